This is an optimization exercise on Yosys and OpenROAD, whose aim is small area and a short achievable clock period, not a production implementation. At most, simulation tests tie the RTL to the original design; equivalence was not proved. Order is by start time. A run may have started before the one above it ended, and the first run may already hold edits. The series may have gaps, and a smaller design here may also do less where the tests do not look. For runs 9, 10, 12, 13, 18 to 20 and 23, only the layout was checked, not whether the RTL still works. Power is estimated from default activity; no workload was simulated.

$ cat flow/config.mk
export PLATFORM = sky130hd
export DESIGN_NAME = Power_Spec_Cal
export DESIGN_NICKNAME = Power_Spec_Cal
export VERILOG_FILES = /design/flow/design.v
export SDC_FILE = /design/flow/constraint.sdc
export NUM_CORES = 4
export LEC_CHECK = 0
export CAP_MARGIN = 20
export CORE_MARGIN = 2
export CORE_UTILIZATION = 40
export PLACE_DENSITY = 0.6
export SLEW_MARGIN = 20
$ cat flow/run.sh
#!/bin/bash
# synth_recipe.tcl (not shown) runs the flow's synth.tcl, then flattens the netlist and writes it again
# the make line also repeats each setting of config.mk as NAME=value (left out here)
make -C /OpenROAD-flow-scripts/flow DESIGN_CONFIG=/design/flow/config.mk WORK_HOME=/design/flow/orfs CLKGATE_MAP_FILE= SYNTH_SCRIPT=/design/flow/synth_recipe.tcl finish
$ cat flow/design.v
`timescale 1ns / 1ps
module Multiplier_25 (
    input  wire               clk,
    input  wire signed [24:0] a,
    input  wire signed [24:0] b,
    output wire signed [49:0] p
);
reg signed [24:0] a_r, b_r;
reg signed [49:0] p_1, p_2, p_3;
always @(posedge clk) begin
    a_r <= a;
    b_r <= b;
    p_1 <= a_r * b_r;
    p_2 <= p_1;
    p_3 <= p_2;
end
assign p = p_3;
endmodule
`timescale 1ns / 1ps
module Power_Spec_Cal(
           input wire clk,
           input wire rst,
           input wire dv,
           input wire [9:0] xk_index,
           input wire [24:0] fft_data_out_re,
           input wire [24:0] fft_data_out_im,
           output reg [49:0] Power_Spec,		 
           output reg data_valid,				 
           output reg dv_FFT					 
       );
reg signed [24:0] fftout_re_d;
reg signed [24:0] fftout_im_d;
wire signed [49:0] re_square;
wire signed [49:0] im_square;
reg [0:2] dv_reg;
always @(posedge clk or posedge rst)
begin : PipelineRegister_process
    if (rst == 1'b1) begin
        fftout_re_d <= 25'sb0;
        fftout_im_d <= 25'sb0;
    end
    else begin
        fftout_re_d <= fft_data_out_re;
        fftout_im_d <= fft_data_out_im;
    end
end
Multiplier_25 Multiplier_RE (
                  .clk(clk),  
                  .a(fftout_re_d),  
                  .b(fftout_re_d),  
                  .p(re_square)  
              );
Multiplier_25 Multiplier_IM (
                  .clk(clk),  
                  .a(fftout_im_d),  
                  .b(fftout_im_d),  
                  .p(im_square)  
              );
always @(posedge clk or posedge rst)
begin
    if(rst == 1)
        Power_Spec <= 0;
    else
        Power_Spec <= re_square + im_square;
end
always @(posedge clk or posedge rst)
begin
    if(rst == 1)
        data_valid <= 0;
    else
        data_valid <= dv_reg[1];
end
always @(posedge clk or posedge rst)
begin
    if(rst == 1)
    begin
        dv_reg[0] <= 0;
        dv_reg[1] <= 0;
        dv_reg[2] <= 0;
    end
    else
    begin
        dv_reg[0] <= (dv & xk_index[9]);	 
        dv_reg[1] <= dv_reg[0];
        dv_reg[2] <= dv_reg[1];
    end
end
always @(posedge clk or posedge rst)
begin
    if(rst == 1)
    begin
        dv_FFT <= 0;
    end
    else
    begin
        dv_FFT <= dv;
    end
end
endmodule
$ cat flow/constraint.sdc
create_clock -name core_clock -period 8.0 [get_ports {clk}]
set_input_delay 1.6000 -clock core_clock [delete_from_list [all_inputs] [get_ports {clk}]]
set_output_delay 1.6000 -clock core_clock [all_outputs]
set_load 0.01 [all_outputs]
==> flow_summary_export.csv, run 1 <==
group,metric,value,unit
outcome,status,"complete, no violations",
critical_path,path_cells,"buf_4 -> and2_1 -> fa_1 -> fa_1 -> inv_1 -> fa_1 -> inv_1 -> fa_1 -> fa_1 -> fa_1 -> inv_1 -> fa_1 -> inv_1 -> ha_1 -> a21oi_1 -> nor2b_1 -> o21ai_0 -> nand2_1 -> a21o_1 -> a21o_1 -> a21oi_1 -> o21ai_1 -> a21oi_1 -> xnor2_1",
yosys,syn_inst,5013,
yosys,synth_most_common_cell,"inv_1",
critical_path,path_delay_family,"adder cells",
grt,grt_remaining_overflow,0,
clock_network,cts_hold_buf,0,
hold_path,hold_class,"reg -> reg",
final_layout,regMostFlops,"Power_Spec",
timing,finalCritPeriodShare,0.946,
critical_path,cp_num_buf_inv,5,
final_layout,fin_nets,6810,
grt,grt_pass1_wl,190000,um
detailed_routing,wl_per_cell,16.2,um
yosys,syn_area,0.0525,mm2
timing,relSlewSlack,0.364,
timing,finalHoldViolations,0,
detailed_routing,wl_met2,55600,um
timing,skew,0.0302,ns
critical_path,crit_start,"Multiplier_RE.a_r[3]",
hold_path,hold_path_end,"Multiplier_IM.p_2[3]",
placed_design,place_congestion,0.875,
yosys,synthArstFlopShare,0.232,
final_layout,largest_reg_flops,50,
critical_path,path_max_fanout,10,
critical_path,startpoint_type,"flop",
critical_path,rrSetupSlack,0.43,ns
hold_path,hp-start,"Multiplier_IM.p_1[3]",
clock_network,path_clk_slew,0.08,ns
floorplan,std_cell_rows,132,
detailed_routing,drtIter0Drc,1354,
clock_network,cts-htree-levels,2,
yosys,yosysTopAreaCell,"fa_1",
final_layout,drive_above_1_share,0.0508,
detailed_routing,m1WireLength,49000,um
clock_network,cts_buffer_depth,3,
yosys,yosys-top-cells-area,"fa_1 (46%), dfxtp_1 (13%), inv_1 (10%), ha_1 (8.4%), dfrtp_1 (5.0%)",
floorplan,die_x,366,um
floorplan,initial_core_util,0.404,
critical_path,critical_path_class,"reg -> reg",
clock_network,cts_tree,"done",
timing,worst_pin_slew,0.952,ns
detailed_routing,met3_length,5530,um
job,cap_violations,0,
critical_path,slowest_stage,"fa_1",
final_layout,postLayoutCoreUtil,0.448,
timing,rsz0062_at_grt,"false",
grt,grt.total_usage,0.179,
placed_design,numPortBuffers,105,
detailed_routing,drtAntennaViolNets,0,
detailed_routing,top_layer_used,"met4",
detailed_routing,vias,32500,
floorplan,ios,115,
detailed_routing,drt_first_pass_iters,5,
clock_network,root_buffer,"clkbuf_16",
clock_network,cts_buffers,47,
final_layout,regArea,0.00949,mm2
critical_path,cp.arrival,8.13,ns
floorplan,fp.dieH,366,um
yosys,synth-main-ff-cell,"dfxtp_1",
hold_path,hold_path_depth,0,
yosys,postSynthAreaPerCell,10.5,um2
floorplan,core,0.130,mm2
clock_network,cts.sinks,448,
yosys,synth_edf_count,0,
critical_path,cpMostUsedCell,"fa_1",
detailed_routing,drc,0,
timing,finalCriticalPeriod,7.57,ns
final_layout,multiInputGateArea,0.0373,mm2
timing,slew_violations,0,
critical_path,critical-path-max-stage-delay,0.74,ns
grt,grt_pass1_vias,36900,
yosys,synthDistinctLibCells,83,
critical_path,timing.rr.end,"Multiplier_RE.p_1[46]",
floorplan,die_area,0.134,mm2
placed_design,hpwl,95900,um
yosys,yosysTopAreaCellShare,0.463,
critical_path,ff2ff_path_depth,24,
critical_path,critPathCaptureType,"flop",
timing,tns,0,ns
critical_path,r2r-start,"Multiplier_RE.a_r[3]",
timing,finalSetupViolations,0,
detailed_routing,vias_per_cell,4.67,
critical_path,critPathRequiredTime,8.57,ns
yosys,synth_commonest_cells,"inv_1 (1404), fa_1 (1213), nand2_1 (401)",
yosys,synth-seq-cells,448,
clock_network,clock_latency,0.66,ns
final_layout,n_fill_cell,12300,
detailed_routing,wirelength,113000,um
final_layout,syn2layout_area_growth,10.7,%
yosys,yosys_warnings,2,
timing,fmax,0.132,GHz
grt,grt_max_degree,70,
yosys,ys_seq_area_frac,0.181,
grt,antenna_found_initial,3,
layout make-up:
| cell class | instances | share of cell area |
|---|---|---|
| clock buffers | 63 | 0.0243 |
| repair buffers | 243 | 0.0370 |
| multi-input cells | 3037 | 0.641 |
| inverters | 1404 | 0.0908 |
| clock inverters | 24 | 0.00562 |
| diodes | 2 | 0.0000861 |
| well taps | 1742 | 0.0375 |
| flip-flops and latches | 448 | 0.163 |
cells in the final DEF (no fill, tap or decap), types with 6 or more instances in the layout:
cell type        synthesis  final
o21bai_1                11     11
nor3_1                  15     15
o211ai_1                 7      7
a21oi_1                104    104
o21ai_1                 26     26
nand3_1                 25     25
a211oi_1                10     10
clkdlybuf4s50_1          0    105
dfrtp_1                104    104
nor2_1                 128    128
nand2_1                401    401
clkbuf_16                0     51
ha_1                   353    353
inv_1                 1404   1403
dfxtp_1                344    343
nand4_1                 12     12
nor2b_1                 46     46
xnor2_1                115    115
o21ai_0                 39     39
nand2b_1                23     23
a31o_2                   6      6
a31oi_1                  8      8
and3_1                  10     10
buf_4                    0    133
fa_1                  1213   1213
o21a_1                  13     13
clkbuf_8                 0      9
xor2_1                  54     54
inv_6                    0      7
and2_1                 237    237
a21o_1                  88     88
routing by layer:
metal | up-vias | track usage
li1 | 14900 | -
met2 | 588 | 0.304
met4 | 0 | 0.0474
met5 | - | 0
met3 | 159 | 0.0275
met1 | 16800 | 0.239
per-stage QoR:
step	std cells	cell area, um2	setup slack (ns)	hold WS [ns]
floorplan	5013	52500	0.923	0.310
global placement	6874	56400	0.325	0.312
detailed placement	6874	56400	0.296	0.312
CTS	6961	58100	0.278	0.309
global route	6961	58100	0.0400	0.321
finish	6963	58100	0.434	0.310
cell families (layout without fill, tap and decap cells):
family                     Yosys count  in the layout  share of synthesized area
adders and majority gates         1566           1566                      0.547
buffers and inverters             1528           1734                      0.109
and+or+nand+nor                    923            923                     0.0851
DFF                                448            448                      0.181
AOI/OAI and AO/OA                  372            372                     0.0484
xor gates and xnor gates           169            169                     0.0282
muxes                                7              7                    0.00141
other                                0              2                          0
how the worst max path moves through the flow:
stage	to	cells past startpoint	slack [ns]
CTS	Multiplier_RE.p_1[47]	27	0.28
global route	Multiplier_RE.p_1[46]	24	0.04
finish	Multiplier_RE.p_1[46]	24	0.43
detailed placement	Multiplier_RE.p_1[48]	26	0.30
floorplan	Multiplier_IM.p_1[47]	25	0.92
global placement	Multiplier_RE.p_1[48]	26	0.33
repair_timing:
action | CTS | global route
setup endpoints to repair | 0 | 6
setup buffers | 0 | 0
hold endpoints to repair | 0 | 0
gates resized for setup | 0 | 1
Power of run 1 is left out: the tool's default activity adds up to more than one toggle a clock period on the data nets, which glitch-free logic cannot reach.
==> run 2: changes to the inputs <==
==> flow/design.v (replaced) <==
`timescale 1ns / 1ps
module Power_Spec_Cal(
           input wire clk,
           input wire rst,
           input wire dv,
           input wire [9:0] xk_index,
           input wire [24:0] fft_data_out_re,
           input wire [24:0] fft_data_out_im,
           output reg [49:0] Power_Spec,
           output reg data_valid,
           output reg dv_FFT
       );
reg [24:0] re1, im1;
reg [49:0] csa_a_r, csa_b_r;
reg [49:0] p3, p4, p5;
wire [49:0] csa_a, csa_b;
reg [0:1] dv_reg;
always @(posedge clk) begin
    re1 <= fft_data_out_re;
    im1 <= fft_data_out_im;
    csa_a_r <= csa_a;
    csa_b_r <= csa_b;
    p3 <= csa_a_r + csa_b_r;
    p4 <= p3;
    p5 <= p4;
    Power_Spec <= p5;
end
always @(posedge clk or posedge rst) begin
    if (rst == 1'b1) begin
        dv_reg[0] <= 1'b0;
        dv_reg[1] <= 1'b0;
        data_valid <= 1'b0;
        dv_FFT <= 1'b0;
    end else begin
        dv_reg[0] <= dv & xk_index[9];
        dv_reg[1] <= dv_reg[0];
        data_valid <= dv_reg[1];
        dv_FFT <= dv;
    end
end
wire w0 = re1[0];
wire w2 = re1[1];
wire w4 = re1[2];
wire w6 = re1[3];
wire w8 = re1[4];
wire w10 = re1[5];
wire w12 = re1[6];
wire w14 = re1[7];
wire w16 = re1[8];
wire w18 = re1[9];
wire w20 = re1[10];
wire w22 = re1[11];
wire w24 = re1[12];
wire w26 = re1[13];
wire w28 = re1[14];
wire w30 = re1[15];
wire w32 = re1[16];
wire w34 = re1[17];
wire w36 = re1[18];
wire w38 = re1[19];
wire w40 = re1[20];
wire w42 = re1[21];
wire w44 = re1[22];
wire w46 = re1[23];
wire w48 = (re1[0] & re1[1]);
wire w50 = (re1[0] & re1[2]);
wire w52 = (re1[0] & re1[3]);
wire w54 = (re1[0] & re1[4]);
wire w56 = (re1[0] & re1[5]);
wire w58 = (re1[0] & re1[6]);
wire w60 = (re1[0] & re1[7]);
wire w62 = (re1[0] & re1[8]);
wire w64 = (re1[0] & re1[9]);
wire w66 = (re1[0] & re1[10]);
wire w68 = (re1[0] & re1[11]);
wire w70 = (re1[0] & re1[12]);
wire w72 = (re1[0] & re1[13]);
wire w74 = (re1[0] & re1[14]);
wire w76 = (re1[0] & re1[15]);
wire w78 = (re1[0] & re1[16]);
wire w80 = (re1[0] & re1[17]);
wire w82 = (re1[0] & re1[18]);
wire w84 = (re1[0] & re1[19]);
wire w86 = (re1[0] & re1[20]);
wire w88 = (re1[0] & re1[21]);
wire w90 = (re1[0] & re1[22]);
wire w92 = (re1[0] & re1[23]);
wire w94 = (re1[1] & re1[2]);
wire w96 = (re1[1] & re1[3]);
wire w98 = (re1[1] & re1[4]);
wire w100 = (re1[1] & re1[5]);
wire w102 = (re1[1] & re1[6]);
wire w104 = (re1[1] & re1[7]);
wire w106 = (re1[1] & re1[8]);
wire w108 = (re1[1] & re1[9]);
wire w110 = (re1[1] & re1[10]);
wire w112 = (re1[1] & re1[11]);
wire w114 = (re1[1] & re1[12]);
wire w116 = (re1[1] & re1[13]);
wire w118 = (re1[1] & re1[14]);
wire w120 = (re1[1] & re1[15]);
wire w122 = (re1[1] & re1[16]);
wire w124 = (re1[1] & re1[17]);
wire w126 = (re1[1] & re1[18]);
wire w128 = (re1[1] & re1[19]);
wire w130 = (re1[1] & re1[20]);
wire w132 = (re1[1] & re1[21]);
wire w134 = (re1[1] & re1[22]);
wire w136 = (re1[1] & re1[23]);
wire w138 = (re1[2] & re1[3]);
wire w140 = (re1[2] & re1[4]);
wire w142 = (re1[2] & re1[5]);
wire w144 = (re1[2] & re1[6]);
wire w146 = (re1[2] & re1[7]);
wire w148 = (re1[2] & re1[8]);
wire w150 = (re1[2] & re1[9]);
wire w152 = (re1[2] & re1[10]);
wire w154 = (re1[2] & re1[11]);
wire w156 = (re1[2] & re1[12]);
wire w158 = (re1[2] & re1[13]);
wire w160 = (re1[2] & re1[14]);
wire w162 = (re1[2] & re1[15]);
wire w164 = (re1[2] & re1[16]);
wire w166 = (re1[2] & re1[17]);
wire w168 = (re1[2] & re1[18]);
wire w170 = (re1[2] & re1[19]);
wire w172 = (re1[2] & re1[20]);
wire w174 = (re1[2] & re1[21]);
wire w176 = (re1[2] & re1[22]);
wire w178 = (re1[2] & re1[23]);
wire w180 = (re1[3] & re1[4]);
wire w182 = (re1[3] & re1[5]);
wire w184 = (re1[3] & re1[6]);
wire w186 = (re1[3] & re1[7]);
wire w188 = (re1[3] & re1[8]);
wire w190 = (re1[3] & re1[9]);
wire w192 = (re1[3] & re1[10]);
wire w194 = (re1[3] & re1[11]);
wire w196 = (re1[3] & re1[12]);
wire w198 = (re1[3] & re1[13]);
wire w200 = (re1[3] & re1[14]);
wire w202 = (re1[3] & re1[15]);
wire w204 = (re1[3] & re1[16]);
wire w206 = (re1[3] & re1[17]);
wire w208 = (re1[3] & re1[18]);
wire w210 = (re1[3] & re1[19]);
wire w212 = (re1[3] & re1[20]);
wire w214 = (re1[3] & re1[21]);
wire w216 = (re1[3] & re1[22]);
wire w218 = (re1[3] & re1[23]);
wire w220 = (re1[4] & re1[5]);
wire w222 = (re1[4] & re1[6]);
wire w224 = (re1[4] & re1[7]);
wire w226 = (re1[4] & re1[8]);
wire w228 = (re1[4] & re1[9]);
wire w230 = (re1[4] & re1[10]);
wire w232 = (re1[4] & re1[11]);
wire w234 = (re1[4] & re1[12]);
wire w236 = (re1[4] & re1[13]);
wire w238 = (re1[4] & re1[14]);
wire w240 = (re1[4] & re1[15]);
wire w242 = (re1[4] & re1[16]);
wire w244 = (re1[4] & re1[17]);
wire w246 = (re1[4] & re1[18]);
wire w248 = (re1[4] & re1[19]);
wire w250 = (re1[4] & re1[20]);
wire w252 = (re1[4] & re1[21]);
wire w254 = (re1[4] & re1[22]);
wire w256 = (re1[4] & re1[23]);
wire w258 = (re1[5] & re1[6]);
wire w260 = (re1[5] & re1[7]);
wire w262 = (re1[5] & re1[8]);
wire w264 = (re1[5] & re1[9]);
wire w266 = (re1[5] & re1[10]);
wire w268 = (re1[5] & re1[11]);
wire w270 = (re1[5] & re1[12]);
wire w272 = (re1[5] & re1[13]);
wire w274 = (re1[5] & re1[14]);
wire w276 = (re1[5] & re1[15]);
wire w278 = (re1[5] & re1[16]);
wire w280 = (re1[5] & re1[17]);
wire w282 = (re1[5] & re1[18]);
wire w284 = (re1[5] & re1[19]);
wire w286 = (re1[5] & re1[20]);
wire w288 = (re1[5] & re1[21]);
wire w290 = (re1[5] & re1[22]);
wire w292 = (re1[5] & re1[23]);
wire w294 = (re1[6] & re1[7]);
wire w296 = (re1[6] & re1[8]);
wire w298 = (re1[6] & re1[9]);
wire w300 = (re1[6] & re1[10]);
wire w302 = (re1[6] & re1[11]);
wire w304 = (re1[6] & re1[12]);
wire w306 = (re1[6] & re1[13]);
wire w308 = (re1[6] & re1[14]);
wire w310 = (re1[6] & re1[15]);
wire w312 = (re1[6] & re1[16]);
wire w314 = (re1[6] & re1[17]);
wire w316 = (re1[6] & re1[18]);
wire w318 = (re1[6] & re1[19]);
wire w320 = (re1[6] & re1[20]);
wire w322 = (re1[6] & re1[21]);
wire w324 = (re1[6] & re1[22]);
wire w326 = (re1[6] & re1[23]);
wire w328 = (re1[7] & re1[8]);
wire w330 = (re1[7] & re1[9]);
wire w332 = (re1[7] & re1[10]);
wire w334 = (re1[7] & re1[11]);
wire w336 = (re1[7] & re1[12]);
wire w338 = (re1[7] & re1[13]);
wire w340 = (re1[7] & re1[14]);
wire w342 = (re1[7] & re1[15]);
wire w344 = (re1[7] & re1[16]);
wire w346 = (re1[7] & re1[17]);
wire w348 = (re1[7] & re1[18]);
wire w350 = (re1[7] & re1[19]);
wire w352 = (re1[7] & re1[20]);
wire w354 = (re1[7] & re1[21]);
wire w356 = (re1[7] & re1[22]);
wire w358 = (re1[7] & re1[23]);
wire w360 = (re1[8] & re1[9]);
wire w362 = (re1[8] & re1[10]);
wire w364 = (re1[8] & re1[11]);
wire w366 = (re1[8] & re1[12]);
wire w368 = (re1[8] & re1[13]);
wire w370 = (re1[8] & re1[14]);
wire w372 = (re1[8] & re1[15]);
wire w374 = (re1[8] & re1[16]);
wire w376 = (re1[8] & re1[17]);
wire w378 = (re1[8] & re1[18]);
wire w380 = (re1[8] & re1[19]);
wire w382 = (re1[8] & re1[20]);
wire w384 = (re1[8] & re1[21]);
wire w386 = (re1[8] & re1[22]);
wire w388 = (re1[8] & re1[23]);
wire w390 = (re1[9] & re1[10]);
wire w392 = (re1[9] & re1[11]);
wire w394 = (re1[9] & re1[12]);
wire w396 = (re1[9] & re1[13]);
wire w398 = (re1[9] & re1[14]);
wire w400 = (re1[9] & re1[15]);
wire w402 = (re1[9] & re1[16]);
wire w404 = (re1[9] & re1[17]);
wire w406 = (re1[9] & re1[18]);
wire w408 = (re1[9] & re1[19]);
wire w410 = (re1[9] & re1[20]);
wire w412 = (re1[9] & re1[21]);
wire w414 = (re1[9] & re1[22]);
wire w416 = (re1[9] & re1[23]);
wire w418 = (re1[10] & re1[11]);
wire w420 = (re1[10] & re1[12]);
wire w422 = (re1[10] & re1[13]);
wire w424 = (re1[10] & re1[14]);
wire w426 = (re1[10] & re1[15]);
wire w428 = (re1[10] & re1[16]);
wire w430 = (re1[10] & re1[17]);
wire w432 = (re1[10] & re1[18]);
wire w434 = (re1[10] & re1[19]);
wire w436 = (re1[10] & re1[20]);
wire w438 = (re1[10] & re1[21]);
wire w440 = (re1[10] & re1[22]);
wire w442 = (re1[10] & re1[23]);
wire w444 = (re1[11] & re1[12]);
wire w446 = (re1[11] & re1[13]);
wire w448 = (re1[11] & re1[14]);
wire w450 = (re1[11] & re1[15]);
wire w452 = (re1[11] & re1[16]);
wire w454 = (re1[11] & re1[17]);
wire w456 = (re1[11] & re1[18]);
wire w458 = (re1[11] & re1[19]);
wire w460 = (re1[11] & re1[20]);
wire w462 = (re1[11] & re1[21]);
wire w464 = (re1[11] & re1[22]);
wire w466 = (re1[11] & re1[23]);
wire w468 = (re1[12] & re1[13]);
wire w470 = (re1[12] & re1[14]);
wire w472 = (re1[12] & re1[15]);
wire w474 = (re1[12] & re1[16]);
wire w476 = (re1[12] & re1[17]);
wire w478 = (re1[12] & re1[18]);
wire w480 = (re1[12] & re1[19]);
wire w482 = (re1[12] & re1[20]);
wire w484 = (re1[12] & re1[21]);
wire w486 = (re1[12] & re1[22]);
wire w488 = (re1[12] & re1[23]);
wire w490 = (re1[13] & re1[14]);
wire w492 = (re1[13] & re1[15]);
wire w494 = (re1[13] & re1[16]);
wire w496 = (re1[13] & re1[17]);
wire w498 = (re1[13] & re1[18]);
wire w500 = (re1[13] & re1[19]);
wire w502 = (re1[13] & re1[20]);
wire w504 = (re1[13] & re1[21]);
wire w506 = (re1[13] & re1[22]);
wire w508 = (re1[13] & re1[23]);
wire w510 = (re1[14] & re1[15]);
wire w512 = (re1[14] & re1[16]);
wire w514 = (re1[14] & re1[17]);
wire w516 = (re1[14] & re1[18]);
wire w518 = (re1[14] & re1[19]);
wire w520 = (re1[14] & re1[20]);
wire w522 = (re1[14] & re1[21]);
wire w524 = (re1[14] & re1[22]);
wire w526 = (re1[14] & re1[23]);
wire w528 = (re1[15] & re1[16]);
wire w530 = (re1[15] & re1[17]);
wire w532 = (re1[15] & re1[18]);
wire w534 = (re1[15] & re1[19]);
wire w536 = (re1[15] & re1[20]);
wire w538 = (re1[15] & re1[21]);
wire w540 = (re1[15] & re1[22]);
wire w542 = (re1[15] & re1[23]);
wire w544 = (re1[16] & re1[17]);
wire w546 = (re1[16] & re1[18]);
wire w548 = (re1[16] & re1[19]);
wire w550 = (re1[16] & re1[20]);
wire w552 = (re1[16] & re1[21]);
wire w554 = (re1[16] & re1[22]);
wire w556 = (re1[16] & re1[23]);
wire w558 = (re1[17] & re1[18]);
wire w560 = (re1[17] & re1[19]);
wire w562 = (re1[17] & re1[20]);
wire w564 = (re1[17] & re1[21]);
wire w566 = (re1[17] & re1[22]);
wire w568 = (re1[17] & re1[23]);
wire w570 = (re1[18] & re1[19]);
wire w572 = (re1[18] & re1[20]);
wire w574 = (re1[18] & re1[21]);
wire w576 = (re1[18] & re1[22]);
wire w578 = (re1[18] & re1[23]);
wire w580 = (re1[19] & re1[20]);
wire w582 = (re1[19] & re1[21]);
wire w584 = (re1[19] & re1[22]);
wire w586 = (re1[19] & re1[23]);
wire w588 = (re1[20] & re1[21]);
wire w590 = (re1[20] & re1[22]);
wire w592 = (re1[20] & re1[23]);
wire w594 = (re1[21] & re1[22]);
wire w596 = (re1[21] & re1[23]);
wire w598 = (re1[22] & re1[23]);
wire w600 = (re1[24] & ~re1[0]);
wire w602 = (re1[24] & ~re1[1]);
wire w604 = (re1[24] & ~re1[2]);
wire w606 = (re1[24] & ~re1[3]);
wire w608 = (re1[24] & ~re1[4]);
wire w610 = (re1[24] & ~re1[5]);
wire w612 = (re1[24] & ~re1[6]);
wire w614 = (re1[24] & ~re1[7]);
wire w616 = (re1[24] & ~re1[8]);
wire w618 = (re1[24] & ~re1[9]);
wire w620 = (re1[24] & ~re1[10]);
wire w622 = (re1[24] & ~re1[11]);
wire w624 = (re1[24] & ~re1[12]);
wire w626 = (re1[24] & ~re1[13]);
wire w628 = (re1[24] & ~re1[14]);
wire w630 = (re1[24] & ~re1[15]);
wire w632 = (re1[24] & ~re1[16]);
wire w634 = (re1[24] & ~re1[17]);
wire w636 = (re1[24] & ~re1[18]);
wire w638 = (re1[24] & ~re1[19]);
wire w640 = (re1[24] & ~re1[20]);
wire w642 = (re1[24] & ~re1[21]);
wire w644 = (re1[24] & ~re1[22]);
wire w646 = (re1[24] & ~re1[23]);
wire w648 = re1[24];
wire w650 = re1[24];
wire w652 = re1[24];
wire w654 = im1[0];
wire w656 = im1[1];
wire w658 = im1[2];
wire w660 = im1[3];
wire w662 = im1[4];
wire w664 = im1[5];
wire w666 = im1[6];
wire w668 = im1[7];
wire w670 = im1[8];
wire w672 = im1[9];
wire w674 = im1[10];
wire w676 = im1[11];
wire w678 = im1[12];
wire w680 = im1[13];
wire w682 = im1[14];
wire w684 = im1[15];
wire w686 = im1[16];
wire w688 = im1[17];
wire w690 = im1[18];
wire w692 = im1[19];
wire w694 = im1[20];
wire w696 = im1[21];
wire w698 = im1[22];
wire w700 = im1[23];
wire w702 = (im1[0] & im1[1]);
wire w704 = (im1[0] & im1[2]);
wire w706 = (im1[0] & im1[3]);
wire w708 = (im1[0] & im1[4]);
wire w710 = (im1[0] & im1[5]);
wire w712 = (im1[0] & im1[6]);
wire w714 = (im1[0] & im1[7]);
wire w716 = (im1[0] & im1[8]);
wire w718 = (im1[0] & im1[9]);
wire w720 = (im1[0] & im1[10]);
wire w722 = (im1[0] & im1[11]);
wire w724 = (im1[0] & im1[12]);
wire w726 = (im1[0] & im1[13]);
wire w728 = (im1[0] & im1[14]);
wire w730 = (im1[0] & im1[15]);
wire w732 = (im1[0] & im1[16]);
wire w734 = (im1[0] & im1[17]);
wire w736 = (im1[0] & im1[18]);
wire w738 = (im1[0] & im1[19]);
wire w740 = (im1[0] & im1[20]);
wire w742 = (im1[0] & im1[21]);
wire w744 = (im1[0] & im1[22]);
wire w746 = (im1[0] & im1[23]);
wire w748 = (im1[1] & im1[2]);
wire w750 = (im1[1] & im1[3]);
wire w752 = (im1[1] & im1[4]);
wire w754 = (im1[1] & im1[5]);
wire w756 = (im1[1] & im1[6]);
wire w758 = (im1[1] & im1[7]);
wire w760 = (im1[1] & im1[8]);
wire w762 = (im1[1] & im1[9]);
wire w764 = (im1[1] & im1[10]);
wire w766 = (im1[1] & im1[11]);
wire w768 = (im1[1] & im1[12]);
wire w770 = (im1[1] & im1[13]);
wire w772 = (im1[1] & im1[14]);
wire w774 = (im1[1] & im1[15]);
wire w776 = (im1[1] & im1[16]);
wire w778 = (im1[1] & im1[17]);
wire w780 = (im1[1] & im1[18]);
wire w782 = (im1[1] & im1[19]);
wire w784 = (im1[1] & im1[20]);
wire w786 = (im1[1] & im1[21]);
wire w788 = (im1[1] & im1[22]);
wire w790 = (im1[1] & im1[23]);
wire w792 = (im1[2] & im1[3]);
wire w794 = (im1[2] & im1[4]);
wire w796 = (im1[2] & im1[5]);
wire w798 = (im1[2] & im1[6]);
wire w800 = (im1[2] & im1[7]);
wire w802 = (im1[2] & im1[8]);
wire w804 = (im1[2] & im1[9]);
wire w806 = (im1[2] & im1[10]);
wire w808 = (im1[2] & im1[11]);
wire w810 = (im1[2] & im1[12]);
wire w812 = (im1[2] & im1[13]);
wire w814 = (im1[2] & im1[14]);
wire w816 = (im1[2] & im1[15]);
wire w818 = (im1[2] & im1[16]);
wire w820 = (im1[2] & im1[17]);
wire w822 = (im1[2] & im1[18]);
wire w824 = (im1[2] & im1[19]);
wire w826 = (im1[2] & im1[20]);
wire w828 = (im1[2] & im1[21]);
wire w830 = (im1[2] & im1[22]);
wire w832 = (im1[2] & im1[23]);
wire w834 = (im1[3] & im1[4]);
wire w836 = (im1[3] & im1[5]);
wire w838 = (im1[3] & im1[6]);
wire w840 = (im1[3] & im1[7]);
wire w842 = (im1[3] & im1[8]);
wire w844 = (im1[3] & im1[9]);
wire w846 = (im1[3] & im1[10]);
wire w848 = (im1[3] & im1[11]);
wire w850 = (im1[3] & im1[12]);
wire w852 = (im1[3] & im1[13]);
wire w854 = (im1[3] & im1[14]);
wire w856 = (im1[3] & im1[15]);
wire w858 = (im1[3] & im1[16]);
wire w860 = (im1[3] & im1[17]);
wire w862 = (im1[3] & im1[18]);
wire w864 = (im1[3] & im1[19]);
wire w866 = (im1[3] & im1[20]);
wire w868 = (im1[3] & im1[21]);
wire w870 = (im1[3] & im1[22]);
wire w872 = (im1[3] & im1[23]);
wire w874 = (im1[4] & im1[5]);
wire w876 = (im1[4] & im1[6]);
wire w878 = (im1[4] & im1[7]);
wire w880 = (im1[4] & im1[8]);
wire w882 = (im1[4] & im1[9]);
wire w884 = (im1[4] & im1[10]);
wire w886 = (im1[4] & im1[11]);
wire w888 = (im1[4] & im1[12]);
wire w890 = (im1[4] & im1[13]);
wire w892 = (im1[4] & im1[14]);
wire w894 = (im1[4] & im1[15]);
wire w896 = (im1[4] & im1[16]);
wire w898 = (im1[4] & im1[17]);
wire w900 = (im1[4] & im1[18]);
wire w902 = (im1[4] & im1[19]);
wire w904 = (im1[4] & im1[20]);
wire w906 = (im1[4] & im1[21]);
wire w908 = (im1[4] & im1[22]);
wire w910 = (im1[4] & im1[23]);
wire w912 = (im1[5] & im1[6]);
wire w914 = (im1[5] & im1[7]);
wire w916 = (im1[5] & im1[8]);
wire w918 = (im1[5] & im1[9]);
wire w920 = (im1[5] & im1[10]);
wire w922 = (im1[5] & im1[11]);
wire w924 = (im1[5] & im1[12]);
wire w926 = (im1[5] & im1[13]);
wire w928 = (im1[5] & im1[14]);
wire w930 = (im1[5] & im1[15]);
wire w932 = (im1[5] & im1[16]);
wire w934 = (im1[5] & im1[17]);
wire w936 = (im1[5] & im1[18]);
wire w938 = (im1[5] & im1[19]);
wire w940 = (im1[5] & im1[20]);
wire w942 = (im1[5] & im1[21]);
wire w944 = (im1[5] & im1[22]);
wire w946 = (im1[5] & im1[23]);
wire w948 = (im1[6] & im1[7]);
wire w950 = (im1[6] & im1[8]);
wire w952 = (im1[6] & im1[9]);
wire w954 = (im1[6] & im1[10]);
wire w956 = (im1[6] & im1[11]);
wire w958 = (im1[6] & im1[12]);
wire w960 = (im1[6] & im1[13]);
wire w962 = (im1[6] & im1[14]);
wire w964 = (im1[6] & im1[15]);
wire w966 = (im1[6] & im1[16]);
wire w968 = (im1[6] & im1[17]);
wire w970 = (im1[6] & im1[18]);
wire w972 = (im1[6] & im1[19]);
wire w974 = (im1[6] & im1[20]);
wire w976 = (im1[6] & im1[21]);
wire w978 = (im1[6] & im1[22]);
wire w980 = (im1[6] & im1[23]);
wire w982 = (im1[7] & im1[8]);
wire w984 = (im1[7] & im1[9]);
wire w986 = (im1[7] & im1[10]);
wire w988 = (im1[7] & im1[11]);
wire w990 = (im1[7] & im1[12]);
wire w992 = (im1[7] & im1[13]);
wire w994 = (im1[7] & im1[14]);
wire w996 = (im1[7] & im1[15]);
wire w998 = (im1[7] & im1[16]);
wire w1000 = (im1[7] & im1[17]);
wire w1002 = (im1[7] & im1[18]);
wire w1004 = (im1[7] & im1[19]);
wire w1006 = (im1[7] & im1[20]);
wire w1008 = (im1[7] & im1[21]);
wire w1010 = (im1[7] & im1[22]);
wire w1012 = (im1[7] & im1[23]);
wire w1014 = (im1[8] & im1[9]);
wire w1016 = (im1[8] & im1[10]);
wire w1018 = (im1[8] & im1[11]);
wire w1020 = (im1[8] & im1[12]);
wire w1022 = (im1[8] & im1[13]);
wire w1024 = (im1[8] & im1[14]);
wire w1026 = (im1[8] & im1[15]);
wire w1028 = (im1[8] & im1[16]);
wire w1030 = (im1[8] & im1[17]);
wire w1032 = (im1[8] & im1[18]);
wire w1034 = (im1[8] & im1[19]);
wire w1036 = (im1[8] & im1[20]);
wire w1038 = (im1[8] & im1[21]);
wire w1040 = (im1[8] & im1[22]);
wire w1042 = (im1[8] & im1[23]);
wire w1044 = (im1[9] & im1[10]);
wire w1046 = (im1[9] & im1[11]);
wire w1048 = (im1[9] & im1[12]);
wire w1050 = (im1[9] & im1[13]);
wire w1052 = (im1[9] & im1[14]);
wire w1054 = (im1[9] & im1[15]);
wire w1056 = (im1[9] & im1[16]);
wire w1058 = (im1[9] & im1[17]);
wire w1060 = (im1[9] & im1[18]);
wire w1062 = (im1[9] & im1[19]);
wire w1064 = (im1[9] & im1[20]);
wire w1066 = (im1[9] & im1[21]);
wire w1068 = (im1[9] & im1[22]);
wire w1070 = (im1[9] & im1[23]);
wire w1072 = (im1[10] & im1[11]);
wire w1074 = (im1[10] & im1[12]);
wire w1076 = (im1[10] & im1[13]);
wire w1078 = (im1[10] & im1[14]);
wire w1080 = (im1[10] & im1[15]);
wire w1082 = (im1[10] & im1[16]);
wire w1084 = (im1[10] & im1[17]);
wire w1086 = (im1[10] & im1[18]);
wire w1088 = (im1[10] & im1[19]);
wire w1090 = (im1[10] & im1[20]);
wire w1092 = (im1[10] & im1[21]);
wire w1094 = (im1[10] & im1[22]);
wire w1096 = (im1[10] & im1[23]);
wire w1098 = (im1[11] & im1[12]);
wire w1100 = (im1[11] & im1[13]);
wire w1102 = (im1[11] & im1[14]);
wire w1104 = (im1[11] & im1[15]);
wire w1106 = (im1[11] & im1[16]);
wire w1108 = (im1[11] & im1[17]);
wire w1110 = (im1[11] & im1[18]);
wire w1112 = (im1[11] & im1[19]);
wire w1114 = (im1[11] & im1[20]);
wire w1116 = (im1[11] & im1[21]);
wire w1118 = (im1[11] & im1[22]);
wire w1120 = (im1[11] & im1[23]);
wire w1122 = (im1[12] & im1[13]);
wire w1124 = (im1[12] & im1[14]);
wire w1126 = (im1[12] & im1[15]);
wire w1128 = (im1[12] & im1[16]);
wire w1130 = (im1[12] & im1[17]);
wire w1132 = (im1[12] & im1[18]);
wire w1134 = (im1[12] & im1[19]);
wire w1136 = (im1[12] & im1[20]);
wire w1138 = (im1[12] & im1[21]);
wire w1140 = (im1[12] & im1[22]);
wire w1142 = (im1[12] & im1[23]);
wire w1144 = (im1[13] & im1[14]);
wire w1146 = (im1[13] & im1[15]);
wire w1148 = (im1[13] & im1[16]);
wire w1150 = (im1[13] & im1[17]);
wire w1152 = (im1[13] & im1[18]);
wire w1154 = (im1[13] & im1[19]);
wire w1156 = (im1[13] & im1[20]);
wire w1158 = (im1[13] & im1[21]);
wire w1160 = (im1[13] & im1[22]);
wire w1162 = (im1[13] & im1[23]);
wire w1164 = (im1[14] & im1[15]);
wire w1166 = (im1[14] & im1[16]);
wire w1168 = (im1[14] & im1[17]);
wire w1170 = (im1[14] & im1[18]);
wire w1172 = (im1[14] & im1[19]);
wire w1174 = (im1[14] & im1[20]);
wire w1176 = (im1[14] & im1[21]);
wire w1178 = (im1[14] & im1[22]);
wire w1180 = (im1[14] & im1[23]);
wire w1182 = (im1[15] & im1[16]);
wire w1184 = (im1[15] & im1[17]);
wire w1186 = (im1[15] & im1[18]);
wire w1188 = (im1[15] & im1[19]);
wire w1190 = (im1[15] & im1[20]);
wire w1192 = (im1[15] & im1[21]);
wire w1194 = (im1[15] & im1[22]);
wire w1196 = (im1[15] & im1[23]);
wire w1198 = (im1[16] & im1[17]);
wire w1200 = (im1[16] & im1[18]);
wire w1202 = (im1[16] & im1[19]);
wire w1204 = (im1[16] & im1[20]);
wire w1206 = (im1[16] & im1[21]);
wire w1208 = (im1[16] & im1[22]);
wire w1210 = (im1[16] & im1[23]);
wire w1212 = (im1[17] & im1[18]);
wire w1214 = (im1[17] & im1[19]);
wire w1216 = (im1[17] & im1[20]);
wire w1218 = (im1[17] & im1[21]);
wire w1220 = (im1[17] & im1[22]);
wire w1222 = (im1[17] & im1[23]);
wire w1224 = (im1[18] & im1[19]);
wire w1226 = (im1[18] & im1[20]);
wire w1228 = (im1[18] & im1[21]);
wire w1230 = (im1[18] & im1[22]);
wire w1232 = (im1[18] & im1[23]);
wire w1234 = (im1[19] & im1[20]);
wire w1236 = (im1[19] & im1[21]);
wire w1238 = (im1[19] & im1[22]);
wire w1240 = (im1[19] & im1[23]);
wire w1242 = (im1[20] & im1[21]);
wire w1244 = (im1[20] & im1[22]);
wire w1246 = (im1[20] & im1[23]);
wire w1248 = (im1[21] & im1[22]);
wire w1250 = (im1[21] & im1[23]);
wire w1252 = (im1[22] & im1[23]);
wire w1254 = (im1[24] & ~im1[0]);
wire w1256 = (im1[24] & ~im1[1]);
wire w1258 = (im1[24] & ~im1[2]);
wire w1260 = (im1[24] & ~im1[3]);
wire w1262 = (im1[24] & ~im1[4]);
wire w1264 = (im1[24] & ~im1[5]);
wire w1266 = (im1[24] & ~im1[6]);
wire w1268 = (im1[24] & ~im1[7]);
wire w1270 = (im1[24] & ~im1[8]);
wire w1272 = (im1[24] & ~im1[9]);
wire w1274 = (im1[24] & ~im1[10]);
wire w1276 = (im1[24] & ~im1[11]);
wire w1278 = (im1[24] & ~im1[12]);
wire w1280 = (im1[24] & ~im1[13]);
wire w1282 = (im1[24] & ~im1[14]);
wire w1284 = (im1[24] & ~im1[15]);
wire w1286 = (im1[24] & ~im1[16]);
wire w1288 = (im1[24] & ~im1[17]);
wire w1290 = (im1[24] & ~im1[18]);
wire w1292 = (im1[24] & ~im1[19]);
wire w1294 = (im1[24] & ~im1[20]);
wire w1296 = (im1[24] & ~im1[21]);
wire w1298 = (im1[24] & ~im1[22]);
wire w1300 = (im1[24] & ~im1[23]);
wire w1302 = im1[24];
wire w1304 = im1[24];
wire w1306 = im1[24];
wire w1308, w1309;
ha uw1308 (.a(w18), .b(w672), .s(w1308), .co(w1309));
wire w1312, w1313;
fa uw1312 (.a(w20), .b(w674), .c(w84), .s(w1312), .co(w1313));
wire w1316, w1317;
ha uw1316 (.a(w126), .b(w166), .s(w1316), .co(w1317));
wire w1320, w1321;
fa uw1320 (.a(w86), .b(w128), .c(w168), .s(w1320), .co(w1321));
wire w1324, w1325;
ha uw1324 (.a(w206), .b(w242), .s(w1324), .co(w1325));
wire w1328, w1329;
fa uw1328 (.a(w22), .b(w676), .c(w88), .s(w1328), .co(w1329));
wire w1332, w1333;
fa uw1332 (.a(w130), .b(w170), .c(w208), .s(w1332), .co(w1333));
wire w1336, w1337;
fa uw1336 (.a(w244), .b(w278), .c(w310), .s(w1336), .co(w1337));
wire w1340, w1341;
ha uw1340 (.a(w340), .b(w368), .s(w1340), .co(w1341));
wire w1344, w1345;
fa uw1344 (.a(w90), .b(w132), .c(w172), .s(w1344), .co(w1345));
wire w1348, w1349;
fa uw1348 (.a(w210), .b(w246), .c(w280), .s(w1348), .co(w1349));
wire w1352, w1353;
fa uw1352 (.a(w312), .b(w342), .c(w370), .s(w1352), .co(w1353));
wire w1356, w1357;
ha uw1356 (.a(w396), .b(w420), .s(w1356), .co(w1357));
wire w1360, w1361;
fa uw1360 (.a(w24), .b(w678), .c(w92), .s(w1360), .co(w1361));
wire w1364, w1365;
fa uw1364 (.a(w134), .b(w174), .c(w212), .s(w1364), .co(w1365));
wire w1368, w1369;
fa uw1368 (.a(w248), .b(w282), .c(w314), .s(w1368), .co(w1369));
wire w1372, w1373;
fa uw1372 (.a(w344), .b(w372), .c(w398), .s(w1372), .co(w1373));
wire w1376, w1377;
fa uw1376 (.a(w422), .b(w444), .c(w746), .s(w1376), .co(w1377));
wire w1380, w1381;
ha uw1380 (.a(w788), .b(w828), .s(w1380), .co(w1381));
wire w1384, w1385;
fa uw1384 (.a(w648), .b(w1302), .c(w136), .s(w1384), .co(w1385));
wire w1388, w1389;
fa uw1388 (.a(w176), .b(w214), .c(w250), .s(w1388), .co(w1389));
wire w1392, w1393;
fa uw1392 (.a(w284), .b(w316), .c(w346), .s(w1392), .co(w1393));
wire w1396, w1397;
fa uw1396 (.a(w374), .b(w400), .c(w424), .s(w1396), .co(w1397));
wire w1400, w1401;
fa uw1400 (.a(w446), .b(w600), .c(w790), .s(w1400), .co(w1401));
wire w1404, w1405;
fa uw1404 (.a(w830), .b(w868), .c(w904), .s(w1404), .co(w1405));
wire w1408, w1409;
ha uw1408 (.a(w938), .b(w970), .s(w1408), .co(w1409));
wire w1412, w1413;
fa uw1412 (.a(w26), .b(w680), .c(w178), .s(w1412), .co(w1413));
wire w1416, w1417;
fa uw1416 (.a(w216), .b(w252), .c(w286), .s(w1416), .co(w1417));
wire w1420, w1421;
fa uw1420 (.a(w318), .b(w348), .c(w376), .s(w1420), .co(w1421));
wire w1424, w1425;
fa uw1424 (.a(w402), .b(w426), .c(w448), .s(w1424), .co(w1425));
wire w1428, w1429;
fa uw1428 (.a(w468), .b(w602), .c(w832), .s(w1428), .co(w1429));
wire w1432, w1433;
fa uw1432 (.a(w870), .b(w906), .c(w940), .s(w1432), .co(w1433));
wire w1436, w1437;
fa uw1436 (.a(w972), .b(w1002), .c(w1030), .s(w1436), .co(w1437));
wire w1440, w1441;
fa uw1440 (.a(w218), .b(w254), .c(w288), .s(w1440), .co(w1441));
wire w1444, w1445;
fa uw1444 (.a(w320), .b(w350), .c(w378), .s(w1444), .co(w1445));
wire w1448, w1449;
fa uw1448 (.a(w404), .b(w428), .c(w450), .s(w1448), .co(w1449));
wire w1452, w1453;
fa uw1452 (.a(w470), .b(w604), .c(w872), .s(w1452), .co(w1453));
wire w1456, w1457;
fa uw1456 (.a(w908), .b(w942), .c(w974), .s(w1456), .co(w1457));
wire w1460, w1461;
fa uw1460 (.a(w28), .b(w682), .c(w256), .s(w1460), .co(w1461));
wire w1464, w1465;
fa uw1464 (.a(w290), .b(w322), .c(w352), .s(w1464), .co(w1465));
wire w1468, w1469;
fa uw1468 (.a(w380), .b(w406), .c(w430), .s(w1468), .co(w1469));
wire w1472, w1473;
fa uw1472 (.a(w452), .b(w472), .c(w490), .s(w1472), .co(w1473));
wire w1476, w1477;
fa uw1476 (.a(w606), .b(w910), .c(w944), .s(w1476), .co(w1477));
wire w1480, w1481;
fa uw1480 (.a(w292), .b(w324), .c(w354), .s(w1480), .co(w1481));
wire w1484, w1485;
fa uw1484 (.a(w382), .b(w408), .c(w432), .s(w1484), .co(w1485));
wire w1488, w1489;
fa uw1488 (.a(w454), .b(w474), .c(w492), .s(w1488), .co(w1489));
wire w1492, w1493;
fa uw1492 (.a(w30), .b(w684), .c(w326), .s(w1492), .co(w1493));
wire w1496, w1497;
fa uw1496 (.a(w356), .b(w384), .c(w410), .s(w1496), .co(w1497));
wire w1500, w1501;
fa uw1500 (.a(w434), .b(w456), .c(w476), .s(w1500), .co(w1501));
wire w1504, w1505;
fa uw1504 (.a(w358), .b(w386), .c(w412), .s(w1504), .co(w1505));
wire w1508, w1509;
fa uw1508 (.a(w32), .b(w686), .c(w388), .s(w1508), .co(w1509));
wire w1512, w1513;
ha uw1512 (.a(w12), .b(w666), .s(w1512), .co(w1513));
wire w1516, w1517;
fa uw1516 (.a(w14), .b(w668), .c(w72), .s(w1516), .co(w1517));
wire w1520, w1521;
ha uw1520 (.a(w114), .b(w154), .s(w1520), .co(w1521));
wire w1524, w1525;
fa uw1524 (.a(w74), .b(w116), .c(w156), .s(w1524), .co(w1525));
wire w1528, w1529;
ha uw1528 (.a(w194), .b(w230), .s(w1528), .co(w1529));
wire w1532, w1533;
fa uw1532 (.a(w16), .b(w670), .c(w76), .s(w1532), .co(w1533));
wire w1536, w1537;
fa uw1536 (.a(w118), .b(w158), .c(w196), .s(w1536), .co(w1537));
wire w1540, w1541;
fa uw1540 (.a(w232), .b(w266), .c(w298), .s(w1540), .co(w1541));
wire w1544, w1545;
ha uw1544 (.a(w328), .b(w730), .s(w1544), .co(w1545));
wire w1548, w1549;
fa uw1548 (.a(w78), .b(w120), .c(w160), .s(w1548), .co(w1549));
wire w1552, w1553;
fa uw1552 (.a(w198), .b(w234), .c(w268), .s(w1552), .co(w1553));
wire w1556, w1557;
fa uw1556 (.a(w300), .b(w330), .c(w732), .s(w1556), .co(w1557));
wire w1560, w1561;
ha uw1560 (.a(w774), .b(w814), .s(w1560), .co(w1561));
wire w1564, w1565;
fa uw1564 (.a(w80), .b(w122), .c(w162), .s(w1564), .co(w1565));
wire w1568, w1569;
fa uw1568 (.a(w200), .b(w236), .c(w270), .s(w1568), .co(w1569));
wire w1572, w1573;
fa uw1572 (.a(w302), .b(w332), .c(w360), .s(w1572), .co(w1573));
wire w1576, w1577;
fa uw1576 (.a(w734), .b(w776), .c(w816), .s(w1576), .co(w1577));
wire w1580, w1581;
fa uw1580 (.a(w854), .b(w890), .c(w924), .s(w1580), .co(w1581));
wire w1584, w1585;
fa uw1584 (.a(w82), .b(w124), .c(w164), .s(w1584), .co(w1585));
wire w1588, w1589;
fa uw1588 (.a(w202), .b(w238), .c(w272), .s(w1588), .co(w1589));
wire w1592, w1593;
fa uw1592 (.a(w304), .b(w334), .c(w362), .s(w1592), .co(w1593));
wire w1596, w1597;
fa uw1596 (.a(w736), .b(w778), .c(w818), .s(w1596), .co(w1597));
wire w1600, w1601;
fa uw1600 (.a(w856), .b(w892), .c(w926), .s(w1600), .co(w1601));
wire w1604, w1605;
ha uw1604 (.a(w958), .b(w988), .s(w1604), .co(w1605));
wire w1608, w1609;
fa uw1608 (.a(w204), .b(w240), .c(w274), .s(w1608), .co(w1609));
wire w1612, w1613;
fa uw1612 (.a(w306), .b(w336), .c(w364), .s(w1612), .co(w1613));
wire w1616, w1617;
fa uw1616 (.a(w390), .b(w738), .c(w780), .s(w1616), .co(w1617));
wire w1620, w1621;
fa uw1620 (.a(w820), .b(w858), .c(w894), .s(w1620), .co(w1621));
wire w1624, w1625;
fa uw1624 (.a(w928), .b(w960), .c(w990), .s(w1624), .co(w1625));
wire w1628, w1629;
fa uw1628 (.a(w1018), .b(w1044), .c(w1312), .s(w1628), .co(w1629));
wire w1632, w1633;
fa uw1632 (.a(w276), .b(w308), .c(w338), .s(w1632), .co(w1633));
wire w1636, w1637;
fa uw1636 (.a(w366), .b(w392), .c(w740), .s(w1636), .co(w1637));
wire w1640, w1641;
fa uw1640 (.a(w782), .b(w822), .c(w860), .s(w1640), .co(w1641));
wire w1644, w1645;
fa uw1644 (.a(w896), .b(w930), .c(w962), .s(w1644), .co(w1645));
wire w1648, w1649;
fa uw1648 (.a(w992), .b(w1020), .c(w1046), .s(w1648), .co(w1649));
wire w1652, w1653;
fa uw1652 (.a(w1313), .b(w1317), .c(w1320), .s(w1652), .co(w1653));
wire w1656, w1657;
fa uw1656 (.a(w394), .b(w418), .c(w742), .s(w1656), .co(w1657));
wire w1660, w1661;
fa uw1660 (.a(w784), .b(w824), .c(w862), .s(w1660), .co(w1661));
wire w1664, w1665;
fa uw1664 (.a(w898), .b(w932), .c(w964), .s(w1664), .co(w1665));
wire w1668, w1669;
fa uw1668 (.a(w994), .b(w1022), .c(w1048), .s(w1668), .co(w1669));
wire w1672, w1673;
fa uw1672 (.a(w1072), .b(w1321), .c(w1325), .s(w1672), .co(w1673));
wire w1676, w1677;
fa uw1676 (.a(w1328), .b(w1332), .c(w1336), .s(w1676), .co(w1677));
wire w1680, w1681;
fa uw1680 (.a(w744), .b(w786), .c(w826), .s(w1680), .co(w1681));
wire w1684, w1685;
fa uw1684 (.a(w864), .b(w900), .c(w934), .s(w1684), .co(w1685));
wire w1688, w1689;
fa uw1688 (.a(w966), .b(w996), .c(w1024), .s(w1688), .co(w1689));
wire w1692, w1693;
fa uw1692 (.a(w1050), .b(w1074), .c(w1329), .s(w1692), .co(w1693));
wire w1696, w1697;
fa uw1696 (.a(w1333), .b(w1337), .c(w1341), .s(w1696), .co(w1697));
wire w1700, w1701;
fa uw1700 (.a(w1344), .b(w1348), .c(w1352), .s(w1700), .co(w1701));
wire w1704, w1705;
fa uw1704 (.a(w866), .b(w902), .c(w936), .s(w1704), .co(w1705));
wire w1708, w1709;
fa uw1708 (.a(w968), .b(w998), .c(w1026), .s(w1708), .co(w1709));
wire w1712, w1713;
fa uw1712 (.a(w1052), .b(w1076), .c(w1098), .s(w1712), .co(w1713));
wire w1716, w1717;
fa uw1716 (.a(w1345), .b(w1349), .c(w1353), .s(w1716), .co(w1717));
wire w1720, w1721;
fa uw1720 (.a(w1357), .b(w1360), .c(w1364), .s(w1720), .co(w1721));
wire w1724, w1725;
fa uw1724 (.a(w1368), .b(w1372), .c(w1376), .s(w1724), .co(w1725));
wire w1728, w1729;
fa uw1728 (.a(w1000), .b(w1028), .c(w1054), .s(w1728), .co(w1729));
wire w1732, w1733;
fa uw1732 (.a(w1078), .b(w1100), .c(w1254), .s(w1732), .co(w1733));
wire w1736, w1737;
fa uw1736 (.a(w1361), .b(w1365), .c(w1369), .s(w1736), .co(w1737));
wire w1740, w1741;
fa uw1740 (.a(w1373), .b(w1377), .c(w1381), .s(w1740), .co(w1741));
wire w1744, w1745;
fa uw1744 (.a(w1384), .b(w1388), .c(w1392), .s(w1744), .co(w1745));
wire w1748, w1749;
fa uw1748 (.a(w1396), .b(w1400), .c(w1404), .s(w1748), .co(w1749));
wire w1752, w1753;
fa uw1752 (.a(w1056), .b(w1080), .c(w1102), .s(w1752), .co(w1753));
wire w1756, w1757;
fa uw1756 (.a(w1122), .b(w1256), .c(w1385), .s(w1756), .co(w1757));
wire w1760, w1761;
fa uw1760 (.a(w1389), .b(w1393), .c(w1397), .s(w1760), .co(w1761));
wire w1764, w1765;
fa uw1764 (.a(w1401), .b(w1405), .c(w1409), .s(w1764), .co(w1765));
wire w1768, w1769;
fa uw1768 (.a(w1412), .b(w1416), .c(w1420), .s(w1768), .co(w1769));
wire w1772, w1773;
fa uw1772 (.a(w1424), .b(w1428), .c(w1432), .s(w1772), .co(w1773));
wire w1776, w1777;
fa uw1776 (.a(w1004), .b(w1032), .c(w1058), .s(w1776), .co(w1777));
wire w1780, w1781;
fa uw1780 (.a(w1082), .b(w1104), .c(w1124), .s(w1780), .co(w1781));
wire w1784, w1785;
fa uw1784 (.a(w1258), .b(w1413), .c(w1417), .s(w1784), .co(w1785));
wire w1788, w1789;
fa uw1788 (.a(w1421), .b(w1425), .c(w1429), .s(w1788), .co(w1789));
wire w1792, w1793;
fa uw1792 (.a(w1433), .b(w1437), .c(w1440), .s(w1792), .co(w1793));
wire w1796, w1797;
fa uw1796 (.a(w1444), .b(w1448), .c(w1452), .s(w1796), .co(w1797));
wire w1800, w1801;
fa uw1800 (.a(w976), .b(w1006), .c(w1034), .s(w1800), .co(w1801));
wire w1804, w1805;
fa uw1804 (.a(w1060), .b(w1084), .c(w1106), .s(w1804), .co(w1805));
wire w1808, w1809;
fa uw1808 (.a(w1126), .b(w1144), .c(w1260), .s(w1808), .co(w1809));
wire w1812, w1813;
fa uw1812 (.a(w1441), .b(w1445), .c(w1449), .s(w1812), .co(w1813));
wire w1816, w1817;
fa uw1816 (.a(w1453), .b(w1457), .c(w1460), .s(w1816), .co(w1817));
wire w1820, w1821;
fa uw1820 (.a(w1464), .b(w1468), .c(w1472), .s(w1820), .co(w1821));
wire w1824, w1825;
fa uw1824 (.a(w608), .b(w946), .c(w978), .s(w1824), .co(w1825));
wire w1828, w1829;
fa uw1828 (.a(w1008), .b(w1036), .c(w1062), .s(w1828), .co(w1829));
wire w1832, w1833;
fa uw1832 (.a(w1086), .b(w1108), .c(w1128), .s(w1832), .co(w1833));
wire w1836, w1837;
fa uw1836 (.a(w1146), .b(w1262), .c(w1461), .s(w1836), .co(w1837));
wire w1840, w1841;
fa uw1840 (.a(w1465), .b(w1469), .c(w1473), .s(w1840), .co(w1841));
wire w1844, w1845;
fa uw1844 (.a(w1477), .b(w1480), .c(w1484), .s(w1844), .co(w1845));
wire w1848, w1849;
fa uw1848 (.a(w494), .b(w510), .c(w610), .s(w1848), .co(w1849));
wire w1852, w1853;
fa uw1852 (.a(w980), .b(w1010), .c(w1038), .s(w1852), .co(w1853));
wire w1856, w1857;
fa uw1856 (.a(w1064), .b(w1088), .c(w1110), .s(w1856), .co(w1857));
wire w1860, w1861;
fa uw1860 (.a(w1130), .b(w1148), .c(w1164), .s(w1860), .co(w1861));
wire w1864, w1865;
fa uw1864 (.a(w1264), .b(w1481), .c(w1485), .s(w1864), .co(w1865));
wire w1868, w1869;
fa uw1868 (.a(w1489), .b(w1492), .c(w1496), .s(w1868), .co(w1869));
wire w1872, w1873;
fa uw1872 (.a(w436), .b(w458), .c(w478), .s(w1872), .co(w1873));
wire w1876, w1877;
fa uw1876 (.a(w496), .b(w512), .c(w612), .s(w1876), .co(w1877));
wire w1880, w1881;
fa uw1880 (.a(w1012), .b(w1040), .c(w1066), .s(w1880), .co(w1881));
wire w1884, w1885;
fa uw1884 (.a(w1090), .b(w1112), .c(w1132), .s(w1884), .co(w1885));
wire w1888, w1889;
fa uw1888 (.a(w1150), .b(w1166), .c(w1266), .s(w1888), .co(w1889));
wire w1892, w1893;
fa uw1892 (.a(w1493), .b(w1497), .c(w1501), .s(w1892), .co(w1893));
wire w1896, w1897;
fa uw1896 (.a(w414), .b(w438), .c(w460), .s(w1896), .co(w1897));
wire w1900, w1901;
fa uw1900 (.a(w480), .b(w498), .c(w514), .s(w1900), .co(w1901));
wire w1904, w1905;
fa uw1904 (.a(w528), .b(w614), .c(w1042), .s(w1904), .co(w1905));
wire w1908, w1909;
fa uw1908 (.a(w1068), .b(w1092), .c(w1114), .s(w1908), .co(w1909));
wire w1912, w1913;
fa uw1912 (.a(w1134), .b(w1152), .c(w1168), .s(w1912), .co(w1913));
wire w1916, w1917;
fa uw1916 (.a(w1182), .b(w1268), .c(w1505), .s(w1916), .co(w1917));
wire w1920, w1921;
fa uw1920 (.a(w416), .b(w440), .c(w462), .s(w1920), .co(w1921));
wire w1924, w1925;
fa uw1924 (.a(w482), .b(w500), .c(w516), .s(w1924), .co(w1925));
wire w1928, w1929;
fa uw1928 (.a(w530), .b(w616), .c(w1070), .s(w1928), .co(w1929));
wire w1932, w1933;
fa uw1932 (.a(w1094), .b(w1116), .c(w1136), .s(w1932), .co(w1933));
wire w1936, w1937;
fa uw1936 (.a(w1154), .b(w1170), .c(w1184), .s(w1936), .co(w1937));
wire w1940, w1941;
fa uw1940 (.a(w34), .b(w688), .c(w442), .s(w1940), .co(w1941));
wire w1944, w1945;
fa uw1944 (.a(w464), .b(w484), .c(w502), .s(w1944), .co(w1945));
wire w1948, w1949;
fa uw1948 (.a(w518), .b(w532), .c(w544), .s(w1948), .co(w1949));
wire w1952, w1953;
fa uw1952 (.a(w618), .b(w1096), .c(w1118), .s(w1952), .co(w1953));
wire w1956, w1957;
fa uw1956 (.a(w1138), .b(w1156), .c(w1172), .s(w1956), .co(w1957));
wire w1960, w1961;
fa uw1960 (.a(w466), .b(w486), .c(w504), .s(w1960), .co(w1961));
wire w1964, w1965;
fa uw1964 (.a(w520), .b(w534), .c(w546), .s(w1964), .co(w1965));
wire w1968, w1969;
fa uw1968 (.a(w620), .b(w1120), .c(w1140), .s(w1968), .co(w1969));
wire w1972, w1973;
fa uw1972 (.a(w36), .b(w690), .c(w488), .s(w1972), .co(w1973));
wire w1976, w1977;
fa uw1976 (.a(w506), .b(w522), .c(w536), .s(w1976), .co(w1977));
wire w1980, w1981;
fa uw1980 (.a(w548), .b(w558), .c(w622), .s(w1980), .co(w1981));
wire w1984, w1985;
fa uw1984 (.a(w508), .b(w524), .c(w538), .s(w1984), .co(w1985));
wire w1988, w1989;
fa uw1988 (.a(w38), .b(w692), .c(w526), .s(w1988), .co(w1989));
wire w1992, w1993;
ha uw1992 (.a(w8), .b(w662), .s(w1992), .co(w1993));
wire w1996, w1997;
fa uw1996 (.a(w10), .b(w664), .c(w64), .s(w1996), .co(w1997));
wire w2000, w2001;
ha uw2000 (.a(w106), .b(w146), .s(w2000), .co(w2001));
wire w2004, w2005;
fa uw2004 (.a(w66), .b(w108), .c(w148), .s(w2004), .co(w2005));
wire w2008, w2009;
ha uw2008 (.a(w186), .b(w222), .s(w2008), .co(w2009));
wire w2012, w2013;
fa uw2012 (.a(w68), .b(w110), .c(w150), .s(w2012), .co(w2013));
wire w2016, w2017;
fa uw2016 (.a(w188), .b(w224), .c(w258), .s(w2016), .co(w2017));
wire w2020, w2021;
fa uw2020 (.a(w722), .b(w764), .c(w804), .s(w2020), .co(w2021));
wire w2024, w2025;
fa uw2024 (.a(w70), .b(w112), .c(w152), .s(w2024), .co(w2025));
wire w2028, w2029;
fa uw2028 (.a(w190), .b(w226), .c(w260), .s(w2028), .co(w2029));
wire w2032, w2033;
fa uw2032 (.a(w724), .b(w766), .c(w806), .s(w2032), .co(w2033));
wire w2036, w2037;
ha uw2036 (.a(w844), .b(w880), .s(w2036), .co(w2037));
wire w2040, w2041;
fa uw2040 (.a(w192), .b(w228), .c(w262), .s(w2040), .co(w2041));
wire w2044, w2045;
fa uw2044 (.a(w294), .b(w726), .c(w768), .s(w2044), .co(w2045));
wire w2048, w2049;
fa uw2048 (.a(w808), .b(w846), .c(w882), .s(w2048), .co(w2049));
wire w2052, w2053;
fa uw2052 (.a(w916), .b(w948), .c(w1516), .s(w2052), .co(w2053));
wire w2056, w2057;
fa uw2056 (.a(w264), .b(w296), .c(w728), .s(w2056), .co(w2057));
wire w2060, w2061;
fa uw2060 (.a(w770), .b(w810), .c(w848), .s(w2060), .co(w2061));
wire w2064, w2065;
fa uw2064 (.a(w884), .b(w918), .c(w950), .s(w2064), .co(w2065));
wire w2068, w2069;
fa uw2068 (.a(w1517), .b(w1521), .c(w1524), .s(w2068), .co(w2069));
wire w2072, w2073;
fa uw2072 (.a(w772), .b(w812), .c(w850), .s(w2072), .co(w2073));
wire w2076, w2077;
fa uw2076 (.a(w886), .b(w920), .c(w952), .s(w2076), .co(w2077));
wire w2080, w2081;
fa uw2080 (.a(w982), .b(w1525), .c(w1529), .s(w2080), .co(w2081));
wire w2084, w2085;
fa uw2084 (.a(w1532), .b(w1536), .c(w1540), .s(w2084), .co(w2085));
wire w2088, w2089;
fa uw2088 (.a(w852), .b(w888), .c(w922), .s(w2088), .co(w2089));
wire w2092, w2093;
fa uw2092 (.a(w954), .b(w984), .c(w1533), .s(w2092), .co(w2093));
wire w2096, w2097;
fa uw2096 (.a(w1537), .b(w1541), .c(w1545), .s(w2096), .co(w2097));
wire w2100, w2101;
fa uw2100 (.a(w1548), .b(w1552), .c(w1556), .s(w2100), .co(w2101));
wire w2104, w2105;
fa uw2104 (.a(w956), .b(w986), .c(w1014), .s(w2104), .co(w2105));
wire w2108, w2109;
fa uw2108 (.a(w1308), .b(w1549), .c(w1553), .s(w2108), .co(w2109));
wire w2112, w2113;
fa uw2112 (.a(w1557), .b(w1561), .c(w1564), .s(w2112), .co(w2113));
wire w2116, w2117;
fa uw2116 (.a(w1568), .b(w1572), .c(w1576), .s(w2116), .co(w2117));
wire w2120, w2121;
fa uw2120 (.a(w1016), .b(w1309), .c(w1565), .s(w2120), .co(w2121));
wire w2124, w2125;
fa uw2124 (.a(w1569), .b(w1573), .c(w1577), .s(w2124), .co(w2125));
wire w2128, w2129;
fa uw2128 (.a(w1581), .b(w1584), .c(w1588), .s(w2128), .co(w2129));
wire w2132, w2133;
fa uw2132 (.a(w1592), .b(w1596), .c(w1600), .s(w2132), .co(w2133));
wire w2136, w2137;
fa uw2136 (.a(w1585), .b(w1589), .c(w1593), .s(w2136), .co(w2137));
wire w2140, w2141;
fa uw2140 (.a(w1597), .b(w1601), .c(w1605), .s(w2140), .co(w2141));
wire w2144, w2145;
fa uw2144 (.a(w1316), .b(w1608), .c(w1612), .s(w2144), .co(w2145));
wire w2148, w2149;
fa uw2148 (.a(w1616), .b(w1620), .c(w1624), .s(w2148), .co(w2149));
wire w2152, w2153;
fa uw2152 (.a(w1609), .b(w1613), .c(w1617), .s(w2152), .co(w2153));
wire w2156, w2157;
fa uw2156 (.a(w1621), .b(w1625), .c(w1324), .s(w2156), .co(w2157));
wire w2160, w2161;
fa uw2160 (.a(w1632), .b(w1636), .c(w1640), .s(w2160), .co(w2161));
wire w2164, w2165;
fa uw2164 (.a(w1644), .b(w1648), .c(w1629), .s(w2164), .co(w2165));
wire w2168, w2169;
fa uw2168 (.a(w1633), .b(w1637), .c(w1641), .s(w2168), .co(w2169));
wire w2172, w2173;
fa uw2172 (.a(w1645), .b(w1649), .c(w1340), .s(w2172), .co(w2173));
wire w2176, w2177;
fa uw2176 (.a(w1656), .b(w1660), .c(w1664), .s(w2176), .co(w2177));
wire w2180, w2181;
fa uw2180 (.a(w1668), .b(w1653), .c(w1672), .s(w2180), .co(w2181));
wire w2184, w2185;
fa uw2184 (.a(w1657), .b(w1661), .c(w1665), .s(w2184), .co(w2185));
wire w2188, w2189;
fa uw2188 (.a(w1669), .b(w1356), .c(w1680), .s(w2188), .co(w2189));
wire w2192, w2193;
fa uw2192 (.a(w1684), .b(w1688), .c(w1673), .s(w2192), .co(w2193));
wire w2196, w2197;
fa uw2196 (.a(w1677), .b(w1692), .c(w1696), .s(w2196), .co(w2197));
wire w2200, w2201;
fa uw2200 (.a(w1681), .b(w1685), .c(w1689), .s(w2200), .co(w2201));
wire w2204, w2205;
fa uw2204 (.a(w1380), .b(w1704), .c(w1708), .s(w2204), .co(w2205));
wire w2208, w2209;
fa uw2208 (.a(w1712), .b(w1693), .c(w1697), .s(w2208), .co(w2209));
wire w2212, w2213;
fa uw2212 (.a(w1701), .b(w1716), .c(w1720), .s(w2212), .co(w2213));
wire w2216, w2217;
fa uw2216 (.a(w1705), .b(w1709), .c(w1713), .s(w2216), .co(w2217));
wire w2220, w2221;
fa uw2220 (.a(w1408), .b(w1728), .c(w1732), .s(w2220), .co(w2221));
wire w2224, w2225;
fa uw2224 (.a(w1717), .b(w1721), .c(w1725), .s(w2224), .co(w2225));
wire w2228, w2229;
fa uw2228 (.a(w1736), .b(w1740), .c(w1744), .s(w2228), .co(w2229));
wire w2232, w2233;
fa uw2232 (.a(w1729), .b(w1733), .c(w1436), .s(w2232), .co(w2233));
wire w2236, w2237;
fa uw2236 (.a(w1752), .b(w1737), .c(w1741), .s(w2236), .co(w2237));
wire w2240, w2241;
fa uw2240 (.a(w1745), .b(w1749), .c(w1756), .s(w2240), .co(w2241));
wire w2244, w2245;
fa uw2244 (.a(w1760), .b(w1764), .c(w1768), .s(w2244), .co(w2245));
wire w2248, w2249;
fa uw2248 (.a(w1753), .b(w1456), .c(w1776), .s(w2248), .co(w2249));
wire w2252, w2253;
fa uw2252 (.a(w1780), .b(w1757), .c(w1761), .s(w2252), .co(w2253));
wire w2256, w2257;
fa uw2256 (.a(w1765), .b(w1769), .c(w1773), .s(w2256), .co(w2257));
wire w2260, w2261;
fa uw2260 (.a(w1784), .b(w1788), .c(w1792), .s(w2260), .co(w2261));
wire w2264, w2265;
fa uw2264 (.a(w1777), .b(w1781), .c(w1476), .s(w2264), .co(w2265));
wire w2268, w2269;
fa uw2268 (.a(w1800), .b(w1804), .c(w1808), .s(w2268), .co(w2269));
wire w2272, w2273;
fa uw2272 (.a(w1785), .b(w1789), .c(w1793), .s(w2272), .co(w2273));
wire w2276, w2277;
fa uw2276 (.a(w1797), .b(w1812), .c(w1816), .s(w2276), .co(w2277));
wire w2280, w2281;
fa uw2280 (.a(w1801), .b(w1805), .c(w1809), .s(w2280), .co(w2281));
wire w2284, w2285;
fa uw2284 (.a(w1488), .b(w1824), .c(w1828), .s(w2284), .co(w2285));
wire w2288, w2289;
fa uw2288 (.a(w1832), .b(w1813), .c(w1817), .s(w2288), .co(w2289));
wire w2292, w2293;
fa uw2292 (.a(w1821), .b(w1836), .c(w1840), .s(w2292), .co(w2293));
wire w2296, w2297;
fa uw2296 (.a(w1825), .b(w1829), .c(w1833), .s(w2296), .co(w2297));
wire w2300, w2301;
fa uw2300 (.a(w1500), .b(w1848), .c(w1852), .s(w2300), .co(w2301));
wire w2304, w2305;
fa uw2304 (.a(w1856), .b(w1860), .c(w1837), .s(w2304), .co(w2305));
wire w2308, w2309;
fa uw2308 (.a(w1841), .b(w1845), .c(w1864), .s(w2308), .co(w2309));
wire w2312, w2313;
fa uw2312 (.a(w1849), .b(w1853), .c(w1857), .s(w2312), .co(w2313));
wire w2316, w2317;
fa uw2316 (.a(w1861), .b(w1504), .c(w1872), .s(w2316), .co(w2317));
wire w2320, w2321;
fa uw2320 (.a(w1876), .b(w1880), .c(w1884), .s(w2320), .co(w2321));
wire w2324, w2325;
fa uw2324 (.a(w1888), .b(w1865), .c(w1869), .s(w2324), .co(w2325));
wire w2328, w2329;
fa uw2328 (.a(w1873), .b(w1877), .c(w1881), .s(w2328), .co(w2329));
wire w2332, w2333;
fa uw2332 (.a(w1885), .b(w1889), .c(w1508), .s(w2332), .co(w2333));
wire w2336, w2337;
fa uw2336 (.a(w1896), .b(w1900), .c(w1904), .s(w2336), .co(w2337));
wire w2340, w2341;
fa uw2340 (.a(w1908), .b(w1912), .c(w1893), .s(w2340), .co(w2341));
wire w2344, w2345;
fa uw2344 (.a(w1270), .b(w1509), .c(w1897), .s(w2344), .co(w2345));
wire w2348, w2349;
fa uw2348 (.a(w1901), .b(w1905), .c(w1909), .s(w2348), .co(w2349));
wire w2352, w2353;
fa uw2352 (.a(w1913), .b(w1920), .c(w1924), .s(w2352), .co(w2353));
wire w2356, w2357;
fa uw2356 (.a(w1928), .b(w1932), .c(w1936), .s(w2356), .co(w2357));
wire w2360, w2361;
fa uw2360 (.a(w1186), .b(w1198), .c(w1272), .s(w2360), .co(w2361));
wire w2364, w2365;
fa uw2364 (.a(w1921), .b(w1925), .c(w1929), .s(w2364), .co(w2365));
wire w2368, w2369;
fa uw2368 (.a(w1933), .b(w1937), .c(w1940), .s(w2368), .co(w2369));
wire w2372, w2373;
fa uw2372 (.a(w1944), .b(w1948), .c(w1952), .s(w2372), .co(w2373));
wire w2376, w2377;
fa uw2376 (.a(w1158), .b(w1174), .c(w1188), .s(w2376), .co(w2377));
wire w2380, w2381;
fa uw2380 (.a(w1200), .b(w1274), .c(w1941), .s(w2380), .co(w2381));
wire w2384, w2385;
fa uw2384 (.a(w1945), .b(w1949), .c(w1953), .s(w2384), .co(w2385));
wire w2388, w2389;
fa uw2388 (.a(w1957), .b(w1960), .c(w1964), .s(w2388), .co(w2389));
wire w2392, w2393;
fa uw2392 (.a(w1142), .b(w1160), .c(w1176), .s(w2392), .co(w2393));
wire w2396, w2397;
fa uw2396 (.a(w1190), .b(w1202), .c(w1212), .s(w2396), .co(w2397));
wire w2400, w2401;
fa uw2400 (.a(w1276), .b(w1961), .c(w1965), .s(w2400), .co(w2401));
wire w2404, w2405;
fa uw2404 (.a(w1969), .b(w1972), .c(w1976), .s(w2404), .co(w2405));
wire w2408, w2409;
fa uw2408 (.a(w550), .b(w560), .c(w624), .s(w2408), .co(w2409));
wire w2412, w2413;
fa uw2412 (.a(w1162), .b(w1178), .c(w1192), .s(w2412), .co(w2413));
wire w2416, w2417;
fa uw2416 (.a(w1204), .b(w1214), .c(w1278), .s(w2416), .co(w2417));
wire w2420, w2421;
fa uw2420 (.a(w1973), .b(w1977), .c(w1981), .s(w2420), .co(w2421));
wire w2424, w2425;
fa uw2424 (.a(w540), .b(w552), .c(w562), .s(w2424), .co(w2425));
wire w2428, w2429;
fa uw2428 (.a(w570), .b(w626), .c(w1180), .s(w2428), .co(w2429));
wire w2432, w2433;
fa uw2432 (.a(w1194), .b(w1206), .c(w1216), .s(w2432), .co(w2433));
wire w2436, w2437;
fa uw2436 (.a(w1224), .b(w1280), .c(w1985), .s(w2436), .co(w2437));
wire w2440, w2441;
fa uw2440 (.a(w542), .b(w554), .c(w564), .s(w2440), .co(w2441));
wire w2444, w2445;
fa uw2444 (.a(w572), .b(w628), .c(w1196), .s(w2444), .co(w2445));
wire w2448, w2449;
fa uw2448 (.a(w1208), .b(w1218), .c(w1226), .s(w2448), .co(w2449));
wire w2452, w2453;
fa uw2452 (.a(w40), .b(w694), .c(w556), .s(w2452), .co(w2453));
wire w2456, w2457;
fa uw2456 (.a(w566), .b(w574), .c(w580), .s(w2456), .co(w2457));
wire w2460, w2461;
fa uw2460 (.a(w630), .b(w1210), .c(w1220), .s(w2460), .co(w2461));
wire w2464, w2465;
fa uw2464 (.a(w568), .b(w576), .c(w582), .s(w2464), .co(w2465));
wire w2468, w2469;
fa uw2468 (.a(w42), .b(w696), .c(w578), .s(w2468), .co(w2469));
wire w2472, w2473;
fa uw2472 (.a(w6), .b(w660), .c(w56), .s(w2472), .co(w2473));
wire w2476, w2477;
ha uw2476 (.a(w58), .b(w100), .s(w2476), .co(w2477));
wire w2480, w2481;
fa uw2480 (.a(w60), .b(w102), .c(w142), .s(w2480), .co(w2481));
wire w2484, w2485;
fa uw2484 (.a(w180), .b(w714), .c(w756), .s(w2484), .co(w2485));
wire w2488, w2489;
fa uw2488 (.a(w62), .b(w104), .c(w144), .s(w2488), .co(w2489));
wire w2492, w2493;
fa uw2492 (.a(w182), .b(w716), .c(w758), .s(w2492), .co(w2493));
wire w2496, w2497;
ha uw2496 (.a(w798), .b(w836), .s(w2496), .co(w2497));
wire w2500, w2501;
fa uw2500 (.a(w184), .b(w220), .c(w718), .s(w2500), .co(w2501));
wire w2504, w2505;
fa uw2504 (.a(w760), .b(w800), .c(w838), .s(w2504), .co(w2505));
wire w2508, w2509;
fa uw2508 (.a(w874), .b(w1996), .c(w2000), .s(w2508), .co(w2509));
wire w2512, w2513;
fa uw2512 (.a(w720), .b(w762), .c(w802), .s(w2512), .co(w2513));
wire w2516, w2517;
fa uw2516 (.a(w840), .b(w876), .c(w1997), .s(w2516), .co(w2517));
wire w2520, w2521;
fa uw2520 (.a(w2001), .b(w2004), .c(w2008), .s(w2520), .co(w2521));
wire w2524, w2525;
fa uw2524 (.a(w842), .b(w878), .c(w912), .s(w2524), .co(w2525));
wire w2528, w2529;
fa uw2528 (.a(w1512), .b(w2005), .c(w2009), .s(w2528), .co(w2529));
wire w2532, w2533;
fa uw2532 (.a(w2012), .b(w2016), .c(w2020), .s(w2532), .co(w2533));
wire w2536, w2537;
fa uw2536 (.a(w914), .b(w1513), .c(w2013), .s(w2536), .co(w2537));
wire w2540, w2541;
fa uw2540 (.a(w2017), .b(w2021), .c(w2024), .s(w2540), .co(w2541));
wire w2544, w2545;
fa uw2544 (.a(w2028), .b(w2032), .c(w2036), .s(w2544), .co(w2545));
wire w2548, w2549;
fa uw2548 (.a(w2025), .b(w2029), .c(w2033), .s(w2548), .co(w2549));
wire w2552, w2553;
fa uw2552 (.a(w2037), .b(w1520), .c(w2040), .s(w2552), .co(w2553));
wire w2556, w2557;
fa uw2556 (.a(w2044), .b(w2048), .c(w2052), .s(w2556), .co(w2557));
wire w2560, w2561;
fa uw2560 (.a(w2041), .b(w2045), .c(w2049), .s(w2560), .co(w2561));
wire w2564, w2565;
fa uw2564 (.a(w1528), .b(w2056), .c(w2060), .s(w2564), .co(w2565));
wire w2568, w2569;
fa uw2568 (.a(w2064), .b(w2053), .c(w2068), .s(w2568), .co(w2569));
wire w2572, w2573;
fa uw2572 (.a(w2057), .b(w2061), .c(w2065), .s(w2572), .co(w2573));
wire w2576, w2577;
fa uw2576 (.a(w1544), .b(w2072), .c(w2076), .s(w2576), .co(w2577));
wire w2580, w2581;
fa uw2580 (.a(w2069), .b(w2080), .c(w2084), .s(w2580), .co(w2581));
wire w2584, w2585;
fa uw2584 (.a(w2073), .b(w2077), .c(w1560), .s(w2584), .co(w2585));
wire w2588, w2589;
fa uw2588 (.a(w2088), .b(w2081), .c(w2085), .s(w2588), .co(w2589));
wire w2592, w2593;
fa uw2592 (.a(w2092), .b(w2096), .c(w2100), .s(w2592), .co(w2593));
wire w2596, w2597;
fa uw2596 (.a(w2089), .b(w1580), .c(w2104), .s(w2596), .co(w2597));
wire w2600, w2601;
fa uw2600 (.a(w2093), .b(w2097), .c(w2101), .s(w2600), .co(w2601));
wire w2604, w2605;
fa uw2604 (.a(w2108), .b(w2112), .c(w2116), .s(w2604), .co(w2605));
wire w2608, w2609;
fa uw2608 (.a(w2105), .b(w1604), .c(w2109), .s(w2608), .co(w2609));
wire w2612, w2613;
fa uw2612 (.a(w2113), .b(w2117), .c(w2120), .s(w2612), .co(w2613));
wire w2616, w2617;
fa uw2616 (.a(w2124), .b(w2128), .c(w2132), .s(w2616), .co(w2617));
wire w2620, w2621;
fa uw2620 (.a(w2121), .b(w2125), .c(w2129), .s(w2620), .co(w2621));
wire w2624, w2625;
fa uw2624 (.a(w2133), .b(w2136), .c(w2140), .s(w2624), .co(w2625));
wire w2628, w2629;
fa uw2628 (.a(w1628), .b(w2144), .c(w2148), .s(w2628), .co(w2629));
wire w2632, w2633;
fa uw2632 (.a(w2137), .b(w2141), .c(w2145), .s(w2632), .co(w2633));
wire w2636, w2637;
fa uw2636 (.a(w2149), .b(w2152), .c(w1652), .s(w2636), .co(w2637));
wire w2640, w2641;
fa uw2640 (.a(w2156), .b(w2160), .c(w2164), .s(w2640), .co(w2641));
wire w2644, w2645;
fa uw2644 (.a(w2153), .b(w2157), .c(w2161), .s(w2644), .co(w2645));
wire w2648, w2649;
fa uw2648 (.a(w2168), .b(w1676), .c(w2172), .s(w2648), .co(w2649));
wire w2652, w2653;
fa uw2652 (.a(w2176), .b(w2165), .c(w2180), .s(w2652), .co(w2653));
wire w2656, w2657;
fa uw2656 (.a(w2169), .b(w2173), .c(w2177), .s(w2656), .co(w2657));
wire w2660, w2661;
fa uw2660 (.a(w2184), .b(w1700), .c(w2188), .s(w2660), .co(w2661));
wire w2664, w2665;
fa uw2664 (.a(w2181), .b(w2192), .c(w2196), .s(w2664), .co(w2665));
wire w2668, w2669;
fa uw2668 (.a(w2185), .b(w2189), .c(w2200), .s(w2668), .co(w2669));
wire w2672, w2673;
fa uw2672 (.a(w1724), .b(w2204), .c(w2193), .s(w2672), .co(w2673));
wire w2676, w2677;
fa uw2676 (.a(w2197), .b(w2208), .c(w2212), .s(w2676), .co(w2677));
wire w2680, w2681;
fa uw2680 (.a(w2201), .b(w2205), .c(w2216), .s(w2680), .co(w2681));
wire w2684, w2685;
fa uw2684 (.a(w1748), .b(w2220), .c(w2209), .s(w2684), .co(w2685));
wire w2688, w2689;
fa uw2688 (.a(w2213), .b(w2224), .c(w2228), .s(w2688), .co(w2689));
wire w2692, w2693;
fa uw2692 (.a(w2217), .b(w2221), .c(w1772), .s(w2692), .co(w2693));
wire w2696, w2697;
fa uw2696 (.a(w2232), .b(w2225), .c(w2236), .s(w2696), .co(w2697));
wire w2700, w2701;
fa uw2700 (.a(w2229), .b(w2240), .c(w2244), .s(w2700), .co(w2701));
wire w2704, w2705;
fa uw2704 (.a(w2233), .b(w1796), .c(w2248), .s(w2704), .co(w2705));
wire w2708, w2709;
fa uw2708 (.a(w2237), .b(w2241), .c(w2252), .s(w2708), .co(w2709));
wire w2712, w2713;
fa uw2712 (.a(w2245), .b(w2256), .c(w2260), .s(w2712), .co(w2713));
wire w2716, w2717;
fa uw2716 (.a(w2249), .b(w1820), .c(w2264), .s(w2716), .co(w2717));
wire w2720, w2721;
fa uw2720 (.a(w2268), .b(w2253), .c(w2257), .s(w2720), .co(w2721));
wire w2724, w2725;
fa uw2724 (.a(w2261), .b(w2272), .c(w2276), .s(w2724), .co(w2725));
wire w2728, w2729;
fa uw2728 (.a(w2265), .b(w2269), .c(w2280), .s(w2728), .co(w2729));
wire w2732, w2733;
fa uw2732 (.a(w1844), .b(w2284), .c(w2273), .s(w2732), .co(w2733));
wire w2736, w2737;
fa uw2736 (.a(w2277), .b(w2288), .c(w2292), .s(w2736), .co(w2737));
wire w2740, w2741;
fa uw2740 (.a(w2281), .b(w2285), .c(w2296), .s(w2740), .co(w2741));
wire w2744, w2745;
fa uw2744 (.a(w1868), .b(w2300), .c(w2289), .s(w2744), .co(w2745));
wire w2748, w2749;
fa uw2748 (.a(w2293), .b(w2304), .c(w2308), .s(w2748), .co(w2749));
wire w2752, w2753;
fa uw2752 (.a(w2297), .b(w1892), .c(w2301), .s(w2752), .co(w2753));
wire w2756, w2757;
fa uw2756 (.a(w2312), .b(w2316), .c(w2320), .s(w2756), .co(w2757));
wire w2760, w2761;
fa uw2760 (.a(w2305), .b(w2309), .c(w2324), .s(w2760), .co(w2761));
wire w2764, w2765;
fa uw2764 (.a(w2313), .b(w1916), .c(w2317), .s(w2764), .co(w2765));
wire w2768, w2769;
fa uw2768 (.a(w2321), .b(w2328), .c(w2332), .s(w2768), .co(w2769));
wire w2772, w2773;
fa uw2772 (.a(w2336), .b(w2325), .c(w2340), .s(w2772), .co(w2773));
wire w2776, w2777;
fa uw2776 (.a(w1917), .b(w2329), .c(w2333), .s(w2776), .co(w2777));
wire w2780, w2781;
fa uw2780 (.a(w2337), .b(w2344), .c(w2348), .s(w2780), .co(w2781));
wire w2784, w2785;
fa uw2784 (.a(w2352), .b(w2356), .c(w2341), .s(w2784), .co(w2785));
wire w2788, w2789;
fa uw2788 (.a(w1956), .b(w2360), .c(w2345), .s(w2788), .co(w2789));
wire w2792, w2793;
fa uw2792 (.a(w2349), .b(w2353), .c(w2357), .s(w2792), .co(w2793));
wire w2796, w2797;
fa uw2796 (.a(w2364), .b(w2368), .c(w2372), .s(w2796), .co(w2797));
wire w2800, w2801;
fa uw2800 (.a(w2361), .b(w1968), .c(w2376), .s(w2800), .co(w2801));
wire w2804, w2805;
fa uw2804 (.a(w2365), .b(w2369), .c(w2373), .s(w2804), .co(w2805));
wire w2808, w2809;
fa uw2808 (.a(w2380), .b(w2384), .c(w2388), .s(w2808), .co(w2809));
wire w2812, w2813;
fa uw2812 (.a(w2377), .b(w1980), .c(w2392), .s(w2812), .co(w2813));
wire w2816, w2817;
fa uw2816 (.a(w2396), .b(w2381), .c(w2385), .s(w2816), .co(w2817));
wire w2820, w2821;
fa uw2820 (.a(w2389), .b(w2400), .c(w2404), .s(w2820), .co(w2821));
wire w2824, w2825;
fa uw2824 (.a(w2393), .b(w2397), .c(w1984), .s(w2824), .co(w2825));
wire w2828, w2829;
fa uw2828 (.a(w2408), .b(w2412), .c(w2416), .s(w2828), .co(w2829));
wire w2832, w2833;
fa uw2832 (.a(w2401), .b(w2405), .c(w2420), .s(w2832), .co(w2833));
wire w2836, w2837;
fa uw2836 (.a(w2409), .b(w2413), .c(w2417), .s(w2836), .co(w2837));
wire w2840, w2841;
fa uw2840 (.a(w1988), .b(w2424), .c(w2428), .s(w2840), .co(w2841));
wire w2844, w2845;
fa uw2844 (.a(w2432), .b(w2421), .c(w2436), .s(w2844), .co(w2845));
wire w2848, w2849;
fa uw2848 (.a(w1282), .b(w1989), .c(w2425), .s(w2848), .co(w2849));
wire w2852, w2853;
fa uw2852 (.a(w2429), .b(w2433), .c(w2440), .s(w2852), .co(w2853));
wire w2856, w2857;
fa uw2856 (.a(w2444), .b(w2448), .c(w2437), .s(w2856), .co(w2857));
wire w2860, w2861;
fa uw2860 (.a(w1228), .b(w1234), .c(w1284), .s(w2860), .co(w2861));
wire w2864, w2865;
fa uw2864 (.a(w2441), .b(w2445), .c(w2449), .s(w2864), .co(w2865));
wire w2868, w2869;
fa uw2868 (.a(w2452), .b(w2456), .c(w2460), .s(w2868), .co(w2869));
wire w2872, w2873;
fa uw2872 (.a(w632), .b(w1222), .c(w1230), .s(w2872), .co(w2873));
wire w2876, w2877;
fa uw2876 (.a(w1236), .b(w1286), .c(w2453), .s(w2876), .co(w2877));
wire w2880, w2881;
fa uw2880 (.a(w2457), .b(w2461), .c(w2464), .s(w2880), .co(w2881));
wire w2884, w2885;
fa uw2884 (.a(w584), .b(w588), .c(w634), .s(w2884), .co(w2885));
wire w2888, w2889;
fa uw2888 (.a(w1232), .b(w1238), .c(w1242), .s(w2888), .co(w2889));
wire w2892, w2893;
fa uw2892 (.a(w1288), .b(w2465), .c(w2468), .s(w2892), .co(w2893));
wire w2896, w2897;
fa uw2896 (.a(w586), .b(w590), .c(w636), .s(w2896), .co(w2897));
wire w2900, w2901;
fa uw2900 (.a(w1240), .b(w1244), .c(w1290), .s(w2900), .co(w2901));
wire w2904, w2905;
fa uw2904 (.a(w44), .b(w698), .c(w592), .s(w2904), .co(w2905));
wire w2908, w2909;
fa uw2908 (.a(w594), .b(w638), .c(w1246), .s(w2908), .co(w2909));
wire w2912, w2913;
fa uw2912 (.a(w4), .b(w658), .c(w52), .s(w2912), .co(w2913));
wire w2916, w2917;
ha uw2916 (.a(w54), .b(w96), .s(w2916), .co(w2917));
wire w2920, w2921;
fa uw2920 (.a(w98), .b(w138), .c(w710), .s(w2920), .co(w2921));
wire w2924, w2925;
ha uw2924 (.a(w752), .b(w792), .s(w2924), .co(w2925));
wire w2928, w2929;
fa uw2928 (.a(w140), .b(w712), .c(w754), .s(w2928), .co(w2929));
wire w2932, w2933;
fa uw2932 (.a(w794), .b(w2473), .c(w2476), .s(w2932), .co(w2933));
wire w2936, w2937;
fa uw2936 (.a(w796), .b(w834), .c(w1992), .s(w2936), .co(w2937));
wire w2940, w2941;
fa uw2940 (.a(w2477), .b(w2480), .c(w2484), .s(w2940), .co(w2941));
wire w2944, w2945;
fa uw2944 (.a(w1993), .b(w2481), .c(w2485), .s(w2944), .co(w2945));
wire w2948, w2949;
fa uw2948 (.a(w2488), .b(w2492), .c(w2496), .s(w2948), .co(w2949));
wire w2952, w2953;
fa uw2952 (.a(w2489), .b(w2493), .c(w2497), .s(w2952), .co(w2953));
wire w2956, w2957;
fa uw2956 (.a(w2500), .b(w2504), .c(w2508), .s(w2956), .co(w2957));
wire w2960, w2961;
fa uw2960 (.a(w2501), .b(w2505), .c(w2512), .s(w2960), .co(w2961));
wire w2964, w2965;
fa uw2964 (.a(w2509), .b(w2516), .c(w2520), .s(w2964), .co(w2965));
wire w2968, w2969;
fa uw2968 (.a(w2513), .b(w2524), .c(w2517), .s(w2968), .co(w2969));
wire w2972, w2973;
fa uw2972 (.a(w2521), .b(w2528), .c(w2532), .s(w2972), .co(w2973));
wire w2976, w2977;
fa uw2976 (.a(w2525), .b(w2529), .c(w2533), .s(w2976), .co(w2977));
wire w2980, w2981;
fa uw2980 (.a(w2536), .b(w2540), .c(w2544), .s(w2980), .co(w2981));
wire w2984, w2985;
fa uw2984 (.a(w2537), .b(w2541), .c(w2545), .s(w2984), .co(w2985));
wire w2988, w2989;
fa uw2988 (.a(w2548), .b(w2552), .c(w2556), .s(w2988), .co(w2989));
wire w2992, w2993;
fa uw2992 (.a(w2549), .b(w2553), .c(w2560), .s(w2992), .co(w2993));
wire w2996, w2997;
fa uw2996 (.a(w2564), .b(w2557), .c(w2568), .s(w2996), .co(w2997));
wire w3000, w3001;
fa uw3000 (.a(w2561), .b(w2565), .c(w2572), .s(w3000), .co(w3001));
wire w3004, w3005;
fa uw3004 (.a(w2576), .b(w2569), .c(w2580), .s(w3004), .co(w3005));
wire w3008, w3009;
fa uw3008 (.a(w2573), .b(w2577), .c(w2584), .s(w3008), .co(w3009));
wire w3012, w3013;
fa uw3012 (.a(w2581), .b(w2588), .c(w2592), .s(w3012), .co(w3013));
wire w3016, w3017;
fa uw3016 (.a(w2585), .b(w2596), .c(w2589), .s(w3016), .co(w3017));
wire w3020, w3021;
fa uw3020 (.a(w2593), .b(w2600), .c(w2604), .s(w3020), .co(w3021));
wire w3024, w3025;
fa uw3024 (.a(w2597), .b(w2601), .c(w2608), .s(w3024), .co(w3025));
wire w3028, w3029;
fa uw3028 (.a(w2605), .b(w2612), .c(w2616), .s(w3028), .co(w3029));
wire w3032, w3033;
fa uw3032 (.a(w2609), .b(w2613), .c(w2617), .s(w3032), .co(w3033));
wire w3036, w3037;
fa uw3036 (.a(w2620), .b(w2624), .c(w2628), .s(w3036), .co(w3037));
wire w3040, w3041;
fa uw3040 (.a(w2621), .b(w2625), .c(w2629), .s(w3040), .co(w3041));
wire w3044, w3045;
fa uw3044 (.a(w2632), .b(w2636), .c(w2640), .s(w3044), .co(w3045));
wire w3048, w3049;
fa uw3048 (.a(w2633), .b(w2637), .c(w2644), .s(w3048), .co(w3049));
wire w3052, w3053;
fa uw3052 (.a(w2648), .b(w2641), .c(w2652), .s(w3052), .co(w3053));
wire w3056, w3057;
fa uw3056 (.a(w2645), .b(w2649), .c(w2656), .s(w3056), .co(w3057));
wire w3060, w3061;
fa uw3060 (.a(w2660), .b(w2653), .c(w2664), .s(w3060), .co(w3061));
wire w3064, w3065;
fa uw3064 (.a(w2657), .b(w2661), .c(w2668), .s(w3064), .co(w3065));
wire w3068, w3069;
fa uw3068 (.a(w2672), .b(w2665), .c(w2676), .s(w3068), .co(w3069));
wire w3072, w3073;
fa uw3072 (.a(w2669), .b(w2680), .c(w2673), .s(w3072), .co(w3073));
wire w3076, w3077;
fa uw3076 (.a(w2684), .b(w2677), .c(w2688), .s(w3076), .co(w3077));
wire w3080, w3081;
fa uw3080 (.a(w2681), .b(w2692), .c(w2685), .s(w3080), .co(w3081));
wire w3084, w3085;
fa uw3084 (.a(w2696), .b(w2689), .c(w2700), .s(w3084), .co(w3085));
wire w3088, w3089;
fa uw3088 (.a(w2693), .b(w2704), .c(w2697), .s(w3088), .co(w3089));
wire w3092, w3093;
fa uw3092 (.a(w2708), .b(w2701), .c(w2712), .s(w3092), .co(w3093));
wire w3096, w3097;
fa uw3096 (.a(w2705), .b(w2716), .c(w2709), .s(w3096), .co(w3097));
wire w3100, w3101;
fa uw3100 (.a(w2720), .b(w2713), .c(w2724), .s(w3100), .co(w3101));
wire w3104, w3105;
fa uw3104 (.a(w2717), .b(w2728), .c(w2721), .s(w3104), .co(w3105));
wire w3108, w3109;
fa uw3108 (.a(w2732), .b(w2725), .c(w2736), .s(w3108), .co(w3109));
wire w3112, w3113;
fa uw3112 (.a(w2729), .b(w2740), .c(w2733), .s(w3112), .co(w3113));
wire w3116, w3117;
fa uw3116 (.a(w2737), .b(w2744), .c(w2748), .s(w3116), .co(w3117));
wire w3120, w3121;
fa uw3120 (.a(w2741), .b(w2752), .c(w2756), .s(w3120), .co(w3121));
wire w3124, w3125;
fa uw3124 (.a(w2745), .b(w2749), .c(w2760), .s(w3124), .co(w3125));
wire w3128, w3129;
fa uw3128 (.a(w2753), .b(w2757), .c(w2764), .s(w3128), .co(w3129));
wire w3132, w3133;
fa uw3132 (.a(w2768), .b(w2761), .c(w2772), .s(w3132), .co(w3133));
wire w3136, w3137;
fa uw3136 (.a(w2765), .b(w2769), .c(w2776), .s(w3136), .co(w3137));
wire w3140, w3141;
fa uw3140 (.a(w2780), .b(w2773), .c(w2784), .s(w3140), .co(w3141));
wire w3144, w3145;
fa uw3144 (.a(w2777), .b(w2781), .c(w2788), .s(w3144), .co(w3145));
wire w3148, w3149;
fa uw3148 (.a(w2792), .b(w2796), .c(w2785), .s(w3148), .co(w3149));
wire w3152, w3153;
fa uw3152 (.a(w2800), .b(w2789), .c(w2793), .s(w3152), .co(w3153));
wire w3156, w3157;
fa uw3156 (.a(w2797), .b(w2804), .c(w2808), .s(w3156), .co(w3157));
wire w3160, w3161;
fa uw3160 (.a(w2801), .b(w2812), .c(w2805), .s(w3160), .co(w3161));
wire w3164, w3165;
fa uw3164 (.a(w2816), .b(w2809), .c(w2820), .s(w3164), .co(w3165));
wire w3168, w3169;
fa uw3168 (.a(w2813), .b(w2824), .c(w2828), .s(w3168), .co(w3169));
wire w3172, w3173;
fa uw3172 (.a(w2817), .b(w2821), .c(w2832), .s(w3172), .co(w3173));
wire w3176, w3177;
fa uw3176 (.a(w2825), .b(w2829), .c(w2836), .s(w3176), .co(w3177));
wire w3180, w3181;
fa uw3180 (.a(w2840), .b(w2833), .c(w2844), .s(w3180), .co(w3181));
wire w3184, w3185;
fa uw3184 (.a(w2837), .b(w2841), .c(w2848), .s(w3184), .co(w3185));
wire w3188, w3189;
fa uw3188 (.a(w2852), .b(w2845), .c(w2856), .s(w3188), .co(w3189));
wire w3192, w3193;
fa uw3192 (.a(w2860), .b(w2849), .c(w2853), .s(w3192), .co(w3193));
wire w3196, w3197;
fa uw3196 (.a(w2864), .b(w2868), .c(w2857), .s(w3196), .co(w3197));
wire w3200, w3201;
fa uw3200 (.a(w2861), .b(w2872), .c(w2865), .s(w3200), .co(w3201));
wire w3204, w3205;
fa uw3204 (.a(w2869), .b(w2876), .c(w2880), .s(w3204), .co(w3205));
wire w3208, w3209;
fa uw3208 (.a(w2873), .b(w2884), .c(w2888), .s(w3208), .co(w3209));
wire w3212, w3213;
fa uw3212 (.a(w2877), .b(w2881), .c(w2892), .s(w3212), .co(w3213));
wire w3216, w3217;
fa uw3216 (.a(w2469), .b(w2885), .c(w2889), .s(w3216), .co(w3217));
wire w3220, w3221;
fa uw3220 (.a(w2896), .b(w2900), .c(w2893), .s(w3220), .co(w3221));
wire w3224, w3225;
fa uw3224 (.a(w1248), .b(w1292), .c(w2897), .s(w3224), .co(w3225));
wire w3228, w3229;
fa uw3228 (.a(w2901), .b(w2904), .c(w2908), .s(w3228), .co(w3229));
wire w3232, w3233;
fa uw3232 (.a(w596), .b(w640), .c(w1250), .s(w3232), .co(w3233));
wire w3236, w3237;
fa uw3236 (.a(w1294), .b(w2905), .c(w2909), .s(w3236), .co(w3237));
wire w3240, w3241;
fa uw3240 (.a(w46), .b(w700), .c(w598), .s(w3240), .co(w3241));
wire w3244, w3245;
fa uw3244 (.a(w642), .b(w1252), .c(w1296), .s(w3244), .co(w3245));
wire w3248, w3249;
ha uw3248 (.a(w2), .b(w656), .s(w3248), .co(w3249));
wire w3252, w3253;
ha uw3252 (.a(w94), .b(w706), .s(w3252), .co(w3253));
wire w3256, w3257;
fa uw3256 (.a(w708), .b(w750), .c(w2913), .s(w3256), .co(w3257));
wire w3260, w3261;
fa uw3260 (.a(w2917), .b(w2472), .c(w2920), .s(w3260), .co(w3261));
wire w3264, w3265;
fa uw3264 (.a(w2921), .b(w2925), .c(w2928), .s(w3264), .co(w3265));
wire w3268, w3269;
fa uw3268 (.a(w2929), .b(w2936), .c(w2933), .s(w3268), .co(w3269));
wire w3272, w3273;
fa uw3272 (.a(w2937), .b(w2941), .c(w2944), .s(w3272), .co(w3273));
wire w3276, w3277;
fa uw3276 (.a(w2945), .b(w2949), .c(w2952), .s(w3276), .co(w3277));
wire w3280, w3281;
fa uw3280 (.a(w2953), .b(w2960), .c(w2957), .s(w3280), .co(w3281));
wire w3284, w3285;
fa uw3284 (.a(w2961), .b(w2968), .c(w2965), .s(w3284), .co(w3285));
wire w3288, w3289;
fa uw3288 (.a(w2969), .b(w2973), .c(w2976), .s(w3288), .co(w3289));
wire w3292, w3293;
fa uw3292 (.a(w2977), .b(w2981), .c(w2984), .s(w3292), .co(w3293));
wire w3296, w3297;
fa uw3296 (.a(w2985), .b(w2992), .c(w2989), .s(w3296), .co(w3297));
wire w3300, w3301;
fa uw3300 (.a(w2993), .b(w3000), .c(w2997), .s(w3300), .co(w3301));
wire w3304, w3305;
fa uw3304 (.a(w3001), .b(w3008), .c(w3005), .s(w3304), .co(w3305));
wire w3308, w3309;
fa uw3308 (.a(w3009), .b(w3016), .c(w3013), .s(w3308), .co(w3309));
wire w3312, w3313;
fa uw3312 (.a(w3017), .b(w3024), .c(w3021), .s(w3312), .co(w3313));
wire w3316, w3317;
fa uw3316 (.a(w3025), .b(w3029), .c(w3032), .s(w3316), .co(w3317));
wire w3320, w3321;
fa uw3320 (.a(w3033), .b(w3037), .c(w3040), .s(w3320), .co(w3321));
wire w3324, w3325;
fa uw3324 (.a(w3041), .b(w3048), .c(w3045), .s(w3324), .co(w3325));
wire w3328, w3329;
fa uw3328 (.a(w3049), .b(w3056), .c(w3053), .s(w3328), .co(w3329));
wire w3332, w3333;
fa uw3332 (.a(w3057), .b(w3064), .c(w3061), .s(w3332), .co(w3333));
wire w3336, w3337;
fa uw3336 (.a(w3065), .b(w3072), .c(w3069), .s(w3336), .co(w3337));
wire w3340, w3341;
fa uw3340 (.a(w3073), .b(w3080), .c(w3077), .s(w3340), .co(w3341));
wire w3344, w3345;
fa uw3344 (.a(w3081), .b(w3088), .c(w3085), .s(w3344), .co(w3345));
wire w3348, w3349;
fa uw3348 (.a(w3089), .b(w3096), .c(w3093), .s(w3348), .co(w3349));
wire w3352, w3353;
fa uw3352 (.a(w3097), .b(w3104), .c(w3101), .s(w3352), .co(w3353));
wire w3356, w3357;
fa uw3356 (.a(w3105), .b(w3112), .c(w3109), .s(w3356), .co(w3357));
wire w3360, w3361;
fa uw3360 (.a(w3120), .b(w3113), .c(w3117), .s(w3360), .co(w3361));
wire w3364, w3365;
fa uw3364 (.a(w3121), .b(w3128), .c(w3125), .s(w3364), .co(w3365));
wire w3368, w3369;
fa uw3368 (.a(w3129), .b(w3136), .c(w3133), .s(w3368), .co(w3369));
wire w3372, w3373;
fa uw3372 (.a(w3137), .b(w3144), .c(w3141), .s(w3372), .co(w3373));
wire w3376, w3377;
fa uw3376 (.a(w3145), .b(w3152), .c(w3149), .s(w3376), .co(w3377));
wire w3380, w3381;
fa uw3380 (.a(w3153), .b(w3160), .c(w3157), .s(w3380), .co(w3381));
wire w3384, w3385;
fa uw3384 (.a(w3168), .b(w3161), .c(w3165), .s(w3384), .co(w3385));
wire w3388, w3389;
fa uw3388 (.a(w3169), .b(w3176), .c(w3173), .s(w3388), .co(w3389));
wire w3392, w3393;
fa uw3392 (.a(w3177), .b(w3184), .c(w3181), .s(w3392), .co(w3393));
wire w3396, w3397;
fa uw3396 (.a(w3185), .b(w3192), .c(w3189), .s(w3396), .co(w3397));
wire w3400, w3401;
fa uw3400 (.a(w3193), .b(w3200), .c(w3204), .s(w3400), .co(w3401));
wire w3404, w3405;
fa uw3404 (.a(w3208), .b(w3201), .c(w3205), .s(w3404), .co(w3405));
wire w3408, w3409;
fa uw3408 (.a(w3209), .b(w3216), .c(w3213), .s(w3408), .co(w3409));
wire w3412, w3413;
fa uw3412 (.a(w3217), .b(w3224), .c(w3228), .s(w3412), .co(w3413));
wire w3416, w3417;
fa uw3416 (.a(w3232), .b(w3225), .c(w3229), .s(w3416), .co(w3417));
wire w3420, w3421;
fa uw3420 (.a(w3233), .b(w3240), .c(w3244), .s(w3420), .co(w3421));
wire w3424, w3425;
fa uw3424 (.a(w644), .b(w1298), .c(w3241), .s(w3424), .co(w3425));
wire w3428, w3429;
fa uw3428 (.a(w650), .b(w1304), .c(w646), .s(w3428), .co(w3429));
wire w3432, w3433;
ha uw3432 (.a(w48), .b(w702), .s(w3432), .co(w3433));
wire w3436, w3437;
fa uw3436 (.a(w50), .b(w704), .c(w3249), .s(w3436), .co(w3437));
wire w3440, w3441;
fa uw3440 (.a(w748), .b(w2912), .c(w3252), .s(w3440), .co(w3441));
wire w3444, w3445;
fa uw3444 (.a(w3253), .b(w2916), .c(w3256), .s(w3444), .co(w3445));
wire w3448, w3449;
fa uw3448 (.a(w2924), .b(w3257), .c(w3260), .s(w3448), .co(w3449));
wire w3452, w3453;
fa uw3452 (.a(w3261), .b(w2932), .c(w3264), .s(w3452), .co(w3453));
wire w3456, w3457;
fa uw3456 (.a(w3265), .b(w2940), .c(w3268), .s(w3456), .co(w3457));
wire w3460, w3461;
fa uw3460 (.a(w2948), .b(w3269), .c(w3272), .s(w3460), .co(w3461));
wire w3464, w3465;
fa uw3464 (.a(w3273), .b(w3276), .c(w2956), .s(w3464), .co(w3465));
wire w3468, w3469;
fa uw3468 (.a(w3277), .b(w2964), .c(w3280), .s(w3468), .co(w3469));
wire w3472, w3473;
fa uw3472 (.a(w2972), .b(w3281), .c(w3284), .s(w3472), .co(w3473));
wire w3476, w3477;
fa uw3476 (.a(w2980), .b(w3285), .c(w3288), .s(w3476), .co(w3477));
wire w3480, w3481;
fa uw3480 (.a(w3289), .b(w3292), .c(w2988), .s(w3480), .co(w3481));
wire w3484, w3485;
fa uw3484 (.a(w3293), .b(w2996), .c(w3296), .s(w3484), .co(w3485));
wire w3488, w3489;
fa uw3488 (.a(w3004), .b(w3297), .c(w3300), .s(w3488), .co(w3489));
wire w3492, w3493;
fa uw3492 (.a(w3012), .b(w3301), .c(w3304), .s(w3492), .co(w3493));
wire w3496, w3497;
fa uw3496 (.a(w3020), .b(w3305), .c(w3308), .s(w3496), .co(w3497));
wire w3500, w3501;
fa uw3500 (.a(w3028), .b(w3309), .c(w3312), .s(w3500), .co(w3501));
wire w3504, w3505;
fa uw3504 (.a(w3036), .b(w3313), .c(w3316), .s(w3504), .co(w3505));
wire w3508, w3509;
fa uw3508 (.a(w3317), .b(w3044), .c(w3320), .s(w3508), .co(w3509));
wire w3512, w3513;
fa uw3512 (.a(w3321), .b(w3052), .c(w3324), .s(w3512), .co(w3513));
wire w3516, w3517;
fa uw3516 (.a(w3060), .b(w3325), .c(w3328), .s(w3516), .co(w3517));
wire w3520, w3521;
fa uw3520 (.a(w3068), .b(w3329), .c(w3332), .s(w3520), .co(w3521));
wire w3524, w3525;
fa uw3524 (.a(w3076), .b(w3333), .c(w3336), .s(w3524), .co(w3525));
wire w3528, w3529;
fa uw3528 (.a(w3084), .b(w3337), .c(w3340), .s(w3528), .co(w3529));
wire w3532, w3533;
fa uw3532 (.a(w3092), .b(w3341), .c(w3344), .s(w3532), .co(w3533));
wire w3536, w3537;
fa uw3536 (.a(w3100), .b(w3345), .c(w3348), .s(w3536), .co(w3537));
wire w3540, w3541;
fa uw3540 (.a(w3108), .b(w3349), .c(w3352), .s(w3540), .co(w3541));
wire w3544, w3545;
fa uw3544 (.a(w3116), .b(w3353), .c(w3356), .s(w3544), .co(w3545));
wire w3548, w3549;
fa uw3548 (.a(w3124), .b(w3357), .c(w3360), .s(w3548), .co(w3549));
wire w3552, w3553;
fa uw3552 (.a(w3132), .b(w3361), .c(w3364), .s(w3552), .co(w3553));
wire w3556, w3557;
fa uw3556 (.a(w3140), .b(w3365), .c(w3368), .s(w3556), .co(w3557));
wire w3560, w3561;
fa uw3560 (.a(w3148), .b(w3369), .c(w3372), .s(w3560), .co(w3561));
wire w3564, w3565;
fa uw3564 (.a(w3156), .b(w3373), .c(w3376), .s(w3564), .co(w3565));
wire w3568, w3569;
fa uw3568 (.a(w3164), .b(w3377), .c(w3380), .s(w3568), .co(w3569));
wire w3572, w3573;
fa uw3572 (.a(w3172), .b(w3381), .c(w3384), .s(w3572), .co(w3573));
wire w3576, w3577;
fa uw3576 (.a(w3180), .b(w3385), .c(w3388), .s(w3576), .co(w3577));
wire w3580, w3581;
fa uw3580 (.a(w3188), .b(w3389), .c(w3392), .s(w3580), .co(w3581));
wire w3584, w3585;
fa uw3584 (.a(w3196), .b(w3393), .c(w3396), .s(w3584), .co(w3585));
wire w3588, w3589;
fa uw3588 (.a(w3197), .b(w3400), .c(w3397), .s(w3588), .co(w3589));
wire w3592, w3593;
fa uw3592 (.a(w3212), .b(w3401), .c(w3404), .s(w3592), .co(w3593));
wire w3596, w3597;
fa uw3596 (.a(w3220), .b(w3405), .c(w3408), .s(w3596), .co(w3597));
wire w3600, w3601;
fa uw3600 (.a(w3221), .b(w3412), .c(w3409), .s(w3600), .co(w3601));
wire w3604, w3605;
fa uw3604 (.a(w3236), .b(w3413), .c(w3416), .s(w3604), .co(w3605));
wire w3608, w3609;
fa uw3608 (.a(w3237), .b(w3420), .c(w3417), .s(w3608), .co(w3609));
wire w3612, w3613;
fa uw3612 (.a(w3245), .b(w3421), .c(w3424), .s(w3612), .co(w3613));
wire w3616, w3617;
fa uw3616 (.a(w1300), .b(w3428), .c(w3425), .s(w3616), .co(w3617));
wire w3620, w3621;
fa uw3620 (.a(w652), .b(w1306), .c(w3429), .s(w3620), .co(w3621));
assign csa_a[0] = w0;
assign csa_b[0] = w654;
assign csa_a[1] = 1'b0;
assign csa_b[1] = 1'b0;
assign csa_a[2] = w3432;
assign csa_b[2] = w3248;
assign csa_a[3] = w3433;
assign csa_b[3] = w3436;
assign csa_a[4] = w3437;
assign csa_b[4] = w3440;
assign csa_a[5] = w3441;
assign csa_b[5] = w3444;
assign csa_a[6] = w3445;
assign csa_b[6] = w3448;
assign csa_a[7] = w3449;
assign csa_b[7] = w3452;
assign csa_a[8] = w3453;
assign csa_b[8] = w3456;
assign csa_a[9] = w3457;
assign csa_b[9] = w3460;
assign csa_a[10] = w3461;
assign csa_b[10] = w3464;
assign csa_a[11] = w3465;
assign csa_b[11] = w3468;
assign csa_a[12] = w3469;
assign csa_b[12] = w3472;
assign csa_a[13] = w3473;
assign csa_b[13] = w3476;
assign csa_a[14] = w3477;
assign csa_b[14] = w3480;
assign csa_a[15] = w3481;
assign csa_b[15] = w3484;
assign csa_a[16] = w3485;
assign csa_b[16] = w3488;
assign csa_a[17] = w3489;
assign csa_b[17] = w3492;
assign csa_a[18] = w3493;
assign csa_b[18] = w3496;
assign csa_a[19] = w3497;
assign csa_b[19] = w3500;
assign csa_a[20] = w3501;
assign csa_b[20] = w3504;
assign csa_a[21] = w3505;
assign csa_b[21] = w3508;
assign csa_a[22] = w3509;
assign csa_b[22] = w3512;
assign csa_a[23] = w3513;
assign csa_b[23] = w3516;
assign csa_a[24] = w3517;
assign csa_b[24] = w3520;
assign csa_a[25] = w3521;
assign csa_b[25] = w3524;
assign csa_a[26] = w3525;
assign csa_b[26] = w3528;
assign csa_a[27] = w3529;
assign csa_b[27] = w3532;
assign csa_a[28] = w3533;
assign csa_b[28] = w3536;
assign csa_a[29] = w3537;
assign csa_b[29] = w3540;
assign csa_a[30] = w3541;
assign csa_b[30] = w3544;
assign csa_a[31] = w3545;
assign csa_b[31] = w3548;
assign csa_a[32] = w3549;
assign csa_b[32] = w3552;
assign csa_a[33] = w3553;
assign csa_b[33] = w3556;
assign csa_a[34] = w3557;
assign csa_b[34] = w3560;
assign csa_a[35] = w3561;
assign csa_b[35] = w3564;
assign csa_a[36] = w3565;
assign csa_b[36] = w3568;
assign csa_a[37] = w3569;
assign csa_b[37] = w3572;
assign csa_a[38] = w3573;
assign csa_b[38] = w3576;
assign csa_a[39] = w3577;
assign csa_b[39] = w3580;
assign csa_a[40] = w3581;
assign csa_b[40] = w3584;
assign csa_a[41] = w3585;
assign csa_b[41] = w3588;
assign csa_a[42] = w3589;
assign csa_b[42] = w3592;
assign csa_a[43] = w3593;
assign csa_b[43] = w3596;
assign csa_a[44] = w3597;
assign csa_b[44] = w3600;
assign csa_a[45] = w3601;
assign csa_b[45] = w3604;
assign csa_a[46] = w3605;
assign csa_b[46] = w3608;
assign csa_a[47] = w3609;
assign csa_b[47] = w3612;
assign csa_a[48] = w3613;
assign csa_b[48] = w3616;
assign csa_a[49] = w3617;
assign csa_b[49] = w3620;
endmodule
module fa (input wire a, input wire b, input wire c, output wire s, output wire co);
assign s = a ^ b ^ c;
assign co = (a & b) | (a & c) | (b & c);
endmodule
module ha (input wire a, input wire b, output wire s, output wire co);
assign s = a ^ b;
assign co = a & b;
endmodule
--- a/flow/config.mk
+++ b/flow/config.mk
@@ -11,2 +11,4 @@
 export PLACE_DENSITY = 0.6
 export SLEW_MARGIN = 20
+export SYNTH_HIERARCHICAL = 1
+export SYNTH_MINIMUM_KEEP_SIZE = 0
==> run 2 against run 1 <==
Compared with the run above:
- register-to-register slack improved by 2.7 ns
- cell count is 57% lower
- setup slack gained 2.7 ns
- global-route usage up 3.4 points
- via count is 52% lower
- sequential share of layout area increased by 8.3 points
- design area down 51%
- maximum frequency grew 56%
- non-clock buffer count decreased by 89
- largest cell class unchanged
==> flow_summary_export.csv, run 2 <==
group,metric,value,unit
outcome,status,"complete, no violations",
grt,grt_remaining_overflow,0,
power_and_ir_drop,p_per_area,390,mW/mm2
detailed_routing,drtIter0Drc,1233,
final_layout,syn2layout_area_growth,13.2,%
critical_path,cp.arrival,5.27,ns
yosys,synth-seq-cells,352,
grt,grt.busiest_layer,"met2",
yosys,synthArstFlopShare,0.0114,
final_layout,postLayoutCoreUtil,0.457,
final_layout,fin_nets,2807,
grt,grt.total_usage,0.213,
clock_network,cts_hold_buf,0,
power_and_ir_drop,ir_drop,0.000237,V
hold_path,hold_class,"reg -> reg",
floorplan,core,0.0629,mm2
floorplan,fp.dieH,256,um
final_layout,final_cell_mix,"and2_1 (556), fa_1 (556), dfxtp_1 (347)",
critical_path,cp_num_buf_inv,1,
critical_path,critical_path_class,"reg -> reg",
yosys,synth-main-ff-cell,"dfxtp_1",
clock_network,cts-htree-levels,2,
critical_path,critPathCaptureType,"flop",
yosys,postSynthAreaPerCell,12.5,um2
detailed_routing,drtAntennaViolNets,0,
yosys,syn_inst,2027,
clock_network,cts_buffers,39,
grt,grt_pass1_vias,17900,
timing,tns,0,ns
timing,finalCritPeriodShare,0.606,
job,cap_violations,0,
floorplan,ios,115,
critical_path,path_max_fanout,15,
floorplan,die_area,0.0654,mm2
timing,worst_pin_slew,0.920,ns
timing,relSlewSlack,0.385,
yosys,synthDistinctLibCells,59,
yosys,syn_area,0.0254,mm2
detailed_routing,drt_first_pass_iters,7,
final_layout,drive_above_1_share,0.0605,
floorplan,std_cell_rows,92,
final_layout,n_fill_cell,5711,
floorplan,die_x,256,um
detailed_routing,vias_per_cell,5.18,
critical_path,slowest_stage,"dfxtp_1",
critical_path,startpoint_type,"flop",
timing,rsz0062_at_grt,"false",
detailed_routing,drc,0,
yosys,yosysTopAreaCellShare,0.439,
clock_network,cts_resized,0,
clock_network,cts_buffer_depth,3,
detailed_routing,wirelength,67900,um
clock_network,cts_setup_buffers,0,
clock_network,cts.sinks,352,
floorplan,initial_core_util,0.404,
placed_design,numPortBuffers,105,
timing,skew,0.0252,ns
timing,finalSetupViolations,0,
yosys,synth_edf_count,0,
clock_network,cts_tree,"done",
critical_path,critical-path-max-stage-delay,0.78,ns
yosys,synth_commonest_cells,"and2_1 (556), fa_1 (556), dfxtp_1 (348)",
clock_network,path_clk_slew,0.06,ns
grt,antenna_found_initial,2,
grt,gr-usage-met1,0.278,
grt,use_met2,0.346,
yosys,yosysTopAreaCell,"fa_1",
placed_design,place_congestion,0.893,
grt,grt_max_degree,28,
timing,finalCriticalPeriod,4.84,ns
critical_path,cpMostUsedCell,"fa_1",
yosys,yosys-top-cells-area,"fa_1 (44%), dfxtp_1 (27%), and2_1 (14%), ha_1 (3.6%), clkbuf_1 (1.5%)",
critical_path,critPathRequiredTime,8.43,ns
grt,grt_use_met3,0.0526,
critical_path,path_delay_family,"adder cells",
timing,slew_violations,0,
grt,grt_pass1_wl,106000,um
clock_network,clock_latency,0.56,ns
detailed_routing,vias,15500,
detailed_routing,wl_per_cell,22.7,um
critical_path,path_cells,"buf_4 -> and2_1 -> fa_1 -> fa_1 -> fa_1 -> fa_1 -> fa_1 -> fa_1 -> fa_1",
power_and_ir_drop,leakage,12.2,nW
yosys,ys_seq_area_frac,0.279,
placed_design,hpwl,45900,um
timing,fmax,0.206,GHz
clock_network,root_buffer,"clkbuf_16",
timing,finalHoldViolations,0,
yosys,yosys_warnings,7,
==> run 2: changes by cell type in the layout (fill, tap and decap cells not counted), moves of 89 or more <==
cell | before | now
inv_1 | 1403 | 14
nor2_1 | 128 | 33
nand2_1 | 401 | 44
dfrtp_1 | 104 | 4
fa_1 | 1213 | 556
ha_1 | 353 | 72
and2_1 | 237 | 556
xnor2_1 | 115 | 26
==> run 2: area by class of cell <==
cell class / instances / area (um2) / area share
clock inverter: 21 / 184 / 0.00640
clock buffer: 51 / 1100 / 0.0384
tap: 846 / 1060 / 0.0369
multi-input combinational: 1555 / 17800 / 0.621
inverter: 14 / 52.6 / 0.00183
sequential: 352 / 7070 / 0.246
antenna: 3 / 7.51 / 0.000261
timing repair buffer: 154 / 1420 / 0.0494
==> run 2: power by group <==
part           switching [mW]  internal [mW]  total, mW  leakage (nW)
combinational            3.72           2.88       6.60          8.57
sequential              0.205           2.65       2.85          2.98
clock                   0.734           1.02       1.75         0.622
total                    4.66           6.54       11.2          12.2
==> run 2: final timing paths <==
| kind | cells after the start | slack (ns) | from | endpoint |
|---|---|---|---|---|
| max | 9 | 3.16 | re1[15] | csa_b_r[27] |
| min | 0 | 0.32 | p3[18] | p4[18] |
| max reg2reg | 9 | 3.16 | re1[15] | csa_b_r[27] |
| min reg2reg | 0 | 0.32 | p3[18] | p4[18] |
| max in group asynchronous | 2 | 6.62 | rst | dv_reg[0] |
| min in group asynchronous | 2 | 1.23 | rst | dv_FFT |
==> run 2: kinds of logic (layout without fill, tap and decap cells) <==
group / after synthesis / in the layout / share of synthesized area
xor gates and xnor gates: 43 / 43 / 0.0148
AOI/OAI and AO/OA: 157 / 157 / 0.0419
DFF: 352 / 352 / 0.279
buffers and inverters: 120 / 240 / 0.0184
and+or+nand+nor: 727 / 727 / 0.172
other: 0 / 3 / 0
adders and majority gates: 628 / 628 / 0.474
==> run 2: through the flow <==
step,setup slack [ns],cell area [um2],hold WS [ns],total power [mW],std cells
after floorplan,3.86,25400,0.310,6.84,2027
after global placement,3.30,27400,0.310,9.21,2921
after detailed placement,3.24,27400,0.312,9.35,2921
after CTS,3.24,28700,0.321,11.2,2993
after global routing,3.09,28700,0.327,12.1,2993
final,3.16,28700,0.320,11.2,2996
==> run 2: Yosys stat by module (local to each module, per instance) <==
module / area [um2] / times used / cells
Power_Spec_Cal: 14000 / 1 / 1448
fa: 20.0 / 555 / 1
ha: 12.5 / 24 / 1
==> run 2: metal layers <==
metal / share of wire / wire length [um]
met1: 0.42 / 28300
met4: 0.028 / 1910
met2: 0.47 / 32200
met3: 0.080 / 5460
met5: 0 / 0
==> run 3: too many edits to list; what changed since run 2 <==
flow/design.v: 1961 -> 2185 lines; modules unchanged: 2
  Power_Spec_Cal: edited, 1952 -> 2172 lines, shown in part
  hai: new, 4 lines
==> module Power_Spec_Cal as of run 3, first 28 of 2172 lines <==
module Power_Spec_Cal(
           input wire clk,
           input wire rst,
           input wire dv,
           input wire [9:0] xk_index,
           input wire [24:0] fft_data_out_re,
           input wire [24:0] fft_data_out_im,
           output reg [49:0] Power_Spec,
           output reg data_valid,
           output reg dv_FFT
       );
reg [0:1] dv_reg;
always @(posedge clk or posedge rst) begin
    if (rst == 1'b1) begin
        dv_reg[0] <= 1'b0;
        dv_reg[1] <= 1'b0;
        data_valid <= 1'b0;
        dv_FFT <= 1'b0;
    end else begin
        dv_reg[0] <= dv & xk_index[9];
        dv_reg[1] <= dv_reg[0];
        data_valid <= dv_reg[1];
        dv_FFT <= dv;
    end
end
reg [24:0] re1, im1;
always @(posedge clk) begin re1 <= fft_data_out_re; im1 <= fft_data_out_im; end
reg [227:0] r2;
==> module hai as of run 3 <==
module hai (input wire a, input wire b, output wire s, output wire co);
assign s = ~(a ^ b);
assign co = a | b;
endmodule
==> run 3 against run 2 <==
Compared with the run above:
- still clean
- setup slack improved by 1.4 ns
- routed wire length increased by 10%
- die area increased by 9.0%
- design area increased by 11%
- critical path depth unchanged
- core utilization increased by 0.68 points
- total power increased by 15%
- register-to-register slack improved by 1.4 ns
- non-clock buffer count unchanged
- cell count increased by 13%
==> flow_summary_export.csv, run 3 <==
group,metric,value,unit
floorplan,core,0.0686,mm2
grt,grt_use_met3,0.0544,
power_and_ir_drop,p_sw,4.80,mW
grt,grt_pass1_wl,114000,um
yosys,synth_compound_area_frac,0.0330,
final_layout,fin_nets,3095,
placed_design,pre_cts_slack,4.59,ns
floorplan,die_x,267,um
power_and_ir_drop,seq_power_share,0.323,
critical_path,ff2ff_path_depth,9,
placed_design,dp_cells,3279,
detailed_routing,wl_per_cell,22.1,um
detailed_routing,drt_first_pass_iters,5,
critical_path,critPathCaptureType,"flop",
timing,finalCriticalPeriod,3.41,ns
yosys,synth_most_common_cell,"nand2_1",
yosys,synthMuxAreaShare,0.000362,
final_layout,final_cell_mix,"nand2_1 (621), fa_1 (557), dfxtp_1 (523)",
detailed_routing,drc,0,
outcome,status,"complete, no violations",
clock_network,cts_buffers,57,
yosys,yosys-top-cells-area,"fa_1 (40%), dfxtp_1 (38%), nand2_1 (8.4%), ha_1 (3.1%), inv_1 (2.0%)",
yosys,yosys_warnings,7,
clock_network,cts_tree,"done",
grt,grt_pass1_vias,19700,
final_layout,syn2layout_area_growth,14.9,%
grt,grt_remaining_overflow,0,
clock_network,cts_hold_buf,0,
yosys,yosysTopAreaCellShare,0.403,
hold_path,hold_class,"reg -> reg",
power_and_ir_drop,total_power,12.8,mW
final_layout,regMostFlops,"r2",
final_layout,drive_above_1_share,0.0619,
yosys,synth-main-ff-cell,"dfxtp_1",
power_and_ir_drop,combPwrFrac,0.465,
grt,grt.busiest_layer,"met2",
power_and_ir_drop,internal_power,8.04,mW
critical_path,startpoint_type,"flop",
power_and_ir_drop,leakage,12.5,nW
yosys,synth_edf_count,0,
detailed_routing,vias_per_cell,5.19,
yosys,postSynthAreaPerCell,12.0,um2
critical_path,path_max_fanout,8,
power_and_ir_drop,switching_share,0.374,
power_and_ir_drop,ir_drop,0.000210,V
power_and_ir_drop,p_per_area,404,mW/mm2
floorplan,die_area,0.0713,mm2
clock_network,path_clk_slew,0.06,ns
yosys,synth-xor-area-share,0.0139,
timing,finalSetupViolations,0,
timing,slew_violations,0,
critical_path,critical_path_class,"reg -> reg",
power_and_ir_drop,clockPowerShare,0.212,
yosys,synthDistinctLibCells,52,
timing,worst_pin_slew,0.851,ns
hold_path,hold_path_depth,0,
yosys,syn_inst,2305,
timing,setup_slack,4.59,ns
yosys,synthArstFlopShare,0.00758,
final_layout,n_fill_cell,6133,
clock_network,root_buffer,"clkbuf_16",
final_layout,layout_commonest_cell,"nand2_1",
yosys,synth-seq-cells,528,
placed_design,hpwl,50200,um
timing,finalCritPeriodShare,0.427,
placed_design,placed_area,0.0298,mm2
detailed_routing,drtAntennaViolNets,0,
timing,rsz0062_at_grt,"false",
placed_design,numPortBuffers,105,
yosys,ys_seq_area_frac,0.383,
final_layout,largest_reg_flops,228,
timing,relSlewSlack,0.433,
detailed_routing,wirelength,74700,um
clock_network,cts-htree-levels,2,
clock_network,cts_buffer_depth,3,
yosys,synth_top_family_by_area,"adder cells",
floorplan,initial_core_util,0.404,
critical_path,critical-path-max-stage-delay,0.64,ns
final_layout,diodes,0,
grt,antenna_found_initial,3,
yosys,syn_area,0.0277,mm2
final_layout,postLayoutCoreUtil,0.464,
yosys,synth_adder_area_share,0.434,
timing,finalHoldViolations,0,
critical_path,slowest_stage,"a211oi_1",
timing,fmax,0.293,GHz
critical_path,cp.arrival,3.91,ns
timing,skew,0.0298,ns
timing,tns,0,ns
floorplan,fp.dieH,267,um
floorplan,ios,115,
final_layout,reg_top3,"r2 x228, r3 x96",
clock_network,clock_latency,0.63,ns
timing,fin_hold_ws,0.321,ns
final_layout,fin_cells,3385,
critical_path,path_cells,"ha_1 -> nand4_1 -> nor3_1 -> a221oi_1 -> a211oi_1 -> o21ai_1 -> a31oi_1 -> a2111oi_0 -> a311oi_1",
grt,gr-usage-met1,0.276,
final_layout,stdcell_area,0.0318,mm2
grt,grt_max_degree,26,
yosys,synth_commonest_cells,"nand2_1 (621), fa_1 (557), dfxtp_1 (524)",
yosys,synthSimpleGateAreaFrac,0.101,
grt,use_met2,0.341,
critical_path,critPathRequiredTime,8.50,ns
yosys,yosysTopAreaCell,"fa_1",
clock_network,cts_resized,0,
grt,grt.total_usage,0.213,
detailed_routing,drtIter0Drc,1618,
detailed_routing,vias,17600,
clock_network,cts_setup_buffers,0,
floorplan,std_cell_rows,96,
job,cap_violations,0,
placed_design,place_congestion,0.897,
clock_network,cts.sinks,528,
[run 3: changes by cell type after synthesis, sizes merged, moves of 11 or more]
cell / previous run / this run
and2: 556 / 7
dfxtp: 348 / 524
inv: 14 / 150
nand2: 46 / 622
nor2: 33 / 22
nor2b: 51 / 4
[run 3: cell type report]
cell class	instances	area, um2	area share
clock buffer	81	1650	0.0518
clock inverter	25	314	0.00987
inverter	150	563	0.0177
multi-input combinational	1516	16100	0.506
sequential	528	10600	0.333
tap	931	1160	0.0366
timing repair buffer	154	1420	0.0446
[run 3: worst paths after layout]
check	from	end	slack, ns
worst max-delay path	r3[24]	p4[45]	4.59
worst min-delay path	p5[28]	Power_Spec[28]	0.32
worst max register to register	r3[24]	p4[45]	4.59
worst min register to register	p5[28]	Power_Spec[28]	0.32
max in group asynchronous	rst	data_valid	6.68
min in group asynchronous	rst	dv_FFT	1.18
[run 3: critical path, delay by kind of cell, from the launching register on]
family / cells / cell delay (ns)
DFF: 1 / 0.30
adders and majority gates: 1 / 0.42
AOI/OAI and AO/OA: 6 / 2.02
and+or+nand+nor: 2 / 0.56
[run 3: power groups by stage]
stage,clock (mW),combinational (mW),sequential (mW)
4_1_cts,2.79,5.97,4.18
5_1_grt,2.88,6.68,4.26
3_3_place_gp,0,5.83,4.21
2_1_floorplan,0,3.64,4.19
3_5_place_dp,0,5.95,4.23
6_report,2.72,5.97,4.15
[run 3: per-layer routing]
layer	vias up	share of wire
met1	8962	0.39
met3	263	0.10
li1	7246	-
met2	1110	0.46
met4	4	0.041
met5	-	0.00032
[run 3: cell families after synthesis]
logic type,Yosys count
and+or+nand+nor,708
adders and majority gates,625
DFF,528
buffers and inverters,261
AOI/OAI and AO/OA,138
xor gates and xnor gates,44
muxes,1
[run 3: per-module statistics from Yosys (local to each module, per instance)]
module,cell area (um2),times used,flip-flops and latches
Power_Spec_Cal,16000,1,528
fa,20.0,557,0
hai,27.5,21,0
--- run 4: outline of the changes from run 3 ---
flow/design.v: 2185 -> 2127 lines; modules unchanged: 3
  Power_Spec_Cal: edited, 2172 -> 2114 lines, shown in part
==> module Power_Spec_Cal, changes in run 4, first 25 of 1206 lines <==
@@ -26,5 +26,5 @@
 reg [24:0] re1, im1;
 always @(posedge clk) begin re1 <= fft_data_out_re; im1 <= fft_data_out_im; end
-reg [227:0] r2;
+reg [170:0] r2;
 always @(posedge clk) r2[0] <= w0;
 always @(posedge clk) r2[1] <= w654;
@@ -33,227 +33,170 @@
 always @(posedge clk) r2[4] <= w2108;
 always @(posedge clk) r2[5] <= w2647;
-always @(posedge clk) r2[6] <= w1320;
-always @(posedge clk) r2[7] <= w2112;
-always @(posedge clk) r2[8] <= w2648;
-always @(posedge clk) r2[9] <= w2116;
-always @(posedge clk) r2[10] <= w2651;
-always @(posedge clk) r2[11] <= w2652;
-always @(posedge clk) r2[12] <= w2655;
-always @(posedge clk) r2[13] <= w2656;
-always @(posedge clk) r2[14] <= w2659;
-always @(posedge clk) r2[15] <= w2132;
-always @(posedge clk) r2[16] <= w2136;
-always @(posedge clk) r2[17] <= w2660;
-always @(posedge clk) r2[18] <= w2663;
-always @(posedge clk) r2[19] <= w2144;
-always @(posedge clk) r2[20] <= w2664;
==> run 4 against run 3 <==
Compared with the run above:
- sequential cell count fell by 58
- sequential power fell by 7.5%
- sequential share of layout area fell by 2.3 points
- area after synthesis fell by 3.7%
- first-iteration DRC count fell by 10%
- hold slack barely moved
- die area fell by 3.6%
- clock power fell by 13%
- design area fell by 4.4%
- cell count fell by 3.7%
- register-to-register slack got worse by 0.12 ns
- largest cell class unchanged
- highest routed layer unchanged
==> flow_summary_export.csv, run 4 <==
group,metric,value,unit
yosys,synthDistinctLibCells,62,
final_layout,reg_top3,"r2 x171, r3 x95",
detailed_routing,drtIter0Drc,1456,
detailed_routing,wl_per_cell,22.3,um
clock_network,cts_resized,0,
detailed_routing,drtAntennaViolNets,0,
clock_network,clock_latency,0.60,ns
timing,finalHoldViolations,0,
timing,finalCritPeriodShare,0.441,
final_layout,largest_reg_flops,171,
grt,antenna_found_initial,1,
critical_path,slowest_stage,"o311ai_0",
floorplan,die_area,0.0688,mm2
yosys,postSynthAreaPerCell,11.8,um2
critical_path,startpoint_type,"flop",
critical_path,critical-path-max-stage-delay,1.06,ns
clock_network,path_clk_slew,0.06,ns
placed_design,dp_cells,3168,
timing,tns,0,ns
critical_path,rrSetupSlack,4.47,ns
critical_path,ff2ff_path_depth,9,
placed_design,numPortBuffers,105,
final_layout,fin_nets,3042,
grt,grt_pass1_vias,19100,
critical_path,critPathRequiredTime,8.48,ns
grt,grt_max_degree,26,
yosys,synth-main-ff-cell,"dfxtp_1",
yosys,synthArstFlopShare,0.00851,
power_and_ir_drop,total_power,12.0,mW
job,cap_violations,0,
outcome,status,"complete, no violations",
yosys,synth-seq-cells,470,
yosys,yosysTopAreaCellShare,0.419,
critical_path,cp.arrival,4.01,ns
floorplan,core,0.0659,mm2
hold_path,hp-start,"p5[39]",
timing,finalSetupViolations,0,
floorplan,fp.dieH,262,um
detailed_routing,wirelength,72600,um
clock_network,cts_hold_buf,0,
clock_network,cts_buffers,49,
clock_network,cts_tree,"done",
clock_network,cts_buffer_depth,3,
final_layout,drive_above_1_share,0.0639,
final_layout,final_cell_mix,"nand2_1 (628), fa_1 (558), dfxtp_1 (466)",
timing,finalCriticalPeriod,3.53,ns
detailed_routing,drt_first_pass_iters,7,
timing,rsz0062_at_grt,"false",
floorplan,initial_core_util,0.405,
timing,relSlewSlack,0.229,
final_layout,layout_commonest_cell,"nand2_1",
detailed_routing,vias_per_cell,5.19,
yosys,synth_edf_count,0,
timing,worst_pin_slew,1.14,ns
critical_path,timing.rr.end,"p4[47]",
yosys,yosysTopAreaCell,"fa_1",
final_layout,regMostFlops,"r2",
placed_design,hpwl,49200,um
hold_path,hold_class,"reg -> reg",
clock_network,cts-htree-levels,2,
hold_path,hold_path_depth,0,
detailed_routing,drc,0,
timing,skew,0.0151,ns
critical_path,critical_path_class,"reg -> reg",
hold_path,hold_path_end,"Power_Spec[39]",
critical_path,path_cells,"ha_1 -> nand2_1 -> nor2_1 -> nand3_1 -> o311ai_0 -> nor3_2 -> o31ai_2 -> a41oi_2 -> xnor2_1",
grt,grt_pass1_wl,111000,um
yosys,syn_area,0.0267,mm2
power_and_ir_drop,p_per_area,393,mW/mm2
critical_path,path_delay_family,"compound AO/OA/AOI/OAI gates",
timing,fmax,0.283,GHz
yosys,yosys_warnings,7,
final_layout,fin_cells,3259,
timing,slew_violations,0,
clock_network,root_buffer,"clkbuf_16",
yosys,synth_most_common_cell,"nand2_1",
yosys,syn_inst,2267,
final_layout,syn2layout_area_growth,14.1,%
power_and_ir_drop,ir_drop,0.000222,V
placed_design,place_congestion,0.863,
power_and_ir_drop,leakage,11.9,nW
floorplan,ios,115,
yosys,synth_commonest_cells,"nand2_1 (628), fa_1 (558), dfxtp_1 (466)",
clock_network,cts.sinks,470,
critical_path,cp_num_buf_inv,0,
critical_path,critPathCaptureType,"flop",
critical_path,r2r-start,"r3[45]",
timing,fin_hold_ws,0.320,ns
final_layout,diodes,0,
grt,grt.total_usage,0.213,
grt,grt_remaining_overflow,0,
yosys,yosys-top-cells-area,"fa_1 (42%), dfxtp_1 (35%), nand2_1 (8.8%), ha_1 (3.1%), inv_1 (2.0%)",
clock_network,cts_setup_buffers,0,
critical_path,path_max_fanout,6,
detailed_routing,vias,16900,
yosys,ys_seq_area_frac,0.354,
floorplan,std_cell_rows,94,
floorplan,die_x,262,um
==> run 4: cell count changes after synthesis, sizes merged, moves of 6 or more <==
cell,delta
a21o,+8
dfxtp,-58
nand2,+6
nor3,+10
or3,-6
xnor2,-7
==> run 4: cell families (layout without fill, tap and decap cells) <==
group / count (synthesis) / in the layout / synth area share
adder cells (fa/ha/maj): 624 / 624 / 0.450
buffers and inverters: 263 / 391 / 0.0371
XOR/XNOR: 42 / 42 / 0.0138
AO/OA/AOI/OAI: 154 / 154 / 0.0388
multiplexers: 1 / 1 / 0.000375
AND/OR/NAND/NOR: 713 / 713 / 0.106
flip-flops: 470 / 470 / 0.354
==> run 4: routing by layer <==
metal  up-vias  global-route usage  share of wire
met1      8506               0.265           0.39
li1       7138                   -              -
met5         -                   0        0.00018
met4         2               0.104          0.046
met2      1042               0.335           0.46
met3       230              0.0673           0.11
==> run 4: worst max-delay path by stage <==
stage,start,end,cells after the start
floorplan,re1[24],r2[84],7
global placement,r3[45],p4[47],9
detailed placement,r3[45],p4[47],9
CTS,r3[45],p4[47],9
global route,r3[2],p4[48],11
finish,r3[45],p4[47],9
==> run 4: modules after synthesis, one instance, submodules excluded <==
module          flops+latches  times used
Power_Spec_Cal            470           1
fa                          0         558
hai                         0          20
==> run 4: per-stage QoR <==
step | area [um2] | utilization | setup WS [ns]
after floorplan | 26700 | - | 5.03
after global placement | 28700 | 0.436 | 4.69
after detailed placement | 28700 | 0.436 | 4.67
after CTS | 30400 | 0.462 | 4.64
after global routing | 30400 | 0.462 | 4.52
final | 30400 | 0.462 | 4.47
==> run 4: final cells by class <==
class | instances | area (um2)
Clock buffer | 60 | 1350
Timing Repair Buffer | 155 | 1430
Inverter | 145 | 544
Sequential cell | 470 | 9430
Fill cell | 5930 | 35400
Tap cell | 864 | 1080
Multi-Input combinational cell | 1534 | 16300
Clock inverter | 31 | 343
==> run 4: report_power, final <==
group	internal (mW)	total, mW	leakage, nW	switching (mW)
Sequential	3.48	3.84	3.98	0.360
Clock	1.36	2.36	0.833	1.00
Combinational	2.49	5.76	7.11	3.27
==> run 4: worst reg2reg max path, cell delays in order, from the launching register on <==
cell	delay, ns
dfxtp_1	0.31
ha_1	0.39
nand2_1	0.14
nor2_1	0.22
nand3_1	0.32
o311ai_0	1.06
nor3_2	0.17
o31ai_2	0.48
a41oi_2	0.18
xnor2_1	0.16
==> run 5: changes to the inputs <==
==> flow/design.v: back to that of run 3 <==
--- a/flow/config.mk
+++ b/flow/config.mk
@@ -10,4 +10,5 @@
 export CORE_UTILIZATION = 40
 export PLACE_DENSITY = 0.6
+export SETUP_SLACK_MARGIN = 5
 export SLEW_MARGIN = 20
 export SYNTH_HIERARCHICAL = 1
==> run 5 against run 4 <==
Compared with the run above:
- sequential cell count up 58
- cell count is 4.0% higher
- maximum frequency grew 19%
- still clean
- total power increased by 8.5%
- sequential share of layout area up 2.1 points
- combinational power increased by 5.6%
- non-clock buffer count is 4 higher
- core utilization is 0.44 points higher
==> flow_summary_export.csv, run 5 <==
group,metric,value,unit
outcome,status,"complete, no violations",
detailed_routing,vias_per_cell,5.19,
timing,finalCriticalPeriod,2.97,ns
final_layout,final_cell_mix,"nand2_1 (621), fa_1 (557), dfxtp_1 (523)",
timing,rsz0062_at_grt,"true",
timing,finalHoldViolations,0,
clock_network,path_clk_slew,0.06,ns
clock_network,cts_buffer_depth,3,
timing,slew_violations,0,
detailed_routing,drt_first_pass_iters,6,
grt,grt_max_degree,26,
final_layout,fin_nets,3100,
yosys,synth_commonest_cells,"nand2_1 (621), fa_1 (557), dfxtp_1 (524)",
timing,fmax,0.337,GHz
yosys,postSynthAreaPerCell,12.0,um2
yosys,yosysTopAreaCellShare,0.403,
clock_network,cts_hold_buf,0,
final_layout,syn2layout_area_growth,15.5,%
grt,grt_remaining_overflow,0,
yosys,yosys-top-cells-area,"fa_1 (40%), dfxtp_1 (38%), nand2_1 (8.4%), ha_1 (3.1%), inv_1 (2.0%)",
critical_path,critPathCaptureType,"flop",
detailed_routing,drtIter0Drc,1613,
clock_network,clock_latency,0.62,ns
yosys,synth_most_common_cell,"nand2_1",
placed_design,hpwl,50200,um
yosys,yosys_warnings,7,
floorplan,die_x,267,um
final_layout,regMostFlops,"r2",
job,cap_violations,0,
power_and_ir_drop,leakage,12.6,nW
critical_path,critical_path_class,"reg -> reg",
timing,worst_pin_slew,0.872,ns
critical_path,cp.arrival,3.46,ns
floorplan,initial_core_util,0.404,
timing,skew,0.0274,ns
placed_design,numPortBuffers,105,
clock_network,cts.sinks,528,
floorplan,die_area,0.0713,mm2
critical_path,critPathRequiredTime,8.49,ns
detailed_routing,drc,0,
power_and_ir_drop,ir_drop,0.000211,V
floorplan,ios,115,
timing,relSlewSlack,0.419,
final_layout,largest_reg_flops,228,
clock_network,cts-htree-levels,2,
yosys,syn_area,0.0277,mm2
floorplan,core,0.0686,mm2
clock_network,root_buffer,"clkbuf_16",
hold_path,hold_class,"reg -> reg",
timing,finalCritPeriodShare,0.371,
yosys,synthDistinctLibCells,52,
yosys,synthArstFlopShare,0.00758,
grt,grt_pass1_wl,114000,um
detailed_routing,vias,17600,
grt,antenna_found_initial,3,
final_layout,reg_top3,"r2 x228, r3 x96",
timing,tns,0,ns
yosys,syn_inst,2305,
detailed_routing,wl_per_cell,22.1,um
power_and_ir_drop,p_per_area,406,mW/mm2
grt,grt_pass1_vias,19700,
final_layout,postLayoutCoreUtil,0.466,
floorplan,fp.dieH,267,um
yosys,yosysTopAreaCell,"fa_1",
timing,finalSetupViolations,0,
yosys,synth_edf_count,0,
yosys,synth-seq-cells,528,
clock_network,cts_tree,"done",
grt,grt.total_usage,0.214,
final_layout,diodes,0,
placed_design,place_congestion,0.897,
clock_network,cts_buffers,57,
yosys,synth-main-ff-cell,"dfxtp_1",
power_and_ir_drop,total_power,13.0,mW
critical_path,path_max_fanout,7,
detailed_routing,drtAntennaViolNets,0,
critical_path,startpoint_type,"flop",
yosys,ys_seq_area_frac,0.383,
floorplan,std_cell_rows,96,
final_layout,layout_commonest_cell,"nand2_1",
final_layout,drive_above_1_share,0.0716,
detailed_routing,wirelength,75000,um
==> run 5: changes by cell type after synthesis, sizes merged, moves of 5 or more <==
| cell | delta |
|---|---|
| and2 | +5 |
| nand2 | -6 |
| xor2 | -5 |
| nand4 | -5 |
| inv | +5 |
| o21a | -5 |
| or3 | +6 |
| nor3 | -10 |
| clkbuf | -5 |
| a21o | -8 |
| xnor2 | +7 |
| nand2b | +5 |
| dfxtp | +58 |
==> run 5: path summary, 6_finish.rpt <==
| check | startpoint | endpoint | slack (ns) | cells past startpoint |
|---|---|---|---|---|
| worst max register to register | r3[23] | p4[45] | 5.03 | 11 |
| worst min-delay path | p5[28] | Power_Spec[28] | 0.32 | 0 |
| worst min register to register | p5[28] | Power_Spec[28] | 0.32 | 0 |
| worst max-delay path | r3[23] | p4[45] | 5.03 | 11 |
| min in group asynchronous | rst | dv_FFT | 1.18 | 2 |
| max in group asynchronous | rst | data_valid | 6.68 | 2 |
==> run 5: through the flow <==
stage / setup slack, ns / instance area, um2 / instances / hold slack, ns
after floorplan: 5.44 / 27700 / 2305 / 0.310
after global placement: 4.66 / 29800 / 3279 / 0.310
after detailed placement: 4.59 / 29800 / 3279 / 0.312
after CTS: 4.89 / 31900 / 3387 / 0.324
after global routing: 4.95 / 32000 / 3390 / 0.327
final: 5.03 / 32000 / 3390 / 0.321
==> run 5: report_power, final <==
group / switching (mW) / internal (mW)
sequential: 0.382 / 3.79
clock: 1.09 / 1.63
combinational: 3.41 / 2.67
total: 4.88 / 8.09
==> run 5: cells by family after synthesis <==
family / share of synthesized area
AO/OA/AOI/OAI: 0.0330
buffers and inverters: 0.0354
adder cells (fa/ha/maj): 0.434
multiplexers: 0.000362
flip-flops: 0.383
AND/OR/NAND/NOR: 0.101
XOR/XNOR: 0.0139
==> run 5: timing repair <==
item | 4_1_cts | 5_1_grt
pin swaps | 3 | 11
setup buffers | 2 | 3
gates resized for setup | 68 | 15
setup endpoints to repair | 60 | 8
==> run 5: critical path, stage by stage (launching register included) <==
cell and delay [ns]:
dfxtp_1 0.33, ha_4 0.31, nand4_1 0.25, nor3_2 0.32, a221oi_2 0.09, buf_4 0.19
a211oi_4 0.22, buf_4 0.18, o21ai_1 0.14, a31oi_2 0.30, a2111oi_0 0.11, a311oi_1 0.40
==> run 5: final cells by class <==
class,count,area (um2)
inverter,150,563
timing repair buffer,159,1400
fill,6124,36600
tap,931,1160
clock buffer,81,1650
multi-input combinational,1516,16300
clock inverter,25,314
sequential,528,10600
==> run 5: metal layers <==
layer | up-vias | global-route usage | wire (um)
met3 | 254 | 0.0546 | 7860
met5 | - | 0 | 24
met1 | 8961 | 0.276 | 29200
met2 | 1121 | 0.342 | 34900
met4 | 4 | 0.0934 | 2970
li1 | 7262 | - | -
==> run 5: modules after synthesis, one instance, submodules excluded <==
module,flops+latches,cells inside,area [um2]
Power_Spec_Cal,528,1643,16000
hai,0,5,27.5
fa,0,1,20.0
==> run 6: changes to the inputs <==
==> flow/design.v: back to that of run 4 <==
==> run 6 against run 5 <==
Compared with the run above:
- critical path depth unchanged
- via count is 3.3% lower
- cell count fell by 3.8%
- count of clock-buffer cells in the layout fell by 21
- first-iteration DRC count fell by 9.8%
- combinational power down 5.8%
- register-to-register slack got worse by 0.04 ns
- die area fell by 3.6%
- core utilization shrank 0.10 points
- clock power shrank 13%
==> flow_summary_export.csv, run 6 <==
group,metric,value,unit
detailed_routing,vias_per_cell,5.22,
critical_path,critical_path_class,"reg -> reg",
critical_path,path_cells,"inv_1 -> ha_1 -> ha_1 -> nor3b_2 -> o2bb2ai_1 -> a211oi_4 -> a211o_1 -> a21oi_2 -> a31oi_2 -> o41ai_1 -> xnor2_1",
timing,fin_hold_ws,0.319,ns
timing,rsz0062_at_grt,"true",
final_layout,drive_above_1_share,0.0672,
final_layout,n_fill_cell,5945,
critical_path,path_max_fanout,5,
yosys,postSynthAreaPerCell,11.8,um2
grt,grt_pass1_vias,19200,
yosys,synthMuxAreaShare,0.000375,
critical_path,cp.arrival,3.52,ns
detailed_routing,vias,17000,
yosys,synthArstFlopShare,0.00851,
detailed_routing,drt_first_pass_iters,5,
yosys,synth_compound_area_frac,0.0388,
job,cap_violations,0,
yosys,synth-main-ff-cell,"dfxtp_1",
critical_path,critPathRequiredTime,8.51,ns
floorplan,core,0.0659,mm2
clock_network,path_clk_slew,0.06,ns
timing,slew_violations,0,
yosys,synth-xor-area-share,0.0138,
yosys,synth-seq-cells,470,
yosys,synth_edf_count,0,
yosys,synth_most_common_cell,"nand2_1",
yosys,yosysTopAreaCellShare,0.419,
final_layout,regMostFlops,"r2",
detailed_routing,drtIter0Drc,1455,
yosys,synthSimpleGateAreaFrac,0.106,
grt,grt_pass1_wl,111000,um
clock_network,cts.sinks,470,
yosys,yosys_warnings,7,
final_layout,layout_commonest_cell,"nand2_1",
critical_path,cp_num_buf_inv,1,
clock_network,cts_buffer_depth,3,
power_and_ir_drop,p_per_area,389,mW/mm2
yosys,ys_seq_area_frac,0.354,
yosys,synth_top_family_by_area,"adder cells",
detailed_routing,wirelength,72400,um
power_and_ir_drop,leakage,12.1,nW
critical_path,critical-path-max-stage-delay,0.46,ns
yosys,yosysTopAreaCell,"fa_1",
final_layout,final_cell_mix,"nand2_1 (628), fa_1 (558), dfxtp_1 (466)",
detailed_routing,drtAntennaViolNets,0,
timing,fmax,0.333,GHz
timing,finalCritPeriodShare,0.376,
timing,relSlewSlack,0.661,
yosys,synth_commonest_cells,"nand2_1 (628), fa_1 (558), dfxtp_1 (466)",
final_layout,diodes,0,
yosys,synth_adder_area_share,0.450,
floorplan,ios,115,
timing,tns,0,ns
grt,grt.total_usage,0.213,
yosys,yosys-top-cells-area,"fa_1 (42%), dfxtp_1 (35%), nand2_1 (8.8%), ha_1 (3.1%), inv_1 (2.0%)",
critical_path,cp_num_cells,11,
placed_design,hpwl,49200,um
outcome,status,"complete, no violations",
detailed_routing,wl_per_cell,22.2,um
final_layout,largest_reg_flops,171,
timing,worst_pin_slew,0.508,ns
critical_path,critPathCaptureType,"flop",
detailed_routing,drc,0,
grt,antenna_found_initial,1,
clock_network,cts_tree,"done",
hold_path,hold_path_depth,0,
critical_path,path_delay_family,"compound AO/OA/AOI/OAI gates",
clock_network,clock_latency,0.61,ns
grt,grt_max_degree,26,
clock_network,root_buffer,"clkbuf_16",
timing,finalCriticalPeriod,3.01,ns
floorplan,std_cell_rows,94,
yosys,syn_inst,2267,
critical_path,cpMostUsedCell,"ha_1",
timing,skew,0.0160,ns
floorplan,die_area,0.0688,mm2
power_and_ir_drop,ir_drop,0.000223,V
final_layout,syn2layout_area_growth,14.9,%
critical_path,startpoint_type,"flop",
timing,finalHoldViolations,0,
yosys,syn_area,0.0267,mm2
hold_path,hold_class,"reg -> reg",
clock_network,cts-htree-levels,2,
floorplan,die_x,262,um
clock_network,cts_buffers,49,
final_layout,reg_top3,"r2 x171, r3 x95",
placed_design,numPortBuffers,105,
critical_path,ff2ff_path_depth,11,
floorplan,initial_core_util,0.405,
floorplan,fp.dieH,262,um
placed_design,place_congestion,0.863,
yosys,synthDistinctLibCells,62,
final_layout,fin_nets,3044,
timing,finalSetupViolations,0,
grt,grt_remaining_overflow,0,
critical_path,slowest_stage,"o41ai_1",
power_and_ir_drop,total_power,11.9,mW
run 6: changes by cell type in the layout (fill, tap and decap cells not counted), moves of 8 or more:
cell | before | now
dfxtp_1 | 523 | 466
buf_4 | 53 | 4
buf_6 | 0 | 38
ha_4 | 9 | 0
a21o_1 | 25 | 33
nor3_1 | 4 | 12
run 6: timing repair:
action,4_1_cts,5_1_grt
pin swaps,1,1
hold endpoints to repair,0,0
buffers inserted,1,1
setup endpoints to repair,79,35
resized for setup,76,46
hold buffers,0,0
run 6: worst register-to-register path, stage by stage (launching register included):
cell	delay, ns
dfxtp_1	0.31
inv_1	0.04
ha_1	0.22
ha_1	0.21
nor3b_2	0.19
o2bb2ai_1	0.26
a211oi_4	0.15
a211o_1	0.34
a21oi_2	0.34
a31oi_2	0.22
o41ai_1	0.46
xnor2_1	0.19
run 6: area by class of cell:
| cell class | instances | area [um2] | share of cell area |
|---|---|---|---|
| clock buffer | 60 | 1350 | 0.0441 |
| clock inverter | 31 | 343 | 0.0112 |
| multi-input combinational | 1534 | 16300 | 0.531 |
| tap | 864 | 1080 | 0.0353 |
| sequential | 470 | 9430 | 0.308 |
| inverter | 145 | 548 | 0.0179 |
| timing repair buffer | 157 | 1610 | 0.0525 |
run 6: power by group:
| group | leakage [nW] | internal, mW | switching [mW] | total [mW] |
|---|---|---|---|---|
| Sequential | 3.98 | 3.48 | 0.357 | 3.84 |
| Clock | 0.833 | 1.36 | 1.00 | 2.36 |
| Combinational | 7.28 | 2.42 | 3.30 | 5.73 |
| Total | 12.1 | 7.26 | 4.66 | 11.9 |
run 6: routing by layer:
layer	routed length [um]	global-route usage	share of wire
met2	33200	0.338	0.46
met1	27900	0.265	0.39
met4	3370	0.103	0.046
met3	7990	0.0651	0.11
met5	13	0	0.00018
run 6: Yosys stat by module (local to each module, per instance):
module          cells  flops+latches  times used  area (um2)
fa                  1              0         558        20.0
Power_Spec_Cal   1609            470           1       14900
hai                 5              0          20        27.5
run 6: per-stage QoR:
step / instance area (um2) / utilization / setup WS (ns) / std cells
after global routing: 30600 / 0.465 / 4.94 / 3261
after detailed placement: 28700 / 0.436 / 4.67 / 3168
after floorplan: 26700 / - / 5.03 / 2267
after global placement: 28700 / 0.436 / 4.69 / 3168
after CTS: 30500 / 0.462 / 5.00 / 3260
final: 30600 / 0.465 / 4.99 / 3261
run 6: logic make-up (layout without fill, tap and decap cells):
family,count (synthesis),after routing
flops,470,470
buf+inv,263,393
mux,1,1
simple gates,713,713
compound gates,154,154
fa+ha+maj,624,624
xor+xnor,42,42
run 6: path summary, 6_finish.rpt:
path | from | to | slack, ns
max | r3[2] | p4[46] | 4.99
min | p5[39] | Power_Spec[39] | 0.32
max reg2reg | r3[2] | p4[46] | 4.99
min reg2reg | p5[39] | Power_Spec[39] | 0.32
max in group asynchronous | rst | dv_reg[1] | 6.67
min in group asynchronous | rst | dv_FFT | 1.19
==> run 7: changes to the inputs <==
--- a/flow/config.mk
+++ b/flow/config.mk
@@ -8,6 +8,6 @@
 export CAP_MARGIN = 20
 export CORE_MARGIN = 2
-export CORE_UTILIZATION = 40
-export PLACE_DENSITY = 0.6
+export CORE_UTILIZATION = 60
+export PLACE_DENSITY = 0.75
 export SETUP_SLACK_MARGIN = 5
 export SLEW_MARGIN = 20
==> run 7 against run 6 <==
Compared with the run above:
- still clean on timing, DRC and antenna
- core utilization increased by 22 points
- routed wire length fell by 1.8%
- synthesized cell count unchanged
- setup slack got worse by 0.024 ns
- sequential share of layout area rose by 0.54 points
- critical path depth shrank 5
- register-to-register slack worse by 0.02 ns
- area after synthesis unchanged
- die area decreased by 33%
- hold slack improved by 0.00067 ns
- global-route usage increased by 10 points
- critical path type unchanged
==> flow_summary_export.csv, run 7 <==
group,metric,value,unit
power_and_ir_drop,p_per_area,397,mW/mm2
placed_design,dp_cells,2895,
grt,grt.total_usage,0.315,
clock_network,cts-htree-levels,2,
clock_network,cts_buffers,47,
critical_path,crit_start,"re1[10]",
detailed_routing,vias,17700,
clock_network,cts_tree,"done",
timing,skew,0.0189,ns
detailed_routing,drtIter0Drc,1868,
clock_network,clock_latency,0.60,ns
yosys,ys_seq_area_frac,0.354,
timing,tns,0,ns
floorplan,initial_core_util,0.606,
critical_path,critical-path-max-stage-delay,0.55,ns
critical_path,startpoint_type,"flop",
detailed_routing,drc,0,
clock_network,cts_buffer_depth,3,
hold_path,hold_class,"reg -> reg",
timing,finalSetupViolations,0,
yosys,synth-seq-cells,470,
grt,grt_pass1_vias,19500,
power_and_ir_drop,ir_drop,0.000251,V
critical_path,cpMostUsedCell,"fa_1",
yosys,syn_inst,2267,
yosys,synth_edf_count,0,
yosys,yosys_warnings,7,
yosys,yosys-top-cells-area,"fa_1 (42%), dfxtp_1 (35%), nand2_1 (8.8%), ha_1 (3.1%), inv_1 (2.0%)",
critical_path,path_cells,"buf_6 -> inv_1 -> fa_1 -> fa_1 -> fa_1 -> fa_1",
detailed_routing,drt_first_pass_iters,5,
hold_path,hold_path_depth,0,
final_layout,syn2layout_area_growth,13.0,%
floorplan,die_area,0.0462,mm2
yosys,synth_commonest_cells,"nand2_1 (628), fa_1 (558), dfxtp_1 (466)",
outcome,status,"complete, no violations",
hold_path,hold_path_end,"p5[0]",
yosys,syn_area,0.0267,mm2
final_layout,regMostFlops,"r2",
yosys,synth_most_common_cell,"nand2_1",
placed_design,hpwl,46500,um
detailed_routing,wl_per_cell,23.9,um
critical_path,rrSetupSlack,4.97,ns
yosys,synth-main-ff-cell,"dfxtp_1",
floorplan,core,0.0440,mm2
floorplan,ios,115,
floorplan,fp.dieH,215,um
final_layout,drive_above_1_share,0.0624,
placed_design,numPortBuffers,105,
critical_path,critPathCaptureType,"flop",
timing,finalCriticalPeriod,3.03,ns
final_layout,final_cell_mix,"nand2_1 (628), fa_1 (558), dfxtp_1 (465)",
grt,antenna_found_initial,3,
grt,grt_remaining_overflow,0,
yosys,yosysTopAreaCell,"fa_1",
placed_design,place_congestion,0.923,
final_layout,fin_cells,2980,
yosys,synthDistinctLibCells,62,
clock_network,root_buffer,"clkbuf_16",
timing,rsz0062_at_grt,"true",
timing,relSlewSlack,0.643,
final_layout,reg_top3,"r2 x171, r3 x95",
critical_path,r2r-start,"re1[10]",
critical_path,path_max_fanout,24,
clock_network,cts_setup_buffers,0,
clock_network,cts.sinks,470,
timing,worst_pin_slew,0.536,ns
floorplan,std_cell_rows,77,
timing,finalHoldViolations,0,
floorplan,die_x,215,um
detailed_routing,wirelength,71100,um
final_layout,layout_commonest_cell,"nand2_1",
final_layout,postLayoutCoreUtil,0.684,
timing,fmax,0.330,GHz
power_and_ir_drop,leakage,12.0,nW
final_layout,fin_nets,3039,
critical_path,cp.arrival,3.47,ns
grt,grt_pass1_wl,109000,um
yosys,synthArstFlopShare,0.00851,
clock_network,cts_hold_buf,0,
power_and_ir_drop,total_power,12.0,mW
critical_path,critical_path_class,"reg -> reg",
yosys,yosysTopAreaCellShare,0.419,
grt,grt_max_degree,26,
timing,slew_violations,0,
critical_path,slowest_stage,"fa_1",
detailed_routing,vias_per_cell,5.92,
hold_path,hp-start,"p4[0]",
timing,finalCritPeriodShare,0.379,
critical_path,critPathRequiredTime,8.44,ns
final_layout,largest_reg_flops,171,
detailed_routing,drtAntennaViolNets,0,
critical_path,ff2ff_path_depth,6,
clock_network,path_clk_slew,0.06,ns
critical_path,timing.rr.end,"r2[62]",
job,cap_violations,0,
yosys,postSynthAreaPerCell,11.8,um2
==> run 7: logic make-up (layout without fill, tap and decap cells) <==
family / Yosys count / count (layout) / share of synthesized area
and+or+nand+nor: 713 / 713 / 0.106
buffers and inverters: 263 / 383 / 0.0371
DFF: 470 / 470 / 0.354
adders and majority gates: 624 / 624 / 0.450
xor gates and xnor gates: 42 / 42 / 0.0138
muxes: 1 / 1 / 0.000375
AOI/OAI and AO/OA: 154 / 154 / 0.0388
other: 0 / 1 / 0
==> run 7: worst max-delay path by stage <==
stage	endpoint	cells past startpoint	slack (ns)
2_1_floorplan	r2[84]	7	5.03
3_3_place_gp	r2[57]	5	4.56
3_5_place_dp	r2[57]	5	4.54
4_1_cts	r2[57]	6	4.99
5_1_grt	p4[48]	9	4.93
6_report	r2[62]	6	4.97
==> run 7: per-module statistics from Yosys, one instance, submodules excluded <==
module,copies in the design,flip-flops and latches
Power_Spec_Cal,1,470
fa,558,0
hai,20,0
==> run 7: through the flow <==
step | worst slack, ns | hold slack [ns] | instance area (um2)
after global placement | 4.56 | 0.310 | 28400
after global routing | 4.93 | 0.326 | 30100
final | 4.97 | 0.320 | 30100
after detailed placement | 4.54 | 0.312 | 28400
after floorplan | 5.03 | 0.310 | 26700
after CTS | 4.99 | 0.323 | 29900
==> run 7: repair_timing <==
item	CTS	global route
setup endpoints to repair	121	31
gates cloned	0	0
gates resized for setup	68	44
==> run 7: metal layers <==
layer / vias up / global-route usage / routed length, um
met5: - / 0 / 27
met4: 4 / 0.175 / 4150
met3: 361 / 0.108 / 10000
met2: 1433 / 0.488 / 32000
met1: 8740 / 0.389 / 24900
li1: 7117 / - / -
==> run 7: cell type report <==
| type | instances | area (um2) |
|---|---|---|
| sequential | 470 | 9430 |
| clock buffer | 61 | 1320 |
| fill | 3098 | 13900 |
| clock inverter | 23 | 254 |
| inverter | 145 | 544 |
| timing repair buffer | 154 | 1550 |
| tap | 592 | 741 |
| multi-input combinational | 1534 | 16300 |
| antenna | 1 | 2.50 |
==> run 7: worst max-delay path: cells and delay by family, from the launching register on <==
kind,cells,cell delay [ns]
fa+ha+maj,4,2.04
buf+inv,2,0.50
flops,1,0.32
==> run 7: power by group <==
group | switching (mW) | leakage, nW | internal, mW | total, mW
combinational | 3.44 | 7.26 | 2.48 | 5.92
sequential | 0.355 | 3.98 | 3.48 | 3.83
clock | 0.941 | 0.753 | 1.27 | 2.21
==> run 8: changes to the inputs <==
--- a/flow/config.mk
+++ b/flow/config.mk
@@ -8,6 +8,7 @@
 export CAP_MARGIN = 20
 export CORE_MARGIN = 2
-export CORE_UTILIZATION = 60
-export PLACE_DENSITY = 0.75
+export CORE_UTILIZATION = 40
+export CTS_BUF_LIST = sky130_fd_sc_hd__clkbuf_4 sky130_fd_sc_hd__clkbuf_8
+export PLACE_DENSITY = 0.6
 export SETUP_SLACK_MARGIN = 5
 export SLEW_MARGIN = 20
==> run 8 against run 7 <==
Compared with the run above:
- sequential share of layout area decreased by 0.69 points
- core utilization decreased by 22 points
- still clean on timing, DRC and antenna
- sequential power about the same
- critical endpoint is now p4[47]
==> flow_summary_export.csv, run 8 <==
group,metric,value,unit
power_and_ir_drop,ir_drop,0.000268,V
yosys,yosysTopAreaCellShare,0.419,
grt,grt_max_degree,26,
timing,fmax,0.332,GHz
clock_network,clock_latency,0.68,ns
clock_network,root_buffer,"clkbuf_8",
yosys,yosys_warnings,7,
detailed_routing,vias_per_cell,5.17,
floorplan,core,0.0659,mm2
final_layout,syn2layout_area_growth,15.5,%
outcome,status,"complete, no violations",
yosys,synth_edf_count,0,
detailed_routing,vias,17200,
critical_path,critical_path_class,"reg -> reg",
critical_path,slowest_stage,"o311ai_2",
clock_network,cts_buffer_depth,3,
critical_path,rrSetupSlack,4.99,ns
power_and_ir_drop,seq_power_share,0.319,
floorplan,fp.dieH,262,um
power_and_ir_drop,clockPowerShare,0.205,
final_layout,fin_cells,3315,
hold_path,hp-start,"p4[13]",
final_layout,n_fill_cell,5945,
yosys,ys_seq_area_frac,0.354,
hold_path,hold_class,"reg -> reg",
grt,grt_pass1_vias,19500,
timing,skew,0.0384,ns
yosys,yosysTopAreaCell,"fa_1",
critical_path,critPathCaptureType,"flop",
power_and_ir_drop,switching_share,0.389,
final_layout,drive_above_1_share,0.0890,
yosys,synth-seq-cells,470,
floorplan,std_cell_rows,94,
critical_path,crit_path_end,"p4[47]",
timing,relSlewSlack,0.655,
final_layout,largest_reg_flops,171,
critical_path,startpoint_type,"flop",
yosys,syn_area,0.0267,mm2
placed_design,hpwl,49200,um
grt,antenna_found_initial,5,
yosys,synth-main-ff-cell,"dfxtp_1",
floorplan,ios,115,
timing,finalSetupViolations,0,
critical_path,cp.arrival,3.57,ns
final_layout,final_cell_mix,"nand2_1 (628), fa_1 (558), dfxtp_1 (466)",
final_layout,layout_commonest_cell,"nand2_1",
yosys,synthDistinctLibCells,62,
critical_path,critical-path-max-stage-delay,0.60,ns
grt,grt_remaining_overflow,0,
timing,rsz0062_at_grt,"true",
power_and_ir_drop,internal_power,7.36,mW
placed_design,dp_cells,3168,
power_and_ir_drop,combPwrFrac,0.477,
timing,tns,0,ns
detailed_routing,wirelength,72900,um
placed_design,place_congestion,0.863,
yosys,postSynthAreaPerCell,11.8,um2
yosys,synthArstFlopShare,0.00851,
timing,finalHoldViolations,0,
detailed_routing,drtIter0Drc,1314,
detailed_routing,drc,0,
grt,grt.total_usage,0.215,
clock_network,cts.sinks,470,
yosys,yosys-top-cells-area,"fa_1 (42%), dfxtp_1 (35%), nand2_1 (8.8%), ha_1 (3.1%), inv_1 (2.0%)",
detailed_routing,wl_per_cell,22.0,um
floorplan,initial_core_util,0.405,
clock_network,cts_hold_buf,0,
power_and_ir_drop,p_per_area,391,mW/mm2
clock_network,cts_tree,"done",
timing,worst_pin_slew,0.517,ns
timing,slew_violations,0,
grt,grt_pass1_wl,112000,um
yosys,syn_inst,2267,
timing,finalCritPeriodShare,0.376,
critical_path,r2r-start,"r3[45]",
detailed_routing,drt_first_pass_iters,5,
final_layout,reg_top3,"r2 x171, r3 x95",
final_layout,regMostFlops,"r2",
critical_path,timing.rr.end,"p4[47]",
job,cap_violations,0,
critical_path,ff2ff_path_depth,9,
final_layout,fin_nets,3075,
critical_path,critPathRequiredTime,8.56,ns
timing,finalCriticalPeriod,3.01,ns
clock_network,cts-htree-levels,3,
critical_path,path_cells,"ha_1 -> nand2_1 -> nor2_1 -> nand3_1 -> o311ai_2 -> nor3_2 -> o31ai_2 -> a41oi_2 -> xnor2_1",
detailed_routing,drtAntennaViolNets,0,
critical_path,path_max_fanout,6,
floorplan,die_area,0.0688,mm2
critical_path,crit_start,"r3[45]",
clock_network,path_clk_slew,0.06,ns
placed_design,numPortBuffers,105,
yosys,synth_most_common_cell,"nand2_1",
floorplan,die_x,262,um
clock_network,cts_buffers,81,
power_and_ir_drop,leakage,12.2,nW
power_and_ir_drop,p_sw,4.69,mW
yosys,synth_commonest_cells,"nand2_1 (628), fa_1 (558), dfxtp_1 (466)",
-- run 8: kinds of logic (layout without fill, tap and decap cells) --
kind of cell    count (synthesis)  after routing  share of synthesized area
buf+inv                       263            446                     0.0371
other cells                     0              1                          0
simple gates                  713            713                      0.106
compound gates                154            154                     0.0388
flops                         470            470                      0.354
fa+ha+maj                     624            624                      0.450
mux                             1              1                   0.000375
xor+xnor                       42             42                     0.0138
-- run 8: through the flow --
step | setup WS, ns | power (mW) | util | hold WS, ns | area (um2)
2_1_floorplan | 5.03 | 7.40 | - | 0.310 | 26700
3_3_place_gp | 4.69 | 9.42 | 0.436 | 0.310 | 28700
3_5_place_dp | 4.67 | 9.58 | 0.436 | 0.312 | 28700
4_1_cts | 5.00 | 12.0 | 0.465 | 0.323 | 30600
5_1_grt | 4.96 | 13.0 | 0.468 | 0.317 | 30800
6_report | 4.99 | 12.0 | 0.468 | 0.321 | 30800
-- run 8: layout make-up --
class | count | area (um2) | share of cell area
diodes | 1 | 2.50 | 0.0000813
multi-input cells | 1534 | 16300 | 0.529
inverters | 145 | 544 | 0.0177
repair buffers | 156 | 1590 | 0.0516
flip-flops and latches | 470 | 9430 | 0.306
clock buffers | 115 | 1450 | 0.0471
clock inverters | 30 | 414 | 0.0134
well taps | 864 | 1080 | 0.0351
-- run 8: critical path, delay by kind of cell (launching register included) --
family	cells	cell delay (ns)
XOR/XNOR	1	0.16
AND/OR/NAND/NOR	4	0.84
adder cells (fa/ha/maj)	1	0.39
flip-flops	1	0.30
AO/OA/AOI/OAI	3	1.23
-- run 8: routing by layer --
layer  vias up  global-route usage  part of all wire  routed length (um)
met2      1057               0.337              0.46               33200
met4         4               0.115             0.049                3570
met3       253              0.0690              0.11                8210
met5         -                   0           0.00040                  29
met1      8642               0.264              0.38               27800
li1       7199                   -                 -                   -
-- run 8: what timing repair did --
item,CTS,global route
setup endpoints to repair,81,30
setup buffers,1,0
pin swaps,1,1
resized for setup,77,41
cloned,0,0
-- run 8: modules after synthesis (local to each module, per instance) --
module	area, um2	flops+latches	copies in the design	cells inside
hai	27.5	0	20	5
Power_Spec_Cal	14900	470	1	1609
fa	20.0	0	558	1
-- run 8: worst min-delay path by stage --
stage | end | cells past startpoint
CTS | Power_Spec[44] | 0
global route | r3[4] | 0
global placement | p5[12] | 0
finish | p5[13] | 0
floorplan | Power_Spec[0] | 0
detailed placement | Power_Spec[10] | 0
-- run 8: power groups by stage --
stage          combinational (mW)  clock (mW)  sequential [mW]
2_1_floorplan                3.53           0             3.86
3_3_place_gp                 5.54           0             3.88
3_5_place_dp                 5.67           0             3.91
4_1_cts                      5.64        2.55             3.85
5_1_grt                      6.38        2.65             3.94
6_report                     5.74        2.46             3.84
## Run 9: large edit since run 8, in outline
flow/design.v: 2127 -> 2186 lines; modules unchanged: 3
  Power_Spec_Cal: edited, 2114 -> 2173 lines, not shown
removed: flow/run.sh
==> flow/flow/run.sh (new file) <==
#!/bin/bash
set -euo pipefail
MARGIN=$(cat flow/margin.txt)
PORTBUF=$(cat flow/port_buffer.txt)
bash standard.sh "SETUP_SLACK_MARGIN=$MARGIN" "BUFFER_PORTS_ARGS=-buffer_cell $PORTBUF" finish > standard_flow.log 2>&1
==> flow/flow/margin.txt (new file) <==
5.3
==> flow/flow/port_buffer.txt (new file) <==
sky130_fd_sc_hd__buf_2
==> flow/standard.sh (new file) <==
#!/bin/bash
# synth_recipe.tcl (not shown) runs the flow's synth.tcl, then flattens the netlist and writes it again
# the make line also repeats each setting of config.mk as NAME=value (left out here)
make -C /OpenROAD-flow-scripts/flow DESIGN_CONFIG=/design/flow/config.mk WORK_HOME=/design/flow/orfs CLKGATE_MAP_FILE= SYNTH_SCRIPT=/design/flow/synth_recipe.tcl "${@:-finish}"
--- a/flow/config.mk
+++ b/flow/config.mk
@@ -9,7 +9,5 @@
 export CORE_MARGIN = 2
 export CORE_UTILIZATION = 40
-export CTS_BUF_LIST = sky130_fd_sc_hd__clkbuf_4 sky130_fd_sc_hd__clkbuf_8
 export PLACE_DENSITY = 0.6
-export SETUP_SLACK_MARGIN = 5
 export SLEW_MARGIN = 20
 export SYNTH_HIERARCHICAL = 1
==> run 9 against run 8 <==
Compared with the run above:
- sequential share of layout area up 2.7 points
- core utilization shrank 0.18 points
- setup slack improved by 0.17 ns
- critical path depth is 1 higher
- highest routed layer unchanged
- combinational power up 7.7%
==> flow_summary_export.csv, run 9 <==
group,metric,value,unit
clock_network,root_buffer,"clkbuf_16",
timing,worst_pin_slew,0.507,ns
critical_path,slowest_stage,"a2111o_1",
timing,relSlewSlack,0.662,
floorplan,die_x,267,um
final_layout,fin_nets,3111,
yosys,yosysTopAreaCell,"fa_1",
grt,antenna_found_initial,2,
timing,finalCritPeriodShare,0.355,
critical_path,critical-path-max-stage-delay,0.43,ns
timing,slew_violations,0,
final_layout,drive_above_1_share,0.137,
grt,grt_max_degree,26,
final_layout,reg_top3,"r2 x228, r3 x96",
clock_network,cts_hold_buf,0,
yosys,synthArstFlopShare,0.00758,
final_layout,syn2layout_area_growth,15.4,%
final_layout,largest_reg_flops,228,
final_layout,regMostFlops,"r2",
yosys,yosys-top-cells-area,"fa_1 (40%), dfxtp_1 (38%), nand2_1 (8.4%), ha_1 (3.1%), inv_1 (2.0%)",
yosys,synth_edf_count,0,
timing,skew,0.0280,ns
final_layout,multiInputGateArea,0.0164,mm2
yosys,postSynthAreaPerCell,12.0,um2
yosys,syn_inst,2305,
final_layout,final_cell_mix,"nand2_1 (620), fa_1 (557), dfxtp_1 (496)",
yosys,yosys_warnings,7,
final_layout,regArea,0.0106,mm2
critical_path,critPathRequiredTime,8.50,ns
critical_path,critPathCaptureType,"flop",
yosys,syn_area,0.0277,mm2
critical_path,cp_num_buf_inv,1,
yosys,synth_commonest_cells,"nand2_1 (621), fa_1 (557), dfxtp_1 (524)",
timing,finalCriticalPeriod,2.84,ns
timing,rsz0062_at_grt,"true",
floorplan,die_area,0.0713,mm2
yosys,synth-seq-cells,528,
floorplan,ios,115,
floorplan,core,0.0686,mm2
clock_network,path_clk_slew,0.06,ns
grt,grt_remaining_overflow,0,
clock_network,cts_tree,"done",
critical_path,path_delay_family,"compound AO/OA/AOI/OAI gates",
critical_path,critical_path_class,"reg -> reg",
clock_network,cts_buffer_depth,3,
grt,grt_pass1_wl,113000,um
placed_design,numPortBuffers,105,
yosys,synthDistinctLibCells,52,
detailed_routing,drt_first_pass_iters,13,
power_and_ir_drop,total_power,13.2,mW
floorplan,fp.dieH,267,um
hold_path,hold_class,"reg -> reg",
job,cap_violations,0,
critical_path,path_max_fanout,5,
detailed_routing,drc,0,
yosys,yosysTopAreaCellShare,0.403,
final_layout,layout_commonest_cell,"nand2_1",
clock_network,cts.sinks,528,
final_layout,diodes,0,
detailed_routing,wirelength,74800,um
clock_network,cts_buffers,58,
power_and_ir_drop,ir_drop,0.000231,V
detailed_routing,vias_per_cell,5.11,
grt,grt.total_usage,0.213,
yosys,ys_seq_area_frac,0.383,
placed_design,place_congestion,0.881,
critical_path,cp.arrival,3.34,ns
timing,tns,0,ns
grt,grt_pass1_vias,19500,
detailed_routing,wl_per_cell,22.0,um
final_layout,n_fill_cell,6142,
yosys,synth_most_common_cell,"nand2_1",
yosys,synth-main-ff-cell,"dfxtp_1",
outcome,status,"complete, no violations",
floorplan,initial_core_util,0.404,
timing,finalHoldViolations,0,
critical_path,startpoint_type,"flop",
timing,fmax,0.352,GHz
timing,finalSetupViolations,0,
critical_path,path_cells,"ha_4 -> nand2_4 -> or3_4 -> a2111o_1 -> a31oi_4 -> buf_12 -> a22oi_2 -> o32a_1 -> a31o_1 -> xor2_1",
floorplan,std_cell_rows,96,
detailed_routing,drtIter0Drc,1508,
detailed_routing,drtAntennaViolNets,0,
clock_network,clock_latency,0.64,ns
placed_design,hpwl,50200,um
power_and_ir_drop,leakage,12.7,nW
detailed_routing,vias,17400,
power_and_ir_drop,p_per_area,414,mW/mm2
clock_network,cts-htree-levels,2,
==> run 9: metrics by stage <==
| stage | utilization | worst slack, ns | area [um2] | std cells | hold WS, ns |
|---|---|---|---|---|---|
| after CTS | 0.462 | 5.16 | 31700 | 3401 | 0.324 |
| after floorplan | - | 5.44 | 27700 | 2305 | 0.310 |
| after detailed placement | 0.428 | 4.77 | 29300 | 3279 | 0.312 |
| after global routing | 0.466 | 5.10 | 31900 | 3402 | 0.328 |
| final | 0.466 | 5.16 | 31900 | 3402 | 0.323 |
| after global placement | 0.428 | 4.78 | 29300 | 3279 | 0.312 |
==> run 9: per-layer routing <==
metal | global-route usage | wire length [um] | vias up
met2 | 0.341 | 34900 | 1086
met4 | 0.0937 | 3160 | 4
li1 | - | - | 7280
met5 | 0 | 25 | -
met1 | 0.273 | 28900 | 8767
met3 | 0.0552 | 7840 | 264
==> run 9: power breakdown <==
group          internal (mW)  switching [mW]  total, mW
registers               3.80           0.405       4.21
logic                   2.73            3.45       6.18
clock network           1.68            1.14       2.82
total                   8.21            5.00       13.2
==> run 9: Yosys stat by module (local to each module, per instance) <==
module,cells inside,copies in the design
fa,1,557
Power_Spec_Cal,1643,1
hai,5,21
==> run 9: final cells by class <==
| cell class | count | share of cell area |
|---|---|---|
| clock buffer | 77 | 0.0511 |
| clock inverter | 31 | 0.0132 |
| inverter | 150 | 0.0176 |
| multi-input combinational | 1516 | 0.512 |
| sequential | 528 | 0.333 |
| tap | 931 | 0.0365 |
| timing repair buffer | 169 | 0.0365 |
==> run 9: path summary, 6_finish.rpt <==
path | slack [ns] | startpoint | cells after the start | end
min in group asynchronous | 0.85 | rst | 2 | dv_FFT
max in group asynchronous | 7.00 | rst | 2 | data_valid
min | 0.32 | r2[8] | 0 | r3[6]
min reg2reg | 0.32 | r2[8] | 0 | r3[6]
max reg2reg | 5.16 | r3[31] | 10 | p4[46]
max | 5.16 | r3[31] | 10 | p4[46]
==> run 9: cells by family (layout without fill, tap and decap cells) <==
logic type | after synthesis | count (layout) | share of synthesized area
compound gates | 138 | 138 | 0.0330
xor+xnor | 44 | 44 | 0.0139
fa+ha+maj | 625 | 625 | 0.434
buf+inv | 261 | 427 | 0.0354
flops | 528 | 528 | 0.383
mux | 1 | 1 | 0.000362
simple gates | 708 | 708 | 0.101
==> run 9: worst register-to-register path: stages, from the launching register on <==
cell      delay (ns)
dfxtp_4         0.36
ha_4            0.29
nand2_4         0.06
or3_4           0.33
a2111o_1        0.43
a31oi_4         0.24
buf_12          0.15
a22oi_2         0.10
o32a_1          0.38
a31o_1          0.23
xor2_1          0.14
==> run 9: repair_timing <==
action / 4_1_cts / 5_1_grt
setup endpoints to repair: 48 / 43
gates resized for setup: 52 / 52
buffers inserted: 14 / 1
pin swaps: 18 / 11
==> run 10: changes to the inputs <==
--- a/flow/design.v
+++ b/flow/design.v
@@ -1862,28 +1862,42 @@
 wire w3003, w3004;
 fa uw3003 (.a(w1300), .b(w2104), .c(w2641), .s(w3003), .co(w3004));
-wire w3235, w3236;
-hai uw3235 (.a(r2[59]), .b(r2[60]), .s(w3235), .co(w3236));
-wire w3239, w3240;
-hai uw3239 (.a(r2[66]), .b(r2[67]), .s(w3239), .co(w3240));
-wire w3243, w3244;
-hai uw3243 (.a(r2[72]), .b(r2[73]), .s(w3243), .co(w3244));
+wire w3235;
+g_xnor2 uw3235 (.a(r2[59]), .b(r2[60]), .y(w3235));
+wire w3236;
+g_or2 uw3236 (.a(r2[59]), .b(r2[60]), .y(w3236));
+wire w3239;
+g_xnor2 uw3239 (.a(r2[66]), .b(r2[67]), .y(w3239));
+wire w3240;
+g_or2 uw3240 (.a(r2[66]), .b(r2[67]), .y(w3240));
+wire w3243;
+g_xnor2 uw3243 (.a(r2[72]), .b(r2[73]), .y(w3243));
+wire w3244;
+g_or2 uw3244 (.a(r2[72]), .b(r2[73]), .y(w3244));
 wire w3247, w3248;
 fa uw3247 (.a(r2[78]), .b(r2[79]), .c(r2[80]), .s(w3247), .co(w3248));
-wire w3251, w3252;
-hai uw3251 (.a(r2[81]), .b(r2[82]), .s(w3251), .co(w3252));
+wire w3251;
+g_xnor2 uw3251 (.a(r2[81]), .b(r2[82]), .y(w3251));
+wire w3252;
+g_or2 uw3252 (.a(r2[81]), .b(r2[82]), .y(w3252));
 wire w3255, w3256;
 fa uw3255 (.a(r2[86]), .b(r2[87]), .c(r2[88]), .s(w3255), .co(w3256));
-wire w3259, w3260;
-hai uw3259 (.a(r2[89]), .b(r2[90]), .s(w3259), .co(w3260));
+wire w3259;
+g_xnor2 uw3259 (.a(r2[89]), .b(r2[90]), .y(w3259));
+wire w3260;
+g_or2 uw3260 (.a(r2[89]), .b(r2[90]), .y(w3260));
 wire w3263, w3264;
 fa uw3263 (.a(r2[93]), .b(r2[94]), .c(r2[95]), .s(w3263), .co(w3264));
-wire w3267, w3268;
-hai uw3267 (.a(r2[96]), .b(r2[97]), .s(w3267), .co(w3268));
+wire w3267;
+g_xnor2 uw3267 (.a(r2[96]), .b(r2[97]), .y(w3267));
+wire w3268;
+g_or2 uw3268 (.a(r2[96]), .b(r2[97]), .y(w3268));
 wire w3271, w3272;
 fa uw3271 (.a(r2[100]), .b(r2[101]), .c(r2[102]), .s(w3271), .co(w3272));
 wire w3275, w3276;
 fa uw3275 (.a(r2[103]), .b(r2[104]), .c(r2[105]), .s(w3275), .co(w3276));
-wire w3279, w3280;
-hai uw3279 (.a(r2[106]), .b(r2[107]), .s(w3279), .co(w3280));
+wire w3279;
+g_xnor2 uw3279 (.a(r2[106]), .b(r2[107]), .y(w3279));
+wire w3280;
+g_or2 uw3280 (.a(r2[106]), .b(r2[107]), .y(w3280));
 wire w3283, w3284;
 fa uw3283 (.a(r2[109]), .b(r2[110]), .c(r2[111]), .s(w3283), .co(w3284));
@@ -1912,26 +1926,40 @@
 wire w3331, w3332;
 fa uw3331 (.a(r2[161]), .b(r2[162]), .c(r2[163]), .s(w3331), .co(w3332));
-wire w3335, w3336;
-hai uw3335 (.a(r2[25]), .b(r2[26]), .s(w3335), .co(w3336));
-wire w3339, w3340;
-hai uw3339 (.a(r2[30]), .b(r2[31]), .s(w3339), .co(w3340));
-wire w3343, w3344;
-hai uw3343 (.a(r2[34]), .b(r2[35]), .s(w3343), .co(w3344));
+wire w3335;
+g_xnor2 uw3335 (.a(r2[25]), .b(r2[26]), .y(w3335));
+wire w3336;
+g_or2 uw3336 (.a(r2[25]), .b(r2[26]), .y(w3336));
+wire w3339;
+g_xnor2 uw3339 (.a(r2[30]), .b(r2[31]), .y(w3339));
+wire w3340;
+g_or2 uw3340 (.a(r2[30]), .b(r2[31]), .y(w3340));
+wire w3343;
+g_xnor2 uw3343 (.a(r2[34]), .b(r2[35]), .y(w3343));
+wire w3344;
+g_or2 uw3344 (.a(r2[34]), .b(r2[35]), .y(w3344));
 wire w3347, w3348;
 fa uw3347 (.a(r2[38]), .b(r2[39]), .c(r2[40]), .s(w3347), .co(w3348));
-wire w3351, w3352;
-hai uw3351 (.a(r2[41]), .b(r2[42]), .s(w3351), .co(w3352));
+wire w3351;
+g_xnor2 uw3351 (.a(r2[41]), .b(r2[42]), .y(w3351));
+wire w3352;
+g_or2 uw3352 (.a(r2[41]), .b(r2[42]), .y(w3352));
 wire w3355, w3356;
 fa uw3355 (.a(r2[44]), .b(r2[45]), .c(r2[46]), .s(w3355), .co(w3356));
-wire w3359, w3360;
-hai uw3359 (.a(r2[47]), .b(r2[48]), .s(w3359), .co(w3360));
+wire w3359;
+g_xnor2 uw3359 (.a(r2[47]), .b(r2[48]), .y(w3359));
+wire w3360;
+g_or2 uw3360 (.a(r2[47]), .b(r2[48]), .y(w3360));
 wire w3363, w3364;
 fa uw3363 (.a(r2[49]), .b(r2[50]), .c(r2[51]), .s(w3363), .co(w3364));
-wire w3367, w3368;
-hai uw3367 (.a(r2[52]), .b(r2[53]), .s(w3367), .co(w3368));
+wire w3367;
+g_xnor2 uw3367 (.a(r2[52]), .b(r2[53]), .y(w3367));
+wire w3368;
+g_or2 uw3368 (.a(r2[52]), .b(r2[53]), .y(w3368));
 wire w3371, w3372;
 fa uw3371 (.a(r2[54]), .b(r2[55]), .c(r2[56]), .s(w3371), .co(w3372));
-wire w3375, w3376;
-hai uw3375 (.a(r2[57]), .b(r2[58]), .s(w3375), .co(w3376));
+wire w3375;
+g_xnor2 uw3375 (.a(r2[57]), .b(r2[58]), .y(w3375));
+wire w3376;
+g_or2 uw3376 (.a(r2[57]), .b(r2[58]), .y(w3376));
 wire w3379, w3380;
 fa uw3379 (.a(r2[61]), .b(r2[62]), .c(r2[63]), .s(w3379), .co(w3380));
@@ -2014,10 +2042,16 @@
 wire w3535, w3536;
 fa uw3535 (.a(r2[199]), .b(r2[200]), .c(r2[201]), .s(w3535), .co(w3536));
-wire w3539, w3540;
-hai uw3539 (.a(r2[15]), .b(r2[16]), .s(w3539), .co(w3540));
-wire w3543, w3544;
-hai uw3543 (.a(r2[19]), .b(r2[20]), .s(w3543), .co(w3544));
-wire w3547, w3548;
-hai uw3547 (.a(r2[22]), .b(r2[23]), .s(w3547), .co(w3548));
+wire w3539;
+g_xnor2 uw3539 (.a(r2[15]), .b(r2[16]), .y(w3539));
+wire w3540;
+g_or2 uw3540 (.a(r2[15]), .b(r2[16]), .y(w3540));
+wire w3543;
+g_xnor2 uw3543 (.a(r2[19]), .b(r2[20]), .y(w3543));
+wire w3544;
+g_or2 uw3544 (.a(r2[19]), .b(r2[20]), .y(w3544));
+wire w3547;
+g_xnor2 uw3547 (.a(r2[22]), .b(r2[23]), .y(w3547));
+wire w3548;
+g_or2 uw3548 (.a(r2[22]), .b(r2[23]), .y(w3548));
 wire w3551, w3552;
 fa uw3551 (.a(r2[27]), .b(r2[28]), .c(r2[29]), .s(w3551), .co(w3552));
@@ -2084,12 +2118,20 @@
 wire w3675, w3676;
 fa uw3675 (.a(r2[211]), .b(r2[212]), .c(r2[213]), .s(w3675), .co(w3676));
-wire w3679, w3680;
-hai uw3679 (.a(r2[6]), .b(r2[7]), .s(w3679), .co(w3680));
-wire w3683, w3684;
-hai uw3683 (.a(r2[9]), .b(r2[10]), .s(w3683), .co(w3684));
-wire w3687, w3688;
-hai uw3687 (.a(r2[11]), .b(r2[12]), .s(w3687), .co(w3688));
-wire w3691, w3692;
-hai uw3691 (.a(r2[13]), .b(r2[14]), .s(w3691), .co(w3692));
+wire w3679;
+g_xnor2 uw3679 (.a(r2[6]), .b(r2[7]), .y(w3679));
+wire w3680;
+g_or2 uw3680 (.a(r2[6]), .b(r2[7]), .y(w3680));
+wire w3683;
+g_xnor2 uw3683 (.a(r2[9]), .b(r2[10]), .y(w3683));
+wire w3684;
+g_or2 uw3684 (.a(r2[9]), .b(r2[10]), .y(w3684));
+wire w3687;
+g_xnor2 uw3687 (.a(r2[11]), .b(r2[12]), .y(w3687));
+wire w3688;
+g_or2 uw3688 (.a(r2[11]), .b(r2[12]), .y(w3688));
+wire w3691;
+g_xnor2 uw3691 (.a(r2[13]), .b(r2[14]), .y(w3691));
+wire w3692;
+g_or2 uw3692 (.a(r2[13]), .b(r2[14]), .y(w3692));
 wire w3695, w3696;
 fa uw3695 (.a(r2[17]), .b(r2[18]), .c(w3539), .s(w3695), .co(w3696));
@@ -2185,2 +2227,8 @@
 assign co = a & b;
 endmodule
+module g_or2 (input wire a, input wire b, output wire y);
+assign y = a | b;
+endmodule
+module g_xnor2 (input wire a, input wire b, output wire y);
+assign y = ~(a ^ b);
+endmodule
--- a/flow/config.mk
+++ b/flow/config.mk
@@ -9,4 +9,6 @@
 export CORE_MARGIN = 2
 export CORE_UTILIZATION = 40
+export CTS_CLUSTER_DIAMETER = 120
+export CTS_CLUSTER_SIZE = 25
 export PLACE_DENSITY = 0.6
 export SLEW_MARGIN = 20
==> run 10 against run 9 <==
Compared with the run above:
- sequential power about the same
- highest routed layer unchanged
- cell count down 5.9%
- count of clock-buffer cells in the layout down 50
- maximum frequency up 1.1%
- clock power down 49%
- area after synthesis down 0.95%
- sequential share of layout area up 2.0 points
- die area down 0.93%
- critical path type unchanged
- first-iteration DRC count up 2.7%
- routed wire length down 0.34%
==> flow_summary_export.csv, run 10 <==
group,metric,value,unit
floorplan,fp.dieH,266,um
final_layout,layout_commonest_cell,"nand2_1",
timing,finalCritPeriodShare,0.351,
timing,slew_violations,0,
yosys,synth-main-ff-cell,"dfxtp_1",
yosys,yosys_warnings,7,
critical_path,critPathRequiredTime,8.47,ns
timing,finalSetupViolations,0,
detailed_routing,wl_per_cell,23.3,um
hold_path,hp-start,"p4[38]",
grt,antenna_found_initial,2,
yosys,synthDistinctLibCells,53,
timing,setup_slack,5.19,ns
final_layout,fin_cells,3200,
power_and_ir_drop,combPwrFrac,0.523,
clock_network,clock_latency,0.60,ns
yosys,yosys-top-cells-area,"fa_1 (41%), dfxtp_1 (38%), nand2_1 (8.5%), ha_1 (2.1%), clkbuf_1 (1.5%)",
final_layout,final_cell_mix,"nand2_1 (621), fa_1 (557), dfxtp_1 (515)",
floorplan,core,0.0675,mm2
grt,grt_pass1_wl,113000,um
final_layout,regMostFlops,"r2",
final_layout,diodes,0,
placed_design,place_congestion,0.851,
power_and_ir_drop,clockPowerShare,0.121,
yosys,synth_most_common_cell,"nand2_1",
placed_design,pre_cts_slack,4.76,ns
clock_network,cts_tree,"done",
power_and_ir_drop,leakage,11.5,nW
yosys,synthArstFlopShare,0.00758,
final_layout,largest_reg_flops,228,
floorplan,die_area,0.0707,mm2
yosys,syn_area,0.0274,mm2
detailed_routing,vias_per_cell,5.35,
final_layout,multiInputGateArea,0.0164,mm2
grt,grt.total_usage,0.213,
clock_network,root_buffer,"clkbuf_16",
detailed_routing,drtIter0Drc,1548,
clock_network,cts-htree-levels,1,
detailed_routing,drt_first_pass_iters,6,
timing,finalHoldViolations,0,
power_and_ir_drop,p_per_area,393,mW/mm2
final_layout,fin_nets,2992,
critical_path,timing.rr.end,"p4[46]",
critical_path,ff2ff_path_depth,12,
detailed_routing,drtAntennaViolNets,0,
power_and_ir_drop,internal_power,7.10,mW
timing,relSlewSlack,0.635,
detailed_routing,vias,17100,
floorplan,initial_core_util,0.406,
grt,grt_pass1_vias,19200,
critical_path,cp.arrival,3.28,ns
yosys,synth-seq-cells,528,
yosys,synth_edf_count,0,
floorplan,std_cell_rows,95,
placed_design,dp_cells,3157,
final_layout,syn2layout_area_growth,9.70,%
job,cap_violations,0,
hold_path,hold_path_end,"p5[38]",
hold_path,hold_path_depth,0,
power_and_ir_drop,switching_share,0.399,
floorplan,die_x,266,um
hold_path,hold_class,"reg -> reg",
clock_network,path_clk_slew,0.10,ns
power_and_ir_drop,p_sw,4.72,mW
yosys,synth_commonest_cells,"nand2_1 (621), fa_1 (557), dfxtp_1 (524)",
clock_network,cts_hold_buf,0,
yosys,syn_inst,2242,
critical_path,critical_path_class,"reg -> reg",
timing,tns,0,ns
timing,worst_pin_slew,0.541,ns
detailed_routing,wirelength,74600,um
critical_path,rrSetupSlack,5.19,ns
detailed_routing,drc,0,
final_layout,regArea,0.0106,mm2
final_layout,reg_top3,"r2 x228, r3 x96",
grt,grt_remaining_overflow,0,
critical_path,startpoint_type,"flop",
placed_design,hpwl,50100,um
critical_path,path_max_fanout,5,
yosys,ys_seq_area_frac,0.386,
timing,finalCriticalPeriod,2.81,ns
timing,rsz0062_at_grt,"true",
yosys,yosysTopAreaCell,"fa_1",
power_and_ir_drop,ir_drop,0.000218,V
timing,skew,0.0310,ns
yosys,postSynthAreaPerCell,12.2,um2
clock_network,cts.sinks,528,
placed_design,numPortBuffers,105,
power_and_ir_drop,seq_power_share,0.356,
yosys,yosysTopAreaCellShare,0.407,
clock_network,cts_buffers,25,
clock_network,cts_buffer_depth,3,
timing,fmax,0.356,GHz
critical_path,r2r-start,"r3[2]",
grt,grt_max_degree,26,
critical_path,critPathCaptureType,"flop",
final_layout,drive_above_1_share,0.102,
final_layout,n_fill_cell,6100,
floorplan,ios,115,
outcome,status,"complete, no violations",
[run 10: cell count changes in the layout (fill, tap and decap cells not counted), sizes merged]
cell | previous run | this run
ha | 68 | 47
inv | 159 | 67
or2 | 2 | 23
clkbuf | 77 | 27
buf | 169 | 167
clkinv | 11 | 1
clkinvlp | 4 | 0
bufinv | 7 | 0
xnor2 | 23 | 44
[run 10: worst max-delay path: stages (launching register included)]
cell and delay [ns]:
dfxtp_1 0.32, inv_1 0.04, ha_2 0.19, ha_4 0.17, nand2b_4 0.06, nand4_1 0.12, a2111o_1 0.52, a31oi_4 0.22
buf_12 0.15, a22oi_2 0.09, o32a_1 0.43, a31o_1 0.24, xor2_1 0.13
[run 10: per-layer routing]
metal	global-route usage	routed length [um]	vias to the layer above
met5	0	13	-
met4	0.0835	2810	2
met3	0.0503	7750	240
li1	-	-	7032
met1	0.280	29500	8771
met2	0.341	34500	1065
[run 10: metrics by stage]
| stage | total power [mW] | utilization | hold slack, ns | instance area [um2] |
|---|---|---|---|---|
| 2_1_floorplan | 7.83 | - | 0.310 | 27400 |
| 3_3_place_gp | 9.95 | 0.429 | 0.311 | 29000 |
| 3_5_place_dp | 10.1 | 0.429 | 0.312 | 29000 |
| 4_1_cts | 11.8 | 0.444 | 0.324 | 30000 |
| 5_1_grt | 12.7 | 0.446 | 0.334 | 30100 |
| 6_report | 11.8 | 0.446 | 0.326 | 30100 |
[run 10: logic make-up (layout without fill, tap and decap cells)]
group,Yosys count,in the layout,share of synthesized area
AOI/OAI and AO/OA,138,138,0.0333
adders and majority gates,604,604,0.428
xor gates and xnor gates,65,65,0.0208
buffers and inverters,177,262,0.0242
and+or+nand+nor,729,729,0.107
DFF,528,528,0.386
muxes,1,1,0.000365
[run 10: what timing repair did]
action | CTS | global route
resized for setup | 41 | 17
endpoints found under the setup margin | 37 | 22
setup buffers | 10 | 4
pin swaps | 19 | 12
[run 10: per-module statistics from Yosys, one instance, submodules excluded]
module	times used	flops+latches	area, um2
Power_Spec_Cal	1	528	16000
fa	557	0	20.0
g_xnor2	21	0	8.76
g_or2	21	0	6.26
[run 10: worst max path at each step]
stage          startpoint     end  slack, ns  cells after the start
2_1_floorplan       r3[2]  p4[46]       5.44                     11
3_3_place_gp       r3[24]  p4[45]       4.79                      9
3_5_place_dp       r3[24]  p4[45]       4.76                      9
4_1_cts             r3[3]  p4[48]       5.21                     12
5_1_grt             r3[2]  p4[46]       5.06                     12
6_report            r3[2]  p4[46]       5.19                     12
[run 10: area by class of cell]
type | instances | share of cell area
Multi-Input combinational cell | 1537 | 0.546
Clock buffer | 27 | 0.0218
Sequential cell | 528 | 0.353
Inverter | 66 | 0.00824
Tap cell | 873 | 0.0363
Timing Repair Buffer | 167 | 0.0344
Clock inverter | 2 | 0.000707
[run 10: power by group through the flow]
stage | Combinational (mW) | Clock (mW) | Sequential (mW)
finish | 6.18 | 1.43 | 4.21
global route | 6.83 | 1.56 | 4.31
CTS | 6.09 | 1.48 | 4.23
detailed placement | 5.85 | 0 | 4.26
global placement | 5.72 | 0 | 4.24
floorplan | 3.62 | 0 | 4.21
==> run 11: changes to the inputs <==
--- a/flow/design.v
+++ b/flow/design.v
@@ -2210,8 +2210,717 @@
 wire w3843, w3844;
 fa uw3843 (.a(r2[220]), .b(r2[221]), .c(r2[222]), .s(w3843), .co(w3844));
-wire [49:0] add_a = {r3[94], r3[92], r3[90], r3[88], r3[86], r3[84], r3[82], r3[80], r3[78], r3[76], r3[74], r3[72], r3[70], r3[68], r3[66], r3[64], r3[62], r3[60], r3[58], r3[56], r3[54], r3[52], r3[50], r3[48], r3[46], r3[44], r3[42], r3[40], r3[38], r3[36], r3[34], r3[32], r3[30], r3[28], r3[26], r3[24], r3[22], r3[20], r3[18], r3[16], r3[14], r3[12], r3[10], r3[8], r3[6], r3[5], r3[4], r3[2], 1'b1, r3[0]};
-wire [49:0] add_b = {r3[95], r3[93], r3[91], r3[89], r3[87], r3[85], r3[83], r3[81], r3[79], r3[77], r3[75], r3[73], r3[71], r3[69], r3[67], r3[65], r3[63], r3[61], r3[59], r3[57], r3[55], r3[53], r3[51], r3[49], r3[47], r3[45], r3[43], r3[41], r3[39], r3[37], r3[35], r3[33], r3[31], r3[29], r3[27], r3[25], r3[23], r3[21], r3[19], r3[17], r3[15], r3[13], r3[11], r3[9], r3[7], 1'b1, 1'b1, r3[3], 1'b1, r3[1]};
-wire [50:0] add_t = {add_a, 1'b1} + {add_b, 1'b1};
-wire [49:0] add_y = ~add_t[50:1];
+wire w3943;
+g_nor2 uw3943 (.a(r3[0]), .b(r3[1]), .y(w3943));
+wire w3944;
+g_xor2 uw3944 (.a(r3[0]), .b(r3[1]), .y(w3944));
+wire w3945;
+g_nor2 uw3945 (.a(r3[2]), .b(r3[3]), .y(w3945));
+wire w3946;
+g_xor2 uw3946 (.a(r3[2]), .b(r3[3]), .y(w3946));
+wire w3947;
+g_inv uw3947 (.a(r3[4]), .y(w3947));
+wire w3948;
+g_inv uw3948 (.a(r3[5]), .y(w3948));
+wire w3949;
+g_nor2 uw3949 (.a(r3[6]), .b(r3[7]), .y(w3949));
+wire w3950;
+g_xor2 uw3950 (.a(r3[6]), .b(r3[7]), .y(w3950));
+wire w3951;
+g_nor2 uw3951 (.a(r3[8]), .b(r3[9]), .y(w3951));
+wire w3952;
+g_xor2 uw3952 (.a(r3[8]), .b(r3[9]), .y(w3952));
+wire w3953;
+g_nor2 uw3953 (.a(r3[10]), .b(r3[11]), .y(w3953));
+wire w3954;
+g_xor2 uw3954 (.a(r3[10]), .b(r3[11]), .y(w3954));
+wire w3955;
+g_nor2 uw3955 (.a(r3[12]), .b(r3[13]), .y(w3955));
+wire w3956;
+g_xor2 uw3956 (.a(r3[12]), .b(r3[13]), .y(w3956));
+wire w3957;
+g_nor2 uw3957 (.a(r3[14]), .b(r3[15]), .y(w3957));
+wire w3958;
+g_xor2 uw3958 (.a(r3[14]), .b(r3[15]), .y(w3958));
+wire w3959;
+g_nor2 uw3959 (.a(r3[16]), .b(r3[17]), .y(w3959));
+wire w3960;
+g_xor2 uw3960 (.a(r3[16]), .b(r3[17]), .y(w3960));
+wire w3961;
+g_nor2 uw3961 (.a(r3[18]), .b(r3[19]), .y(w3961));
+wire w3962;
+g_xor2 uw3962 (.a(r3[18]), .b(r3[19]), .y(w3962));
+wire w3963;
+g_nor2 uw3963 (.a(r3[20]), .b(r3[21]), .y(w3963));
+wire w3964;
+g_xor2 uw3964 (.a(r3[20]), .b(r3[21]), .y(w3964));
+wire w3965;
+g_nor2 uw3965 (.a(r3[22]), .b(r3[23]), .y(w3965));
+wire w3966;
+g_xor2 uw3966 (.a(r3[22]), .b(r3[23]), .y(w3966));
+wire w3967;
+g_nor2 uw3967 (.a(r3[24]), .b(r3[25]), .y(w3967));
+wire w3968;
+g_xor2 uw3968 (.a(r3[24]), .b(r3[25]), .y(w3968));
+wire w3969;
+g_nor2 uw3969 (.a(r3[26]), .b(r3[27]), .y(w3969));
+wire w3970;
+g_xor2 uw3970 (.a(r3[26]), .b(r3[27]), .y(w3970));
+wire w3971;
+g_nor2 uw3971 (.a(r3[28]), .b(r3[29]), .y(w3971));
+wire w3972;
+g_xor2 uw3972 (.a(r3[28]), .b(r3[29]), .y(w3972));
+wire w3973;
+g_nor2 uw3973 (.a(r3[30]), .b(r3[31]), .y(w3973));
+wire w3974;
+g_xor2 uw3974 (.a(r3[30]), .b(r3[31]), .y(w3974));
+wire w3975;
+g_nor2 uw3975 (.a(r3[32]), .b(r3[33]), .y(w3975));
+wire w3976;
+g_xor2 uw3976 (.a(r3[32]), .b(r3[33]), .y(w3976));
+wire w3977;
+g_nor2 uw3977 (.a(r3[34]), .b(r3[35]), .y(w3977));
+wire w3978;
+g_xor2 uw3978 (.a(r3[34]), .b(r3[35]), .y(w3978));
+wire w3979;
+g_nor2 uw3979 (.a(r3[36]), .b(r3[37]), .y(w3979));
+wire w3980;
+g_xor2 uw3980 (.a(r3[36]), .b(r3[37]), .y(w3980));
+wire w3981;
+g_nor2 uw3981 (.a(r3[38]), .b(r3[39]), .y(w3981));
+wire w3982;
+g_xor2 uw3982 (.a(r3[38]), .b(r3[39]), .y(w3982));
+wire w3983;
+g_nor2 uw3983 (.a(r3[40]), .b(r3[41]), .y(w3983));
+wire w3984;
+g_xor2 uw3984 (.a(r3[40]), .b(r3[41]), .y(w3984));
+wire w3985;
+g_nor2 uw3985 (.a(r3[42]), .b(r3[43]), .y(w3985));
+wire w3986;
+g_xor2 uw3986 (.a(r3[42]), .b(r3[43]), .y(w3986));
+wire w3987;
+g_nor2 uw3987 (.a(r3[44]), .b(r3[45]), .y(w3987));
+wire w3988;
+g_xor2 uw3988 (.a(r3[44]), .b(r3[45]), .y(w3988));
+wire w3989;
+g_nor2 uw3989 (.a(r3[46]), .b(r3[47]), .y(w3989));
+wire w3990;
+g_xor2 uw3990 (.a(r3[46]), .b(r3[47]), .y(w3990));
+wire w3991;
+g_nor2 uw3991 (.a(r3[48]), .b(r3[49]), .y(w3991));
+wire w3992;
+g_xor2 uw3992 (.a(r3[48]), .b(r3[49]), .y(w3992));
+wire w3993;
+g_nor2 uw3993 (.a(r3[50]), .b(r3[51]), .y(w3993));
+wire w3994;
+g_xor2 uw3994 (.a(r3[50]), .b(r3[51]), .y(w3994));
+wire w3995;
+g_nor2 uw3995 (.a(r3[52]), .b(r3[53]), .y(w3995));
+wire w3996;
+g_xor2 uw3996 (.a(r3[52]), .b(r3[53]), .y(w3996));
+wire w3997;
+g_nor2 uw3997 (.a(r3[54]), .b(r3[55]), .y(w3997));
+wire w3998;
+g_xor2 uw3998 (.a(r3[54]), .b(r3[55]), .y(w3998));
+wire w3999;
+g_nor2 uw3999 (.a(r3[56]), .b(r3[57]), .y(w3999));
+wire w4000;
+g_xor2 uw4000 (.a(r3[56]), .b(r3[57]), .y(w4000));
+wire w4001;
+g_nor2 uw4001 (.a(r3[58]), .b(r3[59]), .y(w4001));
+wire w4002;
+g_xor2 uw4002 (.a(r3[58]), .b(r3[59]), .y(w4002));
+wire w4003;
+g_nor2 uw4003 (.a(r3[60]), .b(r3[61]), .y(w4003));
+wire w4004;
+g_xor2 uw4004 (.a(r3[60]), .b(r3[61]), .y(w4004));
+wire w4005;
+g_nor2 uw4005 (.a(r3[62]), .b(r3[63]), .y(w4005));
+wire w4006;
+g_xor2 uw4006 (.a(r3[62]), .b(r3[63]), .y(w4006));
+wire w4007;
+g_nor2 uw4007 (.a(r3[64]), .b(r3[65]), .y(w4007));
+wire w4008;
+g_xor2 uw4008 (.a(r3[64]), .b(r3[65]), .y(w4008));
+wire w4009;
+g_nor2 uw4009 (.a(r3[66]), .b(r3[67]), .y(w4009));
+wire w4010;
+g_xor2 uw4010 (.a(r3[66]), .b(r3[67]), .y(w4010));
+wire w4011;
+g_nor2 uw4011 (.a(r3[68]), .b(r3[69]), .y(w4011));
+wire w4012;
+g_xor2 uw4012 (.a(r3[68]), .b(r3[69]), .y(w4012));
+wire w4013;
+g_nor2 uw4013 (.a(r3[70]), .b(r3[71]), .y(w4013));
+wire w4014;
+g_xor2 uw4014 (.a(r3[70]), .b(r3[71]), .y(w4014));
+wire w4015;
+g_nor2 uw4015 (.a(r3[72]), .b(r3[73]), .y(w4015));
+wire w4016;
+g_xor2 uw4016 (.a(r3[72]), .b(r3[73]), .y(w4016));
+wire w4017;
+g_nor2 uw4017 (.a(r3[74]), .b(r3[75]), .y(w4017));
+wire w4018;
+g_xor2 uw4018 (.a(r3[74]), .b(r3[75]), .y(w4018));
+wire w4019;
+g_nor2 uw4019 (.a(r3[76]), .b(r3[77]), .y(w4019));
+wire w4020;
+g_xor2 uw4020 (.a(r3[76]), .b(r3[77]), .y(w4020));
+wire w4021;
+g_nor2 uw4021 (.a(r3[78]), .b(r3[79]), .y(w4021));
+wire w4022;
+g_xor2 uw4022 (.a(r3[78]), .b(r3[79]), .y(w4022));
+wire w4023;
+g_nor2 uw4023 (.a(r3[80]), .b(r3[81]), .y(w4023));
+wire w4024;
+g_xor2 uw4024 (.a(r3[80]), .b(r3[81]), .y(w4024));
+wire w4025;
+g_nor2 uw4025 (.a(r3[82]), .b(r3[83]), .y(w4025));
+wire w4026;
+g_xor2 uw4026 (.a(r3[82]), .b(r3[83]), .y(w4026));
+wire w4027;
+g_nor2 uw4027 (.a(r3[84]), .b(r3[85]), .y(w4027));
+wire w4028;
+g_xor2 uw4028 (.a(r3[84]), .b(r3[85]), .y(w4028));
+wire w4029;
+g_nor2 uw4029 (.a(r3[86]), .b(r3[87]), .y(w4029));
+wire w4030;
+g_xor2 uw4030 (.a(r3[86]), .b(r3[87]), .y(w4030));
+wire w4031;
+g_nor2 uw4031 (.a(r3[88]), .b(r3[89]), .y(w4031));
+wire w4032;
+g_xor2 uw4032 (.a(r3[88]), .b(r3[89]), .y(w4032));
+wire w4033;
+g_nor2 uw4033 (.a(r3[90]), .b(r3[91]), .y(w4033));
+wire w4034;
+g_xor2 uw4034 (.a(r3[90]), .b(r3[91]), .y(w4034));
+wire w4035;
+g_nor2 uw4035 (.a(r3[92]), .b(r3[93]), .y(w4035));
+wire w4036;
+g_xor2 uw4036 (.a(r3[92]), .b(r3[93]), .y(w4036));
+wire w4037;
+g_nor2 uw4037 (.a(r3[94]), .b(r3[95]), .y(w4037));
+wire w4038;
+g_xor2 uw4038 (.a(r3[94]), .b(r3[95]), .y(w4038));
+wire w4039;
+g_and2 uw4039 (.a(w3947), .b(w3945), .y(w4039));
+wire w4040;
+g_and2 uw4040 (.a(w3947), .b(w3946), .y(w4040));
+wire w4041;
+g_and2 uw4041 (.a(w3950), .b(w3948), .y(w4041));
+wire w4042;
+g_ao21 uw4042 (.a(w3953), .b(w3954), .c(w3951), .y(w4042));
+wire w4043;
+g_and2 uw4043 (.a(w3954), .b(w3952), .y(w4043));
+wire w4044;
+g_ao21 uw4044 (.a(w3957), .b(w3958), .c(w3955), .y(w4044));
+wire w4045;
+g_and2 uw4045 (.a(w3958), .b(w3956), .y(w4045));
+wire w4046;
+g_ao21 uw4046 (.a(w3961), .b(w3962), .c(w3959), .y(w4046));
+wire w4047;
+g_and2 uw4047 (.a(w3962), .b(w3960), .y(w4047));
+wire w4048;
+g_ao21 uw4048 (.a(w3965), .b(w3966), .c(w3963), .y(w4048));
+wire w4049;
+g_and2 uw4049 (.a(w3966), .b(w3964), .y(w4049));
+wire w4050;
+g_ao21 uw4050 (.a(w3969), .b(w3970), .c(w3967), .y(w4050));
+wire w4051;
+g_and2 uw4051 (.a(w3970), .b(w3968), .y(w4051));
+wire w4052;
+g_ao21 uw4052 (.a(w3973), .b(w3974), .c(w3971), .y(w4052));
+wire w4053;
+g_and2 uw4053 (.a(w3974), .b(w3972), .y(w4053));
+wire w4054;
+g_ao21 uw4054 (.a(w3977), .b(w3978), .c(w3975), .y(w4054));
+wire w4055;
+g_and2 uw4055 (.a(w3978), .b(w3976), .y(w4055));
+wire w4056;
+g_ao21 uw4056 (.a(w3981), .b(w3982), .c(w3979), .y(w4056));
+wire w4057;
+g_and2 uw4057 (.a(w3982), .b(w3980), .y(w4057));
+wire w4058;
+g_ao21 uw4058 (.a(w3985), .b(w3986), .c(w3983), .y(w4058));
+wire w4059;
+g_and2 uw4059 (.a(w3986), .b(w3984), .y(w4059));
+wire w4060;
+g_ao21 uw4060 (.a(w3989), .b(w3990), .c(w3987), .y(w4060));
+wire w4061;
+g_and2 uw4061 (.a(w3990), .b(w3988), .y(w4061));
+wire w4062;
+g_ao21 uw4062 (.a(w3993), .b(w3994), .c(w3991), .y(w4062));
+wire w4063;
+g_and2 uw4063 (.a(w3994), .b(w3992), .y(w4063));
+wire w4064;
+g_ao21 uw4064 (.a(w3997), .b(w3998), .c(w3995), .y(w4064));
+wire w4065;
+g_and2 uw4065 (.a(w3998), .b(w3996), .y(w4065));
+wire w4066;
+g_ao21 uw4066 (.a(w4001), .b(w4002), .c(w3999), .y(w4066));
+wire w4067;
+g_and2 uw4067 (.a(w4002), .b(w4000), .y(w4067));
+wire w4068;
+g_ao21 uw4068 (.a(w4005), .b(w4006), .c(w4003), .y(w4068));
+wire w4069;
+g_and2 uw4069 (.a(w4006), .b(w4004), .y(w4069));
+wire w4070;
+g_ao21 uw4070 (.a(w4009), .b(w4010), .c(w4007), .y(w4070));
+wire w4071;
+g_and2 uw4071 (.a(w4010), .b(w4008), .y(w4071));
+wire w4072;
+g_ao21 uw4072 (.a(w4013), .b(w4014), .c(w4011), .y(w4072));
+wire w4073;
+g_and2 uw4073 (.a(w4014), .b(w4012), .y(w4073));
+wire w4074;
+g_ao21 uw4074 (.a(w4017), .b(w4018), .c(w4015), .y(w4074));
+wire w4075;
+g_and2 uw4075 (.a(w4018), .b(w4016), .y(w4075));
+wire w4076;
+g_ao21 uw4076 (.a(w4021), .b(w4022), .c(w4019), .y(w4076));
+wire w4077;
+g_and2 uw4077 (.a(w4022), .b(w4020), .y(w4077));
+wire w4078;
+g_ao21 uw4078 (.a(w4025), .b(w4026), .c(w4023), .y(w4078));
+wire w4079;
+g_and2 uw4079 (.a(w4026), .b(w4024), .y(w4079));
+wire w4080;
+g_ao21 uw4080 (.a(w4029), .b(w4030), .c(w4027), .y(w4080));
+wire w4081;
+g_and2 uw4081 (.a(w4030), .b(w4028), .y(w4081));
+wire w4082;
+g_ao21 uw4082 (.a(w4033), .b(w4034), .c(w4031), .y(w4082));
+wire w4083;
+g_and2 uw4083 (.a(w4034), .b(w4032), .y(w4083));
+wire w4084;
+g_ao21 uw4084 (.a(w4037), .b(w4038), .c(w4035), .y(w4084));
+wire w4085;
+g_and2 uw4085 (.a(w4038), .b(w4036), .y(w4085));
+wire w4086;
+g_ao21 uw4086 (.a(w3951), .b(w3952), .c(w3949), .y(w4086));
+wire w4087;
+g_and2 uw4087 (.a(w3952), .b(w4041), .y(w4087));
+wire w4088;
+g_ao21 uw4088 (.a(w4042), .b(w4043), .c(w3949), .y(w4088));
+wire w4089;
+g_and2 uw4089 (.a(w4043), .b(w4041), .y(w4089));
+wire w4090;
+g_ao21 uw4090 (.a(w3959), .b(w3960), .c(w4044), .y(w4090));
+wire w4091;
+g_and2 uw4091 (.a(w3960), .b(w4045), .y(w4091));
+wire w4092;
+g_ao21 uw4092 (.a(w4046), .b(w4047), .c(w4044), .y(w4092));
+wire w4093;
+g_and2 uw4093 (.a(w4047), .b(w4045), .y(w4093));
+wire w4094;
+g_ao21 uw4094 (.a(w3967), .b(w3968), .c(w4048), .y(w4094));
+wire w4095;
+g_and2 uw4095 (.a(w3968), .b(w4049), .y(w4095));
+wire w4096;
+g_ao21 uw4096 (.a(w4050), .b(w4051), .c(w4048), .y(w4096));
+wire w4097;
+g_and2 uw4097 (.a(w4051), .b(w4049), .y(w4097));
+wire w4098;
+g_ao21 uw4098 (.a(w3975), .b(w3976), .c(w4052), .y(w4098));
+wire w4099;
+g_and2 uw4099 (.a(w3976), .b(w4053), .y(w4099));
+wire w4100;
+g_ao21 uw4100 (.a(w4054), .b(w4055), .c(w4052), .y(w4100));
+wire w4101;
+g_and2 uw4101 (.a(w4055), .b(w4053), .y(w4101));
+wire w4102;
+g_ao21 uw4102 (.a(w3983), .b(w3984), .c(w4056), .y(w4102));
+wire w4103;
+g_and2 uw4103 (.a(w3984), .b(w4057), .y(w4103));
+wire w4104;
+g_ao21 uw4104 (.a(w4058), .b(w4059), .c(w4056), .y(w4104));
+wire w4105;
+g_and2 uw4105 (.a(w4059), .b(w4057), .y(w4105));
+wire w4106;
+g_ao21 uw4106 (.a(w3991), .b(w3992), .c(w4060), .y(w4106));
+wire w4107;
+g_and2 uw4107 (.a(w3992), .b(w4061), .y(w4107));
+wire w4108;
+g_ao21 uw4108 (.a(w4062), .b(w4063), .c(w4060), .y(w4108));
+wire w4109;
+g_and2 uw4109 (.a(w4063), .b(w4061), .y(w4109));
+wire w4110;
+g_ao21 uw4110 (.a(w3999), .b(w4000), .c(w4064), .y(w4110));
+wire w4111;
+g_and2 uw4111 (.a(w4000), .b(w4065), .y(w4111));
+wire w4112;
+g_ao21 uw4112 (.a(w4066), .b(w4067), .c(w4064), .y(w4112));
+wire w4113;
+g_and2 uw4113 (.a(w4067), .b(w4065), .y(w4113));
+wire w4114;
+g_ao21 uw4114 (.a(w4007), .b(w4008), .c(w4068), .y(w4114));
+wire w4115;
+g_and2 uw4115 (.a(w4008), .b(w4069), .y(w4115));
+wire w4116;
+g_ao21 uw4116 (.a(w4070), .b(w4071), .c(w4068), .y(w4116));
+wire w4117;
+g_and2 uw4117 (.a(w4071), .b(w4069), .y(w4117));
+wire w4118;
+g_ao21 uw4118 (.a(w4015), .b(w4016), .c(w4072), .y(w4118));
+wire w4119;
+g_and2 uw4119 (.a(w4016), .b(w4073), .y(w4119));
+wire w4120;
+g_ao21 uw4120 (.a(w4074), .b(w4075), .c(w4072), .y(w4120));
+wire w4121;
+g_and2 uw4121 (.a(w4075), .b(w4073), .y(w4121));
+wire w4122;
+g_ao21 uw4122 (.a(w4023), .b(w4024), .c(w4076), .y(w4122));
+wire w4123;
+g_and2 uw4123 (.a(w4024), .b(w4077), .y(w4123));
+wire w4124;
+g_ao21 uw4124 (.a(w4078), .b(w4079), .c(w4076), .y(w4124));
+wire w4125;
+g_and2 uw4125 (.a(w4079), .b(w4077), .y(w4125));
+wire w4126;
+g_ao21 uw4126 (.a(w4031), .b(w4032), .c(w4080), .y(w4126));
+wire w4127;
+g_and2 uw4127 (.a(w4032), .b(w4081), .y(w4127));
+wire w4128;
+g_ao21 uw4128 (.a(w4082), .b(w4083), .c(w4080), .y(w4128));
+wire w4129;
+g_and2 uw4129 (.a(w4083), .b(w4081), .y(w4129));
+wire w4130;
+g_and2 uw4130 (.a(w3948), .b(w4039), .y(w4130));
+wire w4131;
+g_ao21 uw4131 (.a(w3949), .b(w4041), .c(w4039), .y(w4131));
+wire w4132;
+g_ao21 uw4132 (.a(w4086), .b(w4087), .c(w4039), .y(w4132));
+wire w4133;
+g_ao21 uw4133 (.a(w4088), .b(w4089), .c(w4039), .y(w4133));
+wire w4134;
+g_ao21 uw4134 (.a(w3963), .b(w3964), .c(w4092), .y(w4134));
+wire w4135;
+g_and2 uw4135 (.a(w3964), .b(w4093), .y(w4135));
+wire w4136;
+g_ao21 uw4136 (.a(w4048), .b(w4049), .c(w4092), .y(w4136));
+wire w4137;
+g_and2 uw4137 (.a(w4049), .b(w4093), .y(w4137));
+wire w4138;
+g_ao21 uw4138 (.a(w4094), .b(w4095), .c(w4092), .y(w4138));
+wire w4139;
+g_and2 uw4139 (.a(w4095), .b(w4093), .y(w4139));
+wire w4140;
+g_ao21 uw4140 (.a(w4096), .b(w4097), .c(w4092), .y(w4140));
+wire w4141;
+g_and2 uw4141 (.a(w4097), .b(w4093), .y(w4141));
+wire w4142;
+g_ao21 uw4142 (.a(w3979), .b(w3980), .c(w4100), .y(w4142));
+wire w4143;
+g_and2 uw4143 (.a(w3980), .b(w4101), .y(w4143));
+wire w4144;
+g_ao21 uw4144 (.a(w4056), .b(w4057), .c(w4100), .y(w4144));
+wire w4145;
+g_and2 uw4145 (.a(w4057), .b(w4101), .y(w4145));
+wire w4146;
+g_ao21 uw4146 (.a(w4102), .b(w4103), .c(w4100), .y(w4146));
+wire w4147;
+g_and2 uw4147 (.a(w4103), .b(w4101), .y(w4147));
+wire w4148;
+g_ao21 uw4148 (.a(w4104), .b(w4105), .c(w4100), .y(w4148));
+wire w4149;
+g_and2 uw4149 (.a(w4105), .b(w4101), .y(w4149));
+wire w4150;
+g_ao21 uw4150 (.a(w3995), .b(w3996), .c(w4108), .y(w4150));
+wire w4151;
+g_and2 uw4151 (.a(w3996), .b(w4109), .y(w4151));
+wire w4152;
+g_ao21 uw4152 (.a(w4064), .b(w4065), .c(w4108), .y(w4152));
+wire w4153;
+g_and2 uw4153 (.a(w4065), .b(w4109), .y(w4153));
+wire w4154;
+g_ao21 uw4154 (.a(w4110), .b(w4111), .c(w4108), .y(w4154));
+wire w4155;
+g_and2 uw4155 (.a(w4111), .b(w4109), .y(w4155));
+wire w4156;
+g_ao21 uw4156 (.a(w4112), .b(w4113), .c(w4108), .y(w4156));
+wire w4157;
+g_and2 uw4157 (.a(w4113), .b(w4109), .y(w4157));
+wire w4158;
+g_ao21 uw4158 (.a(w4011), .b(w4012), .c(w4116), .y(w4158));
+wire w4159;
+g_and2 uw4159 (.a(w4012), .b(w4117), .y(w4159));
+wire w4160;
+g_ao21 uw4160 (.a(w4072), .b(w4073), .c(w4116), .y(w4160));
+wire w4161;
+g_and2 uw4161 (.a(w4073), .b(w4117), .y(w4161));
+wire w4162;
+g_ao21 uw4162 (.a(w4118), .b(w4119), .c(w4116), .y(w4162));
+wire w4163;
+g_and2 uw4163 (.a(w4119), .b(w4117), .y(w4163));
+wire w4164;
+g_ao21 uw4164 (.a(w4120), .b(w4121), .c(w4116), .y(w4164));
+wire w4165;
+g_and2 uw4165 (.a(w4121), .b(w4117), .y(w4165));
+wire w4166;
+g_ao21 uw4166 (.a(w4027), .b(w4028), .c(w4124), .y(w4166));
+wire w4167;
+g_and2 uw4167 (.a(w4028), .b(w4125), .y(w4167));
+wire w4168;
+g_ao21 uw4168 (.a(w4080), .b(w4081), .c(w4124), .y(w4168));
+wire w4169;
+g_and2 uw4169 (.a(w4081), .b(w4125), .y(w4169));
+wire w4170;
+g_ao21 uw4170 (.a(w4126), .b(w4127), .c(w4124), .y(w4170));
+wire w4171;
+g_and2 uw4171 (.a(w4127), .b(w4125), .y(w4171));
+wire w4172;
+g_ao21 uw4172 (.a(w4128), .b(w4129), .c(w4124), .y(w4172));
+wire w4173;
+g_and2 uw4173 (.a(w4129), .b(w4125), .y(w4173));
+wire w4174;
+g_ao21 uw4174 (.a(w3955), .b(w3956), .c(w4133), .y(w4174));
+wire w4175;
+g_ao21 uw4175 (.a(w4044), .b(w4045), .c(w4133), .y(w4175));
+wire w4176;
+g_ao21 uw4176 (.a(w4090), .b(w4091), .c(w4133), .y(w4176));
+wire w4177;
+g_ao21 uw4177 (.a(w4092), .b(w4093), .c(w4133), .y(w4177));
+wire w4178;
+g_ao21 uw4178 (.a(w4134), .b(w4135), .c(w4133), .y(w4178));
+wire w4179;
+g_ao21 uw4179 (.a(w4136), .b(w4137), .c(w4133), .y(w4179));
+wire w4180;
+g_ao21 uw4180 (.a(w4138), .b(w4139), .c(w4133), .y(w4180));
+wire w4181;
+g_ao21 uw4181 (.a(w4140), .b(w4141), .c(w4133), .y(w4181));
+wire w4182;
+g_ao21 uw4182 (.a(w3987), .b(w3988), .c(w4148), .y(w4182));
+wire w4183;
+g_and2 uw4183 (.a(w3988), .b(w4149), .y(w4183));
+wire w4184;
+g_ao21 uw4184 (.a(w4060), .b(w4061), .c(w4148), .y(w4184));
+wire w4185;
+g_and2 uw4185 (.a(w4061), .b(w4149), .y(w4185));
+wire w4186;
+g_ao21 uw4186 (.a(w4106), .b(w4107), .c(w4148), .y(w4186));
+wire w4187;
+g_and2 uw4187 (.a(w4107), .b(w4149), .y(w4187));
+wire w4188;
+g_ao21 uw4188 (.a(w4108), .b(w4109), .c(w4148), .y(w4188));
+wire w4189;
+g_and2 uw4189 (.a(w4109), .b(w4149), .y(w4189));
+wire w4190;
+g_ao21 uw4190 (.a(w4150), .b(w4151), .c(w4148), .y(w4190));
+wire w4191;
+g_and2 uw4191 (.a(w4151), .b(w4149), .y(w4191));
+wire w4192;
+g_ao21 uw4192 (.a(w4152), .b(w4153), .c(w4148), .y(w4192));
+wire w4193;
+g_and2 uw4193 (.a(w4153), .b(w4149), .y(w4193));
+wire w4194;
+g_ao21 uw4194 (.a(w4154), .b(w4155), .c(w4148), .y(w4194));
+wire w4195;
+g_and2 uw4195 (.a(w4155), .b(w4149), .y(w4195));
+wire w4196;
+g_ao21 uw4196 (.a(w4156), .b(w4157), .c(w4148), .y(w4196));
+wire w4197;
+g_and2 uw4197 (.a(w4157), .b(w4149), .y(w4197));
+wire w4198;
+g_ao21 uw4198 (.a(w4019), .b(w4020), .c(w4164), .y(w4198));
+wire w4199;
+g_and2 uw4199 (.a(w4020), .b(w4165), .y(w4199));
+wire w4200;
+g_ao21 uw4200 (.a(w4076), .b(w4077), .c(w4164), .y(w4200));
+wire w4201;
+g_and2 uw4201 (.a(w4077), .b(w4165), .y(w4201));
+wire w4202;
+g_ao21 uw4202 (.a(w4122), .b(w4123), .c(w4164), .y(w4202));
+wire w4203;
+g_and2 uw4203 (.a(w4123), .b(w4165), .y(w4203));
+wire w4204;
+g_ao21 uw4204 (.a(w4124), .b(w4125), .c(w4164), .y(w4204));
+wire w4205;
+g_and2 uw4205 (.a(w4125), .b(w4165), .y(w4205));
+wire w4206;
+g_ao21 uw4206 (.a(w4166), .b(w4167), .c(w4164), .y(w4206));
+wire w4207;
+g_and2 uw4207 (.a(w4167), .b(w4165), .y(w4207));
+wire w4208;
+g_ao21 uw4208 (.a(w4168), .b(w4169), .c(w4164), .y(w4208));
+wire w4209;
+g_and2 uw4209 (.a(w4169), .b(w4165), .y(w4209));
+wire w4210;
+g_ao21 uw4210 (.a(w4170), .b(w4171), .c(w4164), .y(w4210));
+wire w4211;
+g_and2 uw4211 (.a(w4171), .b(w4165), .y(w4211));
+wire w4212;
+g_ao21 uw4212 (.a(w4172), .b(w4173), .c(w4164), .y(w4212));
+wire w4213;
+g_and2 uw4213 (.a(w4173), .b(w4165), .y(w4213));
+wire w4214;
+g_ao21 uw4214 (.a(w3971), .b(w3972), .c(w4181), .y(w4214));
+wire w4215;
+g_ao21 uw4215 (.a(w4052), .b(w4053), .c(w4181), .y(w4215));
+wire w4216;
+g_ao21 uw4216 (.a(w4098), .b(w4099), .c(w4181), .y(w4216));
+wire w4217;
+g_ao21 uw4217 (.a(w4100), .b(w4101), .c(w4181), .y(w4217));
+wire w4218;
+g_ao21 uw4218 (.a(w4142), .b(w4143), .c(w4181), .y(w4218));
+wire w4219;
+g_ao21 uw4219 (.a(w4144), .b(w4145), .c(w4181), .y(w4219));
+wire w4220;
+g_ao21 uw4220 (.a(w4146), .b(w4147), .c(w4181), .y(w4220));
+wire w4221;
+g_ao21 uw4221 (.a(w4148), .b(w4149), .c(w4181), .y(w4221));
+wire w4222;
+g_ao21 uw4222 (.a(w4182), .b(w4183), .c(w4181), .y(w4222));
+wire w4223;
+g_ao21 uw4223 (.a(w4184), .b(w4185), .c(w4181), .y(w4223));
+wire w4224;
+g_ao21 uw4224 (.a(w4186), .b(w4187), .c(w4181), .y(w4224));
+wire w4225;
+g_ao21 uw4225 (.a(w4188), .b(w4189), .c(w4181), .y(w4225));
+wire w4226;
+g_ao21 uw4226 (.a(w4190), .b(w4191), .c(w4181), .y(w4226));
+wire w4227;
+g_ao21 uw4227 (.a(w4192), .b(w4193), .c(w4181), .y(w4227));
+wire w4228;
+g_ao21 uw4228 (.a(w4194), .b(w4195), .c(w4181), .y(w4228));
+wire w4229;
+g_ao21 uw4229 (.a(w4196), .b(w4197), .c(w4181), .y(w4229));
+wire w4230;
+g_ao21 uw4230 (.a(w4035), .b(w4036), .c(w4212), .y(w4230));
+wire w4231;
+g_and2 uw4231 (.a(w4036), .b(w4213), .y(w4231));
+wire w4232;
+g_ao21 uw4232 (.a(w4084), .b(w4085), .c(w4212), .y(w4232));
+wire w4233;
+g_and2 uw4233 (.a(w4085), .b(w4213), .y(w4233));
+wire w4234;
+g_ao21 uw4234 (.a(w4003), .b(w4004), .c(w4229), .y(w4234));
+wire w4235;
+g_ao21 uw4235 (.a(w4068), .b(w4069), .c(w4229), .y(w4235));
+wire w4236;
+g_ao21 uw4236 (.a(w4114), .b(w4115), .c(w4229), .y(w4236));
+wire w4237;
+g_ao21 uw4237 (.a(w4116), .b(w4117), .c(w4229), .y(w4237));
+wire w4238;
+g_ao21 uw4238 (.a(w4158), .b(w4159), .c(w4229), .y(w4238));
+wire w4239;
+g_ao21 uw4239 (.a(w4160), .b(w4161), .c(w4229), .y(w4239));
+wire w4240;
+g_ao21 uw4240 (.a(w4162), .b(w4163), .c(w4229), .y(w4240));
+wire w4241;
+g_ao21 uw4241 (.a(w4164), .b(w4165), .c(w4229), .y(w4241));
+wire w4242;
+g_ao21 uw4242 (.a(w4198), .b(w4199), .c(w4229), .y(w4242));
+wire w4243;
+g_ao21 uw4243 (.a(w4200), .b(w4201), .c(w4229), .y(w4243));
+wire w4244;
+g_ao21 uw4244 (.a(w4202), .b(w4203), .c(w4229), .y(w4244));
+wire w4245;
+g_ao21 uw4245 (.a(w4204), .b(w4205), .c(w4229), .y(w4245));
+wire w4246;
+g_ao21 uw4246 (.a(w4206), .b(w4207), .c(w4229), .y(w4246));
+wire w4247;
+g_ao21 uw4247 (.a(w4208), .b(w4209), .c(w4229), .y(w4247));
+wire w4248;
+g_ao21 uw4248 (.a(w4210), .b(w4211), .c(w4229), .y(w4248));
+wire w4249;
+g_ao21 uw4249 (.a(w4212), .b(w4213), .c(w4229), .y(w4249));
+wire w4250;
+g_ao21 uw4250 (.a(w4230), .b(w4231), .c(w4229), .y(w4250));
+wire w4251;
+g_ao21 uw4251 (.a(w4232), .b(w4233), .c(w4229), .y(w4251));
+wire w4252;
+g_xor2 uw4252 (.a(w3947), .b(w3945), .y(w4252));
+wire w4253;
+g_xor2 uw4253 (.a(w3948), .b(w4039), .y(w4253));
+wire w4254;
+g_xor2 uw4254 (.a(w3950), .b(w4130), .y(w4254));
+wire w4255;
+g_xor2 uw4255 (.a(w3952), .b(w4131), .y(w4255));
+wire w4256;
+g_xor2 uw4256 (.a(w3954), .b(w4132), .y(w4256));
+wire w4257;
+g_xor2 uw4257 (.a(w3956), .b(w4133), .y(w4257));
+wire w4258;
+g_xor2 uw4258 (.a(w3958), .b(w4174), .y(w4258));
+wire w4259;
+g_xor2 uw4259 (.a(w3960), .b(w4175), .y(w4259));
+wire w4260;
+g_xor2 uw4260 (.a(w3962), .b(w4176), .y(w4260));
+wire w4261;
+g_xor2 uw4261 (.a(w3964), .b(w4177), .y(w4261));
+wire w4262;
+g_xor2 uw4262 (.a(w3966), .b(w4178), .y(w4262));
+wire w4263;
+g_xor2 uw4263 (.a(w3968), .b(w4179), .y(w4263));
+wire w4264;
+g_xor2 uw4264 (.a(w3970), .b(w4180), .y(w4264));
+wire w4265;
+g_xor2 uw4265 (.a(w3972), .b(w4181), .y(w4265));
+wire w4266;
+g_xor2 uw4266 (.a(w3974), .b(w4214), .y(w4266));
+wire w4267;
+g_xor2 uw4267 (.a(w3976), .b(w4215), .y(w4267));
+wire w4268;
+g_xor2 uw4268 (.a(w3978), .b(w4216), .y(w4268));
+wire w4269;
+g_xor2 uw4269 (.a(w3980), .b(w4217), .y(w4269));
+wire w4270;
+g_xor2 uw4270 (.a(w3982), .b(w4218), .y(w4270));
+wire w4271;
+g_xor2 uw4271 (.a(w3984), .b(w4219), .y(w4271));
+wire w4272;
+g_xor2 uw4272 (.a(w3986), .b(w4220), .y(w4272));
+wire w4273;
+g_xor2 uw4273 (.a(w3988), .b(w4221), .y(w4273));
+wire w4274;
+g_xor2 uw4274 (.a(w3990), .b(w4222), .y(w4274));
+wire w4275;
+g_xor2 uw4275 (.a(w3992), .b(w4223), .y(w4275));
+wire w4276;
+g_xor2 uw4276 (.a(w3994), .b(w4224), .y(w4276));
+wire w4277;
+g_xor2 uw4277 (.a(w3996), .b(w4225), .y(w4277));
+wire w4278;
+g_xor2 uw4278 (.a(w3998), .b(w4226), .y(w4278));
+wire w4279;
+g_xor2 uw4279 (.a(w4000), .b(w4227), .y(w4279));
+wire w4280;
+g_xor2 uw4280 (.a(w4002), .b(w4228), .y(w4280));
+wire w4281;
+g_xor2 uw4281 (.a(w4004), .b(w4229), .y(w4281));
+wire w4282;
+g_xor2 uw4282 (.a(w4006), .b(w4234), .y(w4282));
+wire w4283;
+g_xor2 uw4283 (.a(w4008), .b(w4235), .y(w4283));
+wire w4284;
+g_xor2 uw4284 (.a(w4010), .b(w4236), .y(w4284));
+wire w4285;
+g_xor2 uw4285 (.a(w4012), .b(w4237), .y(w4285));
+wire w4286;
+g_xor2 uw4286 (.a(w4014), .b(w4238), .y(w4286));
+wire w4287;
+g_xor2 uw4287 (.a(w4016), .b(w4239), .y(w4287));
+wire w4288;
+g_xor2 uw4288 (.a(w4018), .b(w4240), .y(w4288));
+wire w4289;
+g_xor2 uw4289 (.a(w4020), .b(w4241), .y(w4289));
+wire w4290;
+g_xor2 uw4290 (.a(w4022), .b(w4242), .y(w4290));
+wire w4291;
+g_xor2 uw4291 (.a(w4024), .b(w4243), .y(w4291));
+wire w4292;
+g_xor2 uw4292 (.a(w4026), .b(w4244), .y(w4292));
+wire w4293;
+g_xor2 uw4293 (.a(w4028), .b(w4245), .y(w4293));
+wire w4294;
+g_xor2 uw4294 (.a(w4030), .b(w4246), .y(w4294));
+wire w4295;
+g_xor2 uw4295 (.a(w4032), .b(w4247), .y(w4295));
+wire w4296;
+g_xor2 uw4296 (.a(w4034), .b(w4248), .y(w4296));
+wire w4297;
+g_xor2 uw4297 (.a(w4036), .b(w4249), .y(w4297));
+wire w4298;
+g_xor2 uw4298 (.a(w4038), .b(w4250), .y(w4298));
+wire [49:0] add_y = {w4298, w4297, w4296, w4295, w4294, w4293, w4292, w4291, w4290, w4289, w4288, w4287, w4286, w4285, w4284, w4283, w4282, w4281, w4280, w4279, w4278, w4277, w4276, w4275, w4274, w4273, w4272, w4271, w4270, w4269, w4268, w4267, w4266, w4265, w4264, w4263, w4262, w4261, w4260, w4259, w4258, w4257, w4256, w4255, w4254, w4253, w4252, w3946, w3943, w3944};
 endmodule
 module fa (input wire a, input wire b, input wire c, output wire s, output wire co);
@@ -2227,4 +2936,16 @@
 assign co = a & b;
 endmodule
+module g_and2 (input wire a, input wire b, output wire y);
+assign y = a & b;
+endmodule
+module g_ao21 (input wire a, input wire b, input wire c, output wire y);
+assign y = a | (b & c);
+endmodule
+module g_inv (input wire a, output wire y);
+assign y = ~a;
+endmodule
+module g_nor2 (input wire a, input wire b, output wire y);
+assign y = ~(a | b);
+endmodule
 module g_or2 (input wire a, input wire b, output wire y);
 assign y = a | b;
@@ -2233,2 +2954,5 @@
 assign y = ~(a ^ b);
 endmodule
+module g_xor2 (input wire a, input wire b, output wire y);
+assign y = a ^ b;
+endmodule
==> run 11 against run 10 <==
Compared with the run above:
- via count shrank 3.6%
- register-to-register slack better by 0.15 ns
- combinational power decreased by 21%
- largest cell class unchanged
==> flow_summary_export.csv, run 11 <==
group,metric,value,unit
yosys,synth_edf_count,0,
clock_network,cts.sinks,528,
final_layout,fin_nets,2928,
yosys,synth-main-ff-cell,"dfxtp_1",
timing,tns,0,ns
power_and_ir_drop,switching_share,0.372,
yosys,synthMuxAreaShare,0,
hold_path,hold_class,"reg -> reg",
yosys,syn_area,0.0281,mm2
clock_network,path_clk_slew,0.10,ns
yosys,syn_inst,2276,
yosys,ys_seq_area_frac,0.377,
power_and_ir_drop,clockPowerShare,0.133,
grt,antenna_found_initial,3,
clock_network,cts_setup_buffers,0,
clock_network,cts_hold_buf,0,
critical_path,cp_num_buf_inv,1,
power_and_ir_drop,internal_power,6.60,mW
detailed_routing,vias,16500,
yosys,synth-seq-cells,528,
floorplan,die_area,0.0723,mm2
detailed_routing,drt_first_pass_iters,8,
yosys,synth_commonest_cells,"fa_1 (557), nand2_1 (552), dfxtp_1 (524)",
final_layout,largest_reg_flops,228,
floorplan,fp.dieH,269,um
timing,finalHoldViolations,0,
timing,relSlewSlack,0.641,
timing,rsz0062_at_grt,"true",
placed_design,numPortBuffers,105,
job,cap_violations,0,
yosys,synthSimpleGateAreaFrac,0.114,
power_and_ir_drop,ir_drop,0.000196,V
critical_path,timing.rr.end,"r2[108]",
clock_network,cts_tree,"done",
timing,slew_violations,0,
clock_network,cts_buffers,25,
critical_path,rrSetupSlack,5.34,ns
final_layout,syn2layout_area_growth,6.68,%
timing,fmax,0.372,GHz
clock_network,cts_buffer_depth,3,
final_layout,reg_top3,"r2 x228, r3 x96",
timing,finalCriticalPeriod,2.69,ns
timing,finalCritPeriodShare,0.336,
yosys,synth_top_family_by_area,"adder cells",
placed_design,hpwl,43500,um
power_and_ir_drop,leakage,12.1,nW
detailed_routing,wl_per_cell,20.6,um
power_and_ir_drop,total_power,10.5,mW
detailed_routing,drc,0,
floorplan,die_x,269,um
timing,worst_pin_slew,0.539,ns
floorplan,ios,115,
floorplan,core,0.0698,mm2
critical_path,slowest_stage,"dfrtp_1",
critical_path,critical_path_class,"reg -> out",
grt,grt_pass1_vias,18900,
critical_path,crit_start,"dv_FFT",
hold_path,hp-start,"p5[19]",
critical_path,critPathCaptureType,"primary output",
clock_network,clock_latency,0.61,ns
yosys,yosys-top-cells-area,"fa_1 (40%), dfxtp_1 (37%), nand2_1 (7.4%), a21o_1 (3.3%), xor2_1 (2.9%)",
critical_path,critPathRequiredTime,6.40,ns
yosys,synth_most_common_cell,"fa_1",
grt,grt.total_usage,0.191,
yosys,synthDistinctLibCells,15,
detailed_routing,vias_per_cell,5.08,
floorplan,std_cell_rows,97,
detailed_routing,drtIter0Drc,1300,
grt,grt_pass1_wl,105000,um
clock_network,root_buffer,"clkbuf_16",
yosys,synth_adder_area_share,0.397,
power_and_ir_drop,p_sw,3.92,mW
final_layout,drive_above_1_share,0.0858,
final_layout,layout_commonest_cell,"fa_1",
power_and_ir_drop,combPwrFrac,0.464,
yosys,postSynthAreaPerCell,12.3,um2
hold_path,hold_path_depth,0,
final_layout,regMostFlops,"r2",
critical_path,cp.arrival,1.09,ns
critical_path,path_delay_family,"flip-flops",
yosys,yosysTopAreaCell,"fa_1",
detailed_routing,wirelength,66800,um
final_layout,final_cell_mix,"fa_1 (557), nand2_1 (552), dfxtp_1 (509)",
timing,finalSetupViolations,0,
hold_path,hold_path_end,"Power_Spec[19]",
grt,grt_remaining_overflow,0,
detailed_routing,drtAntennaViolNets,0,
critical_path,path_cells,"buf_2",
critical_path,startpoint_type,"flop",
power_and_ir_drop,seq_power_share,0.403,
critical_path,path_max_fanout,1,
yosys,yosysTopAreaCellShare,0.397,
yosys,synth-xor-area-share,0.0359,
critical_path,r2r-start,"im1[24]",
yosys,synth_compound_area_frac,0.0332,
critical_path,critical-path-max-stage-delay,0.37,ns
floorplan,initial_core_util,0.402,
power_and_ir_drop,p_per_area,351,mW/mm2
yosys,yosys_warnings,7,
placed_design,place_congestion,0.839,
timing,skew,0.0303,ns
clock_network,cts-htree-levels,1,
grt,grt_max_degree,26,
critical_path,ff2ff_path_depth,5,
yosys,synthArstFlopShare,0.00758,
outcome,status,"complete, no violations",
## run 11: changes by cell type after synthesis, moves of 17 or more
cell | previous run | this run
a21o_1 | 25 | 124
a21oi_1 | 43 | 0
and2_1 | 7 | 84
buf_2 | 0 | 53
buf_4 | 0 | 95
clkbuf_1 | 111 | 0
ha_1 | 47 | 0
nand2_1 | 621 | 552
nand2b_1 | 8 | 44
nand3_1 | 17 | 0
nor2_1 | 22 | 46
o21ai_0 | 24 | 0
xnor2_1 | 44 | 21
xor2_1 | 21 | 94
## run 11: layout make-up
| cell class | instances | area, um2 |
|---|---|---|
| clock inverter | 3 | 33.8 |
| sequential | 528 | 10600 |
| clock buffer | 25 | 626 |
| timing repair buffer | 153 | 977 |
| multi-input combinational | 1547 | 16300 |
| tap | 940 | 1180 |
| antenna | 1 | 2.50 |
| inverter | 53 | 199 |
| fill | 6419 | 39800 |
## run 11: cells by family after synthesis
| group | count (synthesis) |
|---|---|
| buffers and inverters | 201 |
| AND/OR/NAND/NOR | 751 |
| flip-flops | 528 |
| XOR/XNOR | 115 |
| AO/OA/AOI/OAI | 124 |
| adder cells (fa/ha/maj) | 557 |
## run 11: power groups by stage
stage,clock network (mW),logic (mW),registers [mW]
final,1.40,4.88,4.24
after global routing,1.57,5.58,4.37
after CTS,1.48,4.93,4.25
after detailed placement,0,4.89,4.31
after global placement,0,4.77,4.30
after floorplan,0,3.31,4.26
## run 11: stage by stage
step	setup WS (ns)	hold WS (ns)	utilization	instance area (um2)	std cells
after detailed placement	4.84	0.312	0.418	29100	3221
after CTS	5.27	0.313	0.428	29800	3249
after global placement	4.90	0.310	0.418	29100	3221
after global routing	5.26	0.308	0.429	29900	3249
final	5.31	0.306	0.429	29900	3250
after floorplan	5.71	0.310	-	28100	2276
## run 11: per-layer routing
metal / vias up / part of all wire / GRT usage
li1: 6836 / - / -
met2: 937 / 0.48 / 0.318
met3: 229 / 0.094 / 0.0422
met5: - / 0.00039 / 0
met1: 8493 / 0.39 / 0.245
met4: 2 / 0.040 / 0.0721
## run 11: how the worst max path moves through the flow
stage                     endpoint  slack, ns  cells after the start
final                       dv_FFT       5.31                      1
after detailed placement    p4[39]       4.84                      8
after floorplan             r3[49]       5.71                      4
after global routing        dv_FFT       5.26                      1
after CTS                   dv_FFT       5.27                      1
after global placement      p4[45]       4.90                      8
## run 11: per-module statistics from Yosys, one instance, submodules excluded, a selection
module	cell area, um2	flops+latches	cells	copies in the design
g_or2	6.26	0	1	21
Power_Spec_Cal	14100	528	1328	1
g_nor2	3.75	0	1	46
g_inv	3.75	0	1	2
g_and2	6.26	0	1	83
fa	20.0	0	1	557
g_xnor2	8.76	0	1	21
## run 11: repair_timing
item	in CTS	in global routing
pin swaps	0	0
endpoints found under the hold margin	0	0
gates resized for setup	9	26
endpoints found under the setup margin	25	49
--- run 12: outline of the changes from run 11 ---
flow/design.v: 2958 -> 2975 lines; modules unchanged: 9
  Power_Spec_Cal: edited, 2924 -> 2945 lines, shown in part
  removed: hai
==> module Power_Spec_Cal as of run 12, first 32 of 2945 lines <==
module Power_Spec_Cal(
           input wire clk,
           input wire rst,
           input wire dv,
           input wire [9:0] xk_index,
           input wire [24:0] fft_data_out_re,
           input wire [24:0] fft_data_out_im,
           output reg [49:0] Power_Spec,
           output reg data_valid,
           output reg dv_FFT
       );
reg [0:1] dv_reg;
always @(posedge clk or posedge rst) begin
    if (rst == 1'b1) begin
        dv_reg[0] <= 1'b0;
        dv_reg[1] <= 1'b0;
        data_valid <= 1'b0;
        dv_FFT <= 1'b0;
    end else begin
        dv_reg[0] <= dv & xk_index[9];
        dv_reg[1] <= dv_reg[0];
        data_valid <= dv_reg[1];
        dv_FFT <= dv;
    end
end
reg [24:0] re1, im1;
always @(posedge clk) begin re1 <= fft_data_out_re; im1 <= fft_data_out_im; end
reg [227:0] r2;
always @(posedge clk) r2[0] <= w0;
always @(posedge clk) r2[1] <= w674;
always @(posedge clk) r2[2] <= w722;
always @(posedge clk) r2[3] <= w1348;
==> run 12 against run 11 <==
Compared with the run above:
- critical endpoint is now r2[123]
- largest power group unchanged
- still clean
- design area decreased by 0.35%
- total power increased by 4.4%
- via count increased by 0.12%
- largest cell class unchanged
==> flow_summary_export.csv, run 12 <==
group,metric,value,unit
detailed_routing,drtAntennaViolNets,0,
timing,finalSetupViolations,0,
yosys,postSynthAreaPerCell,12.6,um2
placed_design,place_congestion,0.879,
clock_network,cts.sinks,528,
timing,finalHoldViolations,0,
detailed_routing,drtIter0Drc,1553,
floorplan,die_area,0.0721,mm2
timing,slew_violations,0,
floorplan,fp.dieH,269,um
timing,finalCriticalPeriod,2.70,ns
yosys,synth-seq-cells,528,
detailed_routing,wirelength,68300,um
critical_path,path_max_fanout,24,
power_and_ir_drop,leakage,12.2,nW
timing,rsz0062_at_grt,"true",
floorplan,core,0.0689,mm2
critical_path,cp.arrival,3.19,ns
placed_design,pre_cts_slack,4.73,ns
timing,finalCritPeriodShare,0.337,
final_layout,reg_top3,"r2 x228, r3 x96",
placed_design,numPortBuffers,105,
floorplan,std_cell_rows,96,
detailed_routing,drc,0,
clock_network,clock_latency,0.61,ns
grt,grt_max_degree,26,
clock_network,root_buffer,"clkbuf_16",
final_layout,regMostFlops,"r2",
timing,setup_slack,5.30,ns
yosys,yosys_warnings,7,
final_layout,multiInputGateArea,0.0161,mm2
detailed_routing,drt_first_pass_iters,7,
grt,grt_pass1_vias,18700,
yosys,synth-main-ff-cell,"dfxtp_1",
critical_path,critPathCaptureType,"flop",
timing,skew,0.0356,ns
final_layout,syn2layout_area_growth,6.57,%
clock_network,cts_buffers,26,
job,cap_violations,0,
timing,relSlewSlack,0.534,
final_layout,layout_commonest_cell,"fa_1",
detailed_routing,vias_per_cell,5.09,
critical_path,critPathRequiredTime,8.49,ns
final_layout,largest_reg_flops,228,
yosys,synth_edf_count,0,
power_and_ir_drop,ir_drop,0.000233,V
clock_network,cts_buffer_depth,3,
yosys,synthArstFlopShare,0.00758,
yosys,yosys-top-cells-area,"fa_1 (40%), dfxtp_1 (37%), nand2_1 (7.4%), buf_6 (3.9%), a21o_1 (3.3%)",
clock_network,cts_hold_buf,0,
power_and_ir_drop,p_per_area,368,mW/mm2
final_layout,fin_nets,2925,
timing,worst_pin_slew,0.698,ns
grt,grt_pass1_wl,105000,um
clock_network,cts-htree-levels,1,
critical_path,critical_path_class,"reg -> reg",
floorplan,die_x,269,um
detailed_routing,vias,16500,
hold_path,hold_class,"reg -> reg",
grt,antenna_found_initial,2,
clock_network,path_clk_slew,0.10,ns
yosys,yosysTopAreaCell,"fa_1",
yosys,synthDistinctLibCells,13,
final_layout,final_cell_mix,"fa_1 (554), nand2_1 (552), dfxtp_1 (513)",
critical_path,startpoint_type,"flop",
timing,tns,0,ns
grt,grt_remaining_overflow,0,
yosys,yosysTopAreaCellShare,0.396,
yosys,syn_inst,2222,
yosys,syn_area,0.0280,mm2
final_layout,drive_above_1_share,0.0873,
yosys,synth_most_common_cell,"fa_1",
outcome,status,"complete, no violations",
floorplan,ios,115,
grt,grt.total_usage,0.194,
yosys,synth_commonest_cells,"fa_1 (554), nand2_1 (552), dfxtp_1 (524)",
placed_design,hpwl,45600,um
floorplan,initial_core_util,0.406,
yosys,ys_seq_area_frac,0.378,
final_layout,regArea,0.0106,mm2
final_layout,n_fill_cell,6398,
timing,fmax,0.371,GHz
clock_network,cts_tree,"done",
detailed_routing,wl_per_cell,21.0,um
run 12: final timing paths:
path / startpoint / cells after the start / endpoint / slack, ns
min reg2reg: p5[29] / 0 / Power_Spec[29] / 0.32
min: p5[29] / 0 / Power_Spec[29] / 0.32
max reg2reg: re1[23] / 4 / r2[123] / 5.30
max in group asynchronous: rst / 2 / dv_reg[0] / 6.98
max: re1[23] / 4 / r2[123] / 5.30
min in group asynchronous: rst / 2 / data_valid / 0.88
run 12: through the flow:
stage	total power [mW]	cells	cell area, um2	util	hold slack [ns]
6_report	11.0	3245	29800	0.433	0.321
5_1_grt	12.0	3244	29800	0.433	0.323
4_1_cts	11.2	3244	29800	0.432	0.318
3_5_place_dp	9.63	3207	28900	0.420	0.312
3_3_place_gp	9.49	3207	28900	0.420	0.310
2_1_floorplan	7.74	2222	28000	-	0.310
run 12: timing repair:
item / CTS / global route
cloned: 1 / 0
setup buffers: 2 / 0
setup endpoints to repair: 179 / 21
gates resized for setup: 10 / 20
run 12: worst max-delay path: stages, from the launching register on:
cell and delay, ns:
dfxtp_2 0.76, nand2_1 0.20, fa_1 0.56, fa_1 0.61
fa_1 0.43
run 12: power by group:
group	switching, mW	internal (mW)
Clock	0.864	0.639
Sequential	0.470	3.81
Combinational	2.84	2.36
run 12: modules after synthesis (local to each module, per instance):
module          cell area [um2]  flip-flops and latches  copies in the design  cells
fa                         20.0                       0                   554      1
g_and2                     6.26                       0                    83      1
g_xor2                     8.76                       0                    94      1
ha                         12.5                       0                     1      1
g_nor2                     3.75                       0                    94      1
g_or2                      6.26                       0                    21      1
g_xnor2                    8.76                       0                    21      1
Power_Spec_Cal            13900                     528                     1   1228
g_ao21                     7.51                       0                   124      1
g_inv                      3.75                       0                     2      1
run 12: layer usage:
metal | routed length [um] | vias to the layer above | track usage
met4 | 3220 | 0 | 0.0826
met3 | 6760 | 239 | 0.0465
met1 | 26000 | 8464 | 0.247
met2 | 32300 | 967 | 0.317
li1 | - | 6846 | -
met5 | 0 | - | 0
run 12: logic make-up after synthesis:
group,share of synthesized area
simple gates,0.110
fa+ha+maj,0.397
flops,0.378
buf+inv,0.0457
compound gates,0.0333
xor+xnor,0.0360
run 12: layout make-up:
cell class              instances  share of cell area
multi-input cells            1545               0.541
inverters                      53             0.00679
flip-flops and latches        528               0.356
clock buffers                  30              0.0237
repair inverters                1            0.000252
diodes                          1           0.0000839
clock inverters                 4             0.00185
repair buffers                152              0.0317
well taps                     931              0.0390
==> run 13: changes to the inputs <==
==> flow/flow/margin.txt (replaced) <==
5.4
==> run 13 against run 12 <==
Compared with the run above:
- non-clock buffer count did not move
- global-route usage barely moved
- first-iteration DRC count decreased by 4.3%
- sequential cell count did not move
- sequential share of layout area decreased by 0.18 points
- setup slack better by 0.015 ns
- critical path type is now reg -> out
==> flow_summary_export.csv, run 13 <==
group,metric,value,unit
grt,grt_max_degree,26,
timing,relSlewSlack,0.673,
clock_network,path_clk_slew,0.10,ns
floorplan,ios,115,
yosys,syn_area,0.0280,mm2
final_layout,drive_above_1_share,0.0930,
floorplan,die_area,0.0721,mm2
timing,skew,0.0349,ns
floorplan,initial_core_util,0.406,
hold_path,hold_path_depth,0,
yosys,synthArstFlopShare,0.00758,
yosys,synth_top_family_by_area,"adder cells",
detailed_routing,vias_per_cell,5.05,
detailed_routing,wl_per_cell,21.0,um
timing,finalCriticalPeriod,2.68,ns
yosys,synthSimpleGateAreaFrac,0.110,
clock_network,root_buffer,"clkbuf_16",
yosys,synth-main-ff-cell,"dfxtp_1",
critical_path,rrSetupSlack,5.39,ns
placed_design,place_congestion,0.879,
power_and_ir_drop,switching_share,0.379,
timing,fmax,0.373,GHz
critical_path,path_delay_family,"flip-flops",
final_layout,final_cell_mix,"fa_1 (553), nand2_1 (552), dfxtp_1 (502)",
critical_path,slowest_stage,"dfrtp_1",
floorplan,die_x,269,um
power_and_ir_drop,p_per_area,367,mW/mm2
critical_path,startpoint_type,"flop",
yosys,synth-seq-cells,528,
critical_path,cp.arrival,1.08,ns
final_layout,largest_reg_flops,228,
grt,grt_pass1_wl,106000,um
power_and_ir_drop,leakage,12.3,nW
critical_path,ff2ff_path_depth,5,
final_layout,multiInputGateArea,0.0161,mm2
critical_path,r2r-start,"re1[16]",
timing,worst_pin_slew,0.491,ns
floorplan,std_cell_rows,96,
yosys,synth_most_common_cell,"fa_1",
power_and_ir_drop,combPwrFrac,0.475,
final_layout,regArea,0.0106,mm2
clock_network,clock_latency,0.61,ns
grt,grt_remaining_overflow,0,
yosys,synth_adder_area_share,0.397,
floorplan,core,0.0689,mm2
power_and_ir_drop,p_sw,4.17,mW
critical_path,critical_path_class,"reg -> out",
grt,grt_pass1_vias,18700,
critical_path,critPathRequiredTime,6.40,ns
critical_path,critical-path-max-stage-delay,0.37,ns
detailed_routing,vias,16400,
yosys,synthDistinctLibCells,13,
final_layout,n_fill_cell,6381,
yosys,yosys_warnings,7,
timing,tns,0,ns
clock_network,cts_buffer_depth,3,
critical_path,path_cells,"buf_2",
yosys,synth-xor-area-share,0.0360,
final_layout,reg_top3,"r2 x228, r3 x96",
detailed_routing,wirelength,68200,um
placed_design,numPortBuffers,105,
yosys,synth_compound_area_frac,0.0333,
timing,rsz0062_at_grt,"true",
placed_design,hpwl,45600,um
clock_network,cts_tree,"done",
detailed_routing,drtIter0Drc,1486,
timing,slew_violations,0,
power_and_ir_drop,total_power,11.0,mW
timing,finalHoldViolations,0,
yosys,yosysTopAreaCell,"fa_1",
outcome,status,"complete, no violations",
critical_path,cp_num_buf_inv,1,
final_layout,syn2layout_area_growth,7.34,%
critical_path,path_max_fanout,1,
yosys,postSynthAreaPerCell,12.6,um2
clock_network,cts_hold_buf,0,
grt,grt.total_usage,0.194,
yosys,synth_edf_count,0,
final_layout,fin_nets,2925,
clock_network,cts.sinks,528,
power_and_ir_drop,seq_power_share,0.389,
hold_path,hold_path_end,"Power_Spec[29]",
critical_path,timing.rr.end,"r2[160]",
yosys,synth_commonest_cells,"fa_1 (554), nand2_1 (552), dfxtp_1 (524)",
final_layout,regMostFlops,"r2",
clock_network,cts-htree-levels,1,
hold_path,hp-start,"p5[29]",
yosys,ys_seq_area_frac,0.378,
yosys,yosys-top-cells-area,"fa_1 (40%), dfxtp_1 (37%), nand2_1 (7.4%), buf_6 (3.9%), a21o_1 (3.3%)",
grt,antenna_found_initial,3,
placed_design,placed_area,0.0289,mm2
yosys,yosysTopAreaCellShare,0.396,
job,cap_violations,0,
power_and_ir_drop,internal_power,6.85,mW
timing,finalCritPeriodShare,0.335,
power_and_ir_drop,clockPowerShare,0.136,
detailed_routing,drc,0,
detailed_routing,drtAntennaViolNets,0,
hold_path,hold_class,"reg -> reg",
power_and_ir_drop,ir_drop,0.000241,V
yosys,synthMuxAreaShare,0,
yosys,syn_inst,2222,
detailed_routing,drt_first_pass_iters,5,
final_layout,stdcell_area,0.0300,mm2
clock_network,cts_buffers,26,
final_layout,postLayoutCoreUtil,0.436,
floorplan,fp.dieH,269,um
critical_path,critPathCaptureType,"primary output",
timing,finalSetupViolations,0,
final_layout,layout_commonest_cell,"fa_1",
run 13: worst max path at each step:
stage / from / endpoint / slack (ns) / cells after the start
after floorplan: re1[24] / r2[123] / 5.62 / 5
after global placement: r3[8] / p4[49] / 4.81 / 8
after detailed placement: r3[8] / p4[49] / 4.73 / 8
after CTS: data_valid / data_valid / 5.26 / 1
after global routing: data_valid / data_valid / 5.27 / 1
final: data_valid / data_valid / 5.32 / 1
run 13: cell families (layout without fill, tap and decap cells):
logic type      after synthesis  count (layout)
simple gates                751             751
fa+ha+maj                   555             555
compound gates              124             124
other cells                   0               1
xor+xnor                    115             115
flops                       528             528
buf+inv                     149             240
run 13: timing repair:
item	4_1_cts	5_1_grt
buffers inserted	2	0
cloned	1	0
gates resized for setup	29	60
endpoints found under the setup margin	236	106
run 13: power by group through the flow:
| stage | sequential [mW] | combinational, mW | clock, mW |
|---|---|---|---|
| finish | 4.29 | 5.23 | 1.50 |
| global route | 4.41 | 5.94 | 1.66 |
| CTS | 4.30 | 5.32 | 1.57 |
| detailed placement | 4.35 | 5.27 | 0 |
| global placement | 4.33 | 5.16 | 0 |
| floorplan | 4.31 | 3.42 | 0 |
run 13: modules after synthesis (local to each module, per instance), a selection:
module | times used | area (um2) | cells inside | flip-flops and latches
g_or2 | 21 | 6.26 | 1 | 0
g_inv | 2 | 3.75 | 1 | 0
g_ao21 | 124 | 7.51 | 1 | 0
g_xor2 | 94 | 8.76 | 1 | 0
g_xnor2 | 21 | 8.76 | 1 | 0
ha | 1 | 12.5 | 1 | 0
fa | 554 | 20.0 | 1 | 0
Power_Spec_Cal | 1 | 13900 | 1228 | 528
g_and2 | 83 | 6.26 | 1 | 0
run 13: per-stage QoR:
step	std cells	worst slack, ns	hold WS (ns)
6_report	3245	5.32	0.322
5_1_grt	3244	5.27	0.323
4_1_cts	3244	5.26	0.318
3_5_place_dp	3207	4.73	0.312
3_3_place_gp	3207	4.81	0.310
2_1_floorplan	2222	5.62	0.310
run 13: cell type report:
| type | instances | share of cell area |
|---|---|---|
| clock inverter | 4 | 0.00183 |
| antenna | 1 | 0.0000833 |
| multi-input combinational | 1545 | 0.537 |
| clock buffer | 30 | 0.0235 |
| sequential | 528 | 0.354 |
| timing repair buffer | 152 | 0.0377 |
| inverter | 53 | 0.00675 |
| tap | 931 | 0.0388 |
| timing repair inverter | 1 | 0.000250 |
run 13: routing by layer:
metal / vias up / routed length (um) / track usage
met5: - / 12 / 0
met4: 2 / 3310 / 0.0818
met3: 234 / 6980 / 0.0472
met2: 966 / 32100 / 0.318
met1: 8342 / 25700 / 0.247
li1: 6845 / - / -
==> run 14: changes to the inputs <==
--- a/flow/design.v
+++ b/flow/design.v
@@ -2423,525 +2423,146 @@
 wire w4071;
 g_xor2 uw4071 (.a(r3[94]), .b(r3[95]), .y(w4071));
-wire w4072;
-g_and2 uw4072 (.a(w3980), .b(w3978), .y(w4072));
-wire w4073;
-g_and2 uw4073 (.a(w3980), .b(w3979), .y(w4073));
-wire w4074;
-g_and2 uw4074 (.a(w3983), .b(w3981), .y(w4074));
-wire w4075;
-g_ao21 uw4075 (.a(w3986), .b(w3987), .c(w3984), .y(w4075));
-wire w4076;
-g_and2 uw4076 (.a(w3987), .b(w3985), .y(w4076));
-wire w4077;
-g_ao21 uw4077 (.a(w3990), .b(w3991), .c(w3988), .y(w4077));
-wire w4078;
-g_and2 uw4078 (.a(w3991), .b(w3989), .y(w4078));
-wire w4079;
-g_ao21 uw4079 (.a(w3994), .b(w3995), .c(w3992), .y(w4079));
-wire w4080;
-g_and2 uw4080 (.a(w3995), .b(w3993), .y(w4080));
-wire w4081;
-g_ao21 uw4081 (.a(w3998), .b(w3999), .c(w3996), .y(w4081));
-wire w4082;
-g_and2 uw4082 (.a(w3999), .b(w3997), .y(w4082));
-wire w4083;
-g_ao21 uw4083 (.a(w4002), .b(w4003), .c(w4000), .y(w4083));
-wire w4084;
-g_and2 uw4084 (.a(w4003), .b(w4001), .y(w4084));
-wire w4085;
-g_ao21 uw4085 (.a(w4006), .b(w4007), .c(w4004), .y(w4085));
-wire w4086;
-g_and2 uw4086 (.a(w4007), .b(w4005), .y(w4086));
-wire w4087;
-g_ao21 uw4087 (.a(w4010), .b(w4011), .c(w4008), .y(w4087));
-wire w4088;
-g_and2 uw4088 (.a(w4011), .b(w4009), .y(w4088));
-wire w4089;
-g_ao21 uw4089 (.a(w4014), .b(w4015), .c(w4012), .y(w4089));
-wire w4090;
-g_and2 uw4090 (.a(w4015), .b(w4013), .y(w4090));
-wire w4091;
-g_ao21 uw4091 (.a(w4018), .b(w4019), .c(w4016), .y(w4091));
-wire w4092;
-g_and2 uw4092 (.a(w4019), .b(w4017), .y(w4092));
-wire w4093;
-g_ao21 uw4093 (.a(w4022), .b(w4023), .c(w4020), .y(w4093));
-wire w4094;
-g_and2 uw4094 (.a(w4023), .b(w4021), .y(w4094));
-wire w4095;
-g_ao21 uw4095 (.a(w4026), .b(w4027), .c(w4024), .y(w4095));
-wire w4096;
-g_and2 uw4096 (.a(w4027), .b(w4025), .y(w4096));
-wire w4097;
-g_ao21 uw4097 (.a(w4030), .b(w4031), .c(w4028), .y(w4097));
-wire w4098;
-g_and2 uw4098 (.a(w4031), .b(w4029), .y(w4098));
-wire w4099;
-g_ao21 uw4099 (.a(w4034), .b(w4035), .c(w4032), .y(w4099));
-wire w4100;
-g_and2 uw4100 (.a(w4035), .b(w4033), .y(w4100));
-wire w4101;
-g_ao21 uw4101 (.a(w4038), .b(w4039), .c(w4036), .y(w4101));
-wire w4102;
-g_and2 uw4102 (.a(w4039), .b(w4037), .y(w4102));
-wire w4103;
-g_ao21 uw4103 (.a(w4042), .b(w4043), .c(w4040), .y(w4103));
-wire w4104;
-g_and2 uw4104 (.a(w4043), .b(w4041), .y(w4104));
-wire w4105;
-g_ao21 uw4105 (.a(w4046), .b(w4047), .c(w4044), .y(w4105));
-wire w4106;
-g_and2 uw4106 (.a(w4047), .b(w4045), .y(w4106));
-wire w4107;
-g_ao21 uw4107 (.a(w4050), .b(w4051), .c(w4048), .y(w4107));
-wire w4108;
-g_and2 uw4108 (.a(w4051), .b(w4049), .y(w4108));
-wire w4109;
-g_ao21 uw4109 (.a(w4054), .b(w4055), .c(w4052), .y(w4109));
-wire w4110;
-g_and2 uw4110 (.a(w4055), .b(w4053), .y(w4110));
-wire w4111;
-g_ao21 uw4111 (.a(w4058), .b(w4059), .c(w4056), .y(w4111));
-wire w4112;
-g_and2 uw4112 (.a(w4059), .b(w4057), .y(w4112));
-wire w4113;
-g_ao21 uw4113 (.a(w4062), .b(w4063), .c(w4060), .y(w4113));
-wire w4114;
-g_and2 uw4114 (.a(w4063), .b(w4061), .y(w4114));
-wire w4115;
-g_ao21 uw4115 (.a(w4066), .b(w4067), .c(w4064), .y(w4115));
-wire w4116;
-g_and2 uw4116 (.a(w4067), .b(w4065), .y(w4116));
-wire w4117;
-g_ao21 uw4117 (.a(w4070), .b(w4071), .c(w4068), .y(w4117));
-wire w4118;
-g_and2 uw4118 (.a(w4071), .b(w4069), .y(w4118));
-wire w4119;
-g_ao21 uw4119 (.a(w3984), .b(w3985), .c(w3982), .y(w4119));
-wire w4120;
-g_and2 uw4120 (.a(w3985), .b(w4074), .y(w4120));
-wire w4121;
-g_ao21 uw4121 (.a(w4075), .b(w4076), .c(w3982), .y(w4121));
-wire w4122;
-g_and2 uw4122 (.a(w4076), .b(w4074), .y(w4122));
-wire w4123;
-g_ao21 uw4123 (.a(w3992), .b(w3993), .c(w4077), .y(w4123));
-wire w4124;
-g_and2 uw4124 (.a(w3993), .b(w4078), .y(w4124));
-wire w4125;
-g_ao21 uw4125 (.a(w4079), .b(w4080), .c(w4077), .y(w4125));
-wire w4126;
-g_and2 uw4126 (.a(w4080), .b(w4078), .y(w4126));
-wire w4127;
-g_ao21 uw4127 (.a(w4000), .b(w4001), .c(w4081), .y(w4127));
-wire w4128;
-g_and2 uw4128 (.a(w4001), .b(w4082), .y(w4128));
-wire w4129;
-g_ao21 uw4129 (.a(w4083), .b(w4084), .c(w4081), .y(w4129));
-wire w4130;
-g_and2 uw4130 (.a(w4084), .b(w4082), .y(w4130));
-wire w4131;
-g_ao21 uw4131 (.a(w4008), .b(w4009), .c(w4085), .y(w4131));
-wire w4132;
-g_and2 uw4132 (.a(w4009), .b(w4086), .y(w4132));
-wire w4133;
-g_ao21 uw4133 (.a(w4087), .b(w4088), .c(w4085), .y(w4133));
-wire w4134;
-g_and2 uw4134 (.a(w4088), .b(w4086), .y(w4134));
-wire w4135;
-g_ao21 uw4135 (.a(w4016), .b(w4017), .c(w4089), .y(w4135));
-wire w4136;
-g_and2 uw4136 (.a(w4017), .b(w4090), .y(w4136));
-wire w4137;
-g_ao21 uw4137 (.a(w4091), .b(w4092), .c(w4089), .y(w4137));
-wire w4138;
-g_and2 uw4138 (.a(w4092), .b(w4090), .y(w4138));
-wire w4139;
-g_ao21 uw4139 (.a(w4024), .b(w4025), .c(w4093), .y(w4139));
-wire w4140;
-g_and2 uw4140 (.a(w4025), .b(w4094), .y(w4140));
-wire w4141;
-g_ao21 uw4141 (.a(w4095), .b(w4096), .c(w4093), .y(w4141));
-wire w4142;
-g_and2 uw4142 (.a(w4096), .b(w4094), .y(w4142));
-wire w4143;
-g_ao21 uw4143 (.a(w4032), .b(w4033), .c(w4097), .y(w4143));
-wire w4144;
-g_and2 uw4144 (.a(w4033), .b(w4098), .y(w4144));
-wire w4145;
-g_ao21 uw4145 (.a(w4099), .b(w4100), .c(w4097), .y(w4145));
-wire w4146;
-g_and2 uw4146 (.a(w4100), .b(w4098), .y(w4146));
-wire w4147;
-g_ao21 uw4147 (.a(w4040), .b(w4041), .c(w4101), .y(w4147));
-wire w4148;
-g_and2 uw4148 (.a(w4041), .b(w4102), .y(w4148));
-wire w4149;
-g_ao21 uw4149 (.a(w4103), .b(w4104), .c(w4101), .y(w4149));
-wire w4150;
-g_and2 uw4150 (.a(w4104), .b(w4102), .y(w4150));
-wire w4151;
-g_ao21 uw4151 (.a(w4048), .b(w4049), .c(w4105), .y(w4151));
-wire w4152;
-g_and2 uw4152 (.a(w4049), .b(w4106), .y(w4152));
-wire w4153;
-g_ao21 uw4153 (.a(w4107), .b(w4108), .c(w4105), .y(w4153));
-wire w4154;
-g_and2 uw4154 (.a(w4108), .b(w4106), .y(w4154));
-wire w4155;
-g_ao21 uw4155 (.a(w4056), .b(w4057), .c(w4109), .y(w4155));
-wire w4156;
-g_and2 uw4156 (.a(w4057), .b(w4110), .y(w4156));
-wire w4157;
-g_ao21 uw4157 (.a(w4111), .b(w4112), .c(w4109), .y(w4157));
-wire w4158;
-g_and2 uw4158 (.a(w4112), .b(w4110), .y(w4158));
-wire w4159;
-g_ao21 uw4159 (.a(w4064), .b(w4065), .c(w4113), .y(w4159));
-wire w4160;
-g_and2 uw4160 (.a(w4065), .b(w4114), .y(w4160));
-wire w4161;
-g_ao21 uw4161 (.a(w4115), .b(w4116), .c(w4113), .y(w4161));
-wire w4162;
-g_and2 uw4162 (.a(w4116), .b(w4114), .y(w4162));
-wire w4163;
-g_and2 uw4163 (.a(w3981), .b(w4072), .y(w4163));
-wire w4164;
-g_ao21 uw4164 (.a(w3982), .b(w4074), .c(w4072), .y(w4164));
-wire w4165;
-g_ao21 uw4165 (.a(w4119), .b(w4120), .c(w4072), .y(w4165));
-wire w4166;
-g_ao21 uw4166 (.a(w4121), .b(w4122), .c(w4072), .y(w4166));
-wire w4167;
-g_ao21 uw4167 (.a(w3996), .b(w3997), .c(w4125), .y(w4167));
-wire w4168;
-g_and2 uw4168 (.a(w3997), .b(w4126), .y(w4168));
-wire w4169;
-g_ao21 uw4169 (.a(w4081), .b(w4082), .c(w4125), .y(w4169));
-wire w4170;
-g_and2 uw4170 (.a(w4082), .b(w4126), .y(w4170));
-wire w4171;
-g_ao21 uw4171 (.a(w4127), .b(w4128), .c(w4125), .y(w4171));
-wire w4172;
-g_and2 uw4172 (.a(w4128), .b(w4126), .y(w4172));
-wire w4173;
-g_ao21 uw4173 (.a(w4129), .b(w4130), .c(w4125), .y(w4173));
-wire w4174;
-g_and2 uw4174 (.a(w4130), .b(w4126), .y(w4174));
-wire w4175;
-g_ao21 uw4175 (.a(w4012), .b(w4013), .c(w4133), .y(w4175));
-wire w4176;
-g_and2 uw4176 (.a(w4013), .b(w4134), .y(w4176));
-wire w4177;
-g_ao21 uw4177 (.a(w4089), .b(w4090), .c(w4133), .y(w4177));
-wire w4178;
-g_and2 uw4178 (.a(w4090), .b(w4134), .y(w4178));
-wire w4179;
-g_ao21 uw4179 (.a(w4135), .b(w4136), .c(w4133), .y(w4179));
-wire w4180;
-g_and2 uw4180 (.a(w4136), .b(w4134), .y(w4180));
-wire w4181;
-g_ao21 uw4181 (.a(w4137), .b(w4138), .c(w4133), .y(w4181));
-wire w4182;
-g_and2 uw4182 (.a(w4138), .b(w4134), .y(w4182));
-wire w4183;
-g_ao21 uw4183 (.a(w4028), .b(w4029), .c(w4141), .y(w4183));
-wire w4184;
-g_and2 uw4184 (.a(w4029), .b(w4142), .y(w4184));
-wire w4185;
-g_ao21 uw4185 (.a(w4097), .b(w4098), .c(w4141), .y(w4185));
-wire w4186;
-g_and2 uw4186 (.a(w4098), .b(w4142), .y(w4186));
-wire w4187;
-g_ao21 uw4187 (.a(w4143), .b(w4144), .c(w4141), .y(w4187));
-wire w4188;
-g_and2 uw4188 (.a(w4144), .b(w4142), .y(w4188));
-wire w4189;
-g_ao21 uw4189 (.a(w4145), .b(w4146), .c(w4141), .y(w4189));
-wire w4190;
-g_and2 uw4190 (.a(w4146), .b(w4142), .y(w4190));
-wire w4191;
-g_ao21 uw4191 (.a(w4044), .b(w4045), .c(w4149), .y(w4191));
-wire w4192;
-g_and2 uw4192 (.a(w4045), .b(w4150), .y(w4192));
-wire w4193;
-g_ao21 uw4193 (.a(w4105), .b(w4106), .c(w4149), .y(w4193));
-wire w4194;
-g_and2 uw4194 (.a(w4106), .b(w4150), .y(w4194));
-wire w4195;
-g_ao21 uw4195 (.a(w4151), .b(w4152), .c(w4149), .y(w4195));
-wire w4196;
-g_and2 uw4196 (.a(w4152), .b(w4150), .y(w4196));
-wire w4197;
-g_ao21 uw4197 (.a(w4153), .b(w4154), .c(w4149), .y(w4197));
-wire w4198;
-g_and2 uw4198 (.a(w4154), .b(w4150), .y(w4198));
-wire w4199;
-g_ao21 uw4199 (.a(w4060), .b(w4061), .c(w4157), .y(w4199));
-wire w4200;
-g_and2 uw4200 (.a(w4061), .b(w4158), .y(w4200));
-wire w4201;
-g_ao21 uw4201 (.a(w4113), .b(w4114), .c(w4157), .y(w4201));
-wire w4202;
-g_and2 uw4202 (.a(w4114), .b(w4158), .y(w4202));
-wire w4203;
-g_ao21 uw4203 (.a(w4159), .b(w4160), .c(w4157), .y(w4203));
-wire w4204;
-g_and2 uw4204 (.a(w4160), .b(w4158), .y(w4204));
-wire w4205;
-g_ao21 uw4205 (.a(w4161), .b(w4162), .c(w4157), .y(w4205));
-wire w4206;
-g_and2 uw4206 (.a(w4162), .b(w4158), .y(w4206));
-wire w4207;
-g_ao21 uw4207 (.a(w3988), .b(w3989), .c(w4166), .y(w4207));
-wire w4208;
-g_ao21 uw4208 (.a(w4077), .b(w4078), .c(w4166), .y(w4208));
-wire w4209;
-g_ao21 uw4209 (.a(w4123), .b(w4124), .c(w4166), .y(w4209));
-wire w4210;
-g_ao21 uw4210 (.a(w4125), .b(w4126), .c(w4166), .y(w4210));
-wire w4211;
-g_ao21 uw4211 (.a(w4167), .b(w4168), .c(w4166), .y(w4211));
-wire w4212;
-g_ao21 uw4212 (.a(w4169), .b(w4170), .c(w4166), .y(w4212));
-wire w4213;
-g_ao21 uw4213 (.a(w4171), .b(w4172), .c(w4166), .y(w4213));
-wire w4214;
-g_ao21 uw4214 (.a(w4173), .b(w4174), .c(w4166), .y(w4214));
-wire w4215;
-g_ao21 uw4215 (.a(w4020), .b(w4021), .c(w4181), .y(w4215));
-wire w4216;
-g_and2 uw4216 (.a(w4021), .b(w4182), .y(w4216));
-wire w4217;
-g_ao21 uw4217 (.a(w4093), .b(w4094), .c(w4181), .y(w4217));
-wire w4218;
-g_and2 uw4218 (.a(w4094), .b(w4182), .y(w4218));
-wire w4219;
-g_ao21 uw4219 (.a(w4139), .b(w4140), .c(w4181), .y(w4219));
-wire w4220;
-g_and2 uw4220 (.a(w4140), .b(w4182), .y(w4220));
-wire w4221;
-g_ao21 uw4221 (.a(w4141), .b(w4142), .c(w4181), .y(w4221));
-wire w4222;
-g_and2 uw4222 (.a(w4142), .b(w4182), .y(w4222));
-wire w4223;
-g_ao21 uw4223 (.a(w4183), .b(w4184), .c(w4181), .y(w4223));
-wire w4224;
-g_and2 uw4224 (.a(w4184), .b(w4182), .y(w4224));
-wire w4225;
-g_ao21 uw4225 (.a(w4185), .b(w4186), .c(w4181), .y(w4225));
-wire w4226;
-g_and2 uw4226 (.a(w4186), .b(w4182), .y(w4226));
-wire w4227;
-g_ao21 uw4227 (.a(w4187), .b(w4188), .c(w4181), .y(w4227));
-wire w4228;
-g_and2 uw4228 (.a(w4188), .b(w4182), .y(w4228));
-wire w4229;
-g_ao21 uw4229 (.a(w4189), .b(w4190), .c(w4181), .y(w4229));
-wire w4230;
-g_and2 uw4230 (.a(w4190), .b(w4182), .y(w4230));
-wire w4231;
-g_ao21 uw4231 (.a(w4052), .b(w4053), .c(w4197), .y(w4231));
-wire w4232;
-g_and2 uw4232 (.a(w4053), .b(w4198), .y(w4232));
-wire w4233;
-g_ao21 uw4233 (.a(w4109), .b(w4110), .c(w4197), .y(w4233));
-wire w4234;
-g_and2 uw4234 (.a(w4110), .b(w4198), .y(w4234));
-wire w4235;
-g_ao21 uw4235 (.a(w4155), .b(w4156), .c(w4197), .y(w4235));
-wire w4236;
-g_and2 uw4236 (.a(w4156), .b(w4198), .y(w4236));
-wire w4237;
-g_ao21 uw4237 (.a(w4157), .b(w4158), .c(w4197), .y(w4237));
-wire w4238;
-g_and2 uw4238 (.a(w4158), .b(w4198), .y(w4238));
-wire w4239;
-g_ao21 uw4239 (.a(w4199), .b(w4200), .c(w4197), .y(w4239));
-wire w4240;
-g_and2 uw4240 (.a(w4200), .b(w4198), .y(w4240));
-wire w4241;
-g_ao21 uw4241 (.a(w4201), .b(w4202), .c(w4197), .y(w4241));
-wire w4242;
-g_and2 uw4242 (.a(w4202), .b(w4198), .y(w4242));
-wire w4243;
-g_ao21 uw4243 (.a(w4203), .b(w4204), .c(w4197), .y(w4243));
-wire w4244;
-g_and2 uw4244 (.a(w4204), .b(w4198), .y(w4244));
-wire w4245;
-g_ao21 uw4245 (.a(w4205), .b(w4206), .c(w4197), .y(w4245));
-wire w4246;
-g_and2 uw4246 (.a(w4206), .b(w4198), .y(w4246));
-wire w4247;
-g_ao21 uw4247 (.a(w4004), .b(w4005), .c(w4214), .y(w4247));
-wire w4248;
-g_ao21 uw4248 (.a(w4085), .b(w4086), .c(w4214), .y(w4248));
-wire w4249;
-g_ao21 uw4249 (.a(w4131), .b(w4132), .c(w4214), .y(w4249));
-wire w4250;
-g_ao21 uw4250 (.a(w4133), .b(w4134), .c(w4214), .y(w4250));
-wire w4251;
-g_ao21 uw4251 (.a(w4175), .b(w4176), .c(w4214), .y(w4251));
-wire w4252;
-g_ao21 uw4252 (.a(w4177), .b(w4178), .c(w4214), .y(w4252));
-wire w4253;
-g_ao21 uw4253 (.a(w4179), .b(w4180), .c(w4214), .y(w4253));
-wire w4254;
-g_ao21 uw4254 (.a(w4181), .b(w4182), .c(w4214), .y(w4254));
-wire w4255;
-g_ao21 uw4255 (.a(w4215), .b(w4216), .c(w4214), .y(w4255));
-wire w4256;
-g_ao21 uw4256 (.a(w4217), .b(w4218), .c(w4214), .y(w4256));
-wire w4257;
-g_ao21 uw4257 (.a(w4219), .b(w4220), .c(w4214), .y(w4257));
-wire w4258;
-g_ao21 uw4258 (.a(w4221), .b(w4222), .c(w4214), .y(w4258));
-wire w4259;
-g_ao21 uw4259 (.a(w4223), .b(w4224), .c(w4214), .y(w4259));
-wire w4260;
-g_ao21 uw4260 (.a(w4225), .b(w4226), .c(w4214), .y(w4260));
-wire w4261;
-g_ao21 uw4261 (.a(w4227), .b(w4228), .c(w4214), .y(w4261));
-wire w4262;
-g_ao21 uw4262 (.a(w4229), .b(w4230), .c(w4214), .y(w4262));
-wire w4263;
-g_ao21 uw4263 (.a(w4068), .b(w4069), .c(w4245), .y(w4263));
-wire w4264;
-g_and2 uw4264 (.a(w4069), .b(w4246), .y(w4264));
-wire w4265;
-g_ao21 uw4265 (.a(w4117), .b(w4118), .c(w4245), .y(w4265));
-wire w4266;
-g_and2 uw4266 (.a(w4118), .b(w4246), .y(w4266));
-wire w4267;
-g_ao21 uw4267 (.a(w4036), .b(w4037), .c(w4262), .y(w4267));
-wire w4268;
-g_ao21 uw4268 (.a(w4101), .b(w4102), .c(w4262), .y(w4268));
-wire w4269;
-g_ao21 uw4269 (.a(w4147), .b(w4148), .c(w4262), .y(w4269));
-wire w4270;
-g_ao21 uw4270 (.a(w4149), .b(w4150), .c(w4262), .y(w4270));
-wire w4271;
-g_ao21 uw4271 (.a(w4191), .b(w4192), .c(w4262), .y(w4271));
-wire w4272;
-g_ao21 uw4272 (.a(w4193), .b(w4194), .c(w4262), .y(w4272));
-wire w4273;
-g_ao21 uw4273 (.a(w4195), .b(w4196), .c(w4262), .y(w4273));
-wire w4274;
-g_ao21 uw4274 (.a(w4197), .b(w4198), .c(w4262), .y(w4274));
-wire w4275;
-g_ao21 uw4275 (.a(w4231), .b(w4232), .c(w4262), .y(w4275));
-wire w4276;
-g_ao21 uw4276 (.a(w4233), .b(w4234), .c(w4262), .y(w4276));
-wire w4277;
-g_ao21 uw4277 (.a(w4235), .b(w4236), .c(w4262), .y(w4277));
-wire w4278;
-g_ao21 uw4278 (.a(w4237), .b(w4238), .c(w4262), .y(w4278));
-wire w4279;
-g_ao21 uw4279 (.a(w4239), .b(w4240), .c(w4262), .y(w4279));
-wire w4280;
-g_ao21 uw4280 (.a(w4241), .b(w4242), .c(w4262), .y(w4280));
-wire w4281;
-g_ao21 uw4281 (.a(w4243), .b(w4244), .c(w4262), .y(w4281));
-wire w4282;
-g_ao21 uw4282 (.a(w4245), .b(w4246), .c(w4262), .y(w4282));
-wire w4283;
-g_ao21 uw4283 (.a(w4263), .b(w4264), .c(w4262), .y(w4283));
-wire w4284;
-g_ao21 uw4284 (.a(w4265), .b(w4266), .c(w4262), .y(w4284));
 wire w4285;
-g_xor2 uw4285 (.a(w3980), .b(w3978), .y(w4285));
 wire w4286;
-g_xor2 uw4286 (.a(w3981), .b(w4072), .y(w4286));
 wire w4287;
-g_xor2 uw4287 (.a(w3983), .b(w4163), .y(w4287));
 wire w4288;
-g_xor2 uw4288 (.a(w3985), .b(w4164), .y(w4288));
 wire w4289;
-g_xor2 uw4289 (.a(w3987), .b(w4165), .y(w4289));
 wire w4290;
-g_xor2 uw4290 (.a(w3989), .b(w4166), .y(w4290));
 wire w4291;
-g_xor2 uw4291 (.a(w3991), .b(w4207), .y(w4291));
 wire w4292;
-g_xor2 uw4292 (.a(w3993), .b(w4208), .y(w4292));
 wire w4293;
-g_xor2 uw4293 (.a(w3995), .b(w4209), .y(w4293));
 wire w4294;
-g_xor2 uw4294 (.a(w3997), .b(w4210), .y(w4294));
 wire w4295;
-g_xor2 uw4295 (.a(w3999), .b(w4211), .y(w4295));
 wire w4296;
-g_xor2 uw4296 (.a(w4001), .b(w4212), .y(w4296));
 wire w4297;
-g_xor2 uw4297 (.a(w4003), .b(w4213), .y(w4297));
 wire w4298;
-g_xor2 uw4298 (.a(w4005), .b(w4214), .y(w4298));
 wire w4299;
-g_xor2 uw4299 (.a(w4007), .b(w4247), .y(w4299));
 wire w4300;
-g_xor2 uw4300 (.a(w4009), .b(w4248), .y(w4300));
 wire w4301;
-g_xor2 uw4301 (.a(w4011), .b(w4249), .y(w4301));
 wire w4302;
-g_xor2 uw4302 (.a(w4013), .b(w4250), .y(w4302));
 wire w4303;
-g_xor2 uw4303 (.a(w4015), .b(w4251), .y(w4303));
 wire w4304;
-g_xor2 uw4304 (.a(w4017), .b(w4252), .y(w4304));
 wire w4305;
-g_xor2 uw4305 (.a(w4019), .b(w4253), .y(w4305));
 wire w4306;
-g_xor2 uw4306 (.a(w4021), .b(w4254), .y(w4306));
 wire w4307;
-g_xor2 uw4307 (.a(w4023), .b(w4255), .y(w4307));
 wire w4308;
-g_xor2 uw4308 (.a(w4025), .b(w4256), .y(w4308));
 wire w4309;
-g_xor2 uw4309 (.a(w4027), .b(w4257), .y(w4309));
 wire w4310;
-g_xor2 uw4310 (.a(w4029), .b(w4258), .y(w4310));
 wire w4311;
-g_xor2 uw4311 (.a(w4031), .b(w4259), .y(w4311));
 wire w4312;
-g_xor2 uw4312 (.a(w4033), .b(w4260), .y(w4312));
 wire w4313;
-g_xor2 uw4313 (.a(w4035), .b(w4261), .y(w4313));
 wire w4314;
-g_xor2 uw4314 (.a(w4037), .b(w4262), .y(w4314));
 wire w4315;
-g_xor2 uw4315 (.a(w4039), .b(w4267), .y(w4315));
 wire w4316;
-g_xor2 uw4316 (.a(w4041), .b(w4268), .y(w4316));
 wire w4317;
-g_xor2 uw4317 (.a(w4043), .b(w4269), .y(w4317));
 wire w4318;
-g_xor2 uw4318 (.a(w4045), .b(w4270), .y(w4318));
 wire w4319;
-g_xor2 uw4319 (.a(w4047), .b(w4271), .y(w4319));
 wire w4320;
-g_xor2 uw4320 (.a(w4049), .b(w4272), .y(w4320));
 wire w4321;
-g_xor2 uw4321 (.a(w4051), .b(w4273), .y(w4321));
 wire w4322;
-g_xor2 uw4322 (.a(w4053), .b(w4274), .y(w4322));
 wire w4323;
-g_xor2 uw4323 (.a(w4055), .b(w4275), .y(w4323));
 wire w4324;
-g_xor2 uw4324 (.a(w4057), .b(w4276), .y(w4324));
 wire w4325;
-g_xor2 uw4325 (.a(w4059), .b(w4277), .y(w4325));
 wire w4326;
-g_xor2 uw4326 (.a(w4061), .b(w4278), .y(w4326));
 wire w4327;
-g_xor2 uw4327 (.a(w4063), .b(w4279), .y(w4327));
 wire w4328;
-g_xor2 uw4328 (.a(w4065), .b(w4280), .y(w4328));
 wire w4329;
-g_xor2 uw4329 (.a(w4067), .b(w4281), .y(w4329));
 wire w4330;
-g_xor2 uw4330 (.a(w4069), .b(w4282), .y(w4330));
+pfx_net u_pfx (.i0(w3980), .i1(w3978), .i2(w3979), .i3(w3983), .i4(w3981), .i5(w3986), .i6(w3987), .i7(w3984), .i8(w3985), .i9(w3990), .i10(w3991), .i11(w3988), .i12(w3989), .i13(w3994), .i14(w3995), .i15(w3992), .i16(w3993), .i17(w3998), .i18(w3999), .i19(w3996), .i20(w3997), .i21(w4002), .i22(w4003), .i23(w4000), .i24(w4001), .i25(w4006), .i26(w4007), .i27(w4004), .i28(w4005), .i29(w4010), .i30(w4011), .i31(w4008), .i32(w4009), .i33(w4014), .i34(w4015), .i35(w4012), .i36(w4013), .i37(w4018), .i38(w4019), .i39(w4016), .i40(w4017), .i41(w4022), .i42(w4023), .i43(w4020), .i44(w4021), .i45(w4026), .i46(w4027), .i47(w4024), .i48(w4025), .i49(w4030), .i50(w4031), .i51(w4028), .i52(w4029), .i53(w4034), .i54(w4035), .i55(w4032), .i56(w4033), .i57(w4038), .i58(w4039), .i59(w4036), .i60(w4037), .i61(w4042), .i62(w4043), .i63(w4040), .i64(w4041), .i65(w4046), .i66(w4047), .i67(w4044), .i68(w4045), .i69(w4050), .i70(w4051), .i71(w4048), .i72(w4049), .i73(w4054), .i74(w4055), .i75(w4052), .i76(w4053), .i77(w4058), .i78(w4059), .i79(w4056), .i80(w4057), .i81(w4062), .i82(w4063), .i83(w4060), .i84(w4061), .i85(w4066), .i86(w4067), .i87(w4064), .i88(w4065), .i89(w4070), .i90(w4071), .i91(w4068), .i92(w4069), .i93(w3982), .o_n4072(w4285), .o_n4163(w4286), .o_n4164(w4287), .o_n4165(w4288), .o_n4166(w4289), .o_n4207(w4290), .o_n4208(w4291), .o_n4209(w4292), .o_n4210(w4293), .o_n4211(w4294), .o_n4212(w4295), .o_n4213(w4296), .o_n4214(w4297), .o_n4247(w4298), .o_n4248(w4299), .o_n4249(w4300), .o_n4250(w4301), .o_n4251(w4302), .o_n4252(w4303), .o_n4253(w4304), .o_n4254(w4305), .o_n4255(w4306), .o_n4256(w4307), .o_n4257(w4308), .o_n4258(w4309), .o_n4259(w4310), .o_n4260(w4311), .o_n4261(w4312), .o_n4262(w4313), .o_n4267(w4314), .o_n4268(w4315), .o_n4269(w4316), .o_n4270(w4317), .o_n4271(w4318), .o_n4272(w4319), .o_n4273(w4320), .o_n4274(w4321), .o_n4275(w4322), .o_n4276(w4323), .o_n4277(w4324), .o_n4278(w4325), .o_n4279(w4326), .o_n4280(w4327), .o_n4281(w4328), .o_n4282(w4329), .o_n4283(w4330));
 wire w4331;
-g_xor2 uw4331 (.a(w4071), .b(w4283), .y(w4331));
-wire [49:0] add_y = {w4331, w4330, w4329, w4328, w4327, w4326, w4325, w4324, w4323, w4322, w4321, w4320, w4319, w4318, w4317, w4316, w4315, w4314, w4313, w4312, w4311, w4310, w4309, w4308, w4307, w4306, w4305, w4304, w4303, w4302, w4301, w4300, w4299, w4298, w4297, w4296, w4295, w4294, w4293, w4292, w4291, w4290, w4289, w4288, w4287, w4286, w4285, w3979, w3976, w3977};
+g_xor2 uw4331 (.a(w3980), .b(w3978), .y(w4331));
+wire w4332;
+g_xor2 uw4332 (.a(w3981), .b(w4285), .y(w4332));
+wire w4333;
+g_xor2 uw4333 (.a(w3983), .b(w4286), .y(w4333));
+wire w4334;
+g_xor2 uw4334 (.a(w3985), .b(w4287), .y(w4334));
+wire w4335;
+g_xor2 uw4335 (.a(w3987), .b(w4288), .y(w4335));
+wire w4336;
+g_xor2 uw4336 (.a(w3989), .b(w4289), .y(w4336));
+wire w4337;
+g_xor2 uw4337 (.a(w3991), .b(w4290), .y(w4337));
+wire w4338;
+g_xor2 uw4338 (.a(w3993), .b(w4291), .y(w4338));
+wire w4339;
+g_xor2 uw4339 (.a(w3995), .b(w4292), .y(w4339));
+wire w4340;
+g_xor2 uw4340 (.a(w3997), .b(w4293), .y(w4340));
+wire w4341;
+g_xor2 uw4341 (.a(w3999), .b(w4294), .y(w4341));
+wire w4342;
+g_xor2 uw4342 (.a(w4001), .b(w4295), .y(w4342));
+wire w4343;
+g_xor2 uw4343 (.a(w4003), .b(w4296), .y(w4343));
+wire w4344;
+g_xor2 uw4344 (.a(w4005), .b(w4297), .y(w4344));
+wire w4345;
+g_xor2 uw4345 (.a(w4007), .b(w4298), .y(w4345));
+wire w4346;
+g_xor2 uw4346 (.a(w4009), .b(w4299), .y(w4346));
+wire w4347;
+g_xor2 uw4347 (.a(w4011), .b(w4300), .y(w4347));
+wire w4348;
+g_xor2 uw4348 (.a(w4013), .b(w4301), .y(w4348));
+wire w4349;
+g_xor2 uw4349 (.a(w4015), .b(w4302), .y(w4349));
+wire w4350;
+g_xor2 uw4350 (.a(w4017), .b(w4303), .y(w4350));
+wire w4351;
+g_xor2 uw4351 (.a(w4019), .b(w4304), .y(w4351));
+wire w4352;
+g_xor2 uw4352 (.a(w4021), .b(w4305), .y(w4352));
+wire w4353;
+g_xor2 uw4353 (.a(w4023), .b(w4306), .y(w4353));
+wire w4354;
+g_xor2 uw4354 (.a(w4025), .b(w4307), .y(w4354));
+wire w4355;
+g_xor2 uw4355 (.a(w4027), .b(w4308), .y(w4355));
+wire w4356;
+g_xor2 uw4356 (.a(w4029), .b(w4309), .y(w4356));
+wire w4357;
+g_xor2 uw4357 (.a(w4031), .b(w4310), .y(w4357));
+wire w4358;
+g_xor2 uw4358 (.a(w4033), .b(w4311), .y(w4358));
+wire w4359;
+g_xor2 uw4359 (.a(w4035), .b(w4312), .y(w4359));
+wire w4360;
+g_xor2 uw4360 (.a(w4037), .b(w4313), .y(w4360));
+wire w4361;
+g_xor2 uw4361 (.a(w4039), .b(w4314), .y(w4361));
+wire w4362;
+g_xor2 uw4362 (.a(w4041), .b(w4315), .y(w4362));
+wire w4363;
+g_xor2 uw4363 (.a(w4043), .b(w4316), .y(w4363));
+wire w4364;
+g_xor2 uw4364 (.a(w4045), .b(w4317), .y(w4364));
+wire w4365;
+g_xor2 uw4365 (.a(w4047), .b(w4318), .y(w4365));
+wire w4366;
+g_xor2 uw4366 (.a(w4049), .b(w4319), .y(w4366));
+wire w4367;
+g_xor2 uw4367 (.a(w4051), .b(w4320), .y(w4367));
+wire w4368;
+g_xor2 uw4368 (.a(w4053), .b(w4321), .y(w4368));
+wire w4369;
+g_xor2 uw4369 (.a(w4055), .b(w4322), .y(w4369));
+wire w4370;
+g_xor2 uw4370 (.a(w4057), .b(w4323), .y(w4370));
+wire w4371;
+g_xor2 uw4371 (.a(w4059), .b(w4324), .y(w4371));
+wire w4372;
+g_xor2 uw4372 (.a(w4061), .b(w4325), .y(w4372));
+wire w4373;
+g_xor2 uw4373 (.a(w4063), .b(w4326), .y(w4373));
+wire w4374;
+g_xor2 uw4374 (.a(w4065), .b(w4327), .y(w4374));
+wire w4375;
+g_xor2 uw4375 (.a(w4067), .b(w4328), .y(w4375));
+wire w4376;
+g_xor2 uw4376 (.a(w4069), .b(w4329), .y(w4376));
+wire w4377;
+g_xor2 uw4377 (.a(w4071), .b(w4330), .y(w4377));
+wire [49:0] add_y = {w4377, w4376, w4375, w4374, w4373, w4372, w4371, w4370, w4369, w4368, w4367, w4366, w4365, w4364, w4363, w4362, w4361, w4360, w4359, w4358, w4357, w4356, w4355, w4354, w4353, w4352, w4351, w4350, w4349, w4348, w4347, w4346, w4345, w4344, w4343, w4342, w4341, w4340, w4339, w4338, w4337, w4336, w4335, w4334, w4333, w4332, w4331, w3979, w3976, w3977};
 endmodule
 module fa (input wire a, input wire b, input wire c, output wire s, output wire co);
@@ -2953,10 +2574,4 @@
 assign co = a & b;
 endmodule
-module g_and2 (input wire a, input wire b, output wire y);
-assign y = a & b;
-endmodule
-module g_ao21 (input wire a, input wire b, input wire c, output wire y);
-assign y = a | (b & c);
-endmodule
 module g_inv (input wire a, output wire y);
 assign y = ~a;
@@ -2974,2 +2589,263 @@
 assign y = a ^ b;
 endmodule
+module pfx_net (input wire i0, input wire i1, input wire i2, input wire i3, input wire i4, input wire i5, input wire i6, input wire i7, input wire i8, input wire i9, input wire i10, input wire i11, input wire i12, input wire i13, input wire i14, input wire i15, input wire i16, input wire i17, input wire i18, input wire i19, input wire i20, input wire i21, input wire i22, input wire i23, input wire i24, input wire i25, input wire i26, input wire i27, input wire i28, input wire i29, input wire i30, input wire i31, input wire i32, input wire i33, input wire i34, input wire i35, input wire i36, input wire i37, input wire i38, input wire i39, input wire i40, input wire i41, input wire i42, input wire i43, input wire i44, input wire i45, input wire i46, input wire i47, input wire i48, input wire i49, input wire i50, input wire i51, input wire i52, input wire i53, input wire i54, input wire i55, input wire i56, input wire i57, input wire i58, input wire i59, input wire i60, input wire i61, input wire i62, input wire i63, input wire i64, input wire i65, input wire i66, input wire i67, input wire i68, input wire i69, input wire i70, input wire i71, input wire i72, input wire i73, input wire i74, input wire i75, input wire i76, input wire i77, input wire i78, input wire i79, input wire i80, input wire i81, input wire i82, input wire i83, input wire i84, input wire i85, input wire i86, input wire i87, input wire i88, input wire i89, input wire i90, input wire i91, input wire i92, input wire i93, output wire o_n4072, output wire o_n4163, output wire o_n4164, output wire o_n4165, output wire o_n4166, output wire o_n4207, output wire o_n4208, output wire o_n4209, output wire o_n4210, output wire o_n4211, output wire o_n4212, output wire o_n4213, output wire o_n4214, output wire o_n4247, output wire o_n4248, output wire o_n4249, output wire o_n4250, output wire o_n4251, output wire o_n4252, output wire o_n4253, output wire o_n4254, output wire o_n4255, output wire o_n4256, output wire o_n4257, output wire o_n4258, output wire o_n4259, output wire o_n4260, output wire o_n4261, output wire o_n4262, output wire o_n4267, output wire o_n4268, output wire o_n4269, output wire o_n4270, output wire o_n4271, output wire o_n4272, output wire o_n4273, output wire o_n4274, output wire o_n4275, output wire o_n4276, output wire o_n4277, output wire o_n4278, output wire o_n4279, output wire o_n4280, output wire o_n4281, output wire o_n4282, output wire o_n4283);
+wire n4072 = i0 & i1;
+wire n4073 = i0 & i2;
+wire n4074 = i3 & i4;
+wire n4075 = i5 | (i6 & i7);
+wire n4076 = i6 & i8;
+wire n4077 = i9 | (i10 & i11);
+wire n4078 = i10 & i12;
+wire n4079 = i13 | (i14 & i15);
+wire n4080 = i14 & i16;
+wire n4081 = i17 | (i18 & i19);
+wire n4082 = i18 & i20;
+wire n4083 = i21 | (i22 & i23);
+wire n4084 = i22 & i24;
+wire n4085 = i25 | (i26 & i27);
+wire n4086 = i26 & i28;
+wire n4087 = i29 | (i30 & i31);
+wire n4088 = i30 & i32;
+wire n4089 = i33 | (i34 & i35);
+wire n4090 = i34 & i36;
+wire n4091 = i37 | (i38 & i39);
+wire n4092 = i38 & i40;
+wire n4093 = i41 | (i42 & i43);
+wire n4094 = i42 & i44;
+wire n4095 = i45 | (i46 & i47);
+wire n4096 = i46 & i48;
+wire n4097 = i49 | (i50 & i51);
+wire n4098 = i50 & i52;
+wire n4099 = i53 | (i54 & i55);
+wire n4100 = i54 & i56;
+wire n4101 = i57 | (i58 & i59);
+wire n4102 = i58 & i60;
+wire n4103 = i61 | (i62 & i63);
+wire n4104 = i62 & i64;
+wire n4105 = i65 | (i66 & i67);
+wire n4106 = i66 & i68;
+wire n4107 = i69 | (i70 & i71);
+wire n4108 = i70 & i72;
+wire n4109 = i73 | (i74 & i75);
+wire n4110 = i74 & i76;
+wire n4111 = i77 | (i78 & i79);
+wire n4112 = i78 & i80;
+wire n4113 = i81 | (i82 & i83);
+wire n4114 = i82 & i84;
+wire n4115 = i85 | (i86 & i87);
+wire n4116 = i86 & i88;
+wire n4117 = i89 | (i90 & i91);
+wire n4118 = i90 & i92;
+wire n4119 = i7 | (i8 & i93);
+wire n4120 = i8 & n4074;
+wire n4121 = n4075 | (n4076 & i93);
+wire n4122 = n4076 & n4074;
+wire n4123 = i15 | (i16 & n4077);
+wire n4124 = i16 & n4078;
+wire n4125 = n4079 | (n4080 & n4077);
+wire n4126 = n4080 & n4078;
+wire n4127 = i23 | (i24 & n4081);
+wire n4128 = i24 & n4082;
+wire n4129 = n4083 | (n4084 & n4081);
+wire n4130 = n4084 & n4082;
+wire n4131 = i31 | (i32 & n4085);
+wire n4132 = i32 & n4086;
+wire n4133 = n4087 | (n4088 & n4085);
+wire n4134 = n4088 & n4086;
+wire n4135 = i39 | (i40 & n4089);
+wire n4136 = i40 & n4090;
+wire n4137 = n4091 | (n4092 & n4089);
+wire n4138 = n4092 & n4090;
+wire n4139 = i47 | (i48 & n4093);
+wire n4140 = i48 & n4094;
+wire n4141 = n4095 | (n4096 & n4093);
+wire n4142 = n4096 & n4094;
+wire n4143 = i55 | (i56 & n4097);
+wire n4144 = i56 & n4098;
+wire n4145 = n4099 | (n4100 & n4097);
+wire n4146 = n4100 & n4098;
+wire n4147 = i63 | (i64 & n4101);
+wire n4148 = i64 & n4102;
+wire n4149 = n4103 | (n4104 & n4101);
+wire n4150 = n4104 & n4102;
+wire n4151 = i71 | (i72 & n4105);
+wire n4152 = i72 & n4106;
+wire n4153 = n4107 | (n4108 & n4105);
+wire n4154 = n4108 & n4106;
+wire n4155 = i79 | (i80 & n4109);
+wire n4156 = i80 & n4110;
+wire n4157 = n4111 | (n4112 & n4109);
+wire n4158 = n4112 & n4110;
+wire n4159 = i87 | (i88 & n4113);
+wire n4160 = i88 & n4114;
+wire n4161 = n4115 | (n4116 & n4113);
+wire n4162 = n4116 & n4114;
+wire n4163 = i4 & n4072;
+wire n4164 = i93 | (n4074 & n4072);
+wire n4165 = n4119 | (n4120 & n4072);
+wire n4166 = n4121 | (n4122 & n4072);
+wire n4167 = i19 | (i20 & n4125);
+wire n4168 = i20 & n4126;
+wire n4169 = n4081 | (n4082 & n4125);
+wire n4170 = n4082 & n4126;
+wire n4171 = n4127 | (n4128 & n4125);
+wire n4172 = n4128 & n4126;
+wire n4173 = n4129 | (n4130 & n4125);
+wire n4174 = n4130 & n4126;
+wire n4175 = i35 | (i36 & n4133);
+wire n4176 = i36 & n4134;
+wire n4177 = n4089 | (n4090 & n4133);
+wire n4178 = n4090 & n4134;
+wire n4179 = n4135 | (n4136 & n4133);
+wire n4180 = n4136 & n4134;
+wire n4181 = n4137 | (n4138 & n4133);
+wire n4182 = n4138 & n4134;
+wire n4183 = i51 | (i52 & n4141);
+wire n4184 = i52 & n4142;
+wire n4185 = n4097 | (n4098 & n4141);
+wire n4186 = n4098 & n4142;
+wire n4187 = n4143 | (n4144 & n4141);
+wire n4188 = n4144 & n4142;
+wire n4189 = n4145 | (n4146 & n4141);
+wire n4190 = n4146 & n4142;
+wire n4191 = i67 | (i68 & n4149);
+wire n4192 = i68 & n4150;
+wire n4193 = n4105 | (n4106 & n4149);
+wire n4194 = n4106 & n4150;
+wire n4195 = n4151 | (n4152 & n4149);
+wire n4196 = n4152 & n4150;
+wire n4197 = n4153 | (n4154 & n4149);
+wire n4198 = n4154 & n4150;
+wire n4199 = i83 | (i84 & n4157);
+wire n4200 = i84 & n4158;
+wire n4201 = n4113 | (n4114 & n4157);
+wire n4202 = n4114 & n4158;
+wire n4203 = n4159 | (n4160 & n4157);
+wire n4204 = n4160 & n4158;
+wire n4205 = n4161 | (n4162 & n4157);
+wire n4206 = n4162 & n4158;
+wire n4207 = i11 | (i12 & n4166);
+wire n4208 = n4077 | (n4078 & n4166);
+wire n4209 = n4123 | (n4124 & n4166);
+wire n4210 = n4125 | (n4126 & n4166);
+wire n4211 = n4167 | (n4168 & n4166);
+wire n4212 = n4169 | (n4170 & n4166);
+wire n4213 = n4171 | (n4172 & n4166);
+wire n4214 = n4173 | (n4174 & n4166);
+wire n4215 = i43 | (i44 & n4181);
+wire n4216 = i44 & n4182;
+wire n4217 = n4093 | (n4094 & n4181);
+wire n4218 = n4094 & n4182;
+wire n4219 = n4139 | (n4140 & n4181);
+wire n4220 = n4140 & n4182;
+wire n4221 = n4141 | (n4142 & n4181);
+wire n4222 = n4142 & n4182;
+wire n4223 = n4183 | (n4184 & n4181);
+wire n4224 = n4184 & n4182;
+wire n4225 = n4185 | (n4186 & n4181);
+wire n4226 = n4186 & n4182;
+wire n4227 = n4187 | (n4188 & n4181);
+wire n4228 = n4188 & n4182;
+wire n4229 = n4189 | (n4190 & n4181);
+wire n4230 = n4190 & n4182;
+wire n4231 = i75 | (i76 & n4197);
+wire n4232 = i76 & n4198;
+wire n4233 = n4109 | (n4110 & n4197);
+wire n4234 = n4110 & n4198;
+wire n4235 = n4155 | (n4156 & n4197);
+wire n4236 = n4156 & n4198;
+wire n4237 = n4157 | (n4158 & n4197);
+wire n4238 = n4158 & n4198;
+wire n4239 = n4199 | (n4200 & n4197);
+wire n4240 = n4200 & n4198;
+wire n4241 = n4201 | (n4202 & n4197);
+wire n4242 = n4202 & n4198;
+wire n4243 = n4203 | (n4204 & n4197);
+wire n4244 = n4204 & n4198;
+wire n4245 = n4205 | (n4206 & n4197);
+wire n4246 = n4206 & n4198;
+wire n4247 = i27 | (i28 & n4214);
+wire n4248 = n4085 | (n4086 & n4214);
+wire n4249 = n4131 | (n4132 & n4214);
+wire n4250 = n4133 | (n4134 & n4214);
+wire n4251 = n4175 | (n4176 & n4214);
+wire n4252 = n4177 | (n4178 & n4214);
+wire n4253 = n4179 | (n4180 & n4214);
+wire n4254 = n4181 | (n4182 & n4214);
+wire n4255 = n4215 | (n4216 & n4214);
+wire n4256 = n4217 | (n4218 & n4214);
+wire n4257 = n4219 | (n4220 & n4214);
+wire n4258 = n4221 | (n4222 & n4214);
+wire n4259 = n4223 | (n4224 & n4214);
+wire n4260 = n4225 | (n4226 & n4214);
+wire n4261 = n4227 | (n4228 & n4214);
+wire n4262 = n4229 | (n4230 & n4214);
+wire n4263 = i91 | (i92 & n4245);
+wire n4264 = i92 & n4246;
+wire n4265 = n4117 | (n4118 & n4245);
+wire n4266 = n4118 & n4246;
+wire n4267 = i59 | (i60 & n4262);
+wire n4268 = n4101 | (n4102 & n4262);
+wire n4269 = n4147 | (n4148 & n4262);
+wire n4270 = n4149 | (n4150 & n4262);
+wire n4271 = n4191 | (n4192 & n4262);
+wire n4272 = n4193 | (n4194 & n4262);
+wire n4273 = n4195 | (n4196 & n4262);
+wire n4274 = n4197 | (n4198 & n4262);
+wire n4275 = n4231 | (n4232 & n4262);
+wire n4276 = n4233 | (n4234 & n4262);
+wire n4277 = n4235 | (n4236 & n4262);
+wire n4278 = n4237 | (n4238 & n4262);
+wire n4279 = n4239 | (n4240 & n4262);
+wire n4280 = n4241 | (n4242 & n4262);
+wire n4281 = n4243 | (n4244 & n4262);
+wire n4282 = n4245 | (n4246 & n4262);
+wire n4283 = n4263 | (n4264 & n4262);
+wire n4284 = n4265 | (n4266 & n4262);
+assign o_n4072 = n4072;
+assign o_n4163 = n4163;
+assign o_n4164 = n4164;
+assign o_n4165 = n4165;
+assign o_n4166 = n4166;
+assign o_n4207 = n4207;
+assign o_n4208 = n4208;
+assign o_n4209 = n4209;
+assign o_n4210 = n4210;
+assign o_n4211 = n4211;
+assign o_n4212 = n4212;
+assign o_n4213 = n4213;
+assign o_n4214 = n4214;
+assign o_n4247 = n4247;
+assign o_n4248 = n4248;
+assign o_n4249 = n4249;
+assign o_n4250 = n4250;
+assign o_n4251 = n4251;
+assign o_n4252 = n4252;
+assign o_n4253 = n4253;
+assign o_n4254 = n4254;
+assign o_n4255 = n4255;
+assign o_n4256 = n4256;
+assign o_n4257 = n4257;
+assign o_n4258 = n4258;
+assign o_n4259 = n4259;
+assign o_n4260 = n4260;
+assign o_n4261 = n4261;
+assign o_n4262 = n4262;
+assign o_n4267 = n4267;
+assign o_n4268 = n4268;
+assign o_n4269 = n4269;
+assign o_n4270 = n4270;
+assign o_n4271 = n4271;
+assign o_n4272 = n4272;
+assign o_n4273 = n4273;
+assign o_n4274 = n4274;
+assign o_n4275 = n4275;
+assign o_n4276 = n4276;
+assign o_n4277 = n4277;
+assign o_n4278 = n4278;
+assign o_n4279 = n4279;
+assign o_n4280 = n4280;
+assign o_n4281 = n4281;
+assign o_n4282 = n4282;
+assign o_n4283 = n4283;
+endmodule
==> run 14 against run 13 <==
Compared with the run above:
- first-iteration DRC count shrank 1.1%
- synthesized cell count shrank 3.4%
- count of clock-buffer cells in the layout shrank 5
- sequential share of layout area grew 0.30 points
- critical endpoint unchanged
- largest cell class unchanged
==> flow_summary_export.csv, run 14 <==
group,metric,value,unit
grt,antenna_found_initial,2,
final_layout,regMostFlops,"r2",
final_layout,syn2layout_area_growth,9.36,%
yosys,syn_area,0.0273,mm2
floorplan,initial_core_util,0.405,
job,cap_violations,0,
timing,tns,0,ns
power_and_ir_drop,ir_drop,0.000214,V
critical_path,path_delay_family,"flip-flops",
placed_design,dp_cells,3073,
critical_path,cp_num_buf_inv,1,
floorplan,fp.dieH,265,um
power_and_ir_drop,switching_share,0.378,
final_layout,layout_commonest_cell,"nand2_1",
clock_network,path_clk_slew,0.09,ns
final_layout,stdcell_area,0.0299,mm2
final_layout,fin_nets,2875,
final_layout,fin_cells,3132,
grt,grt_pass1_vias,18200,
timing,slew_violations,0,
critical_path,path_cells,"buf_2",
clock_network,cts_tree,"done",
timing,skew,0.0235,ns
power_and_ir_drop,p_per_area,366,mW/mm2
final_layout,drive_above_1_share,0.138,
clock_network,cts-htree-levels,1,
critical_path,cp_num_cells,1,
power_and_ir_drop,total_power,10.9,mW
grt,grt_remaining_overflow,0,
timing,finalHoldViolations,0,
timing,finalCritPeriodShare,0.335,
detailed_routing,vias,16100,
detailed_routing,vias_per_cell,5.14,
critical_path,crit_start,"data_valid",
critical_path,r2r-start,"r3[30]",
clock_network,cts_buffers,25,
detailed_routing,drc,0,
power_and_ir_drop,clockPowerShare,0.130,
yosys,syn_inst,2147,
power_and_ir_drop,seq_power_share,0.398,
critical_path,ff2ff_path_depth,12,
timing,fmax,0.373,GHz
grt,grt.total_usage,0.196,
yosys,postSynthAreaPerCell,12.7,um2
final_layout,reg_top3,"r2 x228, r3 x96",
power_and_ir_drop,leakage,11.7,nW
clock_network,root_buffer,"clkbuf_16",
clock_network,cts.sinks,528,
power_and_ir_drop,combPwrFrac,0.472,
critical_path,slowest_stage,"dfrtp_1",
yosys,yosys_warnings,7,
floorplan,ios,115,
critical_path,cp.arrival,1.08,ns
critical_path,rrSetupSlack,5.39,ns
detailed_routing,wirelength,68200,um
timing,finalCriticalPeriod,2.68,ns
final_layout,diodes,0,
detailed_routing,drtIter0Drc,1470,
critical_path,timing.rr.end,"p4[49]",
grt,grt_pass1_wl,104000,um
critical_path,startpoint_type,"flop",
detailed_routing,drtAntennaViolNets,0,
floorplan,die_x,265,um
placed_design,numPortBuffers,105,
detailed_routing,drt_first_pass_iters,5,
grt,grt_max_degree,26,
critical_path,critPathRequiredTime,6.40,ns
timing,rsz0062_at_grt,"true",
floorplan,core,0.0674,mm2
placed_design,place_congestion,0.891,
timing,finalSetupViolations,0,
floorplan,die_area,0.0704,mm2
timing,worst_pin_slew,0.546,ns
final_layout,final_cell_mix,"nand2_1 (569), fa_1 (553), dfxtp_1 (476)",
floorplan,std_cell_rows,95,
final_layout,postLayoutCoreUtil,0.443,
power_and_ir_drop,internal_power,6.81,mW
critical_path,crit_path_end,"data_valid",
clock_network,clock_latency,0.60,ns
critical_path,critPathCaptureType,"primary output",
placed_design,hpwl,45200,um
critical_path,critical-path-max-stage-delay,0.37,ns
power_and_ir_drop,p_sw,4.13,mW
detailed_routing,wl_per_cell,21.8,um
placed_design,placed_area,0.0282,mm2
final_layout,largest_reg_flops,228,
outcome,status,"complete, no violations",
critical_path,critical_path_class,"reg -> out",
hold_path,hold_class,"reg -> reg",
critical_path,path_max_fanout,1,
clock_network,cts_buffer_depth,3,
timing,relSlewSlack,0.635,
## run 14: per-stage QoR
step	worst slack [ns]	hold slack, ns
2_1_floorplan	5.59	0.310
3_3_place_gp	4.49	0.312
3_5_place_dp	4.48	0.312
4_1_cts	5.27	0.325
5_1_grt	5.26	0.329
6_report	5.32	0.325
## run 14: final cells by class
type / instances / area [um2]
clock buffer: 25 / 626
multi-input combinational: 1463 / 15800
fill: 6089 / 37500
sequential: 528 / 10700
clock inverter: 4 / 60.1
timing repair buffer: 177 / 1390
tap: 873 / 1090
inverter: 60 / 233
timing repair inverter: 2 / 15.0
## run 14: repair_timing
item | in CTS | in global routing
gates cloned | 2 | 0
setup endpoints to repair | 184 | 109
hold buffers | 0 | 0
gates resized for setup | 59 | 123
setup buffers | 11 | 17
endpoints found under the hold margin | 0 | 0
pin swaps | 7 | 29
## run 14: per-layer routing
metal,GRT usage,vias up,wire (um)
met5,0,-,27
met4,0.0767,4,2840
met3,0.0529,211,7030
met2,0.326,946,33000
met1,0.246,8321,25400
li1,-,6619,-
## run 14: power by group through the flow
stage	clock, mW	sequential (mW)	combinational, mW
2_1_floorplan	0	4.31	3.10
6_report	1.42	4.35	5.16
5_1_grt	1.57	4.48	5.83
3_3_place_gp	0	4.33	4.65
4_1_cts	1.48	4.31	4.96
3_5_place_dp	0	4.35	4.72
## run 14: worst min-delay path by stage
stage	from	endpoint	slack, ns	depth (start not counted)
4_1_cts	r2[224]	r3[92]	0.33	0
3_5_place_dp	p5[20]	Power_Spec[20]	0.31	0
3_3_place_gp	p4[6]	p5[6]	0.31	0
5_1_grt	p5[20]	Power_Spec[20]	0.33	0
6_report	p5[20]	Power_Spec[20]	0.33	0
2_1_floorplan	p5[0]	Power_Spec[0]	0.31	0
==> run 15: changes to the inputs <==
==> flow/flow/margin.txt (replaced) <==
5.2
==> run 15 against run 14 <==
Compared with the run above:
- still clean
- global-route usage fell by 0.057 points
- routed wire length is 0.73% lower
- total power is 3.9% lower
- count of clock-buffer cells in the layout is the same
- largest power group unchanged
- highest routed layer unchanged
==> flow_summary_export.csv, run 15 <==
group,metric,value,unit
outcome,status,"complete, no violations",
timing,rsz0062_at_grt,"true",
yosys,postSynthAreaPerCell,12.7,um2
critical_path,startpoint_type,"flop",
detailed_routing,drtIter0Drc,1486,
floorplan,initial_core_util,0.405,
clock_network,cts.sinks,528,
placed_design,hpwl,45200,um
hold_path,hold_class,"reg -> reg",
detailed_routing,drtAntennaViolNets,0,
timing,tns,0,ns
grt,grt_max_degree,26,
final_layout,regMostFlops,"r2",
final_layout,fin_nets,2856,
critical_path,timing.rr.end,"r2[187]",
floorplan,die_area,0.0704,mm2
timing,finalCritPeriodShare,0.347,
yosys,syn_inst,2147,
final_layout,drive_above_1_share,0.0987,
power_and_ir_drop,p_per_area,361,mW/mm2
floorplan,fp.dieH,265,um
clock_network,cts_buffers,25,
final_layout,n_fill_cell,6158,
hold_path,hold_path_depth,0,
clock_network,path_clk_slew,0.10,ns
critical_path,critPathRequiredTime,8.46,ns
clock_network,root_buffer,"clkbuf_16",
placed_design,dp_cells,3073,
clock_network,cts_hold_buf,0,
power_and_ir_drop,leakage,11.5,nW
detailed_routing,vias_per_cell,5.17,
timing,finalSetupViolations,0,
yosys,syn_area,0.0273,mm2
detailed_routing,wl_per_cell,21.8,um
timing,worst_pin_slew,0.733,ns
clock_network,clock_latency,0.60,ns
final_layout,final_cell_mix,"nand2_1 (571), fa_1 (554), dfxtp_1 (519)",
timing,setup_slack,5.22,ns
critical_path,ff2ff_path_depth,5,
detailed_routing,wirelength,67700,um
power_and_ir_drop,total_power,10.5,mW
placed_design,numPortBuffers,105,
timing,finalCriticalPeriod,2.78,ns
clock_network,cts_tree,"done",
hold_path,hp-start,"p5[20]",
yosys,yosys_warnings,7,
timing,fmax,0.360,GHz
grt,antenna_found_initial,2,
detailed_routing,drc,0,
clock_network,cts-htree-levels,1,
placed_design,place_congestion,0.891,
placed_design,pre_cts_slack,4.48,ns
floorplan,std_cell_rows,95,
final_layout,syn2layout_area_growth,6.60,%
hold_path,hold_path_end,"Power_Spec[20]",
timing,slew_violations,0,
grt,grt_pass1_vias,18100,
critical_path,r2r-start,"re1[24]",
critical_path,path_max_fanout,12,
grt,grt.total_usage,0.196,
timing,finalHoldViolations,0,
detailed_routing,drt_first_pass_iters,5,
final_layout,regArea,0.0106,mm2
power_and_ir_drop,ir_drop,0.000219,V
job,cap_violations,0,
critical_path,rrSetupSlack,5.22,ns
critical_path,cp.arrival,3.24,ns
final_layout,layout_commonest_cell,"nand2_1",
final_layout,multiInputGateArea,0.0156,mm2
floorplan,ios,115,
timing,relSlewSlack,0.511,
clock_network,cts_buffer_depth,3,
floorplan,die_x,265,um
timing,skew,0.0220,ns
grt,grt_remaining_overflow,0,
floorplan,core,0.0674,mm2
critical_path,critical_path_class,"reg -> reg",
grt,grt_pass1_wl,104000,um
critical_path,critPathCaptureType,"flop",
final_layout,largest_reg_flops,228,
final_layout,diodes,0,
final_layout,fin_cells,3113,
final_layout,reg_top3,"r2 x228, r3 x96",
detailed_routing,vias,16100,
[run 15: final cells by class]
cell class / instances / share of cell area
clock buffer: 25 / 0.0215
clock inverter: 4 / 0.00206
inverter: 60 / 0.00799
multi-input combinational: 1463 / 0.534
sequential: 528 / 0.364
tap: 873 / 0.0375
timing repair buffer: 158 / 0.0323
timing repair inverter: 2 / 0.000515
[run 15: how the worst max path moves through the flow]
stage,from,endpoint,slack (ns),depth (start not counted)
after floorplan,r3[7],p4[14],5.59,10
after global placement,r3[7],p4[49],4.49,10
after detailed placement,r3[7],p4[49],4.48,10
after CTS,r3[7],p4[39],5.23,10
after global routing,r3[43],p4[43],5.17,11
final,re1[24],r2[187],5.22,5
[run 15: through the flow]
step                      cell area [um2]  utilization  hold slack [ns]
after floorplan                     27300            -            0.310
after detailed placement            28200        0.418            0.312
after CTS                           29000        0.431            0.325
final                               29100        0.432            0.329
after global placement              28200        0.418            0.312
after global routing                29100        0.432            0.335
[run 15: what timing repair did]
item / in CTS / in global routing
hold endpoints to repair: 0 / 0
cloned: 2 / 0
setup buffers: 6 / 3
endpoints found under the setup margin: 84 / 22
resized for setup: 21 / 13
pin swaps: 0 / 4
[run 15: critical path, stage by stage, from the launching register on]
cell and delay, ns:
dfxtp_1 0.53, clkinvlp_4 0.46, nor2_1 0.27, fa_1 0.48, fa_1 0.43, fa_1 0.48
[run 15: power breakdown]
group | internal, mW | switching, mW | total (mW)
logic | 2.12 | 2.68 | 4.80
clock network | 0.601 | 0.823 | 1.42
registers | 3.80 | 0.474 | 4.28
[run 15: metal layers]
metal	vias to the layer above	share of wire	track usage
li1	6596	-	-
met1	8325	0.37	0.246
met2	940	0.48	0.325
met3	215	0.11	0.0517
met4	4	0.043	0.0745
met5	-	0.00040	0
==> run 16: changes to the inputs <==
==> flow/flow/margin.txt (replaced) <==
5.3
==> run 16 against run 15 <==
Compared with the run above:
- still clean
- area after synthesis did not move
- die area did not move
- non-clock buffer count rose by 9
- sequential cell count did not move
- first-iteration DRC count fell by 7.5%
- global-route usage barely moved
- clock power barely moved
- setup slack improved by 0.091 ns
- critical path depth fell by 4
- clock skew fell by 0.0020 ns
- critical path type is now reg -> out
- critical endpoint is now data_valid
- largest cell class unchanged
==> flow_summary_export.csv, run 16 <==
group,metric,value,unit
timing,setup_slack,5.32,ns
clock_network,cts_hold_buf,0,
clock_network,cts_buffer_depth,3,
critical_path,cp.arrival,1.08,ns
hold_path,hold_class,"reg -> reg",
floorplan,core,0.0674,mm2
critical_path,cp_num_buf_inv,1,
final_layout,regMostFlops,"r2",
placed_design,placed_area,0.0282,mm2
floorplan,std_cell_rows,95,
timing,fmax,0.373,GHz
grt,antenna_found_initial,2,
clock_network,cts_tree,"done",
timing,finalHoldViolations,0,
clock_network,path_clk_slew,0.10,ns
clock_network,cts.sinks,528,
power_and_ir_drop,p_per_area,362,mW/mm2
final_layout,stdcell_area,0.0293,mm2
final_layout,reg_top3,"r2 x228, r3 x96",
floorplan,die_x,265,um
yosys,syn_area,0.0273,mm2
grt,grt_pass1_wl,104000,um
hold_path,hp-start,"r2[224]",
placed_design,pre_cts_slack,4.48,ns
yosys,postSynthAreaPerCell,12.7,um2
grt,grt_max_degree,26,
final_layout,drive_above_1_share,0.108,
final_layout,diodes,0,
critical_path,r2r-start,"im1[12]",
critical_path,path_delay_family,"flip-flops",
timing,finalCriticalPeriod,2.68,ns
timing,relSlewSlack,0.516,
detailed_routing,wirelength,68000,um
floorplan,fp.dieH,265,um
detailed_routing,drc,0,
final_layout,syn2layout_area_growth,7.28,%
placed_design,numPortBuffers,105,
detailed_routing,drtAntennaViolNets,0,
clock_network,cts_buffers,25,
grt,grt.total_usage,0.196,
critical_path,slowest_stage,"dfrtp_1",
outcome,status,"complete, no violations",
critical_path,critPathCaptureType,"primary output",
yosys,syn_inst,2147,
power_and_ir_drop,ir_drop,0.000219,V
yosys,yosys_warnings,7,
critical_path,critical_path_class,"reg -> out",
critical_path,path_cells,"buf_2",
final_layout,fin_nets,2865,
clock_network,cts-htree-levels,1,
timing,rsz0062_at_grt,"true",
timing,finalCritPeriodShare,0.336,
timing,slew_violations,0,
timing,skew,0.0200,ns
floorplan,die_area,0.0704,mm2
final_layout,postLayoutCoreUtil,0.435,
detailed_routing,vias,16100,
final_layout,n_fill_cell,6155,
job,cap_violations,0,
final_layout,layout_commonest_cell,"nand2_1",
critical_path,critical-path-max-stage-delay,0.37,ns
grt,grt_pass1_vias,18100,
timing,tns,0,ns
critical_path,startpoint_type,"flop",
grt,grt_remaining_overflow,0,
critical_path,critPathRequiredTime,6.40,ns
critical_path,path_max_fanout,1,
timing,finalSetupViolations,0,
placed_design,place_congestion,0.891,
floorplan,ios,115,
detailed_routing,vias_per_cell,5.17,
timing,worst_pin_slew,0.725,ns
final_layout,final_cell_mix,"nand2_1 (571), fa_1 (554), dfxtp_1 (515)",
power_and_ir_drop,leakage,11.5,nW
clock_network,clock_latency,0.60,ns
placed_design,hpwl,45200,um
final_layout,largest_reg_flops,228,
detailed_routing,drt_first_pass_iters,6,
floorplan,initial_core_util,0.405,
detailed_routing,wl_per_cell,21.8,um
detailed_routing,drtIter0Drc,1375,
critical_path,crit_start,"data_valid",
clock_network,root_buffer,"clkbuf_16",
## run 16: final timing paths
path | end | slack [ns] | cells past startpoint
worst max-delay path | data_valid | 5.32 | 1
worst min-delay path | r3[92] | 0.33 | 0
worst max register to register | r2[188] | 5.32 | 6
worst min register to register | r3[92] | 0.33 | 0
max in group asynchronous | dv_FFT | 6.99 | 2
min in group asynchronous | data_valid | 0.87 | 2
## run 16: area by class of cell
cell class | instances | area (um2) | area share
tap | 873 | 1090 | 0.0373
sequential | 528 | 10600 | 0.362
timing repair inverter | 2 | 15.0 | 0.000512
multi-input combinational | 1463 | 15600 | 0.534
clock inverter | 4 | 60.1 | 0.00205
inverter | 60 | 233 | 0.00794
timing repair buffer | 167 | 1040 | 0.0355
clock buffer | 25 | 626 | 0.0213
## run 16: timing repair
action	CTS	global route
buffers inserted	10	8
gates cloned	2	0
setup endpoints to repair	116	32
resized for setup	28	30
pin swaps	4	11
## run 16: routing by layer
metal / up-vias / share of wire / global-route usage
li1: 6607 / - / -
met1: 8346 / 0.37 / 0.246
met2: 976 / 0.48 / 0.325
met3: 196 / 0.11 / 0.0522
met4: 4 / 0.040 / 0.0745
met5: - / 0.00040 / 0
## run 16: power by group
| part | total [mW] | switching (mW) | internal [mW] |
|---|---|---|---|
| registers | 4.29 | 0.487 | 3.81 |
| clock network | 1.42 | 0.822 | 0.601 |
| logic | 4.90 | 2.71 | 2.19 |
## run 16: stage by stage
stage               std cells  total power [mW]  hold WS, ns
finish                   3122              10.6        0.328
global route             3122              11.6        0.335
CTS                      3114              10.6        0.325
detailed placement       3073              9.07        0.312
global placement         3073              8.98        0.312
floorplan                2147              7.42        0.310
==> run 17: changes to the inputs <==
--- a/flow/config.mk
+++ b/flow/config.mk
@@ -8,8 +8,8 @@
 export CAP_MARGIN = 20
 export CORE_MARGIN = 2
-export CORE_UTILIZATION = 40
+export CORE_UTILIZATION = 55
 export CTS_CLUSTER_DIAMETER = 120
 export CTS_CLUSTER_SIZE = 25
-export PLACE_DENSITY = 0.6
+export PLACE_DENSITY = 0.7
 export SLEW_MARGIN = 20
 export SYNTH_HIERARCHICAL = 1
==> run 17 against run 16 <==
Compared with the run above:
- clock power barely moved
- count of clock-buffer cells in the layout rose by 1
- first-iteration DRC count rose by 11%
- core utilization rose by 16 points
- critical endpoint is now r2[188]
- largest power group unchanged
- highest routed layer unchanged
==> flow_summary_export.csv, run 17 <==
group,metric,value,unit
final_layout,final_cell_mix,"nand2_1 (571), fa_1 (554), dfxtp_1 (519)",
grt,grt_pass1_vias,18300,
power_and_ir_drop,p_per_area,365,mW/mm2
grt,grt.busiest_layer,"met2",
detailed_routing,vias,16300,
detailed_routing,drtAntennaViolNets,0,
placed_design,hpwl,43800,um
outcome,status,"complete, no violations",
clock_network,cts_buffer_depth,3,
timing,finalCriticalPeriod,2.70,ns
hold_path,hold_class,"reg -> reg",
yosys,yosys_warnings,7,
placed_design,placed_area,0.0280,mm2
floorplan,initial_core_util,0.558,
grt,grt_use_met3,0.0792,
grt,grt_max_degree,26,
floorplan,core,0.0490,mm2
final_layout,regMostFlops,"r2",
clock_network,cts_buffers,25,
critical_path,r2r-start,"im1[12]",
critical_path,critPathRequiredTime,8.49,ns
hold_path,hp-start,"p5[26]",
timing,slew_violations,0,
timing,finalCritPeriodShare,0.338,
floorplan,std_cell_rows,81,
timing,setup_slack,5.30,ns
yosys,syn_area,0.0273,mm2
yosys,syn_inst,2147,
clock_network,cts_tree,"done",
grt,use_met2,0.430,
placed_design,numPortBuffers,105,
timing,skew,0.0359,ns
grt,grt_remaining_overflow,0,
final_layout,n_fill_cell,3899,
critical_path,crit_start,"im1[12]",
critical_path,cp.arrival,3.19,ns
final_layout,layout_commonest_cell,"nand2_1",
grt,gr-usage-met1,0.339,
final_layout,stdcell_area,0.0289,mm2
final_layout,fin_nets,2860,
detailed_routing,drtIter0Drc,1521,
power_and_ir_drop,leakage,11.5,nW
detailed_routing,wl_per_cell,22.8,um
grt,antenna_found_initial,0,
critical_path,critical_path_class,"reg -> reg",
clock_network,cts.sinks,528,
placed_design,place_congestion,0.909,
floorplan,die_area,0.0515,mm2
detailed_routing,wirelength,66400,um
final_layout,diodes,0,
timing,fin_hold_ws,0.321,ns
timing,rsz0062_at_grt,"true",
floorplan,die_x,227,um
grt,grt.total_usage,0.268,
critical_path,critPathCaptureType,"flop",
critical_path,path_max_fanout,24,
critical_path,cpMostUsedCell,"fa_1",
placed_design,pre_cts_slack,4.45,ns
timing,fmax,0.370,GHz
power_and_ir_drop,ir_drop,0.000210,V
detailed_routing,drc,0,
final_layout,largest_reg_flops,228,
power_and_ir_drop,total_power,10.6,mW
timing,relSlewSlack,0.533,
timing,finalSetupViolations,0,
critical_path,startpoint_type,"flop",
timing,tns,0,ns
clock_network,path_clk_slew,0.11,ns
clock_network,clock_latency,0.60,ns
floorplan,ios,115,
critical_path,slowest_stage,"fa_1",
detailed_routing,vias_per_cell,5.61,
timing,finalHoldViolations,0,
floorplan,fp.dieH,227,um
critical_path,critical-path-max-stage-delay,0.54,ns
final_layout,drive_above_1_share,0.101,
detailed_routing,drt_first_pass_iters,7,
yosys,postSynthAreaPerCell,12.7,um2
final_layout,syn2layout_area_growth,5.81,%
final_layout,reg_top3,"r2 x228, r3 x96",
clock_network,cts-htree-levels,1,
clock_network,root_buffer,"clkbuf_16",
job,cap_violations,0,
final_layout,fin_cells,2907,
placed_design,dp_cells,2866,
final_layout,postLayoutCoreUtil,0.591,
critical_path,path_cells,"buf_4 -> inv_1 -> nor2_1 -> fa_1 -> fa_1 -> fa_1",
grt,grt_pass1_wl,102000,um
timing,worst_pin_slew,0.700,ns
## run 17: worst max-delay path: cells and delay by family, from the launching register on
kind / cells / cell delay, ns
AND/OR/NAND/NOR: 1 / 0.27
flip-flops: 1 / 0.32
buffers and inverters: 2 / 0.57
adder cells (fa/ha/maj): 3 / 1.44
## run 17: path summary, 6_finish.rpt
| path | cells after the start | endpoint | slack (ns) |
|---|---|---|---|
| worst max-delay path | 6 | r2[188] | 5.30 |
| worst min-delay path | 0 | Power_Spec[26] | 0.32 |
| worst max register to register | 6 | r2[188] | 5.30 |
| worst min register to register | 0 | Power_Spec[26] | 0.32 |
| max in group asynchronous | 2 | dv_reg[0] | 6.99 |
| min in group asynchronous | 2 | data_valid | 0.87 |
## run 17: final cells by class
cell class / count / area (um2) / share of cell area
timing repair buffer: 163 / 992 / 0.0343
tap: 664 / 831 / 0.0287
clock buffer: 26 / 639 / 0.0221
multi-input combinational: 1463 / 15600 / 0.539
inverter: 60 / 229 / 0.00792
sequential: 528 / 10600 / 0.367
timing repair inverter: 1 / 7.51 / 0.000260
clock inverter: 2 / 25.0 / 0.000865
## run 17: layer usage
metal | vias up | wire (um)
li1 | 6599 | -
met1 | 8294 | 23800
met2 | 1144 | 31000
met3 | 258 | 8260
met4 | 2 | 3240
met5 | - | 24
## run 17: report_power, final
part | switching (mW) | leakage, nW | total, mW | internal [mW]
Combinational | 2.74 | 6.68 | 4.89 | 2.15
Clock | 0.816 | 0.329 | 1.39 | 0.577
Sequential | 0.483 | 4.46 | 4.29 | 3.80
## run 17: what timing repair did
action	CTS	global route
endpoints found under the setup margin	187	29
pin swaps	4	10
gates resized for setup	22	21
gates cloned	1	0
setup buffers	3	9
hold buffers	0	0
## Run 18: large edit since run 17, in outline
flow/design.v: 2851 -> 3281 lines; modules unchanged: 7
  Power_Spec_Cal: edited, 2566 -> 2991 lines, shown in part
  g_a22oi: new, 3 lines
  g_nand2: new, 3 lines
  pfx_net: edited, 261 -> 260 lines, not shown
==> module Power_Spec_Cal as of run 18, first 9 of 2991 lines <==
module Power_Spec_Cal(
           input wire clk,
           input wire rst,
           input wire dv,
           input wire [9:0] xk_index,
           input wire [24:0] fft_data_out_re,
           input wire [24:0] fft_data_out_im,
           output reg [49:0] Power_Spec,
           output reg data_valid,
==> module g_a22oi as of run 18 <==
module g_a22oi (input wire a, input wire b, input wire c, input wire d, output wire y);
assign y = ~((a & b) | (c & d));
endmodule
==> module g_nand2 as of run 18 <==
module g_nand2 (input wire a, input wire b, output wire y);
assign y = ~(a & b);
endmodule
--- a/flow/config.mk
+++ b/flow/config.mk
@@ -8,8 +8,8 @@
 export CAP_MARGIN = 20
 export CORE_MARGIN = 2
-export CORE_UTILIZATION = 55
+export CORE_UTILIZATION = 40
 export CTS_CLUSTER_DIAMETER = 120
 export CTS_CLUSTER_SIZE = 25
-export PLACE_DENSITY = 0.7
+export PLACE_DENSITY = 0.6
 export SLEW_MARGIN = 20
 export SYNTH_HIERARCHICAL = 1
==> run 18 against run 17 <==
Compared with the run above:
- still clean on timing, DRC and antenna
- critical path depth is 2 higher
- register-to-register slack worse by 0.35 ns
- largest power group unchanged
- sequential share of layout area is 10 points lower
- routed wire length is 35% higher
- core utilization is 3.9 points lower
==> flow_summary_export.csv, run 18 <==
group,metric,value,unit
outcome,status,"complete, no violations",
floorplan,core,0.0660,mm2
job,cap_violations,0,
timing,finalHoldViolations,0,
timing,finalCriticalPeriod,3.05,ns
critical_path,critical_path_class,"reg -> reg",
floorplan,initial_core_util,0.405,
yosys,syn_inst,2022,
detailed_routing,drtAntennaViolNets,0,
timing,finalCritPeriodShare,0.381,
power_and_ir_drop,ir_drop,0.000242,V
final_layout,final_cell_mix,"dfxtp_1 (397), xor2_1 (357), a22oi_2 (312)",
detailed_routing,wirelength,89800,um
final_layout,fin_nets,3035,
final_layout,diodes,0,
timing,fmax,0.328,GHz
clock_network,cts-htree-levels,1,
placed_design,place_congestion,0.813,
critical_path,critPathRequiredTime,8.47,ns
yosys,yosys_warnings,7,
power_and_ir_drop,total_power,11.7,mW
final_layout,n_fill_cell,5317,
final_layout,reg_top3,"r2 x168, r3 x96",
detailed_routing,drc,0,
placed_design,numPortBuffers,105,
critical_path,path_max_fanout,7,
final_layout,drive_above_1_share,0.497,
critical_path,critPathCaptureType,"flop",
placed_design,pre_cts_slack,4.04,ns
floorplan,die_area,0.0690,mm2
timing,finalSetupViolations,0,
clock_network,cts_hold_buf,0,
clock_network,cts_tree,"done",
grt,antenna_found_initial,1,
grt,grt.total_usage,0.251,
floorplan,ios,115,
detailed_routing,wl_per_cell,25.8,um
timing,relSlewSlack,0.596,
power_and_ir_drop,leakage,14.4,nW
final_layout,largest_reg_flops,168,
clock_network,cts.sinks,468,
clock_network,path_clk_slew,0.10,ns
clock_network,root_buffer,"clkbuf_16",
timing,setup_slack,4.95,ns
timing,slew_violations,0,
hold_path,hold_class,"reg -> reg",
power_and_ir_drop,p_per_area,321,mW/mm2
detailed_routing,vias_per_cell,5.42,
clock_network,cts_buffers,23,
grt,grt_remaining_overflow,0,
clock_network,cts_buffer_depth,3,
grt,grt_pass1_vias,20100,
timing,skew,0.0234,ns
grt,grt_max_degree,27,
critical_path,startpoint_type,"flop",
detailed_routing,vias,18900,
floorplan,std_cell_rows,94,
timing,tns,0,ns
timing,rsz0062_at_grt,"true",
detailed_routing,drtIter0Drc,1512,
critical_path,cp.arrival,3.52,ns
clock_network,clock_latency,0.61,ns
grt,grt_pass1_wl,129000,um
placed_design,hpwl,46000,um
detailed_routing,drt_first_pass_iters,5,
yosys,syn_area,0.0268,mm2
floorplan,fp.dieH,263,um
floorplan,die_x,263,um
final_layout,layout_commonest_cell,"dfxtp_1",
final_layout,regMostFlops,"r2",
final_layout,syn2layout_area_growth,36.1,%
yosys,postSynthAreaPerCell,13.2,um2
timing,worst_pin_slew,0.604,ns
==> run 18: cell type report <==
type	instances	area [um2]	share of cell area
Clock inverter	5	65.1	0.00179
Tap cell	864	1080	0.0297
Multi-Input combinational cell	1506	19300	0.529
Inverter	82	315	0.00866
Sequential cell	468	9600	0.264
Clock buffer	29	598	0.0164
Timing Repair inverter	2	15.0	0.000412
Timing Repair Buffer	522	5470	0.150
==> run 18: critical path, stage by stage (launching register included) <==
cell and delay (ns):
dfxtp_4 0.40, buf_12 0.14, xor2_4 0.18, buf_12 0.16, a22oi_2 0.23, xor2_1 0.28
fa_2 0.53, fa_2 0.56, fa_2 0.44
==> run 18: what timing repair did <==
action,4_1_cts,5_1_grt
gates cloned,10,7
gates resized for setup,168,119
endpoints found under the hold margin,0,0
endpoints found under the setup margin,181,121
pin swaps,159,152
buffers inserted,328,74
==> run 18: final timing paths <==
| path | startpoint | to | slack, ns | cells after the start |
|---|---|---|---|---|
| max in group asynchronous | rst | data_valid | 6.99 | 2 |
| hold reg to reg | p5[13] | Power_Spec[13] | 0.33 | 0 |
| setup / recovery | re1[14] | r2[52] | 4.95 | 8 |
| min in group asynchronous | rst | dv_reg[1] | 0.86 | 2 |
| setup reg to reg | re1[14] | r2[52] | 4.95 | 8 |
| hold / removal | p5[13] | Power_Spec[13] | 0.33 | 0 |
==> run 18: layer usage <==
metal,up-vias,global-route usage,wire length [um]
met2,1038,0.402,40400
met1,9519,0.317,35400
met3,350,0.0566,8280
met5,-,0,11
li1,7944,-,-
met4,2,0.132,5750
==> run 18: report_power, final <==
group | internal, mW | switching (mW) | leakage (nW)
registers | 3.58 | 0.495 | 3.98
clock network | 0.545 | 0.768 | 0.319
logic | 2.98 | 3.31 | 10.1
==> run 18: metrics by stage <==
step	hold WS (ns)	cell area (um2)	cells	util
3_3_place_gp	0.311	29800	3025	0.452
4_1_cts	0.331	35000	3397	0.531
5_1_grt	0.335	36400	3478	0.552
6_report	0.330	36400	3478	0.552
3_5_place_dp	0.312	29800	3025	0.452
2_1_floorplan	0.310	28500	2069	-
--- run 19: outline of the changes from run 18 ---
flow/design.v: 3281 -> 2851 lines; modules unchanged: 7
  Power_Spec_Cal: edited, 2991 -> 2566 lines, shown in part
  pfx_net: edited, 260 -> 261 lines, not shown
  removed: g_a22oi, g_nand2
==> module Power_Spec_Cal as of run 19, first 31 of 2566 lines <==
module Power_Spec_Cal(
           input wire clk,
           input wire rst,
           input wire dv,
           input wire [9:0] xk_index,
           input wire [24:0] fft_data_out_re,
           input wire [24:0] fft_data_out_im,
           output reg [49:0] Power_Spec,
           output reg data_valid,
           output reg dv_FFT
       );
reg [0:1] dv_reg;
always @(posedge clk or posedge rst) begin
    if (rst == 1'b1) begin
        dv_reg[0] <= 1'b0;
        dv_reg[1] <= 1'b0;
        data_valid <= 1'b0;
        dv_FFT <= 1'b0;
    end else begin
        dv_reg[0] <= dv & xk_index[9];
        dv_reg[1] <= dv_reg[0];
        data_valid <= dv_reg[1];
        dv_FFT <= dv;
    end
end
reg [24:0] re1, im1;
always @(posedge clk) begin re1 <= fft_data_out_re; im1 <= fft_data_out_im; end
reg [227:0] r2;
always @(posedge clk) r2[0] <= w0;
always @(posedge clk) r2[1] <= w674;
always @(posedge clk) r2[2] <= w722;
==> run 19 against run 18 <==
Compared with the run above:
- core utilization fell by 12 points
- sequential power rose by 5.4%
- design area fell by 19%
- via count fell by 15%
- total power fell by 8.5%
- critical path depth fell by 3
- hold slack got worse by 0.0075 ns
- non-clock buffer count fell by 350
- combinational power fell by 21%
- sequential share of layout area rose by 9.8 points
- register-to-register slack improved by 0.35 ns
- highest routed layer unchanged
==> flow_summary_export.csv, run 19 <==
group,metric,value,unit
grt,grt.total_usage,0.195,
critical_path,r2r-start,"re1[13]",
final_layout,final_cell_mix,"nand2_1 (571), fa_1 (554), dfxtp_1 (510)",
job,cap_violations,0,
detailed_routing,vias_per_cell,5.12,
final_layout,layout_commonest_cell,"nand2_1",
detailed_routing,drtAntennaViolNets,0,
final_layout,reg_top3,"r2 x228, r3 x96",
critical_path,critical_path_class,"reg -> reg",
detailed_routing,wirelength,68300,um
placed_design,dp_cells,3074,
clock_network,cts_buffer_depth,3,
critical_path,cpMostUsedCell,"fa_1",
detailed_routing,drt_first_pass_iters,6,
timing,finalHoldViolations,0,
clock_network,cts_tree,"done",
grt,antenna_found_initial,2,
timing,tns,0,ns
clock_network,path_clk_slew,0.10,ns
final_layout,fin_cells,3125,
critical_path,critical-path-max-stage-delay,0.57,ns
hold_path,hold_path_end,"p5[27]",
timing,relSlewSlack,0.522,
clock_network,cts_buffers,25,
placed_design,placed_area,0.0282,mm2
detailed_routing,drtIter0Drc,1508,
floorplan,initial_core_util,0.405,
final_layout,fin_nets,2868,
final_layout,diodes,0,
critical_path,rrSetupSlack,5.30,ns
power_and_ir_drop,ir_drop,0.000225,V
critical_path,critPathCaptureType,"flop",
floorplan,die_x,265,um
critical_path,critPathRequiredTime,8.45,ns
clock_network,cts-htree-levels,1,
timing,finalCriticalPeriod,2.70,ns
detailed_routing,drc,0,
timing,skew,0.0408,ns
floorplan,die_area,0.0704,mm2
floorplan,core,0.0674,mm2
detailed_routing,vias,16000,
placed_design,place_congestion,0.883,
final_layout,regMostFlops,"r2",
floorplan,fp.dieH,265,um
floorplan,ios,115,
grt,grt_max_degree,26,
timing,rsz0062_at_grt,"true",
hold_path,hold_path_depth,0,
grt,grt_pass1_wl,103000,um
critical_path,timing.rr.end,"r2[116]",
detailed_routing,wl_per_cell,21.9,um
clock_network,cts.sinks,528,
final_layout,largest_reg_flops,228,
final_layout,drive_above_1_share,0.113,
yosys,syn_area,0.0273,mm2
critical_path,ff2ff_path_depth,5,
grt,grt_remaining_overflow,0,
clock_network,cts_hold_buf,0,
timing,slew_violations,0,
timing,worst_pin_slew,0.717,ns
power_and_ir_drop,leakage,11.5,nW
critical_path,path_cells,"buf_4 -> inv_1 -> fa_1 -> fa_1 -> fa_1",
yosys,yosys_warnings,7,
clock_network,clock_latency,0.61,ns
critical_path,path_max_fanout,24,
placed_design,hpwl,46100,um
critical_path,slowest_stage,"fa_1",
critical_path,startpoint_type,"flop",
hold_path,hold_class,"reg -> reg",
timing,fmax,0.370,GHz
yosys,postSynthAreaPerCell,12.7,um2
outcome,status,"complete, no violations",
critical_path,cp.arrival,3.15,ns
placed_design,numPortBuffers,105,
timing,fin_hold_ws,0.322,ns
timing,finalCritPeriodShare,0.337,
timing,finalSetupViolations,0,
grt,grt_pass1_vias,18100,
floorplan,std_cell_rows,95,
power_and_ir_drop,p_per_area,364,mW/mm2
hold_path,hp-start,"p4[27]",
final_layout,syn2layout_area_growth,7.32,%
clock_network,root_buffer,"clkbuf_16",
final_layout,stdcell_area,0.0293,mm2
yosys,syn_inst,2147,
-- run 19: worst max-delay path by stage --
stage	from	endpoint	slack [ns]
6_report	re1[13]	r2[116]	5.30
5_1_grt	r3[39]	p4[47]	5.22
4_1_cts	r3[46]	p4[49]	5.20
3_5_place_dp	r3[38]	p4[49]	4.31
3_3_place_gp	r3[38]	p4[49]	4.36
2_1_floorplan	r3[7]	p4[14]	5.59
-- run 19: worst max-delay path: cells and delay by family (launching register included) --
kind / cells / cell delay [ns]
adder cells (fa/ha/maj): 3 / 1.56
flip-flops: 1 / 0.33
buffers and inverters: 2 / 0.65
-- run 19: power by group --
group          switching [mW]  internal (mW)  total [mW]  leakage [nW]
clock                   0.830          0.568        1.40         0.325
sequential              0.490           3.80        4.29          4.46
combinational            2.75           2.24        4.99          6.74
-- run 19: stage by stage --
step | power, mW | setup WS [ns] | util
CTS | 10.6 | 5.20 | 0.430
global route | 11.6 | 5.22 | 0.435
global placement | 8.91 | 4.36 | 0.418
finish | 10.7 | 5.30 | 0.435
floorplan | 7.36 | 5.59 | -
detailed placement | 9.06 | 4.31 | 0.419
-- run 19: final cells by class --
class / count / area, um2
clock inverters: 3 / 27.5
well taps: 873 / 1090
repair buffers: 172 / 1050
multi-input cells: 1463 / 15700
inverters: 60 / 225
clock buffers: 26 / 629
flip-flops and latches: 528 / 10600
fillers: 6163 / 38100
-- run 19: routing by layer --
layer	wire length, um	vias to the layer above	global-route usage	share of wire
met2	32400	936	0.320	0.47
met5	13	-	0	0.00019
met4	2650	2	0.0744	0.039
met1	26000	8245	0.248	0.38
met3	7250	198	0.0518	0.11
li1	-	6621	-	-
-- run 19: repair_timing --
item,4_1_cts,5_1_grt
pin swaps,6,26
setup buffers,4,18
hold endpoints to repair,0,0
setup endpoints to repair,119,20
resized for setup,28,39
==> run 20: changes to the inputs <==
--- a/flow/design.v
+++ b/flow/design.v
@@ -152,14 +152,14 @@
 always @(posedge clk) r2[122] <= w2872;
 always @(posedge clk) r2[123] <= w2876;
-always @(posedge clk) r2[124] <= w2865;
-always @(posedge clk) r2[125] <= w2472;
+always @(posedge clk) r2[124] <= w2472;
+always @(posedge clk) r2[125] <= w2865;
 always @(posedge clk) r2[126] <= w2869;
 always @(posedge clk) r2[127] <= w2873;
 always @(posedge clk) r2[128] <= w2880;
-always @(posedge clk) r2[129] <= w2884;
-always @(posedge clk) r2[130] <= w2877;
+always @(posedge clk) r2[129] <= w2877;
+always @(posedge clk) r2[130] <= w2884;
 always @(posedge clk) r2[131] <= w2888;
-always @(posedge clk) r2[132] <= w2492;
-always @(posedge clk) r2[133] <= w2473;
+always @(posedge clk) r2[132] <= w2488;
+always @(posedge clk) r2[133] <= w2492;
 always @(posedge clk) r2[134] <= w2881;
 always @(posedge clk) r2[135] <= w2885;
@@ -173,6 +173,6 @@
 always @(posedge clk) r2[143] <= w2897;
 always @(posedge clk) r2[144] <= w2904;
-always @(posedge clk) r2[145] <= w2908;
-always @(posedge clk) r2[146] <= w2901;
+always @(posedge clk) r2[145] <= w2901;
+always @(posedge clk) r2[146] <= w2908;
 always @(posedge clk) r2[147] <= w2912;
 always @(posedge clk) r2[148] <= w2905;
@@ -182,14 +182,14 @@
 always @(posedge clk) r2[152] <= w2920;
 always @(posedge clk) r2[153] <= w2924;
-always @(posedge clk) r2[154] <= w2525;
+always @(posedge clk) r2[154] <= w2540;
 always @(posedge clk) r2[155] <= w2917;
 always @(posedge clk) r2[156] <= w2921;
 always @(posedge clk) r2[157] <= w2928;
 always @(posedge clk) r2[158] <= w2932;
-always @(posedge clk) r2[159] <= w2936;
-always @(posedge clk) r2[160] <= w2925;
+always @(posedge clk) r2[159] <= w2925;
+always @(posedge clk) r2[160] <= w2936;
 always @(posedge clk) r2[161] <= w2552;
-always @(posedge clk) r2[162] <= w2929;
-always @(posedge clk) r2[163] <= w2556;
+always @(posedge clk) r2[162] <= w2556;
+always @(posedge clk) r2[163] <= w2929;
 always @(posedge clk) r2[164] <= w2933;
 always @(posedge clk) r2[165] <= w2940;
@@ -205,8 +205,8 @@
 always @(posedge clk) r2[175] <= w2953;
 always @(posedge clk) r2[176] <= w2960;
-always @(posedge clk) r2[177] <= w2964;
-always @(posedge clk) r2[178] <= w2957;
-always @(posedge clk) r2[179] <= w2596;
-always @(posedge clk) r2[180] <= w2585;
+always @(posedge clk) r2[177] <= w2957;
+always @(posedge clk) r2[178] <= w2964;
+always @(posedge clk) r2[179] <= w2592;
+always @(posedge clk) r2[180] <= w2596;
 always @(posedge clk) r2[181] <= w2961;
 always @(posedge clk) r2[182] <= w2968;
@@ -217,9 +217,9 @@
 always @(posedge clk) r2[187] <= w2976;
 always @(posedge clk) r2[188] <= w2980;
-always @(posedge clk) r2[189] <= w2609;
+always @(posedge clk) r2[189] <= w2620;
 always @(posedge clk) r2[190] <= w2977;
 always @(posedge clk) r2[191] <= w2984;
-always @(posedge clk) r2[192] <= w2988;
-always @(posedge clk) r2[193] <= w2981;
+always @(posedge clk) r2[192] <= w2981;
+always @(posedge clk) r2[193] <= w2988;
 always @(posedge clk) r2[194] <= w2628;
 always @(posedge clk) r2[195] <= w2985;
@@ -237,8 +237,8 @@
 always @(posedge clk) r2[207] <= w2652;
 always @(posedge clk) r2[208] <= w3005;
-always @(posedge clk) r2[209] <= w3012;
-always @(posedge clk) r2[210] <= w3009;
-always @(posedge clk) r2[211] <= w2656;
-always @(posedge clk) r2[212] <= w2653;
+always @(posedge clk) r2[209] <= w3009;
+always @(posedge clk) r2[210] <= w3012;
+always @(posedge clk) r2[211] <= w2653;
+always @(posedge clk) r2[212] <= w2656;
 always @(posedge clk) r2[213] <= w3013;
 always @(posedge clk) r2[214] <= w3016;
@@ -660,51 +660,51 @@
 wire w598 = ~(re1[22] & re1[23]);
 wire w601;
-g_nor2 uw601 (.a(re1_n[24]), .b(re1_n[0]), .y(w601));
+g_and2 uw601 (.a(re1[24]), .b(re1[0]), .y(w601));
 wire w604;
-g_nor2 uw604 (.a(re1_n[24]), .b(re1_n[1]), .y(w604));
+g_and2 uw604 (.a(re1[24]), .b(re1[1]), .y(w604));
 wire w607;
-g_nor2 uw607 (.a(re1_n[24]), .b(re1_n[2]), .y(w607));
+g_and2 uw607 (.a(re1[24]), .b(re1[2]), .y(w607));
 wire w610;
-g_nor2 uw610 (.a(re1_n[24]), .b(re1_n[3]), .y(w610));
+g_and2 uw610 (.a(re1[24]), .b(re1[3]), .y(w610));
 wire w613;
-g_nor2 uw613 (.a(re1_n[24]), .b(re1_n[4]), .y(w613));
+g_and2 uw613 (.a(re1[24]), .b(re1[4]), .y(w613));
 wire w616;
-g_nor2 uw616 (.a(re1_n[24]), .b(re1_n[5]), .y(w616));
+g_and2 uw616 (.a(re1[24]), .b(re1[5]), .y(w616));
 wire w619;
-g_nor2 uw619 (.a(re1_n[24]), .b(re1_n[6]), .y(w619));
+g_and2 uw619 (.a(re1[24]), .b(re1[6]), .y(w619));
 wire w622;
-g_nor2 uw622 (.a(re1_n[24]), .b(re1_n[7]), .y(w622));
+g_and2 uw622 (.a(re1[24]), .b(re1[7]), .y(w622));
 wire w625;
-g_nor2 uw625 (.a(re1_n[24]), .b(re1_n[8]), .y(w625));
+g_and2 uw625 (.a(re1[24]), .b(re1[8]), .y(w625));
 wire w628;
-g_nor2 uw628 (.a(re1_n[24]), .b(re1_n[9]), .y(w628));
+g_and2 uw628 (.a(re1[24]), .b(re1[9]), .y(w628));
 wire w631;
-g_nor2 uw631 (.a(re1_n[24]), .b(re1_n[10]), .y(w631));
+g_and2 uw631 (.a(re1[24]), .b(re1[10]), .y(w631));
 wire w634;
-g_nor2 uw634 (.a(re1_n[24]), .b(re1_n[11]), .y(w634));
+g_and2 uw634 (.a(re1[24]), .b(re1[11]), .y(w634));
 wire w637;
-g_nor2 uw637 (.a(re1_n[24]), .b(re1_n[12]), .y(w637));
+g_and2 uw637 (.a(re1[24]), .b(re1[12]), .y(w637));
 wire w640;
-g_nor2 uw640 (.a(re1_n[24]), .b(re1_n[13]), .y(w640));
+g_and2 uw640 (.a(re1[24]), .b(re1[13]), .y(w640));
 wire w643;
-g_nor2 uw643 (.a(re1_n[24]), .b(re1_n[14]), .y(w643));
+g_and2 uw643 (.a(re1[24]), .b(re1[14]), .y(w643));
 wire w646;
-g_nor2 uw646 (.a(re1_n[24]), .b(re1_n[15]), .y(w646));
+g_and2 uw646 (.a(re1[24]), .b(re1[15]), .y(w646));
 wire w649;
-g_nor2 uw649 (.a(re1_n[24]), .b(re1_n[16]), .y(w649));
+g_and2 uw649 (.a(re1[24]), .b(re1[16]), .y(w649));
 wire w652;
-g_nor2 uw652 (.a(re1_n[24]), .b(re1_n[17]), .y(w652));
+g_and2 uw652 (.a(re1[24]), .b(re1[17]), .y(w652));
 wire w655;
-g_nor2 uw655 (.a(re1_n[24]), .b(re1_n[18]), .y(w655));
+g_and2 uw655 (.a(re1[24]), .b(re1[18]), .y(w655));
 wire w658;
-g_nor2 uw658 (.a(re1_n[24]), .b(re1_n[19]), .y(w658));
+g_and2 uw658 (.a(re1[24]), .b(re1[19]), .y(w658));
 wire w661;
-g_nor2 uw661 (.a(re1_n[24]), .b(re1_n[20]), .y(w661));
+g_and2 uw661 (.a(re1[24]), .b(re1[20]), .y(w661));
 wire w664;
-g_nor2 uw664 (.a(re1_n[24]), .b(re1_n[21]), .y(w664));
+g_and2 uw664 (.a(re1[24]), .b(re1[21]), .y(w664));
 wire w667;
-g_nor2 uw667 (.a(re1_n[24]), .b(re1_n[22]), .y(w667));
+g_and2 uw667 (.a(re1[24]), .b(re1[22]), .y(w667));
 wire w670;
-g_nor2 uw670 (.a(re1_n[24]), .b(re1_n[23]), .y(w670));
+g_and2 uw670 (.a(re1[24]), .b(re1[23]), .y(w670));
 wire w672 = re1_n[24];
 wire [24:0] im1_n = ~im1;
@@ -1010,51 +1010,51 @@
 wire w1272 = ~(im1[22] & im1[23]);
 wire w1275;
-g_nor2 uw1275 (.a(im1_n[24]), .b(im1_n[0]), .y(w1275));
+g_and2 uw1275 (.a(im1[24]), .b(im1[0]), .y(w1275));
 wire w1278;
-g_nor2 uw1278 (.a(im1_n[24]), .b(im1_n[1]), .y(w1278));
+g_and2 uw1278 (.a(im1[24]), .b(im1[1]), .y(w1278));
 wire w1281;
-g_nor2 uw1281 (.a(im1_n[24]), .b(im1_n[2]), .y(w1281));
+g_and2 uw1281 (.a(im1[24]), .b(im1[2]), .y(w1281));
 wire w1284;
-g_nor2 uw1284 (.a(im1_n[24]), .b(im1_n[3]), .y(w1284));
+g_and2 uw1284 (.a(im1[24]), .b(im1[3]), .y(w1284));
 wire w1287;
-g_nor2 uw1287 (.a(im1_n[24]), .b(im1_n[4]), .y(w1287));
+g_and2 uw1287 (.a(im1[24]), .b(im1[4]), .y(w1287));
 wire w1290;
-g_nor2 uw1290 (.a(im1_n[24]), .b(im1_n[5]), .y(w1290));
+g_and2 uw1290 (.a(im1[24]), .b(im1[5]), .y(w1290));
 wire w1293;
-g_nor2 uw1293 (.a(im1_n[24]), .b(im1_n[6]), .y(w1293));
+g_and2 uw1293 (.a(im1[24]), .b(im1[6]), .y(w1293));
 wire w1296;
-g_nor2 uw1296 (.a(im1_n[24]), .b(im1_n[7]), .y(w1296));
+g_and2 uw1296 (.a(im1[24]), .b(im1[7]), .y(w1296));
 wire w1299;
-g_nor2 uw1299 (.a(im1_n[24]), .b(im1_n[8]), .y(w1299));
+g_and2 uw1299 (.a(im1[24]), .b(im1[8]), .y(w1299));
 wire w1302;
-g_nor2 uw1302 (.a(im1_n[24]), .b(im1_n[9]), .y(w1302));
+g_and2 uw1302 (.a(im1[24]), .b(im1[9]), .y(w1302));
 wire w1305;
-g_nor2 uw1305 (.a(im1_n[24]), .b(im1_n[10]), .y(w1305));
+g_and2 uw1305 (.a(im1[24]), .b(im1[10]), .y(w1305));
 wire w1308;
-g_nor2 uw1308 (.a(im1_n[24]), .b(im1_n[11]), .y(w1308));
+g_and2 uw1308 (.a(im1[24]), .b(im1[11]), .y(w1308));
 wire w1311;
-g_nor2 uw1311 (.a(im1_n[24]), .b(im1_n[12]), .y(w1311));
+g_and2 uw1311 (.a(im1[24]), .b(im1[12]), .y(w1311));
 wire w1314;
-g_nor2 uw1314 (.a(im1_n[24]), .b(im1_n[13]), .y(w1314));
+g_and2 uw1314 (.a(im1[24]), .b(im1[13]), .y(w1314));
 wire w1317;
-g_nor2 uw1317 (.a(im1_n[24]), .b(im1_n[14]), .y(w1317));
+g_and2 uw1317 (.a(im1[24]), .b(im1[14]), .y(w1317));
 wire w1320;
-g_nor2 uw1320 (.a(im1_n[24]), .b(im1_n[15]), .y(w1320));
+g_and2 uw1320 (.a(im1[24]), .b(im1[15]), .y(w1320));
 wire w1323;
-g_nor2 uw1323 (.a(im1_n[24]), .b(im1_n[16]), .y(w1323));
+g_and2 uw1323 (.a(im1[24]), .b(im1[16]), .y(w1323));
 wire w1326;
-g_nor2 uw1326 (.a(im1_n[24]), .b(im1_n[17]), .y(w1326));
+g_and2 uw1326 (.a(im1[24]), .b(im1[17]), .y(w1326));
 wire w1329;
-g_nor2 uw1329 (.a(im1_n[24]), .b(im1_n[18]), .y(w1329));
+g_and2 uw1329 (.a(im1[24]), .b(im1[18]), .y(w1329));
 wire w1332;
-g_nor2 uw1332 (.a(im1_n[24]), .b(im1_n[19]), .y(w1332));
+g_and2 uw1332 (.a(im1[24]), .b(im1[19]), .y(w1332));
 wire w1335;
-g_nor2 uw1335 (.a(im1_n[24]), .b(im1_n[20]), .y(w1335));
+g_and2 uw1335 (.a(im1[24]), .b(im1[20]), .y(w1335));
 wire w1338;
-g_nor2 uw1338 (.a(im1_n[24]), .b(im1_n[21]), .y(w1338));
+g_and2 uw1338 (.a(im1[24]), .b(im1[21]), .y(w1338));
 wire w1341;
-g_nor2 uw1341 (.a(im1_n[24]), .b(im1_n[22]), .y(w1341));
+g_and2 uw1341 (.a(im1[24]), .b(im1[22]), .y(w1341));
 wire w1344;
-g_nor2 uw1344 (.a(im1_n[24]), .b(im1_n[23]), .y(w1344));
+g_and2 uw1344 (.a(im1[24]), .b(im1[23]), .y(w1344));
 wire w1346 = im1_n[24];
 wire w1348, w1349;
@@ -1597,9 +1597,9 @@
 fa uw2420 (.a(w1749), .b(w1753), .c(w1757), .s(w2420), .co(w2421));
 wire w2424, w2425;
-fa uw2424 (.a(w1764), .b(w1768), .c(w1772), .s(w2424), .co(w2425));
+fa uw2424 (.a(w1761), .b(w1764), .c(w1768), .s(w2424), .co(w2425));
 wire w2428, w2429;
-fa uw2428 (.a(w1776), .b(w1780), .c(w1784), .s(w2428), .co(w2429));
+fa uw2428 (.a(w1772), .b(w1776), .c(w1780), .s(w2428), .co(w2429));
 wire w2432, w2433;
-fa uw2432 (.a(w1788), .b(w1792), .c(w1761), .s(w2432), .co(w2433));
+fa uw2432 (.a(w1784), .b(w1788), .c(w1792), .s(w2432), .co(w2433));
 wire w2436, w2437;
 fa uw2436 (.a(w1281), .b(w1765), .c(w1769), .s(w2436), .co(w2437));
@@ -1617,9 +1617,9 @@
 fa uw2460 (.a(w1809), .b(w1813), .c(w1817), .s(w2460), .co(w2461));
 wire w2464, w2465;
-fa uw2464 (.a(w1824), .b(w1828), .c(w1832), .s(w2464), .co(w2465));
+fa uw2464 (.a(w1821), .b(w1824), .c(w1828), .s(w2464), .co(w2465));
 wire w2468, w2469;
-fa uw2468 (.a(w1836), .b(w1840), .c(w1844), .s(w2468), .co(w2469));
+fa uw2468 (.a(w1832), .b(w1836), .c(w1840), .s(w2468), .co(w2469));
 wire w2472, w2473;
-fa uw2472 (.a(w1848), .b(w1821), .c(w1852), .s(w2472), .co(w2473));
+fa uw2472 (.a(w1844), .b(w1848), .c(w1852), .s(w2472), .co(w2473));
 wire w2476, w2477;
 fa uw2476 (.a(w613), .b(w1287), .c(w1825), .s(w2476), .co(w2477));
@@ -1629,7 +1629,7 @@
 fa uw2484 (.a(w1841), .b(w1845), .c(w1849), .s(w2484), .co(w2485));
 wire w2488, w2489;
-fa uw2488 (.a(w1856), .b(w1860), .c(w1864), .s(w2488), .co(w2489));
+fa uw2488 (.a(w1853), .b(w1856), .c(w1860), .s(w2488), .co(w2489));
 wire w2492, w2493;
-fa uw2492 (.a(w1868), .b(w1872), .c(w1876), .s(w2492), .co(w2493));
+fa uw2492 (.a(w1864), .b(w1868), .c(w1872), .s(w2492), .co(w2493));
 wire w2496, w2497;
 fa uw2496 (.a(w1290), .b(w1857), .c(w1861), .s(w2496), .co(w2497));
@@ -1645,7 +1645,7 @@
 fa uw2516 (.a(w1893), .b(w1897), .c(w1901), .s(w2516), .co(w2517));
 wire w2520, w2521;
-fa uw2520 (.a(w1908), .b(w1912), .c(w1916), .s(w2520), .co(w2521));
+fa uw2520 (.a(w1905), .b(w1908), .c(w1912), .s(w2520), .co(w2521));
 wire w2524, w2525;
-fa uw2524 (.a(w1920), .b(w1924), .c(w1905), .s(w2524), .co(w2525));
+fa uw2524 (.a(w1916), .b(w1920), .c(w1924), .s(w2524), .co(w2525));
 wire w2528, w2529;
 fa uw2528 (.a(w622), .b(w1296), .c(w1909), .s(w2528), .co(w2529));
@@ -1653,7 +1653,7 @@
 fa uw2532 (.a(w1913), .b(w1917), .c(w1921), .s(w2532), .co(w2533));
 wire w2536, w2537;
-fa uw2536 (.a(w1925), .b(w1932), .c(w1936), .s(w2536), .co(w2537));
+fa uw2536 (.a(w1925), .b(w1929), .c(w1932), .s(w2536), .co(w2537));
 wire w2540, w2541;
-fa uw2540 (.a(w1940), .b(w1944), .c(w1948), .s(w2540), .co(w2541));
+fa uw2540 (.a(w1936), .b(w1940), .c(w1944), .s(w2540), .co(w2541));
 wire w2544, w2545;
 fa uw2544 (.a(w1299), .b(w1933), .c(w1937), .s(w2544), .co(w2545));
@@ -1667,7 +1667,7 @@
 fa uw2560 (.a(w1957), .b(w1961), .c(w1965), .s(w2560), .co(w2561));
 wire w2564, w2565;
-fa uw2564 (.a(w1969), .b(w1976), .c(w1980), .s(w2564), .co(w2565));
+fa uw2564 (.a(w1969), .b(w1973), .c(w1976), .s(w2564), .co(w2565));
 wire w2568, w2569;
-fa uw2568 (.a(w1984), .b(w1988), .c(w1992), .s(w2568), .co(w2569));
+fa uw2568 (.a(w1980), .b(w1984), .c(w1988), .s(w2568), .co(w2569));
 wire w2572, w2573;
 fa uw2572 (.a(w631), .b(w1305), .c(w1977), .s(w2572), .co(w2573));
@@ -1675,7 +1675,7 @@
 fa uw2576 (.a(w1981), .b(w1985), .c(w1989), .s(w2576), .co(w2577));
 wire w2580, w2581;
-fa uw2580 (.a(w1993), .b(w2000), .c(w2004), .s(w2580), .co(w2581));
+fa uw2580 (.a(w1993), .b(w1997), .c(w2000), .s(w2580), .co(w2581));
 wire w2584, w2585;
-fa uw2584 (.a(w2008), .b(w2012), .c(w1997), .s(w2584), .co(w2585));
+fa uw2584 (.a(w2004), .b(w2008), .c(w2012), .s(w2584), .co(w2585));
 wire w2588, w2589;
 fa uw2588 (.a(w1308), .b(w2001), .c(w2005), .s(w2588), .co(w2589));
@@ -1687,13 +1687,13 @@
 fa uw2600 (.a(w2017), .b(w2021), .c(w2025), .s(w2600), .co(w2601));
 wire w2604, w2605;
-fa uw2604 (.a(w2029), .b(w2036), .c(w2040), .s(w2604), .co(w2605));
+fa uw2604 (.a(w2029), .b(w2033), .c(w2036), .s(w2604), .co(w2605));
 wire w2608, w2609;
-fa uw2608 (.a(w2044), .b(w2033), .c(w2048), .s(w2608), .co(w2609));
+fa uw2608 (.a(w2040), .b(w2044), .c(w2048), .s(w2608), .co(w2609));
 wire w2612, w2613;
 fa uw2612 (.a(w640), .b(w1314), .c(w2037), .s(w2612), .co(w2613));
 wire w2616, w2617;
-fa uw2616 (.a(w2041), .b(w2045), .c(w2052), .s(w2616), .co(w2617));
+fa uw2616 (.a(w2041), .b(w2045), .c(w2049), .s(w2616), .co(w2617));
 wire w2620, w2621;
-fa uw2620 (.a(w2056), .b(w2060), .c(w2064), .s(w2620), .co(w2621));
+fa uw2620 (.a(w2052), .b(w2056), .c(w2060), .s(w2620), .co(w2621));
 wire w2624, w2625;
 fa uw2624 (.a(w1317), .b(w2053), .c(w2057), .s(w2624), .co(w2625));
@@ -1701,11 +1701,11 @@
 fa uw2628 (.a(w2061), .b(w2065), .c(w2068), .s(w2628), .co(w2629));
 wire w2632, w2633;
-fa uw2632 (.a(w2069), .b(w2073), .c(w2080), .s(w2632), .co(w2633));
+fa uw2632 (.a(w2069), .b(w2073), .c(w2077), .s(w2632), .co(w2633));
 wire w2636, w2637;
-fa uw2636 (.a(w2084), .b(w2088), .c(w2077), .s(w2636), .co(w2637));
+fa uw2636 (.a(w2080), .b(w2084), .c(w2088), .s(w2636), .co(w2637));
 wire w2640, w2641;
 fa uw2640 (.a(w649), .b(w1323), .c(w2081), .s(w2640), .co(w2641));
 wire w2644, w2645;
-fa uw2644 (.a(w2085), .b(w2089), .c(w2096), .s(w2644), .co(w2645));
+fa uw2644 (.a(w2085), .b(w2089), .c(w2093), .s(w2644), .co(w2645));
 wire w2648, w2649;
 fa uw2648 (.a(w1326), .b(w2097), .c(w2101), .s(w2648), .co(w2649));
@@ -1713,13 +1713,13 @@
 fa uw2652 (.a(w2104), .b(w2108), .c(w2112), .s(w2652), .co(w2653));
 wire w2656, w2657;
-fa uw2656 (.a(w2105), .b(w2109), .c(w2116), .s(w2656), .co(w2657));
+fa uw2656 (.a(w2105), .b(w2109), .c(w2113), .s(w2656), .co(w2657));
 wire w2660, w2661;
 fa uw2660 (.a(w658), .b(w1332), .c(w2117), .s(w2660), .co(w2661));
 wire w2664, w2665;
-fa uw2664 (.a(w2124), .b(w2128), .c(w2121), .s(w2664), .co(w2665));
+fa uw2664 (.a(w2121), .b(w2124), .c(w2128), .s(w2664), .co(w2665));
 wire w2668, w2669;
 fa uw2668 (.a(w1335), .b(w2125), .c(w2129), .s(w2668), .co(w2669));
 wire w2672, w2673;
-fa uw2672 (.a(w2136), .b(w2133), .c(w2140), .s(w2672), .co(w2673));
+fa uw2672 (.a(w2133), .b(w2136), .c(w2140), .s(w2672), .co(w2673));
 wire w2676, w2677;
 fa uw2676 (.a(w667), .b(w1341), .c(w2137), .s(w2676), .co(w2677));
@@ -1823,5 +1823,5 @@
 fa uw2872 (.a(w2444), .b(w2425), .c(w2429), .s(w2872), .co(w2873));
 wire w2876, w2877;
-fa uw2876 (.a(w2448), .b(w2452), .c(w2433), .s(w2876), .co(w2877));
+fa uw2876 (.a(w2433), .b(w2448), .c(w2452), .s(w2876), .co(w2877));
 wire w2880, w2881;
 fa uw2880 (.a(w2437), .b(w2441), .c(w2445), .s(w2880), .co(w2881));
@@ -1831,9 +1831,9 @@
 fa uw2888 (.a(w2453), .b(w2464), .c(w2468), .s(w2888), .co(w2889));
 wire w2892, w2893;
-fa uw2892 (.a(w1853), .b(w2457), .c(w2461), .s(w2892), .co(w2893));
+fa uw2892 (.a(w1876), .b(w2457), .c(w2461), .s(w2892), .co(w2893));
 wire w2896, w2897;
 fa uw2896 (.a(w2476), .b(w2480), .c(w2484), .s(w2896), .co(w2897));
 wire w2900, w2901;
-fa uw2900 (.a(w2465), .b(w2469), .c(w2488), .s(w2900), .co(w2901));
+fa uw2900 (.a(w2465), .b(w2469), .c(w2473), .s(w2900), .co(w2901));
 wire w2904, w2905;
 fa uw2904 (.a(w1900), .b(w1904), .c(w2477), .s(w2904), .co(w2905));
@@ -1849,9 +1849,9 @@
 fa uw2924 (.a(w2509), .b(w2520), .c(w2524), .s(w2924), .co(w2925));
 wire w2928, w2929;
-fa uw2928 (.a(w1952), .b(w1929), .c(w2513), .s(w2928), .co(w2929));
+fa uw2928 (.a(w1948), .b(w1952), .c(w2513), .s(w2928), .co(w2929));
 wire w2932, w2933;
 fa uw2932 (.a(w2517), .b(w2528), .c(w2532), .s(w2932), .co(w2933));
 wire w2936, w2937;
-fa uw2936 (.a(w2521), .b(w2536), .c(w2540), .s(w2936), .co(w2937));
+fa uw2936 (.a(w2521), .b(w2525), .c(w2536), .s(w2936), .co(w2937));
 wire w2940, w2941;
 fa uw2940 (.a(w2529), .b(w2533), .c(w2544), .s(w2940), .co(w2941));
@@ -1859,9 +1859,9 @@
 fa uw2944 (.a(w2548), .b(w2537), .c(w2541), .s(w2944), .co(w2945));
 wire w2948, w2949;
-fa uw2948 (.a(w1973), .b(w1996), .c(w2545), .s(w2948), .co(w2949));
+fa uw2948 (.a(w1992), .b(w1996), .c(w2545), .s(w2948), .co(w2949));
 wire w2952, w2953;
 fa uw2952 (.a(w2549), .b(w2560), .c(w2553), .s(w2952), .co(w2953));
 wire w2956, w2957;
-fa uw2956 (.a(w2564), .b(w2568), .c(w2557), .s(w2956), .co(w2957));
+fa uw2956 (.a(w2557), .b(w2564), .c(w2568), .s(w2956), .co(w2957));
 wire w2960, w2961;
 fa uw2960 (.a(w2561), .b(w2572), .c(w2576), .s(w2960), .co(w2961));
@@ -1871,5 +1871,5 @@
 fa uw2968 (.a(w2032), .b(w2573), .c(w2577), .s(w2968), .co(w2969));
 wire w2972, w2973;
-fa uw2972 (.a(w2588), .b(w2581), .c(w2592), .s(w2972), .co(w2973));
+fa uw2972 (.a(w2588), .b(w2581), .c(w2585), .s(w2972), .co(w2973));
 wire w2976, w2977;
 fa uw2976 (.a(w2589), .b(w2600), .c(w2593), .s(w2976), .co(w2977));
@@ -1877,23 +1877,23 @@
 fa uw2980 (.a(w2597), .b(w2604), .c(w2608), .s(w2980), .co(w2981));
 wire w2984, w2985;
-fa uw2984 (.a(w2049), .b(w2601), .c(w2612), .s(w2984), .co(w2985));
+fa uw2984 (.a(w2064), .b(w2601), .c(w2612), .s(w2984), .co(w2985));
 wire w2988, w2989;
-fa uw2988 (.a(w2605), .b(w2616), .c(w2620), .s(w2988), .co(w2989));
+fa uw2988 (.a(w2605), .b(w2609), .c(w2616), .s(w2988), .co(w2989));
 wire w2992, w2993;
 fa uw2992 (.a(w2072), .b(w2076), .c(w2613), .s(w2992), .co(w2993));
 wire w2996, w2997;
-fa uw2996 (.a(w2624), .b(w2617), .c(w2621), .s(w2996), .co(w2997));
+fa uw2996 (.a(w2617), .b(w2624), .c(w2621), .s(w2996), .co(w2997));
 wire w3000, w3001;
 fa uw3000 (.a(w2092), .b(w2625), .c(w2629), .s(w3000), .co(w3001));
 wire w3004, w3005;
-fa uw3004 (.a(w2100), .b(w2093), .c(w2640), .s(w3004), .co(w3005));
+fa uw3004 (.a(w2096), .b(w2100), .c(w2633), .s(w3004), .co(w3005));
 wire w3008, w3009;
-fa uw3008 (.a(w2633), .b(w2644), .c(w2637), .s(w3008), .co(w3009));
+fa uw3008 (.a(w2640), .b(w2637), .c(w2644), .s(w3008), .co(w3009));
 wire w3012, w3013;
-fa uw3012 (.a(w2641), .b(w2648), .c(w2645), .s(w3012), .co(w3013));
+fa uw3012 (.a(w2641), .b(w2645), .c(w2648), .s(w3012), .co(w3013));
 wire w3016, w3017;
-fa uw3016 (.a(w2113), .b(w2120), .c(w2649), .s(w3016), .co(w3017));
+fa uw3016 (.a(w2116), .b(w2120), .c(w2649), .s(w3016), .co(w3017));
 wire w3020, w3021;
-fa uw3020 (.a(w2660), .b(w2657), .c(w2664), .s(w3020), .co(w3021));
+fa uw3020 (.a(w2657), .b(w2660), .c(w2664), .s(w3020), .co(w3021));
 wire w3024, w3025;
 fa uw3024 (.a(w2132), .b(w2661), .c(w2668), .s(w3024), .co(w3025));
@@ -2574,4 +2574,7 @@
 assign co = a & b;
 endmodule
+module g_and2 (input wire a, input wire b, output wire y);
+assign y = a & b;
+endmodule
 module g_inv (input wire a, output wire y);
 assign y = ~a;
==> run 20 against run 19 <==
Compared with the run above:
- still clean
- area after synthesis rose by 0.44%
- register-to-register slack improved by 0.03 ns
- clock power barely moved
- global-route usage barely moved
- hold slack got worse by 0.0077 ns
- sequential cell count did not move
- sequential share of layout area fell by 0.057 points
- combinational power fell by 4.8%
- cell count barely moved
- design area rose by 0.37%
- sequential power barely moved
- critical path type is now reg -> out
==> flow_summary_export.csv, run 20 <==
group,metric,value,unit
outcome,status,"complete, no violations",
final_layout,reg_top3,"r2 x228, r3 x96",
floorplan,ios,115,
floorplan,std_cell_rows,96,
final_layout,fin_nets,2860,
clock_network,cts-htree-levels,1,
floorplan,fp.dieH,266,um
timing,rsz0062_at_grt,"true",
power_and_ir_drop,p_per_area,356,mW/mm2
clock_network,cts_tree,"done",
placed_design,numPortBuffers,105,
final_layout,n_fill_cell,6217,
timing,worst_pin_slew,0.628,ns
power_and_ir_drop,leakage,11.5,nW
final_layout,stdcell_area,0.0294,mm2
critical_path,path_max_fanout,1,
clock_network,cts_hold_buf,0,
critical_path,critPathRequiredTime,6.40,ns
timing,fmax,0.371,GHz
detailed_routing,drtAntennaViolNets,0,
timing,finalCritPeriodShare,0.337,
detailed_routing,wirelength,67600,um
critical_path,ff2ff_path_depth,11,
timing,tns,0,ns
final_layout,postLayoutCoreUtil,0.431,
power_and_ir_drop,ir_drop,0.000191,V
critical_path,slowest_stage,"dfrtp_1",
critical_path,critPathCaptureType,"primary output",
grt,grt_remaining_overflow,0,
final_layout,layout_commonest_cell,"nand2_1",
detailed_routing,wl_per_cell,21.6,um
floorplan,core,0.0682,mm2
timing,finalCriticalPeriod,2.70,ns
final_layout,regMostFlops,"r2",
hold_path,hold_class,"reg -> reg",
yosys,syn_area,0.0274,mm2
placed_design,pre_cts_slack,4.50,ns
timing,skew,0.0223,ns
grt,grt_max_degree,26,
critical_path,cp_num_cells,1,
detailed_routing,drt_first_pass_iters,5,
final_layout,largest_reg_flops,228,
final_layout,drive_above_1_share,0.113,
placed_design,place_congestion,0.838,
hold_path,hold_path_depth,0,
final_layout,final_cell_mix,"nand2_1 (571), fa_1 (554), dfxtp_1 (496)",
power_and_ir_drop,total_power,10.5,mW
clock_network,root_buffer,"clkbuf_16",
placed_design,dp_cells,3084,
critical_path,cp_num_buf_inv,1,
final_layout,syn2layout_area_growth,7.25,%
clock_network,cts_buffers,25,
timing,slew_violations,0,
yosys,yosys_warnings,7,
critical_path,critical-path-max-stage-delay,0.36,ns
clock_network,clock_latency,0.62,ns
detailed_routing,vias_per_cell,5.09,
grt,antenna_found_initial,2,
job,cap_violations,0,
clock_network,cts.sinks,528,
yosys,postSynthAreaPerCell,12.8,um2
timing,finalHoldViolations,0,
placed_design,hpwl,43800,um
critical_path,path_cells,"buf_2",
detailed_routing,drtIter0Drc,1492,
timing,setup_slack,5.30,ns
critical_path,path_delay_family,"flip-flops",
clock_network,cts_buffer_depth,3,
critical_path,critical_path_class,"reg -> out",
floorplan,die_x,266,um
timing,relSlewSlack,0.580,
floorplan,initial_core_util,0.402,
detailed_routing,vias,15900,
floorplan,die_area,0.0707,mm2
timing,finalSetupViolations,0,
clock_network,path_clk_slew,0.11,ns
critical_path,startpoint_type,"flop",
placed_design,placed_area,0.0283,mm2
timing,fin_hold_ws,0.314,ns
yosys,syn_inst,2147,
critical_path,cp.arrival,1.10,ns
grt,grt_pass1_vias,18300,
grt,grt.total_usage,0.196,
grt,grt_pass1_wl,105000,um
final_layout,fin_cells,3126,
detailed_routing,drc,0,
run 20: path summary, 6_finish.rpt:
path                            start          to  slack (ns)
max in group asynchronous         rst   dv_reg[0]        7.01
hold reg to reg                p4[41]      p5[41]        0.31
setup reg to reg                r3[7]      p4[39]        5.33
setup / recovery           data_valid  data_valid        5.30
min in group asynchronous         rst   dv_reg[1]        0.85
hold / removal                 p4[41]      p5[41]        0.31
run 20: final cells by class:
type / count / area, um2 / share of cell area
diodes: 1 / 2.50 / 0.0000850
multi-input cells: 1463 / 15700 / 0.535
clock inverters: 3 / 45.0 / 0.00153
inverters: 60 / 225 / 0.00765
clock buffers: 25 / 626 / 0.0213
flip-flops and latches: 528 / 10600 / 0.361
well taps: 882 / 1100 / 0.0375
repair buffers: 164 / 1060 / 0.0359
run 20: report_power, final:
group / leakage (nW) / internal (mW) / switching, mW
logic: 6.73 / 2.17 / 2.59
registers: 4.46 / 3.81 / 0.506
clock network: 0.330 / 0.573 / 0.842
total: 11.5 / 6.55 / 3.94
run 20: per-layer routing:
layer  global-route usage  share of wire  up-vias
met1                0.252           0.39     8208
met4               0.0809          0.039        2
met2                0.321           0.47      886
li1                     -              -     6604
met3               0.0429          0.096      198
met5                    0        0.00024        -
run 20: timing repair:
item,in CTS,in global routing
gates cloned,0,0
setup buffers,4,9
endpoints found under the setup margin,44,65
resized for setup,31,45
pin swaps,6,23
==> run 21: changes to the inputs <==
==> flow/design.v: back to that of run 14 <==
--- a/flow/config.mk
+++ b/flow/config.mk
@@ -11,5 +11,5 @@
 export CTS_CLUSTER_DIAMETER = 120
 export CTS_CLUSTER_SIZE = 25
-export PLACE_DENSITY = 0.6
+export PLACE_DENSITY = 0.65
 export SLEW_MARGIN = 20
 export SYNTH_HIERARCHICAL = 1
==> run 21 against run 20 <==
Compared with the run above:
- critical path depth rose by 4
- sequential share of layout area is 0.12 points higher
- maximum frequency down 1.1%
- clock power hardly changed
- via count is 2.7% higher
- sequential power about the same
- still clean on timing, DRC and antenna
- cell count decreased by 0.29%
- first-iteration DRC count grew 9.7%
==> flow_summary_export.csv, run 21 <==
group,metric,value,unit
yosys,yosys_warnings,7,
timing,finalCriticalPeriod,2.73,ns
grt,grt.busiest_layer,"met2",
grt,grt.total_usage,0.196,
clock_network,path_clk_slew,0.09,ns
critical_path,critPathRequiredTime,8.47,ns
floorplan,core,0.0674,mm2
placed_design,placed_area,0.0282,mm2
final_layout,drive_above_1_share,0.109,
critical_path,cp.arrival,3.20,ns
floorplan,ios,115,
outcome,status,"complete, no violations",
critical_path,r2r-start,"re1[1]",
power_and_ir_drop,leakage,11.5,nW
job,cap_violations,0,
final_layout,reg_top3,"r2 x228, r3 x96",
detailed_routing,wl_per_cell,21.9,um
detailed_routing,drtAntennaViolNets,0,
clock_network,cts_hold_buf,0,
hold_path,hp-start,"p4[22]",
grt,grt_pass1_wl,104000,um
detailed_routing,drt_first_pass_iters,6,
final_layout,n_fill_cell,6118,
timing,skew,0.0407,ns
floorplan,die_area,0.0704,mm2
timing,finalHoldViolations,0,
grt,antenna_found_initial,1,
timing,tns,0,ns
timing,finalCritPeriodShare,0.341,
clock_network,cts_tree,"done",
final_layout,syn2layout_area_growth,7.12,%
critical_path,cpMostUsedCell,"fa_1",
detailed_routing,drc,0,
critical_path,critical_path_class,"reg -> reg",
floorplan,die_x,265,um
critical_path,crit_start,"re1[1]",
timing,finalSetupViolations,0,
timing,worst_pin_slew,0.733,ns
timing,relSlewSlack,0.512,
critical_path,path_max_fanout,24,
timing,fmax,0.366,GHz
placed_design,place_congestion,0.892,
grt,use_met2,0.317,
grt,grt_pass1_vias,18700,
yosys,syn_inst,2147,
clock_network,cts.sinks,528,
critical_path,critPathCaptureType,"flop",
floorplan,std_cell_rows,95,
power_and_ir_drop,total_power,10.6,mW
detailed_routing,vias_per_cell,5.24,
grt,grt_use_met3,0.0544,
final_layout,layout_commonest_cell,"nand2_1",
final_layout,regMostFlops,"r2",
detailed_routing,vias,16300,
hold_path,hold_class,"reg -> reg",
critical_path,critical-path-max-stage-delay,0.80,ns
timing,rsz0062_at_grt,"true",
yosys,syn_area,0.0273,mm2
floorplan,initial_core_util,0.405,
placed_design,numPortBuffers,105,
power_and_ir_drop,p_per_area,363,mW/mm2
final_layout,stdcell_area,0.0293,mm2
final_layout,postLayoutCoreUtil,0.434,
power_and_ir_drop,ir_drop,0.000189,V
yosys,postSynthAreaPerCell,12.7,um2
detailed_routing,wirelength,68200,um
critical_path,startpoint_type,"flop",
clock_network,root_buffer,"clkbuf_16",
placed_design,hpwl,45500,um
final_layout,diodes,0,
final_layout,largest_reg_flops,228,
grt,grt_remaining_overflow,0,
critical_path,rrSetupSlack,5.27,ns
timing,slew_violations,0,
floorplan,fp.dieH,265,um
critical_path,path_cells,"inv_1 -> nor2_1 -> fa_1 -> fa_1 -> fa_1",
critical_path,slowest_stage,"dfxtp_2",
final_layout,final_cell_mix,"nand2_1 (571), fa_1 (554), dfxtp_1 (511)",
clock_network,cts-htree-levels,1,
detailed_routing,drtIter0Drc,1637,
grt,gr-usage-met1,0.244,
clock_network,cts_buffers,25,
clock_network,clock_latency,0.61,ns
final_layout,fin_nets,2861,
grt,grt_max_degree,26,
clock_network,cts_buffer_depth,3,
[run 21: cell count changes in the layout (fill, tap and decap cells not counted), sizes merged]
cell	delta
inv	-3
diode	-1
nor2	+48
buf	-1
clkinv	+1
and2	-48
clkinvlp	+4
[run 21: power by group]
part	leakage (nW)	total, mW	internal [mW]	switching [mW]
combinational	6.70	4.93	2.18	2.75
sequential	4.46	4.30	3.81	0.489
clock	0.326	1.40	0.569	0.826
total	11.5	10.6	6.55	4.07
[run 21: final cells by class]
cell class / count / area [um2] / share of cell area
sequential: 528 / 10600 / 0.362
inverter: 60 / 233 / 0.00795
clock buffer: 25 / 626 / 0.0214
multi-input combinational: 1463 / 15700 / 0.535
clock inverter: 3 / 36.3 / 0.00124
timing repair inverter: 2 / 15.0 / 0.000513
timing repair buffer: 163 / 1010 / 0.0345
tap: 873 / 1090 / 0.0373
[run 21: repair_timing]
action	4_1_cts	5_1_grt
setup endpoints to repair	197	34
setup buffers	9	4
pin swaps	4	9
gates resized for setup	31	33
cloned	2	0
[run 21: stage by stage]
stage / worst slack [ns] / cells / hold WS, ns
after CTS: 5.26 / 3113 / 0.320
after global routing: 5.25 / 3117 / 0.317
after global placement: 4.55 / 3074 / 0.312
final: 5.27 / 3117 / 0.317
after floorplan: 5.59 / 2147 / 0.310
after detailed placement: 4.53 / 3074 / 0.312
[run 21: worst paths after layout]
check / depth (start not counted) / endpoint
worst min register to register: 0 / p5[22]
worst min-delay path: 0 / p5[22]
worst max-delay path: 5 / r2[121]
worst max register to register: 5 / r2[121]
min in group asynchronous: 2 / data_valid
max in group asynchronous: 2 / dv_FFT
[run 21: layer usage]
layer | vias to the layer above | part of all wire | wire [um]
met3 | 255 | 0.12 | 8030
met4 | 0 | 0.053 | 3610
met2 | 1138 | 0.47 | 31900
met1 | 8321 | 0.36 | 24700
met5 | - | 0 | 0
li1 | 6606 | - | -
[run 21: critical path, delay by kind of cell, from the launching register on]
| family | cells | cell delay (ns) |
|---|---|---|
| adders and majority gates | 3 | 1.34 |
| buffers and inverters | 1 | 0.23 |
| and+or+nand+nor | 1 | 0.22 |
| DFF | 1 | 0.80 |
==> run 22: changes to the inputs <==
--- a/flow/config.mk
+++ b/flow/config.mk
@@ -10,6 +10,6 @@
 export CORE_UTILIZATION = 40
 export CTS_CLUSTER_DIAMETER = 120
-export CTS_CLUSTER_SIZE = 25
-export PLACE_DENSITY = 0.65
+export CTS_CLUSTER_SIZE = 28
+export PLACE_DENSITY = 0.6
 export SLEW_MARGIN = 20
 export SYNTH_HIERARCHICAL = 1
==> run 22 against run 21 <==
Compared with the run above:
- maximum frequency increased by 1.9%
- register-to-register slack improved by 0.05 ns
- highest routed layer is now met5
- largest power group unchanged
- cell count unchanged
- clock skew increased by 0.0024 ns
- hold slack improved by 0.016 ns
- die area unchanged
==> flow_summary_export.csv, run 22 <==
group,metric,value,unit
outcome,status,"complete, no violations",
timing,tns,0,ns
floorplan,core,0.0674,mm2
detailed_routing,wl_met2,32700,um
yosys,yosys_warnings,7,
final_layout,fin_nets,2859,
timing,finalSetupViolations,0,
clock_network,cts-htree-levels,1,
grt,grt_pass1_wl,104000,um
final_layout,syn2layout_area_growth,6.99,%
critical_path,critPathRequiredTime,8.47,ns
power_and_ir_drop,ir_drop,0.000259,V
clock_network,cts_hold_buf,0,
grt,grt_max_degree,29,
power_and_ir_drop,internal_power,6.50,mW
grt,grt.total_usage,0.196,
timing,relSlewSlack,0.529,
critical_path,critical_path_class,"reg -> reg",
floorplan,die_area,0.0704,mm2
timing,finalCriticalPeriod,2.68,ns
detailed_routing,vias_per_cell,5.17,
critical_path,critPathCaptureType,"flop",
final_layout,largest_reg_flops,228,
placed_design,numPortBuffers,105,
yosys,postSynthAreaPerCell,12.7,um2
detailed_routing,top_layer_used,"met5",
power_and_ir_drop,switching_share,0.381,
job,cap_violations,0,
final_layout,n_fill_cell,6149,
clock_network,cts.sinks,528,
detailed_routing,drtIter0Drc,1393,
final_layout,regMostFlops,"r2",
detailed_routing,wirelength,68000,um
yosys,syn_inst,2147,
grt,grt_pass1_vias,18200,
final_layout,reg_top3,"r2 x228, r3 x96",
floorplan,fp.dieH,265,um
clock_network,path_clk_slew,0.12,ns
detailed_routing,drc,0,
final_layout,postLayoutCoreUtil,0.434,
power_and_ir_drop,combPwrFrac,0.462,
clock_network,cts_tree,"done",
critical_path,cp.arrival,3.15,ns
power_and_ir_drop,p_per_area,359,mW/mm2
floorplan,initial_core_util,0.405,
yosys,syn_area,0.0273,mm2
timing,skew,0.0432,ns
timing,finalCritPeriodShare,0.335,
floorplan,std_cell_rows,95,
timing,finalHoldViolations,0,
final_layout,diodes,0,
floorplan,die_x,265,um
final_layout,fin_cells,3117,
final_layout,drive_above_1_share,0.106,
power_and_ir_drop,p_sw,4.00,mW
clock_network,clock_latency,0.60,ns
final_layout,final_cell_mix,"nand2_1 (571), fa_1 (554), dfxtp_1 (514)",
timing,slew_violations,0,
hold_path,hold_class,"reg -> reg",
detailed_routing,met3_length,7290,um
placed_design,hpwl,45200,um
critical_path,startpoint_type,"flop",
critical_path,path_max_fanout,24,
placed_design,dp_cells,3073,
final_layout,layout_commonest_cell,"nand2_1",
floorplan,ios,115,
timing,fmax,0.373,GHz
grt,antenna_found_initial,2,
power_and_ir_drop,leakage,11.5,nW
clock_network,cts_buffers,23,
detailed_routing,drtAntennaViolNets,0,
detailed_routing,m1WireLength,25100,um
power_and_ir_drop,seq_power_share,0.408,
placed_design,place_congestion,0.891,
clock_network,cts_buffer_depth,3,
detailed_routing,wl_per_cell,21.8,um
power_and_ir_drop,total_power,10.5,mW
power_and_ir_drop,clockPowerShare,0.129,
timing,rsz0062_at_grt,"true",
detailed_routing,drt_first_pass_iters,8,
detailed_routing,vias,16100,
grt,grt_remaining_overflow,0,
timing,worst_pin_slew,0.706,ns
clock_network,root_buffer,"clkbuf_16",
run 22: power groups by stage:
stage	Sequential (mW)	Combinational [mW]	Clock (mW)
global route	4.42	5.51	1.51
global placement	4.33	4.65	0
finish	4.29	4.85	1.36
detailed placement	4.35	4.72	0
floorplan	4.31	3.10	0
CTS	4.30	4.83	1.42
run 22: layout make-up:
type                            instances  area, um2  area share
Sequential cell                       528      10600       0.363
Timing Repair inverter                  2       15.0    0.000514
Inverter                               60        233     0.00796
Tap cell                              873       1090      0.0374
Clock inverter                          4       35.0     0.00120
Timing Repair Buffer                  163       1020      0.0347
Multi-Input combinational cell       1463      15600       0.535
Clock buffer                           24        601      0.0205
run 22: final timing paths:
path                         start       endpoint  slack [ns]  depth (start not counted)
hold reg to reg              p5[9]  Power_Spec[9]        0.33                          0
min in group asynchronous      rst     data_valid        0.88                          2
max in group asynchronous      rst         dv_FFT        6.98                          2
hold / removal               p5[9]  Power_Spec[9]        0.33                          0
setup reg to reg           im1[12]        r2[188]        5.32                          6
setup / recovery           im1[12]        r2[188]        5.32                          6
run 22: per-stage QoR:
stage	cell area [um2]	setup slack [ns]	hold WS [ns]
after floorplan	27300	5.59	0.310
after global placement	28200	4.49	0.312
after CTS	29100	5.27	0.329
final	29200	5.32	0.333
after global routing	29200	5.27	0.339
after detailed placement	28200	4.48	0.312
run 22: layer usage:
layer | vias up | global-route usage
met5 | - | 0
met4 | 4 | 0.0782
met3 | 219 | 0.0521
met2 | 936 | 0.324
met1 | 8363 | 0.245
li1 | 6602 | -
run 22: worst max-delay path, cell delays in order, from the launching register on:
cell,delay [ns]
dfxtp_1,0.33
buf_4,0.36
inv_1,0.16
nor2_1,0.29
fa_1,0.49
fa_1,0.51
fa_1,0.41
run 22: repair_timing:
item,CTS,global route
resized for setup,26,35
endpoints found under the setup margin,120,38
cloned,2,0
pin swaps,4,6
setup buffers,11,3
==> run 23: changes to the inputs <==
==> flow/design.v: back to that of run 20 <==
==> flow/flow/port_buffer.txt (replaced) <==
sky130_fd_sc_hd__buf_1
--- a/flow/config.mk
+++ b/flow/config.mk
@@ -10,5 +10,5 @@
 export CORE_UTILIZATION = 40
 export CTS_CLUSTER_DIAMETER = 120
-export CTS_CLUSTER_SIZE = 28
+export CTS_CLUSTER_SIZE = 25
 export PLACE_DENSITY = 0.6
 export SLEW_MARGIN = 20
==> run 23 against run 22 <==
Compared with the run above:
- clock skew decreased by 0.018 ns
- area after synthesis increased by 0.44%
- core utilization decreased by 0.43 points
- maximum frequency decreased by 0.22%
==> flow_summary_export.csv, run 23 <==
group,metric,value,unit
timing,fmax,0.373,GHz
final_layout,layout_commonest_cell,"nand2_1",
clock_network,path_clk_slew,0.09,ns
outcome,status,"complete, no violations",
critical_path,critPathRequiredTime,8.47,ns
power_and_ir_drop,total_power,10.5,mW
power_and_ir_drop,internal_power,6.53,mW
placed_design,hpwl,43700,um
critical_path,startpoint_type,"flop",
power_and_ir_drop,seq_power_share,0.410,
final_layout,final_cell_mix,"nand2_1 (571), fa_1 (554), dfxtp_1 (516)",
timing,worst_pin_slew,0.603,ns
final_layout,fin_cells,3131,
floorplan,initial_core_util,0.402,
grt,grt_pass1_vias,18300,
detailed_routing,wl_per_cell,21.7,um
placed_design,numPortBuffers,105,
timing,finalSetupViolations,0,
final_layout,syn2layout_area_growth,6.77,%
critical_path,critPathCaptureType,"flop",
detailed_routing,wirelength,67800,um
clock_network,root_buffer,"clkbuf_16",
timing,finalHoldViolations,0,
clock_network,cts_hold_buf,0,
timing,relSlewSlack,0.595,
detailed_routing,drtAntennaViolNets,0,
critical_path,path_max_fanout,4,
final_layout,postLayoutCoreUtil,0.430,
timing,skew,0.0256,ns
timing,finalCriticalPeriod,2.68,ns
grt,grt_pass1_wl,104000,um
power_and_ir_drop,ir_drop,0.000240,V
power_and_ir_drop,combPwrFrac,0.455,
detailed_routing,drtIter0Drc,1451,
final_layout,n_fill_cell,6226,
hold_path,hold_class,"reg -> reg",
final_layout,fin_nets,2866,
final_layout,regMostFlops,"r2",
final_layout,drive_above_1_share,0.0800,
final_layout,reg_top3,"r2 x228, r3 x96",
detailed_routing,vias_per_cell,5.09,
placed_design,place_congestion,0.834,
detailed_routing,drc,0,
floorplan,die_x,266,um
timing,rsz0062_at_grt,"true",
placed_design,placed_area,0.0282,mm2
critical_path,cp.arrival,3.16,ns
power_and_ir_drop,switching_share,0.376,
clock_network,cts_buffers,25,
power_and_ir_drop,leakage,11.4,nW
critical_path,critical_path_class,"reg -> reg",
final_layout,largest_reg_flops,228,
yosys,syn_area,0.0274,mm2
job,cap_violations,0,
floorplan,core,0.0682,mm2
grt,grt_remaining_overflow,0,
floorplan,ios,115,
clock_network,cts-htree-levels,1,
clock_network,cts.sinks,528,
final_layout,stdcell_area,0.0293,mm2
detailed_routing,drt_first_pass_iters,5,
grt,grt_max_degree,26,
clock_network,clock_latency,0.60,ns
final_layout,diodes,0,
timing,tns,0,ns
timing,finalCritPeriodShare,0.336,
power_and_ir_drop,p_sw,3.94,mW
placed_design,dp_cells,3085,
power_and_ir_drop,clockPowerShare,0.135,
yosys,postSynthAreaPerCell,12.8,um2
timing,slew_violations,0,
power_and_ir_drop,p_per_area,357,mW/mm2
yosys,yosys_warnings,7,
detailed_routing,vias,15900,
grt,antenna_found_initial,2,
floorplan,std_cell_rows,96,
yosys,syn_inst,2147,
floorplan,fp.dieH,266,um
clock_network,cts_tree,"done",
grt,grt.total_usage,0.195,
floorplan,die_area,0.0707,mm2
clock_network,cts_buffer_depth,3,
## run 23: cell count changes in the layout (fill, tap and decap cells not counted), moves of 3 or more
cell        previous run  this run
clkbuf_2               0        29
buf_1                  0        60
a21oi_2                0         3
nor2_1                97        49
clkinvlp_4             4         0
buf_6                  8         2
buf_2                105        16
buf_4                 48        62
and2_1                 4        52
## run 23: layout make-up
type / instances / area (um2) / area share
multi-input combinational: 1463 / 15700 / 0.537
sequential: 528 / 10600 / 0.362
tap: 882 / 1100 / 0.0377
timing repair buffer: 170 / 958 / 0.0327
clock buffer: 26 / 639 / 0.0218
inverter: 60 / 225 / 0.00769
clock inverter: 2 / 27.5 / 0.000939
## run 23: repair_timing
action / in CTS / in global routing
resized for setup: 38 / 55
buffers inserted: 4 / 14
endpoints found under the setup margin: 57 / 53
gates cloned: 0 / 0
pin swaps: 7 / 19
## run 23: routing by layer
metal,up-vias,track usage,wire length (um),part of all wire
met5,-,0,32,0.00047
met1,8203,0.254,26500,0.39
met2,913,0.316,32000,0.47
li1,6604,-,-,-
met4,4,0.0852,2860,0.042
met3,206,0.0400,6350,0.094
## run 23: path summary, 6_finish.rpt
| kind | startpoint | endpoint | slack (ns) | depth (start not counted) |
|---|---|---|---|---|
| max | r3[7] | p4[39] | 5.32 | 10 |
| min | p5[39] | Power_Spec[39] | 0.33 | 0 |
| max reg2reg | r3[7] | p4[39] | 5.32 | 10 |
| min reg2reg | p5[39] | Power_Spec[39] | 0.33 | 0 |
| max in group asynchronous | rst | dv_reg[0] | 7.00 | 2 |
| min in group asynchronous | rst | data_valid | 0.86 | 2 |
## run 23: power by group through the flow
stage	sequential (mW)	clock (mW)	combinational, mW
finish	4.30	1.41	4.76
global route	4.41	1.56	5.45
CTS	4.29	1.48	4.68
detailed placement	4.35	0	4.55
global placement	4.33	0	4.43
floorplan	4.31	0	3.08
## run 23: metrics by stage
stage                     setup slack (ns)  hold slack, ns
after global routing                  5.16           0.335
after floorplan                       5.59           0.310
after detailed placement              4.48           0.312
after global placement                4.51           0.312
after CTS                             5.24           0.332
final                                 5.32           0.330
## run 23: critical path: stages (launching register included)
cell and delay, ns:
dfxtp_2 0.35, xor2_2 0.17, a41o_1 0.24, o22a_2 0.26, a32oi_1 0.20, o21a_2 0.29, or2_4 0.18, a21oi_4 0.08
a41o_1 0.32, a211o_1 0.32, xor2_1 0.16
==> run 24: changes to the inputs <==
==> flow/design.v: back to that of run 14 <==
==> flow/flow/port_buffer.txt (replaced) <==
sky130_fd_sc_hd__buf_2
--- a/flow/config.mk
+++ b/flow/config.mk
@@ -15,2 +15,3 @@
 export SYNTH_HIERARCHICAL = 1
 export SYNTH_MINIMUM_KEEP_SIZE = 0
+export TNS_END_PERCENT = 5
==> run 24 against run 23 <==
Compared with the run above:
- routed wire length rose by 0.30%
- via count rose by 1.5%
- critical path depth fell by 5
- design area fell by 0.40%
- hold slack got worse by 0.0014 ns
- register-to-register slack got worse by 0.20 ns
- sequential power barely moved
- global-route usage rose by 0.11 points
- largest cell class unchanged
- highest routed layer unchanged
==> flow_summary_export.csv, run 24 <==
group,metric,value,unit
clock_network,cts_buffer_depth,3,
grt,gr-usage-met1,0.246,
clock_network,root_buffer,"clkbuf_16",
timing,tns,0,ns
floorplan,initial_core_util,0.405,
timing,finalCriticalPeriod,2.89,ns
critical_path,path_max_fanout,24,
clock_network,cts_hold_buf,0,
power_and_ir_drop,combPwrFrac,0.458,
power_and_ir_drop,clockPowerShare,0.135,
final_layout,reg_top3,"r2 x228, r3 x96",
floorplan,std_cell_rows,95,
yosys,syn_area,0.0273,mm2
power_and_ir_drop,p_per_area,361,mW/mm2
outcome,status,"complete, no violations",
floorplan,core,0.0674,mm2
floorplan,ios,115,
detailed_routing,drt_first_pass_iters,7,
detailed_routing,vias,16200,
clock_network,path_clk_slew,0.11,ns
yosys,syn_inst,2147,
critical_path,cp.arrival,3.35,ns
power_and_ir_drop,seq_power_share,0.407,
final_layout,regMostFlops,"r2",
yosys,yosys_warnings,7,
timing,finalSetupViolations,0,
timing,fmax,0.346,GHz
job,cap_violations,0,
final_layout,fin_cells,3115,
clock_network,cts-htree-levels,1,
grt,grt_pass1_vias,18100,
final_layout,fin_nets,2857,
grt,grt.busiest_layer,"met2",
placed_design,numPortBuffers,105,
final_layout,final_cell_mix,"nand2_1 (570), fa_1 (554), dfxtp_1 (517)",
timing,worst_pin_slew,0.748,ns
grt,grt_max_degree,26,
placed_design,placed_area,0.0282,mm2
floorplan,die_x,265,um
critical_path,rrSetupSlack,5.11,ns
clock_network,cts_buffers,25,
power_and_ir_drop,internal_power,6.54,mW
timing,relSlewSlack,0.501,
detailed_routing,drtAntennaViolNets,0,
critical_path,r2r-start,"re1[1]",
power_and_ir_drop,leakage,11.5,nW
grt,grt_pass1_wl,104000,um
critical_path,critical_path_class,"reg -> reg",
timing,slew_violations,0,
hold_path,hold_class,"reg -> reg",
power_and_ir_drop,ir_drop,0.000219,V
critical_path,critPathCaptureType,"flop",
critical_path,timing.rr.end,"r2[121]",
power_and_ir_drop,p_sw,4.00,mW
floorplan,die_area,0.0704,mm2
placed_design,hpwl,45200,um
critical_path,startpoint_type,"flop",
detailed_routing,vias_per_cell,5.19,
detailed_routing,wirelength,68000,um
timing,skew,0.0210,ns
clock_network,clock_latency,0.60,ns
detailed_routing,drc,0,
final_layout,layout_commonest_cell,"nand2_1",
grt,grt_remaining_overflow,0,
timing,rsz0062_at_grt,"true",
critical_path,crit_start,"re1[1]",
final_layout,largest_reg_flops,228,
placed_design,dp_cells,3073,
timing,finalHoldViolations,0,
final_layout,postLayoutCoreUtil,0.433,
critical_path,crit_path_end,"r2[121]",
grt,grt.total_usage,0.196,
detailed_routing,drtIter0Drc,1407,
critical_path,ff2ff_path_depth,5,
final_layout,drive_above_1_share,0.102,
final_layout,syn2layout_area_growth,6.81,%
floorplan,fp.dieH,265,um
final_layout,stdcell_area,0.0292,mm2
clock_network,cts_tree,"done",
grt,antenna_found_initial,2,
clock_network,cts.sinks,528,
power_and_ir_drop,switching_share,0.379,
grt,grt_use_met3,0.0517,
detailed_routing,wl_per_cell,21.8,um
yosys,postSynthAreaPerCell,12.7,um2
timing,finalCritPeriodShare,0.361,
grt,use_met2,0.325,
placed_design,place_congestion,0.891,
critical_path,critPathRequiredTime,8.46,ns
run 24: layer usage:
metal	vias up	part of all wire
met5	-	0.00040
met2	983	0.48
met4	4	0.039
li1	6592	-
met3	208	0.10
met1	8374	0.37
run 24: through the flow:
| stage | total power, mW | worst slack (ns) | hold WS, ns |
|---|---|---|---|
| 2_1_floorplan | 7.42 | 5.59 | 0.310 |
| 3_3_place_gp | 8.98 | 4.49 | 0.312 |
| 3_5_place_dp | 9.07 | 4.48 | 0.312 |
| 4_1_cts | 10.6 | 5.19 | 0.325 |
| 5_1_grt | 11.5 | 5.15 | 0.335 |
| 6_report | 10.5 | 5.11 | 0.329 |
run 24: layout make-up:
class,count,area (um2)
fill,6159,38200
multi-input combinational,1463,15600
sequential,528,10600
tap,873,1090
timing repair buffer,159,943
clock buffer,25,626
inverter,60,233
clock inverter,4,60.1
timing repair inverter,2,15.0
antenna,1,2.50
run 24: timing repair:
action / CTS / global route
cloned: 2 / 0
pin swaps: 1 / 10
gates resized for setup: 20 / 21
endpoints found under the hold margin: 0 / 0
buffers inserted: 7 / 3
endpoints found under the setup margin: 116 / 64
run 24: worst min path at each step:
| stage | from | endpoint | slack (ns) | depth (start not counted) |
|---|---|---|---|---|
| 2_1_floorplan | p5[0] | Power_Spec[0] | 0.31 | 0 |
| 3_3_place_gp | p4[6] | p5[6] | 0.31 | 0 |
| 3_5_place_dp | p5[20] | Power_Spec[20] | 0.31 | 0 |
| 4_1_cts | r2[224] | r3[92] | 0.33 | 0 |
| 5_1_grt | p5[20] | Power_Spec[20] | 0.34 | 0 |
| 6_report | r2[224] | r3[92] | 0.33 | 0 |
run 24: worst max-delay path, stage by stage, from the launching register on:
cell	delay, ns
dfxtp_2	0.82
inv_1	0.24
nor2_1	0.27
fa_1	0.49
fa_1	0.42
fa_1	0.48
run 24: power groups by stage:
stage / clock network (mW) / logic, mW / registers [mW]
floorplan: 0 / 3.10 / 4.31
global placement: 0 / 4.65 / 4.33
detailed placement: 0 / 4.72 / 4.35
CTS: 1.48 / 4.83 / 4.30
global route: 1.57 / 5.50 / 4.42
finish: 1.43 / 4.83 / 4.29
==> run 25: changes to the inputs <==
==> flow/flow/port_buffer.txt (replaced) <==
sky130_fd_sc_hd__buf_1
--- a/flow/config.mk
+++ b/flow/config.mk
@@ -15,3 +15,3 @@
 export SYNTH_HIERARCHICAL = 1
 export SYNTH_MINIMUM_KEEP_SIZE = 0
-export TNS_END_PERCENT = 5
+export TNS_END_PERCENT = 20
==> run 25 against run 24 <==
Compared with the run above:
- first-iteration DRC count is 2.2% higher
- total power hardly changed
- sequential share of layout area is 0.14 points higher
- cell count about the same
- still clean
==> flow_summary_export.csv, run 25 <==
group,metric,value,unit
grt,grt_max_degree,26,
grt,grt_pass1_vias,18100,
hold_path,hold_class,"reg -> reg",
timing,fin_hold_ws,0.324,ns
clock_network,path_clk_slew,0.10,ns
grt,antenna_found_initial,1,
grt,grt.total_usage,0.195,
critical_path,critPathRequiredTime,8.48,ns
grt,grt_pass1_wl,103000,um
final_layout,fin_nets,2859,
yosys,syn_inst,2147,
power_and_ir_drop,ir_drop,0.000193,V
critical_path,cpMostUsedCell,"fa_1",
timing,finalCriticalPeriod,2.73,ns
detailed_routing,drtIter0Drc,1438,
detailed_routing,drc,0,
floorplan,die_x,265,um
timing,setup_slack,5.27,ns
detailed_routing,wirelength,67600,um
clock_network,cts.sinks,528,
floorplan,std_cell_rows,95,
placed_design,numPortBuffers,105,
final_layout,reg_top3,"r2 x228, r3 x96",
critical_path,path_cells,"buf_4 -> inv_1 -> nor2_1 -> fa_1 -> fa_1 -> fa_1",
final_layout,largest_reg_flops,228,
detailed_routing,drt_first_pass_iters,6,
timing,skew,0.0167,ns
critical_path,path_max_fanout,24,
yosys,syn_area,0.0273,mm2
critical_path,critPathCaptureType,"flop",
critical_path,critical_path_class,"reg -> reg",
clock_network,root_buffer,"clkbuf_16",
floorplan,initial_core_util,0.405,
final_layout,regMostFlops,"r2",
yosys,yosys_warnings,7,
timing,relSlewSlack,0.539,
timing,fmax,0.367,GHz
power_and_ir_drop,p_per_area,362,mW/mm2
critical_path,cp_num_buf_inv,2,
critical_path,startpoint_type,"flop",
floorplan,ios,115,
clock_network,cts_hold_buf,0,
final_layout,layout_commonest_cell,"nand2_1",
final_layout,drive_above_1_share,0.0548,
placed_design,place_congestion,0.898,
clock_network,clock_latency,0.59,ns
placed_design,pre_cts_slack,4.47,ns
grt,grt_remaining_overflow,0,
detailed_routing,vias,16000,
timing,slew_violations,0,
yosys,postSynthAreaPerCell,12.7,um2
detailed_routing,vias_per_cell,5.13,
detailed_routing,wl_per_cell,21.7,um
detailed_routing,drtAntennaViolNets,0,
timing,finalSetupViolations,0,
timing,rsz0062_at_grt,"true",
floorplan,core,0.0674,mm2
clock_network,cts-htree-levels,1,
final_layout,final_cell_mix,"nand2_1 (571), fa_1 (554), dfxtp_1 (519)",
timing,finalHoldViolations,0,
final_layout,syn2layout_area_growth,6.41,%
placed_design,dp_cells,3074,
timing,tns,0,ns
clock_network,cts_buffer_depth,3,
clock_network,cts_tree,"done",
power_and_ir_drop,leakage,11.2,nW
final_layout,fin_cells,3117,
final_layout,diodes,0,
timing,finalCritPeriodShare,0.341,
clock_network,cts_buffers,25,
timing,worst_pin_slew,0.691,ns
critical_path,cp.arrival,3.20,ns
placed_design,hpwl,45400,um
floorplan,die_area,0.0704,mm2
job,cap_violations,0,
critical_path,slowest_stage,"fa_1",
floorplan,fp.dieH,265,um
critical_path,critical-path-max-stage-delay,0.57,ns
outcome,status,"complete, no violations",
critical_path,path_delay_family,"adder cells",
[run 25: final timing paths]
path                       startpoint        endpoint  slack (ns)  cells past startpoint
max in group asynchronous         rst      data_valid        7.02                      2
min in group asynchronous         rst          dv_FFT        0.85                      2
max reg2reg                    re1[6]         r2[153]        5.27                      6
min                            p5[38]  Power_Spec[38]        0.32                      0
min reg2reg                    p5[38]  Power_Spec[38]        0.32                      0
max                            re1[6]         r2[153]        5.27                      6
[run 25: layout make-up]
| cell class | count | area (um2) |
|---|---|---|
| Clock inverter | 3 | 31.3 |
| Multi-Input combinational cell | 1463 | 15600 |
| Inverter | 60 | 229 |
| Sequential cell | 528 | 10600 |
| Clock buffer | 27 | 643 |
| Timing Repair inverter | 1 | 7.51 |
| Tap cell | 873 | 1090 |
| Timing Repair Buffer | 162 | 855 |
| Fill cell | 6157 | 38300 |
[run 25: what timing repair did]
| item | in CTS | in global routing |
|---|---|---|
| pin swaps | 4 | 6 |
| buffers inserted | 7 | 5 |
| gates cloned | 1 | 0 |
| setup endpoints to repair | 129 | 79 |
| gates resized for setup | 24 | 19 |
[run 25: stage by stage]
stage	util	power (mW)	area, um2
floorplan	-	7.42	27300
global placement	0.417	8.95	28100
detailed placement	0.417	9.05	28100
CTS	0.429	10.6	28900
global route	0.431	11.5	29100
finish	0.431	10.5	29100
[run 25: layer usage]
layer	up-vias	GRT usage	wire, um
li1	6607	-	-
met1	8164	0.247	25300
met2	1009	0.326	32700
met3	200	0.0421	6810
met4	2	0.0786	2820
met5	-	0	11
[run 25: report_power, final]
part / total (mW) / switching, mW / internal [mW]
clock: 1.40 / 0.824 / 0.581
combinational: 4.84 / 2.70 / 2.14
sequential: 4.29 / 0.484 / 3.80
total: 10.5 / 4.01 / 6.52
==> run 26: changes to the inputs <==
==> flow/flow/run.sh (replaced) <==
#!/bin/bash
# Layout flow: the standard ORFS flow (standard.sh: standard synthesis,
# floorplan, place, CTS, route, finish), with these changes to how the layout
# is optimised; the clock period and all constraints stay the design's:
#  - the port buffers that the standard flow inserts are the cell in
#    flow/port_buffer.txt instead of the resizer's default choice;
#  - before the resizer's design repair, flow/presize.tcl gives the heavily
#    loaded input registers a stronger drive (same flip-flop type).
# Every tool's output goes to the ORFS logs under orfs/logs/, and the make
# output to standard_flow.log in this folder.
set -euo pipefail
MARGIN=$(cat flow/margin.txt)
PORTBUF=$(cat flow/port_buffer.txt)
bash standard.sh "SETUP_SLACK_MARGIN=$MARGIN" "BUFFER_PORTS_ARGS=-buffer_cell $PORTBUF" \
  "PRE_RESIZE_TCL=$PWD/flow/presize.tcl" finish > standard_flow.log 2>&1
==> flow/flow/presize.tcl (new file) <==
set lc [get_lib_cell sky130_fd_sc_hd__dfxtp_4]
set n 0
foreach inst [get_cells -quiet {re1* im1*}] {
  if {[get_property [get_property $inst liberty_cell] name] eq "sky130_fd_sc_hd__dfxtp_1"} {
    replace_cell $inst $lc
    incr n
  }
}
puts "presize: $n input registers set to dfxtp_4"
--- a/flow/config.mk
+++ b/flow/config.mk
@@ -15,3 +15,2 @@
 export SYNTH_HIERARCHICAL = 1
 export SYNTH_MINIMUM_KEEP_SIZE = 0
-export TNS_END_PERCENT = 20
==> run 26 against run 25 <==
Compared with the run above:
- largest power group unchanged
- combinational power rose by 3%
- area after synthesis did not move
- register-to-register slack improved by 0.06 ns
- setup slack improved by 0.047 ns
- core utilization rose by 0.65 points
- synthesized cell count did not move
- largest cell class unchanged
- still clean
- hold slack barely moved
- sequential share of layout area rose by 0.11 points
- sequential cell count did not move
- clock skew rose by 0.0077 ns
- sequential power barely moved
==> flow_summary_export.csv, run 26 <==
group,metric,value,unit
outcome,status,"complete, no violations",
yosys,syn_area,0.0273,mm2
timing,finalHoldViolations,0,
timing,rsz0062_at_grt,"true",
yosys,syn_inst,2147,
floorplan,std_cell_rows,95,
floorplan,fp.dieH,265,um
power_and_ir_drop,leakage,11.4,nW
floorplan,ios,115,
timing,finalCriticalPeriod,2.68,ns
power_and_ir_drop,combPwrFrac,0.467,
final_layout,drive_above_1_share,0.110,
detailed_routing,wl_per_cell,21.6,um
yosys,yosys_warnings,7,
detailed_routing,drtIter0Drc,1314,
final_layout,diodes,0,
grt,grt_remaining_overflow,0,
final_layout,syn2layout_area_growth,8.01,%
timing,fmax,0.373,GHz
timing,finalSetupViolations,0,
detailed_routing,drc,0,
critical_path,slowest_stage,"dfrtp_1",
final_layout,final_cell_mix,"nand2_1 (571), fa_1 (554), dfxtp_1 (461)",
placed_design,hpwl,45400,um
power_and_ir_drop,total_power,10.7,mW
final_layout,reg_top3,"r2 x228, r3 x96",
hold_path,hold_class,"reg -> reg",
timing,tns,0,ns
floorplan,die_x,265,um
detailed_routing,wirelength,67800,um
clock_network,path_clk_slew,0.09,ns
timing,setup_slack,5.32,ns
clock_network,root_buffer,"clkbuf_16",
final_layout,regMostFlops,"r2",
grt,antenna_found_initial,1,
grt,grt_max_degree,27,
yosys,postSynthAreaPerCell,12.7,um2
critical_path,cp.arrival,1.08,ns
timing,finalCritPeriodShare,0.335,
final_layout,layout_commonest_cell,"nand2_1",
power_and_ir_drop,clockPowerShare,0.132,
power_and_ir_drop,switching_share,0.380,
final_layout,stdcell_area,0.0295,mm2
power_and_ir_drop,p_sw,4.07,mW
floorplan,core,0.0674,mm2
critical_path,startpoint_type,"flop",
detailed_routing,vias,16100,
power_and_ir_drop,ir_drop,0.000194,V
floorplan,die_area,0.0704,mm2
final_layout,largest_reg_flops,228,
power_and_ir_drop,seq_power_share,0.401,
timing,relSlewSlack,0.618,
final_layout,fin_nets,2867,
placed_design,dp_cells,3074,
critical_path,cp_num_buf_inv,1,
critical_path,critPathCaptureType,"primary output",
critical_path,path_max_fanout,1,
timing,worst_pin_slew,0.571,ns
timing,slew_violations,0,
clock_network,cts.sinks,528,
clock_network,cts-htree-levels,1,
grt,grt_pass1_vias,18300,
final_layout,fin_cells,3134,
clock_network,cts_buffers,25,
clock_network,cts_tree,"done",
placed_design,placed_area,0.0283,mm2
critical_path,path_delay_family,"flip-flops",
placed_design,pre_cts_slack,4.45,ns
job,cap_violations,0,
critical_path,critPathRequiredTime,6.40,ns
final_layout,n_fill_cell,6153,
power_and_ir_drop,p_per_area,363,mW/mm2
grt,grt_pass1_wl,103000,um
placed_design,numPortBuffers,105,
critical_path,path_cells,"clkbuf_2",
detailed_routing,drt_first_pass_iters,6,
placed_design,place_congestion,0.898,
timing,skew,0.0244,ns
clock_network,clock_latency,0.60,ns
critical_path,critical_path_class,"reg -> out",
grt,grt.total_usage,0.195,
power_and_ir_drop,internal_power,6.64,mW
clock_network,cts_buffer_depth,3,
detailed_routing,vias_per_cell,5.13,
critical_path,critical-path-max-stage-delay,0.37,ns
floorplan,initial_core_util,0.405,
detailed_routing,drtAntennaViolNets,0,
[run 26: power by group through the flow]
stage / clock network [mW] / logic [mW] / registers (mW)
after floorplan: 0 / 3.10 / 4.31
after global placement: 0 / 4.62 / 4.33
after detailed placement: 0 / 4.70 / 4.35
after CTS: 1.48 / 4.88 / 4.30
after global routing: 1.57 / 5.67 / 4.42
final: 1.41 / 5.00 / 4.30
[run 26: worst reg2reg max path, delay by kind of cell, from the launching register on]
kind	cells	cell delay, ns
flip-flops	1	0.35
adder cells (fa/ha/maj)	3	1.50
buffers and inverters	2	0.45
AND/OR/NAND/NOR	1	0.27
[run 26: path summary, 6_finish.rpt]
path / start / end / slack (ns) / depth (start not counted)
min in group asynchronous: rst / dv_reg[0] / 0.84 / 2
setup / recovery: data_valid / data_valid / 5.32 / 1
max in group asynchronous: rst / dv_reg[1] / 7.02 / 2
setup reg to reg: re1[12] / r2[188] / 5.33 / 6
hold / removal: p5[7] / Power_Spec[7] / 0.32 / 0
hold reg to reg: p5[7] / Power_Spec[7] / 0.32 / 0
[run 26: per-layer routing]
layer / GRT usage / vias to the layer above / routed length, um
met4: 0.0709 / 2 / 2680
li1: - / 6636 / -
met2: 0.329 / 971 / 32800
met1: 0.241 / 8258 / 25100
met3: 0.0506 / 219 / 7190
met5: 0 / - / 13
[run 26: repair_timing]
action,4_1_cts,5_1_grt
cloned,1,0
hold buffers,0,0
endpoints found under the setup margin,129,63
pin swaps,6,21
hold endpoints to repair,0,0
resized for setup,51,69
buffers inserted,8,12
[run 26: stage by stage]
step | hold WS, ns | util
after CTS | 0.328 | 0.433
after detailed placement | 0.312 | 0.419
after global routing | 0.338 | 0.438
final | 0.323 | 0.438
after floorplan | 0.310 | -
after global placement | 0.312 | 0.417
[run 26: final cells by class]
| class | count | area, um2 | share of cell area |
|---|---|---|---|
| multi-input cells | 1463 | 15700 | 0.531 |
| flip-flops and latches | 528 | 10800 | 0.366 |
| well taps | 873 | 1090 | 0.0370 |
| repair buffers | 170 | 1020 | 0.0345 |
| clock buffers | 35 | 663 | 0.0225 |
| inverters | 60 | 229 | 0.00776 |
| clock inverters | 4 | 38.8 | 0.00131 |
| repair inverters | 1 | 7.51 | 0.000254 |
==> run 27: changes to the inputs <==
==> flow/flow/run.sh (replaced) <==
#!/bin/bash
set -euo pipefail
MARGIN=$(cat flow/margin.txt)
PORTBUF=$(cat flow/port_buffer.txt)
bash standard.sh "SETUP_SLACK_MARGIN=$MARGIN" "BUFFER_PORTS_ARGS=-buffer_cell $PORTBUF" finish > standard_flow.log 2>&1
removed: flow/flow/presize.tcl
==> run 27 against run 26 <==
Compared with the run above:
- critical path type unchanged
- register-to-register slack gained 0.02 ns
- sequential power is essentially flat
- highest routed layer unchanged
- count of clock-buffer cells in the layout shrank 8
- largest cell class unchanged
- clock skew shrank 0.0065 ns
- combinational power shrank 3%
==> flow_summary_export.csv, run 27 <==
group,metric,value,unit
detailed_routing,drtAntennaViolNets,0,
critical_path,path_cells,"clkbuf_2",
detailed_routing,drc,0,
timing,rsz0062_at_grt,"true",
placed_design,numPortBuffers,105,
clock_network,clock_latency,0.59,ns
detailed_routing,vias_per_cell,5.14,
floorplan,die_x,265,um
grt,grt_remaining_overflow,0,
critical_path,path_max_fanout,1,
clock_network,cts_hold_buf,0,
final_layout,syn2layout_area_growth,6.71,%
timing,finalCritPeriodShare,0.334,
final_layout,reg_top3,"r2 x228, r3 x96",
critical_path,path_delay_family,"flip-flops",
timing,fmax,0.374,GHz
yosys,syn_inst,2147,
final_layout,final_cell_mix,"nand2_1 (571), fa_1 (554), dfxtp_1 (514)",
clock_network,cts-htree-levels,1,
grt,grt.total_usage,0.195,
grt,grt_max_degree,26,
final_layout,layout_commonest_cell,"nand2_1",
placed_design,place_congestion,0.898,
clock_network,cts.sinks,528,
timing,relSlewSlack,0.605,
detailed_routing,vias,16000,
hold_path,hold_class,"reg -> reg",
timing,slew_violations,0,
critical_path,critPathCaptureType,"primary output",
final_layout,largest_reg_flops,228,
timing,tns,0,ns
floorplan,fp.dieH,265,um
clock_network,path_clk_slew,0.09,ns
job,cap_violations,0,
critical_path,critical-path-max-stage-delay,0.37,ns
timing,worst_pin_slew,0.593,ns
detailed_routing,drt_first_pass_iters,5,
timing,finalCriticalPeriod,2.67,ns
timing,setup_slack,5.33,ns
final_layout,diodes,0,
final_layout,drive_above_1_share,0.0771,
power_and_ir_drop,p_per_area,362,mW/mm2
final_layout,fin_nets,2859,
grt,grt_pass1_vias,18100,
critical_path,slowest_stage,"dfrtp_1",
floorplan,std_cell_rows,95,
timing,finalSetupViolations,0,
final_layout,postLayoutCoreUtil,0.433,
clock_network,cts_buffers,25,
clock_network,root_buffer,"clkbuf_16",
grt,grt_pass1_wl,103000,um
yosys,yosys_warnings,7,
final_layout,regArea,0.0106,mm2
clock_network,cts_buffer_depth,3,
outcome,status,"complete, no violations",
detailed_routing,wl_per_cell,21.7,um
critical_path,cp.arrival,1.07,ns
final_layout,regMostFlops,"r2",
clock_network,cts_tree,"done",
power_and_ir_drop,ir_drop,0.000198,V
power_and_ir_drop,leakage,11.3,nW
placed_design,hpwl,45400,um
critical_path,startpoint_type,"flop",
floorplan,core,0.0674,mm2
grt,antenna_found_initial,1,
detailed_routing,drtIter0Drc,1528,
yosys,syn_area,0.0273,mm2
floorplan,ios,115,
placed_design,pre_cts_slack,4.47,ns
detailed_routing,wirelength,67600,um
floorplan,die_area,0.0704,mm2
final_layout,n_fill_cell,6152,
critical_path,critical_path_class,"reg -> out",
yosys,postSynthAreaPerCell,12.7,um2
timing,finalHoldViolations,0,
critical_path,cp_num_buf_inv,1,
placed_design,placed_area,0.0281,mm2
final_layout,multiInputGateArea,0.0156,mm2
final_layout,stdcell_area,0.0292,mm2
floorplan,initial_core_util,0.405,
timing,skew,0.0179,ns
critical_path,critPathRequiredTime,6.40,ns
-- run 27: worst paths after layout --
| check | startpoint | to | slack [ns] | cells past startpoint |
|---|---|---|---|---|
| worst max-delay path | data_valid | data_valid | 5.33 | 1 |
| worst min register to register | p5[38] | Power_Spec[38] | 0.32 | 0 |
| min in group asynchronous | rst | dv_FFT | 0.85 | 2 |
| worst max register to register | re1[13] | r2[116] | 5.35 | 5 |
| worst min-delay path | p5[38] | Power_Spec[38] | 0.32 | 0 |
| max in group asynchronous | rst | data_valid | 7.02 | 2 |
-- run 27: metrics by stage --
step / hold slack (ns) / power, mW / std cells
6_report: 0.321 / 10.6 / 3117
5_1_grt: 0.321 / 11.5 / 3117
4_1_cts: 0.324 / 10.6 / 3114
3_5_place_dp: 0.312 / 9.05 / 3074
3_3_place_gp: 0.312 / 8.95 / 3074
2_1_floorplan: 0.310 / 7.42 / 2147
-- run 27: final cells by class --
type                            instances  share of cell area
Clock buffer                           27              0.0221
Clock inverter                          3             0.00107
Inverter                               60             0.00785
Multi-Input combinational cell       1463               0.536
Sequential cell                       528               0.364
Tap cell                              873              0.0375
Timing Repair Buffer                  162              0.0318
Timing Repair inverter                  1            0.000257
-- run 27: power by group --
part | total [mW] | switching [mW] | leakage [nW] | internal, mW
sequential | 4.29 | 0.483 | 4.46 | 3.81
combinational | 4.86 | 2.70 | 6.52 | 2.17
clock | 1.40 | 0.822 | 0.333 | 0.581
-- run 27: metal layers --
metal	vias to the layer above	routed length (um)	global-route usage
li1	6605	-	-
met1	8191	25100	0.246
met2	993	32600	0.325
met3	228	6940	0.0426
met4	2	2980	0.0799
met5	-	9	0
-- run 27: what timing repair did --
action / CTS / global route
pin swaps: 4 / 6
resized for setup: 44 / 55
gates cloned: 1 / 0
setup endpoints to repair: 129 / 58
setup buffers: 9 / 3
==> run 28: changes to the inputs <==
==> flow/flow/margin.txt (replaced) <==
5.35
==> run 28 against run 27 <==
Compared with the run above:
- routed wire length is essentially flat
- die area is the same
- design area grew 0.96%
- sequential share of layout area shrank 0.22 points
- global-route usage is essentially flat
- total power grew 1.2%
- first-iteration DRC count shrank 9.4%
- cell count is essentially flat
- critical path depth is the same
==> flow_summary_export.csv, run 28 <==
group,metric,value,unit
detailed_routing,wl_per_cell,21.7,um
floorplan,fp.dieH,265,um
detailed_routing,drc,0,
timing,rsz0062_at_grt,"true",
clock_network,cts.sinks,528,
power_and_ir_drop,combPwrFrac,0.464,
critical_path,timing.rr.end,"r2[116]",
grt,grt_max_degree,26,
yosys,syn_area,0.0273,mm2
final_layout,multiInputGateArea,0.0157,mm2
outcome,status,"complete, no violations",
clock_network,root_buffer,"clkbuf_16",
timing,relSlewSlack,0.598,
critical_path,rrSetupSlack,5.37,ns
clock_network,cts_buffer_depth,3,
power_and_ir_drop,seq_power_share,0.405,
placed_design,place_congestion,0.898,
timing,finalCriticalPeriod,2.67,ns
placed_design,numPortBuffers,105,
job,cap_violations,0,
final_layout,fin_cells,3118,
hold_path,hold_path_depth,0,
power_and_ir_drop,leakage,11.4,nW
grt,grt_remaining_overflow,0,
final_layout,regMostFlops,"r2",
critical_path,critical-path-max-stage-delay,0.37,ns
critical_path,r2r-start,"im1[13]",
final_layout,diodes,0,
yosys,yosys_warnings,7,
final_layout,layout_commonest_cell,"nand2_1",
grt,grt.total_usage,0.195,
power_and_ir_drop,p_sw,4.03,mW
critical_path,cp.arrival,1.07,ns
power_and_ir_drop,total_power,10.7,mW
floorplan,ios,115,
clock_network,clock_latency,0.59,ns
detailed_routing,vias_per_cell,5.15,
detailed_routing,drtIter0Drc,1384,
final_layout,drive_above_1_share,0.0949,
critical_path,path_delay_family,"flip-flops",
placed_design,dp_cells,3074,
power_and_ir_drop,p_per_area,363,mW/mm2
critical_path,cp_num_cells,1,
final_layout,final_cell_mix,"nand2_1 (570), fa_1 (554), dfxtp_1 (486)",
final_layout,fin_nets,2860,
floorplan,core,0.0674,mm2
timing,finalCritPeriodShare,0.334,
timing,slew_violations,0,
final_layout,largest_reg_flops,228,
power_and_ir_drop,internal_power,6.65,mW
clock_network,path_clk_slew,0.09,ns
power_and_ir_drop,clockPowerShare,0.132,
critical_path,crit_start,"data_valid",
critical_path,critical_path_class,"reg -> out",
final_layout,syn2layout_area_growth,7.73,%
final_layout,n_fill_cell,6147,
final_layout,stdcell_area,0.0294,mm2
critical_path,crit_path_end,"data_valid",
timing,finalSetupViolations,0,
floorplan,die_x,265,um
clock_network,cts_buffers,25,
yosys,postSynthAreaPerCell,12.7,um2
final_layout,reg_top3,"r2 x228, r3 x96",
detailed_routing,drt_first_pass_iters,5,
placed_design,hpwl,45400,um
detailed_routing,wirelength,67700,um
floorplan,initial_core_util,0.405,
power_and_ir_drop,switching_share,0.378,
timing,tns,0,ns
timing,skew,0.0178,ns
grt,grt_pass1_vias,18100,
floorplan,std_cell_rows,95,
clock_network,cts-htree-levels,1,
timing,finalHoldViolations,0,
floorplan,die_area,0.0704,mm2
grt,antenna_found_initial,1,
detailed_routing,drtAntennaViolNets,0,
critical_path,path_max_fanout,1,
placed_design,placed_area,0.0281,mm2
timing,worst_pin_slew,0.602,ns
yosys,syn_inst,2147,
detailed_routing,vias,16100,
final_layout,regArea,0.0107,mm2
timing,fmax,0.374,GHz
clock_network,cts_tree,"done",
critical_path,critPathCaptureType,"primary output",
critical_path,slowest_stage,"dfrtp_1",
power_and_ir_drop,ir_drop,0.000193,V
final_layout,postLayoutCoreUtil,0.437,
critical_path,cp_num_buf_inv,1,
hold_path,hold_class,"reg -> reg",
critical_path,startpoint_type,"flop",
critical_path,critPathRequiredTime,6.40,ns
critical_path,path_cells,"clkbuf_2",
grt,grt_pass1_wl,103000,um
critical_path,ff2ff_path_depth,5,
## run 28: how the worst min path moves through the flow
stage	start	end	slack (ns)
2_1_floorplan	p5[0]	Power_Spec[0]	0.31
3_3_place_gp	p4[3]	p5[3]	0.31
3_5_place_dp	p5[20]	Power_Spec[20]	0.31
4_1_cts	p5[38]	Power_Spec[38]	0.32
5_1_grt	p5[36]	Power_Spec[36]	0.32
6_report	p5[38]	Power_Spec[38]	0.32
## run 28: layout make-up
type                       count  share of cell area
multi-input combinational   1463               0.532
timing repair buffer         163              0.0381
clock buffer                  27              0.0218
timing repair inverter         1            0.000255
clock inverter                 3             0.00106
inverter                      60             0.00778
sequential                   528               0.362
tap                          873              0.0371
## run 28: repair_timing
item,in CTS,in global routing
setup endpoints to repair,170,96
hold buffers,0,0
buffers inserted,6,7
pin swaps,6,12
resized for setup,101,74
gates cloned,1,0
## run 28: power by group through the flow
stage	combinational (mW)	clock (mW)	sequential, mW
final	4.96	1.41	4.32
after global routing	5.63	1.55	4.45
after CTS	4.91	1.47	4.31
after detailed placement	4.70	0	4.36
after global placement	4.62	0	4.33
after floorplan	3.10	0	4.31
## run 28: per-layer routing
layer	up-vias	global-route usage	routed length [um]
met5	-	0	54
met4	2	0.0779	2760
met3	201	0.0422	7030
met2	1014	0.326	32800
met1	8222	0.246	25100
li1	6611	-	-
## run 28: per-stage QoR
step	setup WS [ns]	hold slack (ns)
after floorplan	5.59	0.310
final	5.33	0.317
after CTS	5.28	0.324
after global routing	5.26	0.321
after detailed placement	4.47	0.312
after global placement	4.49	0.312
==> run 29: changes to the inputs <==
==> flow/flow/margin.txt (replaced) <==
5.3
--- a/flow/config.mk
+++ b/flow/config.mk
@@ -11,4 +11,5 @@
 export CTS_CLUSTER_DIAMETER = 120
 export CTS_CLUSTER_SIZE = 25
+export GPL_ROUTABILITY_DRIVEN = 0
 export PLACE_DENSITY = 0.6
 export SLEW_MARGIN = 20
==> run 29 against run 28 <==
Compared with the run above:
- sequential power hardly changed
- via count is 0.82% higher
- setup slack worse by 0.020 ns
- die area stayed put
- critical path depth is 3 higher
- still clean
- hold slack better by 0.0094 ns
- clock skew is 0.0088 ns higher
- routed wire length is 0.91% higher
- first-iteration DRC count is 6.1% lower
- core utilization is 0.20 points lower
==> flow_summary_export.csv, run 29 <==
group,metric,value,unit
timing,skew,0.0267,ns
final_layout,diodes,0,
timing,finalHoldViolations,0,
power_and_ir_drop,combPwrFrac,0.462,
final_layout,drive_above_1_share,0.0834,
grt,grt_pass1_vias,18400,
power_and_ir_drop,clockPowerShare,0.136,
critical_path,r2r-start,"re1[23]",
grt,grt_pass1_wl,104000,um
hold_path,hold_path_end,"Power_Spec[18]",
clock_network,clock_latency,0.61,ns
timing,relSlewSlack,0.566,
critical_path,timing.rr.end,"r2[131]",
floorplan,ios,115,
floorplan,fp.dieH,265,um
critical_path,critPathRequiredTime,8.48,ns
timing,rsz0062_at_grt,"true",
power_and_ir_drop,ir_drop,0.000207,V
critical_path,path_delay_family,"adder cells",
critical_path,path_max_fanout,24,
clock_network,cts-htree-levels,1,
detailed_routing,wirelength,68300,um
floorplan,die_area,0.0704,mm2
detailed_routing,drc,0,
final_layout,fin_cells,3127,
timing,setup_slack,5.31,ns
critical_path,critical_path_class,"reg -> reg",
detailed_routing,vias,16200,
final_layout,fin_nets,2868,
floorplan,std_cell_rows,95,
final_layout,largest_reg_flops,228,
floorplan,initial_core_util,0.405,
critical_path,critical-path-max-stage-delay,0.73,ns
grt,grt.total_usage,0.197,
clock_network,root_buffer,"clkbuf_16",
final_layout,final_cell_mix,"nand2_1 (571), fa_1 (554), dfxtp_1 (516)",
timing,finalCritPeriodShare,0.337,
timing,finalSetupViolations,0,
floorplan,core,0.0674,mm2
placed_design,dp_cells,3074,
critical_path,cp_num_buf_inv,0,
detailed_routing,drtIter0Drc,1300,
timing,slew_violations,0,
grt,grt.busiest_layer,"met2",
detailed_routing,vias_per_cell,5.17,
placed_design,hpwl,45500,um
critical_path,cpMostUsedCell,"fa_1",
power_and_ir_drop,switching_share,0.379,
grt,antenna_found_initial,1,
critical_path,cp.arrival,3.17,ns
clock_network,cts_buffer_depth,3,
grt,grt_remaining_overflow,0,
grt,grt_use_met3,0.0572,
clock_network,cts.sinks,528,
timing,tns,0,ns
timing,finalCriticalPeriod,2.69,ns
grt,grt_max_degree,26,
final_layout,regMostFlops,"r2",
final_layout,reg_top3,"r2 x228, r3 x96",
critical_path,path_cells,"nand2_1 -> fa_1 -> fa_1 -> fa_1",
critical_path,startpoint_type,"flop",
detailed_routing,drt_first_pass_iters,5,
yosys,syn_area,0.0273,mm2
final_layout,layout_commonest_cell,"nand2_1",
critical_path,slowest_stage,"dfxtp_2",
clock_network,cts_buffers,25,
grt,gr-usage-met1,0.244,
floorplan,die_x,265,um
hold_path,hold_path_depth,0,
yosys,syn_inst,2147,
clock_network,cts_tree,"done",
placed_design,pre_cts_slack,4.59,ns
clock_network,path_clk_slew,0.09,ns
clock_network,cts_hold_buf,0,
yosys,postSynthAreaPerCell,12.7,um2
detailed_routing,drtAntennaViolNets,0,
critical_path,ff2ff_path_depth,4,
power_and_ir_drop,seq_power_share,0.402,
hold_path,hp-start,"p5[18]",
timing,fmax,0.371,GHz
critical_path,cp_num_cells,4,
critical_path,critPathCaptureType,"flop",
grt,use_met2,0.320,
placed_design,numPortBuffers,105,
hold_path,hold_class,"reg -> reg",
critical_path,rrSetupSlack,5.31,ns
yosys,yosys_warnings,7,
power_and_ir_drop,internal_power,6.62,mW
job,cap_violations,0,
final_layout,syn2layout_area_growth,7.25,%
power_and_ir_drop,leakage,11.4,nW
power_and_ir_drop,p_sw,4.05,mW
detailed_routing,wl_per_cell,21.8,um
power_and_ir_drop,p_per_area,364,mW/mm2
outcome,status,"complete, no violations",
timing,worst_pin_slew,0.649,ns
[run 29: power groups by stage]
stage               Sequential (mW)  Clock, mW  Combinational [mW]
floorplan                      4.31          0                3.10
global placement               4.33          0                4.59
detailed placement             4.35          0                4.67
CTS                            4.30       1.51                4.79
global route                   4.41       1.58                5.61
finish                         4.29       1.45                4.93
[run 29: worst max-delay path by stage]
stage | from | endpoint | slack [ns]
6_report | re1[23] | r2[131] | 5.31
4_1_cts | data_valid | data_valid | 5.27
5_1_grt | r3[7] | p4[39] | 5.21
3_5_place_dp | r3[7] | p4[49] | 4.59
2_1_floorplan | r3[7] | p4[14] | 5.59
3_3_place_gp | r3[43] | p4[49] | 4.29
[run 29: what timing repair did]
action / in CTS / in global routing
gates cloned: 2 / 0
gates resized for setup: 45 / 63
pin swaps: 5 / 13
setup buffers: 9 / 11
setup endpoints to repair: 150 / 58
endpoints found under the hold margin: 0 / 0
[run 29: area by class of cell]
cell class                      count  area (um2)
Multi-Input combinational cell   1463       15700
Timing Repair inverter              2        15.0
Clock inverter                      4        56.3
Clock buffer                       27         643
Inverter                           60         233
Timing Repair Buffer              170        1000
Fill cell                        6083       38100
Sequential cell                   528       10600
Tap cell                          873        1090
[run 29: per-stage QoR]
stage	utilization	hold slack (ns)	cell area [um2]	power (mW)
6_report	0.435	0.327	29300	10.7
2_1_floorplan	-	0.310	27300	7.42
4_1_cts	0.430	0.326	29000	10.6
3_5_place_dp	0.417	0.312	28100	9.03
5_1_grt	0.435	0.340	29300	11.6
3_3_place_gp	0.417	0.312	28100	8.92
[run 29: metal layers]
metal	vias to the layer above	share of wire
met5	-	0
met4	0	0.046
met3	220	0.11
met2	1043	0.47
met1	8299	0.37
li1	6620	-
==> run 30: changes to the inputs <==
--- a/flow/config.mk
+++ b/flow/config.mk
@@ -10,6 +10,5 @@
 export CORE_UTILIZATION = 40
 export CTS_CLUSTER_DIAMETER = 120
-export CTS_CLUSTER_SIZE = 25
-export GPL_ROUTABILITY_DRIVEN = 0
+export CTS_CLUSTER_SIZE = 28
 export PLACE_DENSITY = 0.6
 export SLEW_MARGIN = 20
==> run 30 against run 29 <==
Compared with the run above:
- still clean on timing, DRC and antenna
- area after synthesis unchanged
- sequential share of layout area up 0.053 points
- total power up 0.67%
- combinational power up 2%
- core utilization up 0.059 points
==> flow_summary_export.csv, run 30 <==
group,metric,value,unit
timing,skew,0.0349,ns
critical_path,crit_start,"data_valid",
grt,antenna_found_initial,1,
clock_network,cts_hold_buf,0,
power_and_ir_drop,p_per_area,366,mW/mm2
final_layout,syn2layout_area_growth,7.39,%
yosys,syn_area,0.0273,mm2
job,cap_violations,0,
power_and_ir_drop,leakage,11.4,nW
hold_path,hold_class,"reg -> reg",
placed_design,hpwl,45400,um
yosys,yosys_warnings,7,
final_layout,largest_reg_flops,228,
timing,tns,0,ns
critical_path,critical_path_class,"reg -> out",
final_layout,final_cell_mix,"nand2_1 (571), fa_1 (554), dfxtp_1 (498)",
clock_network,root_buffer,"clkbuf_16",
critical_path,critPathCaptureType,"primary output",
placed_design,numPortBuffers,105,
critical_path,startpoint_type,"flop",
clock_network,cts_tree,"done",
placed_design,place_congestion,0.898,
clock_network,cts-htree-levels,1,
outcome,status,"complete, no violations",
floorplan,core,0.0674,mm2
timing,rsz0062_at_grt,"true",
yosys,postSynthAreaPerCell,12.7,um2
floorplan,ios,115,
floorplan,die_x,265,um
clock_network,clock_latency,0.60,ns
floorplan,initial_core_util,0.405,
detailed_routing,wirelength,67900,um
timing,fmax,0.373,GHz
detailed_routing,drtIter0Drc,1446,
critical_path,cp.arrival,1.08,ns
yosys,syn_inst,2147,
timing,relSlewSlack,0.561,
final_layout,diodes,0,
timing,finalCritPeriodShare,0.335,
critical_path,slowest_stage,"dfrtp_1",
critical_path,critical-path-max-stage-delay,0.37,ns
detailed_routing,drtAntennaViolNets,0,
grt,grt_pass1_wl,103000,um
final_layout,fin_cells,3125,
detailed_routing,vias_per_cell,5.11,
grt,grt_max_degree,29,
timing,worst_pin_slew,0.659,ns
grt,grt.total_usage,0.195,
final_layout,drive_above_1_share,0.0937,
grt,grt_remaining_overflow,0,
detailed_routing,drc,0,
timing,finalCriticalPeriod,2.68,ns
critical_path,cp_num_buf_inv,1,
critical_path,path_cells,"clkbuf_2",
clock_network,path_clk_slew,0.10,ns
placed_design,dp_cells,3074,
final_layout,reg_top3,"r2 x228, r3 x96",
final_layout,regMostFlops,"r2",
power_and_ir_drop,ir_drop,0.000244,V
clock_network,cts.sinks,528,
detailed_routing,vias,16000,
floorplan,fp.dieH,265,um
floorplan,std_cell_rows,95,
grt,grt_pass1_vias,18200,
final_layout,fin_nets,2867,
critical_path,r2r-start,"re1[10]",
final_layout,layout_commonest_cell,"nand2_1",
critical_path,critPathRequiredTime,6.40,ns
floorplan,die_area,0.0704,mm2
critical_path,path_delay_family,"flip-flops",
clock_network,cts_buffers,23,
timing,finalSetupViolations,0,
clock_network,cts_buffer_depth,3,
hold_path,hp-start,"p5[38]",
timing,slew_violations,0,
timing,finalHoldViolations,0,
detailed_routing,wl_per_cell,21.7,um
critical_path,path_max_fanout,1,
detailed_routing,drt_first_pass_iters,6,
## run 30: metrics by stage
step	worst slack, ns	cell area, um2	utilization	power (mW)	hold WS [ns]
floorplan	5.59	27300	-	7.42	0.310
global placement	4.49	28100	0.417	8.95	0.312
detailed placement	4.47	28100	0.417	9.05	0.312
CTS	5.19	28900	0.430	10.6	0.322
global route	5.26	29300	0.435	11.7	0.326
finish	5.32	29300	0.435	10.7	0.323
## run 30: worst paths after layout
path	end	slack, ns	depth (start not counted)
setup / recovery	data_valid	5.32	1
hold / removal	Power_Spec[38]	0.32	0
setup reg to reg	r2[71]	5.35	5
hold reg to reg	Power_Spec[38]	0.32	0
max in group asynchronous	data_valid	7.02	2
min in group asynchronous	dv_FFT	0.84	2
## run 30: where the power goes
group          internal [mW]  total (mW)  leakage, nW  switching (mW)
clock                  0.564        1.40        0.318           0.833
sequential              3.81        4.31         4.46           0.494
combinational           2.27        5.03         6.61            2.75
## run 30: cell type report
class,count,area (um2)
Clock buffer,23,576
Clock inverter,5,72.6
Fill cell,6151,38000
Inverter,60,229
Multi-Input combinational cell,1463,15700
Sequential cell,528,10600
Tap cell,873,1090
Timing Repair Buffer,172,1050
Timing Repair inverter,1,7.51
## run 30: what timing repair did
action	in CTS	in global routing
pin swaps	6	24
buffers inserted	6	16
endpoints found under the setup margin	133	71
cloned	1	0
gates resized for setup	50	84
## run 30: per-layer routing
layer,wire length [um],part of all wire,GRT usage,vias up
li1,-,-,-,6614
met1,25300,0.37,0.244,8209
met2,32000,0.47,0.319,918
met3,7110,0.10,0.0470,220
met4,3350,0.049,0.0898,2
met5,52,0.00077,0,-
==> run 31: changes to the inputs <==
--- a/flow/config.mk
+++ b/flow/config.mk
@@ -6,11 +6,11 @@
 export NUM_CORES = 4
 export LEC_CHECK = 0
-export CAP_MARGIN = 20
+export CAP_MARGIN = 0
 export CORE_MARGIN = 2
 export CORE_UTILIZATION = 40
 export CTS_CLUSTER_DIAMETER = 120
-export CTS_CLUSTER_SIZE = 28
+export CTS_CLUSTER_SIZE = 25
 export PLACE_DENSITY = 0.6
-export SLEW_MARGIN = 20
+export SLEW_MARGIN = 0
 export SYNTH_HIERARCHICAL = 1
 export SYNTH_MINIMUM_KEEP_SIZE = 0
==> run 31 against run 30 <==
Compared with the run above:
- core utilization down 0.16 points
- via count down 0.13%
- synthesized cell count unchanged
- design area is 0.36% lower
- area after synthesis unchanged
- sequential share of layout area is 0.063 points higher
- die area unchanged
- cell count shrank 0.22%
- count of clock-buffer cells in the layout is 4 higher
- total power decreased by 1.2%
- critical endpoint is now r2[188]
==> flow_summary_export.csv, run 31 <==
group,metric,value,unit
clock_network,cts-htree-levels,1,
critical_path,startpoint_type,"flop",
clock_network,cts_buffers,25,
timing,finalCritPeriodShare,0.335,
timing,slew_violations,0,
timing,relSlewSlack,0.543,
placed_design,place_congestion,0.898,
clock_network,cts_tree,"done",
timing,tns,0,ns
final_layout,reg_top3,"r2 x228, r3 x96",
final_layout,drive_above_1_share,0.0820,
detailed_routing,top_layer_used,"met4",
power_and_ir_drop,ir_drop,0.000202,V
timing,finalHoldViolations,0,
final_layout,largest_reg_flops,228,
detailed_routing,drt_first_pass_iters,6,
clock_network,clock_latency,0.60,ns
timing,fin_hold_ws,0.325,ns
detailed_routing,m1WireLength,25300,um
detailed_routing,wl_per_cell,21.6,um
placed_design,hpwl,45400,um
floorplan,fp.dieH,265,um
floorplan,die_x,265,um
critical_path,crit_start,"re1[12]",
grt,grt_max_degree,26,
detailed_routing,vias_per_cell,5.11,
critical_path,cpMostUsedCell,"fa_1",
timing,skew,0.0159,ns
final_layout,n_fill_cell,6171,
detailed_routing,drtAntennaViolNets,0,
yosys,yosys_warnings,7,
critical_path,critical_path_class,"reg -> reg",
power_and_ir_drop,leakage,11.3,nW
floorplan,initial_core_util,0.405,
job,cap_violations,0,
final_layout,final_cell_mix,"nand2_1 (571), fa_1 (554), dfxtp_1 (510)",
final_layout,regMostFlops,"r2",
critical_path,critPathRequiredTime,8.47,ns
yosys,postSynthAreaPerCell,12.7,um2
power_and_ir_drop,p_per_area,363,mW/mm2
critical_path,ff2ff_path_depth,6,
outcome,status,"complete, no violations",
hold_path,hold_class,"reg -> reg",
grt,grt.total_usage,0.195,
detailed_routing,wirelength,67400,um
yosys,syn_inst,2147,
detailed_routing,wl_met2,32200,um
detailed_routing,met3_length,6780,um
clock_network,cts_buffer_depth,3,
critical_path,rrSetupSlack,5.32,ns
critical_path,r2r-start,"re1[12]",
floorplan,die_area,0.0704,mm2
timing,finalSetupViolations,0,
final_layout,fin_nets,2859,
critical_path,timing.rr.end,"r2[188]",
grt,antenna_found_initial,0,
critical_path,critPathCaptureType,"flop",
critical_path,path_max_fanout,24,
placed_design,numPortBuffers,105,
clock_network,cts.sinks,528,
clock_network,cts_hold_buf,0,
critical_path,path_cells,"buf_6 -> inv_1 -> nor2_1 -> fa_1 -> fa_1 -> fa_1",
critical_path,cp.arrival,3.15,ns
critical_path,slowest_stage,"fa_1",
timing,finalCriticalPeriod,2.68,ns
timing,worst_pin_slew,0.685,ns
detailed_routing,vias,15900,
critical_path,crit_path_end,"r2[188]",
yosys,syn_area,0.0273,mm2
clock_network,path_clk_slew,0.10,ns
timing,fmax,0.373,GHz
floorplan,core,0.0674,mm2
clock_network,root_buffer,"clkbuf_16",
critical_path,critical-path-max-stage-delay,0.58,ns
detailed_routing,drtIter0Drc,1287,
timing,rsz0062_at_grt,"true",
grt,grt_pass1_vias,18200,
grt,grt_pass1_wl,103000,um
floorplan,std_cell_rows,95,
grt,grt_remaining_overflow,0,
floorplan,ios,115,
detailed_routing,drc,0,
final_layout,layout_commonest_cell,"nand2_1",
final_layout,syn2layout_area_growth,7.01,%
## run 31: metal layers
| layer | GRT usage | vias to the layer above |
|---|---|---|
| met1 | 0.243 | 8175 |
| met3 | 0.0481 | 223 |
| met4 | 0.0831 | 0 |
| met5 | 0 | - |
| met2 | 0.323 | 930 |
| li1 | - | 6614 |
## run 31: metrics by stage
| step | utilization | std cells | instance area (um2) | total power [mW] | setup slack [ns] |
|---|---|---|---|---|---|
| floorplan | - | 2147 | 27300 | 7.42 | 5.59 |
| global placement | 0.417 | 3074 | 28100 | 8.95 | 4.49 |
| detailed placement | 0.417 | 3074 | 28100 | 9.04 | 4.46 |
| CTS | 0.430 | 3109 | 29000 | 10.6 | 5.24 |
| global route | 0.434 | 3117 | 29200 | 11.5 | 5.26 |
| finish | 0.434 | 3118 | 29200 | 10.6 | 5.32 |
## run 31: critical path: cells and delay by family (launching register included)
kind / cells / cell delay, ns
adders and majority gates: 3 / 1.49
DFF: 1 / 0.33
buffers and inverters: 2 / 0.46
and+or+nand+nor: 1 / 0.27
## run 31: worst min-delay path by stage
stage / from / cells past startpoint / end
after global routing: p5[36] / 0 / Power_Spec[36]
after detailed placement: p5[20] / 0 / Power_Spec[20]
final: p5[38] / 0 / Power_Spec[38]
after CTS: p5[38] / 0 / Power_Spec[38]
after floorplan: p5[0] / 0 / Power_Spec[0]
after global placement: p4[3] / 0 / p5[3]
## run 31: layout make-up
class                   instances  area, um2  area share
multi-input cells            1463      15700       0.537
flip-flops and latches        528      10600       0.363
well taps                     873       1090      0.0374
repair buffers                162        937      0.0320
clock buffers                  27        633      0.0217
inverters                      60        229     0.00783
clock inverters                 3       36.3     0.00124
repair inverters                1       7.51    0.000257
diodes                          1       2.50   0.0000856
## run 31: timing repair
item                                    CTS  global route
endpoints found under the setup margin  222            61
resized for setup                        58            61
setup buffers                             4             8
cloned                                    1             0
pin swaps                                 5             7
## run 31: report_power, final
group          switching (mW)  internal, mW
clock network           0.829         0.573
logic                    2.72          2.18
registers               0.494          3.81
==> run 32: changes to the inputs <==
--- a/flow/config.mk
+++ b/flow/config.mk
@@ -6,5 +6,5 @@
 export NUM_CORES = 4
 export LEC_CHECK = 0
-export CAP_MARGIN = 0
+export CAP_MARGIN = 10
 export CORE_MARGIN = 2
 export CORE_UTILIZATION = 40
@@ -12,5 +12,5 @@
 export CTS_CLUSTER_SIZE = 25
 export PLACE_DENSITY = 0.6
-export SLEW_MARGIN = 0
+export SLEW_MARGIN = 10
 export SYNTH_HIERARCHICAL = 1
 export SYNTH_MINIMUM_KEEP_SIZE = 0
==> run 32 against run 31 <==
Compared with the run above:
- still clean
- count of clock-buffer cells in the layout did not move
- sequential share of layout area did not move
- area after synthesis did not move
- die area did not move
- first-iteration DRC count did not move
- synthesized cell count did not move
- critical path type unchanged
- highest routed layer unchanged
==> flow_summary_export.csv, run 32 <==
group,metric,value,unit
outcome,status,"complete, no violations",
power_and_ir_drop,leakage,11.3,nW
critical_path,critical_path_class,"reg -> reg",
floorplan,fp.dieH,265,um
placed_design,place_congestion,0.898,
clock_network,cts-htree-levels,1,
clock_network,cts_buffer_depth,3,
floorplan,std_cell_rows,95,
clock_network,cts.sinks,528,
detailed_routing,drtIter0Drc,1287,
critical_path,critPathCaptureType,"flop",
placed_design,hpwl,45400,um
final_layout,reg_top3,"r2 x228, r3 x96",
grt,grt_remaining_overflow,0,
detailed_routing,vias_per_cell,5.11,
hold_path,hold_class,"reg -> reg",
detailed_routing,drt_first_pass_iters,6,
detailed_routing,drtAntennaViolNets,0,
timing,fmax,0.373,GHz
floorplan,die_x,265,um
clock_network,cts_tree,"done",
final_layout,largest_reg_flops,228,
floorplan,die_area,0.0704,mm2
timing,skew,0.0159,ns
power_and_ir_drop,p_per_area,363,mW/mm2
detailed_routing,drc,0,
placed_design,numPortBuffers,105,
timing,slew_violations,0,
critical_path,cp.arrival,3.15,ns
critical_path,critPathRequiredTime,8.47,ns
critical_path,r2r-start,"re1[12]",
critical_path,slowest_stage,"fa_1",
detailed_routing,vias,15900,
timing,finalHoldViolations,0,
timing,worst_pin_slew,0.685,ns
detailed_routing,wirelength,67400,um
final_layout,drive_above_1_share,0.0820,
final_layout,final_cell_mix,"nand2_1 (571), fa_1 (554), dfxtp_1 (510)",
power_and_ir_drop,total_power,10.6,mW
timing,finalCritPeriodShare,0.335,
critical_path,crit_start,"re1[12]",
power_and_ir_drop,ir_drop,0.000202,V
clock_network,clock_latency,0.60,ns
final_layout,regMostFlops,"r2",
clock_network,path_clk_slew,0.10,ns
timing,finalCriticalPeriod,2.68,ns
final_layout,fin_nets,2859,
clock_network,root_buffer,"clkbuf_16",
floorplan,ios,115,
critical_path,crit_path_end,"r2[188]",
detailed_routing,wl_per_cell,21.6,um
floorplan,initial_core_util,0.405,
timing,finalSetupViolations,0,
job,cap_violations,0,
grt,grt_max_degree,26,
yosys,postSynthAreaPerCell,12.7,um2
critical_path,startpoint_type,"flop",
critical_path,timing.rr.end,"r2[188]",
grt,antenna_found_initial,0,
critical_path,path_cells,"buf_6 -> inv_1 -> nor2_1 -> fa_1 -> fa_1 -> fa_1",
floorplan,core,0.0674,mm2
timing,fin_hold_ws,0.325,ns
grt,grt.total_usage,0.195,
clock_network,cts_hold_buf,0,
yosys,syn_area,0.0273,mm2
clock_network,cts_buffers,25,
timing,rsz0062_at_grt,"true",
timing,tns,0,ns
critical_path,rrSetupSlack,5.32,ns
grt,grt_pass1_wl,103000,um
timing,relSlewSlack,0.543,
final_layout,syn2layout_area_growth,7.01,%
critical_path,path_max_fanout,24,
yosys,yosys_warnings,7,
yosys,syn_inst,2147,
critical_path,critical-path-max-stage-delay,0.58,ns
grt,grt_pass1_vias,18200,
critical_path,cpMostUsedCell,"fa_1",
final_layout,layout_commonest_cell,"nand2_1",
critical_path,ff2ff_path_depth,6,
final_layout,postLayoutCoreUtil,0.434,
run 32: report_power, final:
part | internal, mW | switching [mW] | total [mW]
registers | 3.81 | 0.494 | 4.30
clock network | 0.573 | 0.829 | 1.40
logic | 2.18 | 2.72 | 4.90
run 32: worst max-delay path, delay by kind of cell, from the launching register on:
family,cells,cell delay [ns]
DFF,1,0.33
adders and majority gates,3,1.49
and+or+nand+nor,1,0.27
buffers and inverters,2,0.46
run 32: cell type report:
type	instances	area (um2)
Clock buffer	27	633
Antenna cell	1	2.50
Clock inverter	3	36.3
Fill cell	6171	38200
Tap cell	873	1090
Sequential cell	528	10600
Timing Repair Buffer	162	937
Inverter	60	229
Timing Repair inverter	1	7.51
Multi-Input combinational cell	1463	15700
run 32: how the worst min path moves through the flow:
stage,endpoint,startpoint,slack (ns),cells past startpoint
after floorplan,Power_Spec[0],p5[0],0.31,0
after global placement,p5[3],p4[3],0.31,0
after detailed placement,Power_Spec[20],p5[20],0.31,0
after CTS,Power_Spec[38],p5[38],0.32,0
after global routing,Power_Spec[36],p5[36],0.32,0
final,Power_Spec[38],p5[38],0.32,0
run 32: repair_timing:
item,4_1_cts,5_1_grt
gates cloned,1,0
buffers inserted,4,8
pin swaps,5,7
endpoints found under the setup margin,222,61
resized for setup,58,61
run 32: per-layer routing:
metal	global-route usage	vias to the layer above	share of wire
met4	0.0831	0	0.047
li1	-	6614	-
met5	0	-	0
met3	0.0481	223	0.10
met2	0.323	930	0.48
met1	0.243	8175	0.38
run 32: stage by stage:
stage / area [um2] / setup WS, ns / instances
after floorplan: 27300 / 5.59 / 2147
after global placement: 28100 / 4.49 / 3074
after detailed placement: 28100 / 4.46 / 3074
after CTS: 29000 / 5.24 / 3109
after global routing: 29200 / 5.26 / 3117
final: 29200 / 5.32 / 3118

## separate check: timing with driven ports
Ports are ideal in the flow. The routed layouts listed here were re-timed in OpenROAD.
Step 1 sets driving cells, clkbuf_16 on the clock port and buf_2 on the other inputs (assumed; they add their load-dependent delay and slew).
Step 2 moves the port delays by t, midway between the first and last clock arrival at a register: inputs arrive t later, outputs are due t later. That takes back most of the time a late clock gives input paths.
Slacks: ideal ports / drivers / drivers and shift; pairs: ideal ports / drivers.
run	t, ns	setup slack, ns	worst slew at a driven data input, ns	pins driven straight from the clock port
run 1	0.714	0.434 / 0.434 / 0.434	0.06	1
run 2	0.606	3.155 / 3.155 / 3.155	0.04	1
run 3	0.669	4.587 / 4.587 / 4.587	0.04	1
run 4	0.657	4.469 / 4.469 / 4.469	0.04	1
run 5	0.669	5.033 / 5.033 / 5.033	0.04	1
run 6	0.657	4.993 / 4.993 / 4.993	0.04	1
run 7	0.645	4.969 / 4.969 / 4.969	0.04	1
run 8	0.718	4.990 / 4.990 / 4.990	0.04	1
run 9	0.684	5.159 / 5.159 / 5.159	0.04	1
run 10	0.649	5.191 / 5.191 / 5.191	0.04	1
run 11	0.655	5.314 / 5.254 / 5.336	0.04	1
run 12	0.661	5.305 / 5.256 / 5.305	0.04	1
run 13	0.661	5.320 / 5.253 / 5.391	0.04	1
run 14	0.648	5.318 / 5.258 / 5.388	0.06	1
run 15	0.650	5.225 / 5.225 / 5.225	0.07	1
run 16	0.649	5.316 / 5.255 / 5.319	0.06	1
run 17	0.641	5.299 / 5.252 / 5.299	0.04	1
run 18	0.659	4.953 / 4.953 / 4.953	0.04	1
run 19	0.650	5.301 / 5.271 / 5.301	0.04	1
run 20	0.663	5.301 / 5.242 / 5.332	0.05	1
run 21	0.647	5.270 / 5.252 / 5.270	0.05	1
run 22	0.639	5.322 / 5.273 / 5.322	0.07	1
run 23	0.644	5.316 / 5.277 / 5.316	0.07	1
run 24	0.651	5.113 / 5.113 / 5.113	0.06	1
run 25	0.645	5.273 / 5.250 / 5.273	0.05	1
run 26	0.649	5.320 / 5.260 / 5.330	0.05	1
run 27	0.643	5.326 / 5.266 / 5.346	0.05	1
run 28	0.645	5.326 / 5.266 / 5.369	0.05	1
run 29	0.658	5.306 / 5.261 / 5.306	0.06	1
run 30	0.647	5.316 / 5.255 / 5.349	0.05	1
run 31	0.653	5.321 / 5.257 / 5.321	0.05	1
run 32	0.653	5.321 / 5.257 / 5.321	0.05	1
After both steps every run listed still meets setup and hold.
